From an optimization exercise on the open Yosys and OpenROAD flow, aimed at small area; shortcuts taken in it are not production practice.
At most, simulation tests tie the RTL to the original design; equivalence was not proved.
The runs stand in the order in which they began. Some may have run side by side, so a run need not build on the results above it, and the first need not be the original design.
The series may have gaps, and a smaller design here may also do less where the tests do not look.
The RTL of runs 3, 5, 9 to 12 and 16 to 20 was laid out without a check of its function.
No activity file was given, so power comes from the tool's default toggle rates.

[design/flow/run.sh]
#!/bin/bash
# synth_recipe.tcl (not shown) runs the flow's synth.tcl, then flattens the netlist and writes it again
# the make line also repeats each setting of config.mk as NAME=value (left out here)
make -C /OpenROAD-flow-scripts/flow DESIGN_CONFIG=/design/flow/config.mk WORK_HOME=/design/flow/orfs CLKGATE_MAP_FILE= SYNTH_SCRIPT=/design/flow/synth_recipe.tcl finish
[design/flow/config.mk]
export PLATFORM = sky130hd
export DESIGN_NAME = custom_alu_top
export DESIGN_NICKNAME = custom_alu_top
export VERILOG_FILES = /design/flow/design.v
export SDC_FILE = /design/flow/constraint.sdc
export NUM_CORES = 4
export LEC_CHECK = 0
export CAP_MARGIN = 20
export CORE_MARGIN = 2
export CORE_UTILIZATION = 40
export CTS_CLUSTER_DIAMETER = 60
export CTS_CLUSTER_SIZE = 10
export SLEW_MARGIN = 20
[design/flow/constraint.sdc]
create_clock -name core_clock -period 75.0 [get_ports {CLK}]
set_input_delay 15.0000 -clock core_clock [delete_from_list [all_inputs] [get_ports {CLK}]]
set_output_delay 15.0000 -clock core_clock [all_outputs]
set_load 0.01 [all_outputs]
[design/flow/design.v]
module custom_alu_top(
    input             CLK,
    input      [31:0] RA,
    input      [31:0] RB,
    input      [4:0]  ALU_OP,
    output reg [31:0] Y,
    output reg        C
    );
reg [31:0] ra_q;
reg [31:0] rb_q;
reg [4:0]  op_q;
wire [31:0] y_d;
wire        c_d;
custom_alu CUSTOM_ALU(
.RA(ra_q),
.RB(rb_q),
.ALU_OP(op_q),
.Y(y_d),
.C(c_d)
);
always @(posedge CLK) begin
    ra_q <= RA;
    rb_q <= RB;
    op_q <= ALU_OP;
    Y    <= y_d;
    C    <= c_d;
end
endmodule

`timescale 1ns / 1ps
module custom_alu(
    input [31:0] RA,
    input [31:0] RB,
    input [4:0] ALU_OP,
    output reg [31:0] Y,
    output reg C
    );
always@(*)begin
    Y = 32'b0;
    C = 1'b0;
    case (ALU_OP)
        5'b00000: begin
            Y = RA+RB;
            C = Y!=0;
        end
        5'b00001: begin
            Y = RA-RB;
            C = Y!=0;
        end
        5'b00010: begin
            Y = RA^RB;
            C = Y!=0;
        end
        5'b00011: begin
            Y = {31'b0, (RA!=0)^(RB!=0)};
            C = Y!=0;
        end
        5'b00100: begin
            Y = ~(RA^RB);
            C = Y!=0;
        end
        5'b00101: begin
            Y = {31'b0, ~((RA!=0)^(RB!=0))};
            C = Y!=0;
        end
        5'b00110: begin
            Y = RA|RB;
            C = Y!=0;
        end
        5'b00111: begin
            Y = RA||RB;
            C = Y!=0;
        end
        5'b01000: begin
            Y = RA&RB;
            C = Y!=0;
        end
        5'b01001: begin
            Y = RA&&RB;
            C = Y!=0;
        end
        5'b01010: begin
            Y = RA<<RB;
            C = Y!=0;
        end
        5'b01011: begin
            Y = RA>>RB;
            C = Y!=0;
        end
        5'b01100: begin
            Y = RA*RB;
            C = Y!=0;
        end
        5'b01101: begin
            Y = (RB==0) ? 32'hFFFFFFFF : RA/RB;
            C = Y!=0;
        end
        5'b01110: begin
            C = RA<RB;
            Y = {31'b0, C};
        end
        5'b01111: begin
            C = RA<=RB;
            Y = {31'b0, C};
        end
        5'b10000: begin
            C = RA>RB;
            Y = {31'b0, C};
        end
        5'b10001: begin
            C = RA>=RB;
            Y = {31'b0, C};
        end
        5'b10010: begin
            C = RA==RB;
            Y = {31'b0, C};
        end
        5'b10011: begin
            C = RA!=RB;
            Y = {31'b0, C};
        end
        5'b10100: begin
            Y = RA;
            C = Y!=0;
        end
        5'b10101: begin
            Y = RB;
            C = Y!=0;
        end
        default: begin
            Y = 32'b0;
            C = 1'b0;
        end
    endcase
end    
endmodule
==> flow_results.org, run 1 <==
** Die
- Measured along the y axis, the die boundary spans ~380 microns.
- The floorplan step defined a die boundary enclosing roughly 150000 sq um.
- The die is between 300 and 400 microns wide.
- The region available for standard cell placement spans between 100000 and 150000 sq um.
- During I/O placement, the number of pins put on the boundary was 103.
- Count of standard-cell rows :: around 140
- Effective utilization at floorplan :: 0.404

** Critical path
- The worst setup path is captured at a register.
- The worst setup path is of the register to register kind.
- Most Frequent Cell on Critical Path :: ha_1
- STA classifies the critical path startpoint as a register.
- On the critical path, the stage with the largest delay is an instance of a2111oi_0.
- For flop-to-flop paths, the worst setup slack is 3.15 ns.
- Critical path required time :: 75.34 ns
- Worst stage delay on the critical path :: about 0.70 ns
- CP Data Arrival Time :: 72.19 ns
- Of all nets on the critical path, the largest fanout is 27.

** Timing
- Skew final :: around 0.035 ns
- Final critical-path share of the clock period :: 0.958
- Worst-Margin Slew :: between 1 and 1.5 ns
- Post-route minimum period :: between 70 and 80 ns
- # setup viols final :: 0
- The worst pin sits at a relative slew slack of 0.119.
- After routing, the total negative slack on setup checks comes to 0 ns.
- Maximum operating frequency :: between 0.01 and 0.015 GHz
- Across all hold checks on the routed design, the worst slack comes to roughly 0.8 ns.
- The final number of max-transition violations came to 0.
- The number of endpoints with negative hold slack in the final report is 0.

** Routing
- DRC marker count from the first detailed-route iteration :: about 8400
- The first detailed-routing pass ran for 7 iterations.
- The count of nets left with antenna violations once routing finished came out at 0.
- Wire per inst :: 31.3 microns
- After detailed routing, the number of remaining DRC violations is 0.
- Total vias in the final route :: between 60000 and 70000
- Wires add up to 307 mm.
- After detailed routing, the number of vias per cell comes to between 6 and 7.

** Cells and area
- Excluding fillers, the count of instances in the completed layout stands at about 9800.
- The area growth from synthesis to layout is 9.22%.
- Layout cell share with drive strength beyond 1 :: 0.0909
- Summing all non-filler instances in the final layout gives an area of 62700 sq um.
- Final #Nets :: between 9000 and 10000

** Clock network
- Clock insertion delay at the later pin of the skew report :: approximately 0.47 ns
- Num CTS Buffers :: 9
- Clk buf depth :: 2
- Clock sink total :: approximately 100
- In this run, post-CTS hold repair placed 0 buffers.
- Clock tree from TritonCTS :: built
- In this run the number of H-tree levels came out at 3.
- In this run the clock root is driven by a clkbuf_16.
- Clock input transition at the sequential cells of the worst setup and hold paths :: 0.11 ns

** GRT
- GRT Residual Overflow :: 0
- The number of global-route vias before repair came to 61817.
- Global-route wire length before repair :: 435 mm
- The number of antenna violations at the first check in global routing came to 23.
- Overall track demand over capacity in global routing :: 0.405
- Maximum number of pins on one net before global-route repair :: 50

** Synthesis
- Of the synthesized area, sequential elements account for 0.0356.
- Counting every instance in the synthesized netlist gives a little under 8000.
- After synthesis, the most frequently instantiated cells are 951 x nand2_1, 761 x nor2_1, 752 x ha_1.
- Cell area after technology mapping :: roughly 57000 sq um
- The number of nets in the synthesized netlist is between 9000 and 10000.
- The largest total area in the synthesized netlist belongs to ha_1.
- Yosys reg bits :: slightly above 100
- Fraction of registers with async set or reset after synthesis :: 0
- Yosys mapped the design onto about 100 distinct sky130hd cell types.
- Cell types occupying the most area after synthesis :: ha_1 16%, fa_1 14%, nand2_1 6.2%
- Primary FF master, synth :: dfxtp_1
- Yosys instantiated no cell more often than nand2_1.
- Post-synth EDFFs :: 0
- Yosys top cell area share :: 0.164
- Yosys warnings :: 2
- A synthesized cell averages approximately 7.3 sq um.

** Power and ir drop
- The worst-case IR drop observed on VDD is approximately 230 uV.
- Cell Pwr Density :: 38.9 nW/um^2
- Leakage dissipation :: roughly 29 nW
- The design draws roughly 2.4 mW.

** Run status
- Outcome :: timing/DRC/antenna clean

** Placement
- Cell count after placement :: ~10000
- Instance area at placement :: between 60000 and 70000 sq um
- DP HPWL :: 238 mm
- At the end of routability-driven placement, the weighted congestion stood at 1.08.
- Port buffering added ~100 buffers.

** Run
- Max-cap violations :: 0

** Hold path
- In this run the worst hold path is classified as register to register.
## final timing paths
path	startpoint	end	cells after the start
setup / recovery	rb_q[15]	C	292
setup reg to reg	rb_q[15]	C	292
hold reg to reg	rb_q[5]	Y[8]	3
hold / removal	rb_q[5]	Y[8]	3
## worst max-delay path: cells and delay by family, from the launching register on
| family | cells | cell delay (ns) |
|---|---|---|
| compound gates | 160 | 37.10 |
| simple gates | 74 | 17.43 |
| fa+ha+maj | 31 | 10.37 |
| buf+inv | 24 | 5.04 |
| mux | 2 | 0.95 |
| flops | 1 | 0.35 |
| xor+xnor | 1 | 0.28 |
## final cells by class
| cell class | count | area (sq um) |
|---|---|---|
| Antenna cell | 11 | 27.5 |
| Clock buffer | 9 | 225 |
| Clock inverter | 7 | 58.8 |
| Fill cell | 14717 | 79300 |
| Inverter | 700 | 2630 |
| Multi-Input combinational cell | 6658 | 51800 |
| Sequential cell | 102 | 2070 |
| Tap cell | 1890 | 2360 |
| Timing Repair Buffer | 427 | 3500 |
## routing by layer
layer | global-route usage | wire (microns) | up-vias
met3 | 0.0916 | 33900 | 931
met5 | 0 | 103 | -
met4 | 0.232 | 21100 | 14
li1 | - | - | 28014
met1 | 0.531 | 123000 | 31390
met2 | 0.611 | 129000 | 4197
## logic make-up (layout without fill, tap and decap cells)
group	after synthesis	in the layout	share of synthesized area
multiplexers	230	230	0.0540
other	0	11	0
adder cells (fa/ha/maj)	1162	1162	0.307
XOR/XNOR	456	456	0.0696
flip-flops	102	102	0.0356
AND/OR/NAND/NOR	2677	2678	0.214
buffers and inverters	1093	1143	0.0722
AO/OA/AOI/OAI	2129	2132	0.248
## registers in the layout, summed over array words and instances (netlist names)
signal,cells
ra_q,32
C,1
rb_q,32
op_q,5
Y,32
## where the power goes
group          total, mW  switching (mW)  internal (mW)
Sequential        0.0729          0.0103         0.0626
Combinational       2.31            1.46          0.849
Clock             0.0556          0.0326         0.0230
## per-stage QoR
step,utilization,setup slack (ns)
floorplan,-,3.00
global placement,0.435,-1.30
detailed placement,0.435,-1.83
CTS,0.437,0.0886
global route,0.441,-0.143
finish,0.442,3.15
## cells in the final DEF, fill, tap and decap left out, types with 32 or more instances in the layout
master             n
o211ai_1          83
xor2_1           171
a211oi_1          82
o31ai_1           51
or3_1             71
dfxtp_1           86
mux2_2            68
nor2b_1           67
mux2i_1          104
a221oi_1          32
ha_1             752
buf_4            321
xnor2_1          285
nor2_1           747
o21a_1           145
nor3_1           183
o2111ai_1         32
o21ai_0          363
o22ai_1           40
a21o_1           194
nand3_1          162
and2_1            43
a21oi_1          513
nand2_1          950
and3_1            45
a31oi_1          100
inv_1            681
nand4_1           79
nor4_1            80
nand2b_1          64
o21bai_1          52
or2_2             53
clkdlybuf4s50_1  102
o221ai_1          43
mux4_2            57
fa_1             410
## repair_timing
item                                    CTS  global route
setup buffers                             2            12
endpoints found under the setup margin    2             4
pin swaps                                 1            13
cloned                                    0             4
gates resized for setup                  11           112
## Run 2: large edit since run 1, in outline
design/flow/design.v: 136 -> 4140 lines; modules unchanged: 1
  custom_alu: edited, 106 -> 4110 lines, shown in part
==> module custom_alu, changes in run 2, first 57 of 4206 lines <==
@@ -3,104 +3,4108 @@
     input [31:0] RB,
     input [4:0] ALU_OP,
     output reg [31:0] Y,
-    output reg C
+    output C
     );
-always@(*)begin
-    Y = 32'b0;
-    C = 1'b0;
+wire op_add = (ALU_OP == 5'd0);
+wire op_shl = (ALU_OP == 5'd10);
+wire op_shr = (ALU_OP == 5'd11);
+wire op_mul = (ALU_OP == 5'd12);
+wire op_div = (ALU_OP == 5'd13);
+wire m  = op_mul | op_shl;         
+wire d  = op_div | op_shr;         
+wire sh = op_shl | op_shr;
+wire big = |RB[31:5];
+wire [31:0] oh = 32'd1 << RB[4:0];
+wire [31:0] bo = sh ? oh : RB;     
+wire [31:0] bhi;
+assign bhi[31] = 1'b0;
+genvar k;
+generate
+    for (k = 30; k >= 0; k = k - 1) begin : g_bhi
+        assign bhi[k] = bhi[k+1] | bo[k+1];
+    end
+endgenerate
+wire [31:0] am  = {32{m}} & RA;        
+wire [31:0] nbd = ~({32{m}} | bo);     
+wire [31:0] ax  = {32{~m}} & RA;       
+wire [31:0] q;                         
+wire [0:0] x0, y0, r0;
+assign x0[0] = ax[31];
+assign y0 = (am[0:0] & {1{bo[31]}}) | nbd[0:0];
+    wire [1:0] a0_c;
+    wire [0:0] a0_s;
+    assign a0_c[0] = ~m;
+    assign a0_s[0] = x0[0] ^ y0[0] ^ a0_c[0];
+    assign a0_c[1] = (x0[0] & y0[0]) | (a0_c[0] & (x0[0] ^ y0[0]));
+assign q[0] = d & a0_c[1] & ~bhi[0];
+wire sel0 = m | q[0];
+assign r0 = sel0 ? {a0_s[0]} : x0;
+wire [1:0] x1, y1, r1;
+assign x1[0] = ax[30];
+assign x1[1:1] = r0;
+assign y1 = (am[1:0] & {2{bo[30]}}) | nbd[1:0];
+    wire [2:0] a1_c;
+    wire [1:0] a1_s;
+    assign a1_c[0] = ~m;
+    assign a1_s[0] = x1[0] ^ y1[0] ^ a1_c[0];
+    assign a1_c[1] = (x1[0] & y1[0]) | (a1_c[0] & (x1[0] ^ y1[0]));
+    assign a1_s[1] = x1[1] ^ y1[1] ^ a1_c[1];
+    assign a1_c[2] = (x1[1] & y1[1]) | (a1_c[1] & (x1[1] ^ y1[1]));
+assign q[1] = d & a1_c[2] & ~bhi[1];
+wire sel1 = m | q[1];
--- a/design/flow/config.mk
+++ b/design/flow/config.mk
@@ -5,6 +5,7 @@
 export SDC_FILE = /design/flow/constraint.sdc
 export NUM_CORES = 4
 export LEC_CHECK = 0
+export ABC_AREA = 1
 export CAP_MARGIN = 20
 export CORE_MARGIN = 2
 export CORE_UTILIZATION = 40
==> run 2 against run 1 <==
Effect of this change: still clean; combinational power fell by 61%; via count fell by 30%; worst hold slack improved by 0.047 ns; maximum frequency rose by 1.1%; core utilization rose by 2.6 points; critical path depth rose by 237; clock skew rose by 0.0082 ns; sequential share of layout area rose by 1.2 points; largest cell class unchanged.
==> flow_results.org, run 2 <==
** Synthesis
- For this run, the leading register cell type out of synthesis is dfxtp_1.
- The basic-gate share of the synthesized area counting and, or, nand and nor cells was 0.340 (+0.126).
- Yosys top cell area share :: 0.156 (-0.00825)
- The sequential-to-total area share from yosys stat was 0.0516 (+0.0161).
- The most common cell in the synthesized netlist is nand2_1.
- The number of synthesized flops with an enable pin was 0 (unchanged).
- Yosys reg bits :: 102 (unchanged)
- Proportion of synthesized area in mux cells :: 0.00155 (-0.0525)
- In the synthesized netlist, the cells that appear most often are 1307 x nand2_1, 912 x inv_1, 815 x o21ai_0.
- The number of distinct library cells after synthesis was 89 (-14%).
- Post-synthesis compound-gate area fraction :: 0.200 (-0.0481)
- The biggest area contributor in the post-synthesis netlist is ha_1.
- Cells after synthesis :: 6283 (-20%)
- The average footprint of a synthesized cell was 6.29 sq um (-14%).
- By area, the combinational part of the netlist is dominated by simple AND/OR/NAND/NOR gates.
- The xor-xnor portion of the synthesized cell area was 0.0510 (-0.0186).
- Yosys warnings :: 2 (unchanged)
- Adder and majority gate portion of the synthesized area :: 0.220 (-0.0875)
- Mapped Nets :: 6971 (-23%)
- The netlist area before placement was 39500 sq um (-31%).
- Ranked by total cell area, the synthesized netlist is headed by ha_1 16%, nand2_1 12%, o21ai_0 10%.
- The fraction of registers with async set/reset is 0 (unchanged).

** Die
- Effective utilization at floorplan :: 0.403 (-0.00144)
- IO Pins :: 103 (unchanged)
- The area of the core was 98100 sq um (-31%).
- Die Footprint :: 101000 sq um (-31%)
- Chip width :: 318 microns (-17%)
- The number of rows created at floorplan was 115 (-17%).
- Vert. Die Dim :: 318 microns (-17%)

** Clock network
- Clock tree from TritonCTS :: built
- The root buffer cell chosen for the clock tree is clkbuf_16.
- The total CTS buffers was 9 (unchanged).
- Clock sink total :: 102 (unchanged)
- The clock latency on the worst-skew pair was 0.46 ns (about the same).
- The maximum clock path buffer count was 2 (unchanged).
- The register clock-pin slew on the reported worst setup and hold paths was 0.12 ns (about the same).
- The H-tree depth reported by CTS was 3 (unchanged).

** Routing
- The average wire per standard cell is 22.0 microns (-30%).
- Residual DRC :: 0 (unchanged)
- DRC marker count from the first detailed-route iteration :: 4242 (-50%)
- Length of the first detailed-routing pass in iterations :: 6 (-1)
- Met3 wire length :: 16.7 mm (-51%)
- The vias after detailed routing was 45123 (-30%).
- The total routed wirelength was 173 mm (-44%).
- Routed length on met1 :: 70.0 mm (-43%)
- The routed length on met2 was 74.8 mm (-42%).
- The via density per instance is 5.75 (-13%).
- Uppermost metal layer occupied by signal nets :: met5
- The final antenna-violating net count came to 0 (unchanged).

** Cells and area
- The ratio of cells with drive above 1 in the final layout is 0.202 (+0.111).
- The largest registers in the layout are Y: 32 flops, ra_q: 32 flops, rb_q: 32 flops.
- Count of fill cells added during filler insertion :: 10312 (-30%)
- The number of non-filler instances in the completed layout came to 7841 (-20%).
- The library cell used most frequently in the layout, excluding fill and tap cells, is nand2_1.
- Core Util, Final :: 0.467 (+0.0258)
- Synth-to-layout area growth :: 16.0%
- The post-layout net count was 7233 (-21%).
- Commonest cells after routing, fill and taps aside :: 1269 x nand2_1, 891 x inv_1, 678 x o21ai_0

** Power and ir drop
- Leading power group :: combinational cells
- Cell Pwr Density :: 22.2 nW/um^2 (-43%)
- The sequential logic power is 0.0651 mW (-11%).
- Register share of total power :: 0.064 (+0.034)
- The net switching component of the power came to 0.586 mW (-61%).
- The total power came to 1.02 mW (-58%).
- Fraction of power spent switching nets :: 0.576 (-0.0406)
- Clock group share of total power :: 0.061 (+0.038)
- Leakage dissipation :: 23.6 nW (-18%)
- Power in the clock group :: 0.0616 mW (+11%)
- Internal power of the cells :: 0.432 mW (-54%)
- Part of the total power dissipated in combinational logic :: 0.876 (-0.071)
- The maximum VDD drop is 18.0 uV (-92%).
- Combinational gate power :: 0.892 mW (-61%)

** Critical path
- The endpoint identified for the worst register-to-register timing path is C.
- Most Frequent Cell on Critical Path :: nand2_1
- STA classifies the critical path endpoint as a register.
- Setup slack on the worst flop-to-flop path :: 3.93 ns (+0.78 ns)
- The number of stages on the worst setup path is 529 (+81%).
- The biggest fanout along the worst timing path is 19 (-30%).
- The cell depth of the worst flop-to-flop path came to 529 (+81%).
- The required time at the endpoint of the critical path came to 75.33 ns (about the same).
- The delay contributed by the slowest stage of the critical path was 0.57 ns (-0.13 ns).
- The count of buffer and inverter cells on the critical path is 84 (+250%).
- In this run the critical register-to-register path is launched from op_q[2].
- The kind of cell with the highest combined delay along the critical path is simple AND/OR/NAND/NOR gates.
- STA classifies the critical path startpoint as a register.
- The signal arrival time at the worst endpoint is 71.41 ns (-0.78 ns).
- Timing startpoint of the critical path :: op_q[2]
- Destination of the critical timing path :: C
- Slowest cell on the critical path :: or4_4
- Startpoint-to-endpoint class of the critical path :: register to register

** Hold path
- Path type of the worst min-delay path :: register to register
- For hold timing, the worst endpoint is Y[0].
- The cell depth of the worst hold path was 4 (+1).
- Startpoint of the worst hold path :: op_q[4]

** Placement
- The number of port buffers was 102 (unchanged).
- DP HPWL :: 130 mm (-45%)
- Cell count after placement :: 7680 (-21%)
- Routability-driven placement congestion ratio :: 1.04 (-3.6%)

** GRT
- Via count of the first global-routing pass :: 40823 (-34%)
- The number of antenna violations at the first check in global routing is 11 (-52%).
- The global-route wire length before repair was 249 mm (-43%).
- The global-route usage over all layers was 0.320 (-0.0851).
- The pin count of the biggest net entering global routing was 83 (+66%).
- GRT Residual Overflow :: 0 (unchanged)

** Timing
- The number of endpoints with negative hold slack in the final report is 0 (unchanged).
- Maximum operating frequency :: 0.0141 GHz (+1.1%)
- The final number of max-transition violations is 0 (unchanged).
- Final critical-path share of the clock period :: 0.948 (-0.0104)
- Post-route minimum period :: 71.07 ns (-0.781 ns)
- The hold slack is 0.870 ns (+0.0471 ns).
- Worst slew margin :: 0.195 (+0.0761)
- The maximum clock skew at final layout is 0.0434 ns (+0.00825 ns).
- Worst-Margin Slew :: 1.20 ns (-0.103 ns)
- The count of final setup violators came to 0 (unchanged).

** Run status
- The flow ran to the end and the layout has no timing, DRC or antenna violations.

** Run
- Max-cap violations :: 0 (unchanged)
-- run 2: cell types whose count changed in the layout (fill, tap and decap cells not counted), moves of 150 or more --
cell | previous run | this run
o21ai_0 | 363 | 678
nor3_1 | 183 | 29
nand2_2 | 1 | 237
nand3_1 | 162 | 312
ha_1 | 752 | 470
inv_1 | 681 | 891
nand2_1 | 950 | 1269
a21oi_1 | 513 | 250
a21o_1 | 194 | 9
nor2_1 | 747 | 247
xnor2_1 | 285 | 93
fa_1 | 410 | 109
-- run 2: cells by family (layout without fill, tap and decap cells) --
logic type | Yosys count | in the layout
and+or+nand+nor | 2691 | 2692
AOI/OAI and AO/OA | 1409 | 1409
buffers and inverters | 1227 | 1493
adders and majority gates | 618 | 618
xor gates and xnor gates | 230 | 230
DFF | 102 | 102
muxes | 6 | 6
other | 0 | 4
-- run 2: repair_timing --
action                     in CTS  in global routing
hold buffers                    0                  0
cloned                          0                 15
resized for setup              52                505
setup endpoints to repair       1                 24
setup buffers                   0                126
pin swaps                       0                168
-- run 2: cell type report --
| class | instances | area (sq um) | share of cell area |
|---|---|---|---|
| clock inverter | 7 | 111 | 0.00243 |
| tap | 1287 | 1610 | 0.0351 |
| multi-input combinational | 4955 | 33600 | 0.733 |
| inverter | 984 | 3840 | 0.0836 |
| sequential | 102 | 2050 | 0.0448 |
| timing repair inverter | 7 | 66.3 | 0.00145 |
| clock buffer | 9 | 225 | 0.00491 |
| timing repair buffer | 486 | 4340 | 0.0947 |
| antenna | 4 | 10.0 | 0.000218 |
-- run 2: how the worst max path moves through the flow --
| stage | startpoint | to |
|---|---|---|
| global placement | rb_q[2] | C |
| floorplan | op_q[3] | C |
-- run 2: per-layer routing --
metal | vias to the layer above | track usage
li1 | 21302 | -
met3 | 552 | 0.0593
met1 | 21008 | 0.415
met4 | 6 | 0.176
met2 | 2255 | 0.501
met5 | - | 0
-- run 2: through the flow --
step / setup TNS, ns / setup WS (ns) / area (sq um)
after detailed placement: -1.83 / -1.83 / 42500
final: 0 / 3.93 / 45900
after floorplan: 0 / 0.0601 / 39600
after global placement: -0.346 / -0.346 / 42500
after global routing: -0.528 / -0.528 / 45900
after CTS: 0 / 0.0367 / 43000
-- run 2: power groups by stage --
stage	clock network (mW)	registers, mW	logic, mW
2_1_floorplan	0	0.0639	0.602
3_3_place_gp	0	0.0659	0.792
==> run 3: changes to the inputs <==
--- a/design/flow/design.v
+++ b/design/flow/design.v
@@ -54,25 +54,24 @@
         assign bhi[k] = bhi[k+1] | bo[k+1];
     end
 endgenerate
-wire [31:0] am  = {32{m}} & RA;        
-wire [31:0] nbd = ~({32{m}} | bo);     
+wire [31:0] yc  = m ? RA : ~bo;        
 wire [31:0] ax  = {32{~m}} & RA;       
 wire [31:0] q;                         
 wire [0:0] x0, y0, r0;
 assign x0[0] = ax[31];
-assign y0 = (am[0:0] & {1{bo[31]}}) | nbd[0:0];
+assign y0 = yc[0:0];
     wire [1:0] a0_c;
     wire [0:0] a0_s;
     assign a0_c[0] = ~m;
     assign a0_s[0] = x0[0] ^ y0[0] ^ a0_c[0];
     assign a0_c[1] = (x0[0] & y0[0]) | (a0_c[0] & (x0[0] ^ y0[0]));
 assign q[0] = d & a0_c[1] & ~bhi[0];
-wire sel0 = m | q[0];
+wire sel0 = (m & bo[31]) | q[0];
 assign r0 = sel0 ? {a0_s[0]} : x0;
 wire [1:0] x1, y1, r1;
 assign x1[0] = ax[30];
 assign x1[1:1] = r0;
-assign y1 = (am[1:0] & {2{bo[30]}}) | nbd[1:0];
+assign y1 = yc[1:0];
     wire [2:0] a1_c;
     wire [1:0] a1_s;
     assign a1_c[0] = ~m;
@@ -81,12 +80,12 @@
     assign a1_s[1] = x1[1] ^ y1[1] ^ a1_c[1];
     assign a1_c[2] = (x1[1] & y1[1]) | (a1_c[1] & (x1[1] ^ y1[1]));
 assign q[1] = d & a1_c[2] & ~bhi[1];
-wire sel1 = m | q[1];
+wire sel1 = (m & bo[30]) | q[1];
 assign r1 = sel1 ? {a1_s[1], a1_s[0]} : x1;
 wire [2:0] x2, y2, r2;
 assign x2[0] = ax[29];
 assign x2[2:1] = r1;
-assign y2 = (am[2:0] & {3{bo[29]}}) | nbd[2:0];
+assign y2 = yc[2:0];
     wire [3:0] a2_c;
     wire [2:0] a2_s;
     assign a2_c[0] = ~m;
@@ -97,12 +96,12 @@
     assign a2_s[2] = x2[2] ^ y2[2] ^ a2_c[2];
     assign a2_c[3] = (x2[2] & y2[2]) | (a2_c[2] & (x2[2] ^ y2[2]));
 assign q[2] = d & a2_c[3] & ~bhi[2];
-wire sel2 = m | q[2];
+wire sel2 = (m & bo[29]) | q[2];
 assign r2 = sel2 ? {a2_s[2], a2_s[1], a2_s[0]} : x2;
 wire [3:0] x3, y3, r3;
 assign x3[0] = ax[28];
 assign x3[3:1] = r2;
-assign y3 = (am[3:0] & {4{bo[28]}}) | nbd[3:0];
+assign y3 = yc[3:0];
     wire [4:0] a3_c;
     wire [3:0] a3_s;
     assign a3_c[0] = ~m;
@@ -115,12 +114,12 @@
     assign a3_s[3] = x3[3] ^ y3[3] ^ a3_c[3];
     assign a3_c[4] = (x3[3] & y3[3]) | (a3_c[3] & (x3[3] ^ y3[3]));
 assign q[3] = d & a3_c[4] & ~bhi[3];
-wire sel3 = m | q[3];
+wire sel3 = (m & bo[28]) | q[3];
 assign r3 = sel3 ? {a3_s[3], a3_s[2], a3_s[1], a3_s[0]} : x3;
 wire [4:0] x4, y4, r4;
 assign x4[0] = ax[27];
 assign x4[4:1] = r3;
-assign y4 = (am[4:0] & {5{bo[27]}}) | nbd[4:0];
+assign y4 = yc[4:0];
     wire [5:0] a4_c;
     wire [4:0] a4_s;
     assign a4_c[0] = ~m;
@@ -135,12 +134,12 @@
     assign a4_s[4] = x4[4] ^ y4[4] ^ a4_c[4];
     assign a4_c[5] = (x4[4] & y4[4]) | (a4_c[4] & (x4[4] ^ y4[4]));
 assign q[4] = d & a4_c[5] & ~bhi[4];
-wire sel4 = m | q[4];
+wire sel4 = (m & bo[27]) | q[4];
 assign r4 = sel4 ? {a4_s[4], a4_s[3], a4_s[2], a4_s[1], a4_s[0]} : x4;
 wire [5:0] x5, y5, r5;
 assign x5[0] = ax[26];
 assign x5[5:1] = r4;
-assign y5 = (am[5:0] & {6{bo[26]}}) | nbd[5:0];
+assign y5 = yc[5:0];
     wire [6:0] a5_c;
     wire [5:0] a5_s;
     assign a5_c[0] = ~m;
@@ -157,12 +156,12 @@
     assign a5_s[5] = x5[5] ^ y5[5] ^ a5_c[5];
     assign a5_c[6] = (x5[5] & y5[5]) | (a5_c[5] & (x5[5] ^ y5[5]));
 assign q[5] = d & a5_c[6] & ~bhi[5];
-wire sel5 = m | q[5];
+wire sel5 = (m & bo[26]) | q[5];
 assign r5 = sel5 ? {a5_s[5], a5_s[4], a5_s[3], a5_s[2], a5_s[1], a5_s[0]} : x5;
 wire [6:0] x6, y6, r6;
 assign x6[0] = ax[25];
 assign x6[6:1] = r5;
-assign y6 = (am[6:0] & {7{bo[25]}}) | nbd[6:0];
+assign y6 = yc[6:0];
     wire [7:0] a6_c;
     wire [6:0] a6_s;
     assign a6_c[0] = ~m;
@@ -181,12 +180,12 @@
     assign a6_s[6] = x6[6] ^ y6[6] ^ a6_c[6];
     assign a6_c[7] = (x6[6] & y6[6]) | (a6_c[6] & (x6[6] ^ y6[6]));
 assign q[6] = d & a6_c[7] & ~bhi[6];
-wire sel6 = m | q[6];
+wire sel6 = (m & bo[25]) | q[6];
 assign r6 = sel6 ? {a6_s[6], a6_s[5], a6_s[4], a6_s[3], a6_s[2], a6_s[1], a6_s[0]} : x6;
 wire [7:0] x7, y7, r7;
 assign x7[0] = ax[24];
 assign x7[7:1] = r6;
-assign y7 = (am[7:0] & {8{bo[24]}}) | nbd[7:0];
+assign y7 = yc[7:0];
     wire [8:0] a7_c;
     wire [7:0] a7_s;
     assign a7_c[0] = ~m;
@@ -207,12 +206,12 @@
     assign a7_s[7] = x7[7] ^ y7[7] ^ a7_c[7];
     assign a7_c[8] = (x7[7] & y7[7]) | (a7_c[7] & (x7[7] ^ y7[7]));
 assign q[7] = d & a7_c[8] & ~bhi[7];
-wire sel7 = m | q[7];
+wire sel7 = (m & bo[24]) | q[7];
 assign r7 = sel7 ? {a7_s[7], a7_s[6], a7_s[5], a7_s[4], a7_s[3], a7_s[2], a7_s[1], a7_s[0]} : x7;
 wire [8:0] x8, y8, r8;
 assign x8[0] = ax[23];
 assign x8[8:1] = r7;
-assign y8 = (am[8:0] & {9{bo[23]}}) | nbd[8:0];
+assign y8 = yc[8:0];
     wire [9:0] a8_p, a8_g;
     assign a8_p[0] = 1'b0;
     assign a8_g[0] = ~m;
@@ -273,12 +272,12 @@
     wire a8_s7 = a8_p[8] ^ a8_G2_7;
     wire a8_s8 = a8_p[9] ^ a8_G3_8;
 assign q[8] = d & a8_G3_9 & ~bhi[8];
-wire sel8 = m | q[8];
+wire sel8 = (m & bo[23]) | q[8];
 assign r8 = sel8 ? {a8_s8, a8_s7, a8_s6, a8_s5, a8_s4, a8_s3, a8_s2, a8_s1, a8_s0} : x8;
 wire [9:0] x9, y9, r9;
 assign x9[0] = ax[22];
 assign x9[9:1] = r8;
-assign y9 = (am[9:0] & {10{bo[22]}}) | nbd[9:0];
+assign y9 = yc[9:0];
     wire [10:0] a9_p, a9_g;
     assign a9_p[0] = 1'b0;
     assign a9_g[0] = ~m;
@@ -346,12 +345,12 @@
     wire a9_s8 = a9_p[9] ^ a9_G3_8;
     wire a9_s9 = a9_p[10] ^ a9_G3_9;
 assign q[9] = d & a9_G3_10 & ~bhi[9];
-wire sel9 = m | q[9];
+wire sel9 = (m & bo[22]) | q[9];
 assign r9 = sel9 ? {a9_s9, a9_s8, a9_s7, a9_s6, a9_s5, a9_s4, a9_s3, a9_s2, a9_s1, a9_s0} : x9;
 wire [10:0] x10, y10, r10;
 assign x10[0] = ax[21];
 assign x10[10:1] = r9;
-assign y10 = (am[10:0] & {11{bo[21]}}) | nbd[10:0];
+assign y10 = yc[10:0];
     wire [11:0] a10_p, a10_g;
     assign a10_p[0] = 1'b0;
     assign a10_g[0] = ~m;
@@ -428,12 +427,12 @@
     wire a10_s9 = a10_p[10] ^ a10_G3_9;
     wire a10_s10 = a10_p[11] ^ a10_G3_10;
 assign q[10] = d & a10_G3_11 & ~bhi[10];
-wire sel10 = m | q[10];
+wire sel10 = (m & bo[21]) | q[10];
 assign r10 = sel10 ? {a10_s10, a10_s9, a10_s8, a10_s7, a10_s6, a10_s5, a10_s4, a10_s3, a10_s2, a10_s1, a10_s0} : x10;
 wire [11:0] x11, y11, r11;
 assign x11[0] = ax[20];
 assign x11[11:1] = r10;
-assign y11 = (am[11:0] & {12{bo[20]}}) | nbd[11:0];
+assign y11 = yc[11:0];
     wire [12:0] a11_p, a11_g;
     assign a11_p[0] = 1'b0;
     assign a11_g[0] = ~m;
@@ -517,12 +516,12 @@
     wire a11_s10 = a11_p[11] ^ a11_G3_10;
     wire a11_s11 = a11_p[12] ^ a11_G3_11;
 assign q[11] = d & a11_G3_12 & ~bhi[11];
-wire sel11 = m | q[11];
+wire sel11 = (m & bo[20]) | q[11];
 assign r11 = sel11 ? {a11_s11, a11_s10, a11_s9, a11_s8, a11_s7, a11_s6, a11_s5, a11_s4, a11_s3, a11_s2, a11_s1, a11_s0} : x11;
 wire [12:0] x12, y12, r12;
 assign x12[0] = ax[19];
 assign x12[12:1] = r11;
-assign y12 = (am[12:0] & {13{bo[19]}}) | nbd[12:0];
+assign y12 = yc[12:0];
     wire [13:0] a12_p, a12_g;
     assign a12_p[0] = 1'b0;
     assign a12_g[0] = ~m;
@@ -615,12 +614,12 @@
     wire a12_s11 = a12_p[12] ^ a12_G3_11;
     wire a12_s12 = a12_p[13] ^ a12_G3_12;
 assign q[12] = d & a12_G3_13 & ~bhi[12];
-wire sel12 = m | q[12];
+wire sel12 = (m & bo[19]) | q[12];
 assign r12 = sel12 ? {a12_s12, a12_s11, a12_s10, a12_s9, a12_s8, a12_s7, a12_s6, a12_s5, a12_s4, a12_s3, a12_s2, a12_s1, a12_s0} : x12;
 wire [13:0] x13, y13, r13;
 assign x13[0] = ax[18];
 assign x13[13:1] = r12;
-assign y13 = (am[13:0] & {14{bo[18]}}) | nbd[13:0];
+assign y13 = yc[13:0];
     wire [14:0] a13_p, a13_g;
     assign a13_p[0] = 1'b0;
     assign a13_g[0] = ~m;
@@ -722,12 +721,12 @@
     wire a13_s12 = a13_p[13] ^ a13_G3_12;
     wire a13_s13 = a13_p[14] ^ a13_G3_13;
 assign q[13] = d & a13_G3_14 & ~bhi[13];
-wire sel13 = m | q[13];
+wire sel13 = (m & bo[18]) | q[13];
 assign r13 = sel13 ? {a13_s13, a13_s12, a13_s11, a13_s10, a13_s9, a13_s8, a13_s7, a13_s6, a13_s5, a13_s4, a13_s3, a13_s2, a13_s1, a13_s0} : x13;
 wire [14:0] x14, y14, r14;
 assign x14[0] = ax[17];
 assign x14[14:1] = r13;
-assign y14 = (am[14:0] & {15{bo[17]}}) | nbd[14:0];
+assign y14 = yc[14:0];
     wire [15:0] a14_p, a14_g;
     assign a14_p[0] = 1'b0;
     assign a14_g[0] = ~m;
@@ -840,12 +839,12 @@
     wire a14_s13 = a14_p[14] ^ a14_G3_13;
     wire a14_s14 = a14_p[15] ^ a14_G3_14;
 assign q[14] = d & a14_G3_15 & ~bhi[14];
-wire sel14 = m | q[14];
+wire sel14 = (m & bo[17]) | q[14];
 assign r14 = sel14 ? {a14_s14, a14_s13, a14_s12, a14_s11, a14_s10, a14_s9, a14_s8, a14_s7, a14_s6, a14_s5, a14_s4, a14_s3, a14_s2, a14_s1, a14_s0} : x14;
 wire [15:0] x15, y15, r15;
 assign x15[0] = ax[16];
 assign x15[15:1] = r14;
-assign y15 = (am[15:0] & {16{bo[16]}}) | nbd[15:0];
+assign y15 = yc[15:0];
     wire [16:0] a15_p, a15_g;
     assign a15_p[0] = 1'b0;
     assign a15_g[0] = ~m;
@@ -963,12 +962,12 @@
     wire a15_s14 = a15_p[15] ^ a15_G3_14;
     wire a15_s15 = a15_p[16] ^ a15_G3_15;
 assign q[15] = d & a15_G4_16 & ~bhi[15];
-wire sel15 = m | q[15];
+wire sel15 = (m & bo[16]) | q[15];
 assign r15 = sel15 ? {a15_s15, a15_s14, a15_s13, a15_s12, a15_s11, a15_s10, a15_s9, a15_s8, a15_s7, a15_s6, a15_s5, a15_s4, a15_s3, a15_s2, a15_s1, a15_s0} : x15;
 wire [16:0] x16, y16, r16;
 assign x16[0] = ax[15];
 assign x16[16:1] = r15;
-assign y16 = (am[16:0] & {17{bo[15]}}) | nbd[16:0];
+assign y16 = yc[16:0];
     wire [17:0] a16_p, a16_g;
     assign a16_p[0] = 1'b0;
     assign a16_g[0] = ~m;
@@ -1093,12 +1092,12 @@
     wire a16_s15 = a16_p[16] ^ a16_G3_15;
     wire a16_s16 = a16_p[17] ^ a16_G4_16;
 assign q[16] = d & a16_G4_17 & ~bhi[16];
-wire sel16 = m | q[16];
+wire sel16 = (m & bo[15]) | q[16];
 assign r16 = sel16 ? {a16_s16, a16_s15, a16_s14, a16_s13, a16_s12, a16_s11, a16_s10, a16_s9, a16_s8, a16_s7, a16_s6, a16_s5, a16_s4, a16_s3, a16_s2, a16_s1, a16_s0} : x16;
 wire [17:0] x17, y17, r17;
 assign x17[0] = ax[14];
 assign x17[17:1] = r16;
-assign y17 = (am[17:0] & {18{bo[14]}}) | nbd[17:0];
+assign y17 = yc[17:0];
     wire [18:0] a17_p, a17_g;
     assign a17_p[0] = 1'b0;
     assign a17_g[0] = ~m;
@@ -1230,12 +1229,12 @@
     wire a17_s16 = a17_p[17] ^ a17_G4_16;
     wire a17_s17 = a17_p[18] ^ a17_G4_17;
 assign q[17] = d & a17_G4_18 & ~bhi[17];
-wire sel17 = m | q[17];
+wire sel17 = (m & bo[14]) | q[17];
 assign r17 = sel17 ? {a17_s17, a17_s16, a17_s15, a17_s14, a17_s13, a17_s12, a17_s11, a17_s10, a17_s9, a17_s8, a17_s7, a17_s6, a17_s5, a17_s4, a17_s3, a17_s2, a17_s1, a17_s0} : x17;
 wire [18:0] x18, y18, r18;
 assign x18[0] = ax[13];
 assign x18[18:1] = r17;
-assign y18 = (am[18:0] & {19{bo[13]}}) | nbd[18:0];
+assign y18 = yc[18:0];
     wire [19:0] a18_p, a18_g;
     assign a18_p[0] = 1'b0;
     assign a18_g[0] = ~m;
@@ -1376,12 +1375,12 @@
     wire a18_s17 = a18_p[18] ^ a18_G4_17;
     wire a18_s18 = a18_p[19] ^ a18_G4_18;
 assign q[18] = d & a18_G4_19 & ~bhi[18];
-wire sel18 = m | q[18];
+wire sel18 = (m & bo[13]) | q[18];
 assign r18 = sel18 ? {a18_s18, a18_s17, a18_s16, a18_s15, a18_s14, a18_s13, a18_s12, a18_s11, a18_s10, a18_s9, a18_s8, a18_s7, a18_s6, a18_s5, a18_s4, a18_s3, a18_s2, a18_s1, a18_s0} : x18;
 wire [19:0] x19, y19, r19;
 assign x19[0] = ax[12];
 assign x19[19:1] = r18;
-assign y19 = (am[19:0] & {20{bo[12]}}) | nbd[19:0];
+assign y19 = yc[19:0];
     wire [20:0] a19_p, a19_g;
     assign a19_p[0] = 1'b0;
     assign a19_g[0] = ~m;
@@ -1529,12 +1528,12 @@
     wire a19_s18 = a19_p[19] ^ a19_G4_18;
     wire a19_s19 = a19_p[20] ^ a19_G4_19;
 assign q[19] = d & a19_G4_20 & ~bhi[19];
-wire sel19 = m | q[19];
+wire sel19 = (m & bo[12]) | q[19];
 assign r19 = sel19 ? {a19_s19, a19_s18, a19_s17, a19_s16, a19_s15, a19_s14, a19_s13, a19_s12, a19_s11, a19_s10, a19_s9, a19_s8, a19_s7, a19_s6, a19_s5, a19_s4, a19_s3, a19_s2, a19_s1, a19_s0} : x19;
 wire [20:0] x20, y20, r20;
 assign x20[0] = ax[11];
 assign x20[20:1] = r19;
-assign y20 = (am[20:0] & {21{bo[11]}}) | nbd[20:0];
+assign y20 = yc[20:0];
     wire [21:0] a20_p, a20_g;
     assign a20_p[0] = 1'b0;
     assign a20_g[0] = ~m;
@@ -1691,12 +1690,12 @@
     wire a20_s19 = a20_p[20] ^ a20_G4_19;
     wire a20_s20 = a20_p[21] ^ a20_G4_20;
 assign q[20] = d & a20_G4_21 & ~bhi[20];
-wire sel20 = m | q[20];
+wire sel20 = (m & bo[11]) | q[20];
 assign r20 = sel20 ? {a20_s20, a20_s19, a20_s18, a20_s17, a20_s16, a20_s15, a20_s14, a20_s13, a20_s12, a20_s11, a20_s10, a20_s9, a20_s8, a20_s7, a20_s6, a20_s5, a20_s4, a20_s3, a20_s2, a20_s1, a20_s0} : x20;
 wire [21:0] x21, y21, r21;
 assign x21[0] = ax[10];
 assign x21[21:1] = r20;
-assign y21 = (am[21:0] & {22{bo[10]}}) | nbd[21:0];
+assign y21 = yc[21:0];
     wire [22:0] a21_p, a21_g;
     assign a21_p[0] = 1'b0;
     assign a21_g[0] = ~m;
@@ -1862,12 +1861,12 @@
     wire a21_s20 = a21_p[21] ^ a21_G4_20;
     wire a21_s21 = a21_p[22] ^ a21_G4_21;
 assign q[21] = d & a21_G4_22 & ~bhi[21];
-wire sel21 = m | q[21];
+wire sel21 = (m & bo[10]) | q[21];
 assign r21 = sel21 ? {a21_s21, a21_s20, a21_s19, a21_s18, a21_s17, a21_s16, a21_s15, a21_s14, a21_s13, a21_s12, a21_s11, a21_s10, a21_s9, a21_s8, a21_s7, a21_s6, a21_s5, a21_s4, a21_s3, a21_s2, a21_s1, a21_s0} : x21;
 wire [22:0] x22, y22, r22;
 assign x22[0] = ax[9];
 assign x22[22:1] = r21;
-assign y22 = (am[22:0] & {23{bo[9]}}) | nbd[22:0];
+assign y22 = yc[22:0];
     wire [23:0] a22_p, a22_g;
     assign a22_p[0] = 1'b0;
     assign a22_g[0] = ~m;
@@ -2044,12 +2043,12 @@
     wire a22_s21 = a22_p[22] ^ a22_G4_21;
     wire a22_s22 = a22_p[23] ^ a22_G4_22;
 assign q[22] = d & a22_G4_23 & ~bhi[22];
-wire sel22 = m | q[22];
+wire sel22 = (m & bo[9]) | q[22];
 assign r22 = sel22 ? {a22_s22, a22_s21, a22_s20, a22_s19, a22_s18, a22_s17, a22_s16, a22_s15, a22_s14, a22_s13, a22_s12, a22_s11, a22_s10, a22_s9, a22_s8, a22_s7, a22_s6, a22_s5, a22_s4, a22_s3, a22_s2, a22_s1, a22_s0} : x22;
 wire [23:0] x23, y23, r23;
 assign x23[0] = ax[8];
 assign x23[23:1] = r22;
-assign y23 = (am[23:0] & {24{bo[8]}}) | nbd[23:0];
+assign y23 = yc[23:0];
     wire [24:0] a23_p, a23_g;
     assign a23_p[0] = 1'b0;
     assign a23_g[0] = ~m;
@@ -2233,12 +2232,12 @@
     wire a23_s22 = a23_p[23] ^ a23_G4_22;
     wire a23_s23 = a23_p[24] ^ a23_G4_23;
 assign q[23] = d & a23_G4_24 & ~bhi[23];
-wire sel23 = m | q[23];
+wire sel23 = (m & bo[8]) | q[23];
 assign r23 = sel23 ? {a23_s23, a23_s22, a23_s21, a23_s20, a23_s19, a23_s18, a23_s17, a23_s16, a23_s15, a23_s14, a23_s13, a23_s12, a23_s11, a23_s10, a23_s9, a23_s8, a23_s7, a23_s6, a23_s5, a23_s4, a23_s3, a23_s2, a23_s1, a23_s0} : x23;
 wire [24:0] x24, y24, r24;
 assign x24[0] = ax[7];
 assign x24[24:1] = r23;
-assign y24 = (am[24:0] & {25{bo[7]}}) | nbd[24:0];
+assign y24 = yc[24:0];
     wire [25:0] a24_p, a24_g;
     assign a24_p[0] = 1'b0;
     assign a24_g[0] = ~m;
@@ -2431,12 +2430,12 @@
     wire a24_s23 = a24_p[24] ^ a24_G4_23;
     wire a24_s24 = a24_p[25] ^ a24_G4_24;
 assign q[24] = d & a24_G4_25 & ~bhi[24];
-wire sel24 = m | q[24];
+wire sel24 = (m & bo[7]) | q[24];
 assign r24 = sel24 ? {a24_s24, a24_s23, a24_s22, a24_s21, a24_s20, a24_s19, a24_s18, a24_s17, a24_s16, a24_s15, a24_s14, a24_s13, a24_s12, a24_s11, a24_s10, a24_s9, a24_s8, a24_s7, a24_s6, a24_s5, a24_s4, a24_s3, a24_s2, a24_s1, a24_s0} : x24;
 wire [25:0] x25, y25, r25;
 assign x25[0] = ax[6];
 assign x25[25:1] = r24;
-assign y25 = (am[25:0] & {26{bo[6]}}) | nbd[25:0];
+assign y25 = yc[25:0];
     wire [26:0] a25_p, a25_g;
     assign a25_p[0] = 1'b0;
     assign a25_g[0] = ~m;
@@ -2638,12 +2637,12 @@
     wire a25_s24 = a25_p[25] ^ a25_G4_24;
     wire a25_s25 = a25_p[26] ^ a25_G4_25;
 assign q[25] = d & a25_G4_26 & ~bhi[25];
-wire sel25 = m | q[25];
+wire sel25 = (m & bo[6]) | q[25];
 assign r25 = sel25 ? {a25_s25, a25_s24, a25_s23, a25_s22, a25_s21, a25_s20, a25_s19, a25_s18, a25_s17, a25_s16, a25_s15, a25_s14, a25_s13, a25_s12, a25_s11, a25_s10, a25_s9, a25_s8, a25_s7, a25_s6, a25_s5, a25_s4, a25_s3, a25_s2, a25_s1, a25_s0} : x25;
 wire [26:0] x26, y26, r26;
 assign x26[0] = ax[5];
 assign x26[26:1] = r25;
-assign y26 = (am[26:0] & {27{bo[5]}}) | nbd[26:0];
+assign y26 = yc[26:0];
     wire [27:0] a26_p, a26_g;
     assign a26_p[0] = 1'b0;
     assign a26_g[0] = ~m;
@@ -2856,12 +2855,12 @@
     wire a26_s25 = a26_p[26] ^ a26_G4_25;
     wire a26_s26 = a26_p[27] ^ a26_G4_26;
 assign q[26] = d & a26_G4_27 & ~bhi[26];
-wire sel26 = m | q[26];
+wire sel26 = (m & bo[5]) | q[26];
 assign r26 = sel26 ? {a26_s26, a26_s25, a26_s24, a26_s23, a26_s22, a26_s21, a26_s20, a26_s19, a26_s18, a26_s17, a26_s16, a26_s15, a26_s14, a26_s13, a26_s12, a26_s11, a26_s10, a26_s9, a26_s8, a26_s7, a26_s6, a26_s5, a26_s4, a26_s3, a26_s2, a26_s1, a26_s0} : x26;
 wire [27:0] x27, y27, r27;
 assign x27[0] = ax[4];
 assign x27[27:1] = r26;
-assign y27 = (am[27:0] & {28{bo[4]}}) | nbd[27:0];
+assign y27 = yc[27:0];
     wire [28:0] a27_p, a27_g;
     assign a27_p[0] = 1'b0;
     assign a27_g[0] = ~m;
@@ -3083,12 +3082,12 @@
     wire a27_s26 = a27_p[27] ^ a27_G4_26;
     wire a27_s27 = a27_p[28] ^ a27_G4_27;
 assign q[27] = d & a27_G4_28 & ~bhi[27];
-wire sel27 = m | q[27];
+wire sel27 = (m & bo[4]) | q[27];
 assign r27 = sel27 ? {a27_s27, a27_s26, a27_s25, a27_s24, a27_s23, a27_s22, a27_s21, a27_s20, a27_s19, a27_s18, a27_s17, a27_s16, a27_s15, a27_s14, a27_s13, a27_s12, a27_s11, a27_s10, a27_s9, a27_s8, a27_s7, a27_s6, a27_s5, a27_s4, a27_s3, a27_s2, a27_s1, a27_s0} : x27;
 wire [28:0] x28, y28, r28;
 assign x28[0] = ax[3];
 assign x28[28:1] = r27;
-assign y28 = (am[28:0] & {29{bo[3]}}) | nbd[28:0];
+assign y28 = yc[28:0];
     wire [29:0] a28_p, a28_g;
     assign a28_p[0] = 1'b0;
     assign a28_g[0] = ~m;
@@ -3321,12 +3320,12 @@
     wire a28_s27 = a28_p[28] ^ a28_G4_27;
     wire a28_s28 = a28_p[29] ^ a28_G4_28;
 assign q[28] = d & a28_G4_29 & ~bhi[28];
-wire sel28 = m | q[28];
+wire sel28 = (m & bo[3]) | q[28];
 assign r28 = sel28 ? {a28_s28, a28_s27, a28_s26, a28_s25, a28_s24, a28_s23, a28_s22, a28_s21, a28_s20, a28_s19, a28_s18, a28_s17, a28_s16, a28_s15, a28_s14, a28_s13, a28_s12, a28_s11, a28_s10, a28_s9, a28_s8, a28_s7, a28_s6, a28_s5, a28_s4, a28_s3, a28_s2, a28_s1, a28_s0} : x28;
 wire [29:0] x29, y29, r29;
 assign x29[0] = ax[2];
 assign x29[29:1] = r28;
-assign y29 = (am[29:0] & {30{bo[2]}}) | nbd[29:0];
+assign y29 = yc[29:0];
     wire [30:0] a29_p, a29_g;
     assign a29_p[0] = 1'b0;
     assign a29_g[0] = ~m;
@@ -3570,12 +3569,12 @@
     wire a29_s28 = a29_p[29] ^ a29_G4_28;
     wire a29_s29 = a29_p[30] ^ a29_G4_29;
 assign q[29] = d & a29_G4_30 & ~bhi[29];
-wire sel29 = m | q[29];
+wire sel29 = (m & bo[2]) | q[29];
 assign r29 = sel29 ? {a29_s29, a29_s28, a29_s27, a29_s26, a29_s25, a29_s24, a29_s23, a29_s22, a29_s21, a29_s20, a29_s19, a29_s18, a29_s17, a29_s16, a29_s15, a29_s14, a29_s13, a29_s12, a29_s11, a29_s10, a29_s9, a29_s8, a29_s7, a29_s6, a29_s5, a29_s4, a29_s3, a29_s2, a29_s1, a29_s0} : x29;
 wire [30:0] x30, y30, r30;
 assign x30[0] = ax[1];
 assign x30[30:1] = r29;
-assign y30 = (am[30:0] & {31{bo[1]}}) | nbd[30:0];
+assign y30 = yc[30:0];
     wire [31:0] a30_p, a30_g;
     assign a30_p[0] = 1'b0;
     assign a30_g[0] = ~m;
@@ -3832,11 +3831,11 @@
     wire a30_s29 = a30_p[30] ^ a30_G4_29;
     wire a30_s30 = a30_p[31] ^ a30_G4_30;
 assign q[30] = d & a30_G4_31 & ~bhi[30];
-wire sel30 = m | q[30];
+wire sel30 = (m & bo[1]) | q[30];
 assign r30 = sel30 ? {a30_s30, a30_s29, a30_s28, a30_s27, a30_s26, a30_s25, a30_s24, a30_s23, a30_s22, a30_s21, a30_s20, a30_s19, a30_s18, a30_s17, a30_s16, a30_s15, a30_s14, a30_s13, a30_s12, a30_s11, a30_s10, a30_s9, a30_s8, a30_s7, a30_s6, a30_s5, a30_s4, a30_s3, a30_s2, a30_s1, a30_s0} : x30;
 wire [31:0] x31, y31;
 assign x31 = {r30, ax[0]};
-assign y31 = m ? (am & {32{bo[0]}}) : (op_add ? bo : ~bo);
+assign y31 = m ? (RA & {32{bo[0]}}) : (op_add ? bo : ~bo);
     wire [32:0] a31_p, a31_g;
     assign a31_p[0] = 1'b0;
     assign a31_g[0] = ~m & ~op_add;
--- a/design/flow/config.mk
+++ b/design/flow/config.mk
@@ -5,7 +5,6 @@
 export SDC_FILE = /design/flow/constraint.sdc
 export NUM_CORES = 4
 export LEC_CHECK = 0
-export ABC_AREA = 1
 export CAP_MARGIN = 20
 export CORE_MARGIN = 2
 export CORE_UTILIZATION = 40
==> run 3 against run 2 <==
Effect of this change: worst setup slack worse by 1.5 ns; core utilization up 2.7 points; largest cell class unchanged; clock skew down 0.025 ns; clock-buffer cell count unchanged; largest power group unchanged; cell area down 2.7%; flip-flop and latch count unchanged; cell count down 16%; synthesized cell count down 20%; register-to-register slack worse by 1.5 ns; first-iteration DRC count up 8.3%; non-clock buffer count up 121.
==> flow_results.org, run 3 <==
** Synthesis
- Summed over all instances, the cell type with the most area after synthesis is ha_1.
- The average footprint of a synthesized cell was 7.32 sq um (+16%).
- Yosys instantiated no cell more often than nand2_1.
- Post-synth EDFFs :: 0 (unchanged)
- The number of distinct library cells after synthesis is 110 (+24%).
- The post-synthesis instance total is 5001 (-20%).
- The netlist area before placement came to 36600 sq um (-7.4%).
- Sequential area share after synthesis :: 0.0558 (+0.00415)
- The number of warnings printed during yosys synthesis was 2 (unchanged).
- Yosys reg bits :: 102 (unchanged)
- Yosys top cell area share :: 0.182 (+0.0265)
- The most used flip-flop cell after synthesis is dfxtp_1.
- Most numerous cell types in the synthesized netlist :: 534 x nand2_1, 533 x ha_1, 452 x nor2_1
- The number of nets in the synthesized netlist came to 5753 (-17%).
- By area the synthesized netlist is led by ha_1 18%, fa_1 8.2%, dfxtp_1 5.6%.
- Fraction of registers with async set or reset after synthesis :: 0 (unchanged)

** Die
- The number of rows created at floorplan came to 110 (-4.3%).
- Vert. Die Dim :: 306 microns (-3.7%)
- IO Pins :: 103 (unchanged)
- The die area is 93900 sq um (-7.3%).
- The horizontal die dimension was 306 microns (-3.7%).
- The starting utilization of the core area is 0.405 (+0.00245).
- The area of the core is 90300 sq um (-8.0%).

** Cells and area
- The ratio of cells with drive above 1 in the final layout was 0.180 (-0.0215).
- The utilization after layout was 0.494 (+0.0268).
- The post-layout net count was 6188 (-14%).
- Most common cell after layout, fill and taps aside :: ha_1
- Count of fill cells added during filler insertion :: 9066 (-12%)
- In the layout the commonest cells are 527 x ha_1, 522 x nand2_1, 468 x buf_4.
- Largest registers ranked by flip-flop count :: Y: 32 flops, ra_q: 32 flops, rb_q: 32 flops
- Synth-to-layout area growth :: 21.9%

** Power and ir drop
- The share of total power in the clock network was 0.057 (-0.004).
- Worst IR Drop VDD :: 11.1 uV (-38%)
- The net switching component of the power was 0.514 mW (-12%).
- The share of total power in sequential cells is 0.071 (+0.007).
- Cell Pwr Density :: 21.1 nW/um^2 (-4.8%)
- The combinational fraction of design power is 0.872 (-0.004).
- Internal power of the cells :: 0.429 mW (-0.73%)
- The switching part of the total is 0.545 (-0.0305).
- Leakage dissipation :: 20.3 nW (-14%)

** Placement
- Number of I/O port buffers :: 102 (unchanged)
- The final estimated routing congestion in global placement came to 1.05 (+0.97%).
- DP HPWL :: 152 mm (+17%)
- Worst slack at placement :: -4.92 ns (-3.09 ns)

** GRT
- Overall track demand over capacity in global routing :: 0.386 (+0.0657)
- GRT Residual Overflow :: 0 (unchanged)
- The number of global-route vias before repair came to 39933 (-2.2%).
- The global-route wire length before repair is 270 mm (+8.6%).
- Maximum number of pins on one net before global-route repair :: 86 (+3.6%)
- The number of antenna violations at the first check in global routing was 4 (-7).

** Clock network
- The total CTS buffers is 9 (unchanged).
- Clock input transition at the sequential cells of the worst setup and hold paths :: 0.09 ns (-0.03 ns)
- Clock insertion delay at the later pin of the skew report :: 0.41 ns (-0.05 ns)
- Root Buffer Master :: clkbuf_16
- The maximum clock path buffer count was 2 (unchanged).
- H-tree depth reported by CTS :: 3 (unchanged)
- Clock tree from TritonCTS :: built
- Quantity of hold-fixing buffers added after cts :: 0 (unchanged)
- The sink count of the clock tree is 102 (unchanged).

** Routing
- Length of the first detailed-routing pass in iterations :: 6 (unchanged)
- The vias after detailed routing was 42461 (-5.9%).
- The average wire per standard cell was 28.5 microns (+30%).
- Residual DRC :: 0 (unchanged)
- DRC marker count from the first detailed-route iteration :: 4595 (+8.3%)
- Wire length reported by the detailed router :: 189 mm (+9.4%)
- Number of nets with antenna violations after routing :: 0 (unchanged)
- The via density per instance is 6.41 (+11%).

** Timing
- The number of endpoints with negative hold slack in the final report came to 0 (unchanged).
- # setup viols final :: 0 (unchanged)
- The worst relative slew slack came to 0.130 (-0.0651).
- The final period utilization was 0.968 (+0.0202).
- The time the worst path needs with I/O delays and setup was 72.59 ns (+1.51 ns).
- The fmax is 0.0138 GHz (-2.1%).
- The final number of max-transition violations came to 0 (unchanged).
- The maximum clock skew at final layout was 0.0186 ns (-0.0248 ns).
- The transition time of the tightest slew-check pin is 1.29 ns (+0.0837 ns).
- The final critical-path setup slack was 2.41 ns (-1.51 ns).

** Critical path
- Element type at the critical path start :: register
- The delay contributed by the slowest stage of the critical path was 0.60 ns (+0.03 ns).
- Startpoint-to-endpoint class of the critical path :: register to register
- The worst setup path is captured at a register.
- CP Data Arrival Time :: 72.88 ns (+1.47 ns)
- The required time at the endpoint of the critical path is 75.29 ns (-0.04 ns).
- Most Frequent Cell on Critical Path :: fa_1
- Top fanout value on the critical path :: 18 (-1)
- Slowest cell on the critical path :: or4_4

** Run
- Max-cap violations :: 0 (unchanged)

** Hold path
- The worst hold path belongs to the class register to register.

** Run status
- The flow ran to the end and the layout has no timing, DRC or antenna violations.
==> run 3: power groups by stage <==
| stage | sequential [mW] | combinational, mW | clock, mW |
|---|---|---|---|
| global route | 0.0671 | 0.888 | 0.0564 |
| finish | 0.0670 | 0.823 | 0.0534 |
| global placement | 0.0677 | 0.758 | 0 |
| detailed placement | 0.0676 | 0.756 | 0 |
| floorplan | 0.0652 | 0.517 | 0 |
| CTS | 0.0664 | 0.770 | 0.0540 |
==> run 3: path summary, 6_finish.rpt <==
path / slack [ns] / cells past startpoint / from / end
setup / recovery: 2.41 / 334 / rb_q[28] / C
hold / removal: 0.97 / 5 / ra_q[29] / C
hold reg to reg: 0.97 / 5 / ra_q[29] / C
setup reg to reg: 2.41 / 334 / rb_q[28] / C
==> run 3: per-layer routing <==
metal	GRT usage	vias to the layer above	part of all wire
met3	0.0657	525	0.091
met5	0	-	0.00014
met2	0.615	2192	0.44
met4	0.185	4	0.059
met1	0.505	20464	0.41
li1	-	19276	-
==> run 3: worst max-delay path, delay by kind of cell, from the launching register on <==
kind	cells	cell delay [ns]
AOI/OAI and AO/OA	151	29.61
DFF	1	0.34
adders and majority gates	55	16.93
xor gates and xnor gates	3	0.43
muxes	6	2.02
buffers and inverters	35	5.04
and+or+nand+nor	84	17.87
==> run 3: logic make-up after synthesis <==
kind of cell | count (synthesis) | share of synthesized area
xor+xnor | 327 | 0.0783
flops | 102 | 0.0558
simple gates | 1622 | 0.209
compound gates | 1684 | 0.309
buf+inv | 462 | 0.0487
mux | 122 | 0.0352
fa+ha+maj | 682 | 0.264
==> run 3: layout make-up <==
cell class,count,area [sq um],area share
tap,1176,1470,0.0330
antenna,4,10.0,0.000224
inverter,279,1050,0.0236
clock inverter,7,87.6,0.00196
clock buffer,9,225,0.00505
timing repair buffer,607,5120,0.115
sequential,102,2050,0.0459
multi-input combinational,4437,34600,0.776
==> run 3: metrics by stage <==
stage / hold WS, ns / instances / power [mW] / instance area (sq um) / TNS, ns
3_5_place_dp: 0.917 / 6504 / 0.824 / 41900 / -76.44
6_report: 0.973 / 6621 / 0.943 / 44600 / 0
3_3_place_gp: 0.900 / 6502 / 0.826 / 41900 / -91.12
2_1_floorplan: 0.606 / 5001 / 0.582 / 36800 / 0
5_1_grt: 1.03 / 6617 / 1.01 / 44600 / -0.432
4_1_cts: 0.926 / 6546 / 0.891 / 42800 / 0
==> run 3: repair_timing <==
item | CTS | global route
pin swaps | 17 | 100
gates resized for setup | 98 | 300
setup buffers | 26 | 68
gates cloned | 0 | 3
endpoints found under the setup margin | 33 | 33
==> run 4: too many edits to list; what changed since run 3 <==
design/flow/design.v: 4139 -> 3697 lines; modules unchanged: 1
  custom_alu: edited, 4109 -> 410 lines, shown in part
  custom_alu_row0: new, 10 lines
  custom_alu_row1: new, 12 lines
  custom_alu_row2: new, 14 lines
  custom_alu_row3: new, 16 lines
  custom_alu_row4: new, 18 lines
  custom_alu_row5: new, 20 lines
  custom_alu_row6: new, 22 lines
  custom_alu_row7: new, 24 lines, not shown
  custom_alu_row8: new, 62 lines, not shown
  custom_alu_row9: new, 67 lines, not shown
  custom_alu_row10: new, 76 lines, not shown
  custom_alu_row11: new, 81 lines, not shown
  custom_alu_row12: new, 88 lines, not shown
  custom_alu_row13: new, 93 lines, not shown
  custom_alu_row14: new, 104 lines, not shown
  custom_alu_row15: new, 109 lines, not shown
  custom_alu_row16: new, 116 lines, not shown
  custom_alu_row17: new, 121 lines, not shown
  custom_alu_row18: new, 130 lines, not shown
  custom_alu_row19: new, 135 lines, not shown
  custom_alu_row20: new, 142 lines, not shown
  custom_alu_row21: new, 147 lines, not shown
  custom_alu_row22: new, 158 lines, not shown
  custom_alu_row23: new, 163 lines, not shown
  custom_alu_row24: new, 170 lines, not shown
  custom_alu_row25: new, 175 lines, not shown
  custom_alu_row26: new, 184 lines, not shown
  custom_alu_row27: new, 189 lines, not shown
  custom_alu_row28: new, 196 lines, not shown
  and 2 more new or edited modules, 0 of them shown
==> module custom_alu, changes in run 4, first 46 of 4097 lines <==
@@ -27,3782 +27,129 @@
 wire [31:0] yc  = m ? RA : ~bo;        
 wire [31:0] ax  = {32{~m}} & RA;       
 wire [31:0] q;                         
-wire [0:0] x0, y0, r0;
+wire [0:0] x0, r0;
 assign x0[0] = ax[31];
-assign y0 = yc[0:0];
-    wire [1:0] a0_c;
-    wire [0:0] a0_s;
-    assign a0_c[0] = ~m;
-    assign a0_s[0] = x0[0] ^ y0[0] ^ a0_c[0];
-    assign a0_c[1] = (x0[0] & y0[0]) | (a0_c[0] & (x0[0] ^ y0[0]));
-assign q[0] = d & a0_c[1] & ~bhi[0];
-wire sel0 = (m & bo[31]) | q[0];
-assign r0 = sel0 ? {a0_s[0]} : x0;
-wire [1:0] x1, y1, r1;
+custom_alu_row0 u_row0(.x(x0), .y(yc[0:0]), .ci(~m), .ms(m & bo[31]), .en(d & ~bhi[0]), .r(r0), .qo(q[0]));
+wire [1:0] x1, r1;
 assign x1[0] = ax[30];
 assign x1[1:1] = r0;
-assign y1 = yc[1:0];
-    wire [2:0] a1_c;
-    wire [1:0] a1_s;
-    assign a1_c[0] = ~m;
-    assign a1_s[0] = x1[0] ^ y1[0] ^ a1_c[0];
-    assign a1_c[1] = (x1[0] & y1[0]) | (a1_c[0] & (x1[0] ^ y1[0]));
-    assign a1_s[1] = x1[1] ^ y1[1] ^ a1_c[1];
-    assign a1_c[2] = (x1[1] & y1[1]) | (a1_c[1] & (x1[1] ^ y1[1]));
-assign q[1] = d & a1_c[2] & ~bhi[1];
-wire sel1 = (m & bo[30]) | q[1];
-assign r1 = sel1 ? {a1_s[1], a1_s[0]} : x1;
-wire [2:0] x2, y2, r2;
+custom_alu_row1 u_row1(.x(x1), .y(yc[1:0]), .ci(~m), .ms(m & bo[30]), .en(d & ~bhi[1]), .r(r1), .qo(q[1]));
+wire [2:0] x2, r2;
 assign x2[0] = ax[29];
 assign x2[2:1] = r1;
-assign y2 = yc[2:0];
-    wire [3:0] a2_c;
-    wire [2:0] a2_s;
-    assign a2_c[0] = ~m;
-    assign a2_s[0] = x2[0] ^ y2[0] ^ a2_c[0];
-    assign a2_c[1] = (x2[0] & y2[0]) | (a2_c[0] & (x2[0] ^ y2[0]));
-    assign a2_s[1] = x2[1] ^ y2[1] ^ a2_c[1];
-    assign a2_c[2] = (x2[1] & y2[1]) | (a2_c[1] & (x2[1] ^ y2[1]));
-    assign a2_s[2] = x2[2] ^ y2[2] ^ a2_c[2];
==> module custom_alu_row0 as of run 4 <==
module custom_alu_row0(input [0:0] x, input [0:0] y, input ci, input ms, input en, output [0:0] r, output qo);
    wire [1:0] a_c;
    wire [0:0] a_s;
    assign a_c[0] = ci;
    assign a_s[0] = x[0] ^ y[0] ^ a_c[0];
    assign a_c[1] = (x[0] & y[0]) | (a_c[0] & (x[0] ^ y[0]));
    assign qo = en & a_c[1];
    wire sel = ms | qo;
    assign r = sel ? {a_s[0]} : x;
endmodule
==> module custom_alu_row1 as of run 4 <==
module custom_alu_row1(input [1:0] x, input [1:0] y, input ci, input ms, input en, output [1:0] r, output qo);
    wire [2:0] a_c;
    wire [1:0] a_s;
    assign a_c[0] = ci;
    assign a_s[0] = x[0] ^ y[0] ^ a_c[0];
    assign a_c[1] = (x[0] & y[0]) | (a_c[0] & (x[0] ^ y[0]));
    assign a_s[1] = x[1] ^ y[1] ^ a_c[1];
    assign a_c[2] = (x[1] & y[1]) | (a_c[1] & (x[1] ^ y[1]));
    assign qo = en & a_c[2];
    wire sel = ms | qo;
    assign r = sel ? {a_s[1], a_s[0]} : x;
endmodule
==> module custom_alu_row2 as of run 4 <==
module custom_alu_row2(input [2:0] x, input [2:0] y, input ci, input ms, input en, output [2:0] r, output qo);
    wire [3:0] a_c;
    wire [2:0] a_s;
    assign a_c[0] = ci;
    assign a_s[0] = x[0] ^ y[0] ^ a_c[0];
    assign a_c[1] = (x[0] & y[0]) | (a_c[0] & (x[0] ^ y[0]));
    assign a_s[1] = x[1] ^ y[1] ^ a_c[1];
    assign a_c[2] = (x[1] & y[1]) | (a_c[1] & (x[1] ^ y[1]));
    assign a_s[2] = x[2] ^ y[2] ^ a_c[2];
    assign a_c[3] = (x[2] & y[2]) | (a_c[2] & (x[2] ^ y[2]));
    assign qo = en & a_c[3];
    wire sel = ms | qo;
    assign r = sel ? {a_s[2], a_s[1], a_s[0]} : x;
endmodule
==> module custom_alu_row3 as of run 4 <==
module custom_alu_row3(input [3:0] x, input [3:0] y, input ci, input ms, input en, output [3:0] r, output qo);
    wire [4:0] a_c;
    wire [3:0] a_s;
    assign a_c[0] = ci;
    assign a_s[0] = x[0] ^ y[0] ^ a_c[0];
    assign a_c[1] = (x[0] & y[0]) | (a_c[0] & (x[0] ^ y[0]));
    assign a_s[1] = x[1] ^ y[1] ^ a_c[1];
    assign a_c[2] = (x[1] & y[1]) | (a_c[1] & (x[1] ^ y[1]));
    assign a_s[2] = x[2] ^ y[2] ^ a_c[2];
    assign a_c[3] = (x[2] & y[2]) | (a_c[2] & (x[2] ^ y[2]));
    assign a_s[3] = x[3] ^ y[3] ^ a_c[3];
    assign a_c[4] = (x[3] & y[3]) | (a_c[3] & (x[3] ^ y[3]));
    assign qo = en & a_c[4];
    wire sel = ms | qo;
    assign r = sel ? {a_s[3], a_s[2], a_s[1], a_s[0]} : x;
endmodule
==> module custom_alu_row4 as of run 4 <==
module custom_alu_row4(input [4:0] x, input [4:0] y, input ci, input ms, input en, output [4:0] r, output qo);
    wire [5:0] a_c;
    wire [4:0] a_s;
    assign a_c[0] = ci;
    assign a_s[0] = x[0] ^ y[0] ^ a_c[0];
    assign a_c[1] = (x[0] & y[0]) | (a_c[0] & (x[0] ^ y[0]));
    assign a_s[1] = x[1] ^ y[1] ^ a_c[1];
    assign a_c[2] = (x[1] & y[1]) | (a_c[1] & (x[1] ^ y[1]));
    assign a_s[2] = x[2] ^ y[2] ^ a_c[2];
    assign a_c[3] = (x[2] & y[2]) | (a_c[2] & (x[2] ^ y[2]));
    assign a_s[3] = x[3] ^ y[3] ^ a_c[3];
    assign a_c[4] = (x[3] & y[3]) | (a_c[3] & (x[3] ^ y[3]));
    assign a_s[4] = x[4] ^ y[4] ^ a_c[4];
    assign a_c[5] = (x[4] & y[4]) | (a_c[4] & (x[4] ^ y[4]));
    assign qo = en & a_c[5];
    wire sel = ms | qo;
    assign r = sel ? {a_s[4], a_s[3], a_s[2], a_s[1], a_s[0]} : x;
endmodule
==> module custom_alu_row5 as of run 4 <==
module custom_alu_row5(input [5:0] x, input [5:0] y, input ci, input ms, input en, output [5:0] r, output qo);
    wire [6:0] a_c;
    wire [5:0] a_s;
    assign a_c[0] = ci;
    assign a_s[0] = x[0] ^ y[0] ^ a_c[0];
    assign a_c[1] = (x[0] & y[0]) | (a_c[0] & (x[0] ^ y[0]));
    assign a_s[1] = x[1] ^ y[1] ^ a_c[1];
    assign a_c[2] = (x[1] & y[1]) | (a_c[1] & (x[1] ^ y[1]));
    assign a_s[2] = x[2] ^ y[2] ^ a_c[2];
    assign a_c[3] = (x[2] & y[2]) | (a_c[2] & (x[2] ^ y[2]));
    assign a_s[3] = x[3] ^ y[3] ^ a_c[3];
    assign a_c[4] = (x[3] & y[3]) | (a_c[3] & (x[3] ^ y[3]));
    assign a_s[4] = x[4] ^ y[4] ^ a_c[4];
    assign a_c[5] = (x[4] & y[4]) | (a_c[4] & (x[4] ^ y[4]));
    assign a_s[5] = x[5] ^ y[5] ^ a_c[5];
    assign a_c[6] = (x[5] & y[5]) | (a_c[5] & (x[5] ^ y[5]));
    assign qo = en & a_c[6];
    wire sel = ms | qo;
    assign r = sel ? {a_s[5], a_s[4], a_s[3], a_s[2], a_s[1], a_s[0]} : x;
endmodule
==> module custom_alu_row6 as of run 4 <==
module custom_alu_row6(input [6:0] x, input [6:0] y, input ci, input ms, input en, output [6:0] r, output qo);
    wire [7:0] a_c;
    wire [6:0] a_s;
    assign a_c[0] = ci;
    assign a_s[0] = x[0] ^ y[0] ^ a_c[0];
    assign a_c[1] = (x[0] & y[0]) | (a_c[0] & (x[0] ^ y[0]));
    assign a_s[1] = x[1] ^ y[1] ^ a_c[1];
    assign a_c[2] = (x[1] & y[1]) | (a_c[1] & (x[1] ^ y[1]));
    assign a_s[2] = x[2] ^ y[2] ^ a_c[2];
    assign a_c[3] = (x[2] & y[2]) | (a_c[2] & (x[2] ^ y[2]));
    assign a_s[3] = x[3] ^ y[3] ^ a_c[3];
    assign a_c[4] = (x[3] & y[3]) | (a_c[3] & (x[3] ^ y[3]));
    assign a_s[4] = x[4] ^ y[4] ^ a_c[4];
    assign a_c[5] = (x[4] & y[4]) | (a_c[4] & (x[4] ^ y[4]));
    assign a_s[5] = x[5] ^ y[5] ^ a_c[5];
    assign a_c[6] = (x[5] & y[5]) | (a_c[5] & (x[5] ^ y[5]));
    assign a_s[6] = x[6] ^ y[6] ^ a_c[6];
    assign a_c[7] = (x[6] & y[6]) | (a_c[6] & (x[6] ^ y[6]));
    assign qo = en & a_c[7];
    wire sel = ms | qo;
    assign r = sel ? {a_s[6], a_s[5], a_s[4], a_s[3], a_s[2], a_s[1], a_s[0]} : x;
endmodule
--- a/design/flow/config.mk
+++ b/design/flow/config.mk
@@ -11,3 +11,4 @@
 export CTS_CLUSTER_DIAMETER = 60
 export CTS_CLUSTER_SIZE = 10
 export SLEW_MARGIN = 20
+export SYNTH_HIERARCHICAL = 1
==> run 4 against run 3 <==
Effect of this change: critical path type unchanged; maximum frequency is 1.9% higher; non-clock buffer count decreased by 347; worst hold slack worse by 0.091 ns.
==> flow_results.org, run 4 <==
** Run status
- The flow ran to the end and the layout has no timing, DRC or antenna violations.

** Placement
- Worst slack at placement :: -0.969 ns (+3.96 ns)
- The HPWL after detailed placement came to 99.6 mm (-34%).
- The total placed cells including tap cells came to 5707 (-12%).
- Instance area at placement :: 38800 sq um (-7.3%)
- Routability-driven placement congestion ratio :: 1.03 (-2.8%)
- The number of port buffers was 102 (unchanged).

** Cells and area
- Commonest cells after routing, fill and taps aside :: 551 x inv_1, 522 x ha_1, 389 x nand2_1
- Most common cell after layout, fill and taps aside :: inv_1
- The number of non-filler instances in the completed layout was 5781 (-13%).
- The summed area of non-filler cells in the final layout is 40100 sq um (-10%).
- The number of fillers in the final layout is 8962 (-1.1%).
- Final #Nets :: 5491 (-11%)
- From synthesis to final layout, the design area changed by 11.1%.
- Core Util, Final :: 0.446 (-0.0478)
- Largest registers ranked by flip-flop count :: Y: 32 flops, ra_q: 32 flops, rb_q: 32 flops
- Layout cell share with drive strength beyond 1 :: 0.139 (-0.0417)

** Timing
- Total count of max-transition violations in the final report :: 0 (unchanged)
- Setup Total Neg Slack :: 0 ns (unchanged)
- The time the worst path needs with I/O delays and setup came to 71.22 ns (-1.36 ns).
- The number of endpoints with negative hold slack in the final report was 0 (unchanged).
- Worst slew margin :: 0.243 (+0.113)
- The final period utilization came to 0.950 (-0.0182).
- Worst-Margin Slew :: 1.13 ns (-0.159 ns)
- PnR worst setup slack :: 3.78 ns (+1.36 ns)
- # setup viols final :: 0 (unchanged)
- The hold slack came to 0.882 ns (-0.0909 ns).
- Maximum operating frequency :: 0.0140 GHz (+1.9%)
- Skew final :: 0.0241 ns (+0.00550 ns)

** Die
- Die Footprint :: 92600 sq um (-1.5%)
- IO Pins :: 103 (unchanged)
- Vert. Die Dim :: 304 microns (-0.73%)
- Area inside the core boundary :: 89700 sq um (-0.61%)
- The horizontal die dimension is 304 microns (-0.73%).
- The starting utilization of the core area is 0.402 (-0.00351).
- The number of rows created at floorplan came to 110 (unchanged).

** Clock network
- Clock insertion delay at the later pin of the skew report :: 0.39 ns (-0.02 ns)
- Clock input transition at the sequential cells of the worst setup and hold paths :: 0.09 ns (about the same)
- The H-tree depth reported by CTS came to 3 (unchanged).
- The maximum clock path buffer count was 2 (unchanged).
- Root Buffer Master :: clkbuf_16
- The count of hold buffers inserted by post-cts repair is 0 (unchanged).
- The total CTS buffers came to 9 (unchanged).
- The sink count of the clock tree is 102 (unchanged).
- Clock tree from TritonCTS :: built

** Run
- Max-cap violations :: 0 (unchanged)

** Hold path
- Path type of the worst min-delay path :: register to register
- WHS Path Cells :: 3 (-2)
- Startpoint of the worst hold path :: op_q[2]

** Synthesis
- The commonest cells after synthesis are 551 x inv_1, 522 x ha_1, 390 x nand2_1.
- Cells after synthesis :: 4459 (-11%)
- The area share of the leading cell type in the synthesized netlist is 0.181 (-0.00110).
- Mapped Nets :: 5351 (-7.0%)
- By instance count, the leading cell after synthesis is inv_1.
- The fraction of registers with async set/reset came to 0 (unchanged).
- Sequential area share after synthesis :: 0.0566 (+0.000833)
- Library cell with the largest summed area after synthesis :: ha_1
- Avg Inst Size Synth :: 8.09 sq um (+11%)
- Yosys reg bits :: 102 (unchanged)
- Primary FF master, synth :: dfxtp_1
- The number of distinct library cells after synthesis was 130 (+18%).
- The netlist area before placement was 36100 sq um (-1.5%).
- Sorting the synthesized cells by area gives the leading types as ha_1 18%, fa_1 17%, inv_1 5.7%.
- The number of synthesized flops with an enable pin came to 0 (unchanged).
- The number of warnings printed during yosys synthesis came to 8 (+6).

** Power and ir drop
- Leakage dissipation :: 18.8 nW (-7.4%)
- The share of total power in the clock network came to 0.055 (-0.002).
- The power per standard cell area came to 22.8 nW/um^2 (+7.7%).
- Psw :: 0.488 mW (-5.1%)
- Fraction of power spent switching nets :: 0.535 (-0.00996)
- The internal power of the cells was 0.424 mW (-1.2%).
- Pwr Total :: 0.912 mW (-3.3%)
- Part of the total power dissipated in combinational logic :: 0.871 (about the same)
- The share of total power in sequential cells came to 0.073 (+0.002).
- The maximum VDD drop is 15.2 uV (+36%).

** GRT
- Overall track demand over capacity in global routing :: 0.259 (-0.127)
- Global routing's busiest layer :: met2
- GR Layer Usage met1 :: 0.353 (-0.152)
- Initial antenna violation count :: 2 (-2)
- The met3 layer usage reported by global route is 0.0358 (-0.0299).
- Grt met2 use :: 0.417 (-0.198)
- The global-route wire length before repair was 190 mm (-30%).
- GRT Residual Overflow :: 0 (unchanged)
- The pin count of the biggest net entering global routing came to 48 (-44%).
- Via count of the first global-routing pass :: 32324 (-19%)

** Critical path
- The worst setup path is of the register to register kind.
- Top fanout value on the critical path :: 34 (+16)
- Category of the worst setup path capture point :: register
- Slowest cell on the critical path :: a2111o_2
- The required time at the endpoint of the critical path is 75.25 ns (-0.04 ns).
- The critical path starts at op_q[1].
- In this run the critical register-to-register path is launched from op_q[1].
- The delay contributed by the slowest stage of the critical path was 0.54 ns (-0.06 ns).
- The signal arrival time at the worst endpoint is 71.48 ns (-1.40 ns).
- The register-to-register setup slack was 3.78 ns (+1.36 ns).
- Among the stages of the critical path, the cell type that occurs most often is fa_1.
- Element type at the critical path start :: register
- Reg2reg path depth :: 301 (-9.9%)

** Routing
- The total routed wirelength was 125 mm (-34%).
- The detailed-routing iteration count for the pre-antenna-repair pass is 6 (unchanged).
- DRC marker count from the first detailed-route iteration :: 2758 (-40%)
- Avg Vias per Cell :: 5.82 (-9.3%)
- Residual DRC :: 0 (unchanged)
- Wire per inst :: 21.6 microns (-24%)
- Total vias in the final route :: 33637 (-21%)
- The final antenna-violating net count is 0 (unchanged).
## run 4: cell count changes in the layout (fill, tap and decap cells not counted), sizes merged, moves of 74 or more
cell | before | now
buf | 503 | 158
fa | 149 | 300
inv | 283 | 558
mux2 | 54 | 128
nand2 | 534 | 394
nor3 | 123 | 43
o21a | 152 | 43
o21ai | 315 | 208
xnor2 | 185 | 105
## run 4: critical path, delay by kind of cell, from the launching register on
kind,cells,cell delay (ns)
AO/OA/AOI/OAI,128,24.95
adder cells (fa/ha/maj),69,24.16
AND/OR/NAND/NOR,62,13.27
multiplexers,16,4.65
buffers and inverters,25,3.25
flip-flops,1,0.44
XOR/XNOR,1,0.17
## run 4: final timing paths
path | endpoint
worst max-delay path | C
worst min-delay path | Y[0]
worst max register to register | C
worst min register to register | Y[0]
## run 4: area by class of cell
type | count | area (sq um) | area share
antenna | 1 | 2.50 | 0.0000625
timing repair buffer | 260 | 2310 | 0.0576
clock buffer | 9 | 225 | 0.00562
sequential | 102 | 2050 | 0.0513
inverter | 554 | 2080 | 0.0520
clock inverter | 7 | 81.3 | 0.00203
tap | 1176 | 1470 | 0.0367
multi-input combinational | 3672 | 31800 | 0.795
## run 4: timing repair
action / in CTS / in global routing
buffers inserted: 6 / 42
setup endpoints to repair: 6 / 33
gates cloned: 0 / 9
pin swaps: 3 / 24
gates resized for setup: 9 / 122
## run 4: per-layer routing
layer	wire length (microns)	vias up
li1	-	15937
met1	54800	16226
met2	55100	1227
met3	9600	243
met4	5380	4
met5	29	-
## run 4: kinds of logic (layout without fill, tap and decap cells)
family | count (synthesis) | in the layout | synth area share
xor gates and xnor gates | 229 | 229 | 0.0556
AOI/OAI and AO/OA | 1182 | 1182 | 0.229
DFF | 102 | 102 | 0.0566
buffers and inverters | 694 | 830 | 0.0812
adders and majority gates | 822 | 822 | 0.348
and+or+nand+nor | 1235 | 1244 | 0.165
muxes | 195 | 195 | 0.0653
other | 0 | 1 | 0
## run 4: Yosys stat by module, one instance, submodules excluded, a selection
module | area (sq um) | flip-flops and latches | cells | times used
custom_alu_row16 | 1120 | 0 | 142 | 1
custom_alu_row9 | 544 | 0 | 70 | 1
custom_alu_row25 | 1390 | 0 | 194 | 1
custom_alu_row11 | 702 | 0 | 88 | 1
custom_alu_row23 | 1230 | 0 | 172 | 1
custom_alu_row17 | 966 | 0 | 130 | 1
custom_alu_row1 | 96.3 | 0 | 10 | 1
custom_alu_row28 | 1760 | 0 | 227 | 1
custom_alu_row3 | 165 | 0 | 14 | 1
custom_alu_row2 | 124 | 0 | 12 | 1
## run 4: power groups by stage
stage | registers (mW) | logic, mW | clock network (mW)
floorplan | 0.0648 | 0.584 | 0
global route | 0.0670 | 0.890 | 0.0531
detailed placement | 0.0673 | 0.766 | 0
global placement | 0.0674 | 0.759 | 0
CTS | 0.0662 | 0.774 | 0.0514
finish | 0.0669 | 0.794 | 0.0505
==> run 5: changes to the inputs <==
--- a/design/flow/design.v
+++ b/design/flow/design.v
@@ -575,290 +575,120 @@
     assign r = sel ? {a_s[7], a_s[6], a_s[5], a_s[4], a_s[3], a_s[2], a_s[1], a_s[0]} : x;
 endmodule
 module custom_alu_row8(input [8:0] x, input [8:0] y, input ci, input ms, input en, output [8:0] r, output qo);
-    wire [9:0] a_p, a_g;
-    assign a_p[0] = 1'b0;
-    assign a_g[0] = ci;
-    assign a_p[1] = x[0] ^ y[0];
-    assign a_g[1] = x[0] & y[0];
-    assign a_p[2] = x[1] ^ y[1];
-    assign a_g[2] = x[1] & y[1];
-    assign a_p[3] = x[2] ^ y[2];
-    assign a_g[3] = x[2] & y[2];
-    assign a_p[4] = x[3] ^ y[3];
-    assign a_g[4] = x[3] & y[3];
-    assign a_p[5] = x[4] ^ y[4];
-    assign a_g[5] = x[4] & y[4];
-    assign a_p[6] = x[5] ^ y[5];
-    assign a_g[6] = x[5] & y[5];
-    assign a_p[7] = x[6] ^ y[6];
-    assign a_g[7] = x[6] & y[6];
-    assign a_p[8] = x[7] ^ y[7];
-    assign a_g[8] = x[7] & y[7];
-    assign a_p[9] = x[8] ^ y[8];
-    assign a_g[9] = x[8] & y[8];
-    wire a_G0_1 = a_g[1] | (a_p[1] & a_g[0]);
-    wire a_G0_3 = a_g[3] | (a_p[3] & a_g[2]);
-    wire a_P0_3 = a_p[3] & a_p[2];
-    wire a_G0_5 = a_g[5] | (a_p[5] & a_g[4]);
-    wire a_P0_5 = a_p[5] & a_p[4];
-    wire a_G0_7 = a_g[7] | (a_p[7] & a_g[6]);
-    wire a_P0_7 = a_p[7] & a_p[6];
-    wire a_G0_9 = a_g[9] | (a_p[9] & a_g[8]);
-    wire a_P0_9 = a_p[9] & a_p[8];
-    wire a_G1_3 = a_G0_3 | (a_P0_3 & a_G0_1);
-    wire a_P1_3 = a_P0_3 & 1'b0;
-    wire a_G1_7 = a_G0_7 | (a_P0_7 & a_G0_5);
-    wire a_P1_7 = a_P0_7 & a_P0_5;
-    wire a_G2_7 = a_G1_7 | (a_P1_7 & a_G1_3);
-    wire a_P2_7 = a_P1_7 & a_P1_3;
-    wire a_G3_5 = a_G0_5 | (a_P0_5 & a_G1_3);
-    wire a_P3_5 = a_P0_5 & a_P1_3;
-    wire a_G3_9 = a_G0_9 | (a_P0_9 & a_G2_7);
-    wire a_P3_9 = a_P0_9 & a_P2_7;
-    wire a_G4_2 = a_g[2] | (a_p[2] & a_G0_1);
-    wire a_P4_2 = a_p[2] & 1'b0;
-    wire a_G4_4 = a_g[4] | (a_p[4] & a_G1_3);
-    wire a_P4_4 = a_p[4] & a_P1_3;
-    wire a_G4_6 = a_g[6] | (a_p[6] & a_G3_5);
-    wire a_P4_6 = a_p[6] & a_P3_5;
-    wire a_G4_8 = a_g[8] | (a_p[8] & a_G2_7);
-    wire a_P4_8 = a_p[8] & a_P2_7;
-    wire a_s0 = a_p[1] ^ a_g[0];
-    wire a_s1 = a_p[2] ^ a_G0_1;
-    wire a_s2 = a_p[3] ^ a_G4_2;
-    wire a_s3 = a_p[4] ^ a_G1_3;
-    wire a_s4 = a_p[5] ^ a_G4_4;
-    wire a_s5 = a_p[6] ^ a_G3_5;
-    wire a_s6 = a_p[7] ^ a_G4_6;
-    wire a_s7 = a_p[8] ^ a_G2_7;
-    wire a_s8 = a_p[9] ^ a_G4_8;
-    assign qo = en & a_G3_9;
+    wire [9:0] a_c;
+    wire [8:0] a_s;
+    assign a_c[0] = ci;
+    assign a_s[0] = x[0] ^ y[0] ^ a_c[0];
+    assign a_c[1] = (x[0] & y[0]) | (a_c[0] & (x[0] ^ y[0]));
+    assign a_s[1] = x[1] ^ y[1] ^ a_c[1];
+    assign a_c[2] = (x[1] & y[1]) | (a_c[1] & (x[1] ^ y[1]));
+    assign a_s[2] = x[2] ^ y[2] ^ a_c[2];
+    assign a_c[3] = (x[2] & y[2]) | (a_c[2] & (x[2] ^ y[2]));
+    assign a_s[3] = x[3] ^ y[3] ^ a_c[3];
+    assign a_c[4] = (x[3] & y[3]) | (a_c[3] & (x[3] ^ y[3]));
+    assign a_s[4] = x[4] ^ y[4] ^ a_c[4];
+    assign a_c[5] = (x[4] & y[4]) | (a_c[4] & (x[4] ^ y[4]));
+    assign a_s[5] = x[5] ^ y[5] ^ a_c[5];
+    assign a_c[6] = (x[5] & y[5]) | (a_c[5] & (x[5] ^ y[5]));
+    assign a_s[6] = x[6] ^ y[6] ^ a_c[6];
+    assign a_c[7] = (x[6] & y[6]) | (a_c[6] & (x[6] ^ y[6]));
+    assign a_s[7] = x[7] ^ y[7] ^ a_c[7];
+    assign a_c[8] = (x[7] & y[7]) | (a_c[7] & (x[7] ^ y[7]));
+    assign a_s[8] = x[8] ^ y[8] ^ a_c[8];
+    assign a_c[9] = (x[8] & y[8]) | (a_c[8] & (x[8] ^ y[8]));
+    assign qo = en & a_c[9];
     wire sel = ms | qo;
-    assign r = sel ? {a_s8, a_s7, a_s6, a_s5, a_s4, a_s3, a_s2, a_s1, a_s0} : x;
+    assign r = sel ? {a_s[8], a_s[7], a_s[6], a_s[5], a_s[4], a_s[3], a_s[2], a_s[1], a_s[0]} : x;
 endmodule
 module custom_alu_row9(input [9:0] x, input [9:0] y, input ci, input ms, input en, output [9:0] r, output qo);
-    wire [10:0] a_p, a_g;
-    assign a_p[0] = 1'b0;
-    assign a_g[0] = ci;
-    assign a_p[1] = x[0] ^ y[0];
-    assign a_g[1] = x[0] & y[0];
-    assign a_p[2] = x[1] ^ y[1];
-    assign a_g[2] = x[1] & y[1];
-    assign a_p[3] = x[2] ^ y[2];
-    assign a_g[3] = x[2] & y[2];
-    assign a_p[4] = x[3] ^ y[3];
-    assign a_g[4] = x[3] & y[3];
-    assign a_p[5] = x[4] ^ y[4];
-    assign a_g[5] = x[4] & y[4];
-    assign a_p[6] = x[5] ^ y[5];
-    assign a_g[6] = x[5] & y[5];
-    assign a_p[7] = x[6] ^ y[6];
-    assign a_g[7] = x[6] & y[6];
-    assign a_p[8] = x[7] ^ y[7];
-    assign a_g[8] = x[7] & y[7];
-    assign a_p[9] = x[8] ^ y[8];
-    assign a_g[9] = x[8] & y[8];
-    assign a_p[10] = x[9] ^ y[9];
-    assign a_g[10] = x[9] & y[9];
-    wire a_G0_1 = a_g[1] | (a_p[1] & a_g[0]);
-    wire a_G0_3 = a_g[3] | (a_p[3] & a_g[2]);
-    wire a_P0_3 = a_p[3] & a_p[2];
-    wire a_G0_5 = a_g[5] | (a_p[5] & a_g[4]);
-    wire a_P0_5 = a_p[5] & a_p[4];
-    wire a_G0_7 = a_g[7] | (a_p[7] & a_g[6]);
-    wire a_P0_7 = a_p[7] & a_p[6];
-    wire a_G0_9 = a_g[9] | (a_p[9] & a_g[8]);
-    wire a_P0_9 = a_p[9] & a_p[8];
-    wire a_G1_3 = a_G0_3 | (a_P0_3 & a_G0_1);
-    wire a_P1_3 = a_P0_3 & 1'b0;
-    wire a_G1_7 = a_G0_7 | (a_P0_7 & a_G0_5);
-    wire a_P1_7 = a_P0_7 & a_P0_5;
-    wire a_G2_7 = a_G1_7 | (a_P1_7 & a_G1_3);
-    wire a_P2_7 = a_P1_7 & a_P1_3;
-    wire a_G3_5 = a_G0_5 | (a_P0_5 & a_G1_3);
-    wire a_P3_5 = a_P0_5 & a_P1_3;
-    wire a_G3_9 = a_G0_9 | (a_P0_9 & a_G2_7);
-    wire a_P3_9 = a_P0_9 & a_P2_7;
-    wire a_G4_2 = a_g[2] | (a_p[2] & a_G0_1);
-    wire a_P4_2 = a_p[2] & 1'b0;
-    wire a_G4_4 = a_g[4] | (a_p[4] & a_G1_3);
-    wire a_P4_4 = a_p[4] & a_P1_3;
-    wire a_G4_6 = a_g[6] | (a_p[6] & a_G3_5);
-    wire a_P4_6 = a_p[6] & a_P3_5;
-    wire a_G4_8 = a_g[8] | (a_p[8] & a_G2_7);
-    wire a_P4_8 = a_p[8] & a_P2_7;
-    wire a_G4_10 = a_g[10] | (a_p[10] & a_G3_9);
-    wire a_P4_10 = a_p[10] & a_P3_9;
-    wire a_s0 = a_p[1] ^ a_g[0];
-    wire a_s1 = a_p[2] ^ a_G0_1;
-    wire a_s2 = a_p[3] ^ a_G4_2;
-    wire a_s3 = a_p[4] ^ a_G1_3;
-    wire a_s4 = a_p[5] ^ a_G4_4;
-    wire a_s5 = a_p[6] ^ a_G3_5;
-    wire a_s6 = a_p[7] ^ a_G4_6;
-    wire a_s7 = a_p[8] ^ a_G2_7;
-    wire a_s8 = a_p[9] ^ a_G4_8;
-    wire a_s9 = a_p[10] ^ a_G3_9;
-    assign qo = en & a_G4_10;
+    wire [10:0] a_c;
+    wire [9:0] a_s;
+    assign a_c[0] = ci;
+    assign a_s[0] = x[0] ^ y[0] ^ a_c[0];
+    assign a_c[1] = (x[0] & y[0]) | (a_c[0] & (x[0] ^ y[0]));
+    assign a_s[1] = x[1] ^ y[1] ^ a_c[1];
+    assign a_c[2] = (x[1] & y[1]) | (a_c[1] & (x[1] ^ y[1]));
+    assign a_s[2] = x[2] ^ y[2] ^ a_c[2];
+    assign a_c[3] = (x[2] & y[2]) | (a_c[2] & (x[2] ^ y[2]));
+    assign a_s[3] = x[3] ^ y[3] ^ a_c[3];
+    assign a_c[4] = (x[3] & y[3]) | (a_c[3] & (x[3] ^ y[3]));
+    assign a_s[4] = x[4] ^ y[4] ^ a_c[4];
+    assign a_c[5] = (x[4] & y[4]) | (a_c[4] & (x[4] ^ y[4]));
+    assign a_s[5] = x[5] ^ y[5] ^ a_c[5];
+    assign a_c[6] = (x[5] & y[5]) | (a_c[5] & (x[5] ^ y[5]));
+    assign a_s[6] = x[6] ^ y[6] ^ a_c[6];
+    assign a_c[7] = (x[6] & y[6]) | (a_c[6] & (x[6] ^ y[6]));
+    assign a_s[7] = x[7] ^ y[7] ^ a_c[7];
+    assign a_c[8] = (x[7] & y[7]) | (a_c[7] & (x[7] ^ y[7]));
+    assign a_s[8] = x[8] ^ y[8] ^ a_c[8];
+    assign a_c[9] = (x[8] & y[8]) | (a_c[8] & (x[8] ^ y[8]));
+    assign a_s[9] = x[9] ^ y[9] ^ a_c[9];
+    assign a_c[10] = (x[9] & y[9]) | (a_c[9] & (x[9] ^ y[9]));
+    assign qo = en & a_c[10];
     wire sel = ms | qo;
-    assign r = sel ? {a_s9, a_s8, a_s7, a_s6, a_s5, a_s4, a_s3, a_s2, a_s1, a_s0} : x;
+    assign r = sel ? {a_s[9], a_s[8], a_s[7], a_s[6], a_s[5], a_s[4], a_s[3], a_s[2], a_s[1], a_s[0]} : x;
 endmodule
 module custom_alu_row10(input [10:0] x, input [10:0] y, input ci, input ms, input en, output [10:0] r, output qo);
-    wire [11:0] a_p, a_g;
-    assign a_p[0] = 1'b0;
-    assign a_g[0] = ci;
-    assign a_p[1] = x[0] ^ y[0];
-    assign a_g[1] = x[0] & y[0];
-    assign a_p[2] = x[1] ^ y[1];
-    assign a_g[2] = x[1] & y[1];
-    assign a_p[3] = x[2] ^ y[2];
-    assign a_g[3] = x[2] & y[2];
-    assign a_p[4] = x[3] ^ y[3];
-    assign a_g[4] = x[3] & y[3];
-    assign a_p[5] = x[4] ^ y[4];
-    assign a_g[5] = x[4] & y[4];
-    assign a_p[6] = x[5] ^ y[5];
-    assign a_g[6] = x[5] & y[5];
-    assign a_p[7] = x[6] ^ y[6];
-    assign a_g[7] = x[6] & y[6];
-    assign a_p[8] = x[7] ^ y[7];
-    assign a_g[8] = x[7] & y[7];
-    assign a_p[9] = x[8] ^ y[8];
-    assign a_g[9] = x[8] & y[8];
-    assign a_p[10] = x[9] ^ y[9];
-    assign a_g[10] = x[9] & y[9];
-    assign a_p[11] = x[10] ^ y[10];
-    assign a_g[11] = x[10] & y[10];
-    wire a_G0_1 = a_g[1] | (a_p[1] & a_g[0]);
-    wire a_G0_3 = a_g[3] | (a_p[3] & a_g[2]);
-    wire a_P0_3 = a_p[3] & a_p[2];
-    wire a_G0_5 = a_g[5] | (a_p[5] & a_g[4]);
-    wire a_P0_5 = a_p[5] & a_p[4];
-    wire a_G0_7 = a_g[7] | (a_p[7] & a_g[6]);
-    wire a_P0_7 = a_p[7] & a_p[6];
-    wire a_G0_9 = a_g[9] | (a_p[9] & a_g[8]);
-    wire a_P0_9 = a_p[9] & a_p[8];
-    wire a_G0_11 = a_g[11] | (a_p[11] & a_g[10]);
-    wire a_P0_11 = a_p[11] & a_p[10];
-    wire a_G1_3 = a_G0_3 | (a_P0_3 & a_G0_1);
-    wire a_P1_3 = a_P0_3 & 1'b0;
-    wire a_G1_7 = a_G0_7 | (a_P0_7 & a_G0_5);
-    wire a_P1_7 = a_P0_7 & a_P0_5;
-    wire a_G1_11 = a_G0_11 | (a_P0_11 & a_G0_9);
-    wire a_P1_11 = a_P0_11 & a_P0_9;
-    wire a_G2_7 = a_G1_7 | (a_P1_7 & a_G1_3);
-    wire a_P2_7 = a_P1_7 & a_P1_3;
-    wire a_G3_11 = a_G1_11 | (a_P1_11 & a_G2_7);
-    wire a_P3_11 = a_P1_11 & a_P2_7;
-    wire a_G4_5 = a_G0_5 | (a_P0_5 & a_G1_3);
-    wire a_P4_5 = a_P0_5 & a_P1_3;
-    wire a_G4_9 = a_G0_9 | (a_P0_9 & a_G2_7);
-    wire a_P4_9 = a_P0_9 & a_P2_7;
-    wire a_G5_2 = a_g[2] | (a_p[2] & a_G0_1);
-    wire a_P5_2 = a_p[2] & 1'b0;
-    wire a_G5_4 = a_g[4] | (a_p[4] & a_G1_3);
-    wire a_P5_4 = a_p[4] & a_P1_3;
-    wire a_G5_6 = a_g[6] | (a_p[6] & a_G4_5);
-    wire a_P5_6 = a_p[6] & a_P4_5;
-    wire a_G5_8 = a_g[8] | (a_p[8] & a_G2_7);
-    wire a_P5_8 = a_p[8] & a_P2_7;
-    wire a_G5_10 = a_g[10] | (a_p[10] & a_G4_9);
-    wire a_P5_10 = a_p[10] & a_P4_9;
-    wire a_s0 = a_p[1] ^ a_g[0];
-    wire a_s1 = a_p[2] ^ a_G0_1;
-    wire a_s2 = a_p[3] ^ a_G5_2;
-    wire a_s3 = a_p[4] ^ a_G1_3;
-    wire a_s4 = a_p[5] ^ a_G5_4;
-    wire a_s5 = a_p[6] ^ a_G4_5;
-    wire a_s6 = a_p[7] ^ a_G5_6;
-    wire a_s7 = a_p[8] ^ a_G2_7;
-    wire a_s8 = a_p[9] ^ a_G5_8;
-    wire a_s9 = a_p[10] ^ a_G4_9;
-    wire a_s10 = a_p[11] ^ a_G5_10;
-    assign qo = en & a_G3_11;
+    wire [11:0] a_c;
+    wire [10:0] a_s;
+    assign a_c[0] = ci;
+    assign a_s[0] = x[0] ^ y[0] ^ a_c[0];
+    assign a_c[1] = (x[0] & y[0]) | (a_c[0] & (x[0] ^ y[0]));
+    assign a_s[1] = x[1] ^ y[1] ^ a_c[1];
+    assign a_c[2] = (x[1] & y[1]) | (a_c[1] & (x[1] ^ y[1]));
+    assign a_s[2] = x[2] ^ y[2] ^ a_c[2];
+    assign a_c[3] = (x[2] & y[2]) | (a_c[2] & (x[2] ^ y[2]));
+    assign a_s[3] = x[3] ^ y[3] ^ a_c[3];
+    assign a_c[4] = (x[3] & y[3]) | (a_c[3] & (x[3] ^ y[3]));
+    assign a_s[4] = x[4] ^ y[4] ^ a_c[4];
+    assign a_c[5] = (x[4] & y[4]) | (a_c[4] & (x[4] ^ y[4]));
+    assign a_s[5] = x[5] ^ y[5] ^ a_c[5];
+    assign a_c[6] = (x[5] & y[5]) | (a_c[5] & (x[5] ^ y[5]));
+    assign a_s[6] = x[6] ^ y[6] ^ a_c[6];
+    assign a_c[7] = (x[6] & y[6]) | (a_c[6] & (x[6] ^ y[6]));
+    assign a_s[7] = x[7] ^ y[7] ^ a_c[7];
+    assign a_c[8] = (x[7] & y[7]) | (a_c[7] & (x[7] ^ y[7]));
+    assign a_s[8] = x[8] ^ y[8] ^ a_c[8];
+    assign a_c[9] = (x[8] & y[8]) | (a_c[8] & (x[8] ^ y[8]));
+    assign a_s[9] = x[9] ^ y[9] ^ a_c[9];
+    assign a_c[10] = (x[9] & y[9]) | (a_c[9] & (x[9] ^ y[9]));
+    assign a_s[10] = x[10] ^ y[10] ^ a_c[10];
+    assign a_c[11] = (x[10] & y[10]) | (a_c[10] & (x[10] ^ y[10]));
+    assign qo = en & a_c[11];
     wire sel = ms | qo;
-    assign r = sel ? {a_s10, a_s9, a_s8, a_s7, a_s6, a_s5, a_s4, a_s3, a_s2, a_s1, a_s0} : x;
+    assign r = sel ? {a_s[10], a_s[9], a_s[8], a_s[7], a_s[6], a_s[5], a_s[4], a_s[3], a_s[2], a_s[1], a_s[0]} : x;
 endmodule
 module custom_alu_row11(input [11:0] x, input [11:0] y, input ci, input ms, input en, output [11:0] r, output qo);
-    wire [12:0] a_p, a_g;
-    assign a_p[0] = 1'b0;
-    assign a_g[0] = ci;
-    assign a_p[1] = x[0] ^ y[0];
-    assign a_g[1] = x[0] & y[0];
-    assign a_p[2] = x[1] ^ y[1];
-    assign a_g[2] = x[1] & y[1];
-    assign a_p[3] = x[2] ^ y[2];
-    assign a_g[3] = x[2] & y[2];
-    assign a_p[4] = x[3] ^ y[3];
-    assign a_g[4] = x[3] & y[3];
-    assign a_p[5] = x[4] ^ y[4];
-    assign a_g[5] = x[4] & y[4];
-    assign a_p[6] = x[5] ^ y[5];
-    assign a_g[6] = x[5] & y[5];
-    assign a_p[7] = x[6] ^ y[6];
-    assign a_g[7] = x[6] & y[6];
-    assign a_p[8] = x[7] ^ y[7];
-    assign a_g[8] = x[7] & y[7];
-    assign a_p[9] = x[8] ^ y[8];
-    assign a_g[9] = x[8] & y[8];
-    assign a_p[10] = x[9] ^ y[9];
-    assign a_g[10] = x[9] & y[9];
-    assign a_p[11] = x[10] ^ y[10];
-    assign a_g[11] = x[10] & y[10];
-    assign a_p[12] = x[11] ^ y[11];
-    assign a_g[12] = x[11] & y[11];
-    wire a_G0_1 = a_g[1] | (a_p[1] & a_g[0]);
-    wire a_G0_3 = a_g[3] | (a_p[3] & a_g[2]);
-    wire a_P0_3 = a_p[3] & a_p[2];
-    wire a_G0_5 = a_g[5] | (a_p[5] & a_g[4]);
-    wire a_P0_5 = a_p[5] & a_p[4];
-    wire a_G0_7 = a_g[7] | (a_p[7] & a_g[6]);
-    wire a_P0_7 = a_p[7] & a_p[6];
-    wire a_G0_9 = a_g[9] | (a_p[9] & a_g[8]);
-    wire a_P0_9 = a_p[9] & a_p[8];
-    wire a_G0_11 = a_g[11] | (a_p[11] & a_g[10]);
-    wire a_P0_11 = a_p[11] & a_p[10];
-    wire a_G1_3 = a_G0_3 | (a_P0_3 & a_G0_1);
-    wire a_P1_3 = a_P0_3 & 1'b0;
-    wire a_G1_7 = a_G0_7 | (a_P0_7 & a_G0_5);
-    wire a_P1_7 = a_P0_7 & a_P0_5;
-    wire a_G1_11 = a_G0_11 | (a_P0_11 & a_G0_9);
-    wire a_P1_11 = a_P0_11 & a_P0_9;
-    wire a_G2_7 = a_G1_7 | (a_P1_7 & a_G1_3);
-    wire a_P2_7 = a_P1_7 & a_P1_3;
-    wire a_G3_11 = a_G1_11 | (a_P1_11 & a_G2_7);
-    wire a_P3_11 = a_P1_11 & a_P2_7;
-    wire a_G4_5 = a_G0_5 | (a_P0_5 & a_G1_3);
-    wire a_P4_5 = a_P0_5 & a_P1_3;
-    wire a_G4_9 = a_G0_9 | (a_P0_9 & a_G2_7);
-    wire a_P4_9 = a_P0_9 & a_P2_7;
-    wire a_G5_2 = a_g[2] | (a_p[2] & a_G0_1);
-    wire a_P5_2 = a_p[2] & 1'b0;
-    wire a_G5_4 = a_g[4] | (a_p[4] & a_G1_3);
-    wire a_P5_4 = a_p[4] & a_P1_3;
-    wire a_G5_6 = a_g[6] | (a_p[6] & a_G4_5);
-    wire a_P5_6 = a_p[6] & a_P4_5;
-    wire a_G5_8 = a_g[8] | (a_p[8] & a_G2_7);
-    wire a_P5_8 = a_p[8] & a_P2_7;
-    wire a_G5_10 = a_g[10] | (a_p[10] & a_G4_9);
-    wire a_P5_10 = a_p[10] & a_P4_9;
-    wire a_G5_12 = a_g[12] | (a_p[12] & a_G3_11);
-    wire a_P5_12 = a_p[12] & a_P3_11;
-    wire a_s0 = a_p[1] ^ a_g[0];
-    wire a_s1 = a_p[2] ^ a_G0_1;
-    wire a_s2 = a_p[3] ^ a_G5_2;
-    wire a_s3 = a_p[4] ^ a_G1_3;
-    wire a_s4 = a_p[5] ^ a_G5_4;
-    wire a_s5 = a_p[6] ^ a_G4_5;
-    wire a_s6 = a_p[7] ^ a_G5_6;
-    wire a_s7 = a_p[8] ^ a_G2_7;
-    wire a_s8 = a_p[9] ^ a_G5_8;
-    wire a_s9 = a_p[10] ^ a_G4_9;
-    wire a_s10 = a_p[11] ^ a_G5_10;
-    wire a_s11 = a_p[12] ^ a_G3_11;
-    assign qo = en & a_G5_12;
+    wire [12:0] a_c;
+    wire [11:0] a_s;
+    assign a_c[0] = ci;
+    assign a_s[0] = x[0] ^ y[0] ^ a_c[0];
+    assign a_c[1] = (x[0] & y[0]) | (a_c[0] & (x[0] ^ y[0]));
+    assign a_s[1] = x[1] ^ y[1] ^ a_c[1];
+    assign a_c[2] = (x[1] & y[1]) | (a_c[1] & (x[1] ^ y[1]));
+    assign a_s[2] = x[2] ^ y[2] ^ a_c[2];
+    assign a_c[3] = (x[2] & y[2]) | (a_c[2] & (x[2] ^ y[2]));
+    assign a_s[3] = x[3] ^ y[3] ^ a_c[3];
+    assign a_c[4] = (x[3] & y[3]) | (a_c[3] & (x[3] ^ y[3]));
+    assign a_s[4] = x[4] ^ y[4] ^ a_c[4];
+    assign a_c[5] = (x[4] & y[4]) | (a_c[4] & (x[4] ^ y[4]));
+    assign a_s[5] = x[5] ^ y[5] ^ a_c[5];
+    assign a_c[6] = (x[5] & y[5]) | (a_c[5] & (x[5] ^ y[5]));
+    assign a_s[6] = x[6] ^ y[6] ^ a_c[6];
+    assign a_c[7] = (x[6] & y[6]) | (a_c[6] & (x[6] ^ y[6]));
+    assign a_s[7] = x[7] ^ y[7] ^ a_c[7];
+    assign a_c[8] = (x[7] & y[7]) | (a_c[7] & (x[7] ^ y[7]));
+    assign a_s[8] = x[8] ^ y[8] ^ a_c[8];
+    assign a_c[9] = (x[8] & y[8]) | (a_c[8] & (x[8] ^ y[8]));
+    assign a_s[9] = x[9] ^ y[9] ^ a_c[9];
+    assign a_c[10] = (x[9] & y[9]) | (a_c[9] & (x[9] ^ y[9]));
+    assign a_s[10] = x[10] ^ y[10] ^ a_c[10];
+    assign a_c[11] = (x[10] & y[10]) | (a_c[10] & (x[10] ^ y[10]));
+    assign a_s[11] = x[11] ^ y[11] ^ a_c[11];
+    assign a_c[12] = (x[11] & y[11]) | (a_c[11] & (x[11] ^ y[11]));
+    assign qo = en & a_c[12];
     wire sel = ms | qo;
-    assign r = sel ? {a_s11, a_s10, a_s9, a_s8, a_s7, a_s6, a_s5, a_s4, a_s3, a_s2, a_s1, a_s0} : x;
+    assign r = sel ? {a_s[11], a_s[10], a_s[9], a_s[8], a_s[7], a_s[6], a_s[5], a_s[4], a_s[3], a_s[2], a_s[1], a_s[0]} : x;
 endmodule
 module custom_alu_row12(input [12:0] x, input [12:0] y, input ci, input ms, input en, output [12:0] r, output qo);
     wire [13:0] a_p, a_g;
--- a/design/flow/config.mk
+++ b/design/flow/config.mk
@@ -10,5 +10,6 @@
 export CORE_UTILIZATION = 40
 export CTS_CLUSTER_DIAMETER = 60
 export CTS_CLUSTER_SIZE = 10
+export GPL_TIMING_DRIVEN = 0
 export SLEW_MARGIN = 20
 export SYNTH_HIERARCHICAL = 1
==> run 5 against run 4 <==
Effect of this change: the layout now fails its checks (setup timing); combinational power up 21%; worst hold slack got worse by 0.030 ns; critical path depth rose by 32; maximum frequency is 5.6% lower; core utilization is 12 points higher; sequential power down 0.6%; largest cell class unchanged; sequential share of layout area shrank 0.94 points; clock-buffer cell count rose by 1; cell count up 3.5%; clock power decreased by 4.2%; routed wire length is 13% higher; global-route usage up 3.8 points.
==> flow_results.org, run 5 <==
** Critical path
- Top fanout value on the critical path :: 10 (-71%)
- The delay contributed by the slowest stage of the critical path was 0.47 ns (-0.07 ns).
- For this design, the slowest cell found on the critical path is fa_1.
- The critical path in this run is classified as register to register.
- The cell depth of the worst flop-to-flop path was 333 (+11%).
- Following the worst setup path forward leads to its endpoint at C.
- The number of stages on the worst setup path came to 333 (+11%).
- STA classifies the critical path endpoint as a register.
- CP Data Arrival Time :: 75.70 ns (+4.22 ns)
- The count of buffer and inverter cells on the critical path was 47 (+88%).
- Setup slack on the worst flop-to-flop path :: -0.42 ns (-4.20 ns)
- The required time at the endpoint of the critical path was 75.28 ns (+0.03 ns).
- The worst setup path is launched from a register.
- Timing startpoint of the critical path :: op_q[2]
- The endpoint identified for the worst register-to-register timing path is C.
- The startpoint identified for the worst register-to-register timing path is op_q[2].
- Among cell families on the critical path, the largest total delay comes from adder cells.
- The cell that appears most often on the critical path is fa_2.

** Synthesis
- The basic-gate share of the synthesized area counting and, or, nand and nor cells is 0.155 (-0.00969).
- After synthesis, the largest family of logic cells by area is adder cells.
- Library cell with the largest summed area after synthesis :: fa_1
- Sequential area share after synthesis :: 0.0584 (+0.00181)
- The average footprint of a synthesized cell came to 8.24 sq um (+1.9%).
- The number of distinct library cells after synthesis came to 123 (-5.4%).
- The number of warnings printed during yosys synthesis was 8 (unchanged).
- Cell types occupying the most area after synthesis :: fa_1 18%, ha_1 17%, dfxtp_1 5.8%
- inv_1 is the most common cell in the netlist.
- The fraction of registers with async set/reset came to 0 (unchanged).
- The arithmetic-cell share of the synthesized area counting full adders, half adders and majority gates was 0.356 (+0.00854).
- Proportion of synthesized area in mux cells :: 0.0764 (+0.0110)
- Cell area after technology mapping :: 34900 sq um (-3.1%)
- The area share of the leading cell type in the synthesized netlist came to 0.182 (+0.00107).
- The number of nets in the synthesized netlist was 5116 (-4.4%).
- The most used flip-flop cell after synthesis is dfxtp_1.
- Post-synth EDFFs :: 0 (unchanged)
- The post-synthesis instance total is 4242 (-4.9%).
- The synthesized-area fraction occupied by ao, oa, aoi and oai cells was 0.221 (-0.00794).
- Most numerous cell types in the synthesized netlist :: 527 x inv_1, 486 x ha_1, 356 x nand2_1
- The synthesized flop and latch total came to 102 (unchanged).
- The xor-xnor portion of the synthesized cell area came to 0.0531 (-0.00248).

** Die
- Effective utilization at floorplan :: 0.403 (+0.00157)
- The area of the core is 86600 sq um (-3.5%).
- The die area is 89700 sq um (-3.1%).
- The horizontal die dimension came to 300 microns (-1.5%).
- Count of standard-cell rows :: 108 (-1.8%)
- IO Pins :: 103 (unchanged)
- Vert. Die Dim :: 300 microns (-1.5%)

** GRT
- Global-route wire length before repair :: 207 mm (+9.0%)
- Maximum number of pins on one net before global-route repair :: 41 (-15%)
- The global-route usage over all layers is 0.297 (+0.0375).
- The number of antenna violations at the first check in global routing is 2 (unchanged).
- The global-route congestion overflow total is 0 (unchanged).
- Via count of the first global-routing pass :: 34429 (+6.5%)

** Timing
- The final number of max-transition violations was 0 (unchanged).
- Setup repair after global routing missed its margin :: yes
- Final critical-path share of the clock period :: 1.01 (+0.0559)
- The transition time of the tightest slew-check pin came to 1.20 ns (+0.0732 ns).
- Post-route minimum period :: 75.42 ns (+4.20 ns)
- Maximum operating frequency :: 0.0133 GHz (-5.6%)
- Final hold viol count :: 0 (unchanged)
- PnR worst setup slack :: -0.420 ns (-4.20 ns)
- The count of final setup violators is 1 (+1).
- The maximum clock skew at final layout was 0.0192 ns (-0.00490 ns).
- The worst relative slew slack is 0.195 (-0.0477).

** Power and ir drop
- Cell Pwr Density :: 22.0 nW/um^2 (-3.2%)
- The total power came to 1.08 mW (+18%).
- Worst IR Drop VDD :: 19.4 uV (+27%)
- Leakage dissipation :: 21.3 nW (+14%)

** Placement
- The total placed cells including tap cells is 5542 (-2.9%).
- DP HPWL :: 105 mm (+5.5%)
- Worst slack at placement :: -12.74 ns (-11.77 ns)
- Instance area at placement :: 39000 sq um (+0.49%)
- Number of I/O port buffers :: 102 (unchanged)
- Routability-driven placement congestion ratio :: 1.01 (-1.0%)

** Routing
- Avg Vias per Cell :: 5.94 (+2.1%)
- Number of nets with antenna violations after routing :: 0 (unchanged)
- Length of the first detailed-routing pass in iterations :: 6 (unchanged)
- The total routed wirelength came to 141 mm (+13%).
- Total vias in the final route :: 35541 (+5.7%)
- DRC marker count from the first detailed-route iteration :: 2770 (+0.44%)
- Residual DRC :: 0 (unchanged)
- The average wire per standard cell was 23.5 microns (+8.8%).

** Clock network
- TritonCTS built the clock tree.
- The clock latency on the worst-skew pair came to 0.40 ns (about the same).
- The maximum clock path buffer count is 2 (unchanged).
- Num CTS Buffers :: 9 (unchanged)
- Clock sink total :: 102 (unchanged)
- Root Buffer Master :: clkbuf_16
- The H-tree depth reported by CTS came to 3 (unchanged).
- The register clock-pin slew on the reported worst setup and hold paths was 0.09 ns (about the same).
- The count of hold buffers inserted by post-cts repair was 0 (unchanged).

** Cells and area
- Commonest cells after routing, fill and taps aside :: 503 x inv_1, 377 x buf_4, 348 x ha_1
- Number of antenna diodes :: 0 (-1)
- The number of non-filler instances in the completed layout was 5985 (+3.5%).
- Synth-to-layout area growth :: 40.2%
- The largest registers in the layout are Y: 32 flops, ra_q: 32 flops, rb_q: 32 flops.
- Final #Nets :: 5699 (+3.8%)
- The ratio of cells with drive above 1 in the final layout is 0.355 (+0.216).
- Final instance area :: 49000 sq um (+22%)
- Most common cell after layout, fill and taps aside :: inv_1

** Run status
- The flow ran to the end, but the layout failed its checks.
- The checks that failed were setup timing.

** Hold path
- Path type of the worst min-delay path :: register to register

** Run
- Max-cap violations :: 0 (unchanged)
==> run 5: worst min-delay path by stage <==
| stage | start | endpoint | slack [ns] | cells after the start |
|---|---|---|---|---|
| 5_1_grt | ra_q[3] | Y[3] | 0.91 | 3 |
| 3_3_place_gp | rb_q[3] | Y[3] | 0.75 | 4 |
| 4_1_cts | rb_q[3] | Y[3] | 0.83 | 4 |
| 3_5_place_dp | rb_q[3] | Y[3] | 0.75 | 4 |
| 6_report | rb_q[3] | Y[3] | 0.85 | 4 |
| 2_1_floorplan | rb_q[20] | Y[20] | 0.61 | 3 |
==> run 5: repair_timing <==
item	CTS	global route
pin swaps	278	248
buffers inserted	259	167
setup endpoints to repair	33	33
cloned	15	8
gates resized for setup	776	448
==> run 5: final cells by class <==
type	instances	area [sq um]
Buffer	135	1380
Clock buffer	10	229
Tap cell	1155	1450
Multi-Input combinational cell	3470	36000
Clock inverter	6	62.6
Sequential cell	102	2050
Inverter	527	1990
Timing Repair Buffer	580	5830
Fill cell	7513	37600
==> run 5: metal layers <==
metal | wire length (microns) | vias to the layer above | track usage
met5 | 28 | - | 0.00212
met1 | 60200 | 17617 | 0.407
met4 | 6170 | 4 | 0.104
met3 | 10600 | 357 | 0.0447
met2 | 63500 | 1473 | 0.474
li1 | - | 16090 | -
==> run 5: worst reg2reg max path, delay by kind of cell, from the launching register on <==
family                   cells  cell delay (ns)
AND/OR/NAND/NOR             59            10.86
AO/OA/AOI/OAI              107            20.37
multiplexers                18             5.16
buffers and inverters       47             5.64
adder cells (fa/ha/maj)    101            32.81
flip-flops                   1             0.36
XOR/XNOR                     1             0.14
==> run 5: stage by stage <==
step / hold WS [ns] / util / setup TNS (ns)
2_1_floorplan: 0.612 / - / -0.538
3_3_place_gp: 0.745 / 0.435 / -464.52
3_5_place_dp: 0.753 / 0.450 / -351.17
4_1_cts: 0.834 / 0.526 / -1.91
5_1_grt: 0.913 / 0.565 / -35.77
6_report: 0.853 / 0.565 / -0.420
==> run 5: where the power goes <==
part           switching, mW  leakage, nW  internal, mW
sequential           0.00698        0.857        0.0595
clock                 0.0249        0.143        0.0235
combinational          0.513         20.3         0.450
total                  0.545         21.3         0.533
==> run 5: cell families (layout without fill, tap and decap cells) <==
logic type                 count (synthesis)  count (layout)
muxes                                    224             224
and+or+nand+nor                         1125            1126
DFF                                      102             102
buffers and inverters                    671            1258
AOI/OAI and AO/OA                       1104            1104
xor gates and xnor gates                 212             212
adders and majority gates                804             804
==> run 5: per-module statistics from Yosys (local to each module, per instance), excerpt <==
| module | cells | flip-flops and latches |
|---|---|---|
| custom_alu_row0 | 7 | 0 |
| custom_alu_row21 | 163 | 0 |
| custom_alu_row18 | 144 | 0 |
| custom_alu_row27 | 203 | 0 |
| custom_alu_row12 | 79 | 0 |
| custom_alu_row4 | 16 | 0 |
| custom_alu_row2 | 12 | 0 |
--- run 6: outline of the changes from run 5 ---
design/flow/design.v: 3527 -> 3240 lines; modules unchanged: 9
  custom_alu: edited, 410 -> 379 lines, shown in part
  custom_alu_row8: edited, 26 -> 54 lines
  custom_alu_row9: edited, 28 -> 58 lines, not shown
  custom_alu_row10: edited, 30 -> 66 lines, not shown
  custom_alu_row11: edited, 32 -> 70 lines, not shown
  custom_alu_row12: edited, 88 -> 76 lines, not shown
  custom_alu_row13: edited, 93 -> 80 lines, not shown
  custom_alu_row14: edited, 104 -> 90 lines, not shown
  custom_alu_row15: edited, 109 -> 94 lines, not shown
  custom_alu_row16: edited, 116 -> 100 lines, not shown
  custom_alu_row17: edited, 121 -> 104 lines, not shown
  custom_alu_row18: edited, 130 -> 112 lines, not shown
  custom_alu_row19: edited, 135 -> 116 lines, not shown
  custom_alu_row20: edited, 142 -> 122 lines, not shown
  custom_alu_row21: edited, 147 -> 126 lines, not shown
  custom_alu_row22: edited, 158 -> 136 lines, not shown
  custom_alu_row23: edited, 163 -> 140 lines, not shown
  custom_alu_row24: edited, 170 -> 146 lines, not shown
  custom_alu_row25: edited, 175 -> 150 lines, not shown
  custom_alu_row26: edited, 184 -> 158 lines, not shown
  custom_alu_row27: edited, 189 -> 162 lines, not shown
  custom_alu_row28: edited, 196 -> 168 lines, not shown
  custom_alu_row29: edited, 201 -> 172 lines, not shown
  custom_alu_row30: edited, 214 -> 184 lines, not shown
  custom_alu_pg: new, 4 lines
  custom_alu_gp: new, 4 lines
  custom_alu_go: new, 3 lines
==> module custom_alu as of run 6, first 52 of 379 lines <==
module custom_alu(
    input [31:0] RA,
    input [31:0] RB,
    input [4:0] ALU_OP,
    output reg [31:0] Y,
    output C
    );
wire op_add = (ALU_OP == 5'd0);
wire op_shl = (ALU_OP == 5'd10);
wire op_shr = (ALU_OP == 5'd11);
wire op_mul = (ALU_OP == 5'd12);
wire op_div = (ALU_OP == 5'd13);
wire m  = op_mul | op_shl;         
wire d  = op_div | op_shr;         
wire sh = op_shl | op_shr;
wire big = |RB[31:5];
wire [31:0] oh = 32'd1 << RB[4:0];
wire [31:0] bo = sh ? oh : RB;     
wire [31:0] bhi;
assign bhi[31] = 1'b0;
genvar k;
generate
    for (k = 30; k >= 0; k = k - 1) begin : g_bhi
        assign bhi[k] = bhi[k+1] | bo[k+1];
    end
endgenerate
wire [31:0] yc  = m ? RA : ~bo;        
wire [31:0] ax  = {32{~m}} & RA;       
wire [31:0] q;                         
wire [0:0] x0, r0;
assign x0[0] = ax[31];
custom_alu_row0 u_row0(.x(x0), .y(yc[0:0]), .ci(~m), .ms(m & bo[31]), .en(d & ~bhi[0]), .r(r0), .qo(q[0]));
wire [1:0] x1, r1;
assign x1[0] = ax[30];
assign x1[1:1] = r0;
custom_alu_row1 u_row1(.x(x1), .y(yc[1:0]), .ci(~m), .ms(m & bo[30]), .en(d & ~bhi[1]), .r(r1), .qo(q[1]));
wire [2:0] x2, r2;
assign x2[0] = ax[29];
assign x2[2:1] = r1;
custom_alu_row2 u_row2(.x(x2), .y(yc[2:0]), .ci(~m), .ms(m & bo[29]), .en(d & ~bhi[2]), .r(r2), .qo(q[2]));
wire [3:0] x3, r3;
assign x3[0] = ax[28];
assign x3[3:1] = r2;
custom_alu_row3 u_row3(.x(x3), .y(yc[3:0]), .ci(~m), .ms(m & bo[28]), .en(d & ~bhi[3]), .r(r3), .qo(q[3]));
wire [4:0] x4, r4;
assign x4[0] = ax[27];
assign x4[4:1] = r3;
custom_alu_row4 u_row4(.x(x4), .y(yc[4:0]), .ci(~m), .ms(m & bo[27]), .en(d & ~bhi[4]), .r(r4), .qo(q[4]));
wire [5:0] x5, r5;
assign x5[0] = ax[26];
assign x5[5:1] = r4;
custom_alu_row5 u_row5(.x(x5), .y(yc[5:0]), .ci(~m), .ms(m & bo[26]), .en(d & ~bhi[5]), .r(r5), .qo(q[5]));
==> module custom_alu_row8 as of run 6 <==
module custom_alu_row8(input [8:0] x, input [8:0] y, input ci, input ms, input en, output [8:0] r, output qo);
    wire [9:0] a_p, a_g;
    assign a_p[0] = 1'b0;
    assign a_g[0] = ci;
    custom_alu_pg a_pg0 (.a(x[0]), .b(y[0]), .p(a_p[1]), .g(a_g[1]));
    custom_alu_pg a_pg1 (.a(x[1]), .b(y[1]), .p(a_p[2]), .g(a_g[2]));
    custom_alu_pg a_pg2 (.a(x[2]), .b(y[2]), .p(a_p[3]), .g(a_g[3]));
    custom_alu_pg a_pg3 (.a(x[3]), .b(y[3]), .p(a_p[4]), .g(a_g[4]));
    custom_alu_pg a_pg4 (.a(x[4]), .b(y[4]), .p(a_p[5]), .g(a_g[5]));
    custom_alu_pg a_pg5 (.a(x[5]), .b(y[5]), .p(a_p[6]), .g(a_g[6]));
    custom_alu_pg a_pg6 (.a(x[6]), .b(y[6]), .p(a_p[7]), .g(a_g[7]));
    custom_alu_pg a_pg7 (.a(x[7]), .b(y[7]), .p(a_p[8]), .g(a_g[8]));
    custom_alu_pg a_pg8 (.a(x[8]), .b(y[8]), .p(a_p[9]), .g(a_g[9]));
    wire a_G0_1;
    custom_alu_go a_G0_1_u (.gh(a_g[1]), .ph(a_p[1]), .gl(a_g[0]), .g(a_G0_1));
    wire a_G0_3, a_P0_3;
    custom_alu_gp a_G0_3_u (.gh(a_g[3]), .ph(a_p[3]), .gl(a_g[2]), .pl(a_p[2]), .g(a_G0_3), .p(a_P0_3));
    wire a_G0_5, a_P0_5;
    custom_alu_gp a_G0_5_u (.gh(a_g[5]), .ph(a_p[5]), .gl(a_g[4]), .pl(a_p[4]), .g(a_G0_5), .p(a_P0_5));
    wire a_G0_7, a_P0_7;
    custom_alu_gp a_G0_7_u (.gh(a_g[7]), .ph(a_p[7]), .gl(a_g[6]), .pl(a_p[6]), .g(a_G0_7), .p(a_P0_7));
    wire a_G0_9, a_P0_9;
    custom_alu_gp a_G0_9_u (.gh(a_g[9]), .ph(a_p[9]), .gl(a_g[8]), .pl(a_p[8]), .g(a_G0_9), .p(a_P0_9));
    wire a_G1_3;
    custom_alu_go a_G1_3_u (.gh(a_G0_3), .ph(a_P0_3), .gl(a_G0_1), .g(a_G1_3));
    wire a_G1_7, a_P1_7;
    custom_alu_gp a_G1_7_u (.gh(a_G0_7), .ph(a_P0_7), .gl(a_G0_5), .pl(a_P0_5), .g(a_G1_7), .p(a_P1_7));
    wire a_G2_7;
    custom_alu_go a_G2_7_u (.gh(a_G1_7), .ph(a_P1_7), .gl(a_G1_3), .g(a_G2_7));
    wire a_G3_5;
    custom_alu_go a_G3_5_u (.gh(a_G0_5), .ph(a_P0_5), .gl(a_G1_3), .g(a_G3_5));
    wire a_G3_9;
    custom_alu_go a_G3_9_u (.gh(a_G0_9), .ph(a_P0_9), .gl(a_G2_7), .g(a_G3_9));
    wire a_G4_2;
    custom_alu_go a_G4_2_u (.gh(a_g[2]), .ph(a_p[2]), .gl(a_G0_1), .g(a_G4_2));
    wire a_G4_4;
    custom_alu_go a_G4_4_u (.gh(a_g[4]), .ph(a_p[4]), .gl(a_G1_3), .g(a_G4_4));
    wire a_G4_6;
    custom_alu_go a_G4_6_u (.gh(a_g[6]), .ph(a_p[6]), .gl(a_G3_5), .g(a_G4_6));
    wire a_G4_8;
    custom_alu_go a_G4_8_u (.gh(a_g[8]), .ph(a_p[8]), .gl(a_G2_7), .g(a_G4_8));
    wire a_s0 = a_p[1] ^ a_g[0];
    wire a_s1 = a_p[2] ^ a_G0_1;
    wire a_s2 = a_p[3] ^ a_G4_2;
    wire a_s3 = a_p[4] ^ a_G1_3;
    wire a_s4 = a_p[5] ^ a_G4_4;
    wire a_s5 = a_p[6] ^ a_G3_5;
    wire a_s6 = a_p[7] ^ a_G4_6;
    wire a_s7 = a_p[8] ^ a_G2_7;
    wire a_s8 = a_p[9] ^ a_G4_8;
    assign qo = en & a_G3_9;
    wire sel = ms | qo;
    assign r = sel ? {a_s8, a_s7, a_s6, a_s5, a_s4, a_s3, a_s2, a_s1, a_s0} : x;
endmodule
==> module custom_alu_pg as of run 6 <==
module custom_alu_pg(input a, input b, output p, output g);
    assign p = a ^ b;
    assign g = a & b;
endmodule
==> module custom_alu_gp as of run 6 <==
module custom_alu_gp(input gh, input ph, input gl, input pl, output g, output p);
    assign g = gh | (ph & gl);
    assign p = ph & pl;
endmodule
==> module custom_alu_go as of run 6 <==
module custom_alu_go(input gh, input ph, input gl, output g);
    assign g = gh | (ph & gl);
endmodule
--- a/design/flow/config.mk
+++ b/design/flow/config.mk
@@ -10,6 +10,5 @@
 export CORE_UTILIZATION = 40
 export CTS_CLUSTER_DIAMETER = 60
 export CTS_CLUSTER_SIZE = 10
-export GPL_TIMING_DRIVEN = 0
 export SLEW_MARGIN = 20
 export SYNTH_HIERARCHICAL = 1
==> run 6 against run 5 <==
Effect of this change: now clean on timing, DRC and antenna; routed wire length down 15%; global-route usage down 3.1 points; cell count decreased by 15%; worst setup slack better by 2.9 ns; synthesized cell count decreased by 11%; die area decreased by 2.0%; cell area decreased by 22%; clock power increased by 18%; critical endpoint unchanged; worst hold slack gained 0.022 ns; clock skew up 0.029 ns; first-iteration DRC count shrank 17%; non-clock buffer count fell by 456.
==> flow_results.org, run 6 <==
** Power and ir drop
- The share of total power in the clock network came to 0.059 (+0.014).
- Worst IR Drop VDD :: 13.6 uV (-30%)
- The switching part of the total is 0.495 (-0.0106).
- Cell Pwr Density :: 25.7 nW/um^2 (+17%)
- The total leakage power came to 21.7 nW (+1.6%).
- The combinational fraction of design power is 0.874 (-0.019).
- The internal power of the cells came to 0.494 mW (-7.4%).
- Pwr Total :: 0.978 mW (-9.3%)
- The share of total power in sequential cells was 0.068 (+0.006).
- Psw :: 0.484 mW (-11%)

** GRT
- Initial antenna violation count :: 2 (unchanged)
- The number of global-route vias before repair came to 28523 (-17%).
- The global-route wire length before repair came to 178 mm (-14%).
- Maximum number of pins on one net before global-route repair :: 46 (+12%)
- Overall track demand over capacity in global routing :: 0.266 (-0.0311)
- GRT Residual Overflow :: 0 (unchanged)

** Synthesis
- Primary FF master, synth :: dfxtp_1
- By instance count, the leading cell after synthesis is a21o_1.
- Number of distinct library cells after synthesis :: 84 (-32%)
- The sequential-to-total area share from yosys stat was 0.0597 (+0.00122).
- The synthesized design spends more area on one cell type than any other, namely ha_1.
- The fraction of registers with async set/reset was 0 (unchanged).
- The post-synthesis instance total is 3788 (-11%).
- Cell types occupying the most area after synthesis :: ha_1 20%, a21o_1 19%, mux2_2 13%
- The synthesized flop and latch total is 102 (unchanged).
- The number of warnings printed during yosys synthesis came to 8 (unchanged).
- Avg Inst Size Synth :: 9.03 sq um (+9.7%)
- The commonest cells after synthesis are 849 x a21o_1, 558 x ha_1, 487 x xor2_1.
- The netlist area before placement came to 34200 sq um (-2.1%).
- Yosys top cell area share :: 0.204 (+0.0218)
- The number of nets in the synthesized netlist was 4452 (-13%).
- The number of synthesized flops with an enable pin was 0 (unchanged).

** Routing
- The average wire per standard cell came to 23.3 microns (-0.65%).
- The final antenna-violating net count is 0 (unchanged).
- Residual DRC :: 0 (unchanged)
- The total routed wirelength was 119 mm (-15%).
- The vias after detailed routing was 29533 (-17%).
- The via density per instance came to 5.78 (-2.6%).
- Length of the first detailed-routing pass in iterations :: 5 (-1)
- DRC marker count from the first detailed-route iteration :: 2288 (-17%)

** Clock network
- Clock tree synthesis selected as its root buffer the cell clkbuf_16.
- The H-tree depth reported by CTS was 3 (unchanged).
- The maximum clock path buffer count was 2 (unchanged).
- The sink count of the clock tree came to 102 (unchanged).
- Clock input transition at the sequential cells of the worst setup and hold paths :: 0.12 ns (+0.03 ns)
- The count of hold buffers inserted by post-cts repair is 0 (unchanged).
- The clock latency on the worst-skew pair is 0.45 ns (+0.05 ns).
- TritonCTS built the clock tree.
- The total CTS buffers came to 9 (unchanged).

** Placement
- Routability-driven placement congestion ratio :: 1.04 (+2.0%)
- Number of I/O port buffers :: 102 (unchanged)
- The total placed cells including tap cells is 5031 (-9.2%).
- DP HPWL :: 94.1 mm (-11%)
- The standard cell area after detailed placement was 36900 sq um (-5.4%).
- Worst slack at placement :: -0.595 ns (+12.15 ns)

** Critical path
- The register-to-register setup slack came to 2.50 ns (+2.92 ns).
- The signal arrival time at the worst endpoint came to 72.79 ns (-2.91 ns).
- The worst setup path is launched from a register.
- The required time at the endpoint of the critical path was 75.28 ns (about the same).
- Worst stage delay on the critical path :: 0.70 ns (+0.23 ns)
- The biggest fanout along the worst timing path came to 20 (+10).
- By startpoint and endpoint, the worst setup path is classified as register to register.
- The endpoint identified for the worst register-to-register timing path is C.
- Reg2reg path depth :: 296 (-11%)
- The startpoint identified for the worst register-to-register timing path is rb_q[1].
- The slowest stage of the critical path is the nor4_2 cell.
- STA classifies the critical path endpoint as a register.
- Most Frequent Cell on Critical Path :: a21o_1

** Timing
- Worst slew margin :: 0.129 (-0.0665)
- Total count of max-transition violations in the final report :: 0 (unchanged)
- The total negative slack for setup checks came to 0 ns (+0.420 ns).
- The transition time of the tightest slew-check pin is 1.29 ns (+0.0907 ns).
- PnR worst setup slack :: 2.50 ns (+2.92 ns)
- Final hold viol count :: 0 (unchanged)
- The count of final setup violators came to 0 (-1).
- The fmax is 0.0138 GHz (+4.0%).
- The time the worst path needs with I/O delays and setup was 72.50 ns (-2.92 ns).
- Skew final :: 0.0483 ns (+0.0291 ns)
- The hold slack came to 0.875 ns (+0.0222 ns).
- The final period utilization is 0.967 (-0.0389).

** Cells and area
- Non-filler instance count after layout :: 5107 (-15%)
- Relative to the synthesized area, the layout overhead comes to 11.2%.
- Layout cell share with drive strength beyond 1 :: 0.197 (-0.157)
- Leaving out fill and tap cells, the most frequent cell in the layout is a21o_1.
- Largest registers ranked by flip-flop count :: Y: 32 flops, ra_q: 32 flops, rb_q: 32 flops
- The utilization after layout is 0.448 (-0.118).
- In the layout the commonest cells are 842 x a21o_1, 558 x ha_1, 487 x xor2_1.
- Final #Nets :: 4620 (-19%)
- Final instance area :: 38100 sq um (-22%)

** Die
- Effective utilization at floorplan :: 0.403 (-0.000816)
- Area inside the core boundary :: 85000 sq um (-1.9%)
- The number of rows created at floorplan is 107 (-0.93%).
- The horizontal die dimension is 297 microns (-1.0%).
- IO Pins :: 103 (unchanged)
- Vert. Die Dim :: 297 microns (-1.0%)
- Die Footprint :: 87900 sq um (-2.0%)

** Hold path
- The path with the worst hold slack has its endpoint at Y[25].
- WHS Path Cells :: 3 (-1)
- In this run the most critical hold path is launched from ra_q[25].
- The path class of the tightest hold or removal check is register to register.

** Run status
- Outcome :: timing/DRC/antenna clean

** Run
- Max-cap violations :: 0 (unchanged)
==> run 6: cell count changes in the layout (fill, tap and decap cells not counted), moves of 187 or more <==
| cell | before | now |
|---|---|---|
| xor2_1 | 110 | 487 |
| nand2_1 | 333 | 93 |
| ha_1 | 348 | 558 |
| mux2_2 | 75 | 383 |
| and2_1 | 35 | 374 |
| buf_4 | 377 | 129 |
| inv_1 | 503 | 101 |
| a21o_1 | 62 | 842 |
| fa_1 | 222 | 35 |
==> run 6: cell type report <==
type / count / area [sq um]
diodes: 2 / 5.00
fillers: 8342 / 47000
clock buffers: 9 / 225
flip-flops and latches: 102 / 2050
multi-input cells: 3481 / 31300
clock inverters: 7 / 93.8
repair buffers: 259 / 2520
well taps: 1144 / 1430
inverters: 103 / 393
==> run 6: cells by family after synthesis <==
group                    share of synthesized area
buffers and inverters                       0.0350
XOR/XNOR                                     0.126
AND/OR/NAND/NOR                              0.119
adder cells (fa/ha/maj)                      0.225
flip-flops                                  0.0597
AO/OA/AOI/OAI                                0.259
multiplexers                                 0.175
==> run 6: timing repair <==
| item | 4_1_cts | 5_1_grt |
|---|---|---|
| pin swaps | 2 | 32 |
| gates resized for setup | 1 | 54 |
| cloned | 2 | 3 |
| endpoints found under the setup margin | 1 | 33 |
| endpoints found under the hold margin | 0 | 0 |
| buffers inserted | 2 | 50 |
==> run 6: how the worst max path moves through the flow <==
stage | start | end | cells after the start
final | rb_q[1] | C | 296
after global routing | op_q[2] | C | 297
after CTS | op_q[4] | C | 289
after detailed placement | op_q[4] | C | 288
after global placement | rb_q[3] | C | 287
after floorplan | op_q[1] | C | 294
==> run 6: power by group through the flow <==
stage                     logic (mW)  clock network (mW)  registers [mW]
after floorplan                0.650                   0          0.0655
after global placement         0.828                   0          0.0670
after detailed placement       0.832                   0          0.0668
after CTS                      0.840              0.0586          0.0656
after global routing           0.936              0.0599          0.0664
final                          0.855              0.0573          0.0662
==> run 6: worst max-delay path, delay by kind of cell (launching register included) <==
family / cells / cell delay, ns
buffers and inverters: 33 / 4.91
muxes: 31 / 10.61
adders and majority gates: 52 / 18.19
xor gates and xnor gates: 1 / 0.22
and+or+nand+nor: 34 / 6.84
AOI/OAI and AO/OA: 145 / 30.84
DFF: 1 / 0.54
==> run 6: per-layer routing <==
metal,vias to the layer above,GRT usage,part of all wire
li1,14299,-,-
met2,946,0.418,0.43
met5,-,0,0
met4,0,0.112,0.045
met3,211,0.0298,0.059
met1,14077,0.367,0.46
==> run 6: Yosys stat by module, one instance, submodules excluded, a selection <==
module,cells,flip-flops and latches,area (sq um)
custom_alu_top,102,102,2040
custom_alu_row28,63,0,672
custom_alu_row27,60,0,613
custom_alu_row26,58,0,593
custom_alu_row25,56,0,573
custom_alu_row22,50,0,510
custom_alu_row18,41,0,462
custom_alu_row14,33,0,382
custom_alu_row11,27,0,268
custom_alu_row6,20,0,256
custom_alu_row10,25,0,248
custom_alu_row9,22,0,224
custom_alu_row8,20,0,204
custom_alu_go,1,0,7.51
## Run 7: large edit since run 6, in outline
design/flow/design.v: 3240 -> 3242 lines; modules unchanged: 10
  custom_alu: edited, 379 -> 381 lines, shown in part
  custom_alu_row8: edited, 54 -> 54 lines
  custom_alu_row9: edited, 58 -> 58 lines, not shown
  custom_alu_row10: edited, 66 -> 66 lines, not shown
  custom_alu_row11: edited, 70 -> 70 lines, not shown
  custom_alu_row12: edited, 76 -> 76 lines, not shown
  custom_alu_row13: edited, 80 -> 80 lines, not shown
  custom_alu_row14: edited, 90 -> 90 lines, not shown
  custom_alu_row15: edited, 94 -> 94 lines, not shown
  custom_alu_row16: edited, 100 -> 100 lines, not shown
  custom_alu_row17: edited, 104 -> 104 lines, not shown
  custom_alu_row18: edited, 112 -> 112 lines, not shown
  custom_alu_row19: edited, 116 -> 116 lines, not shown
  custom_alu_row20: edited, 122 -> 122 lines, not shown
  custom_alu_row21: edited, 126 -> 126 lines, not shown
  custom_alu_row22: edited, 136 -> 136 lines, not shown
  custom_alu_row23: edited, 140 -> 140 lines, not shown
  custom_alu_row24: edited, 146 -> 146 lines, not shown
  custom_alu_row25: edited, 150 -> 150 lines, not shown
  custom_alu_row26: edited, 158 -> 158 lines, not shown
  custom_alu_row27: edited, 162 -> 162 lines, not shown
  custom_alu_row28: edited, 168 -> 168 lines, not shown
  custom_alu_row29: edited, 172 -> 172 lines, not shown
  custom_alu_row30: edited, 184 -> 184 lines, not shown
  custom_alu_go_ppp_p: new, 3 lines
  custom_alu_gp_pppp_p: new, 4 lines
  removed: custom_alu_gp, custom_alu_go
==> module custom_alu, changes in run 7, first 26 of 226 lines <==
@@ -152,7 +152,8 @@
 custom_alu_row30 u_row30(.x(x30), .y(yc[30:0]), .ci(~m), .ms(m & bo[1]), .en(d & ~bhi[30]), .r(r30), .qo(q[30]));
 wire [31:0] x31, y31;
 assign x31 = {r30, ax[0]};
-assign y31 = m ? (RA & {32{bo[0]}}) : (op_add ? bo : ~bo);
+wire yb31 = op_add | (ALU_OP == 5'd2) | (ALU_OP == 5'd4) | (ALU_OP == 5'd6) | (ALU_OP == 5'd8);
+assign y31 = m ? (RA & {32{bo[0]}}) : (yb31 ? bo : ~bo);
     wire [32:0] a31_p, a31_g;
     assign a31_p[0] = 1'b0;
     assign a31_g[0] = ~m & ~op_add;
@@ -189,121 +190,121 @@
     custom_alu_pg a31_pg30 (.a(x31[30]), .b(y31[30]), .p(a31_p[31]), .g(a31_g[31]));
     custom_alu_pg a31_pg31 (.a(x31[31]), .b(y31[31]), .p(a31_p[32]), .g(a31_g[32]));
     wire a31_G0_1;
-    custom_alu_go a31_G0_1_u (.gh(a31_g[1]), .ph(a31_p[1]), .gl(a31_g[0]), .g(a31_G0_1));
+    custom_alu_go_ppp_p a31_G0_1_u (.gh(a31_g[1]), .ph(a31_p[1]), .gl(a31_g[0]), .g(a31_G0_1));
     wire a31_G0_3, a31_P0_3;
-    custom_alu_gp a31_G0_3_u (.gh(a31_g[3]), .ph(a31_p[3]), .gl(a31_g[2]), .pl(a31_p[2]), .g(a31_G0_3), .p(a31_P0_3));
+    custom_alu_gp_pppp_p a31_G0_3_u (.gh(a31_g[3]), .ph(a31_p[3]), .gl(a31_g[2]), .pl(a31_p[2]), .g(a31_G0_3), .p(a31_P0_3));
     wire a31_G0_5, a31_P0_5;
-    custom_alu_gp a31_G0_5_u (.gh(a31_g[5]), .ph(a31_p[5]), .gl(a31_g[4]), .pl(a31_p[4]), .g(a31_G0_5), .p(a31_P0_5));
+    custom_alu_gp_pppp_p a31_G0_5_u (.gh(a31_g[5]), .ph(a31_p[5]), .gl(a31_g[4]), .pl(a31_p[4]), .g(a31_G0_5), .p(a31_P0_5));
     wire a31_G0_7, a31_P0_7;
-    custom_alu_gp a31_G0_7_u (.gh(a31_g[7]), .ph(a31_p[7]), .gl(a31_g[6]), .pl(a31_p[6]), .g(a31_G0_7), .p(a31_P0_7));
+    custom_alu_gp_pppp_p a31_G0_7_u (.gh(a31_g[7]), .ph(a31_p[7]), .gl(a31_g[6]), .pl(a31_p[6]), .g(a31_G0_7), .p(a31_P0_7));
     wire a31_G0_9, a31_P0_9;
==> module custom_alu_row8 as of run 7 <==
module custom_alu_row8(input [8:0] x, input [8:0] y, input ci, input ms, input en, output [8:0] r, output qo);
    wire [9:0] a_p, a_g;
    assign a_p[0] = 1'b0;
    assign a_g[0] = ci;
    custom_alu_pg a_pg0 (.a(x[0]), .b(y[0]), .p(a_p[1]), .g(a_g[1]));
    custom_alu_pg a_pg1 (.a(x[1]), .b(y[1]), .p(a_p[2]), .g(a_g[2]));
    custom_alu_pg a_pg2 (.a(x[2]), .b(y[2]), .p(a_p[3]), .g(a_g[3]));
    custom_alu_pg a_pg3 (.a(x[3]), .b(y[3]), .p(a_p[4]), .g(a_g[4]));
    custom_alu_pg a_pg4 (.a(x[4]), .b(y[4]), .p(a_p[5]), .g(a_g[5]));
    custom_alu_pg a_pg5 (.a(x[5]), .b(y[5]), .p(a_p[6]), .g(a_g[6]));
    custom_alu_pg a_pg6 (.a(x[6]), .b(y[6]), .p(a_p[7]), .g(a_g[7]));
    custom_alu_pg a_pg7 (.a(x[7]), .b(y[7]), .p(a_p[8]), .g(a_g[8]));
    custom_alu_pg a_pg8 (.a(x[8]), .b(y[8]), .p(a_p[9]), .g(a_g[9]));
    wire a_G0_1;
    custom_alu_go_ppp_p a_G0_1_u (.gh(a_g[1]), .ph(a_p[1]), .gl(a_g[0]), .g(a_G0_1));
    wire a_G0_3, a_P0_3;
    custom_alu_gp_pppp_p a_G0_3_u (.gh(a_g[3]), .ph(a_p[3]), .gl(a_g[2]), .pl(a_p[2]), .g(a_G0_3), .p(a_P0_3));
    wire a_G0_5, a_P0_5;
    custom_alu_gp_pppp_p a_G0_5_u (.gh(a_g[5]), .ph(a_p[5]), .gl(a_g[4]), .pl(a_p[4]), .g(a_G0_5), .p(a_P0_5));
    wire a_G0_7, a_P0_7;
    custom_alu_gp_pppp_p a_G0_7_u (.gh(a_g[7]), .ph(a_p[7]), .gl(a_g[6]), .pl(a_p[6]), .g(a_G0_7), .p(a_P0_7));
    wire a_G0_9, a_P0_9;
    custom_alu_gp_pppp_p a_G0_9_u (.gh(a_g[9]), .ph(a_p[9]), .gl(a_g[8]), .pl(a_p[8]), .g(a_G0_9), .p(a_P0_9));
    wire a_G1_3;
    custom_alu_go_ppp_p a_G1_3_u (.gh(a_G0_3), .ph(a_P0_3), .gl(a_G0_1), .g(a_G1_3));
    wire a_G1_7, a_P1_7;
    custom_alu_gp_pppp_p a_G1_7_u (.gh(a_G0_7), .ph(a_P0_7), .gl(a_G0_5), .pl(a_P0_5), .g(a_G1_7), .p(a_P1_7));
    wire a_G2_7;
    custom_alu_go_ppp_p a_G2_7_u (.gh(a_G1_7), .ph(a_P1_7), .gl(a_G1_3), .g(a_G2_7));
    wire a_G3_5;
    custom_alu_go_ppp_p a_G3_5_u (.gh(a_G0_5), .ph(a_P0_5), .gl(a_G1_3), .g(a_G3_5));
    wire a_G3_9;
    custom_alu_go_ppp_p a_G3_9_u (.gh(a_G0_9), .ph(a_P0_9), .gl(a_G2_7), .g(a_G3_9));
    wire a_G4_2;
    custom_alu_go_ppp_p a_G4_2_u (.gh(a_g[2]), .ph(a_p[2]), .gl(a_G0_1), .g(a_G4_2));
    wire a_G4_4;
    custom_alu_go_ppp_p a_G4_4_u (.gh(a_g[4]), .ph(a_p[4]), .gl(a_G1_3), .g(a_G4_4));
    wire a_G4_6;
    custom_alu_go_ppp_p a_G4_6_u (.gh(a_g[6]), .ph(a_p[6]), .gl(a_G3_5), .g(a_G4_6));
    wire a_G4_8;
    custom_alu_go_ppp_p a_G4_8_u (.gh(a_g[8]), .ph(a_p[8]), .gl(a_G2_7), .g(a_G4_8));
    wire a_s0 = a_p[1] ^ a_g[0];
    wire a_s1 = a_p[2] ^ a_G0_1;
    wire a_s2 = a_p[3] ^ a_G4_2;
    wire a_s3 = a_p[4] ^ a_G1_3;
    wire a_s4 = a_p[5] ^ a_G4_4;
    wire a_s5 = a_p[6] ^ a_G3_5;
    wire a_s6 = a_p[7] ^ a_G4_6;
    wire a_s7 = a_p[8] ^ a_G2_7;
    wire a_s8 = a_p[9] ^ a_G4_8;
    assign qo = en & a_G3_9;
    wire sel = ms | qo;
    assign r = sel ? {a_s8, a_s7, a_s6, a_s5, a_s4, a_s3, a_s2, a_s1, a_s0} : x;
endmodule
==> module custom_alu_go_ppp_p as of run 7 <==
module custom_alu_go_ppp_p(input gh, input ph, input gl, output g);
    assign g = (gh | (ph & gl));
endmodule
==> module custom_alu_gp_pppp_p as of run 7 <==
module custom_alu_gp_pppp_p(input gh, input ph, input gl, input pl, output g, output p);
    assign g = (gh | (ph & gl));
    assign p = (ph & pl);
endmodule
==> run 7 against run 6 <==
Effect of this change: global-route usage down 1.6 points; clock power fell by 4.9%; register-to-register slack improved by 0.26 ns; clock-buffer cell count stayed put; synthesized cell count decreased by 4.1%; worst hold slack worse by 0.024 ns; non-clock buffer count shrank 22; critical path type unchanged; highest routed layer unchanged.
==> flow_results.org, run 7 <==
** Run status
- Outcome :: timing/DRC/antenna clean

** Clock network
- Clock sink total :: 102 (unchanged)
- The maximum clock path buffer count came to 2 (unchanged).
- Num CTS Buffers :: 9 (unchanged)
- Quantity of hold-fixing buffers added after cts :: 0 (unchanged)
- Clock tree from TritonCTS :: built
- H-tree depth reported by CTS :: 3 (unchanged)
- The register clock-pin slew on the reported worst setup and hold paths came to 0.08 ns (-0.04 ns).
- Root Buffer Master :: clkbuf_16
- The clock latency on the worst-skew pair is 0.44 ns (about the same).

** Critical path
- STA classifies the critical path startpoint as a register.
- Critical R2R Launch :: op_q[4]
- Reg2reg path depth :: 293 (-1.0%)
- Setup slack on the worst flop-to-flop path :: 2.76 ns (+0.26 ns)
- Critical path required time :: 75.29 ns (about the same)
- The biggest fanout along the worst timing path came to 26 (+30%).
- Startpoint-to-endpoint class of the critical path :: register to register
- Slowest cell on the critical path :: a22oi_1
- The delay contributed by the slowest stage of the critical path came to 0.71 ns (about the same).
- Worst flop-to-flop path endpoint :: C
- The signal arrival time at the worst endpoint came to 72.54 ns (-0.25 ns).
- Most Frequent Cell on Critical Path :: a21o_1
- Category of the worst setup path capture point :: register

** Placement
- The HPWL after detailed placement was 84.8 mm (-9.9%).
- The final estimated routing congestion in global placement is 1.02 (-1.2%).
- The worst slack at placement is -0.784 ns (-0.190 ns).
- Number of I/O port buffers :: 102 (unchanged)

** Run
- Max-cap violations :: 0 (unchanged)

** Routing
- Wire per inst :: 22.3 microns (-4.3%)
- The detailed-routing iteration count for the pre-antenna-repair pass came to 6 (+1).
- The via density per instance came to 5.80 (+0.25%).
- The total routed wirelength came to 109 mm (-8.8%).
- The vias after detailed routing was 28197 (-4.5%).
- DRC marker count from the first detailed-route iteration :: 2162 (-5.5%)
- Number of nets with antenna violations after routing :: 0 (unchanged)
- Residual DRC :: 0 (unchanged)

** Timing
- Worst slew margin :: 0.226 (+0.0975)
- Post-route minimum period :: 72.24 ns (-0.258 ns)
- The final critical-path setup slack is 2.76 ns (+0.258 ns).
- Maximum operating frequency :: 0.0138 GHz (+0.36%)
- Total count of max-transition violations in the final report :: 0 (unchanged)
- # setup viols final :: 0 (unchanged)
- Skew final :: 0.0275 ns (-0.0208 ns)
- Final critical-path share of the clock period :: 0.963 (-0.00344)
- Final hold viol count :: 0 (unchanged)
- Worst-Margin Slew :: 1.15 ns (-0.139 ns)

** Power and ir drop
- Cell Pwr Density :: 27.2 nW/um^2 (+5.8%)
- Worst IR Drop VDD :: 16.5 uV (+21%)
- Leakage dissipation :: 20.9 nW (-3.6%)

** Synthesis
- Counting instances in the post-synthesis netlist gives the leading cell types as 852 x a21o_1, 494 x ha_1, 476 x xor2_1.
- The synthesized flop and latch total is 102 (unchanged).
- Sequential area share after synthesis :: 0.0616 (+0.00197)
- The number of warnings printed during yosys synthesis was 8 (unchanged).
- Library cell with the largest summed area after synthesis :: a21o_1
- Among all flip-flop cells after synthesis, the most frequent one is dfxtp_1.
- The fraction of registers with async set/reset is 0 (unchanged).
- Cells after synthesis :: 3633 (-4.1%)
- The number of nets in the synthesized netlist is 4233 (-4.9%).
- Post-synth EDFFs :: 0 (unchanged)
- By area the synthesized netlist is led by a21o_1 19%, ha_1 19%, mux2_2 13%.
- Yosys instantiated no cell more often than a21o_1.
- The average footprint of a synthesized cell came to 9.12 sq um (+0.94%).
- The netlist area before placement came to 33100 sq um (-3.2%).
- Yosys top cell area share :: 0.193 (-0.0109)
- Number of distinct library cells after synthesis :: 84 (unchanged)

** Cells and area
- The ratio of cells with drive above 1 in the final layout was 0.194 (-0.00333).
- Final #Nets :: 4387 (-5.0%)
- Synth-to-layout area growth :: 10.4%
- The library cell used most frequently in the layout, excluding fill and tap cells, is a21o_1.
- Largest registers ranked by flip-flop count :: Y: 32 flops, ra_q: 32 flops, rb_q: 32 flops
- The utilization after layout came to 0.445 (-0.00231).
- The library cells used most frequently in the layout, excluding fill and tap cells, are 846 x a21o_1, 494 x ha_1, 476 x xor2_1.

** Die
- Chip width :: 292 microns (-1.6%)
- The die extent in y is 292 microns (-1.6%).
- IO Pins :: 103 (unchanged)
- Area inside the core boundary :: 82100 sq um (-3.4%)
- The number of rows created at floorplan was 105 (-1.9%).
- The starting utilization of the core area came to 0.404 (+0.000929).
- The die area was 85100 sq um (-3.1%).

** Hold path
- The path with the worst hold slack has its endpoint at Y[0].
- Startpoint of the worst hold path :: op_q[1]
- Path type of the worst min-delay path :: register to register
- WHS Path Cells :: 3 (unchanged)

** GRT
- The number of antenna violations at the first check in global routing came to 7 (+5).
- The global-route wire length before repair came to 165 mm (-6.9%).
- The global-route usage over all layers is 0.250 (-0.0159).
- GRT Residual Overflow :: 0 (unchanged)
- Maximum number of pins on one net before global-route repair :: 46 (unchanged)
- Via count of the first global-routing pass :: 27791 (-2.6%)
-- run 7: cell types whose count changed after synthesis, moves of 24 or more --
cell,delta
a221o_1,+35
a22oi_1,-30
and2_1,+40
ha_1,-64
inv_1,-60
mux2i_1,+29
nand2_1,+54
nand3_1,-24
o21ai_0,-64
-- run 7: metrics by stage --
step           area, sq um  power [mW]  std cells  hold WS (ns)  setup TNS (ns)
2_1_floorplan        33100       0.731       3633         0.643               0
3_3_place_gp         35500       0.917       4786         0.882               0
3_5_place_dp         35500       0.920       4786         0.851           -1.07
4_1_cts              35800       0.983       4806         0.898               0
5_1_grt              36600        1.08       4862         0.868          -0.109
6_report             36600       0.994       4864         0.851               0
-- run 7: Yosys stat by module (local to each module, per instance), a selection --
| module | flip-flops and latches | cells | copies in the design |
|---|---|---|---|
| custom_alu_row15 | 0 | 35 | 1 |
| custom_alu_pg | 0 | 1 | 492 |
| custom_alu_row9 | 0 | 22 | 1 |
| custom_alu_row6 | 0 | 20 | 1 |
| custom_alu_row16 | 0 | 37 | 1 |
| custom_alu_row14 | 0 | 33 | 1 |
| custom_alu_row17 | 0 | 39 | 1 |
| custom_alu_row8 | 0 | 20 | 1 |
| custom_alu_row1 | 0 | 10 | 1 |
| custom_alu_row18 | 0 | 41 | 1 |
| custom_alu_top | 102 | 102 | 1 |
| custom_alu_go_ppp_p | 0 | 1 | 492 |
| custom_alu_row25 | 0 | 56 | 1 |
| custom_alu_row26 | 0 | 58 | 1 |
| custom_alu_row5 | 0 | 18 | 1 |
-- run 7: cell families after synthesis --
family | share of synthesized area
and+or+nand+nor | 0.132
AOI/OAI and AO/OA | 0.253
DFF | 0.0616
xor gates and xnor gates | 0.128
buffers and inverters | 0.0286
adders and majority gates | 0.208
muxes | 0.189
-- run 7: area by class of cell --
class,count,area (sq um)
antenna,2,5.00
clock buffer,9,225
clock inverter,7,86.3
fill,7949,45500
inverter,43,169
multi-input combinational,3394,30400
sequential,102,2040
tap,1070,1340
timing repair buffer,237,2320
-- run 7: what timing repair did --
| item | in CTS | in global routing |
|---|---|---|
| pin swaps | 4 | 25 |
| gates resized for setup | 0 | 36 |
| cloned | 4 | 1 |
| setup buffers | 0 | 55 |
| endpoints found under the setup margin | 9 | 33 |
-- run 7: where the power goes --
group	switching (mW)	internal, mW
logic	0.450	0.418
registers	0.00735	0.0637
clock network	0.0305	0.0241
-- run 7: worst max path at each step --
stage,from,to,slack [ns],cells after the start
finish,op_q[4],C,2.76,293
global route,op_q[4],C,-0.11,298
CTS,rb_q[1],C,0.04,286
detailed placement,rb_q[1],C,-0.78,286
global placement,op_q[4],C,0.30,290
floorplan,op_q[1],C,6.62,295
-- run 7: worst max-delay path: cells and delay by family, from the launching register on --
family                     cells  cell delay [ns]
AOI/OAI and AO/OA            145            31.51
adders and majority gates     51            18.08
buffers and inverters         30             4.50
DFF                            1             0.42
muxes                         31            10.99
and+or+nand+nor               36             6.36
-- run 7: layer usage --
metal  vias to the layer above  GRT usage  wire length [microns]
li1                      13728          -                      -
met5                         -          0                      0
met3                       227     0.0329                   6590
met4                         0      0.102                   5210
met1                     13343      0.335                  49500
met2                       899      0.403                  47400
==> run 8: changes to the inputs <==
--- a/design/flow/design.v
+++ b/design/flow/design.v
@@ -55,131 +55,132 @@
     end
 endgenerate
 wire [31:0] yc  = m ? RA : ~bo;        
+wire [31:0] ycn = ~yc;                
 wire [31:0] ax  = {32{~m}} & RA;       
 wire [31:0] q;                         
 wire [0:0] x0, r0;
-assign x0[0] = ax[31];
-custom_alu_row0 u_row0(.x(x0), .y(yc[0:0]), .ci(~m), .ms(m & bo[31]), .en(d & ~bhi[0]), .r(r0), .qo(q[0]));
+assign x0[0] = ~ax[31];
+custom_alu_row0 u_row0(.x(x0), .y(ycn[0:0]), .ci(m), .ms(m & bo[31]), .en(d & ~bhi[0]), .r(r0), .qo(q[0]));
 wire [1:0] x1, r1;
 assign x1[0] = ax[30];
 assign x1[1:1] = r0;
 custom_alu_row1 u_row1(.x(x1), .y(yc[1:0]), .ci(~m), .ms(m & bo[30]), .en(d & ~bhi[1]), .r(r1), .qo(q[1]));
 wire [2:0] x2, r2;
-assign x2[0] = ax[29];
+assign x2[0] = ~ax[29];
 assign x2[2:1] = r1;
-custom_alu_row2 u_row2(.x(x2), .y(yc[2:0]), .ci(~m), .ms(m & bo[29]), .en(d & ~bhi[2]), .r(r2), .qo(q[2]));
+custom_alu_row2 u_row2(.x(x2), .y(ycn[2:0]), .ci(m), .ms(m & bo[29]), .en(d & ~bhi[2]), .r(r2), .qo(q[2]));
 wire [3:0] x3, r3;
 assign x3[0] = ax[28];
 assign x3[3:1] = r2;
 custom_alu_row3 u_row3(.x(x3), .y(yc[3:0]), .ci(~m), .ms(m & bo[28]), .en(d & ~bhi[3]), .r(r3), .qo(q[3]));
 wire [4:0] x4, r4;
-assign x4[0] = ax[27];
+assign x4[0] = ~ax[27];
 assign x4[4:1] = r3;
-custom_alu_row4 u_row4(.x(x4), .y(yc[4:0]), .ci(~m), .ms(m & bo[27]), .en(d & ~bhi[4]), .r(r4), .qo(q[4]));
+custom_alu_row4 u_row4(.x(x4), .y(ycn[4:0]), .ci(m), .ms(m & bo[27]), .en(d & ~bhi[4]), .r(r4), .qo(q[4]));
 wire [5:0] x5, r5;
 assign x5[0] = ax[26];
 assign x5[5:1] = r4;
 custom_alu_row5 u_row5(.x(x5), .y(yc[5:0]), .ci(~m), .ms(m & bo[26]), .en(d & ~bhi[5]), .r(r5), .qo(q[5]));
 wire [6:0] x6, r6;
-assign x6[0] = ax[25];
+assign x6[0] = ~ax[25];
 assign x6[6:1] = r5;
-custom_alu_row6 u_row6(.x(x6), .y(yc[6:0]), .ci(~m), .ms(m & bo[25]), .en(d & ~bhi[6]), .r(r6), .qo(q[6]));
+custom_alu_row6 u_row6(.x(x6), .y(ycn[6:0]), .ci(m), .ms(m & bo[25]), .en(d & ~bhi[6]), .r(r6), .qo(q[6]));
 wire [7:0] x7, r7;
 assign x7[0] = ax[24];
 assign x7[7:1] = r6;
 custom_alu_row7 u_row7(.x(x7), .y(yc[7:0]), .ci(~m), .ms(m & bo[24]), .en(d & ~bhi[7]), .r(r7), .qo(q[7]));
 wire [8:0] x8, r8;
-assign x8[0] = ax[23];
+assign x8[0] = ~ax[23];
 assign x8[8:1] = r7;
-custom_alu_row8 u_row8(.x(x8), .y(yc[8:0]), .ci(~m), .ms(m & bo[23]), .en(d & ~bhi[8]), .r(r8), .qo(q[8]));
+custom_alu_row8 u_row8(.x(x8), .y(ycn[8:0]), .ci(m), .ms(m & bo[23]), .en(d & ~bhi[8]), .r(r8), .qo(q[8]));
 wire [9:0] x9, r9;
 assign x9[0] = ax[22];
 assign x9[9:1] = r8;
 custom_alu_row9 u_row9(.x(x9), .y(yc[9:0]), .ci(~m), .ms(m & bo[22]), .en(d & ~bhi[9]), .r(r9), .qo(q[9]));
 wire [10:0] x10, r10;
-assign x10[0] = ax[21];
+assign x10[0] = ~ax[21];
 assign x10[10:1] = r9;
-custom_alu_row10 u_row10(.x(x10), .y(yc[10:0]), .ci(~m), .ms(m & bo[21]), .en(d & ~bhi[10]), .r(r10), .qo(q[10]));
+custom_alu_row10 u_row10(.x(x10), .y(ycn[10:0]), .ci(m), .ms(m & bo[21]), .en(d & ~bhi[10]), .r(r10), .qo(q[10]));
 wire [11:0] x11, r11;
 assign x11[0] = ax[20];
 assign x11[11:1] = r10;
 custom_alu_row11 u_row11(.x(x11), .y(yc[11:0]), .ci(~m), .ms(m & bo[20]), .en(d & ~bhi[11]), .r(r11), .qo(q[11]));
 wire [12:0] x12, r12;
-assign x12[0] = ax[19];
+assign x12[0] = ~ax[19];
 assign x12[12:1] = r11;
-custom_alu_row12 u_row12(.x(x12), .y(yc[12:0]), .ci(~m), .ms(m & bo[19]), .en(d & ~bhi[12]), .r(r12), .qo(q[12]));
+custom_alu_row12 u_row12(.x(x12), .y(ycn[12:0]), .ci(m), .ms(m & bo[19]), .en(d & ~bhi[12]), .r(r12), .qo(q[12]));
 wire [13:0] x13, r13;
 assign x13[0] = ax[18];
 assign x13[13:1] = r12;
 custom_alu_row13 u_row13(.x(x13), .y(yc[13:0]), .ci(~m), .ms(m & bo[18]), .en(d & ~bhi[13]), .r(r13), .qo(q[13]));
 wire [14:0] x14, r14;
-assign x14[0] = ax[17];
+assign x14[0] = ~ax[17];
 assign x14[14:1] = r13;
-custom_alu_row14 u_row14(.x(x14), .y(yc[14:0]), .ci(~m), .ms(m & bo[17]), .en(d & ~bhi[14]), .r(r14), .qo(q[14]));
+custom_alu_row14 u_row14(.x(x14), .y(ycn[14:0]), .ci(m), .ms(m & bo[17]), .en(d & ~bhi[14]), .r(r14), .qo(q[14]));
 wire [15:0] x15, r15;
 assign x15[0] = ax[16];
 assign x15[15:1] = r14;
 custom_alu_row15 u_row15(.x(x15), .y(yc[15:0]), .ci(~m), .ms(m & bo[16]), .en(d & ~bhi[15]), .r(r15), .qo(q[15]));
 wire [16:0] x16, r16;
-assign x16[0] = ax[15];
+assign x16[0] = ~ax[15];
 assign x16[16:1] = r15;
-custom_alu_row16 u_row16(.x(x16), .y(yc[16:0]), .ci(~m), .ms(m & bo[15]), .en(d & ~bhi[16]), .r(r16), .qo(q[16]));
+custom_alu_row16 u_row16(.x(x16), .y(ycn[16:0]), .ci(m), .ms(m & bo[15]), .en(d & ~bhi[16]), .r(r16), .qo(q[16]));
 wire [17:0] x17, r17;
 assign x17[0] = ax[14];
 assign x17[17:1] = r16;
 custom_alu_row17 u_row17(.x(x17), .y(yc[17:0]), .ci(~m), .ms(m & bo[14]), .en(d & ~bhi[17]), .r(r17), .qo(q[17]));
 wire [18:0] x18, r18;
-assign x18[0] = ax[13];
+assign x18[0] = ~ax[13];
 assign x18[18:1] = r17;
-custom_alu_row18 u_row18(.x(x18), .y(yc[18:0]), .ci(~m), .ms(m & bo[13]), .en(d & ~bhi[18]), .r(r18), .qo(q[18]));
+custom_alu_row18 u_row18(.x(x18), .y(ycn[18:0]), .ci(m), .ms(m & bo[13]), .en(d & ~bhi[18]), .r(r18), .qo(q[18]));
 wire [19:0] x19, r19;
 assign x19[0] = ax[12];
 assign x19[19:1] = r18;
 custom_alu_row19 u_row19(.x(x19), .y(yc[19:0]), .ci(~m), .ms(m & bo[12]), .en(d & ~bhi[19]), .r(r19), .qo(q[19]));
 wire [20:0] x20, r20;
-assign x20[0] = ax[11];
+assign x20[0] = ~ax[11];
 assign x20[20:1] = r19;
-custom_alu_row20 u_row20(.x(x20), .y(yc[20:0]), .ci(~m), .ms(m & bo[11]), .en(d & ~bhi[20]), .r(r20), .qo(q[20]));
+custom_alu_row20 u_row20(.x(x20), .y(ycn[20:0]), .ci(m), .ms(m & bo[11]), .en(d & ~bhi[20]), .r(r20), .qo(q[20]));
 wire [21:0] x21, r21;
 assign x21[0] = ax[10];
 assign x21[21:1] = r20;
 custom_alu_row21 u_row21(.x(x21), .y(yc[21:0]), .ci(~m), .ms(m & bo[10]), .en(d & ~bhi[21]), .r(r21), .qo(q[21]));
 wire [22:0] x22, r22;
-assign x22[0] = ax[9];
+assign x22[0] = ~ax[9];
 assign x22[22:1] = r21;
-custom_alu_row22 u_row22(.x(x22), .y(yc[22:0]), .ci(~m), .ms(m & bo[9]), .en(d & ~bhi[22]), .r(r22), .qo(q[22]));
+custom_alu_row22 u_row22(.x(x22), .y(ycn[22:0]), .ci(m), .ms(m & bo[9]), .en(d & ~bhi[22]), .r(r22), .qo(q[22]));
 wire [23:0] x23, r23;
 assign x23[0] = ax[8];
 assign x23[23:1] = r22;
 custom_alu_row23 u_row23(.x(x23), .y(yc[23:0]), .ci(~m), .ms(m & bo[8]), .en(d & ~bhi[23]), .r(r23), .qo(q[23]));
 wire [24:0] x24, r24;
-assign x24[0] = ax[7];
+assign x24[0] = ~ax[7];
 assign x24[24:1] = r23;
-custom_alu_row24 u_row24(.x(x24), .y(yc[24:0]), .ci(~m), .ms(m & bo[7]), .en(d & ~bhi[24]), .r(r24), .qo(q[24]));
+custom_alu_row24 u_row24(.x(x24), .y(ycn[24:0]), .ci(m), .ms(m & bo[7]), .en(d & ~bhi[24]), .r(r24), .qo(q[24]));
 wire [25:0] x25, r25;
 assign x25[0] = ax[6];
 assign x25[25:1] = r24;
 custom_alu_row25 u_row25(.x(x25), .y(yc[25:0]), .ci(~m), .ms(m & bo[6]), .en(d & ~bhi[25]), .r(r25), .qo(q[25]));
 wire [26:0] x26, r26;
-assign x26[0] = ax[5];
+assign x26[0] = ~ax[5];
 assign x26[26:1] = r25;
-custom_alu_row26 u_row26(.x(x26), .y(yc[26:0]), .ci(~m), .ms(m & bo[5]), .en(d & ~bhi[26]), .r(r26), .qo(q[26]));
+custom_alu_row26 u_row26(.x(x26), .y(ycn[26:0]), .ci(m), .ms(m & bo[5]), .en(d & ~bhi[26]), .r(r26), .qo(q[26]));
 wire [27:0] x27, r27;
 assign x27[0] = ax[4];
 assign x27[27:1] = r26;
 custom_alu_row27 u_row27(.x(x27), .y(yc[27:0]), .ci(~m), .ms(m & bo[4]), .en(d & ~bhi[27]), .r(r27), .qo(q[27]));
 wire [28:0] x28, r28;
-assign x28[0] = ax[3];
+assign x28[0] = ~ax[3];
 assign x28[28:1] = r27;
-custom_alu_row28 u_row28(.x(x28), .y(yc[28:0]), .ci(~m), .ms(m & bo[3]), .en(d & ~bhi[28]), .r(r28), .qo(q[28]));
+custom_alu_row28 u_row28(.x(x28), .y(ycn[28:0]), .ci(m), .ms(m & bo[3]), .en(d & ~bhi[28]), .r(r28), .qo(q[28]));
 wire [29:0] x29, r29;
 assign x29[0] = ax[2];
 assign x29[29:1] = r28;
 custom_alu_row29 u_row29(.x(x29), .y(yc[29:0]), .ci(~m), .ms(m & bo[2]), .en(d & ~bhi[29]), .r(r29), .qo(q[29]));
 wire [30:0] x30, r30;
-assign x30[0] = ax[1];
+assign x30[0] = ~ax[1];
 assign x30[30:1] = r29;
-custom_alu_row30 u_row30(.x(x30), .y(yc[30:0]), .ci(~m), .ms(m & bo[1]), .en(d & ~bhi[30]), .r(r30), .qo(q[30]));
+custom_alu_row30 u_row30(.x(x30), .y(ycn[30:0]), .ci(m), .ms(m & bo[1]), .en(d & ~bhi[30]), .r(r30), .qo(q[30]));
 wire [31:0] x31, y31;
 assign x31 = {r30, ax[0]};
 wire yb31 = op_add | (ALU_OP == 5'd2) | (ALU_OP == 5'd4) | (ALU_OP == 5'd6) | (ALU_OP == 5'd8);
@@ -415,9 +416,9 @@
     assign a_c[0] = ci;
     assign a_s[0] = x[0] ^ y[0] ^ a_c[0];
     assign a_c[1] = (x[0] & y[0]) | (a_c[0] & (x[0] ^ y[0]));
-    assign qo = en & a_c[1];
+    assign qo = en & ~(a_c[1]);
     wire sel = ms | qo;
-    assign r = sel ? {a_s[0]} : x;
+    assign r = ~(sel ? {a_s[0]} : x);    
 endmodule
 module custom_alu_row1(input [1:0] x, input [1:0] y, input ci, input ms, input en, output [1:0] r, output qo);
     wire [2:0] a_c;
@@ -427,9 +428,9 @@
     assign a_c[1] = (x[0] & y[0]) | (a_c[0] & (x[0] ^ y[0]));
     assign a_s[1] = x[1] ^ y[1] ^ a_c[1];
     assign a_c[2] = (x[1] & y[1]) | (a_c[1] & (x[1] ^ y[1]));
-    assign qo = en & a_c[2];
+    assign qo = en & (a_c[2]);
     wire sel = ms | qo;
-    assign r = sel ? {a_s[1], a_s[0]} : x;
+    assign r = ~(sel ? {a_s[1], a_s[0]} : x);    
 endmodule
 module custom_alu_row2(input [2:0] x, input [2:0] y, input ci, input ms, input en, output [2:0] r, output qo);
     wire [3:0] a_c;
@@ -441,9 +442,9 @@
     assign a_c[2] = (x[1] & y[1]) | (a_c[1] & (x[1] ^ y[1]));
     assign a_s[2] = x[2] ^ y[2] ^ a_c[2];
     assign a_c[3] = (x[2] & y[2]) | (a_c[2] & (x[2] ^ y[2]));
-    assign qo = en & a_c[3];
+    assign qo = en & ~(a_c[3]);
     wire sel = ms | qo;
-    assign r = sel ? {a_s[2], a_s[1], a_s[0]} : x;
+    assign r = ~(sel ? {a_s[2], a_s[1], a_s[0]} : x);    
 endmodule
 module custom_alu_row3(input [3:0] x, input [3:0] y, input ci, input ms, input en, output [3:0] r, output qo);
     wire [4:0] a_c;
@@ -457,9 +458,9 @@
     assign a_c[3] = (x[2] & y[2]) | (a_c[2] & (x[2] ^ y[2]));
     assign a_s[3] = x[3] ^ y[3] ^ a_c[3];
     assign a_c[4] = (x[3] & y[3]) | (a_c[3] & (x[3] ^ y[3]));
-    assign qo = en & a_c[4];
+    assign qo = en & (a_c[4]);
     wire sel = ms | qo;
-    assign r = sel ? {a_s[3], a_s[2], a_s[1], a_s[0]} : x;
+    assign r = ~(sel ? {a_s[3], a_s[2], a_s[1], a_s[0]} : x);    
 endmodule
 module custom_alu_row4(input [4:0] x, input [4:0] y, input ci, input ms, input en, output [4:0] r, output qo);
     wire [5:0] a_c;
@@ -475,9 +476,9 @@
     assign a_c[4] = (x[3] & y[3]) | (a_c[3] & (x[3] ^ y[3]));
     assign a_s[4] = x[4] ^ y[4] ^ a_c[4];
     assign a_c[5] = (x[4] & y[4]) | (a_c[4] & (x[4] ^ y[4]));
-    assign qo = en & a_c[5];
+    assign qo = en & ~(a_c[5]);
     wire sel = ms | qo;
-    assign r = sel ? {a_s[4], a_s[3], a_s[2], a_s[1], a_s[0]} : x;
+    assign r = ~(sel ? {a_s[4], a_s[3], a_s[2], a_s[1], a_s[0]} : x);    
 endmodule
 module custom_alu_row5(input [5:0] x, input [5:0] y, input ci, input ms, input en, output [5:0] r, output qo);
     wire [6:0] a_c;
@@ -495,9 +496,9 @@
     assign a_c[5] = (x[4] & y[4]) | (a_c[4] & (x[4] ^ y[4]));
     assign a_s[5] = x[5] ^ y[5] ^ a_c[5];
     assign a_c[6] = (x[5] & y[5]) | (a_c[5] & (x[5] ^ y[5]));
-    assign qo = en & a_c[6];
+    assign qo = en & (a_c[6]);
     wire sel = ms | qo;
-    assign r = sel ? {a_s[5], a_s[4], a_s[3], a_s[2], a_s[1], a_s[0]} : x;
+    assign r = ~(sel ? {a_s[5], a_s[4], a_s[3], a_s[2], a_s[1], a_s[0]} : x);    
 endmodule
 module custom_alu_row6(input [6:0] x, input [6:0] y, input ci, input ms, input en, output [6:0] r, output qo);
     wire [7:0] a_c;
@@ -517,9 +518,9 @@
     assign a_c[6] = (x[5] & y[5]) | (a_c[5] & (x[5] ^ y[5]));
     assign a_s[6] = x[6] ^ y[6] ^ a_c[6];
     assign a_c[7] = (x[6] & y[6]) | (a_c[6] & (x[6] ^ y[6]));
-    assign qo = en & a_c[7];
+    assign qo = en & ~(a_c[7]);
     wire sel = ms | qo;
-    assign r = sel ? {a_s[6], a_s[5], a_s[4], a_s[3], a_s[2], a_s[1], a_s[0]} : x;
+    assign r = ~(sel ? {a_s[6], a_s[5], a_s[4], a_s[3], a_s[2], a_s[1], a_s[0]} : x);    
 endmodule
 module custom_alu_row7(input [7:0] x, input [7:0] y, input ci, input ms, input en, output [7:0] r, output qo);
     wire [8:0] a_c;
@@ -541,121 +542,63 @@
     assign a_c[7] = (x[6] & y[6]) | (a_c[6] & (x[6] ^ y[6]));
     assign a_s[7] = x[7] ^ y[7] ^ a_c[7];
     assign a_c[8] = (x[7] & y[7]) | (a_c[7] & (x[7] ^ y[7]));
-    assign qo = en & a_c[8];
+    assign qo = en & (a_c[8]);
     wire sel = ms | qo;
-    assign r = sel ? {a_s[7], a_s[6], a_s[5], a_s[4], a_s[3], a_s[2], a_s[1], a_s[0]} : x;
+    assign r = ~(sel ? {a_s[7], a_s[6], a_s[5], a_s[4], a_s[3], a_s[2], a_s[1], a_s[0]} : x);    
 endmodule
 module custom_alu_row8(input [8:0] x, input [8:0] y, input ci, input ms, input en, output [8:0] r, output qo);
-    wire [9:0] a_p, a_g;
-    assign a_p[0] = 1'b0;
-    assign a_g[0] = ci;
-    custom_alu_pg a_pg0 (.a(x[0]), .b(y[0]), .p(a_p[1]), .g(a_g[1]));
-    custom_alu_pg a_pg1 (.a(x[1]), .b(y[1]), .p(a_p[2]), .g(a_g[2]));
-    custom_alu_pg a_pg2 (.a(x[2]), .b(y[2]), .p(a_p[3]), .g(a_g[3]));
-    custom_alu_pg a_pg3 (.a(x[3]), .b(y[3]), .p(a_p[4]), .g(a_g[4]));
-    custom_alu_pg a_pg4 (.a(x[4]), .b(y[4]), .p(a_p[5]), .g(a_g[5]));
-    custom_alu_pg a_pg5 (.a(x[5]), .b(y[5]), .p(a_p[6]), .g(a_g[6]));
-    custom_alu_pg a_pg6 (.a(x[6]), .b(y[6]), .p(a_p[7]), .g(a_g[7]));
-    custom_alu_pg a_pg7 (.a(x[7]), .b(y[7]), .p(a_p[8]), .g(a_g[8]));
-    custom_alu_pg a_pg8 (.a(x[8]), .b(y[8]), .p(a_p[9]), .g(a_g[9]));
-    wire a_G0_1;
-    custom_alu_go_ppp_p a_G0_1_u (.gh(a_g[1]), .ph(a_p[1]), .gl(a_g[0]), .g(a_G0_1));
-    wire a_G0_3, a_P0_3;
-    custom_alu_gp_pppp_p a_G0_3_u (.gh(a_g[3]), .ph(a_p[3]), .gl(a_g[2]), .pl(a_p[2]), .g(a_G0_3), .p(a_P0_3));
-    wire a_G0_5, a_P0_5;
-    custom_alu_gp_pppp_p a_G0_5_u (.gh(a_g[5]), .ph(a_p[5]), .gl(a_g[4]), .pl(a_p[4]), .g(a_G0_5), .p(a_P0_5));
-    wire a_G0_7, a_P0_7;
-    custom_alu_gp_pppp_p a_G0_7_u (.gh(a_g[7]), .ph(a_p[7]), .gl(a_g[6]), .pl(a_p[6]), .g(a_G0_7), .p(a_P0_7));
-    wire a_G0_9, a_P0_9;
-    custom_alu_gp_pppp_p a_G0_9_u (.gh(a_g[9]), .ph(a_p[9]), .gl(a_g[8]), .pl(a_p[8]), .g(a_G0_9), .p(a_P0_9));
-    wire a_G1_3;
-    custom_alu_go_ppp_p a_G1_3_u (.gh(a_G0_3), .ph(a_P0_3), .gl(a_G0_1), .g(a_G1_3));
-    wire a_G1_7, a_P1_7;
-    custom_alu_gp_pppp_p a_G1_7_u (.gh(a_G0_7), .ph(a_P0_7), .gl(a_G0_5), .pl(a_P0_5), .g(a_G1_7), .p(a_P1_7));
-    wire a_G2_7;
-    custom_alu_go_ppp_p a_G2_7_u (.gh(a_G1_7), .ph(a_P1_7), .gl(a_G1_3), .g(a_G2_7));
-    wire a_G3_5;
-    custom_alu_go_ppp_p a_G3_5_u (.gh(a_G0_5), .ph(a_P0_5), .gl(a_G1_3), .g(a_G3_5));
-    wire a_G3_9;
-    custom_alu_go_ppp_p a_G3_9_u (.gh(a_G0_9), .ph(a_P0_9), .gl(a_G2_7), .g(a_G3_9));
-    wire a_G4_2;
-    custom_alu_go_ppp_p a_G4_2_u (.gh(a_g[2]), .ph(a_p[2]), .gl(a_G0_1), .g(a_G4_2));
-    wire a_G4_4;
-    custom_alu_go_ppp_p a_G4_4_u (.gh(a_g[4]), .ph(a_p[4]), .gl(a_G1_3), .g(a_G4_4));
-    wire a_G4_6;
-    custom_alu_go_ppp_p a_G4_6_u (.gh(a_g[6]), .ph(a_p[6]), .gl(a_G3_5), .g(a_G4_6));
-    wire a_G4_8;
-    custom_alu_go_ppp_p a_G4_8_u (.gh(a_g[8]), .ph(a_p[8]), .gl(a_G2_7), .g(a_G4_8));
-    wire a_s0 = a_p[1] ^ a_g[0];
-    wire a_s1 = a_p[2] ^ a_G0_1;
-    wire a_s2 = a_p[3] ^ a_G4_2;
-    wire a_s3 = a_p[4] ^ a_G1_3;
-    wire a_s4 = a_p[5] ^ a_G4_4;
-    wire a_s5 = a_p[6] ^ a_G3_5;
-    wire a_s6 = a_p[7] ^ a_G4_6;
-    wire a_s7 = a_p[8] ^ a_G2_7;
-    wire a_s8 = a_p[9] ^ a_G4_8;
-    assign qo = en & a_G3_9;
+    wire [9:0] a_c;
+    wire [8:0] a_s;
+    assign a_c[0] = ci;
+    assign a_s[0] = x[0] ^ y[0] ^ a_c[0];
+    assign a_c[1] = (x[0] & y[0]) | (a_c[0] & (x[0] ^ y[0]));
+    assign a_s[1] = x[1] ^ y[1] ^ a_c[1];
+    assign a_c[2] = (x[1] & y[1]) | (a_c[1] & (x[1] ^ y[1]));
+    assign a_s[2] = x[2] ^ y[2] ^ a_c[2];
+    assign a_c[3] = (x[2] & y[2]) | (a_c[2] & (x[2] ^ y[2]));
+    assign a_s[3] = x[3] ^ y[3] ^ a_c[3];
+    assign a_c[4] = (x[3] & y[3]) | (a_c[3] & (x[3] ^ y[3]));
+    assign a_s[4] = x[4] ^ y[4] ^ a_c[4];
+    assign a_c[5] = (x[4] & y[4]) | (a_c[4] & (x[4] ^ y[4]));
+    assign a_s[5] = x[5] ^ y[5] ^ a_c[5];
+    assign a_c[6] = (x[5] & y[5]) | (a_c[5] & (x[5] ^ y[5]));
+    assign a_s[6] = x[6] ^ y[6] ^ a_c[6];
+    assign a_c[7] = (x[6] & y[6]) | (a_c[6] & (x[6] ^ y[6]));
+    assign a_s[7] = x[7] ^ y[7] ^ a_c[7];
+    assign a_c[8] = (x[7] & y[7]) | (a_c[7] & (x[7] ^ y[7]));
+    assign a_s[8] = x[8] ^ y[8] ^ a_c[8];
+    assign a_c[9] = (x[8] & y[8]) | (a_c[8] & (x[8] ^ y[8]));
+    assign qo = en & ~(a_c[9]);
     wire sel = ms | qo;
-    assign r = sel ? {a_s8, a_s7, a_s6, a_s5, a_s4, a_s3, a_s2, a_s1, a_s0} : x;
+    assign r = ~(sel ? {a_s[8], a_s[7], a_s[6], a_s[5], a_s[4], a_s[3], a_s[2], a_s[1], a_s[0]} : x);    
 endmodule
 module custom_alu_row9(input [9:0] x, input [9:0] y, input ci, input ms, input en, output [9:0] r, output qo);
-    wire [10:0] a_p, a_g;
-    assign a_p[0] = 1'b0;
-    assign a_g[0] = ci;
-    custom_alu_pg a_pg0 (.a(x[0]), .b(y[0]), .p(a_p[1]), .g(a_g[1]));
-    custom_alu_pg a_pg1 (.a(x[1]), .b(y[1]), .p(a_p[2]), .g(a_g[2]));
-    custom_alu_pg a_pg2 (.a(x[2]), .b(y[2]), .p(a_p[3]), .g(a_g[3]));
-    custom_alu_pg a_pg3 (.a(x[3]), .b(y[3]), .p(a_p[4]), .g(a_g[4]));
-    custom_alu_pg a_pg4 (.a(x[4]), .b(y[4]), .p(a_p[5]), .g(a_g[5]));
-    custom_alu_pg a_pg5 (.a(x[5]), .b(y[5]), .p(a_p[6]), .g(a_g[6]));
-    custom_alu_pg a_pg6 (.a(x[6]), .b(y[6]), .p(a_p[7]), .g(a_g[7]));
-    custom_alu_pg a_pg7 (.a(x[7]), .b(y[7]), .p(a_p[8]), .g(a_g[8]));
-    custom_alu_pg a_pg8 (.a(x[8]), .b(y[8]), .p(a_p[9]), .g(a_g[9]));
-    custom_alu_pg a_pg9 (.a(x[9]), .b(y[9]), .p(a_p[10]), .g(a_g[10]));
-    wire a_G0_1;
-    custom_alu_go_ppp_p a_G0_1_u (.gh(a_g[1]), .ph(a_p[1]), .gl(a_g[0]), .g(a_G0_1));
-    wire a_G0_3, a_P0_3;
-    custom_alu_gp_pppp_p a_G0_3_u (.gh(a_g[3]), .ph(a_p[3]), .gl(a_g[2]), .pl(a_p[2]), .g(a_G0_3), .p(a_P0_3));
-    wire a_G0_5, a_P0_5;
-    custom_alu_gp_pppp_p a_G0_5_u (.gh(a_g[5]), .ph(a_p[5]), .gl(a_g[4]), .pl(a_p[4]), .g(a_G0_5), .p(a_P0_5));
-    wire a_G0_7, a_P0_7;
-    custom_alu_gp_pppp_p a_G0_7_u (.gh(a_g[7]), .ph(a_p[7]), .gl(a_g[6]), .pl(a_p[6]), .g(a_G0_7), .p(a_P0_7));
-    wire a_G0_9, a_P0_9;
-    custom_alu_gp_pppp_p a_G0_9_u (.gh(a_g[9]), .ph(a_p[9]), .gl(a_g[8]), .pl(a_p[8]), .g(a_G0_9), .p(a_P0_9));
-    wire a_G1_3;
-    custom_alu_go_ppp_p a_G1_3_u (.gh(a_G0_3), .ph(a_P0_3), .gl(a_G0_1), .g(a_G1_3));
-    wire a_G1_7, a_P1_7;
-    custom_alu_gp_pppp_p a_G1_7_u (.gh(a_G0_7), .ph(a_P0_7), .gl(a_G0_5), .pl(a_P0_5), .g(a_G1_7), .p(a_P1_7));
-    wire a_G2_7;
-    custom_alu_go_ppp_p a_G2_7_u (.gh(a_G1_7), .ph(a_P1_7), .gl(a_G1_3), .g(a_G2_7));
-    wire a_G3_5;
-    custom_alu_go_ppp_p a_G3_5_u (.gh(a_G0_5), .ph(a_P0_5), .gl(a_G1_3), .g(a_G3_5));
-    wire a_G3_9;
-    custom_alu_go_ppp_p a_G3_9_u (.gh(a_G0_9), .ph(a_P0_9), .gl(a_G2_7), .g(a_G3_9));
-    wire a_G4_2;
-    custom_alu_go_ppp_p a_G4_2_u (.gh(a_g[2]), .ph(a_p[2]), .gl(a_G0_1), .g(a_G4_2));
-    wire a_G4_4;
-    custom_alu_go_ppp_p a_G4_4_u (.gh(a_g[4]), .ph(a_p[4]), .gl(a_G1_3), .g(a_G4_4));
-    wire a_G4_6;
-    custom_alu_go_ppp_p a_G4_6_u (.gh(a_g[6]), .ph(a_p[6]), .gl(a_G3_5), .g(a_G4_6));
-    wire a_G4_8;
-    custom_alu_go_ppp_p a_G4_8_u (.gh(a_g[8]), .ph(a_p[8]), .gl(a_G2_7), .g(a_G4_8));
-    wire a_G4_10;
-    custom_alu_go_ppp_p a_G4_10_u (.gh(a_g[10]), .ph(a_p[10]), .gl(a_G3_9), .g(a_G4_10));
-    wire a_s0 = a_p[1] ^ a_g[0];
-    wire a_s1 = a_p[2] ^ a_G0_1;
-    wire a_s2 = a_p[3] ^ a_G4_2;
-    wire a_s3 = a_p[4] ^ a_G1_3;
-    wire a_s4 = a_p[5] ^ a_G4_4;
-    wire a_s5 = a_p[6] ^ a_G3_5;
-    wire a_s6 = a_p[7] ^ a_G4_6;
-    wire a_s7 = a_p[8] ^ a_G2_7;
-    wire a_s8 = a_p[9] ^ a_G4_8;
-    wire a_s9 = a_p[10] ^ a_G3_9;
-    assign qo = en & a_G4_10;
+    wire [10:0] a_c;
+    wire [9:0] a_s;
+    assign a_c[0] = ci;
+    assign a_s[0] = x[0] ^ y[0] ^ a_c[0];
+    assign a_c[1] = (x[0] & y[0]) | (a_c[0] & (x[0] ^ y[0]));
+    assign a_s[1] = x[1] ^ y[1] ^ a_c[1];
+    assign a_c[2] = (x[1] & y[1]) | (a_c[1] & (x[1] ^ y[1]));
+    assign a_s[2] = x[2] ^ y[2] ^ a_c[2];
+    assign a_c[3] = (x[2] & y[2]) | (a_c[2] & (x[2] ^ y[2]));
+    assign a_s[3] = x[3] ^ y[3] ^ a_c[3];
+    assign a_c[4] = (x[3] & y[3]) | (a_c[3] & (x[3] ^ y[3]));
+    assign a_s[4] = x[4] ^ y[4] ^ a_c[4];
+    assign a_c[5] = (x[4] & y[4]) | (a_c[4] & (x[4] ^ y[4]));
+    assign a_s[5] = x[5] ^ y[5] ^ a_c[5];
+    assign a_c[6] = (x[5] & y[5]) | (a_c[5] & (x[5] ^ y[5]));
+    assign a_s[6] = x[6] ^ y[6] ^ a_c[6];
+    assign a_c[7] = (x[6] & y[6]) | (a_c[6] & (x[6] ^ y[6]));
+    assign a_s[7] = x[7] ^ y[7] ^ a_c[7];
+    assign a_c[8] = (x[7] & y[7]) | (a_c[7] & (x[7] ^ y[7]));
+    assign a_s[8] = x[8] ^ y[8] ^ a_c[8];
+    assign a_c[9] = (x[8] & y[8]) | (a_c[8] & (x[8] ^ y[8]));
+    assign a_s[9] = x[9] ^ y[9] ^ a_c[9];
+    assign a_c[10] = (x[9] & y[9]) | (a_c[9] & (x[9] ^ y[9]));
+    assign qo = en & (a_c[10]);
     wire sel = ms | qo;
-    assign r = sel ? {a_s9, a_s8, a_s7, a_s6, a_s5, a_s4, a_s3, a_s2, a_s1, a_s0} : x;
+    assign r = ~(sel ? {a_s[9], a_s[8], a_s[7], a_s[6], a_s[5], a_s[4], a_s[3], a_s[2], a_s[1], a_s[0]} : x);    
 endmodule
 module custom_alu_row10(input [10:0] x, input [10:0] y, input ci, input ms, input en, output [10:0] r, output qo);
     wire [11:0] a_p, a_g;
@@ -719,9 +662,9 @@
     wire a_s8 = a_p[9] ^ a_G5_8;
     wire a_s9 = a_p[10] ^ a_G4_9;
     wire a_s10 = a_p[11] ^ a_G5_10;
-    assign qo = en & a_G3_11;
+    assign qo = en & ~(a_G3_11);
     wire sel = ms | qo;
-    assign r = sel ? {a_s10, a_s9, a_s8, a_s7, a_s6, a_s5, a_s4, a_s3, a_s2, a_s1, a_s0} : x;
+    assign r = ~(sel ? {a_s10, a_s9, a_s8, a_s7, a_s6, a_s5, a_s4, a_s3, a_s2, a_s1, a_s0} : x);    
 endmodule
 module custom_alu_row11(input [11:0] x, input [11:0] y, input ci, input ms, input en, output [11:0] r, output qo);
     wire [12:0] a_p, a_g;
@@ -789,9 +732,9 @@
     wire a_s9 = a_p[10] ^ a_G4_9;
     wire a_s10 = a_p[11] ^ a_G5_10;
     wire a_s11 = a_p[12] ^ a_G3_11;
-    assign qo = en & a_G5_12;
+    assign qo = en & (a_G5_12);
     wire sel = ms | qo;
-    assign r = sel ? {a_s11, a_s10, a_s9, a_s8, a_s7, a_s6, a_s5, a_s4, a_s3, a_s2, a_s1, a_s0} : x;
+    assign r = ~(sel ? {a_s11, a_s10, a_s9, a_s8, a_s7, a_s6, a_s5, a_s4, a_s3, a_s2, a_s1, a_s0} : x);    
 endmodule
 module custom_alu_row12(input [12:0] x, input [12:0] y, input ci, input ms, input en, output [12:0] r, output qo);
     wire [13:0] a_p, a_g;
@@ -865,9 +808,9 @@
     wire a_s10 = a_p[11] ^ a_G5_10;
     wire a_s11 = a_p[12] ^ a_G3_11;
     wire a_s12 = a_p[13] ^ a_G5_12;
-    assign qo = en & a_G4_13;
+    assign qo = en & ~(a_G4_13);
     wire sel = ms | qo;
-    assign r = sel ? {a_s12, a_s11, a_s10, a_s9, a_s8, a_s7, a_s6, a_s5, a_s4, a_s3, a_s2, a_s1, a_s0} : x;
+    assign r = ~(sel ? {a_s12, a_s11, a_s10, a_s9, a_s8, a_s7, a_s6, a_s5, a_s4, a_s3, a_s2, a_s1, a_s0} : x);    
 endmodule
 module custom_alu_row13(input [13:0] x, input [13:0] y, input ci, input ms, input en, output [13:0] r, output qo);
     wire [14:0] a_p, a_g;
@@ -945,9 +888,9 @@
     wire a_s11 = a_p[12] ^ a_G3_11;
     wire a_s12 = a_p[13] ^ a_G5_12;
     wire a_s13 = a_p[14] ^ a_G4_13;
-    assign qo = en & a_G5_14;
+    assign qo = en & (a_G5_14);
     wire sel = ms | qo;
-    assign r = sel ? {a_s13, a_s12, a_s11, a_s10, a_s9, a_s8, a_s7, a_s6, a_s5, a_s4, a_s3, a_s2, a_s1, a_s0} : x;
+    assign r = ~(sel ? {a_s13, a_s12, a_s11, a_s10, a_s9, a_s8, a_s7, a_s6, a_s5, a_s4, a_s3, a_s2, a_s1, a_s0} : x);    
 endmodule
 module custom_alu_row14(input [14:0] x, input [14:0] y, input ci, input ms, input en, output [14:0] r, output qo);
     wire [15:0] a_p, a_g;
@@ -1035,9 +978,9 @@
     wire a_s12 = a_p[13] ^ a_G6_12;
     wire a_s13 = a_p[14] ^ a_G5_13;
     wire a_s14 = a_p[15] ^ a_G6_14;
-    assign qo = en & a_G3_15;
+    assign qo = en & ~(a_G3_15);
     wire sel = ms | qo;
-    assign r = sel ? {a_s14, a_s13, a_s12, a_s11, a_s10, a_s9, a_s8, a_s7, a_s6, a_s5, a_s4, a_s3, a_s2, a_s1, a_s0} : x;
+    assign r = ~(sel ? {a_s14, a_s13, a_s12, a_s11, a_s10, a_s9, a_s8, a_s7, a_s6, a_s5, a_s4, a_s3, a_s2, a_s1, a_s0} : x);    
 endmodule
 module custom_alu_row15(input [15:0] x, input [15:0] y, input ci, input ms, input en, output [15:0] r, output qo);
     wire [16:0] a_p, a_g;
@@ -1129,9 +1072,9 @@
     wire a_s13 = a_p[14] ^ a_G5_13;
     wire a_s14 = a_p[15] ^ a_G6_14;
     wire a_s15 = a_p[16] ^ a_G3_15;
-    assign qo = en & a_G6_16;
+    assign qo = en & (a_G6_16);
     wire sel = ms | qo;
-    assign r = sel ? {a_s15, a_s14, a_s13, a_s12, a_s11, a_s10, a_s9, a_s8, a_s7, a_s6, a_s5, a_s4, a_s3, a_s2, a_s1, a_s0} : x;
+    assign r = ~(sel ? {a_s15, a_s14, a_s13, a_s12, a_s11, a_s10, a_s9, a_s8, a_s7, a_s6, a_s5, a_s4, a_s3, a_s2, a_s1, a_s0} : x);    
 endmodule
 module custom_alu_row16(input [16:0] x, input [16:0] y, input ci, input ms, input en, output [16:0] r, output qo);
     wire [17:0] a_p, a_g;
@@ -1229,9 +1172,9 @@
     wire a_s14 = a_p[15] ^ a_G6_14;
     wire a_s15 = a_p[16] ^ a_G3_15;
     wire a_s16 = a_p[17] ^ a_G6_16;
-    assign qo = en & a_G5_17;
+    assign qo = en & ~(a_G5_17);
     wire sel = ms | qo;
-    assign r = sel ? {a_s16, a_s15, a_s14, a_s13, a_s12, a_s11, a_s10, a_s9, a_s8, a_s7, a_s6, a_s5, a_s4, a_s3, a_s2, a_s1, a_s0} : x;
+    assign r = ~(sel ? {a_s16, a_s15, a_s14, a_s13, a_s12, a_s11, a_s10, a_s9, a_s8, a_s7, a_s6, a_s5, a_s4, a_s3, a_s2, a_s1, a_s0} : x);    
 endmodule
 module custom_alu_row17(input [17:0] x, input [17:0] y, input ci, input ms, input en, output [17:0] r, output qo);
     wire [18:0] a_p, a_g;
@@ -1333,9 +1276,9 @@
     wire a_s15 = a_p[16] ^ a_G3_15;
     wire a_s16 = a_p[17] ^ a_G6_16;
     wire a_s17 = a_p[18] ^ a_G5_17;
-    assign qo = en & a_G6_18;
+    assign qo = en & (a_G6_18);
     wire sel = ms | qo;
-    assign r = sel ? {a_s17, a_s16, a_s15, a_s14, a_s13, a_s12, a_s11, a_s10, a_s9, a_s8, a_s7, a_s6, a_s5, a_s4, a_s3, a_s2, a_s1, a_s0} : x;
+    assign r = ~(sel ? {a_s17, a_s16, a_s15, a_s14, a_s13, a_s12, a_s11, a_s10, a_s9, a_s8, a_s7, a_s6, a_s5, a_s4, a_s3, a_s2, a_s1, a_s0} : x);    
 endmodule
 module custom_alu_row18(input [18:0] x, input [18:0] y, input ci, input ms, input en, output [18:0] r, output qo);
     wire [19:0] a_p, a_g;
@@ -1445,9 +1388,9 @@
     wire a_s16 = a_p[17] ^ a_G6_16;
     wire a_s17 = a_p[18] ^ a_G5_17;
     wire a_s18 = a_p[19] ^ a_G6_18;
-    assign qo = en & a_G4_19;
+    assign qo = en & ~(a_G4_19);
     wire sel = ms | qo;
-    assign r = sel ? {a_s18, a_s17, a_s16, a_s15, a_s14, a_s13, a_s12, a_s11, a_s10, a_s9, a_s8, a_s7, a_s6, a_s5, a_s4, a_s3, a_s2, a_s1, a_s0} : x;
+    assign r = ~(sel ? {a_s18, a_s17, a_s16, a_s15, a_s14, a_s13, a_s12, a_s11, a_s10, a_s9, a_s8, a_s7, a_s6, a_s5, a_s4, a_s3, a_s2, a_s1, a_s0} : x);    
 endmodule
 module custom_alu_row19(input [19:0] x, input [19:0] y, input ci, input ms, input en, output [19:0] r, output qo);
     wire [20:0] a_p, a_g;
@@ -1561,9 +1504,9 @@
     wire a_s17 = a_p[18] ^ a_G5_17;
     wire a_s18 = a_p[19] ^ a_G6_18;
     wire a_s19 = a_p[20] ^ a_G4_19;
-    assign qo = en & a_G6_20;
+    assign qo = en & (a_G6_20);
     wire sel = ms | qo;
-    assign r = sel ? {a_s19, a_s18, a_s17, a_s16, a_s15, a_s14, a_s13, a_s12, a_s11, a_s10, a_s9, a_s8, a_s7, a_s6, a_s5, a_s4, a_s3, a_s2, a_s1, a_s0} : x;
+    assign r = ~(sel ? {a_s19, a_s18, a_s17, a_s16, a_s15, a_s14, a_s13, a_s12, a_s11, a_s10, a_s9, a_s8, a_s7, a_s6, a_s5, a_s4, a_s3, a_s2, a_s1, a_s0} : x);    
 endmodule
 module custom_alu_row20(input [20:0] x, input [20:0] y, input ci, input ms, input en, output [20:0] r, output qo);
     wire [21:0] a_p, a_g;
@@ -1683,9 +1626,9 @@
     wire a_s18 = a_p[19] ^ a_G6_18;
     wire a_s19 = a_p[20] ^ a_G4_19;
     wire a_s20 = a_p[21] ^ a_G6_20;
-    assign qo = en & a_G5_21;
+    assign qo = en & ~(a_G5_21);
     wire sel = ms | qo;
-    assign r = sel ? {a_s20, a_s19, a_s18, a_s17, a_s16, a_s15, a_s14, a_s13, a_s12, a_s11, a_s10, a_s9, a_s8, a_s7, a_s6, a_s5, a_s4, a_s3, a_s2, a_s1, a_s0} : x;
+    assign r = ~(sel ? {a_s20, a_s19, a_s18, a_s17, a_s16, a_s15, a_s14, a_s13, a_s12, a_s11, a_s10, a_s9, a_s8, a_s7, a_s6, a_s5, a_s4, a_s3, a_s2, a_s1, a_s0} : x);    
 endmodule
 module custom_alu_row21(input [21:0] x, input [21:0] y, input ci, input ms, input en, output [21:0] r, output qo);
     wire [22:0] a_p, a_g;
@@ -1809,9 +1752,9 @@
     wire a_s19 = a_p[20] ^ a_G4_19;
     wire a_s20 = a_p[21] ^ a_G6_20;
     wire a_s21 = a_p[22] ^ a_G5_21;
-    assign qo = en & a_G6_22;
+    assign qo = en & (a_G6_22);
     wire sel = ms | qo;
-    assign r = sel ? {a_s21, a_s20, a_s19, a_s18, a_s17, a_s16, a_s15, a_s14, a_s13, a_s12, a_s11, a_s10, a_s9, a_s8, a_s7, a_s6, a_s5, a_s4, a_s3, a_s2, a_s1, a_s0} : x;
+    assign r = ~(sel ? {a_s21, a_s20, a_s19, a_s18, a_s17, a_s16, a_s15, a_s14, a_s13, a_s12, a_s11, a_s10, a_s9, a_s8, a_s7, a_s6, a_s5, a_s4, a_s3, a_s2, a_s1, a_s0} : x);    
 endmodule
 module custom_alu_row22(input [22:0] x, input [22:0] y, input ci, input ms, input en, output [22:0] r, output qo);
     wire [23:0] a_p, a_g;
@@ -1945,9 +1888,9 @@
     wire a_s20 = a_p[21] ^ a_G7_20;
     wire a_s21 = a_p[22] ^ a_G6_21;
     wire a_s22 = a_p[23] ^ a_G7_22;
-    assign qo = en & a_G4_23;
+    assign qo = en & ~(a_G4_23);
     wire sel = ms | qo;
-    assign r = sel ? {a_s22, a_s21, a_s20, a_s19, a_s18, a_s17, a_s16, a_s15, a_s14, a_s13, a_s12, a_s11, a_s10, a_s9, a_s8, a_s7, a_s6, a_s5, a_s4, a_s3, a_s2, a_s1, a_s0} : x;
+    assign r = ~(sel ? {a_s22, a_s21, a_s20, a_s19, a_s18, a_s17, a_s16, a_s15, a_s14, a_s13, a_s12, a_s11, a_s10, a_s9, a_s8, a_s7, a_s6, a_s5, a_s4, a_s3, a_s2, a_s1, a_s0} : x);    
 endmodule
 module custom_alu_row23(input [23:0] x, input [23:0] y, input ci, input ms, input en, output [23:0] r, output qo);
     wire [24:0] a_p, a_g;
@@ -2085,9 +2028,9 @@
     wire a_s21 = a_p[22] ^ a_G6_21;
     wire a_s22 = a_p[23] ^ a_G7_22;
     wire a_s23 = a_p[24] ^ a_G4_23;
-    assign qo = en & a_G7_24;
+    assign qo = en & (a_G7_24);
     wire sel = ms | qo;
-    assign r = sel ? {a_s23, a_s22, a_s21, a_s20, a_s19, a_s18, a_s17, a_s16, a_s15, a_s14, a_s13, a_s12, a_s11, a_s10, a_s9, a_s8, a_s7, a_s6, a_s5, a_s4, a_s3, a_s2, a_s1, a_s0} : x;
+    assign r = ~(sel ? {a_s23, a_s22, a_s21, a_s20, a_s19, a_s18, a_s17, a_s16, a_s15, a_s14, a_s13, a_s12, a_s11, a_s10, a_s9, a_s8, a_s7, a_s6, a_s5, a_s4, a_s3, a_s2, a_s1, a_s0} : x);    
 endmodule
 module custom_alu_row24(input [24:0] x, input [24:0] y, input ci, input ms, input en, output [24:0] r, output qo);
     wire [25:0] a_p, a_g;
@@ -2231,9 +2174,9 @@
     wire a_s22 = a_p[23] ^ a_G7_22;
     wire a_s23 = a_p[24] ^ a_G4_23;
     wire a_s24 = a_p[25] ^ a_G7_24;
-    assign qo = en & a_G6_25;
+    assign qo = en & ~(a_G6_25);
     wire sel = ms | qo;
-    assign r = sel ? {a_s24, a_s23, a_s22, a_s21, a_s20, a_s19, a_s18, a_s17, a_s16, a_s15, a_s14, a_s13, a_s12, a_s11, a_s10, a_s9, a_s8, a_s7, a_s6, a_s5, a_s4, a_s3, a_s2, a_s1, a_s0} : x;
+    assign r = ~(sel ? {a_s24, a_s23, a_s22, a_s21, a_s20, a_s19, a_s18, a_s17, a_s16, a_s15, a_s14, a_s13, a_s12, a_s11, a_s10, a_s9, a_s8, a_s7, a_s6, a_s5, a_s4, a_s3, a_s2, a_s1, a_s0} : x);    
 endmodule
 module custom_alu_row25(input [25:0] x, input [25:0] y, input ci, input ms, input en, output [25:0] r, output qo);
     wire [26:0] a_p, a_g;
@@ -2381,9 +2324,9 @@
     wire a_s23 = a_p[24] ^ a_G4_23;
     wire a_s24 = a_p[25] ^ a_G7_24;
     wire a_s25 = a_p[26] ^ a_G6_25;
-    assign qo = en & a_G7_26;
+    assign qo = en & (a_G7_26);
     wire sel = ms | qo;
-    assign r = sel ? {a_s25, a_s24, a_s23, a_s22, a_s21, a_s20, a_s19, a_s18, a_s17, a_s16, a_s15, a_s14, a_s13, a_s12, a_s11, a_s10, a_s9, a_s8, a_s7, a_s6, a_s5, a_s4, a_s3, a_s2, a_s1, a_s0} : x;
+    assign r = ~(sel ? {a_s25, a_s24, a_s23, a_s22, a_s21, a_s20, a_s19, a_s18, a_s17, a_s16, a_s15, a_s14, a_s13, a_s12, a_s11, a_s10, a_s9, a_s8, a_s7, a_s6, a_s5, a_s4, a_s3, a_s2, a_s1, a_s0} : x);    
 endmodule
 module custom_alu_row26(input [26:0] x, input [26:0] y, input ci, input ms, input en, output [26:0] r, output qo);
     wire [27:0] a_p, a_g;
@@ -2539,9 +2482,9 @@
     wire a_s24 = a_p[25] ^ a_G7_24;
     wire a_s25 = a_p[26] ^ a_G6_25;
     wire a_s26 = a_p[27] ^ a_G7_26;
-    assign qo = en & a_G5_27;
+    assign qo = en & ~(a_G5_27);
     wire sel = ms | qo;
-    assign r = sel ? {a_s26, a_s25, a_s24, a_s23, a_s22, a_s21, a_s20, a_s19, a_s18, a_s17, a_s16, a_s15, a_s14, a_s13, a_s12, a_s11, a_s10, a_s9, a_s8, a_s7, a_s6, a_s5, a_s4, a_s3, a_s2, a_s1, a_s0} : x;
+    assign r = ~(sel ? {a_s26, a_s25, a_s24, a_s23, a_s22, a_s21, a_s20, a_s19, a_s18, a_s17, a_s16, a_s15, a_s14, a_s13, a_s12, a_s11, a_s10, a_s9, a_s8, a_s7, a_s6, a_s5, a_s4, a_s3, a_s2, a_s1, a_s0} : x);    
 endmodule
 module custom_alu_row27(input [27:0] x, input [27:0] y, input ci, input ms, input en, output [27:0] r, output qo);
     wire [28:0] a_p, a_g;
@@ -2701,9 +2644,9 @@
     wire a_s25 = a_p[26] ^ a_G6_25;
     wire a_s26 = a_p[27] ^ a_G7_26;
     wire a_s27 = a_p[28] ^ a_G5_27;
-    assign qo = en & a_G7_28;
+    assign qo = en & (a_G7_28);
     wire sel = ms | qo;
-    assign r = sel ? {a_s27, a_s26, a_s25, a_s24, a_s23, a_s22, a_s21, a_s20, a_s19, a_s18, a_s17, a_s16, a_s15, a_s14, a_s13, a_s12, a_s11, a_s10, a_s9, a_s8, a_s7, a_s6, a_s5, a_s4, a_s3, a_s2, a_s1, a_s0} : x;
+    assign r = ~(sel ? {a_s27, a_s26, a_s25, a_s24, a_s23, a_s22, a_s21, a_s20, a_s19, a_s18, a_s17, a_s16, a_s15, a_s14, a_s13, a_s12, a_s11, a_s10, a_s9, a_s8, a_s7, a_s6, a_s5, a_s4, a_s3, a_s2, a_s1, a_s0} : x);    
 endmodule
 module custom_alu_row28(input [28:0] x, input [28:0] y, input ci, input ms, input en, output [28:0] r, output qo);
     wire [29:0] a_p, a_g;
@@ -2869,9 +2812,9 @@
     wire a_s26 = a_p[27] ^ a_G7_26;
     wire a_s27 = a_p[28] ^ a_G5_27;
     wire a_s28 = a_p[29] ^ a_G7_28;
-    assign qo = en & a_G6_29;
+    assign qo = en & ~(a_G6_29);
     wire sel = ms | qo;
-    assign r = sel ? {a_s28, a_s27, a_s26, a_s25, a_s24, a_s23, a_s22, a_s21, a_s20, a_s19, a_s18, a_s17, a_s16, a_s15, a_s14, a_s13, a_s12, a_s11, a_s10, a_s9, a_s8, a_s7, a_s6, a_s5, a_s4, a_s3, a_s2, a_s1, a_s0} : x;
+    assign r = ~(sel ? {a_s28, a_s27, a_s26, a_s25, a_s24, a_s23, a_s22, a_s21, a_s20, a_s19, a_s18, a_s17, a_s16, a_s15, a_s14, a_s13, a_s12, a_s11, a_s10, a_s9, a_s8, a_s7, a_s6, a_s5, a_s4, a_s3, a_s2, a_s1, a_s0} : x);    
 endmodule
 module custom_alu_row29(input [29:0] x, input [29:0] y, input ci, input ms, input en, output [29:0] r, output qo);
     wire [30:0] a_p, a_g;
@@ -3041,9 +2984,9 @@
     wire a_s27 = a_p[28] ^ a_G5_27;
     wire a_s28 = a_p[29] ^ a_G7_28;
     wire a_s29 = a_p[30] ^ a_G6_29;
-    assign qo = en & a_G7_30;
+    assign qo = en & (a_G7_30);
     wire sel = ms | qo;
-    assign r = sel ? {a_s29, a_s28, a_s27, a_s26, a_s25, a_s24, a_s23, a_s22, a_s21, a_s20, a_s19, a_s18, a_s17, a_s16, a_s15, a_s14, a_s13, a_s12, a_s11, a_s10, a_s9, a_s8, a_s7, a_s6, a_s5, a_s4, a_s3, a_s2, a_s1, a_s0} : x;
+    assign r = ~(sel ? {a_s29, a_s28, a_s27, a_s26, a_s25, a_s24, a_s23, a_s22, a_s21, a_s20, a_s19, a_s18, a_s17, a_s16, a_s15, a_s14, a_s13, a_s12, a_s11, a_s10, a_s9, a_s8, a_s7, a_s6, a_s5, a_s4, a_s3, a_s2, a_s1, a_s0} : x);    
 endmodule
 module custom_alu_row30(input [30:0] x, input [30:0] y, input ci, input ms, input en, output [30:0] r, output qo);
     wire [31:0] a_p, a_g;
@@ -3225,9 +3168,9 @@
     wire a_s28 = a_p[29] ^ a_G8_28;
     wire a_s29 = a_p[30] ^ a_G7_29;
     wire a_s30 = a_p[31] ^ a_G8_30;
-    assign qo = en & a_G4_31;
+    assign qo = en & ~(a_G4_31);
     wire sel = ms | qo;
-    assign r = sel ? {a_s30, a_s29, a_s28, a_s27, a_s26, a_s25, a_s24, a_s23, a_s22, a_s21, a_s20, a_s19, a_s18, a_s17, a_s16, a_s15, a_s14, a_s13, a_s12, a_s11, a_s10, a_s9, a_s8, a_s7, a_s6, a_s5, a_s4, a_s3, a_s2, a_s1, a_s0} : x;
+    assign r = ~(sel ? {a_s30, a_s29, a_s28, a_s27, a_s26, a_s25, a_s24, a_s23, a_s22, a_s21, a_s20, a_s19, a_s18, a_s17, a_s16, a_s15, a_s14, a_s13, a_s12, a_s11, a_s10, a_s9, a_s8, a_s7, a_s6, a_s5, a_s4, a_s3, a_s2, a_s1, a_s0} : x);    
 endmodule
 module custom_alu_pg(input a, input b, output p, output g);
     assign p = a ^ b;
==> run 8 against run 7 <==
Effect of this change: core utilization grew 1.9 points; cell area is 2.2% higher; routed wire length rose by 13%; power is 11% lower; non-clock buffer count is 58 higher; sequential share of layout area is 0.10 points lower; critical path type unchanged; cell count grew 1.6%; combinational power decreased by 12%.
==> flow_results.org, run 8 <==
** Clock network
- The tree is rooted in a clkbuf_16.
- The total CTS buffers came to 9 (unchanged).
- The maximum clock path buffer count is 2 (unchanged).
- The sink count of the clock tree is 102 (unchanged).
- TritonCTS built the clock tree.
- H-tree depth reported by CTS :: 3 (unchanged)
- Clock input transition at the sequential cells of the worst setup and hold paths :: 0.08 ns (about the same)
- The clock latency on the worst-skew pair was 0.38 ns (-0.06 ns).

** Die
- Count of standard-cell rows :: 104 (-0.95%)
- The die extent in y came to 289 microns (-0.83%).
- The count of boundary I/O pins was 103 (unchanged).
- Area inside the core boundary :: 80500 sq um (-1.9%)
- Chip width :: 289 microns (-0.83%)
- Die Footprint :: 83700 sq um (-1.7%)
- The starting utilization of the core area is 0.404 (+0.000932).

** Routing
- Number of nets with antenna violations after routing :: 0 (unchanged)
- The number of DRC markers after the initial detailed-route iteration was 2427 (+12%).
- Wire length reported by the detailed router :: 123 mm (+13%)
- The detailed-routing iteration count for the pre-antenna-repair pass is 6 (unchanged).
- Residual DRC :: 0 (unchanged)
- Avg Vias per Cell :: 5.94 (+2.5%)
- The vias after detailed routing is 29391 (+4.2%).
- Wire per inst :: 24.9 microns (+12%)

** Critical path
- Critical path required time :: 75.25 ns (-0.04 ns)
- Element type at the critical path start :: register
- The signal arrival time at the worst endpoint came to 72.80 ns (+0.26 ns).
- Top fanout value on the critical path :: 14 (-46%)
- Worst stage delay on the critical path :: 0.69 ns (-0.02 ns)
- Counting stages on the worst path, the most repeated cell is a21o_1.
- Category of the worst setup path capture point :: register
- The worst setup path is of the register to register kind.
- The cell depth of the worst flop-to-flop path was 318 (+8.5%).
- The largest individual stage delay along the critical path comes from the cell dfxtp_1.

** GRT
- Initial antenna violation count :: 5 (-2)
- Overall track demand over capacity in global routing :: 0.281 (+0.0307)
- GRT Residual Overflow :: 0 (unchanged)
- Global-route wire length before repair :: 176 mm (+6.7%)
- Via count of the first global-routing pass :: 27556 (-0.85%)
- Maximum number of pins on one net before global-route repair :: 62 (+35%)

** Timing
- The transition time of the tightest slew-check pin was 1.24 ns (+0.0905 ns).
- The hold slack is 0.899 ns (+0.0486 ns).
- # setup viols final :: 0 (unchanged)
- Post-route minimum period :: 72.56 ns (+0.311 ns)
- Worst slew margin :: 0.162 (-0.0646)
- Final hold viol count :: 0 (unchanged)
- The final period utilization came to 0.967 (+0.00415).
- The fmax is 0.0138 GHz (-0.43%).
- The maximum clock skew at final layout was 0.0195 ns (-0.00799 ns).
- The final number of max-transition violations was 0 (unchanged).

** Synthesis
- Mapped Nets :: 4278 (+1.1%)
- The synthesized flop and latch total was 102 (unchanged).
- Cell types occupying the most area after synthesis :: a21o_1 19%, ha_1 18%, mux2i_1 15%
- Most used standard cell by instance count after synthesis :: a21o_1
- The number of warnings printed during yosys synthesis is 8 (unchanged).
- The post-synthesis instance total was 3678 (+1.2%).
- The number of synthesized flops with an enable pin was 0 (unchanged).
- The commonest cells after synthesis are 820 x a21o_1, 494 x mux2i_1, 475 x ha_1.
- Library cell with the largest summed area after synthesis :: a21o_1
- The average footprint of a synthesized cell is 8.86 sq um (-2.9%).
- The sequential-to-total area share from yosys stat was 0.0627 (+0.00105).
- Cell area after technology mapping :: 32600 sq um (-1.7%)
- Yosys top cell area share :: 0.189 (-0.00408)
- Fraction of registers with async set or reset after synthesis :: 0 (unchanged)
- In the synthesized netlist the dominant register cell turns out to be dfxtp_1.
- The number of distinct library cells after synthesis came to 75 (-11%).

** Hold path
- Path type of the worst min-delay path :: register to register
- WHS Path Cells :: 3 (unchanged)

** Power and ir drop
- Pwr Total :: 0.886 mW (-11%)
- Worst IR Drop VDD :: 13.3 uV (-20%)
- The share of total power in the clock network came to 0.054 (about the same).
- Part of the total power dissipated in combinational logic :: 0.863 (-0.011)
- Cell Pwr Density :: 23.7 nW/um^2 (-13%)
- The total leakage power came to 22.4 nW (+7.4%).
- The switching part of the total was 0.510 (+0.0188).
- Psw :: 0.452 mW (-7.5%)
- Internal power of the cells :: 0.435 mW (-14%)
- The share of total power in sequential cells was 0.083 (+0.012).

** Cells and area
- Most common cell after layout, fill and taps aside :: a21o_1
- Synth-to-layout area growth :: 14.8%
- The ratio of cells with drive above 1 in the final layout came to 0.132 (-0.0617).
- The post-layout net count was 4477 (+2.1%).
- The largest registers in the layout are Y: 32 flops, ra_q: 32 flops, rb_q: 32 flops.
- Commonest cells after routing, fill and taps aside :: 810 x a21o_1, 475 x ha_1, 454 x xor2_1

** Run status
- Outcome :: timing/DRC/antenna clean

** Run
- The count of maximum capacitance violations was 0 (unchanged).

** Placement
- The number of port buffers is 102 (unchanged).
- DP HPWL :: 95.3 mm (+12%)
- Routability-driven placement congestion ratio :: 1.06 (+3.3%)
run 8: cell count changes after synthesis, sizes merged, moves of 22 or more:
| cell | delta |
|---|---|
| nand2 | -22 |
| o22ai | +30 |
| mux2 | -454 |
| mux2i | +454 |
| a221o | -24 |
| clkbuf | +29 |
| o311ai | +25 |
| and2 | -33 |
| nor2 | -30 |
| xor2 | -23 |
| a21o | -32 |
| inv | +86 |
| a311o | +25 |
| o21ai | +25 |
run 8: logic make-up (layout without fill, tap and decap cells):
| logic type | after synthesis | count (layout) | share of synthesized area |
|---|---|---|---|
| compound gates | 1076 | 1076 | 0.251 |
| xor+xnor | 475 | 475 | 0.128 |
| fa+ha+maj | 530 | 530 | 0.216 |
| buf+inv | 243 | 438 | 0.0442 |
| flops | 102 | 102 | 0.0627 |
| mux | 528 | 528 | 0.164 |
| other cells | 0 | 2 | 0 |
| simple gates | 724 | 733 | 0.135 |
run 8: critical path, delay by kind of cell, from the launching register on:
| kind | cells | cell delay, ns |
|---|---|---|
| adders and majority gates | 67 | 21.55 |
| AOI/OAI and AO/OA | 131 | 27.47 |
| and+or+nand+nor | 53 | 9.96 |
| DFF | 1 | 0.69 |
| buffers and inverters | 36 | 4.41 |
| muxes | 31 | 7.99 |
run 8: final cells by class:
cell class                      instances  area (sq um)
Antenna cell                            2          5.00
Clock buffer                            9           225
Multi-Input combinational cell       3342         30400
Sequential cell                       102          2050
Clock inverter                          7          71.3
Fill cell                            7755         43200
Inverter                              127           477
Tap cell                             1060          1330
Timing Repair Buffer                  295          2820
run 8: path summary, 6_finish.rpt:
kind	from	slack, ns	to
min reg2reg	rb_q[17]	0.90	Y[17]
max	rb_q[2]	2.44	C
max reg2reg	rb_q[2]	2.44	C
min	rb_q[17]	0.90	Y[17]
run 8: metal layers:
metal  global-route usage  vias to the layer above  part of all wire
met1                0.367                    13995              0.43
met5                    0                        -           0.00011
met3               0.0588                      299             0.085
li1                     -                    13904                 -
met4                0.131                        2             0.057
met2                0.440                     1191              0.43
run 8: power groups by stage:
stage                     logic [mW]  registers [mW]  clock network, mW
after floorplan                0.542          0.0736                  0
after global placement         0.712          0.0741                  0
after detailed placement       0.713          0.0739                  0
after CTS                      0.718          0.0729             0.0494
after global routing           0.831          0.0738             0.0511
final                          0.765          0.0734             0.0482
run 8: metrics by stage:
step / TNS [ns] / area, sq um / std cells / util / setup slack, ns
after CTS: 0 / 35200 / 4845 / 0.437 / 0.0963
after global routing: -0.245 / 37400 / 4942 / 0.464 / -0.245
after detailed placement: -0.549 / 34800 / 4826 / 0.433 / -0.549
final: 0 / 37400 / 4944 / 0.464 / 2.44
after floorplan: 0 / 32600 / 3678 / - / 8.88
after global placement: 0 / 34800 / 4826 / 0.432 / 0.0810
run 8: Yosys stat by module, one instance, submodules excluded, a selection:
| module | copies in the design | cells | area, sq um | flip-flops and latches |
|---|---|---|---|---|
| custom_alu | 1 | 756 | 4580 | 0 |
| custom_alu_row29 | 1 | 65 | 632 | 0 |
| custom_alu_row27 | 1 | 61 | 593 | 0 |
| custom_alu_row26 | 1 | 58 | 581 | 0 |
| custom_alu_row24 | 1 | 54 | 543 | 0 |
| custom_alu_row23 | 1 | 52 | 504 | 0 |
| custom_alu_row22 | 1 | 50 | 495 | 0 |
| custom_alu_row20 | 1 | 46 | 459 | 0 |
| custom_alu_row19 | 1 | 44 | 414 | 0 |
| custom_alu_row17 | 1 | 40 | 385 | 0 |
| custom_alu_row8 | 1 | 37 | 367 | 0 |
| custom_alu_row15 | 1 | 35 | 344 | 0 |
| custom_alu_row6 | 1 | 29 | 289 | 0 |
| custom_alu_row2 | 1 | 11 | 118 | 0 |
run 8: timing repair:
action | in CTS | in global routing
hold buffers | 0 | 0
pin swaps | 4 | 33
gates cloned | 3 | 12
hold endpoints to repair | 0 | 0
gates resized for setup | 1 | 249
setup endpoints to repair | 1 | 33
buffers inserted | 0 | 85
==> run 9: changes to the inputs <==
--- a/design/flow/design.v
+++ b/design/flow/design.v
@@ -601,140 +601,66 @@
     assign r = ~(sel ? {a_s[9], a_s[8], a_s[7], a_s[6], a_s[5], a_s[4], a_s[3], a_s[2], a_s[1], a_s[0]} : x);    
 endmodule
 module custom_alu_row10(input [10:0] x, input [10:0] y, input ci, input ms, input en, output [10:0] r, output qo);
-    wire [11:0] a_p, a_g;
-    assign a_p[0] = 1'b0;
-    assign a_g[0] = ci;
-    custom_alu_pg a_pg0 (.a(x[0]), .b(y[0]), .p(a_p[1]), .g(a_g[1]));
-    custom_alu_pg a_pg1 (.a(x[1]), .b(y[1]), .p(a_p[2]), .g(a_g[2]));
-    custom_alu_pg a_pg2 (.a(x[2]), .b(y[2]), .p(a_p[3]), .g(a_g[3]));
-    custom_alu_pg a_pg3 (.a(x[3]), .b(y[3]), .p(a_p[4]), .g(a_g[4]));
-    custom_alu_pg a_pg4 (.a(x[4]), .b(y[4]), .p(a_p[5]), .g(a_g[5]));
-    custom_alu_pg a_pg5 (.a(x[5]), .b(y[5]), .p(a_p[6]), .g(a_g[6]));
-    custom_alu_pg a_pg6 (.a(x[6]), .b(y[6]), .p(a_p[7]), .g(a_g[7]));
-    custom_alu_pg a_pg7 (.a(x[7]), .b(y[7]), .p(a_p[8]), .g(a_g[8]));
-    custom_alu_pg a_pg8 (.a(x[8]), .b(y[8]), .p(a_p[9]), .g(a_g[9]));
-    custom_alu_pg a_pg9 (.a(x[9]), .b(y[9]), .p(a_p[10]), .g(a_g[10]));
-    custom_alu_pg a_pg10 (.a(x[10]), .b(y[10]), .p(a_p[11]), .g(a_g[11]));
-    wire a_G0_1;
-    custom_alu_go_ppp_p a_G0_1_u (.gh(a_g[1]), .ph(a_p[1]), .gl(a_g[0]), .g(a_G0_1));
-    wire a_G0_3, a_P0_3;
-    custom_alu_gp_pppp_p a_G0_3_u (.gh(a_g[3]), .ph(a_p[3]), .gl(a_g[2]), .pl(a_p[2]), .g(a_G0_3), .p(a_P0_3));
-    wire a_G0_5, a_P0_5;
-    custom_alu_gp_pppp_p a_G0_5_u (.gh(a_g[5]), .ph(a_p[5]), .gl(a_g[4]), .pl(a_p[4]), .g(a_G0_5), .p(a_P0_5));
-    wire a_G0_7, a_P0_7;
-    custom_alu_gp_pppp_p a_G0_7_u (.gh(a_g[7]), .ph(a_p[7]), .gl(a_g[6]), .pl(a_p[6]), .g(a_G0_7), .p(a_P0_7));
-    wire a_G0_9, a_P0_9;
-    custom_alu_gp_pppp_p a_G0_9_u (.gh(a_g[9]), .ph(a_p[9]), .gl(a_g[8]), .pl(a_p[8]), .g(a_G0_9), .p(a_P0_9));
-    wire a_G0_11, a_P0_11;
-    custom_alu_gp_pppp_p a_G0_11_u (.gh(a_g[11]), .ph(a_p[11]), .gl(a_g[10]), .pl(a_p[10]), .g(a_G0_11), .p(a_P0_11));
-    wire a_G1_3;
-    custom_alu_go_ppp_p a_G1_3_u (.gh(a_G0_3), .ph(a_P0_3), .gl(a_G0_1), .g(a_G1_3));
-    wire a_G1_7, a_P1_7;
-    custom_alu_gp_pppp_p a_G1_7_u (.gh(a_G0_7), .ph(a_P0_7), .gl(a_G0_5), .pl(a_P0_5), .g(a_G1_7), .p(a_P1_7));
-    wire a_G1_11, a_P1_11;
-    custom_alu_gp_pppp_p a_G1_11_u (.gh(a_G0_11), .ph(a_P0_11), .gl(a_G0_9), .pl(a_P0_9), .g(a_G1_11), .p(a_P1_11));
-    wire a_G2_7;
-    custom_alu_go_ppp_p a_G2_7_u (.gh(a_G1_7), .ph(a_P1_7), .gl(a_G1_3), .g(a_G2_7));
-    wire a_G3_11;
-    custom_alu_go_ppp_p a_G3_11_u (.gh(a_G1_11), .ph(a_P1_11), .gl(a_G2_7), .g(a_G3_11));
-    wire a_G4_5;
-    custom_alu_go_ppp_p a_G4_5_u (.gh(a_G0_5), .ph(a_P0_5), .gl(a_G1_3), .g(a_G4_5));
-    wire a_G4_9;
-    custom_alu_go_ppp_p a_G4_9_u (.gh(a_G0_9), .ph(a_P0_9), .gl(a_G2_7), .g(a_G4_9));
-    wire a_G5_2;
-    custom_alu_go_ppp_p a_G5_2_u (.gh(a_g[2]), .ph(a_p[2]), .gl(a_G0_1), .g(a_G5_2));
-    wire a_G5_4;
-    custom_alu_go_ppp_p a_G5_4_u (.gh(a_g[4]), .ph(a_p[4]), .gl(a_G1_3), .g(a_G5_4));
-    wire a_G5_6;
-    custom_alu_go_ppp_p a_G5_6_u (.gh(a_g[6]), .ph(a_p[6]), .gl(a_G4_5), .g(a_G5_6));
-    wire a_G5_8;
-    custom_alu_go_ppp_p a_G5_8_u (.gh(a_g[8]), .ph(a_p[8]), .gl(a_G2_7), .g(a_G5_8));
-    wire a_G5_10;
-    custom_alu_go_ppp_p a_G5_10_u (.gh(a_g[10]), .ph(a_p[10]), .gl(a_G4_9), .g(a_G5_10));
-    wire a_s0 = a_p[1] ^ a_g[0];
-    wire a_s1 = a_p[2] ^ a_G0_1;
-    wire a_s2 = a_p[3] ^ a_G5_2;
-    wire a_s3 = a_p[4] ^ a_G1_3;
-    wire a_s4 = a_p[5] ^ a_G5_4;
-    wire a_s5 = a_p[6] ^ a_G4_5;
-    wire a_s6 = a_p[7] ^ a_G5_6;
-    wire a_s7 = a_p[8] ^ a_G2_7;
-    wire a_s8 = a_p[9] ^ a_G5_8;
-    wire a_s9 = a_p[10] ^ a_G4_9;
-    wire a_s10 = a_p[11] ^ a_G5_10;
-    assign qo = en & ~(a_G3_11);
+    wire [11:0] a_c;
+    wire [10:0] a_s;
+    assign a_c[0] = ci;
+    assign a_s[0] = x[0] ^ y[0] ^ a_c[0];
+    assign a_c[1] = (x[0] & y[0]) | (a_c[0] & (x[0] ^ y[0]));
+    assign a_s[1] = x[1] ^ y[1] ^ a_c[1];
+    assign a_c[2] = (x[1] & y[1]) | (a_c[1] & (x[1] ^ y[1]));
+    assign a_s[2] = x[2] ^ y[2] ^ a_c[2];
+    assign a_c[3] = (x[2] & y[2]) | (a_c[2] & (x[2] ^ y[2]));
+    assign a_s[3] = x[3] ^ y[3] ^ a_c[3];
+    assign a_c[4] = (x[3] & y[3]) | (a_c[3] & (x[3] ^ y[3]));
+    assign a_s[4] = x[4] ^ y[4] ^ a_c[4];
+    assign a_c[5] = (x[4] & y[4]) | (a_c[4] & (x[4] ^ y[4]));
+    assign a_s[5] = x[5] ^ y[5] ^ a_c[5];
+    assign a_c[6] = (x[5] & y[5]) | (a_c[5] & (x[5] ^ y[5]));
+    assign a_s[6] = x[6] ^ y[6] ^ a_c[6];
+    assign a_c[7] = (x[6] & y[6]) | (a_c[6] & (x[6] ^ y[6]));
+    assign a_s[7] = x[7] ^ y[7] ^ a_c[7];
+    assign a_c[8] = (x[7] & y[7]) | (a_c[7] & (x[7] ^ y[7]));
+    assign a_s[8] = x[8] ^ y[8] ^ a_c[8];
+    assign a_c[9] = (x[8] & y[8]) | (a_c[8] & (x[8] ^ y[8]));
+    assign a_s[9] = x[9] ^ y[9] ^ a_c[9];
+    assign a_c[10] = (x[9] & y[9]) | (a_c[9] & (x[9] ^ y[9]));
+    assign a_s[10] = x[10] ^ y[10] ^ a_c[10];
+    assign a_c[11] = (x[10] & y[10]) | (a_c[10] & (x[10] ^ y[10]));
+    assign qo = en & ~(a_c[11]);
     wire sel = ms | qo;
-    assign r = ~(sel ? {a_s10, a_s9, a_s8, a_s7, a_s6, a_s5, a_s4, a_s3, a_s2, a_s1, a_s0} : x);    
+    assign r = ~(sel ? {a_s[10], a_s[9], a_s[8], a_s[7], a_s[6], a_s[5], a_s[4], a_s[3], a_s[2], a_s[1], a_s[0]} : x);    
 endmodule
 module custom_alu_row11(input [11:0] x, input [11:0] y, input ci, input ms, input en, output [11:0] r, output qo);
-    wire [12:0] a_p, a_g;
-    assign a_p[0] = 1'b0;
-    assign a_g[0] = ci;
-    custom_alu_pg a_pg0 (.a(x[0]), .b(y[0]), .p(a_p[1]), .g(a_g[1]));
-    custom_alu_pg a_pg1 (.a(x[1]), .b(y[1]), .p(a_p[2]), .g(a_g[2]));
-    custom_alu_pg a_pg2 (.a(x[2]), .b(y[2]), .p(a_p[3]), .g(a_g[3]));
-    custom_alu_pg a_pg3 (.a(x[3]), .b(y[3]), .p(a_p[4]), .g(a_g[4]));
-    custom_alu_pg a_pg4 (.a(x[4]), .b(y[4]), .p(a_p[5]), .g(a_g[5]));
-    custom_alu_pg a_pg5 (.a(x[5]), .b(y[5]), .p(a_p[6]), .g(a_g[6]));
-    custom_alu_pg a_pg6 (.a(x[6]), .b(y[6]), .p(a_p[7]), .g(a_g[7]));
-    custom_alu_pg a_pg7 (.a(x[7]), .b(y[7]), .p(a_p[8]), .g(a_g[8]));
-    custom_alu_pg a_pg8 (.a(x[8]), .b(y[8]), .p(a_p[9]), .g(a_g[9]));
-    custom_alu_pg a_pg9 (.a(x[9]), .b(y[9]), .p(a_p[10]), .g(a_g[10]));
-    custom_alu_pg a_pg10 (.a(x[10]), .b(y[10]), .p(a_p[11]), .g(a_g[11]));
-    custom_alu_pg a_pg11 (.a(x[11]), .b(y[11]), .p(a_p[12]), .g(a_g[12]));
-    wire a_G0_1;
-    custom_alu_go_ppp_p a_G0_1_u (.gh(a_g[1]), .ph(a_p[1]), .gl(a_g[0]), .g(a_G0_1));
-    wire a_G0_3, a_P0_3;
-    custom_alu_gp_pppp_p a_G0_3_u (.gh(a_g[3]), .ph(a_p[3]), .gl(a_g[2]), .pl(a_p[2]), .g(a_G0_3), .p(a_P0_3));
-    wire a_G0_5, a_P0_5;
-    custom_alu_gp_pppp_p a_G0_5_u (.gh(a_g[5]), .ph(a_p[5]), .gl(a_g[4]), .pl(a_p[4]), .g(a_G0_5), .p(a_P0_5));
-    wire a_G0_7, a_P0_7;
-    custom_alu_gp_pppp_p a_G0_7_u (.gh(a_g[7]), .ph(a_p[7]), .gl(a_g[6]), .pl(a_p[6]), .g(a_G0_7), .p(a_P0_7));
-    wire a_G0_9, a_P0_9;
-    custom_alu_gp_pppp_p a_G0_9_u (.gh(a_g[9]), .ph(a_p[9]), .gl(a_g[8]), .pl(a_p[8]), .g(a_G0_9), .p(a_P0_9));
-    wire a_G0_11, a_P0_11;
-    custom_alu_gp_pppp_p a_G0_11_u (.gh(a_g[11]), .ph(a_p[11]), .gl(a_g[10]), .pl(a_p[10]), .g(a_G0_11), .p(a_P0_11));
-    wire a_G1_3;
-    custom_alu_go_ppp_p a_G1_3_u (.gh(a_G0_3), .ph(a_P0_3), .gl(a_G0_1), .g(a_G1_3));
-    wire a_G1_7, a_P1_7;
-    custom_alu_gp_pppp_p a_G1_7_u (.gh(a_G0_7), .ph(a_P0_7), .gl(a_G0_5), .pl(a_P0_5), .g(a_G1_7), .p(a_P1_7));
-    wire a_G1_11, a_P1_11;
-    custom_alu_gp_pppp_p a_G1_11_u (.gh(a_G0_11), .ph(a_P0_11), .gl(a_G0_9), .pl(a_P0_9), .g(a_G1_11), .p(a_P1_11));
-    wire a_G2_7;
-    custom_alu_go_ppp_p a_G2_7_u (.gh(a_G1_7), .ph(a_P1_7), .gl(a_G1_3), .g(a_G2_7));
-    wire a_G3_11;
-    custom_alu_go_ppp_p a_G3_11_u (.gh(a_G1_11), .ph(a_P1_11), .gl(a_G2_7), .g(a_G3_11));
-    wire a_G4_5;
-    custom_alu_go_ppp_p a_G4_5_u (.gh(a_G0_5), .ph(a_P0_5), .gl(a_G1_3), .g(a_G4_5));
-    wire a_G4_9;
-    custom_alu_go_ppp_p a_G4_9_u (.gh(a_G0_9), .ph(a_P0_9), .gl(a_G2_7), .g(a_G4_9));
-    wire a_G5_2;
-    custom_alu_go_ppp_p a_G5_2_u (.gh(a_g[2]), .ph(a_p[2]), .gl(a_G0_1), .g(a_G5_2));
-    wire a_G5_4;
-    custom_alu_go_ppp_p a_G5_4_u (.gh(a_g[4]), .ph(a_p[4]), .gl(a_G1_3), .g(a_G5_4));
-    wire a_G5_6;
-    custom_alu_go_ppp_p a_G5_6_u (.gh(a_g[6]), .ph(a_p[6]), .gl(a_G4_5), .g(a_G5_6));
-    wire a_G5_8;
-    custom_alu_go_ppp_p a_G5_8_u (.gh(a_g[8]), .ph(a_p[8]), .gl(a_G2_7), .g(a_G5_8));
-    wire a_G5_10;
-    custom_alu_go_ppp_p a_G5_10_u (.gh(a_g[10]), .ph(a_p[10]), .gl(a_G4_9), .g(a_G5_10));
-    wire a_G5_12;
-    custom_alu_go_ppp_p a_G5_12_u (.gh(a_g[12]), .ph(a_p[12]), .gl(a_G3_11), .g(a_G5_12));
-    wire a_s0 = a_p[1] ^ a_g[0];
-    wire a_s1 = a_p[2] ^ a_G0_1;
-    wire a_s2 = a_p[3] ^ a_G5_2;
-    wire a_s3 = a_p[4] ^ a_G1_3;
-    wire a_s4 = a_p[5] ^ a_G5_4;
-    wire a_s5 = a_p[6] ^ a_G4_5;
-    wire a_s6 = a_p[7] ^ a_G5_6;
-    wire a_s7 = a_p[8] ^ a_G2_7;
-    wire a_s8 = a_p[9] ^ a_G5_8;
-    wire a_s9 = a_p[10] ^ a_G4_9;
-    wire a_s10 = a_p[11] ^ a_G5_10;
-    wire a_s11 = a_p[12] ^ a_G3_11;
-    assign qo = en & (a_G5_12);
+    wire [12:0] a_c;
+    wire [11:0] a_s;
+    assign a_c[0] = ci;
+    assign a_s[0] = x[0] ^ y[0] ^ a_c[0];
+    assign a_c[1] = (x[0] & y[0]) | (a_c[0] & (x[0] ^ y[0]));
+    assign a_s[1] = x[1] ^ y[1] ^ a_c[1];
+    assign a_c[2] = (x[1] & y[1]) | (a_c[1] & (x[1] ^ y[1]));
+    assign a_s[2] = x[2] ^ y[2] ^ a_c[2];
+    assign a_c[3] = (x[2] & y[2]) | (a_c[2] & (x[2] ^ y[2]));
+    assign a_s[3] = x[3] ^ y[3] ^ a_c[3];
+    assign a_c[4] = (x[3] & y[3]) | (a_c[3] & (x[3] ^ y[3]));
+    assign a_s[4] = x[4] ^ y[4] ^ a_c[4];
+    assign a_c[5] = (x[4] & y[4]) | (a_c[4] & (x[4] ^ y[4]));
+    assign a_s[5] = x[5] ^ y[5] ^ a_c[5];
+    assign a_c[6] = (x[5] & y[5]) | (a_c[5] & (x[5] ^ y[5]));
+    assign a_s[6] = x[6] ^ y[6] ^ a_c[6];
+    assign a_c[7] = (x[6] & y[6]) | (a_c[6] & (x[6] ^ y[6]));
+    assign a_s[7] = x[7] ^ y[7] ^ a_c[7];
+    assign a_c[8] = (x[7] & y[7]) | (a_c[7] & (x[7] ^ y[7]));
+    assign a_s[8] = x[8] ^ y[8] ^ a_c[8];
+    assign a_c[9] = (x[8] & y[8]) | (a_c[8] & (x[8] ^ y[8]));
+    assign a_s[9] = x[9] ^ y[9] ^ a_c[9];
+    assign a_c[10] = (x[9] & y[9]) | (a_c[9] & (x[9] ^ y[9]));
+    assign a_s[10] = x[10] ^ y[10] ^ a_c[10];
+    assign a_c[11] = (x[10] & y[10]) | (a_c[10] & (x[10] ^ y[10]));
+    assign a_s[11] = x[11] ^ y[11] ^ a_c[11];
+    assign a_c[12] = (x[11] & y[11]) | (a_c[11] & (x[11] ^ y[11]));
+    assign qo = en & (a_c[12]);
     wire sel = ms | qo;
-    assign r = ~(sel ? {a_s11, a_s10, a_s9, a_s8, a_s7, a_s6, a_s5, a_s4, a_s3, a_s2, a_s1, a_s0} : x);    
+    assign r = ~(sel ? {a_s[11], a_s[10], a_s[9], a_s[8], a_s[7], a_s[6], a_s[5], a_s[4], a_s[3], a_s[2], a_s[1], a_s[0]} : x);    
 endmodule
 module custom_alu_row12(input [12:0] x, input [12:0] y, input ci, input ms, input en, output [12:0] r, output qo);
     wire [13:0] a_p, a_g;
==> run 9 against run 8 <==
Effect of this change: clock-buffer cell count unchanged; cell count increased by 1.2%; core utilization increased by 1.7 points; critical path depth increased by 14; now fails the layout checks on setup timing; maximum frequency decreased by 3.5%; sequential share of layout area decreased by 0.19 points; non-clock buffer count increased by 93; clock power increased by about 10%; clock skew increased by 0.0056 ns.
==> flow_results.org, run 9 <==
** Run status
- The flow ran to the end, but the layout failed its checks.
- The layout checks failed on setup timing.

** Cells and area
- The largest registers in the layout are Y: 32 flops, ra_q: 32 flops, rb_q: 32 flops.
- The area growth from synthesis to layout is 19.5%.
- Most common cell after layout, fill and taps aside :: a21o_1
- Commonest cells after routing, fill and taps aside :: 778 x a21o_1, 431 x xor2_1, 425 x ha_1
- Count of fill cells added during filler insertion :: 7627 (-1.7%)
- Final instance area :: 38600 sq um (+3.3%)
- Layout cell share with drive strength beyond 1 :: 0.172 (+0.0394)
- The post-layout net count was 4536 (+1.3%).

** Power and ir drop
- Leakage dissipation :: 22.6 nW (+0.47%)
- Clock group share of total power :: 0.058 (+0.004)
- The share of total power in sequential cells came to 0.080 (-0.003).
- The internal power of the cells is 0.455 mW (+4.8%).
- The combinational fraction of design power was 0.862 (about the same).
- The net switching component of the power was 0.454 mW (+0.55%).
- The maximum VDD drop was 15.0 uV (+13%).
- The power per standard cell area was 23.6 nW/um^2 (-0.62%).
- The switching part of the total came to 0.499 (-0.0103).

** Routing
- Residual DRC :: 0 (unchanged)
- The via density per instance is 5.89 (-0.97%).
- The total routed wirelength was 124 mm (+0.59%).
- The number of DRC markers after the initial detailed-route iteration is 2330 (-4.0%).
- The detailed-routing iteration count for the pre-antenna-repair pass is 6 (unchanged).
- The average wire per standard cell came to 24.8 microns (-0.60%).
- The final antenna-violating net count is 0 (unchanged).
- The vias after detailed routing came to 29452 (+0.21%).

** Timing
- Setup repair after global routing could not meet its margin everywhere.
- Skew final :: 0.0251 ns (+0.00564 ns)
- Post-route minimum period :: 75.21 ns (+2.65 ns)
- The count of final setup violators is 1 (+1).
- Worst slew margin :: 0.357 (+0.196)
- The hold slack came to 0.871 ns (-0.0287 ns).
- The final number of max-transition violations is 0 (unchanged).
- The final period utilization came to 1.00 (+0.0354).
- Worst-Margin Slew :: 0.964 ns (-0.280 ns)
- The fmax is 0.0133 GHz (-3.5%).
- Final hold viol count :: 0 (unchanged)
- The final critical-path setup slack was -0.207 ns (-2.65 ns).

** Synthesis
- The number of synthesized flops with an enable pin is 0 (unchanged).
- Adder and majority gate portion of the synthesized area :: 0.223 (+0.00702)
- Number of distinct library cells after synthesis :: 75 (unchanged)
- Yosys attributes the largest share of cell area to a21o_1 18%, ha_1 17%, mux2i_1 15%.
- Counting instances in the post-synthesis netlist gives the leading cell types as 783 x a21o_1, 476 x mux2i_1, 452 x ha_1.
- The xor-xnor portion of the synthesized cell area is 0.122 (-0.00524).
- Yosys top cell area share :: 0.182 (-0.00712)
- Among all flip-flop cells after synthesis, the most frequent one is dfxtp_1.
- The basic-gate share of the synthesized area counting and, or, nand and nor cells is 0.133 (-0.00220).
- Mapped Nets :: 4245 (-0.77%)
- The sequential-to-total area share from yosys stat is 0.0632 (+0.000488).
- a21o_1 is the most common cell in the netlist.
- The synthesized-area fraction occupied by ao, oa, aoi and oai cells came to 0.244 (-0.00660).
- Cells after synthesis :: 3645 (-0.90%)
- Dominant combinational cell family by area after synthesis :: compound AO/OA/AOI/OAI gates
- Cell area after technology mapping :: 32300 sq um (-0.77%)
- Fraction of registers with async set or reset after synthesis :: 0 (unchanged)
- Library cell with the largest summed area after synthesis :: a21o_1
- Yosys reg bits :: 102 (unchanged)
- The number of warnings printed during yosys synthesis was 8 (unchanged).
- Avg Inst Size Synth :: 8.87 sq um (+0.13%)
- Proportion of synthesized area in mux cells :: 0.166 (+0.00197)

** Clock network
- Clock sink total :: 102 (unchanged)
- Clock tree from TritonCTS :: built
- CTS placed an instance of clkbuf_16 at the clock tree root.
- The H-tree depth reported by CTS came to 3 (unchanged).
- Clock input transition at the sequential cells of the worst setup and hold paths :: 0.09 ns (about the same)
- The total CTS buffers was 9 (unchanged).
- The maximum clock path buffer count was 2 (unchanged).
- The clock latency on the worst-skew pair is 0.40 ns (+0.02 ns).
- Quantity of hold-fixing buffers added after cts :: 0 (unchanged)

** GRT
- GRT Residual Overflow :: 0 (unchanged)
- Via count of the first global-routing pass :: 27853 (+1.1%)
- Global-route wire length before repair :: 179 mm (+1.8%)
- The number of antenna violations at the first check in global routing came to 4 (-1).
- Overall track demand over capacity in global routing :: 0.288 (+0.00722)
- The pin count of the biggest net entering global routing came to 51 (-18%).

** Placement
- Number of I/O port buffers :: 102 (unchanged)
- The final estimated routing congestion in global placement came to 1.05 (-0.67%).
- The HPWL after detailed placement is 95.3 mm (about the same).
- The standard cell area after detailed placement came to 35300 sq um (+1.4%).

** Critical path
- Element type at the critical path start :: register
- CP Data Arrival Time :: 75.47 ns (+2.67 ns)
- The slowest stage of the critical path is the or4_4 cell.
- STA classifies the critical path endpoint as a register.
- Reg2reg path depth :: 332 (+4.4%)
- Startpoint-to-endpoint class of the critical path :: register to register
- Worst stage delay on the critical path :: 0.56 ns (-0.13 ns)
- The cell that appears most often on the critical path is a21o_1.
- The biggest fanout along the worst timing path is 17 (+3).
- Critical path required time :: 75.26 ns (about the same)

** Hold path
- The path class of the tightest hold or removal check is register to register.
- WHS Path Cells :: 3 (unchanged)

** Die
- Vert. Die Dim :: 288 microns (-0.38%)
- Effective utilization at floorplan :: 0.403 (-0.00182)
- Count of standard-cell rows :: 104 (unchanged)
- The die area was 83100 sq um (-0.76%).
- The area of the core is 80300 sq um (-0.32%).
- IO Pins :: 103 (unchanged)
- The horizontal die dimension was 288 microns (-0.38%).

** Run
- The count of maximum capacitance violations is 0 (unchanged).
-- run 9: logic make-up after synthesis --
| group | Yosys count |
|---|---|
| AO/OA/AOI/OAI | 1040 |
| XOR/XNOR | 452 |
| adder cells (fa/ha/maj) | 530 |
| buffers and inverters | 284 |
| flip-flops | 102 |
| multiplexers | 528 |
| AND/OR/NAND/NOR | 709 |
-- run 9: worst max-delay path, delay by kind of cell, from the launching register on --
family                   cells  cell delay [ns]
AO/OA/AOI/OAI              118            23.75
flip-flops                   1             0.35
buffers and inverters       43             5.07
adder cells (fa/ha/maj)     86            27.72
multiplexers                31             8.05
AND/OR/NAND/NOR             54             9.86
-- run 9: what timing repair did --
action / CTS / global route
resized for setup: 151 / 202
pin swaps: 17 / 49
endpoints found under the setup margin: 30 / 33
cloned: 9 / 5
hold endpoints to repair: 0 / 0
setup buffers: 34 / 58
-- run 9: power groups by stage --
stage | sequential [mW] | clock (mW) | combinational, mW
6_report | 0.0727 | 0.0531 | 0.784
5_1_grt | 0.0730 | 0.0559 | 0.853
4_1_cts | 0.0722 | 0.0545 | 0.731
3_5_place_dp | 0.0733 | 0 | 0.707
3_3_place_gp | 0.0736 | 0 | 0.703
2_1_floorplan | 0.0735 | 0 | 0.533
-- run 9: metal layers --
metal / track usage / vias to the layer above / part of all wire
met5: 0.00795 / - / 0.00098
li1: - / 13930 / -
met3: 0.0554 / 307 / 0.083
met2: 0.458 / 1169 / 0.44
met1: 0.375 / 14040 / 0.42
met4: 0.133 / 6 / 0.057
-- run 9: final timing paths --
check,from,to,slack (ns)
setup / recovery,op_q[3],C,-0.21
hold / removal,rb_q[24],Y[24],0.87
setup reg to reg,op_q[3],C,-0.21
hold reg to reg,rb_q[24],Y[24],0.87
-- run 9: area by class of cell --
type                            count  area [sq um]  share of cell area
Multi-Input combinational cell   3267         30700               0.795
Timing Repair Buffer              388          3570              0.0924
Sequential cell                   102          2040              0.0529
Tap cell                         1060          1330              0.0343
Inverter                          168           631              0.0163
Clock buffer                        9           225             0.00583
Clock inverter                      7           103             0.00266
Antenna cell                        2          5.00            0.000130
-- run 9: per-module statistics from Yosys, one instance, submodules excluded, excerpt --
module                flops+latches  copies in the design  cells  cell area, sq um
custom_alu_row3                   0                     1     14               164
custom_alu_row27                  0                     1     61               593
custom_alu_row24                  0                     1     54               543
custom_alu_gp_pppp_p              0                   332      2              13.8
custom_alu_row13                  0                     1     31               307
custom_alu_row15                  0                     1     35               344
custom_alu_row0                   0                     1      7              55.1
custom_alu_row28                  0                     1     63               603
custom_alu_row11                  0                     1     47               474
custom_alu_row29                  0                     1     65               632
custom_alu_row30                  0                     1     67               661
custom_alu_row9                   0                     1     38               393
custom_alu_row21                  0                     1     48               467
custom_alu_row22                  0                     1     50               495
-- run 9: per-stage QoR --
step           std cells  power (mW)  worst slack [ns]   util  setup TNS (ns)
2_1_floorplan       3645       0.607              4.10      -               0
3_3_place_gp        4879       0.777            -0.686  0.440          -0.686
3_5_place_dp        4879       0.780             -1.71  0.440          -12.97
4_1_cts             4938       0.857            0.0289  0.459               0
5_1_grt             5001       0.982             -2.88  0.481          -50.86
6_report            5003       0.909            -0.207  0.481          -0.207
==> run 10: changes to the inputs <==
--- a/design/flow/design.v
+++ b/design/flow/design.v
@@ -51,7 +51,7 @@
 genvar k;
 generate
     for (k = 30; k >= 0; k = k - 1) begin : g_bhi
-        assign bhi[k] = bhi[k+1] | bo[k+1];
+        assign bhi[k] = sh ? (RB[4:0] > k) : (|RB[31:k+1]);
     end
 endgenerate
 wire [31:0] yc  = m ? RA : ~bo;        
@@ -601,66 +601,140 @@
     assign r = ~(sel ? {a_s[9], a_s[8], a_s[7], a_s[6], a_s[5], a_s[4], a_s[3], a_s[2], a_s[1], a_s[0]} : x);    
 endmodule
 module custom_alu_row10(input [10:0] x, input [10:0] y, input ci, input ms, input en, output [10:0] r, output qo);
-    wire [11:0] a_c;
-    wire [10:0] a_s;
-    assign a_c[0] = ci;
-    assign a_s[0] = x[0] ^ y[0] ^ a_c[0];
-    assign a_c[1] = (x[0] & y[0]) | (a_c[0] & (x[0] ^ y[0]));
-    assign a_s[1] = x[1] ^ y[1] ^ a_c[1];
-    assign a_c[2] = (x[1] & y[1]) | (a_c[1] & (x[1] ^ y[1]));
-    assign a_s[2] = x[2] ^ y[2] ^ a_c[2];
-    assign a_c[3] = (x[2] & y[2]) | (a_c[2] & (x[2] ^ y[2]));
-    assign a_s[3] = x[3] ^ y[3] ^ a_c[3];
-    assign a_c[4] = (x[3] & y[3]) | (a_c[3] & (x[3] ^ y[3]));
-    assign a_s[4] = x[4] ^ y[4] ^ a_c[4];
-    assign a_c[5] = (x[4] & y[4]) | (a_c[4] & (x[4] ^ y[4]));
-    assign a_s[5] = x[5] ^ y[5] ^ a_c[5];
-    assign a_c[6] = (x[5] & y[5]) | (a_c[5] & (x[5] ^ y[5]));
-    assign a_s[6] = x[6] ^ y[6] ^ a_c[6];
-    assign a_c[7] = (x[6] & y[6]) | (a_c[6] & (x[6] ^ y[6]));
-    assign a_s[7] = x[7] ^ y[7] ^ a_c[7];
-    assign a_c[8] = (x[7] & y[7]) | (a_c[7] & (x[7] ^ y[7]));
-    assign a_s[8] = x[8] ^ y[8] ^ a_c[8];
-    assign a_c[9] = (x[8] & y[8]) | (a_c[8] & (x[8] ^ y[8]));
-    assign a_s[9] = x[9] ^ y[9] ^ a_c[9];
-    assign a_c[10] = (x[9] & y[9]) | (a_c[9] & (x[9] ^ y[9]));
-    assign a_s[10] = x[10] ^ y[10] ^ a_c[10];
-    assign a_c[11] = (x[10] & y[10]) | (a_c[10] & (x[10] ^ y[10]));
-    assign qo = en & ~(a_c[11]);
+    wire [11:0] a_p, a_g;
+    assign a_p[0] = 1'b0;
+    assign a_g[0] = ci;
+    custom_alu_pg a_pg0 (.a(x[0]), .b(y[0]), .p(a_p[1]), .g(a_g[1]));
+    custom_alu_pg a_pg1 (.a(x[1]), .b(y[1]), .p(a_p[2]), .g(a_g[2]));
+    custom_alu_pg a_pg2 (.a(x[2]), .b(y[2]), .p(a_p[3]), .g(a_g[3]));
+    custom_alu_pg a_pg3 (.a(x[3]), .b(y[3]), .p(a_p[4]), .g(a_g[4]));
+    custom_alu_pg a_pg4 (.a(x[4]), .b(y[4]), .p(a_p[5]), .g(a_g[5]));
+    custom_alu_pg a_pg5 (.a(x[5]), .b(y[5]), .p(a_p[6]), .g(a_g[6]));
+    custom_alu_pg a_pg6 (.a(x[6]), .b(y[6]), .p(a_p[7]), .g(a_g[7]));
+    custom_alu_pg a_pg7 (.a(x[7]), .b(y[7]), .p(a_p[8]), .g(a_g[8]));
+    custom_alu_pg a_pg8 (.a(x[8]), .b(y[8]), .p(a_p[9]), .g(a_g[9]));
+    custom_alu_pg a_pg9 (.a(x[9]), .b(y[9]), .p(a_p[10]), .g(a_g[10]));
+    custom_alu_pg a_pg10 (.a(x[10]), .b(y[10]), .p(a_p[11]), .g(a_g[11]));
+    wire a_G0_1;
+    custom_alu_go_ppp_p a_G0_1_u (.gh(a_g[1]), .ph(a_p[1]), .gl(a_g[0]), .g(a_G0_1));
+    wire a_G0_3, a_P0_3;
+    custom_alu_gp_pppp_p a_G0_3_u (.gh(a_g[3]), .ph(a_p[3]), .gl(a_g[2]), .pl(a_p[2]), .g(a_G0_3), .p(a_P0_3));
+    wire a_G0_5, a_P0_5;
+    custom_alu_gp_pppp_p a_G0_5_u (.gh(a_g[5]), .ph(a_p[5]), .gl(a_g[4]), .pl(a_p[4]), .g(a_G0_5), .p(a_P0_5));
+    wire a_G0_7, a_P0_7;
+    custom_alu_gp_pppp_p a_G0_7_u (.gh(a_g[7]), .ph(a_p[7]), .gl(a_g[6]), .pl(a_p[6]), .g(a_G0_7), .p(a_P0_7));
+    wire a_G0_9, a_P0_9;
+    custom_alu_gp_pppp_p a_G0_9_u (.gh(a_g[9]), .ph(a_p[9]), .gl(a_g[8]), .pl(a_p[8]), .g(a_G0_9), .p(a_P0_9));
+    wire a_G0_11, a_P0_11;
+    custom_alu_gp_pppp_p a_G0_11_u (.gh(a_g[11]), .ph(a_p[11]), .gl(a_g[10]), .pl(a_p[10]), .g(a_G0_11), .p(a_P0_11));
+    wire a_G1_3;
+    custom_alu_go_ppp_p a_G1_3_u (.gh(a_G0_3), .ph(a_P0_3), .gl(a_G0_1), .g(a_G1_3));
+    wire a_G1_7, a_P1_7;
+    custom_alu_gp_pppp_p a_G1_7_u (.gh(a_G0_7), .ph(a_P0_7), .gl(a_G0_5), .pl(a_P0_5), .g(a_G1_7), .p(a_P1_7));
+    wire a_G1_11, a_P1_11;
+    custom_alu_gp_pppp_p a_G1_11_u (.gh(a_G0_11), .ph(a_P0_11), .gl(a_G0_9), .pl(a_P0_9), .g(a_G1_11), .p(a_P1_11));
+    wire a_G2_7;
+    custom_alu_go_ppp_p a_G2_7_u (.gh(a_G1_7), .ph(a_P1_7), .gl(a_G1_3), .g(a_G2_7));
+    wire a_G3_11;
+    custom_alu_go_ppp_p a_G3_11_u (.gh(a_G1_11), .ph(a_P1_11), .gl(a_G2_7), .g(a_G3_11));
+    wire a_G4_5;
+    custom_alu_go_ppp_p a_G4_5_u (.gh(a_G0_5), .ph(a_P0_5), .gl(a_G1_3), .g(a_G4_5));
+    wire a_G4_9;
+    custom_alu_go_ppp_p a_G4_9_u (.gh(a_G0_9), .ph(a_P0_9), .gl(a_G2_7), .g(a_G4_9));
+    wire a_G5_2;
+    custom_alu_go_ppp_p a_G5_2_u (.gh(a_g[2]), .ph(a_p[2]), .gl(a_G0_1), .g(a_G5_2));
+    wire a_G5_4;
+    custom_alu_go_ppp_p a_G5_4_u (.gh(a_g[4]), .ph(a_p[4]), .gl(a_G1_3), .g(a_G5_4));
+    wire a_G5_6;
+    custom_alu_go_ppp_p a_G5_6_u (.gh(a_g[6]), .ph(a_p[6]), .gl(a_G4_5), .g(a_G5_6));
+    wire a_G5_8;
+    custom_alu_go_ppp_p a_G5_8_u (.gh(a_g[8]), .ph(a_p[8]), .gl(a_G2_7), .g(a_G5_8));
+    wire a_G5_10;
+    custom_alu_go_ppp_p a_G5_10_u (.gh(a_g[10]), .ph(a_p[10]), .gl(a_G4_9), .g(a_G5_10));
+    wire a_s0 = a_p[1] ^ a_g[0];
+    wire a_s1 = a_p[2] ^ a_G0_1;
+    wire a_s2 = a_p[3] ^ a_G5_2;
+    wire a_s3 = a_p[4] ^ a_G1_3;
+    wire a_s4 = a_p[5] ^ a_G5_4;
+    wire a_s5 = a_p[6] ^ a_G4_5;
+    wire a_s6 = a_p[7] ^ a_G5_6;
+    wire a_s7 = a_p[8] ^ a_G2_7;
+    wire a_s8 = a_p[9] ^ a_G5_8;
+    wire a_s9 = a_p[10] ^ a_G4_9;
+    wire a_s10 = a_p[11] ^ a_G5_10;
+    assign qo = en & ~(a_G3_11);
     wire sel = ms | qo;
-    assign r = ~(sel ? {a_s[10], a_s[9], a_s[8], a_s[7], a_s[6], a_s[5], a_s[4], a_s[3], a_s[2], a_s[1], a_s[0]} : x);    
+    assign r = ~(sel ? {a_s10, a_s9, a_s8, a_s7, a_s6, a_s5, a_s4, a_s3, a_s2, a_s1, a_s0} : x);    
 endmodule
 module custom_alu_row11(input [11:0] x, input [11:0] y, input ci, input ms, input en, output [11:0] r, output qo);
-    wire [12:0] a_c;
-    wire [11:0] a_s;
-    assign a_c[0] = ci;
-    assign a_s[0] = x[0] ^ y[0] ^ a_c[0];
-    assign a_c[1] = (x[0] & y[0]) | (a_c[0] & (x[0] ^ y[0]));
-    assign a_s[1] = x[1] ^ y[1] ^ a_c[1];
-    assign a_c[2] = (x[1] & y[1]) | (a_c[1] & (x[1] ^ y[1]));
-    assign a_s[2] = x[2] ^ y[2] ^ a_c[2];
-    assign a_c[3] = (x[2] & y[2]) | (a_c[2] & (x[2] ^ y[2]));
-    assign a_s[3] = x[3] ^ y[3] ^ a_c[3];
-    assign a_c[4] = (x[3] & y[3]) | (a_c[3] & (x[3] ^ y[3]));
-    assign a_s[4] = x[4] ^ y[4] ^ a_c[4];
-    assign a_c[5] = (x[4] & y[4]) | (a_c[4] & (x[4] ^ y[4]));
-    assign a_s[5] = x[5] ^ y[5] ^ a_c[5];
-    assign a_c[6] = (x[5] & y[5]) | (a_c[5] & (x[5] ^ y[5]));
-    assign a_s[6] = x[6] ^ y[6] ^ a_c[6];
-    assign a_c[7] = (x[6] & y[6]) | (a_c[6] & (x[6] ^ y[6]));
-    assign a_s[7] = x[7] ^ y[7] ^ a_c[7];
-    assign a_c[8] = (x[7] & y[7]) | (a_c[7] & (x[7] ^ y[7]));
-    assign a_s[8] = x[8] ^ y[8] ^ a_c[8];
-    assign a_c[9] = (x[8] & y[8]) | (a_c[8] & (x[8] ^ y[8]));
-    assign a_s[9] = x[9] ^ y[9] ^ a_c[9];
-    assign a_c[10] = (x[9] & y[9]) | (a_c[9] & (x[9] ^ y[9]));
-    assign a_s[10] = x[10] ^ y[10] ^ a_c[10];
-    assign a_c[11] = (x[10] & y[10]) | (a_c[10] & (x[10] ^ y[10]));
-    assign a_s[11] = x[11] ^ y[11] ^ a_c[11];
-    assign a_c[12] = (x[11] & y[11]) | (a_c[11] & (x[11] ^ y[11]));
-    assign qo = en & (a_c[12]);
+    wire [12:0] a_p, a_g;
+    assign a_p[0] = 1'b0;
+    assign a_g[0] = ci;
+    custom_alu_pg a_pg0 (.a(x[0]), .b(y[0]), .p(a_p[1]), .g(a_g[1]));
+    custom_alu_pg a_pg1 (.a(x[1]), .b(y[1]), .p(a_p[2]), .g(a_g[2]));
+    custom_alu_pg a_pg2 (.a(x[2]), .b(y[2]), .p(a_p[3]), .g(a_g[3]));
+    custom_alu_pg a_pg3 (.a(x[3]), .b(y[3]), .p(a_p[4]), .g(a_g[4]));
+    custom_alu_pg a_pg4 (.a(x[4]), .b(y[4]), .p(a_p[5]), .g(a_g[5]));
+    custom_alu_pg a_pg5 (.a(x[5]), .b(y[5]), .p(a_p[6]), .g(a_g[6]));
+    custom_alu_pg a_pg6 (.a(x[6]), .b(y[6]), .p(a_p[7]), .g(a_g[7]));
+    custom_alu_pg a_pg7 (.a(x[7]), .b(y[7]), .p(a_p[8]), .g(a_g[8]));
+    custom_alu_pg a_pg8 (.a(x[8]), .b(y[8]), .p(a_p[9]), .g(a_g[9]));
+    custom_alu_pg a_pg9 (.a(x[9]), .b(y[9]), .p(a_p[10]), .g(a_g[10]));
+    custom_alu_pg a_pg10 (.a(x[10]), .b(y[10]), .p(a_p[11]), .g(a_g[11]));
+    custom_alu_pg a_pg11 (.a(x[11]), .b(y[11]), .p(a_p[12]), .g(a_g[12]));
+    wire a_G0_1;
+    custom_alu_go_ppp_p a_G0_1_u (.gh(a_g[1]), .ph(a_p[1]), .gl(a_g[0]), .g(a_G0_1));
+    wire a_G0_3, a_P0_3;
+    custom_alu_gp_pppp_p a_G0_3_u (.gh(a_g[3]), .ph(a_p[3]), .gl(a_g[2]), .pl(a_p[2]), .g(a_G0_3), .p(a_P0_3));
+    wire a_G0_5, a_P0_5;
+    custom_alu_gp_pppp_p a_G0_5_u (.gh(a_g[5]), .ph(a_p[5]), .gl(a_g[4]), .pl(a_p[4]), .g(a_G0_5), .p(a_P0_5));
+    wire a_G0_7, a_P0_7;
+    custom_alu_gp_pppp_p a_G0_7_u (.gh(a_g[7]), .ph(a_p[7]), .gl(a_g[6]), .pl(a_p[6]), .g(a_G0_7), .p(a_P0_7));
+    wire a_G0_9, a_P0_9;
+    custom_alu_gp_pppp_p a_G0_9_u (.gh(a_g[9]), .ph(a_p[9]), .gl(a_g[8]), .pl(a_p[8]), .g(a_G0_9), .p(a_P0_9));
+    wire a_G0_11, a_P0_11;
+    custom_alu_gp_pppp_p a_G0_11_u (.gh(a_g[11]), .ph(a_p[11]), .gl(a_g[10]), .pl(a_p[10]), .g(a_G0_11), .p(a_P0_11));
+    wire a_G1_3;
+    custom_alu_go_ppp_p a_G1_3_u (.gh(a_G0_3), .ph(a_P0_3), .gl(a_G0_1), .g(a_G1_3));
+    wire a_G1_7, a_P1_7;
+    custom_alu_gp_pppp_p a_G1_7_u (.gh(a_G0_7), .ph(a_P0_7), .gl(a_G0_5), .pl(a_P0_5), .g(a_G1_7), .p(a_P1_7));
+    wire a_G1_11, a_P1_11;
+    custom_alu_gp_pppp_p a_G1_11_u (.gh(a_G0_11), .ph(a_P0_11), .gl(a_G0_9), .pl(a_P0_9), .g(a_G1_11), .p(a_P1_11));
+    wire a_G2_7;
+    custom_alu_go_ppp_p a_G2_7_u (.gh(a_G1_7), .ph(a_P1_7), .gl(a_G1_3), .g(a_G2_7));
+    wire a_G3_11;
+    custom_alu_go_ppp_p a_G3_11_u (.gh(a_G1_11), .ph(a_P1_11), .gl(a_G2_7), .g(a_G3_11));
+    wire a_G4_5;
+    custom_alu_go_ppp_p a_G4_5_u (.gh(a_G0_5), .ph(a_P0_5), .gl(a_G1_3), .g(a_G4_5));
+    wire a_G4_9;
+    custom_alu_go_ppp_p a_G4_9_u (.gh(a_G0_9), .ph(a_P0_9), .gl(a_G2_7), .g(a_G4_9));
+    wire a_G5_2;
+    custom_alu_go_ppp_p a_G5_2_u (.gh(a_g[2]), .ph(a_p[2]), .gl(a_G0_1), .g(a_G5_2));
+    wire a_G5_4;
+    custom_alu_go_ppp_p a_G5_4_u (.gh(a_g[4]), .ph(a_p[4]), .gl(a_G1_3), .g(a_G5_4));
+    wire a_G5_6;
+    custom_alu_go_ppp_p a_G5_6_u (.gh(a_g[6]), .ph(a_p[6]), .gl(a_G4_5), .g(a_G5_6));
+    wire a_G5_8;
+    custom_alu_go_ppp_p a_G5_8_u (.gh(a_g[8]), .ph(a_p[8]), .gl(a_G2_7), .g(a_G5_8));
+    wire a_G5_10;
+    custom_alu_go_ppp_p a_G5_10_u (.gh(a_g[10]), .ph(a_p[10]), .gl(a_G4_9), .g(a_G5_10));
+    wire a_G5_12;
+    custom_alu_go_ppp_p a_G5_12_u (.gh(a_g[12]), .ph(a_p[12]), .gl(a_G3_11), .g(a_G5_12));
+    wire a_s0 = a_p[1] ^ a_g[0];
+    wire a_s1 = a_p[2] ^ a_G0_1;
+    wire a_s2 = a_p[3] ^ a_G5_2;
+    wire a_s3 = a_p[4] ^ a_G1_3;
+    wire a_s4 = a_p[5] ^ a_G5_4;
+    wire a_s5 = a_p[6] ^ a_G4_5;
+    wire a_s6 = a_p[7] ^ a_G5_6;
+    wire a_s7 = a_p[8] ^ a_G2_7;
+    wire a_s8 = a_p[9] ^ a_G5_8;
+    wire a_s9 = a_p[10] ^ a_G4_9;
+    wire a_s10 = a_p[11] ^ a_G5_10;
+    wire a_s11 = a_p[12] ^ a_G3_11;
+    assign qo = en & (a_G5_12);
     wire sel = ms | qo;
-    assign r = ~(sel ? {a_s[11], a_s[10], a_s[9], a_s[8], a_s[7], a_s[6], a_s[5], a_s[4], a_s[3], a_s[2], a_s[1], a_s[0]} : x);    
+    assign r = ~(sel ? {a_s11, a_s10, a_s9, a_s8, a_s7, a_s6, a_s5, a_s4, a_s3, a_s2, a_s1, a_s0} : x);    
 endmodule
 module custom_alu_row12(input [12:0] x, input [12:0] y, input ci, input ms, input en, output [12:0] r, output qo);
     wire [13:0] a_p, a_g;
==> run 10 against run 9 <==
Effect of this change: now clean on timing, DRC and antenna; maximum frequency increased by 3.9%; first-iteration DRC count increased by 18%; clock skew decreased by 0.0061 ns; via count increased by 1.4%.
==> flow_results.org, run 10 <==
** Timing
- Maximum operating frequency :: 0.0138 GHz (+3.9%)
- The final number of max-transition violations came to 0 (unchanged).
- Setup Total Neg Slack :: 0 ns (+0.207 ns)
- The time the worst path needs with I/O delays and setup came to 72.38 ns (-2.83 ns).
- The final critical-path setup slack is 2.62 ns (+2.83 ns).
- Skew final :: 0.0190 ns (-0.00612 ns)
- Worst slew margin :: 0.0857 (-0.272)
- Hold_ws :: 0.771 ns (-0.0993 ns)
- The count of final setup violators came to 0 (-1).
- The transition time of the tightest slew-check pin is 1.36 ns (+0.396 ns).
- Final critical-path share of the clock period :: 0.965 (-0.0377)
- Final hold viol count :: 0 (unchanged)

** Cells and area
- Count of fill cells added during filler insertion :: 8108 (+6.3%)
- Most common cell after layout, fill and taps aside :: a21o_1
- Relative to the synthesized area, the layout overhead comes to 12.2%.
- The area of the multi-input gates is 30000 sq um (-2.3%).
- Largest registers ranked by flip-flop count :: Y: 32 flops, ra_q: 32 flops, rb_q: 32 flops
- The ratio of cells with drive above 1 in the final layout is 0.109 (-0.0624).
- Final #Nets :: 4546 (+0.22%)
- Leaving out fill and tap cells, the most frequent cells in the layout are 822 x a21o_1, 478 x xor2_1, 471 x ha_1.
- The footprint of the flip-flops and latches was 2040 sq um (about the same).
- The utilization after layout is 0.451 (-0.0297).
- Number of antenna diodes :: 0 (-2)

** Critical path
- The signal arrival time at the worst endpoint came to 72.63 ns (-2.84 ns).
- Slowest cell on the critical path :: or4_4
- Top fanout value on the critical path :: 18 (+1)
- Category of the worst setup path capture point :: register
- Most Frequent Cell on Critical Path :: a21o_1
- Startpoint-to-endpoint class of the critical path :: register to register
- The worst setup path is launched from a register.
- Worst stage delay on the critical path :: 0.61 ns (+0.05 ns)
- The required time at the endpoint of the critical path was 75.25 ns (about the same).

** Synthesis
- The synthesized flop and latch total is 102 (unchanged).
- Sorting the synthesized cells by area gives the leading types as a21o_1 19%, ha_1 18%, mux2i_1 14%.
- The number of distinct library cells after synthesis came to 83 (+11%).
- By instance count, the leading cell after synthesis is a21o_1.
- The netlist area before placement is 32900 sq um (+1.7%).
- Most numerous cell types in the synthesized netlist :: 825 x a21o_1, 478 x xor2_1, 475 x ha_1
- Avg Inst Size Synth :: 8.76 sq um (-1.2%)
- Mapped Nets :: 4350 (+2.5%)
- The post-synthesis instance total came to 3750 (+2.9%).
- The area share of the leading cell type in the synthesized netlist is 0.188 (+0.00664).
- Sequential area share after synthesis :: 0.0621 (-0.00103)
- Library cell with the largest summed area after synthesis :: a21o_1
- Fraction of registers with async set or reset after synthesis :: 0 (unchanged)
- For this run, the leading register cell type out of synthesis is dfxtp_1.
- The number of synthesized flops with an enable pin was 0 (unchanged).
- Yosys warnings :: 8 (unchanged)

** GRT
- The global-route congestion overflow total came to 0 (unchanged).
- The global-route wire length before repair was 185 mm (+3.1%).
- The number of antenna violations at the first check in global routing was 3 (-1).
- The global-route usage over all layers was 0.290 (+0.00241).
- Maximum number of pins on one net before global-route repair :: 111 (+120%)
- Via count of the first global-routing pass :: 28140 (+1.0%)

** Clock network
- The maximum clock path buffer count is 2 (unchanged).
- TritonCTS built the clock tree.
- Root Buffer Master :: clkbuf_16
- The register clock-pin slew on the reported worst setup and hold paths came to 0.08 ns (about the same).
- The total CTS buffers came to 9 (unchanged).
- Clock insertion delay at the later pin of the skew report :: 0.39 ns (about the same)
- The H-tree depth reported by CTS is 3 (unchanged).
- Clock sink total :: 102 (unchanged)

** Power and ir drop
- The power per standard cell area came to 23.9 nW/um^2 (+1.3%).
- Leakage dissipation :: 22.9 nW (+1.6%)
- Worst IR Drop VDD :: 11.8 uV (-21%)

** Die
- Count of standard-cell rows :: 105 (+0.96%)
- Vert. Die Dim :: 291 microns (+0.81%)
- IO Pins :: 103 (unchanged)
- Area inside the core boundary :: 81700 sq um (+1.8%)
- The starting utilization of the core area is 0.402 (-0.000502).
- The horizontal die dimension came to 291 microns (+0.81%).
- Die Footprint :: 84500 sq um (+1.6%)

** Placement
- DP HPWL :: 100 mm (+5.1%)
- The final estimated routing congestion in global placement came to 1.03 (-1.5%).
- The number of port buffers is 102 (unchanged).
- The worst slack at placement is -1.67 ns (+0.0410 ns).

** Routing
- DRC marker count from the first detailed-route iteration :: 2745 (+18%)
- Wire length reported by the detailed router :: 129 mm (+4.1%)
- Wire per inst :: 25.7 microns (+3.7%)
- The vias after detailed routing came to 29874 (+1.4%).
- The count of unresolved DRC violations after routing came to 0 (unchanged).
- Number of nets with antenna violations after routing :: 0 (unchanged)
- The via density per instance is 5.95 (+1.1%).
- The detailed-routing iteration count for the pre-antenna-repair pass was 11 (+5).

** Hold path
- Path type of the worst min-delay path :: register to register

** Run status
- The run finished with no timing, DRC or antenna violations.

** Run
- The count of maximum capacitance violations is 0 (unchanged).
==> run 10: changes by cell type after synthesis, sizes merged, moves of 20 or more <==
cell | before | now
nor2 | 52 | 80
xor2 | 431 | 478
a21o | 783 | 825
o21ai | 72 | 35
o311ai | 25 | 1
a222oi | 0 | 20
a311o | 25 | 0
a21oi | 25 | 55
fa | 78 | 55
ha | 452 | 475
inv | 168 | 129
==> run 10: power by group <==
group / internal (mW) / leakage [nW] / switching, mW
Combinational: 0.342 / 21.9 / 0.421
Sequential: 0.0613 / 0.855 / 0.00744
Clock: 0.0240 / 0.143 / 0.0241
==> run 10: area by class of cell <==
class / count / share of cell area
clock buffers: 10 / 0.00648
clock inverters: 6 / 0.00143
inverters: 129 / 0.0132
multi-input cells: 3414 / 0.814
flip-flops and latches: 102 / 0.0554
well taps: 1070 / 0.0363
repair buffers: 290 / 0.0731
==> run 10: kinds of logic after synthesis <==
kind of cell,count (synthesis),share of synthesized area
compound gates,1093,0.252
xor+xnor,491,0.131
fa+ha+maj,530,0.214
buf+inv,246,0.0441
flops,102,0.0621
mux,508,0.156
simple gates,780,0.141
==> run 10: final timing paths <==
kind | start | slack [ns] | end | cells past startpoint
setup reg to reg | rb_q[12] | 2.62 | C | 316
setup / recovery | rb_q[12] | 2.62 | C | 316
hold / removal | rb_q[23] | 0.77 | Y[23] | 2
hold reg to reg | rb_q[23] | 0.77 | Y[23] | 2
==> run 10: modules after synthesis (local to each module, per instance), excerpt <==
module | cells inside | cell area, sq um | times used
custom_alu_row14 | 33 | 335 | 1
custom_alu_row17 | 40 | 385 | 1
custom_alu_row27 | 61 | 593 | 1
custom_alu_row8 | 37 | 367 | 1
custom_alu_row15 | 35 | 344 | 1
custom_alu_pg | 1 | 12.5 | 473
custom_alu_row5 | 22 | 238 | 1
custom_alu | 828 | 4860 | 1
custom_alu_row9 | 38 | 393 | 1
custom_alu_row20 | 46 | 459 | 1
custom_alu_row30 | 67 | 661 | 1
custom_alu_row3 | 14 | 164 | 1
custom_alu_row11 | 27 | 269 | 1
==> run 10: what timing repair did <==
item | in CTS | in global routing
endpoints found under the setup margin | 31 | 33
cloned | 6 | 7
hold buffers | 0 | 0
pin swaps | 7 | 33
resized for setup | 4 | 101
buffers inserted | 2 | 97
==> run 10: per-layer routing <==
metal  vias up  GRT usage  share of wire
met2      1146      0.457           0.43
met4         2      0.120          0.050
met3       262     0.0579          0.083
met1     14333      0.385           0.44
li1      14131          -              -
met5         -          0        0.00010
==> run 10: critical path, delay by kind of cell (launching register included) <==
kind | cells | cell delay [ns]
AO/OA/AOI/OAI | 123 | 26.65
XOR/XNOR | 1 | 0.26
adder cells (fa/ha/maj) | 67 | 21.58
buffers and inverters | 35 | 4.44
flip-flops | 1 | 0.40
multiplexers | 31 | 7.82
AND/OR/NAND/NOR | 59 | 10.88
==> run 10: per-stage QoR <==
| step | cells | area (sq um) | power [mW] |
|---|---|---|---|
| after global placement | 4892 | 35000 | 0.798 |
| final | 5021 | 36900 | 0.879 |
| after detailed placement | 4893 | 35000 | 0.801 |
| after CTS | 4917 | 35400 | 0.856 |
| after floorplan | 3750 | 32900 | 0.633 |
| after global routing | 5021 | 36900 | 0.954 |
==> run 11: changes to the inputs <==
--- a/design/flow/design.v
+++ b/design/flow/design.v
@@ -51,7 +51,7 @@
 genvar k;
 generate
     for (k = 30; k >= 0; k = k - 1) begin : g_bhi
-        assign bhi[k] = sh ? (RB[4:0] > k) : (|RB[31:k+1]);
+        assign bhi[k] = bhi[k+1] | bo[k+1];
     end
 endgenerate
 wire [31:0] yc  = m ? RA : ~bo;        
@@ -547,58 +547,116 @@
     assign r = ~(sel ? {a_s[7], a_s[6], a_s[5], a_s[4], a_s[3], a_s[2], a_s[1], a_s[0]} : x);    
 endmodule
 module custom_alu_row8(input [8:0] x, input [8:0] y, input ci, input ms, input en, output [8:0] r, output qo);
-    wire [9:0] a_c;
-    wire [8:0] a_s;
-    assign a_c[0] = ci;
-    assign a_s[0] = x[0] ^ y[0] ^ a_c[0];
-    assign a_c[1] = (x[0] & y[0]) | (a_c[0] & (x[0] ^ y[0]));
-    assign a_s[1] = x[1] ^ y[1] ^ a_c[1];
-    assign a_c[2] = (x[1] & y[1]) | (a_c[1] & (x[1] ^ y[1]));
-    assign a_s[2] = x[2] ^ y[2] ^ a_c[2];
-    assign a_c[3] = (x[2] & y[2]) | (a_c[2] & (x[2] ^ y[2]));
-    assign a_s[3] = x[3] ^ y[3] ^ a_c[3];
-    assign a_c[4] = (x[3] & y[3]) | (a_c[3] & (x[3] ^ y[3]));
-    assign a_s[4] = x[4] ^ y[4] ^ a_c[4];
-    assign a_c[5] = (x[4] & y[4]) | (a_c[4] & (x[4] ^ y[4]));
-    assign a_s[5] = x[5] ^ y[5] ^ a_c[5];
-    assign a_c[6] = (x[5] & y[5]) | (a_c[5] & (x[5] ^ y[5]));
-    assign a_s[6] = x[6] ^ y[6] ^ a_c[6];
-    assign a_c[7] = (x[6] & y[6]) | (a_c[6] & (x[6] ^ y[6]));
-    assign a_s[7] = x[7] ^ y[7] ^ a_c[7];
-    assign a_c[8] = (x[7] & y[7]) | (a_c[7] & (x[7] ^ y[7]));
-    assign a_s[8] = x[8] ^ y[8] ^ a_c[8];
-    assign a_c[9] = (x[8] & y[8]) | (a_c[8] & (x[8] ^ y[8]));
-    assign qo = en & ~(a_c[9]);
+    wire [9:0] a_p, a_g;
+    assign a_p[0] = 1'b0;
+    assign a_g[0] = ci;
+    custom_alu_pg a_pg0 (.a(x[0]), .b(y[0]), .p(a_p[1]), .g(a_g[1]));
+    custom_alu_pg a_pg1 (.a(x[1]), .b(y[1]), .p(a_p[2]), .g(a_g[2]));
+    custom_alu_pg a_pg2 (.a(x[2]), .b(y[2]), .p(a_p[3]), .g(a_g[3]));
+    custom_alu_pg a_pg3 (.a(x[3]), .b(y[3]), .p(a_p[4]), .g(a_g[4]));
+    custom_alu_pg a_pg4 (.a(x[4]), .b(y[4]), .p(a_p[5]), .g(a_g[5]));
+    custom_alu_pg a_pg5 (.a(x[5]), .b(y[5]), .p(a_p[6]), .g(a_g[6]));
+    custom_alu_pg a_pg6 (.a(x[6]), .b(y[6]), .p(a_p[7]), .g(a_g[7]));
+    custom_alu_pg a_pg7 (.a(x[7]), .b(y[7]), .p(a_p[8]), .g(a_g[8]));
+    custom_alu_pg a_pg8 (.a(x[8]), .b(y[8]), .p(a_p[9]), .g(a_g[9]));
+    wire a_G0_1;
+    custom_alu_go_ppp_p a_G0_1_u (.gh(a_g[1]), .ph(a_p[1]), .gl(a_g[0]), .g(a_G0_1));
+    wire a_G0_3, a_P0_3;
+    custom_alu_gp_pppp_p a_G0_3_u (.gh(a_g[3]), .ph(a_p[3]), .gl(a_g[2]), .pl(a_p[2]), .g(a_G0_3), .p(a_P0_3));
+    wire a_G0_5, a_P0_5;
+    custom_alu_gp_pppp_p a_G0_5_u (.gh(a_g[5]), .ph(a_p[5]), .gl(a_g[4]), .pl(a_p[4]), .g(a_G0_5), .p(a_P0_5));
+    wire a_G0_7, a_P0_7;
+    custom_alu_gp_pppp_p a_G0_7_u (.gh(a_g[7]), .ph(a_p[7]), .gl(a_g[6]), .pl(a_p[6]), .g(a_G0_7), .p(a_P0_7));
+    wire a_G0_9, a_P0_9;
+    custom_alu_gp_pppp_p a_G0_9_u (.gh(a_g[9]), .ph(a_p[9]), .gl(a_g[8]), .pl(a_p[8]), .g(a_G0_9), .p(a_P0_9));
+    wire a_G1_3;
+    custom_alu_go_ppp_p a_G1_3_u (.gh(a_G0_3), .ph(a_P0_3), .gl(a_G0_1), .g(a_G1_3));
+    wire a_G1_7, a_P1_7;
+    custom_alu_gp_pppp_p a_G1_7_u (.gh(a_G0_7), .ph(a_P0_7), .gl(a_G0_5), .pl(a_P0_5), .g(a_G1_7), .p(a_P1_7));
+    wire a_G2_7;
+    custom_alu_go_ppp_p a_G2_7_u (.gh(a_G1_7), .ph(a_P1_7), .gl(a_G1_3), .g(a_G2_7));
+    wire a_G3_5;
+    custom_alu_go_ppp_p a_G3_5_u (.gh(a_G0_5), .ph(a_P0_5), .gl(a_G1_3), .g(a_G3_5));
+    wire a_G3_9;
+    custom_alu_go_ppp_p a_G3_9_u (.gh(a_G0_9), .ph(a_P0_9), .gl(a_G2_7), .g(a_G3_9));
+    wire a_G4_2;
+    custom_alu_go_ppp_p a_G4_2_u (.gh(a_g[2]), .ph(a_p[2]), .gl(a_G0_1), .g(a_G4_2));
+    wire a_G4_4;
+    custom_alu_go_ppp_p a_G4_4_u (.gh(a_g[4]), .ph(a_p[4]), .gl(a_G1_3), .g(a_G4_4));
+    wire a_G4_6;
+    custom_alu_go_ppp_p a_G4_6_u (.gh(a_g[6]), .ph(a_p[6]), .gl(a_G3_5), .g(a_G4_6));
+    wire a_G4_8;
+    custom_alu_go_ppp_p a_G4_8_u (.gh(a_g[8]), .ph(a_p[8]), .gl(a_G2_7), .g(a_G4_8));
+    wire a_s0 = a_p[1] ^ a_g[0];
+    wire a_s1 = a_p[2] ^ a_G0_1;
+    wire a_s2 = a_p[3] ^ a_G4_2;
+    wire a_s3 = a_p[4] ^ a_G1_3;
+    wire a_s4 = a_p[5] ^ a_G4_4;
+    wire a_s5 = a_p[6] ^ a_G3_5;
+    wire a_s6 = a_p[7] ^ a_G4_6;
+    wire a_s7 = a_p[8] ^ a_G2_7;
+    wire a_s8 = a_p[9] ^ a_G4_8;
+    assign qo = en & ~(a_G3_9);
     wire sel = ms | qo;
-    assign r = ~(sel ? {a_s[8], a_s[7], a_s[6], a_s[5], a_s[4], a_s[3], a_s[2], a_s[1], a_s[0]} : x);    
+    assign r = ~(sel ? {a_s8, a_s7, a_s6, a_s5, a_s4, a_s3, a_s2, a_s1, a_s0} : x);    
 endmodule
 module custom_alu_row9(input [9:0] x, input [9:0] y, input ci, input ms, input en, output [9:0] r, output qo);
-    wire [10:0] a_c;
-    wire [9:0] a_s;
-    assign a_c[0] = ci;
-    assign a_s[0] = x[0] ^ y[0] ^ a_c[0];
-    assign a_c[1] = (x[0] & y[0]) | (a_c[0] & (x[0] ^ y[0]));
-    assign a_s[1] = x[1] ^ y[1] ^ a_c[1];
-    assign a_c[2] = (x[1] & y[1]) | (a_c[1] & (x[1] ^ y[1]));
-    assign a_s[2] = x[2] ^ y[2] ^ a_c[2];
-    assign a_c[3] = (x[2] & y[2]) | (a_c[2] & (x[2] ^ y[2]));
-    assign a_s[3] = x[3] ^ y[3] ^ a_c[3];
-    assign a_c[4] = (x[3] & y[3]) | (a_c[3] & (x[3] ^ y[3]));
-    assign a_s[4] = x[4] ^ y[4] ^ a_c[4];
-    assign a_c[5] = (x[4] & y[4]) | (a_c[4] & (x[4] ^ y[4]));
-    assign a_s[5] = x[5] ^ y[5] ^ a_c[5];
-    assign a_c[6] = (x[5] & y[5]) | (a_c[5] & (x[5] ^ y[5]));
-    assign a_s[6] = x[6] ^ y[6] ^ a_c[6];
-    assign a_c[7] = (x[6] & y[6]) | (a_c[6] & (x[6] ^ y[6]));
-    assign a_s[7] = x[7] ^ y[7] ^ a_c[7];
-    assign a_c[8] = (x[7] & y[7]) | (a_c[7] & (x[7] ^ y[7]));
-    assign a_s[8] = x[8] ^ y[8] ^ a_c[8];
-    assign a_c[9] = (x[8] & y[8]) | (a_c[8] & (x[8] ^ y[8]));
-    assign a_s[9] = x[9] ^ y[9] ^ a_c[9];
-    assign a_c[10] = (x[9] & y[9]) | (a_c[9] & (x[9] ^ y[9]));
-    assign qo = en & (a_c[10]);
+    wire [10:0] a_p, a_g;
+    assign a_p[0] = 1'b0;
+    assign a_g[0] = ci;
+    custom_alu_pg a_pg0 (.a(x[0]), .b(y[0]), .p(a_p[1]), .g(a_g[1]));
+    custom_alu_pg a_pg1 (.a(x[1]), .b(y[1]), .p(a_p[2]), .g(a_g[2]));
+    custom_alu_pg a_pg2 (.a(x[2]), .b(y[2]), .p(a_p[3]), .g(a_g[3]));
+    custom_alu_pg a_pg3 (.a(x[3]), .b(y[3]), .p(a_p[4]), .g(a_g[4]));
+    custom_alu_pg a_pg4 (.a(x[4]), .b(y[4]), .p(a_p[5]), .g(a_g[5]));
+    custom_alu_pg a_pg5 (.a(x[5]), .b(y[5]), .p(a_p[6]), .g(a_g[6]));
+    custom_alu_pg a_pg6 (.a(x[6]), .b(y[6]), .p(a_p[7]), .g(a_g[7]));
+    custom_alu_pg a_pg7 (.a(x[7]), .b(y[7]), .p(a_p[8]), .g(a_g[8]));
+    custom_alu_pg a_pg8 (.a(x[8]), .b(y[8]), .p(a_p[9]), .g(a_g[9]));
+    custom_alu_pg a_pg9 (.a(x[9]), .b(y[9]), .p(a_p[10]), .g(a_g[10]));
+    wire a_G0_1;
+    custom_alu_go_ppp_p a_G0_1_u (.gh(a_g[1]), .ph(a_p[1]), .gl(a_g[0]), .g(a_G0_1));
+    wire a_G0_3, a_P0_3;
+    custom_alu_gp_pppp_p a_G0_3_u (.gh(a_g[3]), .ph(a_p[3]), .gl(a_g[2]), .pl(a_p[2]), .g(a_G0_3), .p(a_P0_3));
+    wire a_G0_5, a_P0_5;
+    custom_alu_gp_pppp_p a_G0_5_u (.gh(a_g[5]), .ph(a_p[5]), .gl(a_g[4]), .pl(a_p[4]), .g(a_G0_5), .p(a_P0_5));
+    wire a_G0_7, a_P0_7;
+    custom_alu_gp_pppp_p a_G0_7_u (.gh(a_g[7]), .ph(a_p[7]), .gl(a_g[6]), .pl(a_p[6]), .g(a_G0_7), .p(a_P0_7));
+    wire a_G0_9, a_P0_9;
+    custom_alu_gp_pppp_p a_G0_9_u (.gh(a_g[9]), .ph(a_p[9]), .gl(a_g[8]), .pl(a_p[8]), .g(a_G0_9), .p(a_P0_9));
+    wire a_G1_3;
+    custom_alu_go_ppp_p a_G1_3_u (.gh(a_G0_3), .ph(a_P0_3), .gl(a_G0_1), .g(a_G1_3));
+    wire a_G1_7, a_P1_7;
+    custom_alu_gp_pppp_p a_G1_7_u (.gh(a_G0_7), .ph(a_P0_7), .gl(a_G0_5), .pl(a_P0_5), .g(a_G1_7), .p(a_P1_7));
+    wire a_G2_7;
+    custom_alu_go_ppp_p a_G2_7_u (.gh(a_G1_7), .ph(a_P1_7), .gl(a_G1_3), .g(a_G2_7));
+    wire a_G3_5;
+    custom_alu_go_ppp_p a_G3_5_u (.gh(a_G0_5), .ph(a_P0_5), .gl(a_G1_3), .g(a_G3_5));
+    wire a_G3_9;
+    custom_alu_go_ppp_p a_G3_9_u (.gh(a_G0_9), .ph(a_P0_9), .gl(a_G2_7), .g(a_G3_9));
+    wire a_G4_2;
+    custom_alu_go_ppp_p a_G4_2_u (.gh(a_g[2]), .ph(a_p[2]), .gl(a_G0_1), .g(a_G4_2));
+    wire a_G4_4;
+    custom_alu_go_ppp_p a_G4_4_u (.gh(a_g[4]), .ph(a_p[4]), .gl(a_G1_3), .g(a_G4_4));
+    wire a_G4_6;
+    custom_alu_go_ppp_p a_G4_6_u (.gh(a_g[6]), .ph(a_p[6]), .gl(a_G3_5), .g(a_G4_6));
+    wire a_G4_8;
+    custom_alu_go_ppp_p a_G4_8_u (.gh(a_g[8]), .ph(a_p[8]), .gl(a_G2_7), .g(a_G4_8));
+    wire a_G4_10;
+    custom_alu_go_ppp_p a_G4_10_u (.gh(a_g[10]), .ph(a_p[10]), .gl(a_G3_9), .g(a_G4_10));
+    wire a_s0 = a_p[1] ^ a_g[0];
+    wire a_s1 = a_p[2] ^ a_G0_1;
+    wire a_s2 = a_p[3] ^ a_G4_2;
+    wire a_s3 = a_p[4] ^ a_G1_3;
+    wire a_s4 = a_p[5] ^ a_G4_4;
+    wire a_s5 = a_p[6] ^ a_G3_5;
+    wire a_s6 = a_p[7] ^ a_G4_6;
+    wire a_s7 = a_p[8] ^ a_G2_7;
+    wire a_s8 = a_p[9] ^ a_G4_8;
+    wire a_s9 = a_p[10] ^ a_G3_9;
+    assign qo = en & (a_G4_10);
     wire sel = ms | qo;
-    assign r = ~(sel ? {a_s[9], a_s[8], a_s[7], a_s[6], a_s[5], a_s[4], a_s[3], a_s[2], a_s[1], a_s[0]} : x);    
+    assign r = ~(sel ? {a_s9, a_s8, a_s7, a_s6, a_s5, a_s4, a_s3, a_s2, a_s1, a_s0} : x);    
 endmodule
 module custom_alu_row10(input [10:0] x, input [10:0] y, input ci, input ms, input en, output [10:0] r, output qo);
     wire [11:0] a_p, a_g;
==> run 11 against run 10 <==
Effect of this change: flip-flop and latch count unchanged; area after synthesis down 0.32%; critical endpoint unchanged; critical path type unchanged; core utilization down 0.85 points; sequential power up 7.3%; critical path depth down 13; global-route usage down 1.3 points.
==> flow_results.org, run 11 <==
** Die
- The horizontal die dimension came to 290 microns (-0.16%).
- Vert. Die Dim :: 290 microns (-0.16%)
- The count of boundary I/O pins is 103 (unchanged).
- The die area came to 84200 sq um (-0.32%).
- Area inside the core boundary :: 80800 sq um (-1.1%)
- Effective utilization at floorplan :: 0.405 (+0.00320)
- The number of rows created at floorplan came to 104 (-0.95%).

** Critical path
- Top fanout value on the critical path :: 37 (+19)
- The count of buffer and inverter cells on the critical path came to 27 (-23%).
- On the critical path, the stage with the largest delay is an instance of or4_4.
- CP Data Arrival Time :: 72.07 ns (-0.56 ns)
- Critical path required time :: 75.23 ns (-0.02 ns)
- In this design, the critical path's most frequently occurring cell is a21o_1.
- Element type at the critical path start :: register
- Top cell family by delay on the critical path :: compound AO/OA/AOI/OAI gates
- The worst setup path is of the register to register kind.
- The delay contributed by the slowest stage of the critical path is 0.58 ns (-0.03 ns).
- Category of the worst setup path capture point :: register

** Run status
- The flow ran to the end and the layout has no timing, DRC or antenna violations.

** Synthesis
- Avg Inst Size Synth :: 8.84 sq um (+0.91%)
- Mapped Nets :: 4304 (-1.1%)
- Counting instances in the post-synthesis netlist gives the leading cell types as 849 x a21o_1, 508 x mux2i_1, 494 x ha_1.
- Yosys warnings :: 8 (unchanged)
- Library cell with the largest summed area after synthesis :: a21o_1
- Most used standard cell by instance count after synthesis :: a21o_1
- Yosys reg bits :: 102 (unchanged)
- Sequential area share after synthesis :: 0.0623 (+0.000202)
- Yosys top cell area share :: 0.195 (+0.00611)
- The post-synthesis instance total is 3704 (-1.2%).
- Number of distinct library cells after synthesis :: 75 (-9.6%)
- Fraction of registers with async set or reset after synthesis :: 0 (unchanged)
- Ranked by total cell area, the synthesized netlist is headed by a21o_1 19%, ha_1 19%, mux2i_1 16%.
- Post-synth EDFFs :: 0 (unchanged)
- Cell area after technology mapping :: 32800 sq um (-0.32%)
- Primary FF master, synth :: dfxtp_1

** Timing
- Post-route minimum period :: 71.84 ns (-0.539 ns)
- The final number of max-transition violations was 0 (unchanged).
- Final hold viol count :: 0 (unchanged)
- Maximum operating frequency :: 0.0139 GHz (+0.75%)
- The worst relative slew slack is 0.167 (+0.0817).
- Skew final :: 0.0271 ns (+0.00809 ns)
- The count of final setup violators came to 0 (unchanged).
- The hold slack is 0.842 ns (+0.0707 ns).
- The final period utilization is 0.958 (-0.00719).
- The transition time of the tightest slew-check pin is 1.24 ns (-0.124 ns).

** Routing
- Wire per inst :: 24.9 microns (-3.3%)
- The vias after detailed routing is 29182 (-2.3%).
- The detailed-routing iteration count for the pre-antenna-repair pass was 6 (-5).
- Number of nets with antenna violations after routing :: 0 (unchanged)
- Residual DRC :: 0 (unchanged)
- Wire length reported by the detailed router :: 122 mm (-5.5%)
- The via density per instance came to 5.95 (about the same).
- The number of DRC markers after the initial detailed-route iteration came to 2351 (-14%).

** Power and ir drop
- Pwr Total :: 0.861 mW (-2.1%)
- The switching part of the total is 0.510 (-0.00435).
- Internal power of the cells :: 0.422 mW (-1.3%)
- Register share of total power :: 0.086 (+0.008)
- Worst IR Drop VDD :: 14.9 uV (+26%)
- Part of the total power dissipated in combinational logic :: 0.863 (-0.004)
- The power per standard cell area is 24.1 nW/um^2 (+0.86%).
- Psw :: 0.439 mW (-3.0%)
- Clock group share of total power :: 0.051 (-0.004)
- Leakage dissipation :: 23.0 nW (+0.39%)

** GRT
- Overall track demand over capacity in global routing :: 0.277 (-0.0134)
- Global-route wire length before repair :: 178 mm (-4.0%)
- Initial antenna violation count :: 2 (-1)
- The number of global-route vias before repair was 27471 (-2.4%).
- The global-route congestion overflow total was 0 (unchanged).
- The pin count of the biggest net entering global routing was 56 (-50%).

** Cells and area
- Largest registers ranked by flip-flop count :: Y: 32 flops, ra_q: 32 flops, rb_q: 32 flops
- Commonest cells after routing, fill and taps aside :: 849 x a21o_1, 504 x mux2i_1, 494 x ha_1
- Layout cell share with drive strength beyond 1 :: 0.0710 (-0.0383)
- Leaving out fill and tap cells, the most frequent cell in the layout is a21o_1.
- Synth-to-layout area growth :: 9.22%
- The post-layout net count was 4440 (-2.3%).

** Placement
- DP HPWL :: 95.2 mm (-5.0%)
- Number of I/O port buffers :: 102 (unchanged)
- The final estimated routing congestion in global placement was 1.04 (+0.86%).

** Clock network
- The maximum clock path buffer count was 2 (unchanged).
- Num CTS Buffers :: 9 (unchanged)
- The sink count of the clock tree came to 102 (unchanged).
- The register clock-pin slew on the reported worst setup and hold paths is 0.06 ns (-0.02 ns).
- The cell sitting at the root of the clock tree is a clkbuf_16.
- The H-tree depth reported by CTS was 3 (unchanged).
- Clock insertion delay at the later pin of the skew report :: 0.38 ns (about the same)
- Clock tree from TritonCTS :: built

** Run
- The count of maximum capacitance violations was 0 (unchanged).

** Hold path
- Path type of the worst min-delay path :: register to register
[run 11: cell types whose count changed in the layout (fill, tap and decap cells not counted), moves of 20 or more]
cell / delta
mux2i_1: +102
mux2i_2: -61
buf_4: -48
inv_1: -35
a21oi_1: -30
a21o_1: +27
nor2_1: -27
a311o_1: +25
o21ai_0: +24
o311ai_0: +24
ha_1: +23
a222oi_1: -20
[run 11: worst paths after layout]
kind / startpoint / end / slack (ns) / cells past startpoint
max: op_q[1] / C / 3.16 / 303
min: ra_q[28] / Y[28] / 0.84 / 3
max reg2reg: op_q[1] / C / 3.16 / 303
min reg2reg: ra_q[28] / Y[28] / 0.84 / 3
[run 11: metal layers]
layer	part of all wire	track usage	vias to the layer above
li1	-	-	13963
met1	0.43	0.359	13855
met2	0.44	0.440	1082
met3	0.079	0.0565	282
met4	0.055	0.126	0
met5	0	0	-
[run 11: Yosys stat by module (local to each module, per instance), excerpt]
module | copies in the design | flip-flops and latches
custom_alu_row30 | 1 | 0
custom_alu_row28 | 1 | 0
custom_alu_row18 | 1 | 0
custom_alu_row16 | 1 | 0
custom_alu_row11 | 1 | 0
custom_alu_row4 | 1 | 0
custom_alu_row1 | 1 | 0
custom_alu_gp_pppp_p | 356 | 0
[run 11: kinds of logic (layout without fill, tap and decap cells)]
| kind of cell | Yosys count | in the layout | synth area share |
|---|---|---|---|
| buf+inv | 211 | 345 | 0.0405 |
| xor+xnor | 494 | 494 | 0.132 |
| fa+ha+maj | 530 | 530 | 0.211 |
| mux | 528 | 528 | 0.162 |
| compound gates | 1104 | 1105 | 0.255 |
| simple gates | 735 | 741 | 0.137 |
| flops | 102 | 102 | 0.0623 |
| other cells | 0 | 2 | 0 |
[run 11: worst min-delay path, cell delays in order, from the launching register on]
cell and delay [ns]:
dfxtp_1 0.41, mux2i_1 0.10, o21ai_0 0.14, a221o_1 0.15
[run 11: cell type report]
class,count,area [sq um]
repair buffers,235,2160
flip-flops and latches,102,2050
clock inverters,6,47.5
multi-input cells,3398,29600
fillers,7913,45000
well taps,1060,1330
inverters,94,353
diodes,2,5.00
clock buffers,10,229
[run 11: power groups by stage]
| stage | logic (mW) | registers, mW | clock network [mW] |
|---|---|---|---|
| floorplan | 0.549 | 0.0736 | 0 |
| global placement | 0.723 | 0.0744 | 0 |
| detailed placement | 0.724 | 0.0741 | 0 |
| CTS | 0.728 | 0.0732 | 0.0454 |
| global route | 0.809 | 0.0742 | 0.0474 |
| finish | 0.743 | 0.0738 | 0.0443 |
[run 11: metrics by stage]
step                      utilization  TNS (ns)  std cells  area, sq um  worst slack, ns
after detailed placement        0.431    -0.371       4826        34800           -0.371
after global routing            0.443    -0.157       4905        35800           -0.157
after floorplan                     -         0       3704        32800            12.12
after global placement          0.430         0       4826        34800            0.242
after CTS                       0.434         0       4843        35100           0.0462
final                           0.443         0       4907        35800             3.16
[run 11: what timing repair did]
item,in CTS,in global routing
pin swaps,1,18
hold buffers,0,0
cloned,1,6
gates resized for setup,1,17
buffers inserted,0,56
setup endpoints to repair,1,33
==> run 12: changes to the inputs <==
--- a/design/flow/config.mk
+++ b/design/flow/config.mk
@@ -7,7 +7,7 @@
 export LEC_CHECK = 0
 export CAP_MARGIN = 20
 export CORE_MARGIN = 2
-export CORE_UTILIZATION = 40
+export CORE_UTILIZATION = 55
 export CTS_CLUSTER_DIAMETER = 60
 export CTS_CLUSTER_SIZE = 10
 export SLEW_MARGIN = 20
==> run 12 against run 11 <==
Effect of this change: cell area decreased by 0.74%; via count increased by 4.7%; worst hold slack got worse by 0.037 ns; area after synthesis unchanged; routed wire length increased by 6.8%; clock-buffer cell count decreased by 1; first-iteration DRC count increased by 13%; combinational power increased by 3.0%; sequential share of layout area about the same; critical path type unchanged; largest cell class unchanged.
==> flow_results.org, run 12 <==
** Run status
- The flow ran to the end and the layout has no timing, DRC or antenna violations.

** Synthesis
- The area share of the leading cell type in the synthesized netlist came to 0.195 (unchanged).
- The fraction of registers with async set/reset was 0 (unchanged).
- The post-synthesis instance total was 3704 (unchanged).
- Mapped Nets :: 4304 (unchanged)
- Yosys reg bits :: 102 (unchanged)
- The number of distinct library cells after synthesis is 75 (unchanged).
- Library cell with the largest summed area after synthesis :: a21o_1
- Primary FF master, synth :: dfxtp_1
- Cell types occupying the most area after synthesis :: a21o_1 19%, ha_1 19%, mux2i_1 16%
- Cell area after technology mapping :: 32800 sq um (unchanged)
- By count the netlist is led by 849 x a21o_1, 508 x mux2i_1, 494 x ha_1.
- The average footprint of a synthesized cell came to 8.84 sq um (unchanged).
- Post-synth EDFFs :: 0 (unchanged)
- The number of warnings printed during yosys synthesis came to 8 (unchanged).
- By instance count, the leading cell after synthesis is a21o_1.
- Sequential area share after synthesis :: 0.0623 (unchanged)

** Die
- The die area came to 61500 sq um (-27%).
- Count of standard-cell rows :: 89 (-14%)
- Area inside the core boundary :: 58900 sq um (-27%)
- The die extent in y was 248 microns (-15%).
- Chip width :: 248 microns (-15%)
- The count of boundary I/O pins was 103 (unchanged).
- Effective utilization at floorplan :: 0.556 (+0.151)

** Cells and area
- The largest registers in the layout are Y: 32 flops, ra_q: 32 flops, rb_q: 32 flops.
- Final #Nets :: 4440 (unchanged)
- The ratio of cells with drive above 1 in the final layout is 0.0710 (unchanged).
- In the layout the commonest cells are 849 x a21o_1, 506 x mux2i_1, 494 x ha_1.
- The number of non-filler instances in the completed layout came to 4620 (-5.8%).
- Most common cell after layout, fill and taps aside :: a21o_1
- The summed area of non-filler cells in the final layout was 35500 sq um (-0.74%).
- Compared with the post-synthesis result, the final layout area differs by 8.41%.

** GRT
- The number of antenna violations at the first check in global routing was 4 (+2).
- The global-route congestion overflow total came to 0 (unchanged).
- The global-route usage over all layers is 0.409 (+0.132).
- The number of global-route vias before repair was 30106 (+9.6%).
- Maximum number of pins on one net before global-route repair :: 114 (+100%)
- Global-route wire length before repair :: 188 mm (+5.8%)

** Timing
- The count of final setup violators is 0 (unchanged).
- The worst relative slew slack was 0.185 (+0.0177).
- The fmax is 0.0138 GHz (-0.59%).
- Setup Total Neg Slack :: 0 ns (unchanged)
- Total count of max-transition violations in the final report :: 0 (unchanged)
- PnR worst setup slack :: 2.73 ns (-0.427 ns)
- Post-route minimum period :: 72.27 ns (+0.427 ns)
- The maximum clock skew at final layout came to 0.0191 ns (-0.00804 ns).
- The final period utilization came to 0.964 (+0.00570).
- Final hold viol count :: 0 (unchanged)
- Worst-Margin Slew :: 1.22 ns (-0.0208 ns)
- The hold slack was 0.805 ns (-0.0368 ns).

** Routing
- Total vias in the final route :: 30561 (+4.7%)
- Wire length reported by the detailed router :: 130 mm (+6.8%)
- Wire per inst :: 28.2 microns (+13%)
- The detailed-routing iteration count for the pre-antenna-repair pass is 7 (+1).
- The via density per instance came to 6.61 (+11%).
- DRC marker count from the first detailed-route iteration :: 2659 (+13%)
- The count of unresolved DRC violations after routing was 0 (unchanged).
- Number of nets with antenna violations after routing :: 0 (unchanged)

** Placement
- The standard cell area after detailed placement is 34500 sq um (-0.99%).
- The total placed cells including tap cells is 4541 (-5.9%).
- The HPWL after detailed placement was 101 mm (+6.2%).
- The worst slack at placement came to -1.46 ns (-1.09 ns).
- The final estimated routing congestion in global placement is 1.07 (+2.3%).
- Number of I/O port buffers :: 102 (unchanged)

** Critical path
- The worst register-to-register path begins at op_q[2].
- Most Frequent Cell on Critical Path :: a21o_1
- Worst flop-to-flop path endpoint :: C
- Reg2reg path depth :: 305 (+0.66%)
- The register-to-register setup slack was 2.73 ns (-0.43 ns).
- By startpoint and endpoint, the worst setup path is classified as register to register.
- Category of the worst setup path capture point :: register
- Critical path required time :: 75.25 ns (+0.02 ns)
- The biggest fanout along the worst timing path was 31 (-16%).
- CP Data Arrival Time :: 72.52 ns (+0.45 ns)
- Slowest cell on the critical path :: or4_4
- Element type at the critical path start :: register
- Worst stage delay on the critical path :: 0.54 ns (-0.04 ns)

** Run
- Max-cap violations :: 0 (unchanged)

** Clock network
- The H-tree depth reported by CTS was 3 (unchanged).
- CTS placed an instance of clkbuf_16 at the clock tree root.
- The maximum clock path buffer count came to 2 (unchanged).
- Clock sink total :: 102 (unchanged)
- Clock input transition at the sequential cells of the worst setup and hold paths :: 0.08 ns (+0.02 ns)
- TritonCTS built the clock tree.
- The clock latency on the worst-skew pair was 0.38 ns (about the same).
- Quantity of hold-fixing buffers added after cts :: 0 (unchanged)
- The total CTS buffers came to 9 (unchanged).

** Power and ir drop
- Worst IR Drop VDD :: 20.1 uV (+36%)
- The power per standard cell area was 25.0 nW/um^2 (+3.8%).
- Leakage dissipation :: 23.0 nW (+0.17%)

** Hold path
- For hold timing, the worst endpoint is Y[27].
- The cell depth of the worst hold path came to 4 (+1).
- The worst hold path begins at ra_q[27].
- The worst hold path belongs to the class register to register.
[run 12: how the worst max path moves through the flow]
| stage | endpoint | slack (ns) | start | cells past startpoint |
|---|---|---|---|---|
| after detailed placement | C | -1.46 | op_q[1] | 290 |
| after floorplan | C | 12.12 | op_q[4] | 316 |
| final | C | 2.73 | op_q[2] | 305 |
| after global routing | C | -0.02 | op_q[2] | 303 |
| after CTS | C | 0.14 | op_q[1] | 290 |
| after global placement | C | -0.04 | op_q[1] | 288 |
[run 12: where the power goes]
part | total, mW | internal (mW) | switching (mW) | leakage, nW
clock network | 0.0480 | 0.0237 | 0.0243 | 0.143
registers | 0.0734 | 0.0647 | 0.00869 | 0.860
logic | 0.765 | 0.337 | 0.429 | 22.0
[run 12: cell type report]
type / instances / area [sq um]
diodes: 2 / 5.00
multi-input cells: 3402 / 29700
inverters: 94 / 353
well taps: 773 / 967
flip-flops and latches: 102 / 2050
clock buffers: 9 / 225
repair buffers: 231 / 2170
fillers: 5236 / 23400
clock inverters: 7 / 72.6
[run 12: layer usage]
layer | global-route usage | share of wire | vias up
li1 | - | - | 13942
met1 | 0.517 | 0.41 | 14810
met2 | 0.648 | 0.43 | 1387
met3 | 0.0796 | 0.084 | 418
met4 | 0.233 | 0.070 | 4
met5 | 0 | 0.00015 | -
[run 12: cells by family after synthesis]
| family | synth area share |
|---|---|
| compound gates | 0.255 |
| simple gates | 0.137 |
| fa+ha+maj | 0.211 |
| mux | 0.162 |
| xor+xnor | 0.132 |
| buf+inv | 0.0405 |
| flops | 0.0623 |
[run 12: through the flow]
step                power [mW]   util
floorplan                0.622      -
global placement         0.790  0.585
detailed placement       0.813  0.585
CTS                      0.867  0.591
global route             0.949  0.603
finish                   0.887  0.603
[run 12: per-module statistics from Yosys, one instance, submodules excluded, excerpt]
module            copies in the design  flip-flops and latches  cell area [sq um]
custom_alu                           1                       0               4580
custom_alu_top                       1                     102               2040
custom_alu_row23                     1                       0                504
custom_alu_row22                     1                       0                495
custom_alu_row16                     1                       0                373
custom_alu_row12                     1                       0                298
custom_alu_row6                      1                       0                289
custom_alu_row11                     1                       0                269
[run 12: critical path: cells and delay by family, from the launching register on]
family	cells	cell delay [ns]
AND/OR/NAND/NOR	69	13.24
AO/OA/AOI/OAI	125	27.57
multiplexers	31	9.97
adder cells (fa/ha/maj)	52	16.53
flip-flops	1	0.53
buffers and inverters	28	3.96
[run 12: what timing repair did]
item	4_1_cts	5_1_grt
resized for setup	3	15
gates cloned	6	5
pin swaps	6	20
hold endpoints to repair	0	0
buffers inserted	0	50
endpoints found under the setup margin	29	33
==> run 13: changes to the inputs <==
--- a/design/flow/design.v
+++ b/design/flow/design.v
@@ -463,88 +463,164 @@
     assign r = ~(sel ? {a_s[3], a_s[2], a_s[1], a_s[0]} : x);    
 endmodule
 module custom_alu_row4(input [4:0] x, input [4:0] y, input ci, input ms, input en, output [4:0] r, output qo);
-    wire [5:0] a_c;
-    wire [4:0] a_s;
-    assign a_c[0] = ci;
-    assign a_s[0] = x[0] ^ y[0] ^ a_c[0];
-    assign a_c[1] = (x[0] & y[0]) | (a_c[0] & (x[0] ^ y[0]));
-    assign a_s[1] = x[1] ^ y[1] ^ a_c[1];
-    assign a_c[2] = (x[1] & y[1]) | (a_c[1] & (x[1] ^ y[1]));
-    assign a_s[2] = x[2] ^ y[2] ^ a_c[2];
-    assign a_c[3] = (x[2] & y[2]) | (a_c[2] & (x[2] ^ y[2]));
-    assign a_s[3] = x[3] ^ y[3] ^ a_c[3];
-    assign a_c[4] = (x[3] & y[3]) | (a_c[3] & (x[3] ^ y[3]));
-    assign a_s[4] = x[4] ^ y[4] ^ a_c[4];
-    assign a_c[5] = (x[4] & y[4]) | (a_c[4] & (x[4] ^ y[4]));
-    assign qo = en & ~(a_c[5]);
+    wire [5:0] a_p, a_g;
+    assign a_p[0] = 1'b0;
+    assign a_g[0] = ci;
+    custom_alu_pg a_pg0 (.a(x[0]), .b(y[0]), .p(a_p[1]), .g(a_g[1]));
+    custom_alu_pg a_pg1 (.a(x[1]), .b(y[1]), .p(a_p[2]), .g(a_g[2]));
+    custom_alu_pg a_pg2 (.a(x[2]), .b(y[2]), .p(a_p[3]), .g(a_g[3]));
+    custom_alu_pg a_pg3 (.a(x[3]), .b(y[3]), .p(a_p[4]), .g(a_g[4]));
+    custom_alu_pg a_pg4 (.a(x[4]), .b(y[4]), .p(a_p[5]), .g(a_g[5]));
+    wire a_G0_1;
+    custom_alu_go_ppp_p a_G0_1_u (.gh(a_g[1]), .ph(a_p[1]), .gl(a_g[0]), .g(a_G0_1));
+    wire a_G0_3, a_P0_3;
+    custom_alu_gp_pppp_p a_G0_3_u (.gh(a_g[3]), .ph(a_p[3]), .gl(a_g[2]), .pl(a_p[2]), .g(a_G0_3), .p(a_P0_3));
+    wire a_G0_5, a_P0_5;
+    custom_alu_gp_pppp_p a_G0_5_u (.gh(a_g[5]), .ph(a_p[5]), .gl(a_g[4]), .pl(a_p[4]), .g(a_G0_5), .p(a_P0_5));
+    wire a_G1_3;
+    custom_alu_go_ppp_p a_G1_3_u (.gh(a_G0_3), .ph(a_P0_3), .gl(a_G0_1), .g(a_G1_3));
+    wire a_G2_5;
+    custom_alu_go_ppp_p a_G2_5_u (.gh(a_G0_5), .ph(a_P0_5), .gl(a_G1_3), .g(a_G2_5));
+    wire a_G3_2;
+    custom_alu_go_ppp_p a_G3_2_u (.gh(a_g[2]), .ph(a_p[2]), .gl(a_G0_1), .g(a_G3_2));
+    wire a_G3_4;
+    custom_alu_go_ppp_p a_G3_4_u (.gh(a_g[4]), .ph(a_p[4]), .gl(a_G1_3), .g(a_G3_4));
+    wire a_s0 = a_p[1] ^ a_g[0];
+    wire a_s1 = a_p[2] ^ a_G0_1;
+    wire a_s2 = a_p[3] ^ a_G3_2;
+    wire a_s3 = a_p[4] ^ a_G1_3;
+    wire a_s4 = a_p[5] ^ a_G3_4;
+    assign qo = en & ~(a_G2_5);
     wire sel = ms | qo;
-    assign r = ~(sel ? {a_s[4], a_s[3], a_s[2], a_s[1], a_s[0]} : x);    
+    assign r = ~(sel ? {a_s4, a_s3, a_s2, a_s1, a_s0} : x);    
 endmodule
 module custom_alu_row5(input [5:0] x, input [5:0] y, input ci, input ms, input en, output [5:0] r, output qo);
-    wire [6:0] a_c;
-    wire [5:0] a_s;
-    assign a_c[0] = ci;
-    assign a_s[0] = x[0] ^ y[0] ^ a_c[0];
-    assign a_c[1] = (x[0] & y[0]) | (a_c[0] & (x[0] ^ y[0]));
-    assign a_s[1] = x[1] ^ y[1] ^ a_c[1];
-    assign a_c[2] = (x[1] & y[1]) | (a_c[1] & (x[1] ^ y[1]));
-    assign a_s[2] = x[2] ^ y[2] ^ a_c[2];
-    assign a_c[3] = (x[2] & y[2]) | (a_c[2] & (x[2] ^ y[2]));
-    assign a_s[3] = x[3] ^ y[3] ^ a_c[3];
-    assign a_c[4] = (x[3] & y[3]) | (a_c[3] & (x[3] ^ y[3]));
-    assign a_s[4] = x[4] ^ y[4] ^ a_c[4];
-    assign a_c[5] = (x[4] & y[4]) | (a_c[4] & (x[4] ^ y[4]));
-    assign a_s[5] = x[5] ^ y[5] ^ a_c[5];
-    assign a_c[6] = (x[5] & y[5]) | (a_c[5] & (x[5] ^ y[5]));
-    assign qo = en & (a_c[6]);
+    wire [6:0] a_p, a_g;
+    assign a_p[0] = 1'b0;
+    assign a_g[0] = ci;
+    custom_alu_pg a_pg0 (.a(x[0]), .b(y[0]), .p(a_p[1]), .g(a_g[1]));
+    custom_alu_pg a_pg1 (.a(x[1]), .b(y[1]), .p(a_p[2]), .g(a_g[2]));
+    custom_alu_pg a_pg2 (.a(x[2]), .b(y[2]), .p(a_p[3]), .g(a_g[3]));
+    custom_alu_pg a_pg3 (.a(x[3]), .b(y[3]), .p(a_p[4]), .g(a_g[4]));
+    custom_alu_pg a_pg4 (.a(x[4]), .b(y[4]), .p(a_p[5]), .g(a_g[5]));
+    custom_alu_pg a_pg5 (.a(x[5]), .b(y[5]), .p(a_p[6]), .g(a_g[6]));
+    wire a_G0_1;
+    custom_alu_go_ppp_p a_G0_1_u (.gh(a_g[1]), .ph(a_p[1]), .gl(a_g[0]), .g(a_G0_1));
+    wire a_G0_3, a_P0_3;
+    custom_alu_gp_pppp_p a_G0_3_u (.gh(a_g[3]), .ph(a_p[3]), .gl(a_g[2]), .pl(a_p[2]), .g(a_G0_3), .p(a_P0_3));
+    wire a_G0_5, a_P0_5;
+    custom_alu_gp_pppp_p a_G0_5_u (.gh(a_g[5]), .ph(a_p[5]), .gl(a_g[4]), .pl(a_p[4]), .g(a_G0_5), .p(a_P0_5));
+    wire a_G1_3;
+    custom_alu_go_ppp_p a_G1_3_u (.gh(a_G0_3), .ph(a_P0_3), .gl(a_G0_1), .g(a_G1_3));
+    wire a_G2_5;
+    custom_alu_go_ppp_p a_G2_5_u (.gh(a_G0_5), .ph(a_P0_5), .gl(a_G1_3), .g(a_G2_5));
+    wire a_G3_2;
+    custom_alu_go_ppp_p a_G3_2_u (.gh(a_g[2]), .ph(a_p[2]), .gl(a_G0_1), .g(a_G3_2));
+    wire a_G3_4;
+    custom_alu_go_ppp_p a_G3_4_u (.gh(a_g[4]), .ph(a_p[4]), .gl(a_G1_3), .g(a_G3_4));
+    wire a_G3_6;
+    custom_alu_go_ppp_p a_G3_6_u (.gh(a_g[6]), .ph(a_p[6]), .gl(a_G2_5), .g(a_G3_6));
+    wire a_s0 = a_p[1] ^ a_g[0];
+    wire a_s1 = a_p[2] ^ a_G0_1;
+    wire a_s2 = a_p[3] ^ a_G3_2;
+    wire a_s3 = a_p[4] ^ a_G1_3;
+    wire a_s4 = a_p[5] ^ a_G3_4;
+    wire a_s5 = a_p[6] ^ a_G2_5;
+    assign qo = en & (a_G3_6);
     wire sel = ms | qo;
-    assign r = ~(sel ? {a_s[5], a_s[4], a_s[3], a_s[2], a_s[1], a_s[0]} : x);    
+    assign r = ~(sel ? {a_s5, a_s4, a_s3, a_s2, a_s1, a_s0} : x);    
 endmodule
 module custom_alu_row6(input [6:0] x, input [6:0] y, input ci, input ms, input en, output [6:0] r, output qo);
-    wire [7:0] a_c;
-    wire [6:0] a_s;
-    assign a_c[0] = ci;
-    assign a_s[0] = x[0] ^ y[0] ^ a_c[0];
-    assign a_c[1] = (x[0] & y[0]) | (a_c[0] & (x[0] ^ y[0]));
-    assign a_s[1] = x[1] ^ y[1] ^ a_c[1];
-    assign a_c[2] = (x[1] & y[1]) | (a_c[1] & (x[1] ^ y[1]));
-    assign a_s[2] = x[2] ^ y[2] ^ a_c[2];
-    assign a_c[3] = (x[2] & y[2]) | (a_c[2] & (x[2] ^ y[2]));
-    assign a_s[3] = x[3] ^ y[3] ^ a_c[3];
-    assign a_c[4] = (x[3] & y[3]) | (a_c[3] & (x[3] ^ y[3]));
-    assign a_s[4] = x[4] ^ y[4] ^ a_c[4];
-    assign a_c[5] = (x[4] & y[4]) | (a_c[4] & (x[4] ^ y[4]));
-    assign a_s[5] = x[5] ^ y[5] ^ a_c[5];
-    assign a_c[6] = (x[5] & y[5]) | (a_c[5] & (x[5] ^ y[5]));
-    assign a_s[6] = x[6] ^ y[6] ^ a_c[6];
-    assign a_c[7] = (x[6] & y[6]) | (a_c[6] & (x[6] ^ y[6]));
-    assign qo = en & ~(a_c[7]);
+    wire [7:0] a_p, a_g;
+    assign a_p[0] = 1'b0;
+    assign a_g[0] = ci;
+    custom_alu_pg a_pg0 (.a(x[0]), .b(y[0]), .p(a_p[1]), .g(a_g[1]));
+    custom_alu_pg a_pg1 (.a(x[1]), .b(y[1]), .p(a_p[2]), .g(a_g[2]));
+    custom_alu_pg a_pg2 (.a(x[2]), .b(y[2]), .p(a_p[3]), .g(a_g[3]));
+    custom_alu_pg a_pg3 (.a(x[3]), .b(y[3]), .p(a_p[4]), .g(a_g[4]));
+    custom_alu_pg a_pg4 (.a(x[4]), .b(y[4]), .p(a_p[5]), .g(a_g[5]));
+    custom_alu_pg a_pg5 (.a(x[5]), .b(y[5]), .p(a_p[6]), .g(a_g[6]));
+    custom_alu_pg a_pg6 (.a(x[6]), .b(y[6]), .p(a_p[7]), .g(a_g[7]));
+    wire a_G0_1;
+    custom_alu_go_ppp_p a_G0_1_u (.gh(a_g[1]), .ph(a_p[1]), .gl(a_g[0]), .g(a_G0_1));
+    wire a_G0_3, a_P0_3;
+    custom_alu_gp_pppp_p a_G0_3_u (.gh(a_g[3]), .ph(a_p[3]), .gl(a_g[2]), .pl(a_p[2]), .g(a_G0_3), .p(a_P0_3));
+    wire a_G0_5, a_P0_5;
+    custom_alu_gp_pppp_p a_G0_5_u (.gh(a_g[5]), .ph(a_p[5]), .gl(a_g[4]), .pl(a_p[4]), .g(a_G0_5), .p(a_P0_5));
+    wire a_G0_7, a_P0_7;
+    custom_alu_gp_pppp_p a_G0_7_u (.gh(a_g[7]), .ph(a_p[7]), .gl(a_g[6]), .pl(a_p[6]), .g(a_G0_7), .p(a_P0_7));
+    wire a_G1_3;
+    custom_alu_go_ppp_p a_G1_3_u (.gh(a_G0_3), .ph(a_P0_3), .gl(a_G0_1), .g(a_G1_3));
+    wire a_G1_7, a_P1_7;
+    custom_alu_gp_pppp_p a_G1_7_u (.gh(a_G0_7), .ph(a_P0_7), .gl(a_G0_5), .pl(a_P0_5), .g(a_G1_7), .p(a_P1_7));
+    wire a_G2_7;
+    custom_alu_go_ppp_p a_G2_7_u (.gh(a_G1_7), .ph(a_P1_7), .gl(a_G1_3), .g(a_G2_7));
+    wire a_G3_5;
+    custom_alu_go_ppp_p a_G3_5_u (.gh(a_G0_5), .ph(a_P0_5), .gl(a_G1_3), .g(a_G3_5));
+    wire a_G4_2;
+    custom_alu_go_ppp_p a_G4_2_u (.gh(a_g[2]), .ph(a_p[2]), .gl(a_G0_1), .g(a_G4_2));
+    wire a_G4_4;
+    custom_alu_go_ppp_p a_G4_4_u (.gh(a_g[4]), .ph(a_p[4]), .gl(a_G1_3), .g(a_G4_4));
+    wire a_G4_6;
+    custom_alu_go_ppp_p a_G4_6_u (.gh(a_g[6]), .ph(a_p[6]), .gl(a_G3_5), .g(a_G4_6));
+    wire a_s0 = a_p[1] ^ a_g[0];
+    wire a_s1 = a_p[2] ^ a_G0_1;
+    wire a_s2 = a_p[3] ^ a_G4_2;
+    wire a_s3 = a_p[4] ^ a_G1_3;
+    wire a_s4 = a_p[5] ^ a_G4_4;
+    wire a_s5 = a_p[6] ^ a_G3_5;
+    wire a_s6 = a_p[7] ^ a_G4_6;
+    assign qo = en & ~(a_G2_7);
     wire sel = ms | qo;
-    assign r = ~(sel ? {a_s[6], a_s[5], a_s[4], a_s[3], a_s[2], a_s[1], a_s[0]} : x);    
+    assign r = ~(sel ? {a_s6, a_s5, a_s4, a_s3, a_s2, a_s1, a_s0} : x);    
 endmodule
 module custom_alu_row7(input [7:0] x, input [7:0] y, input ci, input ms, input en, output [7:0] r, output qo);
-    wire [8:0] a_c;
-    wire [7:0] a_s;
-    assign a_c[0] = ci;
-    assign a_s[0] = x[0] ^ y[0] ^ a_c[0];
-    assign a_c[1] = (x[0] & y[0]) | (a_c[0] & (x[0] ^ y[0]));
-    assign a_s[1] = x[1] ^ y[1] ^ a_c[1];
-    assign a_c[2] = (x[1] & y[1]) | (a_c[1] & (x[1] ^ y[1]));
-    assign a_s[2] = x[2] ^ y[2] ^ a_c[2];
-    assign a_c[3] = (x[2] & y[2]) | (a_c[2] & (x[2] ^ y[2]));
-    assign a_s[3] = x[3] ^ y[3] ^ a_c[3];
-    assign a_c[4] = (x[3] & y[3]) | (a_c[3] & (x[3] ^ y[3]));
-    assign a_s[4] = x[4] ^ y[4] ^ a_c[4];
-    assign a_c[5] = (x[4] & y[4]) | (a_c[4] & (x[4] ^ y[4]));
-    assign a_s[5] = x[5] ^ y[5] ^ a_c[5];
-    assign a_c[6] = (x[5] & y[5]) | (a_c[5] & (x[5] ^ y[5]));
-    assign a_s[6] = x[6] ^ y[6] ^ a_c[6];
-    assign a_c[7] = (x[6] & y[6]) | (a_c[6] & (x[6] ^ y[6]));
-    assign a_s[7] = x[7] ^ y[7] ^ a_c[7];
-    assign a_c[8] = (x[7] & y[7]) | (a_c[7] & (x[7] ^ y[7]));
-    assign qo = en & (a_c[8]);
+    wire [8:0] a_p, a_g;
+    assign a_p[0] = 1'b0;
+    assign a_g[0] = ci;
+    custom_alu_pg a_pg0 (.a(x[0]), .b(y[0]), .p(a_p[1]), .g(a_g[1]));
+    custom_alu_pg a_pg1 (.a(x[1]), .b(y[1]), .p(a_p[2]), .g(a_g[2]));
+    custom_alu_pg a_pg2 (.a(x[2]), .b(y[2]), .p(a_p[3]), .g(a_g[3]));
+    custom_alu_pg a_pg3 (.a(x[3]), .b(y[3]), .p(a_p[4]), .g(a_g[4]));
+    custom_alu_pg a_pg4 (.a(x[4]), .b(y[4]), .p(a_p[5]), .g(a_g[5]));
+    custom_alu_pg a_pg5 (.a(x[5]), .b(y[5]), .p(a_p[6]), .g(a_g[6]));
+    custom_alu_pg a_pg6 (.a(x[6]), .b(y[6]), .p(a_p[7]), .g(a_g[7]));
+    custom_alu_pg a_pg7 (.a(x[7]), .b(y[7]), .p(a_p[8]), .g(a_g[8]));
+    wire a_G0_1;
+    custom_alu_go_ppp_p a_G0_1_u (.gh(a_g[1]), .ph(a_p[1]), .gl(a_g[0]), .g(a_G0_1));
+    wire a_G0_3, a_P0_3;
+    custom_alu_gp_pppp_p a_G0_3_u (.gh(a_g[3]), .ph(a_p[3]), .gl(a_g[2]), .pl(a_p[2]), .g(a_G0_3), .p(a_P0_3));
+    wire a_G0_5, a_P0_5;
+    custom_alu_gp_pppp_p a_G0_5_u (.gh(a_g[5]), .ph(a_p[5]), .gl(a_g[4]), .pl(a_p[4]), .g(a_G0_5), .p(a_P0_5));
+    wire a_G0_7, a_P0_7;
+    custom_alu_gp_pppp_p a_G0_7_u (.gh(a_g[7]), .ph(a_p[7]), .gl(a_g[6]), .pl(a_p[6]), .g(a_G0_7), .p(a_P0_7));
+    wire a_G1_3;
+    custom_alu_go_ppp_p a_G1_3_u (.gh(a_G0_3), .ph(a_P0_3), .gl(a_G0_1), .g(a_G1_3));
+    wire a_G1_7, a_P1_7;
+    custom_alu_gp_pppp_p a_G1_7_u (.gh(a_G0_7), .ph(a_P0_7), .gl(a_G0_5), .pl(a_P0_5), .g(a_G1_7), .p(a_P1_7));
+    wire a_G2_7;
+    custom_alu_go_ppp_p a_G2_7_u (.gh(a_G1_7), .ph(a_P1_7), .gl(a_G1_3), .g(a_G2_7));
+    wire a_G3_5;
+    custom_alu_go_ppp_p a_G3_5_u (.gh(a_G0_5), .ph(a_P0_5), .gl(a_G1_3), .g(a_G3_5));
+    wire a_G4_2;
+    custom_alu_go_ppp_p a_G4_2_u (.gh(a_g[2]), .ph(a_p[2]), .gl(a_G0_1), .g(a_G4_2));
+    wire a_G4_4;
+    custom_alu_go_ppp_p a_G4_4_u (.gh(a_g[4]), .ph(a_p[4]), .gl(a_G1_3), .g(a_G4_4));
+    wire a_G4_6;
+    custom_alu_go_ppp_p a_G4_6_u (.gh(a_g[6]), .ph(a_p[6]), .gl(a_G3_5), .g(a_G4_6));
+    wire a_G4_8;
+    custom_alu_go_ppp_p a_G4_8_u (.gh(a_g[8]), .ph(a_p[8]), .gl(a_G2_7), .g(a_G4_8));
+    wire a_s0 = a_p[1] ^ a_g[0];
+    wire a_s1 = a_p[2] ^ a_G0_1;
+    wire a_s2 = a_p[3] ^ a_G4_2;
+    wire a_s3 = a_p[4] ^ a_G1_3;
+    wire a_s4 = a_p[5] ^ a_G4_4;
+    wire a_s5 = a_p[6] ^ a_G3_5;
+    wire a_s6 = a_p[7] ^ a_G4_6;
+    wire a_s7 = a_p[8] ^ a_G2_7;
+    assign qo = en & (a_G4_8);
     wire sel = ms | qo;
-    assign r = ~(sel ? {a_s[7], a_s[6], a_s[5], a_s[4], a_s[3], a_s[2], a_s[1], a_s[0]} : x);    
+    assign r = ~(sel ? {a_s7, a_s6, a_s5, a_s4, a_s3, a_s2, a_s1, a_s0} : x);    
 endmodule
 module custom_alu_row8(input [8:0] x, input [8:0] y, input ci, input ms, input en, output [8:0] r, output qo);
     wire [9:0] a_p, a_g;
--- a/design/flow/config.mk
+++ b/design/flow/config.mk
@@ -7,7 +7,7 @@
 export LEC_CHECK = 0
 export CAP_MARGIN = 20
 export CORE_MARGIN = 2
-export CORE_UTILIZATION = 55
+export CORE_UTILIZATION = 40
 export CTS_CLUSTER_DIAMETER = 60
 export CTS_CLUSTER_SIZE = 10
 export SLEW_MARGIN = 20
==> run 13 against run 12 <==
Effect of this change: still clean on timing, DRC and antenna; worst hold slack improved by 0.15 ns; area after synthesis rose by 0.72%; combinational power fell by 2%; die area rose by 38%; non-clock buffer count fell by 51; register-to-register slack improved by 1.2 ns; cell count rose by 5.9%; critical endpoint unchanged; largest cell class unchanged; highest routed layer is now met4.
==> flow_results.org, run 13 <==
** Run status
- The flow ran to the end and the layout has no timing, DRC or antenna violations.

** Cells and area
- Number of antenna diodes :: 0 (-2)
- Most common cell after layout, fill and taps aside :: a21o_1
- The number of fillers in the final layout is 8085 (+54%).
- In the final layout, the registers with the most flip-flops are Y: 32 flops, ra_q: 32 flops, rb_q: 32 flops.
- Commonest cells after routing, fill and taps aside :: 887 x a21o_1, 524 x mux2i_1, 520 x ha_1
- The utilization after layout was 0.433 (-0.170).
- Compared with the post-synthesis result, the final layout area differs by 7.46%.
- The number of non-filler instances in the completed layout came to 4892 (+5.9%).
- Layout cell share with drive strength beyond 1 :: 0.0497 (-0.0213)
- The summed area of non-filler cells in the final layout is 35400 sq um (-0.17%).
- The post-layout net count is 4417 (-0.52%).

** Critical path
- STA classifies the critical path startpoint as a register.
- Top fanout value on the critical path :: 54 (+74%)
- Slowest cell on the critical path :: dfxtp_1
- Critical path required time :: 75.25 ns (about the same)
- By instance count, the cell type seen most on the critical path is a21o_1.
- Worst stage delay on the critical path :: 0.71 ns (+0.17 ns)
- Startpoint-to-endpoint class of the critical path :: register to register
- The signal arrival time at the worst endpoint came to 71.36 ns (-1.16 ns).
- Category of the worst setup path capture point :: register

** Synthesis
- The average footprint of a synthesized cell came to 8.83 sq um (-0.20%).
- Proportion of synthesized area in mux cells :: 0.161 (-0.00176)
- Number of distinct library cells after synthesis :: 74 (-1.3%)
- Mapped Nets :: 4338 (+0.79%)
- Post-synth EDFFs :: 0 (unchanged)
- Yosys top cell area share :: 0.202 (+0.00726)
- The sequential-to-total area share from yosys stat is 0.0619 (-0.000445).
- The number of warnings printed during yosys synthesis came to 8 (unchanged).
- The synthesized flop and latch total is 102 (unchanged).
- In the synthesized netlist the dominant register cell turns out to be dfxtp_1.
- Cells after synthesis :: 3738 (+0.92%)
- Area fraction in and, or, nand and nor cells after synthesis :: 0.140 (+0.00289)
- The arithmetic-cell share of the synthesized area counting full adders, half adders and majority gates came to 0.203 (-0.00742).
- The fraction of registers with async set/reset was 0 (unchanged).
- Post-synthesis compound-gate area fraction :: 0.261 (+0.00584)
- Most used standard cell by instance count after synthesis :: a21o_1
- Dominant combinational cell family by area after synthesis :: compound AO/OA/AOI/OAI gates
- Cell area after technology mapping :: 33000 sq um (+0.72%)
- The xor-xnor portion of the synthesized cell area was 0.138 (+0.00596).
- Sorting the synthesized cells by area gives the leading types as a21o_1 20%, ha_1 20%, mux2i_1 16%.
- Library cell with the largest summed area after synthesis :: a21o_1
- Most numerous cell types in the synthesized netlist :: 887 x a21o_1, 524 x mux2i_1, 520 x ha_1

** Power and ir drop
- Worst IR Drop VDD :: 11.7 uV (-42%)
- The power per standard cell area is 24.6 nW/um^2 (-1.6%).
- The total leakage power came to 23.1 nW (+0.11%).
- Pwr Total :: 0.871 mW (-1.8%)

** Routing
- The total routed wirelength is 121 mm (-7.1%).
- Residual DRC :: 0 (unchanged)
- The number of DRC markers after the initial detailed-route iteration is 2494 (-6.2%).
- Length of the first detailed-routing pass in iterations :: 6 (-1)
- The via density per instance was 5.99 (-9.5%).
- The average wire per standard cell is 24.8 microns (-12%).
- Number of nets with antenna violations after routing :: 0 (unchanged)
- Total vias in the final route :: 29300 (-4.1%)

** Placement
- The worst slack at placement came to 2.34 ns (+3.80 ns).
- Instance area at placement :: 35000 sq um (+1.5%)
- Number of I/O port buffers :: 102 (unchanged)
- The HPWL after detailed placement was 94.3 mm (-6.7%).
- The total placed cells including tap cells was 4862 (+7.1%).
- The final estimated routing congestion in global placement came to 1.04 (-2.5%).

** Die
- Chip width :: 291 microns (+17%)
- The count of boundary I/O pins is 103 (unchanged).
- The starting utilization of the core area came to 0.403 (-0.153).
- Vert. Die Dim :: 291 microns (+17%)
- Count of standard-cell rows :: 105 (+18%)
- Die Footprint :: 84800 sq um (+38%)
- Area inside the core boundary :: 81800 sq um (+39%)

** Hold path
- In this run the worst hold path is classified as register to register.

** GRT
- The number of antenna violations at the first check in global routing is 2 (-2).
- Global-route wire length before repair :: 178 mm (-5.2%)
- Maximum number of pins on one net before global-route repair :: 55 (-52%)
- GRT Residual Overflow :: 0 (unchanged)
- Via count of the first global-routing pass :: 28287 (-6.0%)
- Overall track demand over capacity in global routing :: 0.275 (-0.134)

** Clock network
- The total CTS buffers came to 9 (unchanged).
- Root Buffer Master :: clkbuf_16
- Clock sink total :: 102 (unchanged)
- TritonCTS built the clock tree.
- The H-tree depth reported by CTS is 3 (unchanged).
- The maximum clock path buffer count is 2 (unchanged).
- The register clock-pin slew on the reported worst setup and hold paths came to 0.08 ns (about the same).
- Clock insertion delay at the later pin of the skew report :: 0.39 ns (about the same)

** Timing
- The final critical-path setup slack came to 3.89 ns (+1.16 ns).
- The transition time of the tightest slew-check pin came to 1.24 ns (+0.0262 ns).
- Setup Total Neg Slack :: 0 ns (unchanged)
- The time the worst path needs with I/O delays and setup is 71.11 ns (-1.16 ns).
- Setup repair after global routing missed its margin :: no
- Final critical-path share of the clock period :: 0.948 (-0.0155)
- The count of final setup violators came to 0 (unchanged).
- Worst slew margin :: 0.164 (-0.0213)
- The maximum clock skew at final layout came to 0.0253 ns (+0.00624 ns).
- Hold_ws :: 0.959 ns (+0.153 ns)
- The final number of max-transition violations came to 0 (unchanged).
- Final hold viol count :: 0 (unchanged)
- The fmax came to 0.0141 GHz (+1.6%).

** Run
- The count of maximum capacitance violations was 0 (unchanged).
-- run 13: cell type report --
type	instances	area, sq um	share of cell area
well taps	1070	1340	0.0378
multi-input cells	3472	29900	0.845
inverters	52	195	0.00551
clock buffers	9	225	0.00635
clock inverters	7	67.6	0.00191
flip-flops and latches	102	2040	0.0576
repair buffers	180	1640	0.0462
-- run 13: worst paths after layout --
path	start	to	slack [ns]	cells past startpoint
setup / recovery	op_q[2]	C	3.89	283
setup reg to reg	op_q[2]	C	3.89	283
hold reg to reg	ra_q[31]	Y[31]	0.96	3
hold / removal	ra_q[31]	Y[31]	0.96	3
-- run 13: worst max-delay path: cells and delay by family, from the launching register on --
kind	cells	cell delay (ns)
muxes	31	10.40
and+or+nand+nor	70	14.34
buffers and inverters	8	2.19
AOI/OAI and AO/OA	140	32.28
adders and majority gates	34	10.69
DFF	1	0.71
-- run 13: per-layer routing --
layer	vias to the layer above	GRT usage	wire [microns]
li1	14015	-	-
met1	13959	0.358	52800
met2	1038	0.435	52600
met3	288	0.0450	8140
met4	0	0.144	7550
met5	-	0	0
-- run 13: where the power goes --
| part | internal (mW) | total [mW] | switching, mW |
|---|---|---|---|
| registers | 0.0646 | 0.0731 | 0.00844 |
| logic | 0.338 | 0.749 | 0.411 |
| clock network | 0.0234 | 0.0489 | 0.0255 |
-- run 13: logic make-up (layout without fill, tap and decap cells) --
group	count (synthesis)	count (layout)
AO/OA/AOI/OAI	1140	1143
adder cells (fa/ha/maj)	530	530
XOR/XNOR	520	520
buffers and inverters	169	248
multiplexers	528	528
AND/OR/NAND/NOR	749	751
flip-flops	102	102
-- run 13: repair_timing --
item / CTS / global route
hold buffers: 0 / 0
endpoints found under the setup margin: 0 / 31
hold endpoints to repair: 0 / 0
gates resized for setup: 0 / 5
setup buffers: 0 / 8
-- run 13: modules after synthesis, one instance, submodules excluded, excerpt --
module	cell area, sq um	cells
custom_alu_row29	632	65
custom_alu_row24	543	54
custom_alu_row20	459	46
custom_alu_row16	373	37
custom_alu_row14	335	33
custom_alu_row12	298	29
custom_alu_row11	269	27
custom_alu_row6	165	16
custom_alu_row3	164	14
custom_alu_row4	128	12
custom_alu_row2	118	11
==> run 14: changes to the inputs <==
==> design/flow/flow/run.sh (new file) <==
#!/bin/bash
# Standard layout, except that the port buffers use the smallest buffer cell
# (sky130_fd_sc_hd__buf_1) instead of the one buffer_ports picks by default,
# and ORFS's power recovery (downsizing cells on paths with slack) runs after
# global routing.
set -e
export BUFFER_PORTS_ARGS="-buffer_cell sky130_fd_sc_hd__buf_1"
export RECOVER_POWER=100
bash standard.sh > standard_sh.log 2>&1
==> design/flow/standard.sh (new file) <==
#!/bin/bash
# synth_recipe.tcl (not shown) runs the flow's synth.tcl, then flattens the netlist and writes it again
# the make line also repeats each setting of config.mk as NAME=value (left out here)
make -C /OpenROAD-flow-scripts/flow DESIGN_CONFIG=/design/flow/config.mk WORK_HOME=/design/flow/orfs CLKGATE_MAP_FILE= SYNTH_SCRIPT=/design/flow/synth_recipe.tcl "${@:-finish}"
removed: design/flow/run.sh
==> run 14 against run 13 <==
Effect of this change: critical endpoint unchanged; still clean on timing, DRC and antenna; global-route usage fell by 0.058 points; die area did not move; first-iteration DRC count fell by 7.6%; highest routed layer is now met5; maximum frequency rose by 0.25%; critical path type unchanged.
==> flow_results.org, run 14 <==
** Timing
- Worst slew margin :: 0.213 (+0.0489)
- Total count of max-transition violations in the final report :: 0 (unchanged)
- The fmax was 0.0141 GHz (+0.25%).
- Hold_ws :: 0.962 ns (+0.00376 ns)
- The count of final setup violators came to 0 (unchanged).
- Setup Total Neg Slack :: 0 ns (unchanged)
- Final hold viol count :: 0 (unchanged)
- Final critical-path share of the clock period :: 0.946 (-0.00236)
- Setup repair after global routing left no endpoint under its margin.
- Post-route minimum period :: 70.93 ns (-0.177 ns)
- The transition time of the tightest slew-check pin was 1.17 ns (-0.0710 ns).
- The maximum clock skew at final layout came to 0.0164 ns (-0.00892 ns).

** Die
- The die extent in y came to 291 microns (unchanged).
- Effective utilization at floorplan :: 0.403 (unchanged)
- IO Pins :: 103 (unchanged)
- The die area is 84800 sq um (unchanged).
- The area of the core is 81800 sq um (unchanged).
- Count of standard-cell rows :: 105 (unchanged)
- The horizontal die dimension was 291 microns (unchanged).

** Clock network
- The clock latency on the worst-skew pair is 0.39 ns (about the same).
- Clk buf depth :: 2 (unchanged)
- Clock input transition at the sequential cells of the worst setup and hold paths :: 0.08 ns (about the same)
- Num CTS Buffers :: 9 (unchanged)
- The H-tree depth reported by CTS was 3 (unchanged).
- The tree is rooted in a clkbuf_16.
- TritonCTS built the clock tree.
- Quantity of hold-fixing buffers added after cts :: 0 (unchanged)
- Clock sink total :: 102 (unchanged)

** Routing
- Uppermost metal layer occupied by signal nets :: met5
- The wire length the detailed router placed on met1 came to 52.2 mm (-1.2%).
- The total routed wirelength was 121 mm (-0.11%).
- Length of the first detailed-routing pass in iterations :: 6 (unchanged)
- Total vias in the final route :: 29334 (+0.12%)
- Residual DRC :: 0 (unchanged)
- Wire length on met2 :: 52.5 mm (-0.23%)
- The number of DRC markers after the initial detailed-route iteration is 2304 (-7.6%).
- Number of nets with antenna violations after routing :: 0 (unchanged)
- Wire per inst :: 24.7 microns (-0.11%)
- Met3 wire length :: 9.16 mm (+13%)
- The via density per instance was 6.00 (+0.12%).

** GRT
- The global-route usage over all layers was 0.275 (-0.000581).
- Maximum number of pins on one net before global-route repair :: 55 (unchanged)
- The number of antenna violations at the first check in global routing came to 1 (-1).
- Global-route wire length before repair :: 178 mm (-0.27%)
- The number of global-route vias before repair is 28104 (-0.65%).
- GRT Residual Overflow :: 0 (unchanged)

** Cells and area
- The library cell used most frequently in the layout, excluding fill and tap cells, is a21o_1.
- Layout cell share with drive strength beyond 1 :: 0.0487 (-0.00101)
- Largest registers ranked by flip-flop count :: Y: 32 flops, ra_q: 32 flops, rb_q: 32 flops
- Leaving out fill and tap cells, the most frequent cells in the layout are 887 x a21o_1, 524 x mux2i_1, 520 x ha_1.
- Final #Nets :: 4414 (-0.068%)
- Synth-to-layout area growth :: 5.48%

** Critical path
- In this run the worst setup path begins at op_q[2].
- The register-to-register setup slack is 4.07 ns (+0.18 ns).
- The slowest stage of the critical path belongs to the cell dfxtp_1.
- Category of the worst setup path capture point :: register
- In this run the worst setup path terminates at C.
- Worst stage delay on the critical path :: 0.73 ns (+0.02 ns)
- The required time at the endpoint of the critical path came to 75.26 ns (about the same).
- Worst flop-to-flop path endpoint :: C
- The biggest fanout along the worst timing path was 54 (unchanged).
- Among the stages of the critical path, the cell type that occurs most often is a21o_1.
- The signal arrival time at the worst endpoint is 71.19 ns (-0.17 ns).
- The worst setup path is of the register to register kind.
- Critical R2R Launch :: op_q[2]
- The cell depth of the worst flop-to-flop path was 282 (-0.35%).
- STA classifies the critical path startpoint as a register.

** Synthesis
- The fraction of registers with async set/reset came to 0 (unchanged).
- The synthesized-area fraction occupied by ao, oa, aoi and oai cells is 0.261 (unchanged).
- Avg Inst Size Synth :: 8.83 sq um (unchanged)
- Primary FF master, synth :: dfxtp_1
- Post-synth EDFFs :: 0 (unchanged)
- Most numerous cell types in the synthesized netlist :: 887 x a21o_1, 524 x mux2i_1, 520 x ha_1
- Library cell with the largest summed area after synthesis :: a21o_1
- The synthesized flop and latch total is 102 (unchanged).
- Mapped Nets :: 4338 (unchanged)
- The most common cell in the synthesized netlist is a21o_1.
- Area fraction in and, or, nand and nor cells after synthesis :: 0.140 (unchanged)
- Cells after synthesis :: 3738 (unchanged)
- Number of distinct library cells after synthesis :: 74 (unchanged)
- Cell types occupying the most area after synthesis :: a21o_1 20%, ha_1 20%, mux2i_1 16%
- Proportion of synthesized area in mux cells :: 0.161 (unchanged)
- XOR/XNOR share of the synthesized area :: 0.138 (unchanged)
- Yosys warnings :: 8 (unchanged)
- The area share of the leading cell type in the synthesized netlist was 0.202 (unchanged).
- The netlist area before placement is 33000 sq um (unchanged).
- Dominant combinational cell family by area after synthesis :: compound AO/OA/AOI/OAI gates
- The arithmetic-cell share of the synthesized area counting full adders, half adders and majority gates was 0.203 (unchanged).
- Sequential area share after synthesis :: 0.0619 (unchanged)

** Power and ir drop
- The total leakage power came to 22.8 nW (-1.2%).
- The power per standard cell area came to 24.7 nW/um^2 (+0.42%).
- Worst IR Drop VDD :: 13.3 uV (+14%)

** Placement
- The final estimated routing congestion in global placement came to 1.02 (-1.7%).
- DP HPWL :: 93.9 mm (-0.52%)
- Number of I/O port buffers :: 102 (unchanged)

** Hold path
- Path type of the worst min-delay path :: register to register

** Run status
- The run finished with no timing, DRC or antenna violations.

** Run
- The count of maximum capacitance violations was 0 (unchanged).
[run 14: kinds of logic (layout without fill, tap and decap cells)]
group / after synthesis / count (layout)
AOI/OAI and AO/OA: 1140 / 1143
and+or+nand+nor: 749 / 751
adders and majority gates: 530 / 530
muxes: 528 / 528
xor gates and xnor gates: 520 / 520
buffers and inverters: 169 / 245
DFF: 102 / 102
other: 0 / 3
[run 14: layout make-up]
type                            count  area, sq um
Antenna cell                        3         7.51
Clock buffer                        9          225
Clock inverter                      7         86.3
Fill cell                        8248        47100
Inverter                           52          195
Multi-Input combinational cell   3472        29900
Sequential cell                   102         2040
Tap cell                         1070         1340
Timing Repair Buffer              177          978
[run 14: repair_timing]
| action | CTS | global route |
|---|---|---|
| buffers inserted | 0 | 6 |
| setup endpoints to repair | 0 | 31 |
| gates resized for setup | 0 | 4 |
[run 14: worst min-delay path by stage]
stage             start  endpoint  slack [ns]  depth (start not counted)
6_report       ra_q[28]     Y[28]        0.96                          3
5_1_grt        ra_q[28]     Y[28]        1.00                          3
4_1_cts        ra_q[28]     Y[28]        0.95                          3
3_5_place_dp   ra_q[28]     Y[28]        0.92                          3
3_3_place_gp   ra_q[30]     Y[30]        0.93                          3
2_1_floorplan  ra_q[27]     Y[27]        0.63                          4
[run 14: layer usage]
layer  vias to the layer above  global-route usage
met4                         2               0.136
met1                     13903               0.353
met2                      1089               0.441
li1                      14039                   -
met5                         -                   0
met3                       301              0.0482
[run 14: power breakdown]
part / total, mW / switching (mW) / internal, mW
Combinational: 0.735 / 0.409 / 0.326
Clock: 0.0507 / 0.0268 / 0.0240
Sequential: 0.0729 / 0.00834 / 0.0646
Total: 0.859 / 0.444 / 0.414
[run 14: modules after synthesis (local to each module, per instance), a selection]
module / copies in the design / cells
custom_alu: 1 / 756
custom_alu_row14: 1 / 33
custom_alu_row16: 1 / 37
custom_alu_row17: 1 / 40
custom_alu_row20: 1 / 46
custom_alu_row27: 1 / 61
custom_alu_row29: 1 / 65
custom_alu_row30: 1 / 67
custom_alu_row4: 1 / 12
custom_alu_row7: 1 / 18
[run 14: stage by stage]
step | power [mW] | setup slack [ns] | cell area, sq um | util | instances
floorplan | 0.630 | 15.65 | 33000 | - | 3738
global placement | 0.791 | 3.34 | 34300 | 0.419 | 4861
detailed placement | 0.793 | 2.34 | 34300 | 0.419 | 4861
CTS | 0.849 | 2.13 | 34600 | 0.423 | 4877
global route | 0.931 | 0.214 | 34800 | 0.425 | 4889
finish | 0.859 | 4.07 | 34800 | 0.425 | 4892
[run 14: worst max-delay path, delay by kind of cell, from the launching register on]
family                     cells  cell delay [ns]
buffers and inverters          7             2.06
muxes                         31             9.81
DFF                            1             0.73
and+or+nand+nor               69            14.49
adders and majority gates     34            10.96
AOI/OAI and AO/OA            141            32.43
==> run 15: changes to the inputs <==
==> design/flow/flow/run.sh (replaced) <==
#!/bin/bash
# Standard layout, except that the port buffers use the smallest buffer cell
# (sky130_fd_sc_hd__buf_1) instead of the one buffer_ports picks by default.
set -e
export BUFFER_PORTS_ARGS="-buffer_cell sky130_fd_sc_hd__buf_1"
bash standard.sh > standard_sh.log 2>&1
--- a/design/flow/config.mk
+++ b/design/flow/config.mk
@@ -5,10 +5,10 @@
 export SDC_FILE = /design/flow/constraint.sdc
 export NUM_CORES = 4
 export LEC_CHECK = 0
-export CAP_MARGIN = 20
+export CAP_MARGIN = 0
 export CORE_MARGIN = 2
 export CORE_UTILIZATION = 40
 export CTS_CLUSTER_DIAMETER = 60
 export CTS_CLUSTER_SIZE = 10
-export SLEW_MARGIN = 20
+export SLEW_MARGIN = 0
 export SYNTH_HIERARCHICAL = 1
==> run 15 against run 14 <==
Effect of this change: first-iteration DRC count rose by 5.5%; still clean on timing, DRC and antenna; global-route usage did not move; area after synthesis did not move; clock power barely moved.
==> flow_results.org, run 15 <==
** Synthesis
- Yosys top cell area share :: 0.202 (unchanged)
- Yosys warnings :: 8 (unchanged)
- The post-synthesis instance total came to 3738 (unchanged).
- The synthesized flop and latch total came to 102 (unchanged).
- Most used standard cell by instance count after synthesis :: a21o_1
- Cell area after technology mapping :: 33000 sq um (unchanged)
- Mapped Nets :: 4338 (unchanged)
- Number of distinct library cells after synthesis :: 74 (unchanged)
- The number of synthesized flops with an enable pin was 0 (unchanged).
- Summed over all instances, the cell type with the most area after synthesis is a21o_1.
- The average footprint of a synthesized cell was 8.83 sq um (unchanged).
- Sequential area share after synthesis :: 0.0619 (unchanged)
- Cell types occupying the most area after synthesis :: a21o_1 20%, ha_1 20%, mux2i_1 16%
- Fraction of registers with async set or reset after synthesis :: 0 (unchanged)
- Among all flip-flop cells after synthesis, the most frequent one is dfxtp_1.
- In the synthesized netlist, the cells that appear most often are 887 x a21o_1, 524 x mux2i_1, 520 x ha_1.

** Power and ir drop
- Pwr Total :: 0.859 mW (about the same)
- The internal power of the cells came to 0.414 mW (about the same).
- Fraction of power spent switching nets :: 0.518 (about the same)
- The power per standard cell area was 24.7 nW/um^2 (about the same).
- The net switching component of the power is 0.445 mW (+0.16%).
- Part of the total power dissipated in combinational logic :: 0.856 (about the same)
- Leakage dissipation :: 22.8 nW (about the same)
- Register share of total power :: 0.085 (about the same)
- Clock group share of total power :: 0.059 (about the same)
- Worst IR Drop VDD :: 13.3 uV (about the same)

** Timing
- The worst relative slew slack is 0.190 (-0.0230).
- # setup viols final :: 0 (unchanged)
- The time the worst path needs with I/O delays and setup was 70.86 ns (-0.0728 ns).
- The final number of max-transition violations was 0 (unchanged).
- Maximum operating frequency :: 0.0141 GHz (+0.10%)
- Setup Total Neg Slack :: 0 ns (unchanged)
- Final hold viol count :: 0 (unchanged)
- The transition time of the tightest slew-check pin is 1.20 ns (+0.0341 ns).
- The maximum clock skew at final layout came to 0.0166 ns (+0.000245 ns).
- Setup repair after global routing left no endpoint under its margin.
- The final period utilization came to 0.945 (-0.000971).

** Placement
- DP HPWL :: 93.9 mm (unchanged)
- The total placed cells including tap cells came to 4861 (unchanged).
- Number of I/O port buffers :: 102 (unchanged)
- Routability-driven placement congestion ratio :: 1.02 (unchanged)

** GRT
- The pin count of the biggest net entering global routing was 55 (unchanged).
- Global-route wire length before repair :: 178 mm (unchanged)
- Overall track demand over capacity in global routing :: 0.275 (unchanged)
- The global-route congestion overflow total is 0 (unchanged).
- The number of global-route vias before repair is 28104 (unchanged).
- The number of antenna violations at the first check in global routing is 1 (unchanged).

** Clock network
- The total CTS buffers is 9 (unchanged).
- The sink count of the clock tree is 102 (unchanged).
- Clk buf depth :: 2 (unchanged)
- Clock insertion delay at the later pin of the skew report :: 0.39 ns (about the same)
- The count of hold buffers inserted by post-cts repair was 0 (unchanged).
- TritonCTS built the clock tree.
- H-tree depth reported by CTS :: 3 (unchanged)
- The register clock-pin slew on the reported worst setup and hold paths came to 0.08 ns (about the same).
- In this run the clock root is driven by a clkbuf_16.

** Cells and area
- Combined flip-flop and latch cell area :: 2040 sq um (unchanged)
- The number of fillers in the final layout is 8254 (+0.073%).
- Commonest cells after routing, fill and taps aside :: 887 x a21o_1, 524 x mux2i_1, 520 x ha_1
- Synth-to-layout area growth :: 5.46% (about the same)
- Largest registers ranked by flip-flop count :: Y: 32 flops, ra_q: 32 flops, rb_q: 32 flops
- Leaving out fill and tap cells, the most frequent cell in the layout is a21o_1.
- Non-filler instance count after layout :: 4892 (unchanged)
- The area of the multi-input gates was 29900 sq um (about the same).
- Final #Nets :: 4414 (unchanged)
- The ratio of cells with drive above 1 in the final layout is 0.0490 (+0.000262).

** Die
- Chip width :: 291 microns (unchanged)
- The count of boundary I/O pins is 103 (unchanged).
- Vert. Die Dim :: 291 microns (unchanged)
- The starting utilization of the core area is 0.403 (unchanged).
- The number of rows created at floorplan came to 105 (unchanged).
- The die area came to 84800 sq um (unchanged).
- The area of the core is 81800 sq um (unchanged).

** Critical path
- The signal arrival time at the worst endpoint came to 71.12 ns (-0.07 ns).
- Startpoint-to-endpoint class of the critical path :: register to register
- Setup slack on the worst flop-to-flop path :: 4.14 ns (+0.07 ns)
- Slowest cell on the critical path :: dfxtp_1
- Element type at the critical path start :: register
- In this design, the critical path's most frequently occurring cell is a21o_1.
- Worst stage delay on the critical path :: 0.73 ns (about the same)
- Top fanout value on the critical path :: 54 (unchanged)
- Critical path required time :: 75.26 ns (about the same)
- The worst setup path is captured at a register.

** Routing
- The total routed wirelength came to 121 mm (+0.17%).
- The number of DRC markers after the initial detailed-route iteration came to 2431 (+5.5%).
- The via density per instance was 6.02 (+0.31%).
- The average wire per standard cell was 24.8 microns (+0.17%).
- The vias after detailed routing came to 29426 (+0.31%).
- Number of nets with antenna violations after routing :: 0 (unchanged)
- The detailed-routing iteration count for the pre-antenna-repair pass was 8 (+2).
- Residual DRC :: 0 (unchanged)

** Run
- Max-cap violations :: 0 (unchanged)

** Run status
- Outcome :: timing/DRC/antenna clean

** Hold path
- Path type of the worst min-delay path :: register to register
run 15: cell count changes in the layout (fill, tap and decap cells not counted), sizes merged:
| cell | delta |
|---|---|
| buf | -1 |
| a21oi | +1 |
run 15: area by class of cell:
| class | count | share of cell area |
|---|---|---|
| repair buffers | 176 | 0.0273 |
| inverters | 52 | 0.00561 |
| flip-flops and latches | 102 | 0.0587 |
| well taps | 1070 | 0.0385 |
| multi-input cells | 3473 | 0.861 |
| clock buffers | 9 | 0.00647 |
| diodes | 3 | 0.000216 |
| clock inverters | 7 | 0.00248 |
run 15: logic make-up (layout without fill, tap and decap cells):
family	count (synthesis)	in the layout	share of synthesized area
flops	102	102	0.0619
other cells	0	3	0
fa+ha+maj	530	530	0.203
mux	528	528	0.161
xor+xnor	520	520	0.138
simple gates	749	751	0.140
buf+inv	169	244	0.0354
compound gates	1140	1144	0.261
run 15: metrics by stage:
step	area, sq um	setup slack [ns]	util	hold slack (ns)
floorplan	33000	15.65	-	0.633
global placement	34300	3.34	0.419	0.935
detailed placement	34300	2.34	0.419	0.925
CTS	34600	2.13	0.423	0.947
global route	34800	0.289	0.425	1.00
finish	34800	4.14	0.425	0.958
run 15: final timing paths:
kind | start | end | cells after the start
min reg2reg | ra_q[28] | Y[28] | 3
min | ra_q[28] | Y[28] | 3
max | op_q[2] | C | 281
max reg2reg | op_q[2] | C | 281
run 15: timing repair:
action / 4_1_cts / 5_1_grt
resized for setup: 0 / 5
buffers inserted: 0 / 6
endpoints found under the setup margin: 0 / 31
hold endpoints to repair: 0 / 0
run 15: Yosys stat by module, one instance, submodules excluded, excerpt:
module                flip-flops and latches  copies in the design  area [sq um]  cells
custom_alu_row30                           0                     1           661     67
custom_alu_row4                            0                     1           128     12
custom_alu_row3                            0                     1           164     14
custom_alu_row27                           0                     1           593     61
custom_alu_gp_pppp_p                       0                   368          13.8      2
custom_alu_row2                            0                     1           118     11
custom_alu_row13                           0                     1           307     31
custom_alu_row6                            0                     1           165     16
custom_alu_row22                           0                     1           495     50
custom_alu_top                           102                     1          2040    102
custom_alu_row17                           0                     1           385     40
custom_alu_row15                           0                     1           344     35
custom_alu_row18                           0                     1           410     41
custom_alu_row29                           0                     1           632     65
run 15: routing by layer:
metal,share of wire,wire length (microns),global-route usage,up-vias
li1,-,-,-,14058
met1,0.43,52600,0.353,13966
met2,0.44,52800,0.441,1105
met3,0.072,8760,0.0482,295
met4,0.058,7020,0.136,2
met5,0.00011,13,0,-
run 15: critical path: cells and delay by family (launching register included):
family,cells,cell delay [ns]
AND/OR/NAND/NOR,70,14.53
adder cells (fa/ha/maj),34,11.24
multiplexers,31,9.54
flip-flops,1,0.73
buffers and inverters,6,1.82
AO/OA/AOI/OAI,140,32.47
run 15: power by group through the flow:
stage	registers, mW	logic (mW)	clock network (mW)
global placement	0.0734	0.717	0
finish	0.0729	0.736	0.0508
global route	0.0732	0.804	0.0537
CTS	0.0724	0.724	0.0526
floorplan	0.0736	0.557	0
detailed placement	0.0735	0.719	0
--- run 16: outline of the changes from run 15 ---
design/flow/design.v: 3319 -> 3326 lines; modules unchanged: 7
  custom_alu: edited, 382 -> 382 lines, not shown
  custom_alu_row4: edited, 32 -> 32 lines
  custom_alu_row5: edited, 36 -> 36 lines
  custom_alu_row6: edited, 44 -> 44 lines, not shown
  custom_alu_row7: edited, 48 -> 48 lines
  custom_alu_row8: edited, 54 -> 54 lines, not shown
  custom_alu_row9: edited, 58 -> 58 lines, not shown
  custom_alu_row10: edited, 66 -> 66 lines, not shown
  custom_alu_row11: edited, 70 -> 70 lines, not shown
  custom_alu_row12: edited, 76 -> 76 lines, not shown
  custom_alu_row13: edited, 80 -> 80 lines, not shown
  custom_alu_row14: edited, 90 -> 90 lines, not shown
  custom_alu_row15: edited, 94 -> 94 lines, not shown
  custom_alu_row16: edited, 100 -> 100 lines, not shown
  custom_alu_row17: edited, 104 -> 104 lines, not shown
  custom_alu_row18: edited, 112 -> 112 lines, not shown
  custom_alu_row19: edited, 116 -> 116 lines, not shown
  custom_alu_row20: edited, 122 -> 122 lines, not shown
  custom_alu_row21: edited, 126 -> 126 lines, not shown
  custom_alu_row22: edited, 136 -> 136 lines, not shown
  custom_alu_row23: edited, 140 -> 140 lines, not shown
  custom_alu_row24: edited, 146 -> 146 lines, not shown
  custom_alu_row25: edited, 150 -> 150 lines, not shown
  custom_alu_row26: edited, 158 -> 158 lines, not shown
  custom_alu_row27: edited, 162 -> 162 lines, not shown
  custom_alu_row28: edited, 168 -> 168 lines, not shown
  custom_alu_row29: edited, 172 -> 172 lines, not shown
  custom_alu_row30: edited, 184 -> 184 lines, not shown
  custom_alu_go_nnp_p: new, 3 lines
  custom_alu_gp_nnnn_p: new, 4 lines
  and 1 more new or edited module, 1 of them shown
  removed: custom_alu_gp_pppp_p
==> module custom_alu_row4 as of run 16 <==
module custom_alu_row4(input [4:0] x, input [4:0] y, input ci, input ms, input en, output [4:0] r, output qo);
    wire [5:0] a_p, a_g;
    assign a_p[0] = 1'b0;
    assign a_g[0] = ci;
    custom_alu_pg a_pg0 (.a(x[0]), .b(y[0]), .p(a_p[1]), .g(a_g[1]));
    custom_alu_pg a_pg1 (.a(x[1]), .b(y[1]), .p(a_p[2]), .g(a_g[2]));
    custom_alu_pg a_pg2 (.a(x[2]), .b(y[2]), .p(a_p[3]), .g(a_g[3]));
    custom_alu_pg a_pg3 (.a(x[3]), .b(y[3]), .p(a_p[4]), .g(a_g[4]));
    custom_alu_pg a_pg4 (.a(x[4]), .b(y[4]), .p(a_p[5]), .g(a_g[5]));
    wire a_G0_1;
    custom_alu_go_ppp_p a_G0_1_u (.gh(a_g[1]), .ph(a_p[1]), .gl(a_g[0]), .g(a_G0_1));
    wire a_G0_3, a_P0_3;
    custom_alu_gp_pppp_n a_G0_3_u (.gh(a_g[3]), .ph(a_p[3]), .gl(a_g[2]), .pl(a_p[2]), .g(a_G0_3), .p(a_P0_3));
    wire a_G0_5, a_P0_5;
    custom_alu_gp_pppp_n a_G0_5_u (.gh(a_g[5]), .ph(a_p[5]), .gl(a_g[4]), .pl(a_p[4]), .g(a_G0_5), .p(a_P0_5));
    wire a_G1_3;
    custom_alu_go_nnp_p a_G1_3_u (.gh(a_G0_3), .ph(a_P0_3), .gl(a_G0_1), .g(a_G1_3));
    wire a_G2_5;
    custom_alu_go_nnp_p a_G2_5_u (.gh(a_G0_5), .ph(a_P0_5), .gl(a_G1_3), .g(a_G2_5));
    wire a_G3_2;
    custom_alu_go_ppp_p a_G3_2_u (.gh(a_g[2]), .ph(a_p[2]), .gl(a_G0_1), .g(a_G3_2));
    wire a_G3_4;
    custom_alu_go_ppp_p a_G3_4_u (.gh(a_g[4]), .ph(a_p[4]), .gl(a_G1_3), .g(a_G3_4));
    wire a_s0 = a_p[1] ^ a_g[0];
    wire a_s1 = a_p[2] ^ a_G0_1;
    wire a_s2 = a_p[3] ^ a_G3_2;
    wire a_s3 = a_p[4] ^ a_G1_3;
    wire a_s4 = a_p[5] ^ a_G3_4;
    assign qo = en & ~(a_G2_5);
    wire sel = ms | qo;
    assign r = ~(sel ? {a_s4, a_s3, a_s2, a_s1, a_s0} : x);    
endmodule
==> module custom_alu_row5, changes in run 16 <==
@@ -11,13 +11,13 @@
     wire a_G0_1;
     custom_alu_go_ppp_p a_G0_1_u (.gh(a_g[1]), .ph(a_p[1]), .gl(a_g[0]), .g(a_G0_1));
     wire a_G0_3, a_P0_3;
-    custom_alu_gp_pppp_p a_G0_3_u (.gh(a_g[3]), .ph(a_p[3]), .gl(a_g[2]), .pl(a_p[2]), .g(a_G0_3), .p(a_P0_3));
+    custom_alu_gp_pppp_n a_G0_3_u (.gh(a_g[3]), .ph(a_p[3]), .gl(a_g[2]), .pl(a_p[2]), .g(a_G0_3), .p(a_P0_3));
     wire a_G0_5, a_P0_5;
-    custom_alu_gp_pppp_p a_G0_5_u (.gh(a_g[5]), .ph(a_p[5]), .gl(a_g[4]), .pl(a_p[4]), .g(a_G0_5), .p(a_P0_5));
+    custom_alu_gp_pppp_n a_G0_5_u (.gh(a_g[5]), .ph(a_p[5]), .gl(a_g[4]), .pl(a_p[4]), .g(a_G0_5), .p(a_P0_5));
     wire a_G1_3;
-    custom_alu_go_ppp_p a_G1_3_u (.gh(a_G0_3), .ph(a_P0_3), .gl(a_G0_1), .g(a_G1_3));
+    custom_alu_go_nnp_p a_G1_3_u (.gh(a_G0_3), .ph(a_P0_3), .gl(a_G0_1), .g(a_G1_3));
     wire a_G2_5;
-    custom_alu_go_ppp_p a_G2_5_u (.gh(a_G0_5), .ph(a_P0_5), .gl(a_G1_3), .g(a_G2_5));
+    custom_alu_go_nnp_p a_G2_5_u (.gh(a_G0_5), .ph(a_P0_5), .gl(a_G1_3), .g(a_G2_5));
     wire a_G3_2;
     custom_alu_go_ppp_p a_G3_2_u (.gh(a_g[2]), .ph(a_p[2]), .gl(a_G0_1), .g(a_G3_2));
     wire a_G3_4;
==> module custom_alu_row7, changes in run 16 <==
@@ -13,19 +13,19 @@
     wire a_G0_1;
     custom_alu_go_ppp_p a_G0_1_u (.gh(a_g[1]), .ph(a_p[1]), .gl(a_g[0]), .g(a_G0_1));
     wire a_G0_3, a_P0_3;
-    custom_alu_gp_pppp_p a_G0_3_u (.gh(a_g[3]), .ph(a_p[3]), .gl(a_g[2]), .pl(a_p[2]), .g(a_G0_3), .p(a_P0_3));
+    custom_alu_gp_pppp_n a_G0_3_u (.gh(a_g[3]), .ph(a_p[3]), .gl(a_g[2]), .pl(a_p[2]), .g(a_G0_3), .p(a_P0_3));
     wire a_G0_5, a_P0_5;
-    custom_alu_gp_pppp_p a_G0_5_u (.gh(a_g[5]), .ph(a_p[5]), .gl(a_g[4]), .pl(a_p[4]), .g(a_G0_5), .p(a_P0_5));
+    custom_alu_gp_pppp_n a_G0_5_u (.gh(a_g[5]), .ph(a_p[5]), .gl(a_g[4]), .pl(a_p[4]), .g(a_G0_5), .p(a_P0_5));
     wire a_G0_7, a_P0_7;
-    custom_alu_gp_pppp_p a_G0_7_u (.gh(a_g[7]), .ph(a_p[7]), .gl(a_g[6]), .pl(a_p[6]), .g(a_G0_7), .p(a_P0_7));
+    custom_alu_gp_pppp_n a_G0_7_u (.gh(a_g[7]), .ph(a_p[7]), .gl(a_g[6]), .pl(a_p[6]), .g(a_G0_7), .p(a_P0_7));
     wire a_G1_3;
-    custom_alu_go_ppp_p a_G1_3_u (.gh(a_G0_3), .ph(a_P0_3), .gl(a_G0_1), .g(a_G1_3));
+    custom_alu_go_nnp_p a_G1_3_u (.gh(a_G0_3), .ph(a_P0_3), .gl(a_G0_1), .g(a_G1_3));
     wire a_G1_7, a_P1_7;
-    custom_alu_gp_pppp_p a_G1_7_u (.gh(a_G0_7), .ph(a_P0_7), .gl(a_G0_5), .pl(a_P0_5), .g(a_G1_7), .p(a_P1_7));
+    custom_alu_gp_nnnn_p a_G1_7_u (.gh(a_G0_7), .ph(a_P0_7), .gl(a_G0_5), .pl(a_P0_5), .g(a_G1_7), .p(a_P1_7));
     wire a_G2_7;
     custom_alu_go_ppp_p a_G2_7_u (.gh(a_G1_7), .ph(a_P1_7), .gl(a_G1_3), .g(a_G2_7));
     wire a_G3_5;
-    custom_alu_go_ppp_p a_G3_5_u (.gh(a_G0_5), .ph(a_P0_5), .gl(a_G1_3), .g(a_G3_5));
+    custom_alu_go_nnp_p a_G3_5_u (.gh(a_G0_5), .ph(a_P0_5), .gl(a_G1_3), .g(a_G3_5));
     wire a_G4_2;
     custom_alu_go_ppp_p a_G4_2_u (.gh(a_g[2]), .ph(a_p[2]), .gl(a_G0_1), .g(a_G4_2));
     wire a_G4_4;
==> module custom_alu_go_nnp_p as of run 16 <==
module custom_alu_go_nnp_p(input gh, input ph, input gl, output g);
    assign g = (~gh | (~ph & gl));
endmodule
==> module custom_alu_gp_nnnn_p as of run 16 <==
module custom_alu_gp_nnnn_p(input gh, input ph, input gl, input pl, output g, output p);
    assign g = (~gh | (~ph & ~gl));
    assign p = (~ph & ~pl);
endmodule
==> module custom_alu_gp_pppp_n as of run 16 <==
module custom_alu_gp_pppp_n(input gh, input ph, input gl, input pl, output g, output p);
    assign g = ~(gh | (ph & gl));
    assign p = ~(ph & pl);
endmodule
removed: design/flow/flow/run.sh
removed: design/flow/standard.sh
==> design/flow/run.sh (new file) <==
#!/bin/bash
# synth_recipe.tcl (not shown) runs the flow's synth.tcl, then flattens the netlist and writes it again
# the make line also repeats each setting of config.mk as NAME=value (left out here)
make -C /OpenROAD-flow-scripts/flow DESIGN_CONFIG=/design/flow/config.mk WORK_HOME=/design/flow/orfs CLKGATE_MAP_FILE= SYNTH_SCRIPT=/design/flow/synth_recipe.tcl finish
--- a/design/flow/config.mk
+++ b/design/flow/config.mk
@@ -5,10 +5,10 @@
 export SDC_FILE = /design/flow/constraint.sdc
 export NUM_CORES = 4
 export LEC_CHECK = 0
-export CAP_MARGIN = 0
+export CAP_MARGIN = 20
 export CORE_MARGIN = 2
 export CORE_UTILIZATION = 40
 export CTS_CLUSTER_DIAMETER = 60
 export CTS_CLUSTER_SIZE = 10
-export SLEW_MARGIN = 0
+export SLEW_MARGIN = 20
 export SYNTH_HIERARCHICAL = 1
==> run 16 against run 15 <==
Effect of this change: clock power up 3%; sequential power about the same; clock-buffer cell count unchanged; worst hold slack worse by 0.050 ns; core utilization up 0.67 points; flip-flop and latch count unchanged; critical path depth up 44; worst setup slack better by 0.95 ns; cell count up 3.3%; global-route usage down 0.34 points; non-clock buffer count down 2; critical path type unchanged; largest cell class unchanged; highest routed layer unchanged.
==> flow_results.org, run 16 <==
** Timing
- The hold slack was 0.908 ns (-0.0499 ns).
- Total count of max-transition violations in the final report :: 0 (unchanged)
- The maximum clock skew at final layout was 0.0249 ns (+0.00825 ns).
- The final critical-path setup slack is 5.10 ns (+0.952 ns).
- The transition time of the tightest slew-check pin is 1.22 ns (+0.0202 ns).
- The fmax is 0.0143 GHz (+1.4%).
- The worst relative slew slack came to 0.179 (-0.0110).
- The number of endpoints with negative hold slack in the final report is 0 (unchanged).
- The total negative slack for setup checks was 0 ns (unchanged).
- The count of final setup violators is 0 (unchanged).
- Setup repair after global routing missed its margin :: no
- The time the worst path needs with I/O delays and setup is 69.90 ns (-0.952 ns).
- The final period utilization is 0.932 (-0.0127).

** Synthesis
- Area fraction in and, or, nand and nor cells after synthesis :: 0.112 (-0.0279)
- By area the synthesized netlist is led by ha_1 20%, mux2i_1 16%, xor2_1 13%.
- Library cell with the largest summed area after synthesis :: ha_1
- The number of nets in the synthesized netlist came to 4506 (+3.9%).
- Most numerous cell types in the synthesized netlist :: 524 x mux2i_1, 520 x ha_1, 499 x xor2_1
- Dominant combinational cell family by area after synthesis :: compound AO/OA/AOI/OAI gates
- The number of warnings printed during yosys synthesis was 8 (unchanged).
- Yosys reg bits :: 102 (unchanged)
- The average footprint of a synthesized cell is 8.45 sq um (-4.3%).
- Number of distinct library cells after synthesis :: 75 (+1.4%)
- The fraction of registers with async set/reset came to 0 (unchanged).
- Cell area after technology mapping :: 33000 sq um (about the same)
- Proportion of synthesized area in mux cells :: 0.161 (about the same)
- Among all flip-flop cells after synthesis, the most frequent one is dfxtp_1.
- Cells after synthesis :: 3906 (+4.5%)
- Post-synth EDFFs :: 0 (unchanged)
- The area share of the leading cell type in the synthesized netlist came to 0.197 (-0.00466).
- Adder and majority gate portion of the synthesized area :: 0.203 (about the same)
- Sequential area share after synthesis :: 0.0619 (about the same)
- The xor-xnor portion of the synthesized cell area is 0.138 (about the same).
- The synthesized-area fraction occupied by ao, oa, aoi and oai cells was 0.270 (+0.00891).
- Most used standard cell by instance count after synthesis :: mux2i_1

** Routing
- Avg Vias per Cell :: 5.91 (-1.8%)
- The total routed wirelength is 119 mm (-1.7%).
- Residual DRC :: 0 (unchanged)
- Total vias in the final route :: 29836 (+1.4%)
- DRC marker count from the first detailed-route iteration :: 3087 (+27%)
- The average wire per standard cell came to 23.6 microns (-4.8%).
- Number of nets with antenna violations after routing :: 0 (unchanged)
- The detailed-routing iteration count for the pre-antenna-repair pass came to 8 (unchanged).

** Cells and area
- Compared with the post-synthesis result, the final layout area differs by 7.11%.
- The post-layout net count was 4575 (+3.6%).
- Most common cell after layout, fill and taps aside :: mux2i_1
- Largest registers ranked by flip-flop count :: Y: 32 flops, ra_q: 32 flops, rb_q: 32 flops
- Layout cell share with drive strength beyond 1 :: 0.155 (+0.106)
- Final instance area :: 35300 sq um (+1.6%)
- Non-filler instance count after layout :: 5051 (+3.3%)
- The utilization after layout came to 0.432 (+0.00673).
- Commonest cells after routing, fill and taps aside :: 524 x mux2i_1, 520 x ha_1, 499 x xor2_1

** Hold path
- Startpoint of the worst hold path :: ra_q[27]
- Path type of the worst min-delay path :: register to register
- The path with the worst hold slack has its endpoint at Y[27].
- WHS Path Cells :: 4 (+1)

** Clock network
- TritonCTS built the clock tree.
- The clock latency on the worst-skew pair was 0.40 ns (about the same).
- The sink count of the clock tree is 102 (unchanged).
- H-tree depth reported by CTS :: 3 (unchanged)
- Root Buffer Master :: clkbuf_16
- Clk buf depth :: 2 (unchanged)
- The register clock-pin slew on the reported worst setup and hold paths was 0.10 ns (+0.02 ns).
- The total CTS buffers was 9 (unchanged).

** GRT
- GRT Residual Overflow :: 0 (unchanged)
- Maximum number of pins on one net before global-route repair :: 57 (+3.6%)
- Overall track demand over capacity in global routing :: 0.271 (-0.00343)
- The number of antenna violations at the first check in global routing came to 6 (+5).
- The number of global-route vias before repair is 28209 (+0.37%).
- The global-route wire length before repair was 176 mm (-1.3%).

** Die
- The die area was 84800 sq um (about the same).
- Effective utilization at floorplan :: 0.403 (about the same)
- The count of boundary I/O pins came to 103 (unchanged).
- Count of standard-cell rows :: 105 (unchanged)
- The area of the core is 81800 sq um (unchanged).
- Chip width :: 291 microns (about the same)
- The die extent in y came to 291 microns (about the same).

** Critical path
- The endpoint identified for the worst register-to-register timing path is C.
- Slowest cell on the critical path :: a21oi_4
- In this run the critical register-to-register path is launched from op_q[2].
- CP bufs+invs :: 50 (+44)
- Critical path required time :: 75.25 ns (about the same)
- The cell that appears most often on the critical path is o21ai_2.
- Setup slack on the worst flop-to-flop path :: 5.10 ns (+0.95 ns)
- Startpoint-to-endpoint class of the critical path :: register to register
- CP Data Arrival Time :: 70.16 ns (-0.96 ns)
- The delay contributed by the slowest stage of the critical path is 0.82 ns (+0.09 ns).
- Top cell family by delay on the critical path :: compound AO/OA/AOI/OAI gates
- STA classifies the critical path startpoint as a register.
- Category of the worst setup path capture point :: register
- Reg2reg path depth :: 325 (+16%)
- The biggest fanout along the worst timing path came to 54 (unchanged).

** Power and ir drop
- Pwr Total :: 0.897 mW (+4.3%)
- The maximum VDD drop was 11.7 uV (-12%).
- The total leakage power is 20.2 nW (-12%).
- Cell Pwr Density :: 25.4 nW/um^2 (+2.7%)

** Run status
- The run finished with no timing, DRC or antenna violations.

** Placement
- Cell count after placement :: 5032 (+3.5%)
- Instance area at placement :: 35000 sq um (+1.9%)
- The HPWL after detailed placement was 94.0 mm (+0.17%).
- Routability-driven placement congestion ratio :: 1.01 (-1.0%)
- Worst slack at placement :: 4.82 ns (+2.49 ns)
- The number of port buffers is 102 (unchanged).

** Run
- Max-cap violations :: 0 (unchanged)
-- run 16: cell count changes after synthesis --
cell     before  now
nand2_1     126  394
a21oi_2       7  275
o21ai_1       3  103
and2_1      404   36
o21ai_2       0  168
inv_1        52  220
nor2_1       42  142
a21o_1      887  351
-- run 16: worst max-delay path by stage --
stage               startpoint  to  slack, ns  depth (start not counted)
global placement       op_q[2]   C       5.96                        323
CTS                    op_q[2]   C       4.66                        324
finish                 op_q[2]   C       5.10                        325
floorplan              op_q[4]   C      19.79                        337
global route           op_q[2]   C       0.24                        325
detailed placement     op_q[2]   C       4.82                        324
-- run 16: cell families after synthesis --
family                     after synthesis
buffers and inverters                  337
muxes                                  528
adders and majority gates              530
xor gates and xnor gates               520
DFF                                    102
and+or+nand+nor                        749
AOI/OAI and AO/OA                     1140
-- run 16: worst min-delay path, stage by stage, from the launching register on --
cell	delay, ns
dfxtp_1	0.43
mux2i_1	0.10
nor2_1	0.10
a221oi_1	0.09
o21ai_0	0.16
-- run 16: cell type report --
| cell class | count | area, sq um |
|---|---|---|
| Inverter | 220 | 826 |
| Tap cell | 1070 | 1340 |
| Antenna cell | 1 | 2.50 |
| Clock buffer | 9 | 225 |
| Timing Repair Buffer | 174 | 1580 |
| Sequential cell | 102 | 2040 |
| Clock inverter | 7 | 86.3 |
| Multi-Input combinational cell | 3468 | 29200 |
| Fill cell | 8191 | 46500 |
-- run 16: per-layer routing --
metal | wire length [microns] | part of all wire | GRT usage | vias to the layer above
met1 | 53500 | 0.45 | 0.371 | 13981
met5 | 13 | 0.00011 | 0 | -
li1 | - | - | - | 14361
met3 | 10200 | 0.086 | 0.0476 | 286
met2 | 49700 | 0.42 | 0.418 | 1206
met4 | 5680 | 0.048 | 0.109 | 2
-- run 16: report_power, final --
| part | switching [mW] | leakage (nW) | internal, mW |
|---|---|---|---|
| clock network | 0.0282 | 0.151 | 0.0241 |
| logic | 0.454 | 19.1 | 0.317 |
| registers | 0.00812 | 0.860 | 0.0646 |
| total | 0.491 | 20.2 | 0.406 |
-- run 16: per-module statistics from Yosys, one instance, submodules excluded, a selection --
module	area [sq um]	cells inside	times used	flops+latches
custom_alu_row24	543	54	1	0
custom_alu_row9	215	23	1	0
custom_alu_row20	459	46	1	0
custom_alu_row30	661	67	1	0
custom_alu_gp_pppp_n	12.5	2	268	0
custom_alu_row0	55.1	7	1	0
custom_alu_row27	593	61	1	0
custom_alu_row4	128	12	1	0
custom_alu_row25	556	57	1	0
custom_alu_row2	118	11	1	0
custom_alu_row28	603	63	1	0
custom_alu_row14	335	33	1	0
custom_alu_row6	165	16	1	0
-- run 16: repair_timing --
action | CTS | global route
setup endpoints to repair | 0 | 1
buffers inserted | 0 | 0
resized for setup | 0 | 0
hold buffers | 0 | 0
endpoints found under the hold margin | 0 | 0
==> run 17: changes to the inputs <==
--- a/design/flow/design.v
+++ b/design/flow/design.v
@@ -463,72 +463,42 @@
     assign r = ~(sel ? {a_s[3], a_s[2], a_s[1], a_s[0]} : x);    
 endmodule
 module custom_alu_row4(input [4:0] x, input [4:0] y, input ci, input ms, input en, output [4:0] r, output qo);
-    wire [5:0] a_p, a_g;
-    assign a_p[0] = 1'b0;
-    assign a_g[0] = ci;
-    custom_alu_pg a_pg0 (.a(x[0]), .b(y[0]), .p(a_p[1]), .g(a_g[1]));
-    custom_alu_pg a_pg1 (.a(x[1]), .b(y[1]), .p(a_p[2]), .g(a_g[2]));
-    custom_alu_pg a_pg2 (.a(x[2]), .b(y[2]), .p(a_p[3]), .g(a_g[3]));
-    custom_alu_pg a_pg3 (.a(x[3]), .b(y[3]), .p(a_p[4]), .g(a_g[4]));
-    custom_alu_pg a_pg4 (.a(x[4]), .b(y[4]), .p(a_p[5]), .g(a_g[5]));
-    wire a_G0_1;
-    custom_alu_go_ppp_p a_G0_1_u (.gh(a_g[1]), .ph(a_p[1]), .gl(a_g[0]), .g(a_G0_1));
-    wire a_G0_3, a_P0_3;
-    custom_alu_gp_pppp_n a_G0_3_u (.gh(a_g[3]), .ph(a_p[3]), .gl(a_g[2]), .pl(a_p[2]), .g(a_G0_3), .p(a_P0_3));
-    wire a_G0_5, a_P0_5;
-    custom_alu_gp_pppp_n a_G0_5_u (.gh(a_g[5]), .ph(a_p[5]), .gl(a_g[4]), .pl(a_p[4]), .g(a_G0_5), .p(a_P0_5));
-    wire a_G1_3;
-    custom_alu_go_nnp_p a_G1_3_u (.gh(a_G0_3), .ph(a_P0_3), .gl(a_G0_1), .g(a_G1_3));
-    wire a_G2_5;
-    custom_alu_go_nnp_p a_G2_5_u (.gh(a_G0_5), .ph(a_P0_5), .gl(a_G1_3), .g(a_G2_5));
-    wire a_G3_2;
-    custom_alu_go_ppp_p a_G3_2_u (.gh(a_g[2]), .ph(a_p[2]), .gl(a_G0_1), .g(a_G3_2));
-    wire a_G3_4;
-    custom_alu_go_ppp_p a_G3_4_u (.gh(a_g[4]), .ph(a_p[4]), .gl(a_G1_3), .g(a_G3_4));
-    wire a_s0 = a_p[1] ^ a_g[0];
-    wire a_s1 = a_p[2] ^ a_G0_1;
-    wire a_s2 = a_p[3] ^ a_G3_2;
-    wire a_s3 = a_p[4] ^ a_G1_3;
-    wire a_s4 = a_p[5] ^ a_G3_4;
-    assign qo = en & ~(a_G2_5);
+    wire [5:0] a_c;
+    wire [4:0] a_s;
+    assign a_c[0] = ci;
+    assign a_s[0] = x[0] ^ y[0] ^ a_c[0];
+    assign a_c[1] = (x[0] & y[0]) | (a_c[0] & (x[0] ^ y[0]));
+    assign a_s[1] = x[1] ^ y[1] ^ a_c[1];
+    assign a_c[2] = (x[1] & y[1]) | (a_c[1] & (x[1] ^ y[1]));
+    assign a_s[2] = x[2] ^ y[2] ^ a_c[2];
+    assign a_c[3] = (x[2] & y[2]) | (a_c[2] & (x[2] ^ y[2]));
+    assign a_s[3] = x[3] ^ y[3] ^ a_c[3];
+    assign a_c[4] = (x[3] & y[3]) | (a_c[3] & (x[3] ^ y[3]));
+    assign a_s[4] = x[4] ^ y[4] ^ a_c[4];
+    assign a_c[5] = (x[4] & y[4]) | (a_c[4] & (x[4] ^ y[4]));
+    assign qo = en & ~(a_c[5]);
     wire sel = ms | qo;
-    assign r = ~(sel ? {a_s4, a_s3, a_s2, a_s1, a_s0} : x);    
+    assign r = ~(sel ? {a_s[4], a_s[3], a_s[2], a_s[1], a_s[0]} : x);    
 endmodule
 module custom_alu_row5(input [5:0] x, input [5:0] y, input ci, input ms, input en, output [5:0] r, output qo);
-    wire [6:0] a_p, a_g;
-    assign a_p[0] = 1'b0;
-    assign a_g[0] = ci;
-    custom_alu_pg a_pg0 (.a(x[0]), .b(y[0]), .p(a_p[1]), .g(a_g[1]));
-    custom_alu_pg a_pg1 (.a(x[1]), .b(y[1]), .p(a_p[2]), .g(a_g[2]));
-    custom_alu_pg a_pg2 (.a(x[2]), .b(y[2]), .p(a_p[3]), .g(a_g[3]));
-    custom_alu_pg a_pg3 (.a(x[3]), .b(y[3]), .p(a_p[4]), .g(a_g[4]));
-    custom_alu_pg a_pg4 (.a(x[4]), .b(y[4]), .p(a_p[5]), .g(a_g[5]));
-    custom_alu_pg a_pg5 (.a(x[5]), .b(y[5]), .p(a_p[6]), .g(a_g[6]));
-    wire a_G0_1;
-    custom_alu_go_ppp_p a_G0_1_u (.gh(a_g[1]), .ph(a_p[1]), .gl(a_g[0]), .g(a_G0_1));
-    wire a_G0_3, a_P0_3;
-    custom_alu_gp_pppp_n a_G0_3_u (.gh(a_g[3]), .ph(a_p[3]), .gl(a_g[2]), .pl(a_p[2]), .g(a_G0_3), .p(a_P0_3));
-    wire a_G0_5, a_P0_5;
-    custom_alu_gp_pppp_n a_G0_5_u (.gh(a_g[5]), .ph(a_p[5]), .gl(a_g[4]), .pl(a_p[4]), .g(a_G0_5), .p(a_P0_5));
-    wire a_G1_3;
-    custom_alu_go_nnp_p a_G1_3_u (.gh(a_G0_3), .ph(a_P0_3), .gl(a_G0_1), .g(a_G1_3));
-    wire a_G2_5;
-    custom_alu_go_nnp_p a_G2_5_u (.gh(a_G0_5), .ph(a_P0_5), .gl(a_G1_3), .g(a_G2_5));
-    wire a_G3_2;
-    custom_alu_go_ppp_p a_G3_2_u (.gh(a_g[2]), .ph(a_p[2]), .gl(a_G0_1), .g(a_G3_2));
-    wire a_G3_4;
-    custom_alu_go_ppp_p a_G3_4_u (.gh(a_g[4]), .ph(a_p[4]), .gl(a_G1_3), .g(a_G3_4));
-    wire a_G3_6;
-    custom_alu_go_ppp_p a_G3_6_u (.gh(a_g[6]), .ph(a_p[6]), .gl(a_G2_5), .g(a_G3_6));
-    wire a_s0 = a_p[1] ^ a_g[0];
-    wire a_s1 = a_p[2] ^ a_G0_1;
-    wire a_s2 = a_p[3] ^ a_G3_2;
-    wire a_s3 = a_p[4] ^ a_G1_3;
-    wire a_s4 = a_p[5] ^ a_G3_4;
-    wire a_s5 = a_p[6] ^ a_G2_5;
-    assign qo = en & (a_G3_6);
+    wire [6:0] a_c;
+    wire [5:0] a_s;
+    assign a_c[0] = ci;
+    assign a_s[0] = x[0] ^ y[0] ^ a_c[0];
+    assign a_c[1] = (x[0] & y[0]) | (a_c[0] & (x[0] ^ y[0]));
+    assign a_s[1] = x[1] ^ y[1] ^ a_c[1];
+    assign a_c[2] = (x[1] & y[1]) | (a_c[1] & (x[1] ^ y[1]));
+    assign a_s[2] = x[2] ^ y[2] ^ a_c[2];
+    assign a_c[3] = (x[2] & y[2]) | (a_c[2] & (x[2] ^ y[2]));
+    assign a_s[3] = x[3] ^ y[3] ^ a_c[3];
+    assign a_c[4] = (x[3] & y[3]) | (a_c[3] & (x[3] ^ y[3]));
+    assign a_s[4] = x[4] ^ y[4] ^ a_c[4];
+    assign a_c[5] = (x[4] & y[4]) | (a_c[4] & (x[4] ^ y[4]));
+    assign a_s[5] = x[5] ^ y[5] ^ a_c[5];
+    assign a_c[6] = (x[5] & y[5]) | (a_c[5] & (x[5] ^ y[5]));
+    assign qo = en & (a_c[6]);
     wire sel = ms | qo;
-    assign r = ~(sel ? {a_s5, a_s4, a_s3, a_s2, a_s1, a_s0} : x);    
+    assign r = ~(sel ? {a_s[5], a_s[4], a_s[3], a_s[2], a_s[1], a_s[0]} : x);    
 endmodule
 module custom_alu_row6(input [6:0] x, input [6:0] y, input ci, input ms, input en, output [6:0] r, output qo);
     wire [7:0] a_p, a_g;
==> run 17 against run 16 <==
Effect of this change: first-iteration DRC count is 12% lower; power is 0.46% lower; die area is 0.31% lower; sequential share of layout area hardly changed; critical endpoint unchanged.
==> flow_results.org, run 17 <==
** Power and ir drop
- The internal power of the cells was 0.404 mW (-0.56%).
- Part of the total power dissipated in combinational logic :: 0.863 (+0.002)
- Leakage dissipation :: 20.0 nW (-0.66%)
- Cell Pwr Density :: 25.3 nW/um^2 (-0.19%)
- Fraction of power spent switching nets :: 0.548 (about the same)
- The net switching component of the power is 0.489 mW (-0.37%).
- Worst IR Drop VDD :: 12.1 uV (+3.1%)
- The share of total power in sequential cells came to 0.082 (about the same).
- Clock group share of total power :: 0.055 (-0.003)

** Routing
- The count of unresolved DRC violations after routing came to 0 (unchanged).
- The routed length on met2 came to 51.6 mm (+3.8%).
- The detailed-routing iteration count for the pre-antenna-repair pass is 6 (-2).
- Number of nets with antenna violations after routing :: 0 (unchanged)
- The total routed wirelength is 121 mm (+1.3%).
- Total vias in the final route :: 29877 (+0.14%)
- The via density per instance is 5.93 (+0.46%).
- Met3 wire length :: 10.4 mm (+1.8%)
- Routed length on met1 :: 53.5 mm (about the same)
- The number of DRC markers after the initial detailed-route iteration came to 2713 (-12%).
- The average wire per standard cell is 24.0 microns (+1.6%).
- Routed signal wires occupy layers up through met5.

** Timing
- The worst relative slew slack was 0.245 (+0.0669).
- PnR worst setup slack :: 5.02 ns (-0.0766 ns)
- Post-route minimum period :: 69.98 ns (+0.0766 ns)
- The fmax was 0.0143 GHz (-0.11%).
- Worst-Margin Slew :: 1.12 ns (-0.102 ns)
- The total negative slack for setup checks came to 0 ns (unchanged).
- The count of final setup violators came to 0 (unchanged).
- The maximum clock skew at final layout came to 0.0191 ns (-0.00577 ns).
- The hold slack came to 0.937 ns (+0.0290 ns).
- The final period utilization was 0.933 (+0.00102).
- The number of endpoints with negative hold slack in the final report came to 0 (unchanged).
- The final number of max-transition violations was 0 (unchanged).
- Setup repair after global routing missed its margin :: no

** Cells and area
- The number of fillers in the final layout came to 8324 (+1.6%).
- Commonest cells after routing, fill and taps aside :: 518 x mux2i_1, 509 x ha_1, 488 x xor2_1
- The largest registers in the layout are Y: 32 flops, ra_q: 32 flops, rb_q: 32 flops.
- Synth-to-layout area growth :: 7.16% (about the same)
- The ratio of cells with drive above 1 in the final layout came to 0.155 (+0.000413).
- Leaving out fill and tap cells, the most frequent cell in the layout is mux2i_1.
- Final #Nets :: 4558 (-0.37%)

** Clock network
- Root Buffer Master :: clkbuf_16
- Num CTS Buffers :: 9 (unchanged)
- Clock insertion delay at the later pin of the skew report :: 0.39 ns (about the same)
- The count of hold buffers inserted by post-cts repair is 0 (unchanged).
- Clock input transition at the sequential cells of the worst setup and hold paths :: 0.10 ns (about the same)
- The maximum clock path buffer count came to 2 (unchanged).
- The H-tree depth reported by CTS came to 3 (unchanged).
- Clock tree from TritonCTS :: built
- The sink count of the clock tree is 102 (unchanged).

** GRT
- Overall track demand over capacity in global routing :: 0.273 (+0.00209)
- The global-route wire length before repair was 176 mm (+0.36%).
- The number of global-route vias before repair came to 28089 (-0.43%).
- Maximum number of pins on one net before global-route repair :: 55 (-3.5%)
- The number of antenna violations at the first check in global routing was 4 (-2).
- The global-route congestion overflow total is 0 (unchanged).

** Run status
- The run finished with no timing, DRC or antenna violations.

** Critical path
- Category of the worst setup path capture point :: register
- The worst setup path is launched from a register.
- The worst setup path is of the register to register kind.
- The biggest fanout along the worst timing path came to 54 (unchanged).
- Timing startpoint of the critical path :: op_q[2]
- Critical R2R Launch :: op_q[2]
- Worst stage delay on the critical path :: 0.76 ns (-0.06 ns)
- Top cell family by delay on the critical path :: compound AO/OA/AOI/OAI gates
- The signal arrival time at the worst endpoint was 70.23 ns (+0.07 ns).
- The required time at the endpoint of the critical path came to 75.25 ns (about the same).
- The cell that appears most often on the critical path is o21ai_2.
- CP bufs+invs :: 48 (-4.0%)
- The largest individual stage delay along the critical path comes from the cell dfxtp_1.

** Synthesis
- Adder and majority gate portion of the synthesized area :: 0.206 (+0.00316)
- After synthesis, the largest family of logic cells by area is compound AO/OA/AOI/OAI gates.
- Mapped Nets :: 4489 (-0.38%)
- Sequential area share after synthesis :: 0.0621 (+0.000198)
- Proportion of synthesized area in mux cells :: 0.161 (+0.000741)
- Avg Inst Size Synth :: 8.46 sq um (+0.12%)
- The number of warnings printed during yosys synthesis was 8 (unchanged).
- The basic-gate share of the synthesized area counting and, or, nand and nor cells came to 0.111 (-0.000898).
- Sorting the synthesized cells by area gives the leading types as ha_1 19%, mux2i_1 16%, xor2_1 13%.
- Among all flip-flop cells after synthesis, the most frequent one is dfxtp_1.
- The synthesized-area fraction occupied by ao, oa, aoi and oai cells is 0.268 (-0.00237).
- The biggest area contributor in the post-synthesis netlist is ha_1.
- Fraction of registers with async set or reset after synthesis :: 0 (unchanged)
- Cell area after technology mapping :: 32900 sq um (-0.32%)
- The number of distinct library cells after synthesis was 76 (+1.3%).
- XOR/XNOR share of the synthesized area :: 0.136 (-0.00249)
- The most common cell in the synthesized netlist is mux2i_1.
- The synthesized flop and latch total was 102 (unchanged).
- Cells after synthesis :: 3889 (-0.44%)
- Yosys top cell area share :: 0.194 (-0.00355)
- Most numerous cell types in the synthesized netlist :: 518 x mux2i_1, 509 x ha_1, 488 x xor2_1
- Post-synth EDFFs :: 0 (unchanged)

** Placement
- The final estimated routing congestion in global placement came to 1.01 (-0.19%).
- DP HPWL :: 94.2 mm (+0.15%)
- Worst slack at placement :: 2.91 ns (-1.91 ns)
- The number of port buffers came to 102 (unchanged).

** Die
- The die extent in y came to 291 microns (-0.16%).
- The starting utilization of the core area is 0.402 (-0.000638).
- IO Pins :: 103 (unchanged)
- Die Footprint :: 84500 sq um (-0.31%)
- The horizontal die dimension is 291 microns (-0.16%).
- Area inside the core boundary :: 81700 sq um (-0.16%)
- The number of rows created at floorplan came to 105 (unchanged).

** Hold path
- The worst hold path belongs to the class register to register.
- Startpoint of the worst hold path :: rb_q[26]

** Run
- The count of maximum capacitance violations is 0 (unchanged).
==> run 17: changes by cell type after synthesis, sizes merged, moves of 4 or more <==
cell / change
xor2: -11
fa: +11
a21o: -7
ha: -11
mux2i: -6
inv: +13
nand2: -4
mux2: +6
o21ai: -4
==> run 17: per-module statistics from Yosys, one instance, submodules excluded, a selection <==
module | area [sq um] | copies in the design
custom_alu_row9 | 215 | 1
custom_alu_row10 | 251 | 1
custom_alu_gp_nnnn_p | 8.76 | 100
custom_alu_row26 | 581 | 1
custom_alu_row27 | 593 | 1
custom_alu_go_ppp_p | 7.51 | 343
custom_alu_row25 | 556 | 1
custom_alu_row23 | 504 | 1
custom_alu_row11 | 269 | 1
==> run 17: cell type report <==
class	count	area, sq um	area share
timing repair buffer	169	1520	0.0432
multi-input combinational	3443	29200	0.827
clock buffer	9	225	0.00639
clock inverter	7	77.6	0.00220
sequential	102	2040	0.0580
inverter	233	875	0.0248
tap	1070	1340	0.0380
antenna	2	5.00	0.000142
==> run 17: path summary, 6_finish.rpt <==
path	endpoint	depth (start not counted)	slack [ns]
max reg2reg	C	322	5.02
min	Y[26]	3	0.94
min reg2reg	Y[26]	3	0.94
max	C	322	5.02
==> run 17: kinds of logic (layout without fill, tap and decap cells) <==
logic type	Yosys count	after routing
flip-flops	102	102
AND/OR/NAND/NOR	744	746
other	0	2
adder cells (fa/ha/maj)	530	530
multiplexers	528	528
buffers and inverters	350	418
AO/OA/AOI/OAI	1126	1130
XOR/XNOR	509	509
==> run 17: power groups by stage <==
stage / clock, mW / sequential [mW] / combinational (mW)
floorplan: 0 / 0.0736 / 0.583
global placement: 0 / 0.0736 / 0.752
detailed placement: 0 / 0.0737 / 0.755
CTS: 0.0502 / 0.0723 / 0.759
global route: 0.0520 / 0.0731 / 0.842
finish: 0.0491 / 0.0728 / 0.771
==> run 17: through the flow <==
step | instance area (sq um) | total power [mW] | cells | util
2_1_floorplan | 32900 | 0.657 | 3889 | -
3_3_place_gp | 34800 | 0.826 | 5010 | 0.426
3_5_place_dp | 34800 | 0.829 | 5010 | 0.426
4_1_cts | 35200 | 0.881 | 5026 | 0.430
5_1_grt | 35200 | 0.967 | 5033 | 0.431
6_report | 35200 | 0.893 | 5035 | 0.431
==> run 17: per-layer routing <==
layer	vias up	track usage
met3	281	0.0548
met1	14143	0.369
li1	14276	-
met2	1171	0.425
met4	6	0.106
met5	-	0
==> run 17: what timing repair did <==
item,in CTS,in global routing
buffers inserted,0,1
endpoints found under the hold margin,0,0
gates resized for setup,0,3
setup endpoints to repair,0,30
==> run 17: worst min-delay path, delay by kind of cell (launching register included) <==
kind | cells | cell delay (ns)
AO/OA/AOI/OAI | 2 | 0.35
flip-flops | 1 | 0.44
multiplexers | 1 | 0.10
==> run 18: changes to the inputs <==
--- a/design/flow/design.v
+++ b/design/flow/design.v
@@ -501,96 +501,50 @@
     assign r = ~(sel ? {a_s[5], a_s[4], a_s[3], a_s[2], a_s[1], a_s[0]} : x);    
 endmodule
 module custom_alu_row6(input [6:0] x, input [6:0] y, input ci, input ms, input en, output [6:0] r, output qo);
-    wire [7:0] a_p, a_g;
-    assign a_p[0] = 1'b0;
-    assign a_g[0] = ci;
-    custom_alu_pg a_pg0 (.a(x[0]), .b(y[0]), .p(a_p[1]), .g(a_g[1]));
-    custom_alu_pg a_pg1 (.a(x[1]), .b(y[1]), .p(a_p[2]), .g(a_g[2]));
-    custom_alu_pg a_pg2 (.a(x[2]), .b(y[2]), .p(a_p[3]), .g(a_g[3]));
-    custom_alu_pg a_pg3 (.a(x[3]), .b(y[3]), .p(a_p[4]), .g(a_g[4]));
-    custom_alu_pg a_pg4 (.a(x[4]), .b(y[4]), .p(a_p[5]), .g(a_g[5]));
-    custom_alu_pg a_pg5 (.a(x[5]), .b(y[5]), .p(a_p[6]), .g(a_g[6]));
-    custom_alu_pg a_pg6 (.a(x[6]), .b(y[6]), .p(a_p[7]), .g(a_g[7]));
-    wire a_G0_1;
-    custom_alu_go_ppp_p a_G0_1_u (.gh(a_g[1]), .ph(a_p[1]), .gl(a_g[0]), .g(a_G0_1));
-    wire a_G0_3, a_P0_3;
-    custom_alu_gp_pppp_n a_G0_3_u (.gh(a_g[3]), .ph(a_p[3]), .gl(a_g[2]), .pl(a_p[2]), .g(a_G0_3), .p(a_P0_3));
-    wire a_G0_5, a_P0_5;
-    custom_alu_gp_pppp_n a_G0_5_u (.gh(a_g[5]), .ph(a_p[5]), .gl(a_g[4]), .pl(a_p[4]), .g(a_G0_5), .p(a_P0_5));
-    wire a_G0_7, a_P0_7;
-    custom_alu_gp_pppp_n a_G0_7_u (.gh(a_g[7]), .ph(a_p[7]), .gl(a_g[6]), .pl(a_p[6]), .g(a_G0_7), .p(a_P0_7));
-    wire a_G1_3;
-    custom_alu_go_nnp_p a_G1_3_u (.gh(a_G0_3), .ph(a_P0_3), .gl(a_G0_1), .g(a_G1_3));
-    wire a_G1_7, a_P1_7;
-    custom_alu_gp_nnnn_p a_G1_7_u (.gh(a_G0_7), .ph(a_P0_7), .gl(a_G0_5), .pl(a_P0_5), .g(a_G1_7), .p(a_P1_7));
-    wire a_G2_7;
-    custom_alu_go_ppp_p a_G2_7_u (.gh(a_G1_7), .ph(a_P1_7), .gl(a_G1_3), .g(a_G2_7));
-    wire a_G3_5;
-    custom_alu_go_nnp_p a_G3_5_u (.gh(a_G0_5), .ph(a_P0_5), .gl(a_G1_3), .g(a_G3_5));
-    wire a_G4_2;
-    custom_alu_go_ppp_p a_G4_2_u (.gh(a_g[2]), .ph(a_p[2]), .gl(a_G0_1), .g(a_G4_2));
-    wire a_G4_4;
-    custom_alu_go_ppp_p a_G4_4_u (.gh(a_g[4]), .ph(a_p[4]), .gl(a_G1_3), .g(a_G4_4));
-    wire a_G4_6;
-    custom_alu_go_ppp_p a_G4_6_u (.gh(a_g[6]), .ph(a_p[6]), .gl(a_G3_5), .g(a_G4_6));
-    wire a_s0 = a_p[1] ^ a_g[0];
-    wire a_s1 = a_p[2] ^ a_G0_1;
-    wire a_s2 = a_p[3] ^ a_G4_2;
-    wire a_s3 = a_p[4] ^ a_G1_3;
-    wire a_s4 = a_p[5] ^ a_G4_4;
-    wire a_s5 = a_p[6] ^ a_G3_5;
-    wire a_s6 = a_p[7] ^ a_G4_6;
-    assign qo = en & ~(a_G2_7);
+    wire [7:0] a_c;
+    wire [6:0] a_s;
+    assign a_c[0] = ci;
+    assign a_s[0] = x[0] ^ y[0] ^ a_c[0];
+    assign a_c[1] = (x[0] & y[0]) | (a_c[0] & (x[0] ^ y[0]));
+    assign a_s[1] = x[1] ^ y[1] ^ a_c[1];
+    assign a_c[2] = (x[1] & y[1]) | (a_c[1] & (x[1] ^ y[1]));
+    assign a_s[2] = x[2] ^ y[2] ^ a_c[2];
+    assign a_c[3] = (x[2] & y[2]) | (a_c[2] & (x[2] ^ y[2]));
+    assign a_s[3] = x[3] ^ y[3] ^ a_c[3];
+    assign a_c[4] = (x[3] & y[3]) | (a_c[3] & (x[3] ^ y[3]));
+    assign a_s[4] = x[4] ^ y[4] ^ a_c[4];
+    assign a_c[5] = (x[4] & y[4]) | (a_c[4] & (x[4] ^ y[4]));
+    assign a_s[5] = x[5] ^ y[5] ^ a_c[5];
+    assign a_c[6] = (x[5] & y[5]) | (a_c[5] & (x[5] ^ y[5]));
+    assign a_s[6] = x[6] ^ y[6] ^ a_c[6];
+    assign a_c[7] = (x[6] & y[6]) | (a_c[6] & (x[6] ^ y[6]));
+    assign qo = en & ~(a_c[7]);
     wire sel = ms | qo;
-    assign r = ~(sel ? {a_s6, a_s5, a_s4, a_s3, a_s2, a_s1, a_s0} : x);    
+    assign r = ~(sel ? {a_s[6], a_s[5], a_s[4], a_s[3], a_s[2], a_s[1], a_s[0]} : x);    
 endmodule
 module custom_alu_row7(input [7:0] x, input [7:0] y, input ci, input ms, input en, output [7:0] r, output qo);
-    wire [8:0] a_p, a_g;
-    assign a_p[0] = 1'b0;
-    assign a_g[0] = ci;
-    custom_alu_pg a_pg0 (.a(x[0]), .b(y[0]), .p(a_p[1]), .g(a_g[1]));
-    custom_alu_pg a_pg1 (.a(x[1]), .b(y[1]), .p(a_p[2]), .g(a_g[2]));
-    custom_alu_pg a_pg2 (.a(x[2]), .b(y[2]), .p(a_p[3]), .g(a_g[3]));
-    custom_alu_pg a_pg3 (.a(x[3]), .b(y[3]), .p(a_p[4]), .g(a_g[4]));
-    custom_alu_pg a_pg4 (.a(x[4]), .b(y[4]), .p(a_p[5]), .g(a_g[5]));
-    custom_alu_pg a_pg5 (.a(x[5]), .b(y[5]), .p(a_p[6]), .g(a_g[6]));
-    custom_alu_pg a_pg6 (.a(x[6]), .b(y[6]), .p(a_p[7]), .g(a_g[7]));
-    custom_alu_pg a_pg7 (.a(x[7]), .b(y[7]), .p(a_p[8]), .g(a_g[8]));
-    wire a_G0_1;
-    custom_alu_go_ppp_p a_G0_1_u (.gh(a_g[1]), .ph(a_p[1]), .gl(a_g[0]), .g(a_G0_1));
-    wire a_G0_3, a_P0_3;
-    custom_alu_gp_pppp_n a_G0_3_u (.gh(a_g[3]), .ph(a_p[3]), .gl(a_g[2]), .pl(a_p[2]), .g(a_G0_3), .p(a_P0_3));
-    wire a_G0_5, a_P0_5;
-    custom_alu_gp_pppp_n a_G0_5_u (.gh(a_g[5]), .ph(a_p[5]), .gl(a_g[4]), .pl(a_p[4]), .g(a_G0_5), .p(a_P0_5));
-    wire a_G0_7, a_P0_7;
-    custom_alu_gp_pppp_n a_G0_7_u (.gh(a_g[7]), .ph(a_p[7]), .gl(a_g[6]), .pl(a_p[6]), .g(a_G0_7), .p(a_P0_7));
-    wire a_G1_3;
-    custom_alu_go_nnp_p a_G1_3_u (.gh(a_G0_3), .ph(a_P0_3), .gl(a_G0_1), .g(a_G1_3));
-    wire a_G1_7, a_P1_7;
-    custom_alu_gp_nnnn_p a_G1_7_u (.gh(a_G0_7), .ph(a_P0_7), .gl(a_G0_5), .pl(a_P0_5), .g(a_G1_7), .p(a_P1_7));
-    wire a_G2_7;
-    custom_alu_go_ppp_p a_G2_7_u (.gh(a_G1_7), .ph(a_P1_7), .gl(a_G1_3), .g(a_G2_7));
-    wire a_G3_5;
-    custom_alu_go_nnp_p a_G3_5_u (.gh(a_G0_5), .ph(a_P0_5), .gl(a_G1_3), .g(a_G3_5));
-    wire a_G4_2;
-    custom_alu_go_ppp_p a_G4_2_u (.gh(a_g[2]), .ph(a_p[2]), .gl(a_G0_1), .g(a_G4_2));
-    wire a_G4_4;
-    custom_alu_go_ppp_p a_G4_4_u (.gh(a_g[4]), .ph(a_p[4]), .gl(a_G1_3), .g(a_G4_4));
-    wire a_G4_6;
-    custom_alu_go_ppp_p a_G4_6_u (.gh(a_g[6]), .ph(a_p[6]), .gl(a_G3_5), .g(a_G4_6));
-    wire a_G4_8;
-    custom_alu_go_ppp_p a_G4_8_u (.gh(a_g[8]), .ph(a_p[8]), .gl(a_G2_7), .g(a_G4_8));
-    wire a_s0 = a_p[1] ^ a_g[0];
-    wire a_s1 = a_p[2] ^ a_G0_1;
-    wire a_s2 = a_p[3] ^ a_G4_2;
-    wire a_s3 = a_p[4] ^ a_G1_3;
-    wire a_s4 = a_p[5] ^ a_G4_4;
-    wire a_s5 = a_p[6] ^ a_G3_5;
-    wire a_s6 = a_p[7] ^ a_G4_6;
-    wire a_s7 = a_p[8] ^ a_G2_7;
-    assign qo = en & (a_G4_8);
+    wire [8:0] a_c;
+    wire [7:0] a_s;
+    assign a_c[0] = ci;
+    assign a_s[0] = x[0] ^ y[0] ^ a_c[0];
+    assign a_c[1] = (x[0] & y[0]) | (a_c[0] & (x[0] ^ y[0]));
+    assign a_s[1] = x[1] ^ y[1] ^ a_c[1];
+    assign a_c[2] = (x[1] & y[1]) | (a_c[1] & (x[1] ^ y[1]));
+    assign a_s[2] = x[2] ^ y[2] ^ a_c[2];
+    assign a_c[3] = (x[2] & y[2]) | (a_c[2] & (x[2] ^ y[2]));
+    assign a_s[3] = x[3] ^ y[3] ^ a_c[3];
+    assign a_c[4] = (x[3] & y[3]) | (a_c[3] & (x[3] ^ y[3]));
+    assign a_s[4] = x[4] ^ y[4] ^ a_c[4];
+    assign a_c[5] = (x[4] & y[4]) | (a_c[4] & (x[4] ^ y[4]));
+    assign a_s[5] = x[5] ^ y[5] ^ a_c[5];
+    assign a_c[6] = (x[5] & y[5]) | (a_c[5] & (x[5] ^ y[5]));
+    assign a_s[6] = x[6] ^ y[6] ^ a_c[6];
+    assign a_c[7] = (x[6] & y[6]) | (a_c[6] & (x[6] ^ y[6]));
+    assign a_s[7] = x[7] ^ y[7] ^ a_c[7];
+    assign a_c[8] = (x[7] & y[7]) | (a_c[7] & (x[7] ^ y[7]));
+    assign qo = en & (a_c[8]);
     wire sel = ms | qo;
-    assign r = ~(sel ? {a_s7, a_s6, a_s5, a_s4, a_s3, a_s2, a_s1, a_s0} : x);    
+    assign r = ~(sel ? {a_s[7], a_s[6], a_s[5], a_s[4], a_s[3], a_s[2], a_s[1], a_s[0]} : x);    
 endmodule
 module custom_alu_row8(input [8:0] x, input [8:0] y, input ci, input ms, input en, output [8:0] r, output qo);
     wire [9:0] a_p, a_g;
==> run 18 against run 17 <==
Effect of this change: sequential share of layout area is essentially flat; via count grew 0.47%; largest power group unchanged; register-to-register slack lost 0.63 ns; cell area rose by 0.85%; worst setup slack worse by 0.63 ns; critical path type unchanged; still clean on timing, DRC and antenna.
==> flow_results.org, run 18 <==
** Clock network
- Clock tree from TritonCTS :: built
- H-tree depth reported by CTS :: 3 (unchanged)
- The maximum clock path buffer count is 2 (unchanged).
- Clock sink total :: 102 (unchanged)
- The total CTS buffers was 9 (unchanged).
- Root Buffer Master :: clkbuf_16
- The clock latency on the worst-skew pair was 0.42 ns (+0.03 ns).
- The register clock-pin slew on the reported worst setup and hold paths is 0.10 ns (about the same).

** Timing
- Maximum operating frequency :: 0.0142 GHz (-0.90%)
- Skew final :: 0.0421 ns (+0.0230 ns)
- The worst relative slew slack was 0.175 (-0.0706).
- The count of final setup violators came to 0 (unchanged).
- Worst-Margin Slew :: 1.23 ns (+0.107 ns)
- The final number of max-transition violations came to 0 (unchanged).
- The number of endpoints with negative hold slack in the final report came to 0 (unchanged).
- The final period utilization was 0.942 (+0.00846).
- The time the worst path needs with I/O delays and setup is 70.62 ns (+0.634 ns).
- Setup Total Neg Slack :: 0 ns (unchanged)

** Cells and area
- Commonest cells after routing, fill and taps aside :: 508 x mux2i_1, 494 x ha_1, 473 x xor2_1
- The ratio of cells with drive above 1 in the final layout came to 0.166 (+0.0103).
- Synth-to-layout area growth :: 8.56%
- Final instance area :: 35500 sq um (+0.85%)
- Final #Nets :: 4576 (+0.39%)
- The number of fillers in the final layout is 8005 (-3.8%).
- Most common cell after layout, fill and taps aside :: mux2i_1
- The largest registers in the layout are Y: 32 flops, ra_q: 32 flops, rb_q: 32 flops.
- The area of the multi-input gates is 29000 sq um (-0.57%).
- Combined flip-flop and latch cell area :: 2040 sq um (about the same)
- Non-filler instance count after layout :: 5043 (+0.16%)

** Synthesis
- Most numerous cell types in the synthesized netlist :: 508 x mux2i_1, 494 x ha_1, 473 x xor2_1
- The netlist area before placement came to 32700 sq um (-0.45%).
- Post-synth EDFFs :: 0 (unchanged)
- Avg Inst Size Synth :: 8.47 sq um (+0.20%)
- Sequential area share after synthesis :: 0.0624 (+0.000280)
- The most used flip-flop cell after synthesis is dfxtp_1.
- Yosys reg bits :: 102 (unchanged)
- The area share of the leading cell type in the synthesized netlist is 0.189 (-0.00486).
- Cells after synthesis :: 3864 (-0.64%)
- The synthesized design spends more area on one cell type than any other, namely ha_1.
- Yosys warnings :: 8 (unchanged)
- Most used standard cell by instance count after synthesis :: mux2i_1
- By area the synthesized netlist is led by ha_1 19%, mux2i_1 16%, xor2_1 13%.
- The fraction of registers with async set/reset was 0 (unchanged).
- The number of nets in the synthesized netlist is 4464 (-0.56%).
- Number of distinct library cells after synthesis :: 76 (unchanged)

** Die
- The starting utilization of the core area is 0.405 (+0.00270).
- Area inside the core boundary :: 80800 sq um (-1.1%)
- The die area is 84200 sq um (-0.44%).
- The horizontal die dimension came to 290 microns (-0.22%).
- Count of standard-cell rows :: 104 (-0.95%)
- Vert. Die Dim :: 290 microns (-0.22%)
- IO Pins :: 103 (unchanged)

** Placement
- Instance area at placement :: 34700 sq um (-0.36%)
- The HPWL after detailed placement came to 94.6 mm (+0.44%).
- The number of port buffers was 102 (unchanged).
- The total placed cells including tap cells came to 4980 (-0.60%).
- Routability-driven placement congestion ratio :: 1.00 (-0.55%)

** Critical path
- Most Frequent Cell on Critical Path :: o21ai_2
- The register-to-register setup slack is 4.38 ns (-0.63 ns).
- Startpoint-to-endpoint class of the critical path :: register to register
- The required time at the endpoint of the critical path was 75.29 ns (+0.04 ns).
- The worst setup path is launched from a register.
- Worst stage delay on the critical path :: 0.58 ns (-0.18 ns)
- The biggest fanout along the worst timing path is 36 (-33%).
- Slowest cell on the critical path :: dfxtp_1
- Category of the worst setup path capture point :: register
- The signal arrival time at the worst endpoint came to 70.91 ns (+0.68 ns).

** GRT
- GRT Residual Overflow :: 0 (unchanged)
- The global-route wire length before repair is 177 mm (+0.60%).
- Initial antenna violation count :: 7 (+3)
- Overall track demand over capacity in global routing :: 0.277 (+0.00348)
- The pin count of the biggest net entering global routing is 49 (-11%).
- Via count of the first global-routing pass :: 27902 (-0.67%)

** Hold path
- Path type of the worst min-delay path :: register to register

** Routing
- Residual DRC :: 0 (unchanged)
- The vias after detailed routing was 30016 (+0.47%).
- The final antenna-violating net count is 0 (unchanged).
- The detailed-routing iteration count for the pre-antenna-repair pass came to 8 (+2).
- Avg Vias per Cell :: 5.95 (+0.31%)
- The average wire per standard cell was 24.2 microns (+0.83%).
- The number of DRC markers after the initial detailed-route iteration is 2995 (+10%).
- Wire length reported by the detailed router :: 122 mm (+0.99%)

** Power and ir drop
- The total leakage power is 20.1 nW (+0.48%).
- Worst IR Drop VDD :: 17.6 uV (+45%)
- The total power came to 0.892 mW (about the same).
- The power per standard cell area was 25.1 nW/um^2 (-0.86%).

** Run
- The count of maximum capacitance violations came to 0 (unchanged).

** Run status
- The run finished with no timing, DRC or antenna violations.
-- run 18: cell types whose count changed after synthesis, moves of 2 or more --
cell and delta:
inv_1 +21, mux2i_1 -10, a21o_1 -11, o21ai_2 -4, fa_1 +15, o21ai_1 -2
nor2_1 -2, a21oi_2 -6, mux2_2 +10, xor2_1 -15, ha_1 -15, nand2_1 -6
-- run 18: per-stage QoR --
stage	hold slack, ns	utilization	setup WS, ns
2_1_floorplan	0.633	-	15.74
3_3_place_gp	0.875	0.430	1.78
3_5_place_dp	0.874	0.430	0.394
4_1_cts	0.857	0.433	0.178
5_1_grt	0.960	0.440	-0.0644
6_report	0.915	0.440	4.38
-- run 18: routing by layer --
layer,global-route usage,part of all wire
met1,0.376,0.44
met2,0.430,0.43
met3,0.0512,0.085
met4,0.112,0.043
met5,0,0.00022
-- run 18: cell type report --
cell class,instances,share of cell area
clock buffers,9,0.00634
inverters,254,0.0268
well taps,1060,0.0373
clock inverters,7,0.00229
flip-flops and latches,102,0.0575
diodes,2,0.000141
multi-input cells,3400,0.816
repair buffers,209,0.0540
-- run 18: modules after synthesis, one instance, submodules excluded, a selection --
module                copies in the design  cells
custom_alu_gp_pppp_n                   258      2
custom_alu_row0                          1      7
custom_alu_row16                         1     37
custom_alu_row17                         1     40
custom_alu_row18                         1     41
custom_alu_row2                          1     11
custom_alu_row22                         1     50
custom_alu_row24                         1     54
custom_alu_row27                         1     61
custom_alu_row28                         1     63
custom_alu_row29                         1     65
custom_alu_row3                          1     14
custom_alu_row4                          1     21
custom_alu_row6                          1     29
custom_alu_row8                          1     20
-- run 18: critical path, delay by kind of cell, from the launching register on --
family,cells,cell delay (ns)
adders and majority gates,52,16.26
and+or+nand+nor,52,9.43
muxes,31,9.13
AOI/OAI and AO/OA,142,28.14
DFF,1,0.58
buffers and inverters,62,6.72
-- run 18: power by group --
part	switching [mW]	internal, mW
clock network	0.0266	0.0264
registers	0.00909	0.0647
logic	0.452	0.314
-- run 18: worst paths after layout --
kind / from / endpoint / cells after the start
max: op_q[4] / C / 339
min: ra_q[30] / Y[30] / 3
max reg2reg: op_q[4] / C / 339
min reg2reg: ra_q[30] / Y[30] / 3
-- run 18: logic make-up after synthesis --
| family | Yosys count | synth area share |
|---|---|---|
| AO/OA/AOI/OAI | 1104 | 0.264 |
| flip-flops | 102 | 0.0624 |
| AND/OR/NAND/NOR | 735 | 0.110 |
| multiplexers | 528 | 0.162 |
| adder cells (fa/ha/maj) | 530 | 0.211 |
| XOR/XNOR | 494 | 0.132 |
| buffers and inverters | 371 | 0.0589 |
-- run 18: what timing repair did --
item	in CTS	in global routing
setup buffers	0	35
hold buffers	0	0
endpoints found under the setup margin	0	33
resized for setup	0	7
==> run 19: changes to the inputs <==
--- a/design/flow/design.v
+++ b/design/flow/design.v
@@ -547,116 +547,58 @@
     assign r = ~(sel ? {a_s[7], a_s[6], a_s[5], a_s[4], a_s[3], a_s[2], a_s[1], a_s[0]} : x);    
 endmodule
 module custom_alu_row8(input [8:0] x, input [8:0] y, input ci, input ms, input en, output [8:0] r, output qo);
-    wire [9:0] a_p, a_g;
-    assign a_p[0] = 1'b0;
-    assign a_g[0] = ci;
-    custom_alu_pg a_pg0 (.a(x[0]), .b(y[0]), .p(a_p[1]), .g(a_g[1]));
-    custom_alu_pg a_pg1 (.a(x[1]), .b(y[1]), .p(a_p[2]), .g(a_g[2]));
-    custom_alu_pg a_pg2 (.a(x[2]), .b(y[2]), .p(a_p[3]), .g(a_g[3]));
-    custom_alu_pg a_pg3 (.a(x[3]), .b(y[3]), .p(a_p[4]), .g(a_g[4]));
-    custom_alu_pg a_pg4 (.a(x[4]), .b(y[4]), .p(a_p[5]), .g(a_g[5]));
-    custom_alu_pg a_pg5 (.a(x[5]), .b(y[5]), .p(a_p[6]), .g(a_g[6]));
-    custom_alu_pg a_pg6 (.a(x[6]), .b(y[6]), .p(a_p[7]), .g(a_g[7]));
-    custom_alu_pg a_pg7 (.a(x[7]), .b(y[7]), .p(a_p[8]), .g(a_g[8]));
-    custom_alu_pg a_pg8 (.a(x[8]), .b(y[8]), .p(a_p[9]), .g(a_g[9]));
-    wire a_G0_1;
-    custom_alu_go_ppp_p a_G0_1_u (.gh(a_g[1]), .ph(a_p[1]), .gl(a_g[0]), .g(a_G0_1));
-    wire a_G0_3, a_P0_3;
-    custom_alu_gp_pppp_n a_G0_3_u (.gh(a_g[3]), .ph(a_p[3]), .gl(a_g[2]), .pl(a_p[2]), .g(a_G0_3), .p(a_P0_3));
-    wire a_G0_5, a_P0_5;
-    custom_alu_gp_pppp_n a_G0_5_u (.gh(a_g[5]), .ph(a_p[5]), .gl(a_g[4]), .pl(a_p[4]), .g(a_G0_5), .p(a_P0_5));
-    wire a_G0_7, a_P0_7;
-    custom_alu_gp_pppp_n a_G0_7_u (.gh(a_g[7]), .ph(a_p[7]), .gl(a_g[6]), .pl(a_p[6]), .g(a_G0_7), .p(a_P0_7));
-    wire a_G0_9, a_P0_9;
-    custom_alu_gp_pppp_n a_G0_9_u (.gh(a_g[9]), .ph(a_p[9]), .gl(a_g[8]), .pl(a_p[8]), .g(a_G0_9), .p(a_P0_9));
-    wire a_G1_3;
-    custom_alu_go_nnp_p a_G1_3_u (.gh(a_G0_3), .ph(a_P0_3), .gl(a_G0_1), .g(a_G1_3));
-    wire a_G1_7, a_P1_7;
-    custom_alu_gp_nnnn_p a_G1_7_u (.gh(a_G0_7), .ph(a_P0_7), .gl(a_G0_5), .pl(a_P0_5), .g(a_G1_7), .p(a_P1_7));
-    wire a_G2_7;
-    custom_alu_go_ppp_p a_G2_7_u (.gh(a_G1_7), .ph(a_P1_7), .gl(a_G1_3), .g(a_G2_7));
-    wire a_G3_5;
-    custom_alu_go_nnp_p a_G3_5_u (.gh(a_G0_5), .ph(a_P0_5), .gl(a_G1_3), .g(a_G3_5));
-    wire a_G3_9;
-    custom_alu_go_nnp_p a_G3_9_u (.gh(a_G0_9), .ph(a_P0_9), .gl(a_G2_7), .g(a_G3_9));
-    wire a_G4_2;
-    custom_alu_go_ppp_p a_G4_2_u (.gh(a_g[2]), .ph(a_p[2]), .gl(a_G0_1), .g(a_G4_2));
-    wire a_G4_4;
-    custom_alu_go_ppp_p a_G4_4_u (.gh(a_g[4]), .ph(a_p[4]), .gl(a_G1_3), .g(a_G4_4));
-    wire a_G4_6;
-    custom_alu_go_ppp_p a_G4_6_u (.gh(a_g[6]), .ph(a_p[6]), .gl(a_G3_5), .g(a_G4_6));
-    wire a_G4_8;
-    custom_alu_go_ppp_p a_G4_8_u (.gh(a_g[8]), .ph(a_p[8]), .gl(a_G2_7), .g(a_G4_8));
-    wire a_s0 = a_p[1] ^ a_g[0];
-    wire a_s1 = a_p[2] ^ a_G0_1;
-    wire a_s2 = a_p[3] ^ a_G4_2;
-    wire a_s3 = a_p[4] ^ a_G1_3;
-    wire a_s4 = a_p[5] ^ a_G4_4;
-    wire a_s5 = a_p[6] ^ a_G3_5;
-    wire a_s6 = a_p[7] ^ a_G4_6;
-    wire a_s7 = a_p[8] ^ a_G2_7;
-    wire a_s8 = a_p[9] ^ a_G4_8;
-    assign qo = en & ~(a_G3_9);
+    wire [9:0] a_c;
+    wire [8:0] a_s;
+    assign a_c[0] = ci;
+    assign a_s[0] = x[0] ^ y[0] ^ a_c[0];
+    assign a_c[1] = (x[0] & y[0]) | (a_c[0] & (x[0] ^ y[0]));
+    assign a_s[1] = x[1] ^ y[1] ^ a_c[1];
+    assign a_c[2] = (x[1] & y[1]) | (a_c[1] & (x[1] ^ y[1]));
+    assign a_s[2] = x[2] ^ y[2] ^ a_c[2];
+    assign a_c[3] = (x[2] & y[2]) | (a_c[2] & (x[2] ^ y[2]));
+    assign a_s[3] = x[3] ^ y[3] ^ a_c[3];
+    assign a_c[4] = (x[3] & y[3]) | (a_c[3] & (x[3] ^ y[3]));
+    assign a_s[4] = x[4] ^ y[4] ^ a_c[4];
+    assign a_c[5] = (x[4] & y[4]) | (a_c[4] & (x[4] ^ y[4]));
+    assign a_s[5] = x[5] ^ y[5] ^ a_c[5];
+    assign a_c[6] = (x[5] & y[5]) | (a_c[5] & (x[5] ^ y[5]));
+    assign a_s[6] = x[6] ^ y[6] ^ a_c[6];
+    assign a_c[7] = (x[6] & y[6]) | (a_c[6] & (x[6] ^ y[6]));
+    assign a_s[7] = x[7] ^ y[7] ^ a_c[7];
+    assign a_c[8] = (x[7] & y[7]) | (a_c[7] & (x[7] ^ y[7]));
+    assign a_s[8] = x[8] ^ y[8] ^ a_c[8];
+    assign a_c[9] = (x[8] & y[8]) | (a_c[8] & (x[8] ^ y[8]));
+    assign qo = en & ~(a_c[9]);
     wire sel = ms | qo;
-    assign r = ~(sel ? {a_s8, a_s7, a_s6, a_s5, a_s4, a_s3, a_s2, a_s1, a_s0} : x);    
+    assign r = ~(sel ? {a_s[8], a_s[7], a_s[6], a_s[5], a_s[4], a_s[3], a_s[2], a_s[1], a_s[0]} : x);    
 endmodule
 module custom_alu_row9(input [9:0] x, input [9:0] y, input ci, input ms, input en, output [9:0] r, output qo);
-    wire [10:0] a_p, a_g;
-    assign a_p[0] = 1'b0;
-    assign a_g[0] = ci;
-    custom_alu_pg a_pg0 (.a(x[0]), .b(y[0]), .p(a_p[1]), .g(a_g[1]));
-    custom_alu_pg a_pg1 (.a(x[1]), .b(y[1]), .p(a_p[2]), .g(a_g[2]));
-    custom_alu_pg a_pg2 (.a(x[2]), .b(y[2]), .p(a_p[3]), .g(a_g[3]));
-    custom_alu_pg a_pg3 (.a(x[3]), .b(y[3]), .p(a_p[4]), .g(a_g[4]));
-    custom_alu_pg a_pg4 (.a(x[4]), .b(y[4]), .p(a_p[5]), .g(a_g[5]));
-    custom_alu_pg a_pg5 (.a(x[5]), .b(y[5]), .p(a_p[6]), .g(a_g[6]));
-    custom_alu_pg a_pg6 (.a(x[6]), .b(y[6]), .p(a_p[7]), .g(a_g[7]));
-    custom_alu_pg a_pg7 (.a(x[7]), .b(y[7]), .p(a_p[8]), .g(a_g[8]));
-    custom_alu_pg a_pg8 (.a(x[8]), .b(y[8]), .p(a_p[9]), .g(a_g[9]));
-    custom_alu_pg a_pg9 (.a(x[9]), .b(y[9]), .p(a_p[10]), .g(a_g[10]));
-    wire a_G0_1;
-    custom_alu_go_ppp_p a_G0_1_u (.gh(a_g[1]), .ph(a_p[1]), .gl(a_g[0]), .g(a_G0_1));
-    wire a_G0_3, a_P0_3;
-    custom_alu_gp_pppp_n a_G0_3_u (.gh(a_g[3]), .ph(a_p[3]), .gl(a_g[2]), .pl(a_p[2]), .g(a_G0_3), .p(a_P0_3));
-    wire a_G0_5, a_P0_5;
-    custom_alu_gp_pppp_n a_G0_5_u (.gh(a_g[5]), .ph(a_p[5]), .gl(a_g[4]), .pl(a_p[4]), .g(a_G0_5), .p(a_P0_5));
-    wire a_G0_7, a_P0_7;
-    custom_alu_gp_pppp_n a_G0_7_u (.gh(a_g[7]), .ph(a_p[7]), .gl(a_g[6]), .pl(a_p[6]), .g(a_G0_7), .p(a_P0_7));
-    wire a_G0_9, a_P0_9;
-    custom_alu_gp_pppp_n a_G0_9_u (.gh(a_g[9]), .ph(a_p[9]), .gl(a_g[8]), .pl(a_p[8]), .g(a_G0_9), .p(a_P0_9));
-    wire a_G1_3;
-    custom_alu_go_nnp_p a_G1_3_u (.gh(a_G0_3), .ph(a_P0_3), .gl(a_G0_1), .g(a_G1_3));
-    wire a_G1_7, a_P1_7;
-    custom_alu_gp_nnnn_p a_G1_7_u (.gh(a_G0_7), .ph(a_P0_7), .gl(a_G0_5), .pl(a_P0_5), .g(a_G1_7), .p(a_P1_7));
-    wire a_G2_7;
-    custom_alu_go_ppp_p a_G2_7_u (.gh(a_G1_7), .ph(a_P1_7), .gl(a_G1_3), .g(a_G2_7));
-    wire a_G3_5;
-    custom_alu_go_nnp_p a_G3_5_u (.gh(a_G0_5), .ph(a_P0_5), .gl(a_G1_3), .g(a_G3_5));
-    wire a_G3_9;
-    custom_alu_go_nnp_p a_G3_9_u (.gh(a_G0_9), .ph(a_P0_9), .gl(a_G2_7), .g(a_G3_9));
-    wire a_G4_2;
-    custom_alu_go_ppp_p a_G4_2_u (.gh(a_g[2]), .ph(a_p[2]), .gl(a_G0_1), .g(a_G4_2));
-    wire a_G4_4;
-    custom_alu_go_ppp_p a_G4_4_u (.gh(a_g[4]), .ph(a_p[4]), .gl(a_G1_3), .g(a_G4_4));
-    wire a_G4_6;
-    custom_alu_go_ppp_p a_G4_6_u (.gh(a_g[6]), .ph(a_p[6]), .gl(a_G3_5), .g(a_G4_6));
-    wire a_G4_8;
-    custom_alu_go_ppp_p a_G4_8_u (.gh(a_g[8]), .ph(a_p[8]), .gl(a_G2_7), .g(a_G4_8));
-    wire a_G4_10;
-    custom_alu_go_ppp_p a_G4_10_u (.gh(a_g[10]), .ph(a_p[10]), .gl(a_G3_9), .g(a_G4_10));
-    wire a_s0 = a_p[1] ^ a_g[0];
-    wire a_s1 = a_p[2] ^ a_G0_1;
-    wire a_s2 = a_p[3] ^ a_G4_2;
-    wire a_s3 = a_p[4] ^ a_G1_3;
-    wire a_s4 = a_p[5] ^ a_G4_4;
-    wire a_s5 = a_p[6] ^ a_G3_5;
-    wire a_s6 = a_p[7] ^ a_G4_6;
-    wire a_s7 = a_p[8] ^ a_G2_7;
-    wire a_s8 = a_p[9] ^ a_G4_8;
-    wire a_s9 = a_p[10] ^ a_G3_9;
-    assign qo = en & (a_G4_10);
+    wire [10:0] a_c;
+    wire [9:0] a_s;
+    assign a_c[0] = ci;
+    assign a_s[0] = x[0] ^ y[0] ^ a_c[0];
+    assign a_c[1] = (x[0] & y[0]) | (a_c[0] & (x[0] ^ y[0]));
+    assign a_s[1] = x[1] ^ y[1] ^ a_c[1];
+    assign a_c[2] = (x[1] & y[1]) | (a_c[1] & (x[1] ^ y[1]));
+    assign a_s[2] = x[2] ^ y[2] ^ a_c[2];
+    assign a_c[3] = (x[2] & y[2]) | (a_c[2] & (x[2] ^ y[2]));
+    assign a_s[3] = x[3] ^ y[3] ^ a_c[3];
+    assign a_c[4] = (x[3] & y[3]) | (a_c[3] & (x[3] ^ y[3]));
+    assign a_s[4] = x[4] ^ y[4] ^ a_c[4];
+    assign a_c[5] = (x[4] & y[4]) | (a_c[4] & (x[4] ^ y[4]));
+    assign a_s[5] = x[5] ^ y[5] ^ a_c[5];
+    assign a_c[6] = (x[5] & y[5]) | (a_c[5] & (x[5] ^ y[5]));
+    assign a_s[6] = x[6] ^ y[6] ^ a_c[6];
+    assign a_c[7] = (x[6] & y[6]) | (a_c[6] & (x[6] ^ y[6]));
+    assign a_s[7] = x[7] ^ y[7] ^ a_c[7];
+    assign a_c[8] = (x[7] & y[7]) | (a_c[7] & (x[7] ^ y[7]));
+    assign a_s[8] = x[8] ^ y[8] ^ a_c[8];
+    assign a_c[9] = (x[8] & y[8]) | (a_c[8] & (x[8] ^ y[8]));
+    assign a_s[9] = x[9] ^ y[9] ^ a_c[9];
+    assign a_c[10] = (x[9] & y[9]) | (a_c[9] & (x[9] ^ y[9]));
+    assign qo = en & (a_c[10]);
     wire sel = ms | qo;
-    assign r = ~(sel ? {a_s9, a_s8, a_s7, a_s6, a_s5, a_s4, a_s3, a_s2, a_s1, a_s0} : x);    
+    assign r = ~(sel ? {a_s[9], a_s[8], a_s[7], a_s[6], a_s[5], a_s[4], a_s[3], a_s[2], a_s[1], a_s[0]} : x);    
 endmodule
 module custom_alu_row10(input [10:0] x, input [10:0] y, input ci, input ms, input en, output [10:0] r, output qo);
     wire [11:0] a_p, a_g;
==> run 19 against run 18 <==
Effect of this change: global-route usage up 0.30 points; sequential power rose by 1%; largest power group unchanged; routed wire length is essentially flat; cell count grew 0.61%; clock-buffer cell count up 3; register-to-register slack got worse by 0.66 ns; clock power increased by 6.6%; via count down 0.67%; still clean on timing, DRC and antenna; flip-flop and latch count unchanged; synthesized cell count decreased by 0.83%; largest cell class unchanged; first-iteration DRC count fell by 12%.
==> flow_results.org, run 19 <==
** Run status
- The run finished with no timing, DRC or antenna violations.

** Critical path
- CP bufs+invs :: 63 (+1.6%)
- The slowest stage of the critical path is the a21oi_2 cell.
- The most critical setup path has its startpoint at op_q[1].
- Reg2reg path depth :: 346 (+2.1%)
- The worst setup path is captured at a register.
- The endpoint identified for the worst register-to-register timing path is C.
- Setup slack on the worst flop-to-flop path :: 3.73 ns (-0.66 ns)
- The worst setup path is launched from a register.
- Destination of the critical timing path :: C
- Top fanout value on the critical path :: 30 (-17%)
- Worst stage delay on the critical path :: 0.78 ns (+0.20 ns)
- Top cell family by delay on the critical path :: compound AO/OA/AOI/OAI gates
- The signal arrival time at the worst endpoint came to 71.54 ns (+0.63 ns).
- In this run the critical register-to-register path is launched from op_q[1].
- Critical path required time :: 75.26 ns (-0.03 ns)
- Startpoint-to-endpoint class of the critical path :: register to register
- The number of stages on the worst setup path came to 346 (+2.1%).

** Clock network
- The H-tree depth reported by CTS came to 3 (unchanged).
- Num CTS Buffers :: 9 (unchanged)
- TritonCTS built the clock tree.
- Clock input transition at the sequential cells of the worst setup and hold paths :: 0.10 ns (about the same)
- Root Buffer Master :: clkbuf_16
- Clock sink total :: 102 (unchanged)
- The maximum clock path buffer count is 2 (unchanged).
- The clock latency on the worst-skew pair was 0.41 ns (about the same).
- The count of hold buffers inserted by post-cts repair came to 0 (unchanged).

** Timing
- Final critical-path share of the clock period :: 0.950 (+0.00878)
- Skew final :: 0.0383 ns (-0.00374 ns)
- Final hold viol count :: 0 (unchanged)
- The total negative slack for setup checks is 0 ns (unchanged).
- The worst relative slew slack came to 0.262 (+0.0866).
- The count of final setup violators was 0 (unchanged).
- The transition time of the tightest slew-check pin came to 1.10 ns (-0.127 ns).
- The fmax was 0.0140 GHz (-0.92%).
- The time the worst path needs with I/O delays and setup was 71.27 ns (+0.658 ns).
- The final number of max-transition violations came to 0 (unchanged).

** Die
- Die Footprint :: 83700 sq um (-0.56%)
- Chip width :: 289 microns (-0.28%)
- The die extent in y was 289 microns (-0.28%).
- The number of rows created at floorplan was 104 (unchanged).
- The starting utilization of the core area is 0.404 (-0.00101).
- IO Pins :: 103 (unchanged)
- The area of the core was 80500 sq um (-0.32%).

** Synthesis
- The synthesized flop and latch total is 102 (unchanged).
- The number of distinct library cells after synthesis came to 76 (unchanged).
- Cell types occupying the most area after synthesis :: ha_1 18%, mux2i_1 15%, xor2_1 12%
- The average footprint of a synthesized cell came to 8.50 sq um (+0.26%).
- The number of warnings printed during yosys synthesis was 8 (unchanged).
- The most common cell in the synthesized netlist is mux2i_1.
- The number of synthesized flops with an enable pin came to 0 (unchanged).
- The area share of the leading cell type in the synthesized netlist was 0.183 (-0.00622).
- Cell area after technology mapping :: 32600 sq um (-0.57%)
- The fraction of registers with async set/reset was 0 (unchanged).
- The number of nets in the synthesized netlist is 4432 (-0.72%).
- Sequential area share after synthesis :: 0.0627 (+0.000357)
- By count the netlist is led by 494 x mux2i_1, 475 x ha_1, 454 x xor2_1.
- The post-synthesis instance total is 3832 (-0.83%).
- The most used flip-flop cell after synthesis is dfxtp_1.
- Library cell with the largest summed area after synthesis :: ha_1

** Cells and area
- Most common cell after layout, fill and taps aside :: mux2i_1
- The utilization after layout is 0.447 (+0.00749).
- Largest registers ranked by flip-flop count :: Y: 32 flops, ra_q: 32 flops, rb_q: 32 flops
- Synth-to-layout area growth :: 10.7%
- Layout cell share with drive strength beyond 1 :: 0.185 (+0.0192)
- Commonest cells after routing, fill and taps aside :: 479 x mux2i_1, 473 x ha_1, 454 x xor2_1
- The post-layout net count was 4606 (+0.66%).

** Routing
- The total routed wirelength is 122 mm (about the same).
- The via density per instance came to 5.88 (-1.3%).
- Residual DRC :: 0 (unchanged)
- Wire per inst :: 24.0 microns (-0.62%)
- Number of nets with antenna violations after routing :: 0 (unchanged)
- The vias after detailed routing came to 29816 (-0.67%).
- DRC marker count from the first detailed-route iteration :: 2641 (-12%)
- The detailed-routing iteration count for the pre-antenna-repair pass came to 7 (-1).

** Hold path
- In this run the worst hold path is classified as register to register.

** Placement
- The HPWL after detailed placement was 94.3 mm (-0.27%).
- Routability-driven placement congestion ratio :: 0.983 (-2.1%)
- The number of port buffers came to 102 (unchanged).

** GRT
- Overall track demand over capacity in global routing :: 0.280 (+0.00304)
- The number of global-route vias before repair came to 28026 (+0.44%).
- Maximum number of pins on one net before global-route repair :: 105 (+110%)
- The global-route wire length before repair is 176 mm (-0.77%).
- GRT Residual Overflow :: 0 (unchanged)
- Initial antenna violation count :: 7 (unchanged)

** Power and ir drop
- The total leakage power came to 20.2 nW (+0.18%).
- Cell Pwr Density :: 24.7 nW/um^2 (-1.5%)
- Worst IR Drop VDD :: 14.9 uV (-15%)

** Run
- Max-cap violations :: 0 (unchanged)
==> run 19: power by group <==
part | switching, mW | internal, mW
registers | 0.00982 | 0.0646
logic | 0.447 | 0.313
clock network | 0.0252 | 0.0313
==> run 19: timing repair <==
action,in CTS,in global routing
gates resized for setup,3,33
gates cloned,4,8
pin swaps,5,25
setup endpoints to repair,27,33
setup buffers,1,85
==> run 19: metrics by stage <==
step           worst slack [ns]  hold WS [ns]  cells  area, sq um  total power [mW]
2_1_floorplan             12.27         0.633   3832        32600             0.644
3_3_place_gp             -0.274         0.874   4956        34600             0.811
3_5_place_dp              -1.48         0.878   4957        34600             0.814
4_1_cts                  0.0493         0.865   4978        35000             0.875
5_1_grt                 -0.0877         0.901   5071        36000             0.964
6_report                   3.73         0.897   5074        36000             0.891
==> run 19: modules after synthesis, one instance, submodules excluded, excerpt <==
| module | cells inside | copies in the design |
|---|---|---|
| custom_alu_go_ppp_p | 1 | 319 |
| custom_alu_row8 | 37 | 1 |
| custom_alu_row9 | 38 | 1 |
| custom_alu_row22 | 50 | 1 |
| custom_alu_row20 | 46 | 1 |
| custom_alu_row26 | 58 | 1 |
| custom_alu_row14 | 33 | 1 |
| custom_alu_row18 | 41 | 1 |
| custom_alu_row13 | 31 | 1 |
==> run 19: layout make-up <==
cell class              instances  area, sq um
fillers                      8024        44500
diodes                          3         7.51
multi-input cells            3345        28800
clock buffers                  12          256
flip-flops and latches        102         2050
inverters                     281         1050
well taps                    1060         1330
repair buffers                267         2430
clock inverters                 4         76.3
==> run 19: worst min-delay path by stage <==
stage | depth (start not counted) | end | slack (ns) | start
after floorplan | 4 | Y[27] | 0.63 | ra_q[27]
after global placement | 4 | Y[27] | 0.87 | ra_q[27]
after detailed placement | 3 | Y[26] | 0.88 | rb_q[26]
after CTS | 3 | Y[26] | 0.86 | rb_q[26]
after global routing | 3 | Y[26] | 0.90 | rb_q[26]
final | 3 | Y[26] | 0.90 | rb_q[26]
==> run 19: per-layer routing <==
| metal | vias up | routed length [microns] | GRT usage |
|---|---|---|---|
| met3 | 307 | 10100 | 0.0581 |
| li1 | 14160 | - | - |
| met2 | 1199 | 52700 | 0.436 |
| met4 | 6 | 5610 | 0.114 |
| met1 | 14144 | 53400 | 0.374 |
| met5 | - | 36 | 0 |
==> run 19: kinds of logic after synthesis <==
family | count (synthesis) | share of synthesized area
AOI/OAI and AO/OA | 1076 | 0.259
xor gates and xnor gates | 475 | 0.128
adders and majority gates | 530 | 0.216
buffers and inverters | 397 | 0.0620
DFF | 102 | 0.0627
muxes | 528 | 0.164
and+or+nand+nor | 724 | 0.108
==> run 19: worst register-to-register path, delay by kind of cell (launching register included) <==
| kind | cells | cell delay [ns] |
|---|---|---|
| multiplexers | 31 | 8.97 |
| flip-flops | 1 | 0.41 |
| adder cells (fa/ha/maj) | 67 | 21.51 |
| AND/OR/NAND/NOR | 56 | 9.27 |
| AO/OA/AOI/OAI | 129 | 24.36 |
| buffers and inverters | 63 | 6.76 |
--- run 20: outline of the changes from run 19 ---
design/flow/design.v: 3192 -> 3432 lines; modules unchanged: 11
  custom_alu: edited, 382 -> 390 lines, shown in part
  custom_alu_row6: edited, 22 -> 46 lines, not shown
  custom_alu_row7: edited, 24 -> 50 lines, not shown
  custom_alu_row8: edited, 26 -> 57 lines, not shown
  custom_alu_row9: edited, 28 -> 61 lines, not shown
  custom_alu_row10: edited, 66 -> 69 lines
  custom_alu_row11: edited, 70 -> 73 lines
  custom_alu_row12: edited, 76 -> 80 lines
  custom_alu_row13: edited, 80 -> 84 lines, not shown
  custom_alu_row14: edited, 90 -> 94 lines, not shown
  custom_alu_row15: edited, 94 -> 98 lines, not shown
  custom_alu_row16: edited, 100 -> 105 lines, not shown
  custom_alu_row17: edited, 104 -> 109 lines, not shown
  custom_alu_row18: edited, 112 -> 117 lines, not shown
  custom_alu_row19: edited, 116 -> 121 lines, not shown
  custom_alu_row20: edited, 122 -> 128 lines, not shown
  custom_alu_row21: edited, 126 -> 132 lines, not shown
  custom_alu_row22: edited, 136 -> 142 lines, not shown
  custom_alu_row23: edited, 140 -> 146 lines, not shown
  custom_alu_row24: edited, 146 -> 153 lines, not shown
  custom_alu_row25: edited, 150 -> 157 lines, not shown
  custom_alu_row26: edited, 158 -> 165 lines, not shown
  custom_alu_row27: edited, 162 -> 169 lines, not shown
  custom_alu_row28: edited, 168 -> 176 lines, not shown
  custom_alu_row29: edited, 172 -> 180 lines, not shown
  custom_alu_row30: edited, 184 -> 192 lines, not shown
  custom_alu_go_nnn_p: new, 3 lines
  removed: custom_alu_go_nnp_p
==> module custom_alu, changes in run 20, first 26 of 62 lines <==
@@ -222,8 +222,9 @@
     custom_alu_gp_pppp_n a31_G0_29_u (.gh(a31_g[29]), .ph(a31_p[29]), .gl(a31_g[28]), .pl(a31_p[28]), .g(a31_G0_29), .p(a31_P0_29));
     wire a31_G0_31, a31_P0_31;
     custom_alu_gp_pppp_n a31_G0_31_u (.gh(a31_g[31]), .ph(a31_p[31]), .gl(a31_g[30]), .pl(a31_p[30]), .g(a31_G0_31), .p(a31_P0_31));
+    wire a31_n0 = ~a31_G0_1;
     wire a31_G1_3;
-    custom_alu_go_nnp_p a31_G1_3_u (.gh(a31_G0_3), .ph(a31_P0_3), .gl(a31_G0_1), .g(a31_G1_3));
+    custom_alu_go_nnn_p a31_G1_3_u (.gh(a31_G0_3), .ph(a31_P0_3), .gl(a31_n0), .g(a31_G1_3));
     wire a31_G1_7, a31_P1_7;
     custom_alu_gp_nnnn_p a31_G1_7_u (.gh(a31_G0_7), .ph(a31_P0_7), .gl(a31_G0_5), .pl(a31_P0_5), .g(a31_G1_7), .p(a31_P1_7));
     wire a31_G1_11, a31_P1_11;
@@ -246,34 +247,41 @@
     custom_alu_gp_pppp_n a31_G2_23_u (.gh(a31_G1_23), .ph(a31_P1_23), .gl(a31_G1_19), .pl(a31_P1_19), .g(a31_G2_23), .p(a31_P2_23));
     wire a31_G2_31, a31_P2_31;
     custom_alu_gp_pppp_n a31_G2_31_u (.gh(a31_G1_31), .ph(a31_P1_31), .gl(a31_G1_27), .pl(a31_P1_27), .g(a31_G2_31), .p(a31_P2_31));
+    wire a31_n1 = ~a31_G2_7;
     wire a31_G3_15;
-    custom_alu_go_nnp_p a31_G3_15_u (.gh(a31_G2_15), .ph(a31_P2_15), .gl(a31_G2_7), .g(a31_G3_15));
+    custom_alu_go_nnn_p a31_G3_15_u (.gh(a31_G2_15), .ph(a31_P2_15), .gl(a31_n1), .g(a31_G3_15));
     wire a31_G3_31, a31_P3_31;
     custom_alu_gp_nnnn_p a31_G3_31_u (.gh(a31_G2_31), .ph(a31_P2_31), .gl(a31_G2_23), .pl(a31_P2_23), .g(a31_G3_31), .p(a31_P3_31));
     wire a31_G4_31;
     custom_alu_go_ppp_p a31_G4_31_u (.gh(a31_G3_31), .ph(a31_P3_31), .gl(a31_G3_15), .g(a31_G4_31));
+    wire a31_n2 = ~a31_G3_15;
     wire a31_G5_23;
-    custom_alu_go_nnp_p a31_G5_23_u (.gh(a31_G2_23), .ph(a31_P2_23), .gl(a31_G3_15), .g(a31_G5_23));
==> module custom_alu_row10, changes in run 20 <==
@@ -25,8 +25,9 @@
     custom_alu_gp_pppp_n a_G0_9_u (.gh(a_g[9]), .ph(a_p[9]), .gl(a_g[8]), .pl(a_p[8]), .g(a_G0_9), .p(a_P0_9));
     wire a_G0_11, a_P0_11;
     custom_alu_gp_pppp_n a_G0_11_u (.gh(a_g[11]), .ph(a_p[11]), .gl(a_g[10]), .pl(a_p[10]), .g(a_G0_11), .p(a_P0_11));
+    wire a_n0 = ~a_G0_1;
     wire a_G1_3;
-    custom_alu_go_nnp_p a_G1_3_u (.gh(a_G0_3), .ph(a_P0_3), .gl(a_G0_1), .g(a_G1_3));
+    custom_alu_go_nnn_p a_G1_3_u (.gh(a_G0_3), .ph(a_P0_3), .gl(a_n0), .g(a_G1_3));
     wire a_G1_7, a_P1_7;
     custom_alu_gp_nnnn_p a_G1_7_u (.gh(a_G0_7), .ph(a_P0_7), .gl(a_G0_5), .pl(a_P0_5), .g(a_G1_7), .p(a_P1_7));
     wire a_G1_11, a_P1_11;
@@ -35,10 +36,12 @@
     custom_alu_go_ppp_p a_G2_7_u (.gh(a_G1_7), .ph(a_P1_7), .gl(a_G1_3), .g(a_G2_7));
     wire a_G3_11;
     custom_alu_go_ppp_p a_G3_11_u (.gh(a_G1_11), .ph(a_P1_11), .gl(a_G2_7), .g(a_G3_11));
+    wire a_n1 = ~a_G1_3;
     wire a_G4_5;
-    custom_alu_go_nnp_p a_G4_5_u (.gh(a_G0_5), .ph(a_P0_5), .gl(a_G1_3), .g(a_G4_5));
+    custom_alu_go_nnn_p a_G4_5_u (.gh(a_G0_5), .ph(a_P0_5), .gl(a_n1), .g(a_G4_5));
+    wire a_n2 = ~a_G2_7;
     wire a_G4_9;
-    custom_alu_go_nnp_p a_G4_9_u (.gh(a_G0_9), .ph(a_P0_9), .gl(a_G2_7), .g(a_G4_9));
+    custom_alu_go_nnn_p a_G4_9_u (.gh(a_G0_9), .ph(a_P0_9), .gl(a_n2), .g(a_G4_9));
     wire a_G5_2;
     custom_alu_go_ppp_p a_G5_2_u (.gh(a_g[2]), .ph(a_p[2]), .gl(a_G0_1), .g(a_G5_2));
     wire a_G5_4;
==> module custom_alu_row11, changes in run 20 <==
@@ -26,8 +26,9 @@
     custom_alu_gp_pppp_n a_G0_9_u (.gh(a_g[9]), .ph(a_p[9]), .gl(a_g[8]), .pl(a_p[8]), .g(a_G0_9), .p(a_P0_9));
     wire a_G0_11, a_P0_11;
     custom_alu_gp_pppp_n a_G0_11_u (.gh(a_g[11]), .ph(a_p[11]), .gl(a_g[10]), .pl(a_p[10]), .g(a_G0_11), .p(a_P0_11));
+    wire a_n0 = ~a_G0_1;
     wire a_G1_3;
-    custom_alu_go_nnp_p a_G1_3_u (.gh(a_G0_3), .ph(a_P0_3), .gl(a_G0_1), .g(a_G1_3));
+    custom_alu_go_nnn_p a_G1_3_u (.gh(a_G0_3), .ph(a_P0_3), .gl(a_n0), .g(a_G1_3));
     wire a_G1_7, a_P1_7;
     custom_alu_gp_nnnn_p a_G1_7_u (.gh(a_G0_7), .ph(a_P0_7), .gl(a_G0_5), .pl(a_P0_5), .g(a_G1_7), .p(a_P1_7));
     wire a_G1_11, a_P1_11;
@@ -36,10 +37,12 @@
     custom_alu_go_ppp_p a_G2_7_u (.gh(a_G1_7), .ph(a_P1_7), .gl(a_G1_3), .g(a_G2_7));
     wire a_G3_11;
     custom_alu_go_ppp_p a_G3_11_u (.gh(a_G1_11), .ph(a_P1_11), .gl(a_G2_7), .g(a_G3_11));
+    wire a_n1 = ~a_G1_3;
     wire a_G4_5;
-    custom_alu_go_nnp_p a_G4_5_u (.gh(a_G0_5), .ph(a_P0_5), .gl(a_G1_3), .g(a_G4_5));
+    custom_alu_go_nnn_p a_G4_5_u (.gh(a_G0_5), .ph(a_P0_5), .gl(a_n1), .g(a_G4_5));
+    wire a_n2 = ~a_G2_7;
     wire a_G4_9;
-    custom_alu_go_nnp_p a_G4_9_u (.gh(a_G0_9), .ph(a_P0_9), .gl(a_G2_7), .g(a_G4_9));
+    custom_alu_go_nnn_p a_G4_9_u (.gh(a_G0_9), .ph(a_P0_9), .gl(a_n2), .g(a_G4_9));
     wire a_G5_2;
     custom_alu_go_ppp_p a_G5_2_u (.gh(a_g[2]), .ph(a_p[2]), .gl(a_G0_1), .g(a_G5_2));
     wire a_G5_4;
==> module custom_alu_row12, changes in run 20 <==
@@ -29,8 +29,9 @@
     custom_alu_gp_pppp_n a_G0_11_u (.gh(a_g[11]), .ph(a_p[11]), .gl(a_g[10]), .pl(a_p[10]), .g(a_G0_11), .p(a_P0_11));
     wire a_G0_13, a_P0_13;
     custom_alu_gp_pppp_n a_G0_13_u (.gh(a_g[13]), .ph(a_p[13]), .gl(a_g[12]), .pl(a_p[12]), .g(a_G0_13), .p(a_P0_13));
+    wire a_n0 = ~a_G0_1;
     wire a_G1_3;
-    custom_alu_go_nnp_p a_G1_3_u (.gh(a_G0_3), .ph(a_P0_3), .gl(a_G0_1), .g(a_G1_3));
+    custom_alu_go_nnn_p a_G1_3_u (.gh(a_G0_3), .ph(a_P0_3), .gl(a_n0), .g(a_G1_3));
     wire a_G1_7, a_P1_7;
     custom_alu_gp_nnnn_p a_G1_7_u (.gh(a_G0_7), .ph(a_P0_7), .gl(a_G0_5), .pl(a_P0_5), .g(a_G1_7), .p(a_P1_7));
     wire a_G1_11, a_P1_11;
@@ -39,12 +40,15 @@
     custom_alu_go_ppp_p a_G2_7_u (.gh(a_G1_7), .ph(a_P1_7), .gl(a_G1_3), .g(a_G2_7));
     wire a_G3_11;
     custom_alu_go_ppp_p a_G3_11_u (.gh(a_G1_11), .ph(a_P1_11), .gl(a_G2_7), .g(a_G3_11));
+    wire a_n1 = ~a_G1_3;
     wire a_G4_5;
-    custom_alu_go_nnp_p a_G4_5_u (.gh(a_G0_5), .ph(a_P0_5), .gl(a_G1_3), .g(a_G4_5));
+    custom_alu_go_nnn_p a_G4_5_u (.gh(a_G0_5), .ph(a_P0_5), .gl(a_n1), .g(a_G4_5));
+    wire a_n2 = ~a_G2_7;
     wire a_G4_9;
-    custom_alu_go_nnp_p a_G4_9_u (.gh(a_G0_9), .ph(a_P0_9), .gl(a_G2_7), .g(a_G4_9));
+    custom_alu_go_nnn_p a_G4_9_u (.gh(a_G0_9), .ph(a_P0_9), .gl(a_n2), .g(a_G4_9));
+    wire a_n3 = ~a_G3_11;
     wire a_G4_13;
-    custom_alu_go_nnp_p a_G4_13_u (.gh(a_G0_13), .ph(a_P0_13), .gl(a_G3_11), .g(a_G4_13));
+    custom_alu_go_nnn_p a_G4_13_u (.gh(a_G0_13), .ph(a_P0_13), .gl(a_n3), .g(a_G4_13));
     wire a_G5_2;
     custom_alu_go_ppp_p a_G5_2_u (.gh(a_g[2]), .ph(a_p[2]), .gl(a_G0_1), .g(a_G5_2));
     wire a_G5_4;
==> module custom_alu_go_nnn_p as of run 20 <==
module custom_alu_go_nnn_p(input gh, input ph, input gl, output g);
    assign g = (~gh | (~ph & ~gl));
endmodule
==> run 20 against run 19 <==
Effect of this change: flip-flop and latch count unchanged; register-to-register slack gained 0.89 ns; worst setup slack better by 0.89 ns; non-clock buffer count is 42 lower; clock skew grew 0.014 ns; cell count shrank 0.71%; global-route usage down 0.86 points; synthesized cell count rose by 0.34%; largest power group unchanged; critical endpoint unchanged; first-iteration DRC count increased by 4.2%; sequential power shrank 2.8%; area after synthesis shrank 1.6%; via count decreased by 0.73%.
==> flow_results.org, run 20 <==
** Critical path
- Worst stage delay on the critical path :: 0.62 ns (-0.16 ns)
- Category of the worst setup path capture point :: register
- Critical path required time :: 75.30 ns (+0.04 ns)
- The cell depth of the worst flop-to-flop path came to 328 (-5.2%).
- The signal arrival time at the worst endpoint is 70.69 ns (-0.85 ns).
- The biggest fanout along the worst timing path was 30 (unchanged).
- Most Frequent Cell on Critical Path :: o21ai_1
- The critical path is of the register to register type.
- On the critical path, the stage with the largest delay is an instance of a21oi_2.
- The worst setup path is launched from a register.

** Synthesis
- The basic-gate share of the synthesized area counting and, or, nand and nor cells was 0.111 (+0.00228).
- Yosys warnings :: 8 (unchanged)
- XOR/XNOR share of the synthesized area :: 0.143 (+0.0153)
- The number of distinct library cells after synthesis is 71 (-6.6%).
- Fraction of registers with async set or reset after synthesis :: 0 (unchanged)
- Yosys reg bits :: 102 (unchanged)
- Adder and majority gate portion of the synthesized area :: 0.212 (-0.00434)
- Primary FF master, synth :: dfxtp_1
- Cells after synthesis :: 3845 (+0.34%)
- Post-synth EDFFs :: 0 (unchanged)
- Yosys top cell area share :: 0.199 (+0.0163)
- Most used standard cell by instance count after synthesis :: mux2i_1
- Cell types occupying the most area after synthesis :: ha_1 20%, mux2i_1 16%, xor2_1 14%
- Avg Inst Size Synth :: 8.33 sq um (-2.0%)
- Cell area after technology mapping :: 32000 sq um (-1.6%)
- By area, the combinational part of the netlist is dominated by compound AO/OA/AOI/OAI gates.
- Sequential area share after synthesis :: 0.0638 (+0.00105)
- The synthesized-area fraction occupied by ao, oa, aoi and oai cells was 0.249 (-0.00981).
- Most numerous cell types in the synthesized netlist :: 521 x mux2i_1, 509 x ha_1, 502 x xor2_1
- The proportion of synthesized area in mux cells came to 0.167 (+0.00275).
- The number of nets in the synthesized netlist is 4445 (+0.29%).
- Of all cell types, the one taking the most synthesized area is ha_1.

** Clock network
- The H-tree depth reported by CTS was 3 (unchanged).
- The cell sitting at the root of the clock tree is a clkbuf_16.
- The clock latency on the worst-skew pair was 0.43 ns (+0.02 ns).
- TritonCTS built the clock tree.
- The register clock-pin slew on the reported worst setup and hold paths is 0.13 ns (+0.03 ns).
- Num CTS Buffers :: 9 (unchanged)
- Clk buf depth :: 2 (unchanged)
- The sink count of the clock tree came to 102 (unchanged).
- The count of hold buffers inserted by post-cts repair came to 0 (unchanged).

** Die
- Effective utilization at floorplan :: 0.405 (+0.000464)
- Die Footprint :: 82300 sq um (-1.6%)
- The area of the core is 79100 sq um (-1.8%).
- The count of boundary I/O pins came to 103 (unchanged).
- The horizontal die dimension is 287 microns (-0.82%).
- Count of standard-cell rows :: 103 (-0.96%)
- The die extent in y is 287 microns (-0.82%).

** Hold path
- The path class of the tightest hold or removal check is register to register.
- The cell depth of the worst hold path was 3 (unchanged).

** Timing
- The final period utilization is 0.939 (-0.0118).
- Hold_ws :: 0.846 ns (-0.0515 ns)
- The maximum clock skew at final layout came to 0.0521 ns (+0.0138 ns).
- Total count of max-transition violations in the final report :: 0 (unchanged)
- # setup viols final :: 0 (unchanged)
- Post-route minimum period :: 70.39 ns (-0.886 ns)
- Worst-Margin Slew :: 1.21 ns (+0.107 ns)
- The worst relative slew slack came to 0.185 (-0.0764).
- The fmax was 0.0142 GHz (+1.3%).
- The number of endpoints with negative hold slack in the final report came to 0 (unchanged).

** Cells and area
- The library cell used most frequently in the layout, excluding fill and tap cells, is mux2i_1.
- The post-layout net count came to 4581 (-0.54%).
- The largest registers in the layout are Y: 32 flops, ra_q: 32 flops, rb_q: 32 flops.
- Synth-to-layout area growth :: 9.43%
- Layout cell share with drive strength beyond 1 :: 0.133 (-0.0520)
- The library cells used most frequently in the layout, excluding fill and tap cells, are 521 x mux2i_1, 509 x ha_1, 502 x xor2_1.
- The utilization after layout was 0.443 (-0.00460).
- Count of fill cells added during filler insertion :: 7965 (-0.74%)

** Placement
- The number of port buffers came to 102 (unchanged).
- Routability-driven placement congestion ratio :: 1.02 (+3.6%)
- The HPWL after detailed placement is 90.2 mm (-4.3%).

** Routing
- The final antenna-violating net count is 0 (unchanged).
- Length of the first detailed-routing pass in iterations :: 6 (-1)
- Avg Vias per Cell :: 5.87 (about the same)
- Residual DRC :: 0 (unchanged)
- Wire length reported by the detailed router :: 117 mm (-4.0%)
- Total vias in the final route :: 29598 (-0.73%)
- Wire per inst :: 23.2 microns (-3.3%)
- DRC marker count from the first detailed-route iteration :: 2753 (+4.2%)

** GRT
- Overall track demand over capacity in global routing :: 0.271 (-0.00856)
- Via count of the first global-routing pass :: 27445 (-2.1%)
- Maximum number of pins on one net before global-route repair :: 54 (-49%)
- The met3 layer usage reported by global route came to 0.0483 (-0.00978).
- The met2 demand-to-capacity share in global routing was 0.426 (-0.0101).
- GRT Residual Overflow :: 0 (unchanged)
- GR Layer Usage met1 :: 0.362 (-0.0116)
- met2 is the most crowded layer.
- Initial antenna violation count :: 3 (-4)
- Global-route wire length before repair :: 170 mm (-3.2%)

** Run status
- The run finished with no timing, DRC or antenna violations.

** Power and ir drop
- Cell Pwr Density :: 28.0 nW/um^2 (+13%)
- Worst IR Drop VDD :: 15.4 uV (+3.0%)
- The total leakage power is 20.1 nW (-0.17%).

** Run
- Max-cap violations :: 0 (unchanged)
-- run 20: per-module statistics from Yosys (local to each module, per instance), excerpt --
module	times used	cells	area, sq um	flip-flops and latches
custom_alu_row6	1	18	173	0
custom_alu_row29	1	73	662	0
custom_alu_row22	1	56	518	0
custom_alu_row11	1	30	280	0
custom_alu_row21	1	54	489	0
custom_alu_row7	1	20	181	0
custom_alu_row8	1	23	214	0
custom_alu_row17	1	45	404	0
custom_alu_row28	1	71	633	0
-- run 20: area by class of cell --
type                       instances  area, sq um  share of cell area
multi-input combinational       3436        28500               0.814
sequential                       102         2050              0.0586
clock inverter                     7         91.3             0.00261
timing repair buffer             225         2050              0.0585
tap                             1050         1310              0.0375
clock buffer                       9          225             0.00643
inverter                         207          778              0.0222
antenna                            2         5.00            0.000143
-- run 20: kinds of logic after synthesis --
logic type      Yosys count
simple gates            736
fa+ha+maj               530
mux                     531
compound gates         1105
xor+xnor                523
buf+inv                 318
flops                   102
-- run 20: where the power goes --
group,leakage [nW],internal (mW),total (mW),switching (mW)
logic,19.1,0.348,0.851,0.503
clock network,0.152,0.0242,0.0561,0.0320
registers,0.859,0.0642,0.0724,0.00824
-- run 20: timing repair --
item	in CTS	in global routing
cloned	1	10
resized for setup	0	23
pin swaps	1	19
setup buffers	0	59
setup endpoints to repair	1	33
-- run 20: path summary, 6_finish.rpt --
path                               start    end  slack (ns)
worst max-delay path             op_q[2]      C        4.61
worst min-delay path            ra_q[31]  Y[31]        0.85
worst max register to register   op_q[2]      C        4.61
worst min register to register  ra_q[31]  Y[31]        0.85
-- run 20: metrics by stage --
step	setup slack, ns	instance area [sq um]	power [mW]	cells	TNS, ns
floorplan	15.75	32000	0.712	3845	0
global placement	1.99	33900	0.898	4950	0
detailed placement	-0.0220	33900	0.901	4950	-0.0220
CTS	0.0927	34300	0.962	4967	0
global route	-0.167	35000	1.06	5036	-0.167
finish	4.61	35000	0.980	5038	0
-- run 20: critical path, delay by kind of cell (launching register included) --
| kind | cells | cell delay [ns] |
|---|---|---|
| adders and majority gates | 41 | 13.11 |
| DFF | 1 | 0.58 |
| AOI/OAI and AO/OA | 144 | 33.40 |
| and+or+nand+nor | 58 | 9.32 |
| buffers and inverters | 54 | 5.34 |
| muxes | 31 | 8.27 |
-- run 20: routing by layer --
| metal | vias to the layer above | share of wire |
|---|---|---|
| met5 | - | 0.00011 |
| met4 | 2 | 0.052 |
| met3 | 330 | 0.079 |
| met2 | 1171 | 0.43 |
| met1 | 13940 | 0.44 |
| li1 | 14155 | - |
==> run 21: changes to the inputs <==
--- a/design/flow/design.v
+++ b/design/flow/design.v
@@ -471,42 +471,76 @@
     assign r = ~(sel ? {a_s[3], a_s[2], a_s[1], a_s[0]} : x);    
 endmodule
 module custom_alu_row4(input [4:0] x, input [4:0] y, input ci, input ms, input en, output [4:0] r, output qo);
-    wire [5:0] a_c;
-    wire [4:0] a_s;
-    assign a_c[0] = ci;
-    assign a_s[0] = x[0] ^ y[0] ^ a_c[0];
-    assign a_c[1] = (x[0] & y[0]) | (a_c[0] & (x[0] ^ y[0]));
-    assign a_s[1] = x[1] ^ y[1] ^ a_c[1];
-    assign a_c[2] = (x[1] & y[1]) | (a_c[1] & (x[1] ^ y[1]));
-    assign a_s[2] = x[2] ^ y[2] ^ a_c[2];
-    assign a_c[3] = (x[2] & y[2]) | (a_c[2] & (x[2] ^ y[2]));
-    assign a_s[3] = x[3] ^ y[3] ^ a_c[3];
-    assign a_c[4] = (x[3] & y[3]) | (a_c[3] & (x[3] ^ y[3]));
-    assign a_s[4] = x[4] ^ y[4] ^ a_c[4];
-    assign a_c[5] = (x[4] & y[4]) | (a_c[4] & (x[4] ^ y[4]));
-    assign qo = en & ~(a_c[5]);
+    wire [5:0] a_p, a_g;
+    assign a_p[0] = 1'b0;
+    assign a_g[0] = ci;
+    custom_alu_pg a_pg0 (.a(x[0]), .b(y[0]), .p(a_p[1]), .g(a_g[1]));
+    custom_alu_pg a_pg1 (.a(x[1]), .b(y[1]), .p(a_p[2]), .g(a_g[2]));
+    custom_alu_pg a_pg2 (.a(x[2]), .b(y[2]), .p(a_p[3]), .g(a_g[3]));
+    custom_alu_pg a_pg3 (.a(x[3]), .b(y[3]), .p(a_p[4]), .g(a_g[4]));
+    custom_alu_pg a_pg4 (.a(x[4]), .b(y[4]), .p(a_p[5]), .g(a_g[5]));
+    wire a_G0_1;
+    custom_alu_go_ppp_p a_G0_1_u (.gh(a_g[1]), .ph(a_p[1]), .gl(a_g[0]), .g(a_G0_1));
+    wire a_G0_3, a_P0_3;
+    custom_alu_gp_pppp_n a_G0_3_u (.gh(a_g[3]), .ph(a_p[3]), .gl(a_g[2]), .pl(a_p[2]), .g(a_G0_3), .p(a_P0_3));
+    wire a_G0_5, a_P0_5;
+    custom_alu_gp_pppp_n a_G0_5_u (.gh(a_g[5]), .ph(a_p[5]), .gl(a_g[4]), .pl(a_p[4]), .g(a_G0_5), .p(a_P0_5));
+    wire a_n0 = ~a_G0_1;
+    wire a_G1_3;
+    custom_alu_go_nnn_p a_G1_3_u (.gh(a_G0_3), .ph(a_P0_3), .gl(a_n0), .g(a_G1_3));
+    wire a_n1 = ~a_G1_3;
+    wire a_G2_5;
+    custom_alu_go_nnn_p a_G2_5_u (.gh(a_G0_5), .ph(a_P0_5), .gl(a_n1), .g(a_G2_5));
+    wire a_G3_2;
+    custom_alu_go_ppp_p a_G3_2_u (.gh(a_g[2]), .ph(a_p[2]), .gl(a_G0_1), .g(a_G3_2));
+    wire a_G3_4;
+    custom_alu_go_ppp_p a_G3_4_u (.gh(a_g[4]), .ph(a_p[4]), .gl(a_G1_3), .g(a_G3_4));
+    wire a_s0 = a_p[1] ^ a_g[0];
+    wire a_s1 = a_p[2] ^ a_G0_1;
+    wire a_s2 = a_p[3] ^ a_G3_2;
+    wire a_s3 = a_p[4] ^ a_G1_3;
+    wire a_s4 = a_p[5] ^ a_G3_4;
+    assign qo = en & ~(a_G2_5);
     wire sel = ms | qo;
-    assign r = ~(sel ? {a_s[4], a_s[3], a_s[2], a_s[1], a_s[0]} : x);    
+    assign r = ~(sel ? {a_s4, a_s3, a_s2, a_s1, a_s0} : x);    
 endmodule
 module custom_alu_row5(input [5:0] x, input [5:0] y, input ci, input ms, input en, output [5:0] r, output qo);
-    wire [6:0] a_c;
-    wire [5:0] a_s;
-    assign a_c[0] = ci;
-    assign a_s[0] = x[0] ^ y[0] ^ a_c[0];
-    assign a_c[1] = (x[0] & y[0]) | (a_c[0] & (x[0] ^ y[0]));
-    assign a_s[1] = x[1] ^ y[1] ^ a_c[1];
-    assign a_c[2] = (x[1] & y[1]) | (a_c[1] & (x[1] ^ y[1]));
-    assign a_s[2] = x[2] ^ y[2] ^ a_c[2];
-    assign a_c[3] = (x[2] & y[2]) | (a_c[2] & (x[2] ^ y[2]));
-    assign a_s[3] = x[3] ^ y[3] ^ a_c[3];
-    assign a_c[4] = (x[3] & y[3]) | (a_c[3] & (x[3] ^ y[3]));
-    assign a_s[4] = x[4] ^ y[4] ^ a_c[4];
-    assign a_c[5] = (x[4] & y[4]) | (a_c[4] & (x[4] ^ y[4]));
-    assign a_s[5] = x[5] ^ y[5] ^ a_c[5];
-    assign a_c[6] = (x[5] & y[5]) | (a_c[5] & (x[5] ^ y[5]));
-    assign qo = en & (a_c[6]);
+    wire [6:0] a_p, a_g;
+    assign a_p[0] = 1'b0;
+    assign a_g[0] = ci;
+    custom_alu_pg a_pg0 (.a(x[0]), .b(y[0]), .p(a_p[1]), .g(a_g[1]));
+    custom_alu_pg a_pg1 (.a(x[1]), .b(y[1]), .p(a_p[2]), .g(a_g[2]));
+    custom_alu_pg a_pg2 (.a(x[2]), .b(y[2]), .p(a_p[3]), .g(a_g[3]));
+    custom_alu_pg a_pg3 (.a(x[3]), .b(y[3]), .p(a_p[4]), .g(a_g[4]));
+    custom_alu_pg a_pg4 (.a(x[4]), .b(y[4]), .p(a_p[5]), .g(a_g[5]));
+    custom_alu_pg a_pg5 (.a(x[5]), .b(y[5]), .p(a_p[6]), .g(a_g[6]));
+    wire a_G0_1;
+    custom_alu_go_ppp_p a_G0_1_u (.gh(a_g[1]), .ph(a_p[1]), .gl(a_g[0]), .g(a_G0_1));
+    wire a_G0_3, a_P0_3;
+    custom_alu_gp_pppp_n a_G0_3_u (.gh(a_g[3]), .ph(a_p[3]), .gl(a_g[2]), .pl(a_p[2]), .g(a_G0_3), .p(a_P0_3));
+    wire a_G0_5, a_P0_5;
+    custom_alu_gp_pppp_n a_G0_5_u (.gh(a_g[5]), .ph(a_p[5]), .gl(a_g[4]), .pl(a_p[4]), .g(a_G0_5), .p(a_P0_5));
+    wire a_n0 = ~a_G0_1;
+    wire a_G1_3;
+    custom_alu_go_nnn_p a_G1_3_u (.gh(a_G0_3), .ph(a_P0_3), .gl(a_n0), .g(a_G1_3));
+    wire a_n1 = ~a_G1_3;
+    wire a_G2_5;
+    custom_alu_go_nnn_p a_G2_5_u (.gh(a_G0_5), .ph(a_P0_5), .gl(a_n1), .g(a_G2_5));
+    wire a_G3_2;
+    custom_alu_go_ppp_p a_G3_2_u (.gh(a_g[2]), .ph(a_p[2]), .gl(a_G0_1), .g(a_G3_2));
+    wire a_G3_4;
+    custom_alu_go_ppp_p a_G3_4_u (.gh(a_g[4]), .ph(a_p[4]), .gl(a_G1_3), .g(a_G3_4));
+    wire a_G3_6;
+    custom_alu_go_ppp_p a_G3_6_u (.gh(a_g[6]), .ph(a_p[6]), .gl(a_G2_5), .g(a_G3_6));
+    wire a_s0 = a_p[1] ^ a_g[0];
+    wire a_s1 = a_p[2] ^ a_G0_1;
+    wire a_s2 = a_p[3] ^ a_G3_2;
+    wire a_s3 = a_p[4] ^ a_G1_3;
+    wire a_s4 = a_p[5] ^ a_G3_4;
+    wire a_s5 = a_p[6] ^ a_G2_5;
+    assign qo = en & (a_G3_6);
     wire sel = ms | qo;
-    assign r = ~(sel ? {a_s[5], a_s[4], a_s[3], a_s[2], a_s[1], a_s[0]} : x);    
+    assign r = ~(sel ? {a_s5, a_s4, a_s3, a_s2, a_s1, a_s0} : x);    
 endmodule
 module custom_alu_row6(input [6:0] x, input [6:0] y, input ci, input ms, input en, output [6:0] r, output qo);
     wire [7:0] a_p, a_g;
==> run 21 against run 20 <==
Effect of this change: clock-buffer cell count did not move; maximum frequency rose by 0.78%; power fell by 0.14%; clock skew fell by 0.035 ns; sequential power fell by 0.6%; sequential share of layout area barely moved; largest power group unchanged.
==> flow_results.org, run 21 <==
** Power and ir drop
- Worst IR Drop VDD :: 13.9 uV (-9.5%)
- The combinational fraction of design power was 0.873 (+0.004).
- The total leakage power came to 20.1 nW (about the same).
- The power per standard cell area was 28.0 nW/um^2 (about the same).
- The switching part of the total came to 0.551 (-0.00392).
- The net switching component of the power came to 0.539 mW (-0.84%).
- Register share of total power :: 0.074 (about the same)
- Internal power of the cells :: 0.440 mW (+0.74%)
- Clock group share of total power :: 0.053 (-0.004)

** Timing
- Final critical-path share of the clock period :: 0.931 (-0.00728)
- The fmax came to 0.0143 GHz (+0.78%).
- The final number of max-transition violations came to 0 (unchanged).
- The maximum clock skew at final layout was 0.0170 ns (-0.0352 ns).
- Hold_ws :: 0.856 ns (+0.00999 ns)
- The transition time of the tightest slew-check pin was 1.38 ns (+0.172 ns).
- Final hold viol count :: 0 (unchanged)
- PnR worst setup slack :: 5.16 ns (+0.546 ns)
- The worst relative slew slack was 0.0692 (-0.116).
- The count of final setup violators was 0 (unchanged).
- Post-route minimum period :: 69.84 ns (-0.546 ns)

** Synthesis
- The number of nets in the synthesized netlist is 4462 (+0.38%).
- The most used flip-flop cell after synthesis is dfxtp_1.
- In the post-synthesis netlist, the biggest area contributors are ha_1 20%, mux2i_1 16%, xor2_1 14%.
- The number of distinct library cells after synthesis is 70 (-1.4%).
- The largest total area in the synthesized netlist belongs to ha_1.
- The number of warnings printed during yosys synthesis is 8 (unchanged).
- Most used standard cell by instance count after synthesis :: mux2i_1
- The commonest cells after synthesis are 527 x mux2i_1, 520 x ha_1, 513 x xor2_1.
- The netlist area before placement came to 32100 sq um (+0.28%).
- Sequential area share after synthesis :: 0.0636 (-0.000179)
- Avg Inst Size Synth :: 8.31 sq um (-0.16%)
- The post-synthesis instance total came to 3862 (+0.44%).
- Post-synth EDFFs :: 0 (unchanged)
- The area share of the leading cell type in the synthesized netlist came to 0.203 (+0.00373).
- The synthesized flop and latch total was 102 (unchanged).
- The fraction of registers with async set/reset was 0 (unchanged).

** Routing
- DRC marker count from the first detailed-route iteration :: 2783 (+1.1%)
- The average wire per standard cell came to 23.1 microns (-0.56%).
- Avg Vias per Cell :: 5.85 (-0.40%)
- Number of nets with antenna violations after routing :: 0 (unchanged)
- Wire length reported by the detailed router :: 117 mm (-0.38%)
- Residual DRC :: 0 (unchanged)
- Length of the first detailed-routing pass in iterations :: 7 (+1)
- Total vias in the final route :: 29533 (-0.22%)

** Critical path
- Critical path required time :: 75.27 ns (-0.03 ns)
- For this design, the slowest cell found on the critical path is or3_1.
- The worst setup path is captured at a register.
- CP Data Arrival Time :: 70.11 ns (-0.58 ns)
- The critical path in this run is classified as register to register.
- Most Frequent Cell on Critical Path :: o21ai_1
- Element type at the critical path start :: register
- The biggest fanout along the worst timing path was 28 (-6.7%).
- The delay contributed by the slowest stage of the critical path was 0.59 ns (-0.03 ns).

** GRT
- Global-route wire length before repair :: 169 mm (-0.53%)
- Maximum number of pins on one net before global-route repair :: 66 (+22%)
- Via count of the first global-routing pass :: 27478 (+0.12%)
- Initial antenna violation count :: 6 (+3)
- The global-route congestion overflow total is 0 (unchanged).
- Overall track demand over capacity in global routing :: 0.269 (-0.00177)

** Die
- The area of the core came to 79300 sq um (+0.16%).
- The horizontal die dimension came to 287 microns (+0.14%).
- Count of standard-cell rows :: 103 (unchanged)
- Die Footprint :: 82500 sq um (+0.28%)
- IO Pins :: 103 (unchanged)
- The starting utilization of the core area is 0.405 (+0.000479).
- Vert. Die Dim :: 287 microns (+0.14%)

** Placement
- Routability-driven placement congestion ratio :: 1.02 (+0.22%)
- Worst slack at placement :: 1.46 ns (+1.48 ns)
- The HPWL after detailed placement was 90.5 mm (+0.33%).
- Number of I/O port buffers :: 102 (unchanged)

** Cells and area
- The largest registers in the layout are Y: 32 flops, ra_q: 32 flops, rb_q: 32 flops.
- Final #Nets :: 4587 (+0.13%)
- Layout cell share with drive strength beyond 1 :: 0.128 (-0.00546)
- The library cell used most frequently in the layout, excluding fill and tap cells, is mux2i_1.
- Core Util, Final :: 0.441 (-0.00170)
- Commonest cells after routing, fill and taps aside :: 527 x mux2i_1, 520 x ha_1, 513 x xor2_1
- From synthesis to final layout, the design area changed by 8.88%.

** Clock network
- The total CTS buffers was 9 (unchanged).
- Clock tree from TritonCTS :: built
- Clock input transition at the sequential cells of the worst setup and hold paths :: 0.07 ns (-0.06 ns)
- The count of hold buffers inserted by post-cts repair was 0 (unchanged).
- Clock sink total :: 102 (unchanged)
- The maximum clock path buffer count came to 2 (unchanged).
- Clock insertion delay at the later pin of the skew report :: 0.41 ns (-0.02 ns)
- In this run the clock root is driven by a clkbuf_16.
- H-tree depth reported by CTS :: 3 (unchanged)

** Run status
- Outcome :: timing/DRC/antenna clean

** Hold path
- The worst hold path belongs to the class register to register.

** Run
- The count of maximum capacitance violations is 0 (unchanged).
run 21: stage by stage:
stage | TNS (ns) | cells | cell area, sq um | total power [mW]
floorplan | 0 | 3862 | 32100 | 0.715
global placement | 0 | 4966 | 34000 | 0.901
detailed placement | 0 | 4966 | 34000 | 0.906
CTS | 0 | 4982 | 34300 | 0.962
global route | -0.119 | 5042 | 34900 | 1.06
finish | 0 | 5047 | 35000 | 0.979
run 21: metal layers:
layer / vias to the layer above / global-route usage / wire length [microns]
met5: - / 0 / 10
met4: 2 / 0.112 / 6030
met1: 13753 / 0.358 / 50000
li1: 14233 / - / -
met3: 323 / 0.0517 / 10500
met2: 1222 / 0.424 / 50100
run 21: final cells by class:
class	count	area, sq um
multi-input combinational	3467	28600
clock inverter	7	81.3
fill	7939	44300
inverter	194	729
sequential	102	2050
clock buffer	9	225
tap	1050	1310
timing repair buffer	213	1920
antenna	5	12.5
run 21: critical path, delay by kind of cell, from the launching register on:
| kind | cells | cell delay, ns |
|---|---|---|
| compound gates | 143 | 33.75 |
| simple gates | 67 | 11.18 |
| fa+ha+maj | 34 | 10.84 |
| mux | 31 | 8.26 |
| buf+inv | 50 | 4.87 |
| flops | 1 | 0.56 |
run 21: path summary, 6_finish.rpt:
kind	start	endpoint	slack, ns	cells past startpoint
worst max-delay path	op_q[2]	C	5.16	325
worst min register to register	rb_q[31]	Y[31]	0.86	3
worst max register to register	op_q[2]	C	5.16	325
worst min-delay path	rb_q[31]	Y[31]	0.86	3
run 21: kinds of logic (layout without fill, tap and decap cells):
kind of cell | count (synthesis) | after routing | share of synthesized area
AOI/OAI and AO/OA | 1119 | 1123 | 0.251
and+or+nand+nor | 741 | 749 | 0.112
xor gates and xnor gates | 534 | 534 | 0.146
muxes | 531 | 531 | 0.166
adders and majority gates | 530 | 530 | 0.209
buffers and inverters | 305 | 423 | 0.0531
DFF | 102 | 102 | 0.0636
other | 0 | 5 | 0
run 21: timing repair:
item | 4_1_cts | 5_1_grt
buffers inserted | 0 | 48
endpoints found under the setup margin | 0 | 33
gates resized for setup | 0 | 13
run 21: power groups by stage:
| stage | sequential (mW) | clock (mW) | combinational, mW |
|---|---|---|---|
| 2_1_floorplan | 0.0725 | 0 | 0.643 |
| 5_1_grt | 0.0724 | 0.0553 | 0.934 |
| 3_3_place_gp | 0.0728 | 0 | 0.828 |
| 4_1_cts | 0.0715 | 0.0539 | 0.837 |
| 3_5_place_dp | 0.0728 | 0 | 0.833 |
| 6_report | 0.0720 | 0.0520 | 0.855 |
run 21: modules after synthesis, one instance, submodules excluded, a selection:
module,cells inside,cell area (sq um),flip-flops and latches
custom_alu_go_nnn_p,1,5.00,0
custom_alu_go_ppp_p,1,7.51,0
custom_alu_gp_pppp_n,2,12.5,0
custom_alu_pg,1,12.5,0
custom_alu_row0,7,55.1,0
custom_alu_row12,33,313,0
custom_alu_row16,42,392,0
custom_alu_row21,54,489,0
custom_alu_row25,64,582,0
custom_alu_row7,20,181,0
==> run 22: changes to the inputs <==
==> design/flow/flow/run.sh (new file) <==
#!/bin/bash
# Standard layout, except that the port buffers use the smallest buffer cell
# (sky130_fd_sc_hd__buf_1) instead of the one buffer_ports picks by default.
set -e
export BUFFER_PORTS_ARGS="-buffer_cell sky130_fd_sc_hd__buf_1"
bash standard.sh > standard_sh.log 2>&1
==> design/flow/standard.sh (new file) <==
#!/bin/bash
# synth_recipe.tcl (not shown) runs the flow's synth.tcl, then flattens the netlist and writes it again
# the make line also repeats each setting of config.mk as NAME=value (left out here)
make -C /OpenROAD-flow-scripts/flow DESIGN_CONFIG=/design/flow/config.mk WORK_HOME=/design/flow/orfs CLKGATE_MAP_FILE= SYNTH_SCRIPT=/design/flow/synth_recipe.tcl "${@:-finish}"
removed: design/flow/run.sh
==> run 22 against run 21 <==
Effect of this change: routed wire length decreased by 0.29%; highest routed layer unchanged; cell area decreased by 2.3%; critical path type unchanged; flip-flop and latch count unchanged; non-clock buffer count decreased by 13; synthesized cell count unchanged; largest power group unchanged; clock power decreased by 3%; area after synthesis unchanged; maximum frequency decreased by 0.17%; combinational power decreased by 2%; via count decreased by 0.14%.
==> flow_results.org, run 22 <==
** Cells and area
- The area of the multi-input gates was 28600 sq um (about the same).
- Largest registers ranked by flip-flop count :: Y: 32 flops, ra_q: 32 flops, rb_q: 32 flops
- Commonest cells after routing, fill and taps aside :: 527 x mux2i_1, 520 x ha_1, 513 x xor2_1
- Non-filler instance count after layout :: 5030 (-0.34%)
- The ratio of cells with drive above 1 in the final layout was 0.125 (-0.00279).
- The post-layout net count is 4573 (-0.31%).
- The summed area of non-filler cells in the final layout is 34200 sq um (-2.3%).
- Most common cell after layout, fill and taps aside :: mux2i_1
- The number of fillers in the final layout was 7991 (+0.65%).
- The area growth from synthesis to layout is 6.39%.
- Combined flip-flop and latch cell area :: 2050 sq um (-0.12%)

** Routing
- Wire length reported by the detailed router :: 116 mm (-0.29%)
- Number of nets with antenna violations after routing :: 0 (unchanged)
- The via density per instance came to 5.86 (+0.20%).
- Wire per inst :: 23.1 microns (about the same)
- DRC marker count from the first detailed-route iteration :: 2506 (-10%)
- Residual DRC :: 0 (unchanged)
- The vias after detailed routing was 29493 (-0.14%).
- The detailed-routing iteration count for the pre-antenna-repair pass came to 9 (+2).

** Run status
- The flow ran to the end and the layout has no timing, DRC or antenna violations.

** Timing
- Final critical-path share of the clock period :: 0.933 (+0.00160)
- # setup viols final :: 0 (unchanged)
- Worst-Margin Slew :: 1.12 ns (-0.263 ns)
- The time the worst path needs with I/O delays and setup was 69.96 ns (+0.120 ns).
- Worst slew margin :: 0.251 (+0.182)
- Final hold viol count :: 0 (unchanged)
- Total count of max-transition violations in the final report :: 0 (unchanged)
- The maximum clock skew at final layout came to 0.0218 ns (+0.00486 ns).
- PnR worst setup slack :: 5.04 ns (-0.120 ns)
- Maximum operating frequency :: 0.0143 GHz (-0.17%)

** Clock network
- The register clock-pin slew on the reported worst setup and hold paths is 0.07 ns (about the same).
- The maximum clock path buffer count was 2 (unchanged).
- The count of hold buffers inserted by post-cts repair is 0 (unchanged).
- The cell sitting at the root of the clock tree is a clkbuf_16.
- The total CTS buffers was 9 (unchanged).
- The clock latency on the worst-skew pair came to 0.41 ns (about the same).
- Clock tree from TritonCTS :: built
- Clock sink total :: 102 (unchanged)
- H-tree depth reported by CTS :: 3 (unchanged)

** GRT
- GRT Residual Overflow :: 0 (unchanged)
- Global-route wire length before repair :: 170 mm (+0.29%)
- Initial antenna violation count :: 8 (+2)
- The global-route usage over all layers is 0.270 (+0.000723).
- Maximum number of pins on one net before global-route repair :: 53 (-20%)
- The number of global-route vias before repair was 27506 (+0.10%).

** Placement
- The number of port buffers came to 102 (unchanged).
- The HPWL after detailed placement came to 90.3 mm (-0.25%).
- The total placed cells including tap cells came to 4966 (unchanged).
- The final estimated routing congestion in global placement is 1.01 (-0.74%).
- Worst slack at placement :: 1.15 ns (-0.310 ns)
- The standard cell area after detailed placement is 33400 sq um (-1.9%).

** Synthesis
- Fraction of registers with async set or reset after synthesis :: 0 (unchanged)
- The post-synthesis instance total was 3862 (unchanged).
- Yosys instantiated no cell more often than mux2i_1.
- The number of distinct library cells after synthesis is 70 (unchanged).
- The synthesized flop and latch total came to 102 (unchanged).
- The sequential-to-total area share from yosys stat came to 0.0636 (unchanged).
- The number of nets in the synthesized netlist is 4462 (unchanged).
- The average footprint of a synthesized cell came to 8.31 sq um (unchanged).
- The largest total area in the synthesized netlist belongs to ha_1.
- Post-synth EDFFs :: 0 (unchanged)
- Ranked by instance count, the synthesized netlist is headed by 527 x mux2i_1, 520 x ha_1, 513 x xor2_1.
- Cell types occupying the most area after synthesis :: ha_1 20%, mux2i_1 16%, xor2_1 14%
- The number of warnings printed during yosys synthesis was 8 (unchanged).
- The area share of the leading cell type in the synthesized netlist is 0.203 (unchanged).
- For this run, the leading register cell type out of synthesis is dfxtp_1.
- The netlist area before placement was 32100 sq um (unchanged).

** Critical path
- The biggest fanout along the worst timing path came to 28 (unchanged).
- The signal arrival time at the worst endpoint came to 70.22 ns (+0.11 ns).
- The slowest stage of the critical path is the or4_4 cell.
- In this run the critical register-to-register path is launched from op_q[2].
- STA classifies the critical path endpoint as a register.
- Worst stage delay on the critical path :: 0.58 ns (about the same)
- STA classifies the critical path startpoint as a register.
- Timing startpoint of the critical path :: op_q[2]
- The critical path in this run is classified as register to register.
- The required time at the endpoint of the critical path came to 75.26 ns (about the same).
- By instance count, the cell type seen most on the critical path is o21ai_1.

** Die
- Vert. Die Dim :: 287 microns (unchanged)
- The number of rows created at floorplan is 103 (unchanged).
- The horizontal die dimension is 287 microns (unchanged).
- The die area was 82500 sq um (unchanged).
- Area inside the core boundary :: 79300 sq um (unchanged)
- IO Pins :: 103 (unchanged)
- Effective utilization at floorplan :: 0.405 (unchanged)

** Power and ir drop
- The power per standard cell area came to 28.2 nW/um^2 (+0.81%).
- The net switching component of the power is 0.539 mW (about the same).
- Clock group share of total power :: 0.052 (about the same)
- Leakage dissipation :: 19.8 nW (-1.8%)
- The internal power of the cells is 0.425 mW (-3.2%).
- The switching part of the total came to 0.559 (+0.00797).
- The share of total power in sequential cells came to 0.075 (about the same).
- The maximum VDD drop was 14.7 uV (+5.7%).
- Part of the total power dissipated in combinational logic :: 0.873 (about the same)

** Hold path
- The min-delay analysis places its worst path in the category register to register.
- The worst hold path begins at rb_q[31].

** Run
- The count of maximum capacitance violations is 0 (unchanged).
==> run 22: worst paths after layout <==
path	end	slack, ns	cells past startpoint
min reg2reg	Y[31]	0.86	3
max reg2reg	C	5.04	323
max	C	5.04	323
min	Y[31]	0.86	3
==> run 22: per-stage QoR <==
stage | hold slack, ns | power, mW | TNS (ns) | util
after floorplan | 0.638 | 0.715 | 0 | -
after global placement | 0.823 | 0.890 | 0 | 0.421
after detailed placement | 0.810 | 0.894 | 0 | 0.421
after CTS | 0.825 | 0.948 | 0 | 0.425
after global routing | 0.887 | 1.05 | -0.123 | 0.431
final | 0.861 | 0.964 | 0 | 0.431
==> run 22: per-layer routing <==
metal	track usage	wire length (microns)	vias to the layer above
li1	-	-	14222
met1	0.358	50600	13691
met2	0.421	49700	1250
met3	0.0523	9610	326
met4	0.125	6430	4
met5	0	30	-
==> run 22: power groups by stage <==
stage	registers, mW	logic, mW	clock network (mW)
after floorplan	0.0725	0.643	0
final	0.0719	0.842	0.0504
after CTS	0.0714	0.825	0.0514
after global placement	0.0727	0.817	0
after global routing	0.0724	0.923	0.0530
after detailed placement	0.0728	0.821	0
==> run 22: cells by family (layout without fill, tap and decap cells) <==
group | count (synthesis) | after routing | share of synthesized area
compound gates | 1119 | 1123 | 0.251
simple gates | 741 | 748 | 0.112
xor+xnor | 534 | 534 | 0.146
mux | 531 | 531 | 0.166
fa+ha+maj | 530 | 530 | 0.209
buf+inv | 305 | 409 | 0.0531
flops | 102 | 102 | 0.0636
other cells | 0 | 3 | 0
==> run 22: final cells by class <==
cell class | count | share of cell area
clock inverters | 5 | 0.00161
repair buffers | 200 | 0.0332
flip-flops and latches | 102 | 0.0600
diodes | 3 | 0.000220
multi-input cells | 3466 | 0.838
inverters | 194 | 0.0214
well taps | 1050 | 0.0385
clock buffers | 10 | 0.00700
==> run 22: repair_timing <==
action | CTS | global route
endpoints found under the setup margin | 0 | 33
gates resized for setup | 0 | 15
buffers inserted | 0 | 35
==> run 22: modules after synthesis (local to each module, per instance), excerpt <==
module,copies in the design,flops+latches
custom_alu_row0,1,0
custom_alu_row17,1,0
custom_alu_row3,1,0
custom_alu_row23,1,0
custom_alu_row9,1,0
custom_alu_gp_pppp_n,268,0
custom_alu_row25,1,0
custom_alu_row19,1,0
custom_alu_row29,1,0
custom_alu_row24,1,0
custom_alu_row6,1,0
custom_alu_row7,1,0
custom_alu_gp_nnnn_p,100,0
custom_alu_row12,1,0
custom_alu,1,0
custom_alu_row15,1,0
==> run 22: critical path: cells and delay by family (launching register included) <==
family                     cells  cell delay [ns]
and+or+nand+nor               61            10.15
AOI/OAI and AO/OA            149            34.63
DFF                            1             0.57
muxes                         31             8.54
adders and majority gates     34            10.93
buffers and inverters         48             4.73
==> run 23: changes to the inputs <==
==> design/flow/run.sh (new file) <==
#!/bin/bash
# synth_recipe.tcl (not shown) runs the flow's synth.tcl, then flattens the netlist and writes it again
# the make line also repeats each setting of config.mk as NAME=value (left out here)
make -C /OpenROAD-flow-scripts/flow DESIGN_CONFIG=/design/flow/config.mk WORK_HOME=/design/flow/orfs CLKGATE_MAP_FILE= SYNTH_SCRIPT=/design/flow/synth_recipe.tcl finish
--- a/design/flow/config.mk
+++ b/design/flow/config.mk
@@ -10,5 +10,6 @@
 export CORE_UTILIZATION = 40
 export CTS_CLUSTER_DIAMETER = 60
 export CTS_CLUSTER_SIZE = 10
+export SETUP_SLACK_MARGIN = -2
 export SLEW_MARGIN = 20
 export SYNTH_HIERARCHICAL = 1
removed: design/flow/flow/run.sh
removed: design/flow/standard.sh
==> run 23 against run 22 <==
Effect of this change: still clean on timing, DRC and antenna; non-clock buffer count is 13 lower; power is 1.3% higher; synthesized cell count stayed put; maximum frequency is 2.4% lower; first-iteration DRC count is 7.6% higher; clock power is 3% higher; critical path type unchanged; largest cell class unchanged; highest routed layer unchanged.
==> flow_results.org, run 23 <==
** Clock network
- H-tree depth reported by CTS :: 3 (unchanged)
- The tree is rooted in a clkbuf_16.
- Clock sink total :: 102 (unchanged)
- Clock tree from TritonCTS :: built
- The total CTS buffers came to 9 (unchanged).
- Clock input transition at the sequential cells of the worst setup and hold paths :: 0.07 ns (about the same)
- The maximum clock path buffer count came to 2 (unchanged).
- The clock latency on the worst-skew pair was 0.41 ns (about the same).

** Timing
- The final critical-path setup slack is 3.29 ns (-1.75 ns).
- The number of endpoints with negative hold slack in the final report is 0 (unchanged).
- Worst slew margin :: 0.157 (-0.0949)
- Final critical-path share of the clock period :: 0.956 (+0.0233)
- The transition time of the tightest slew-check pin was 1.25 ns (+0.133 ns).
- Post-route minimum period :: 71.71 ns (+1.75 ns)
- Maximum operating frequency :: 0.0139 GHz (-2.4%)
- The final number of max-transition violations is 0 (unchanged).
- # setup viols final :: 0 (unchanged)
- Skew final :: 0.0174 ns (-0.00442 ns)
- The hold slack was 0.869 ns (+0.00769 ns).

** Critical path
- The delay contributed by the slowest stage of the critical path was 0.63 ns (+0.05 ns).
- Among all stages on the critical path, the largest delay is contributed by dfxtp_1.
- Critical path required time :: 75.27 ns (about the same)
- CP Data Arrival Time :: 71.98 ns (+1.76 ns)
- STA classifies the critical path startpoint as a register.
- Startpoint-to-endpoint class of the critical path :: register to register
- The register-to-register setup slack came to 3.29 ns (-1.75 ns).
- The worst setup path is captured at a register.
- The biggest fanout along the worst timing path was 28 (unchanged).
- Counting stages on the worst path, the most repeated cell is o21ai_1.
- Top cell family by delay on the critical path :: compound AO/OA/AOI/OAI gates
- CP bufs+invs :: 47 (-2.1%)

** Synthesis
- Most numerous cell types in the synthesized netlist :: 527 x mux2i_1, 520 x ha_1, 513 x xor2_1
- The synthesized flop and latch total was 102 (unchanged).
- Number of distinct library cells after synthesis :: 70 (unchanged)
- Ranked by total cell area, the synthesized netlist is headed by ha_1 20%, mux2i_1 16%, xor2_1 14%.
- Primary FF master, synth :: dfxtp_1
- The number of synthesized flops with an enable pin came to 0 (unchanged).
- Yosys top cell area share :: 0.203 (unchanged)
- The number of nets in the synthesized netlist was 4462 (unchanged).
- The sequential-to-total area share from yosys stat came to 0.0636 (unchanged).
- The post-synthesis instance total came to 3862 (unchanged).
- Of all cell types, the one taking the most synthesized area is ha_1.
- Yosys warnings :: 8 (unchanged)
- The netlist area before placement is 32100 sq um (unchanged).
- Fraction of registers with async set or reset after synthesis :: 0 (unchanged)
- Among all cell types in the netlist, the one instantiated most often is mux2i_1.
- Avg Inst Size Synth :: 8.31 sq um (unchanged)

** Die
- Count of standard-cell rows :: 103 (unchanged)
- Effective utilization at floorplan :: 0.405 (unchanged)
- The die extent in y was 287 microns (unchanged).
- The area of the core is 79300 sq um (unchanged).
- IO Pins :: 103 (unchanged)
- The die area is 82500 sq um (unchanged).
- Chip width :: 287 microns (unchanged)

** Run
- The count of maximum capacitance violations came to 0 (unchanged).

** Placement
- The final estimated routing congestion in global placement is 1.02 (+0.75%).
- Worst slack at placement :: 1.46 ns (+0.310 ns)
- The HPWL after detailed placement came to 90.5 mm (+0.25%).
- The number of port buffers came to 102 (unchanged).

** Cells and area
- Commonest cells after routing, fill and taps aside :: 527 x mux2i_1, 520 x ha_1, 513 x xor2_1
- In the final layout, the registers with the most flip-flops are Y: 32 flops, ra_q: 32 flops, rb_q: 32 flops.
- Layout cell share with drive strength beyond 1 :: 0.120 (-0.00480)
- Final #Nets :: 4556 (-0.37%)
- Relative to the synthesized area, the layout overhead comes to 7.91%.
- Most common cell after layout, fill and taps aside :: mux2i_1

** GRT
- The met3 layer usage reported by global route was 0.0517 (-0.000556).
- GR Layer Usage met1 :: 0.358 (+0.000694)
- Global-route wire length before repair :: 169 mm (-0.29%)
- The number of antenna violations at the first check in global routing was 6 (-2).
- The number of global-route vias before repair came to 27478 (-0.10%).
- Maximum number of pins on one net before global-route repair :: 66 (+25%)
- The global-route usage over all layers came to 0.269 (-0.000723).
- GRT Residual Overflow :: 0 (unchanged)
- In this run the most used layer during global routing was met2.
- The met2 demand-to-capacity share in global routing was 0.424 (+0.00313).

** Power and ir drop
- Part of the total power dissipated in combinational logic :: 0.873 (about the same)
- Leakage dissipation :: 20.0 nW (+1.1%)
- Fraction of power spent switching nets :: 0.551 (-0.00824)
- Worst IR Drop VDD :: 13.9 uV (-5.2%)
- Psw :: 0.538 mW (-0.17%)
- The internal power of the cells was 0.439 mW (+3.2%).
- Cell Pwr Density :: 28.2 nW/um^2 (-0.11%)
- The share of total power in sequential cells was 0.074 (about the same).
- The share of total power in the clock network is 0.053 (about the same).

** Routing
- Avg Vias per Cell :: 5.85 (-0.29%)
- The detailed-routing iteration count for the pre-antenna-repair pass is 7 (-2).
- The vias after detailed routing is 29331 (-0.55%).
- Number of nets with antenna violations after routing :: 0 (unchanged)
- The total routed wirelength came to 116 mm (-0.58%).
- DRC marker count from the first detailed-route iteration :: 2696 (+7.6%)
- The count of unresolved DRC violations after routing was 0 (unchanged).
- Wire per inst :: 23.0 microns (-0.32%)

** Run status
- Outcome :: timing/DRC/antenna clean

** Hold path
- Path type of the worst min-delay path :: register to register
## run 23: stage by stage
step | util | power (mW) | instances | TNS (ns) | cell area, sq um
6_report | 0.437 | 0.977 | 5017 | 0 | 34600
5_1_grt | 0.437 | 1.06 | 5011 | -11.00 | 34600
4_1_cts | 0.433 | 0.962 | 4982 | 0 | 34300
3_5_place_dp | 0.429 | 0.906 | 4966 | 0 | 34000
3_3_place_gp | 0.429 | 0.901 | 4966 | 0 | 34000
2_1_floorplan | - | 0.715 | 3862 | 0 | 32100
## run 23: per-layer routing
layer  vias up  share of wire
met5         -       0.000086
met4         2          0.048
met3       284          0.079
met2      1128           0.43
met1     13743           0.44
li1      14174              -
## run 23: power groups by stage
stage / sequential, mW / clock [mW] / combinational (mW)
floorplan: 0.0725 / 0 / 0.643
global placement: 0.0728 / 0 / 0.828
detailed placement: 0.0728 / 0 / 0.833
CTS: 0.0715 / 0.0539 / 0.837
global route: 0.0724 / 0.0553 / 0.932
finish: 0.0719 / 0.0521 / 0.853
## run 23: worst min-delay path: stages (launching register included)
cell and delay [ns]:
dfxtp_1 0.43, mux2i_1 0.10, o21ai_0 0.14, a221o_1 0.16
## run 23: what timing repair did
item	4_1_cts	5_1_grt
setup buffers	0	22
hold buffers	0	0
resized for setup	0	5
setup endpoints to repair	0	33
## run 23: final cells by class
class / count / area (sq um)
Tap cell: 1050 / 1310
Fill cell: 7952 / 44600
Multi-Input combinational cell: 3462 / 28500
Clock inverter: 7 / 81.3
Clock buffer: 9 / 225
Antenna cell: 6 / 15.0
Sequential cell: 102 / 2050
Timing Repair Buffer: 187 / 1710
Inverter: 194 / 729
## run 23: cells by family after synthesis
kind of cell / synth area share
flip-flops: 0.0636
XOR/XNOR: 0.146
adder cells (fa/ha/maj): 0.209
AND/OR/NAND/NOR: 0.112
AO/OA/AOI/OAI: 0.251
buffers and inverters: 0.0531
multiplexers: 0.166
## run 23: modules after synthesis (local to each module, per instance), a selection
module            copies in the design  flops+latches  cell area, sq um
custom_alu_row28                     1              0               633
custom_alu_row2                      1              0               118
custom_alu_row3                      1              0               164
custom_alu_row13                     1              0               322
custom_alu_pg                      518              0              12.5
custom_alu_row16                     1              0               392
custom_alu_row19                     1              0               433
custom_alu_row0                      1              0              55.1
custom_alu_top                       1            102              2040
custom_alu_row24                     1              0               569
## run 23: final timing paths
check / startpoint / to / depth (start not counted)
max: op_q[4] / C / 322
min: rb_q[31] / Y[31] / 3
max reg2reg: op_q[4] / C / 322
min reg2reg: rb_q[31] / Y[31] / 3
==> run 24: changes to the inputs <==
==> design/flow/flow/run.sh (new file) <==
#!/bin/bash
# Standard layout, except that the port buffers use the smallest buffer cell
# (sky130_fd_sc_hd__buf_1) instead of the one buffer_ports picks by default.
set -e
export BUFFER_PORTS_ARGS="-buffer_cell sky130_fd_sc_hd__buf_1"
bash standard.sh > standard_sh.log 2>&1
==> design/flow/standard.sh (new file) <==
#!/bin/bash
# synth_recipe.tcl (not shown) runs the flow's synth.tcl, then flattens the netlist and writes it again
# the make line also repeats each setting of config.mk as NAME=value (left out here)
make -C /OpenROAD-flow-scripts/flow DESIGN_CONFIG=/design/flow/config.mk WORK_HOME=/design/flow/orfs CLKGATE_MAP_FILE= SYNTH_SCRIPT=/design/flow/synth_recipe.tcl "${@:-finish}"
removed: design/flow/run.sh
==> run 24 against run 23 <==
Effect of this change: still clean on timing, DRC and antenna; worst setup slack got worse by 0.19 ns; clock skew increased by 0.0025 ns; routed wire length hardly changed; clock-buffer cell count increased by 1; die area is the same; sequential power barely moved; largest cell class unchanged; largest power group unchanged.
==> flow_results.org, run 24 <==
** Clock network
- Clk buf depth :: 2 (unchanged)
- The sink count of the clock tree came to 102 (unchanged).
- Clock insertion delay at the later pin of the skew report :: 0.41 ns (about the same)
- H-tree depth reported by CTS :: 3 (unchanged)
- The register clock-pin slew on the reported worst setup and hold paths came to 0.07 ns (about the same).
- Clock tree from TritonCTS :: built
- Quantity of hold-fixing buffers added after cts :: 0 (unchanged)
- Root Buffer Master :: clkbuf_16
- Num CTS Buffers :: 9 (unchanged)

** Cells and area
- Most common cell after layout, fill and taps aside :: mux2i_1
- The area of the multi-input gates was 28600 sq um (about the same).
- Combined flip-flop and latch cell area :: 2050 sq um (unchanged)
- Final instance area :: 33900 sq um (-2.1%)
- The ratio of cells with drive above 1 in the final layout was 0.118 (-0.00159).
- Commonest cells after routing, fill and taps aside :: 527 x mux2i_1, 520 x ha_1, 513 x xor2_1
- The post-layout net count was 4551 (-0.11%).
- The number of fillers in the final layout came to 8011 (+0.74%).
- Compared with the post-synthesis result, the final layout area differs by 5.65%.
- The largest registers in the layout are Y: 32 flops, ra_q: 32 flops, rb_q: 32 flops.

** Die
- IO Pins :: 103 (unchanged)
- Area inside the core boundary :: 79300 sq um (unchanged)
- Effective utilization at floorplan :: 0.405 (unchanged)
- The die area came to 82500 sq um (unchanged).
- The die extent in y is 287 microns (unchanged).
- The number of rows created at floorplan is 103 (unchanged).
- The horizontal die dimension was 287 microns (unchanged).

** Critical path
- Slowest cell on the critical path :: dfxtp_1
- The delay contributed by the slowest stage of the critical path was 0.62 ns (about the same).
- CP Data Arrival Time :: 72.16 ns (+0.18 ns)
- Element type at the critical path start :: register
- The worst setup path is captured at a register.
- Critical path required time :: 75.26 ns (about the same)
- Setup slack on the worst flop-to-flop path :: 3.10 ns (-0.19 ns)
- The setup path with the least slack is of type register to register.
- The biggest fanout along the worst timing path is 28 (unchanged).
- By instance count, the cell type seen most on the critical path is o21ai_1.

** Synthesis
- Post-synth EDFFs :: 0 (unchanged)
- Yosys instantiated no cell more often than mux2i_1.
- By area the synthesized netlist is led by ha_1 20%, mux2i_1 16%, xor2_1 14%.
- Fraction of registers with async set or reset after synthesis :: 0 (unchanged)
- The sequential-to-total area share from yosys stat was 0.0636 (unchanged).
- Most numerous cell types in the synthesized netlist :: 527 x mux2i_1, 520 x ha_1, 513 x xor2_1
- The netlist area before placement was 32100 sq um (unchanged).
- Yosys reg bits :: 102 (unchanged)
- The number of nets in the synthesized netlist is 4462 (unchanged).
- Avg Inst Size Synth :: 8.31 sq um (unchanged)
- Yosys warnings :: 8 (unchanged)
- The area share of the leading cell type in the synthesized netlist came to 0.203 (unchanged).
- Number of distinct library cells after synthesis :: 70 (unchanged)
- The largest total area in the synthesized netlist belongs to ha_1.
- Primary FF master, synth :: dfxtp_1
- The post-synthesis instance total came to 3862 (unchanged).

** Power and ir drop
- Clock group share of total power :: 0.052 (about the same)
- The internal power of the cells came to 0.425 mW (-3.2%).
- Psw :: 0.538 mW (about the same)
- Worst IR Drop VDD :: 14.8 uV (+6.1%)
- The share of total power in sequential cells was 0.075 (about the same).
- Part of the total power dissipated in combinational logic :: 0.873 (about the same)
- The power per standard cell area came to 28.4 nW/um^2 (+0.65%).
- The switching part of the total came to 0.559 (+0.00800).
- Leakage dissipation :: 19.7 nW (-1.6%)

** GRT
- The global-route congestion overflow total is 0 (unchanged).
- Maximum number of pins on one net before global-route repair :: 53 (-20%)
- The number of antenna violations at the first check in global routing was 8 (+2).
- Via count of the first global-routing pass :: 27506 (+0.10%)
- The global-route usage over all layers was 0.270 (+0.000723).
- The global-route wire length before repair came to 170 mm (+0.29%).

** Routing
- Residual DRC :: 0 (unchanged)
- Length of the first detailed-routing pass in iterations :: 6 (-1)
- The final antenna-violating net count is 0 (unchanged).
- Avg Vias per Cell :: 5.88 (+0.50%)
- DRC marker count from the first detailed-route iteration :: 2585 (-4.1%)
- The average wire per standard cell is 23.1 microns (+0.32%).
- The vias after detailed routing is 29413 (+0.28%).
- Wire length reported by the detailed router :: 116 mm (about the same)

** Timing
- The hold slack is 0.839 ns (-0.0299 ns).
- The final period utilization is 0.959 (+0.00255).
- The fmax is 0.0139 GHz (-0.27%).
- Final hold viol count :: 0 (unchanged)
- Total count of max-transition violations in the final report :: 0 (unchanged)
- The count of final setup violators came to 0 (unchanged).
- The transition time of the tightest slew-check pin was 1.15 ns (-0.106 ns).
- Post-route minimum period :: 71.90 ns (+0.191 ns)
- The worst relative slew slack is 0.232 (+0.0753).
- Skew final :: 0.0199 ns (+0.00253 ns)

** Placement
- Number of I/O port buffers :: 102 (unchanged)
- The final estimated routing congestion in global placement was 1.01 (-0.74%).
- Instance area at placement :: 33400 sq um (-1.9%)
- The HPWL after detailed placement is 90.3 mm (-0.25%).

** Run
- The count of maximum capacitance violations is 0 (unchanged).

** Run status
- The flow ran to the end and the layout has no timing, DRC or antenna violations.

** Hold path
- The worst hold path belongs to the class register to register.
[run 24: modules after synthesis, one instance, submodules excluded, a selection]
module | copies in the design | flip-flops and latches | cell area [sq um] | cells inside
custom_alu_gp_nnnn_p | 100 | 0 | 8.76 | 2
custom_alu_row16 | 1 | 0 | 392 | 42
custom_alu_gp_pppp_n | 268 | 0 | 12.5 | 2
custom_alu_row26 | 1 | 0 | 607 | 65
custom_alu_row7 | 1 | 0 | 181 | 20
custom_alu_row24 | 1 | 0 | 569 | 61
custom_alu_go_nnn_p | 168 | 0 | 5.00 | 1
custom_alu_row6 | 1 | 0 | 173 | 18
custom_alu_row14 | 1 | 0 | 350 | 37
custom_alu_row25 | 1 | 0 | 582 | 64
custom_alu_row22 | 1 | 0 | 518 | 56
[run 24: worst paths after layout]
path / from / endpoint / depth (start not counted)
hold reg to reg: rb_q[31] / Y[31] / 3
hold / removal: rb_q[31] / Y[31] / 3
setup reg to reg: op_q[4] / C / 322
setup / recovery: op_q[4] / C / 322
[run 24: layout make-up]
class / instances / area share
diodes: 1 / 0.0000738
multi-input cells: 3464 / 0.842
flip-flops and latches: 102 / 0.0603
well taps: 1050 / 0.0387
repair buffers: 180 / 0.0289
inverters: 194 / 0.0215
clock inverters: 5 / 0.00162
clock buffers: 10 / 0.00705
[run 24: per-layer routing]
layer | global-route usage | wire length [microns] | vias up
met3 | 0.0523 | 10100 | 315
met2 | 0.421 | 49400 | 1218
met5 | 0 | 30 | -
li1 | - | - | 14170
met4 | 0.125 | 6320 | 4
met1 | 0.358 | 49800 | 13706
[run 24: metrics by stage]
step	power, mW	TNS [ns]	worst slack, ns	std cells	utilization
after floorplan	0.715	0	17.11	3862	-
after global placement	0.890	0	2.98	4966	0.421
after detailed placement	0.894	0	1.15	4966	0.421
after CTS	0.948	0	0.917	4981	0.425
after global routing	1.05	-13.05	-2.00	5005	0.428
final	0.962	0	3.10	5006	0.428
[run 24: repair_timing]
action,4_1_cts,5_1_grt
hold endpoints to repair,0,0
setup buffers,0,15
setup endpoints to repair,0,33
gates resized for setup,0,5
[run 24: logic make-up after synthesis]
family / count (synthesis) / synth area share
muxes: 531 / 0.166
and+or+nand+nor: 741 / 0.112
AOI/OAI and AO/OA: 1119 / 0.251
buffers and inverters: 305 / 0.0531
DFF: 102 / 0.0636
xor gates and xnor gates: 534 / 0.146
adders and majority gates: 530 / 0.209
[run 24: worst max-delay path, delay by kind of cell, from the launching register on]
kind	cells	cell delay, ns
AOI/OAI and AO/OA	152	35.31
adders and majority gates	34	11.02
buffers and inverters	47	4.90
DFF	1	0.62
muxes	31	8.96
and+or+nand+nor	58	10.68
[run 24: power groups by stage]
stage               logic, mW  clock network (mW)  registers, mW
detailed placement      0.821                   0         0.0728
CTS                     0.825              0.0514         0.0714
global route            0.922              0.0530         0.0723
global placement        0.817                   0         0.0727
finish                  0.841              0.0501         0.0718
floorplan               0.643                   0         0.0725
==> run 25: changes to the inputs <==
==> design/flow/run.sh (new file) <==
#!/bin/bash
# synth_recipe.tcl (not shown) runs the flow's synth.tcl, then flattens the netlist and writes it again
# the make line also repeats each setting of config.mk as NAME=value (left out here)
make -C /OpenROAD-flow-scripts/flow DESIGN_CONFIG=/design/flow/config.mk WORK_HOME=/design/flow/orfs CLKGATE_MAP_FILE= SYNTH_SCRIPT=/design/flow/synth_recipe.tcl finish
--- a/design/flow/config.mk
+++ b/design/flow/config.mk
@@ -7,7 +7,7 @@
 export LEC_CHECK = 0
 export CAP_MARGIN = 20
 export CORE_MARGIN = 2
-export CORE_UTILIZATION = 40
+export CORE_UTILIZATION = 45
 export CTS_CLUSTER_DIAMETER = 60
 export CTS_CLUSTER_SIZE = 10
 export SETUP_SLACK_MARGIN = -2
removed: design/flow/flow/run.sh
removed: design/flow/standard.sh
==> run 25 against run 24 <==
Effect of this change: still clean; sequential share of layout area fell by 0.10 points; core utilization grew 6.2 points; clock-buffer cell count is 1 lower.
==> flow_results.org, run 25 <==
** Run status
- The run finished with no timing, DRC or antenna violations.

** Cells and area
- Commonest cells after routing, fill and taps aside :: 527 x mux2i_1, 520 x ha_1, 513 x xor2_1
- Layout cell share with drive strength beyond 1 :: 0.118 (about the same)
- Most common cell after layout, fill and taps aside :: mux2i_1
- Synth-to-layout area growth :: 7.33%
- Largest registers ranked by flip-flop count :: Y: 32 flops, ra_q: 32 flops, rb_q: 32 flops
- The utilization after layout is 0.490 (+0.0616).
- Final #Nets :: 4551 (unchanged)

** Synthesis
- Most used standard cell by instance count after synthesis :: mux2i_1
- The number of synthesized flops with an enable pin was 0 (unchanged).
- Sequential area share after synthesis :: 0.0636 (unchanged)
- The most used flip-flop cell after synthesis is dfxtp_1.
- The fraction of registers with async set/reset came to 0 (unchanged).
- The number of distinct library cells after synthesis is 70 (unchanged).
- Cell types occupying the most area after synthesis :: ha_1 20%, mux2i_1 16%, xor2_1 14%
- Most numerous cell types in the synthesized netlist :: 527 x mux2i_1, 520 x ha_1, 513 x xor2_1
- Yosys top cell area share :: 0.203 (unchanged)
- Avg Inst Size Synth :: 8.31 sq um (unchanged)
- Mapped Nets :: 4462 (unchanged)
- Library cell with the largest summed area after synthesis :: ha_1
- Cell area after technology mapping :: 32100 sq um (unchanged)
- Yosys warnings :: 8 (unchanged)
- The synthesized flop and latch total was 102 (unchanged).
- Cells after synthesis :: 3862 (unchanged)

** Die
- Chip width :: 271 microns (-5.6%)
- Area inside the core boundary :: 70400 sq um (-11%)
- The die extent in y was 271 microns (-5.6%).
- The count of boundary I/O pins was 103 (unchanged).
- Effective utilization at floorplan :: 0.456 (+0.0510)
- Die Footprint :: 73500 sq um (-11%)
- The number of rows created at floorplan is 97 (-5.8%).

** Power and ir drop
- Cell Pwr Density :: 28.2 nW/um^2 (-0.46%)
- The total leakage power is 20.0 nW (+1.5%).
- The maximum VDD drop is 15.9 uV (+7.8%).

** Placement
- The final estimated routing congestion in global placement came to 1.01 (-0.61%).
- The HPWL after detailed placement is 90.6 mm (+0.33%).
- Number of I/O port buffers :: 102 (unchanged)
- Worst slack at placement :: 1.15 ns (+0.00134 ns)

** Routing
- Wire length reported by the detailed router :: 115 mm (-0.39%)
- Number of nets with antenna violations after routing :: 0 (unchanged)
- The routed length on met2 was 49.3 mm (-0.19%).
- The count of unresolved DRC violations after routing is 0 (unchanged).
- DRC marker count from the first detailed-route iteration :: 2784 (+7.7%)
- The vias after detailed routing is 29180 (-0.79%).
- The highest layer touched by signal routing is met4.
- The routed wire length on met3 was 10.2 mm (+0.90%).
- Wire per inst :: 23.5 microns (+1.7%)
- The detailed-routing iteration count for the pre-antenna-repair pass came to 6 (unchanged).
- The via density per instance came to 5.95 (+1.3%).
- Routed length on met1 :: 50.0 mm (+0.28%)

** Clock network
- TritonCTS built the clock tree.
- Clk buf depth :: 2 (unchanged)
- Clock insertion delay at the later pin of the skew report :: 0.42 ns (about the same)
- Clock sink total :: 102 (unchanged)
- Quantity of hold-fixing buffers added after cts :: 0 (unchanged)
- Clock input transition at the sequential cells of the worst setup and hold paths :: 0.08 ns (about the same)
- The root buffer cell chosen for the clock tree is clkbuf_16.
- The total CTS buffers was 9 (unchanged).
- H-tree depth reported by CTS :: 3 (unchanged)

** Timing
- The maximum clock skew at final layout is 0.0267 ns (+0.00678 ns).
- The transition time of the tightest slew-check pin is 1.32 ns (+0.176 ns).
- The number of endpoints with negative hold slack in the final report is 0 (unchanged).
- Worst slew margin :: 0.109 (-0.123)
- # setup viols final :: 0 (unchanged)
- Post-route minimum period :: 71.51 ns (-0.398 ns)
- Final critical-path share of the clock period :: 0.953 (-0.00531)
- The final number of max-transition violations came to 0 (unchanged).
- Hold_ws :: 0.878 ns (+0.0394 ns)
- Maximum operating frequency :: 0.0140 GHz (+0.56%)
- The final critical-path setup slack was 3.49 ns (+0.398 ns).

** Critical path
- The delay contributed by the slowest stage of the critical path was 0.72 ns (+0.10 ns).
- The required time at the endpoint of the critical path was 75.27 ns (about the same).
- The worst setup path is captured at a register.
- Slowest cell on the critical path :: dfxtp_1
- The count of buffer and inverter cells on the critical path came to 49 (+4.3%).
- Top cell family by delay on the critical path :: compound AO/OA/AOI/OAI gates
- The signal arrival time at the worst endpoint came to 71.78 ns (-0.38 ns).
- Top fanout value on the critical path :: 28 (unchanged)
- Startpoint-to-endpoint class of the critical path :: register to register
- The cell that appears most often on the critical path is o21ai_1.
- The worst setup path is launched from a register.

** GRT
- Maximum number of pins on one net before global-route repair :: 55 (+3.8%)
- The global-route congestion overflow total is 0 (unchanged).
- The global-route usage over all layers was 0.302 (+0.0319).
- Global-route wire length before repair :: 170 mm (about the same)
- Via count of the first global-routing pass :: 27333 (-0.63%)
- The number of antenna violations at the first check in global routing is 7 (-1).

** Run
- Max-cap violations :: 0 (unchanged)

** Hold path
- The tightest min-delay check is of the register to register type.
-- run 25: cell count changes in the layout (fill, tap and decap cells not counted), sizes merged --
cell / previous run / this run
clkdlybuf4s50: 0 / 102
buf: 180 / 80
diode: 1 / 5
inv: 195 / 197
nor2: 171 / 169
clkbuf: 10 / 9
clkinv: 3 / 2
clkinvlp: 1 / 2
-- run 25: layout make-up --
type	instances	area, sq um
well taps	940	1180
flip-flops and latches	102	2040
repair buffers	182	1670
clock inverters	7	73.8
diodes	5	12.5
fillers	6950	35900
clock buffers	9	225
inverters	194	729
multi-input cells	3462	28500
-- run 25: routing by layer --
layer  vias to the layer above  track usage
met5                         -            0
met1                     13564        0.402
met3                       305       0.0591
met2                      1130        0.471
met4                         0        0.133
li1                      14181            -
-- run 25: worst reg2reg max path: cells and delay by family (launching register included) --
family	cells	cell delay (ns)
compound gates	152	35.46
fa+ha+maj	34	11.51
simple gates	57	10.54
mux	31	8.29
buf+inv	49	4.93
flops	1	0.72
-- run 25: path summary, 6_finish.rpt --
check	startpoint	slack (ns)	endpoint	cells past startpoint
worst min-delay path	rb_q[28]	0.88	Y[28]	3
worst max-delay path	op_q[3]	3.49	C	323
worst min register to register	rb_q[28]	0.88	Y[28]	3
worst max register to register	op_q[3]	3.49	C	323
-- run 25: power by group --
part	internal [mW]	switching, mW	leakage (nW)
sequential	0.0642	0.00766	0.859
clock	0.0238	0.0284	0.141
combinational	0.348	0.501	19.0
total	0.436	0.537	20.0
-- run 25: repair_timing --
item                                    CTS  global route
endpoints found under the setup margin    0            33
setup buffers                             0            19
gates resized for setup                   0             4
-- run 25: through the flow --
| step | power [mW] | setup TNS (ns) | instances | instance area [sq um] |
|---|---|---|---|---|
| after floorplan | 0.715 | 0 | 3862 | 32100 |
| after global placement | 0.901 | 0 | 4853 | 33900 |
| after detailed placement | 0.903 | 0 | 4853 | 33900 |
| after CTS | 0.959 | 0 | 4869 | 34200 |
| after global routing | 1.06 | -11.65 | 4898 | 34500 |
| final | 0.973 | 0 | 4901 | 34500 |
-- run 25: logic make-up (layout without fill, tap and decap cells) --
logic type	count (synthesis)	count (layout)	share of synthesized area
xor+xnor	534	534	0.146
compound gates	1119	1123	0.251
flops	102	102	0.0636
mux	531	531	0.166
other cells	0	5	0
buf+inv	305	392	0.0531
fa+ha+maj	530	530	0.209
simple gates	741	744	0.112
-- run 25: per-module statistics from Yosys, one instance, submodules excluded, excerpt --
module,flip-flops and latches,area [sq um],copies in the design
custom_alu_row10,0,263,1
custom_alu_row5,0,144,1
custom_alu_row13,0,322,1
custom_alu_row22,0,518,1
custom_alu_row26,0,607,1
custom_alu_gp_nnnn_p,0,8.76,100
custom_alu_row17,0,404,1
custom_alu_row11,0,280,1
custom_alu_row27,0,619,1
custom_alu_row8,0,214,1
custom_alu_row6,0,173,1
custom_alu_row16,0,392,1
custom_alu_row28,0,633,1
custom_alu_row29,0,662,1
custom_alu_row9,0,226,1

-- static timing again, ports no longer ideal --
The flow's constraints put no driver on any port. The routed layouts listed below were extracted and timed again, unchanged, in two steps.
Step 1 assumes that a clkbuf_16 drives the clock port and a buf_2 every other input.
Step 2 moves the port delays by t, midway between the first and last clock arrival at a register: inputs arrive t later, outputs are due t later. That takes back most of the time a late clock gives input paths.
a / b / c = ideal ports / drivers / drivers and shift; a / b = the first two.
| run | t, ns | slack for setup (ns) | worst register clock-pin slew, ns |
|---|---|---|---|
| run 1 | 0.518 | 3.148 / 3.148 / 3.148 | 0.11 / 0.11 |
| run 2 | 0.499 | 3.929 / 3.929 / 3.929 | 0.12 / 0.12 |
| run 3 | 0.444 | 2.414 / 2.414 / 2.414 | 0.09 / 0.09 |
| run 4 | 0.420 | 3.775 / 3.775 / 3.775 | 0.10 / 0.10 |
| run 5 | 0.435 | -0.420 / -0.420 / -0.420 | 0.09 / 0.09 |
| run 6 | 0.493 | 2.498 / 2.498 / 2.498 | 0.13 / 0.13 |
| run 7 | 0.488 | 2.756 / 2.756 / 2.756 | 0.11 / 0.11 |
| run 8 | 0.418 | 2.445 / 2.445 / 2.445 | 0.09 / 0.09 |
| run 9 | 0.427 | -0.207 / -0.207 / -0.207 | 0.09 / 0.09 |
| run 10 | 0.420 | 2.623 / 2.623 / 2.623 | 0.09 / 0.09 |
| run 11 | 0.421 | 3.162 / 3.162 / 3.162 | 0.09 / 0.09 |
| run 12 | 0.417 | 2.735 / 2.735 / 2.735 | 0.09 / 0.09 |
| run 13 | 0.438 | 3.893 / 3.893 / 3.893 | 0.10 / 0.10 |
| run 14 | 0.437 | 4.071 / 4.071 / 4.071 | 0.09 / 0.09 |
| run 15 | 0.436 | 4.143 / 4.143 / 4.143 | 0.09 / 0.09 |
| run 16 | 0.443 | 5.096 / 5.096 / 5.096 | 0.11 / 0.11 |
| run 17 | 0.434 | 5.019 / 5.019 / 5.019 | 0.10 / 0.10 |
| run 18 | 0.466 | 4.385 / 4.385 / 4.385 | 0.12 / 0.12 |
| run 19 | 0.455 | 3.726 / 3.726 / 3.726 | 0.11 / 0.11 |
| run 20 | 0.472 | 4.612 / 4.612 / 4.612 | 0.13 / 0.13 |
| run 21 | 0.455 | 5.158 / 5.158 / 5.158 | 0.09 / 0.09 |
| run 22 | 0.460 | 5.038 / 5.038 / 5.038 | 0.09 / 0.09 |
| run 23 | 0.455 | 3.287 / 3.287 / 3.287 | 0.09 / 0.09 |
| run 24 | 0.458 | 3.096 / 3.096 / 3.096 | 0.09 / 0.09 |
| run 25 | 0.465 | 3.495 / 3.494 / 3.494 | 0.10 / 0.10 |
For run 25, which loses most, drivers alone change the setup slack by -0.001 ns; drivers and shift together by -0.001 ns.
